Background: an optimization exercise with open tools, aiming at small area, a short achievable clock period and few clock cycles. Do not read the settings as production practice.
In this exercise RTL edits were held to simulation tests only and were not proved equivalent to the original.
The runs stand in the order in which they began. Some may have run side by side, so a run need not build on the results above it, and the first need not be the original design.
Not every run is shown, and edits may drop behaviour that the tests do not exercise.
No activity file was given, so power comes from the tool's default toggle rates.

--- design/flow/run.sh ---
#!/bin/bash
# synth_recipe.tcl (not shown) runs the flow's synth.tcl, then flattens the netlist and writes it again
# the make line also repeats each setting of config.mk as NAME=value (left out here)
make -C /OpenROAD-flow-scripts/flow DESIGN_CONFIG=/design/flow/config.mk WORK_HOME=/design/flow/orfs CLKGATE_MAP_FILE= SYNTH_SCRIPT=/design/flow/synth_recipe.tcl finish
--- design/flow/config.mk ---
export PLATFORM = sky130hd
export DESIGN_NAME = sw
export DESIGN_NICKNAME = sw
export VERILOG_FILES = /design/flow/design.v
export SDC_FILE = /design/flow/constraint.sdc
export NUM_CORES = 4
export LEC_CHECK = 0
export CAP_MARGIN = 20
export CORE_MARGIN = 2
export CORE_UTILIZATION = 40
export PLACE_DENSITY = 0.6
export SLEW_MARGIN = 20
--- design/flow/constraint.sdc ---
create_clock -name core_clock -period 6.0 [get_ports {clk}]
set_input_delay 1.2000 -clock core_clock [delete_from_list [all_inputs] [get_ports {clk}]]
set_output_delay 1.2000 -clock core_clock [all_outputs]
set_load 0.01 [all_outputs]
--- design/flow/design.v ---
module sw(i0, i1, i2, i3, o0, o1, o2, o3, clk, rst);
  input clk, rst;
  input [9:0] i0, i1, i2, i3;
  output [9:0] o0, o1, o2, o3;
	wire [9:0] co0, co1, co2, co3;  
	wire [3:0] req0, req1, req2, req3;  
	ib ib0(i0, co0, req0, ack0, full0, clk, rst);
	ib ib1(i1, co1, req1, ack1, full1, clk, rst);
	ib ib2(i2, co2, req2, ack2, full2, clk, rst);
	ib ib3(i3, co3, req3, ack3, full3, clk, rst);
	ackor ackor0(ack00, ack10, ack20, ack30, ack0);
	ackor ackor1(ack01, ack11, ack21, ack31, ack1);
	ackor ackor2(ack02, ack12, ack22, ack32, ack2);
	ackor ackor3(ack03, ack13, ack23, ack33, ack3);
	arb arb0(req0[0], req1[0], req2[0], req3[0], ack00, ack01, ack02, ack03, clk, rst);
	arb arb1(req0[1], req1[1], req2[1], req3[1], ack10, ack11, ack12, ack13, clk, rst);
	arb arb2(req0[2], req1[2], req2[2], req3[2], ack20, ack21, ack22, ack23, clk, rst);
	arb arb3(req0[3], req1[3], req2[3], req3[3], ack30, ack31, ack32, ack33, clk, rst);
	cb cb(co0, co1, co2, co3, o0, o1, o2, o3,
		{ack03, ack02, ack01, ack00}, {ack13, ack12, ack11, ack10},
		{ack23, ack22, ack21, ack20}, {ack33, ack32, ack31, ack30});
endmodule
module ib(pkti, pkto, req, ack, full, clk, rst);
  input ack, clk, rst;
  input [9:0] pkti;
  output full;
  output [9:0] pkto;
  output [3:0] req;
	wire [3:0] reqi;
	mkwe mkwe(pkti, we);  
	fifo fifo(pkti, we, full, pkto, re, empty, clk, rst);
	isbm isbm(pkto[9:8], re, empty, reqi, req, ack, clk, rst);
	mkreq mkreq(pkto, reqi, clk, rst);
endmodule
module isbm(cmd, re, empty, reqi, req_out, ack, clk, rst);
  input clk, rst, empty, ack;
  input [1:0] cmd;
  input [3:0] reqi;
  output re;
  reg [3:0] req;
  reg [1:0] mode;
  localparam MODE_WAIT_HEAD = 2'b00;
  localparam MODE_WAIT_ACK = 2'b01;
  localparam MODE_WAIT_TAIL = 2'b10;
  localparam CMD_HEAD = 2'b10;
  localparam CMD_TAIL = 2'b11;
  output [3:0] req_out;
  assign req_out = req;
  assign re = ack;
  always @(posedge clk) begin
    if (rst) begin
      mode <= MODE_WAIT_HEAD;
      req <= 0;
    end else begin
      if (mode == MODE_WAIT_HEAD && !empty && cmd == CMD_HEAD) begin
        mode <= MODE_WAIT_ACK;
        req <= reqi;
      end else if (mode == MODE_WAIT_ACK && ack) begin
        mode <= MODE_WAIT_TAIL;
      end else if (mode == MODE_WAIT_TAIL && !empty && cmd == CMD_TAIL) begin
        mode <= MODE_WAIT_HEAD;
        req <= 0;
      end else begin
      end
    end
  end
endmodule
module fifo(in, we, full, out, re, empty, clk, rst);
  input clk, rst, we, re;
  input [9:0] in;
  output [9:0] out;
  output empty, full;
  reg [4:0] head, tail;
  reg [9:0] buffer [0:16];  
  wire [4:0] next_head;
  wire [4:0] next_tail;
  assign out = empty ? {(9+1){1'b0}} : buffer[head];
  assign next_head = (head + 1) % 17;
  assign next_tail = (tail + 1) % 17;
  assign empty = (head == tail);
  assign full = (next_tail == head);
  integer i;
  always @(posedge clk) begin
    if (rst) begin
      head <= 0;
      tail <= 0;
      for (i = 0; i <= 16; i++) begin
        buffer[i] = 0;
      end
    end else begin
      if (we & !full) begin
        buffer[tail] <= in;
        tail <= next_tail;
      end
      if (re & !empty) begin
        head <= next_head;
      end
    end
  end
endmodule
module mkreq(pkt, req, clk, rst);
  input clk, rst;
  input [9:0] pkt;
  output [3:0] req;
  assign req = pkt[9:8] == 2'b10 ? (1 << pkt[1:0]) : 0;
endmodule
module mkwe (pkt, we);
  input [9:0] pkt;
  output we;
  assign we = pkt[9:8] != 0;
endmodule
module arb (req0, req1, req2, req3, ack0, ack1, ack2, ack3, clk, rst);
  input clk, rst;
  input req0, req1, req2, req3;  
  output ack0, ack1, ack2, ack3;  
  reg [3:0] lead;  
  reg [2:0] ack;  
  wire [3:0] first, second, third, forth;
  wire [3:0] reqs;
  assign first = lead;
  assign second = (lead + 1) % 4;
  assign third = (lead + 2) % 4;
  assign forth = (lead + 3) % 4;
  assign reqs = {req3, req2, req1, req0};
  assign ack0 = (req0 && ack == 1);
  assign ack1 = (req1 && ack == 2);
  assign ack2 = (req2 && ack == 3);
  assign ack3 = (req3 && ack == 4);
  always @(posedge clk) begin
    if (rst) begin
      lead <= 0;
      ack <= 0;
    end else begin
      if (ack != 0) begin
        if ((ack == 1 && !req0) || (ack == 2 && !req1) || (ack == 3 && !req2) || (ack == 4 && !req3)) begin
          ack <= 0;
        end
      end else begin
        if (reqs[first]) begin
          ack <= first + 1;
          lead <= (lead + 1) % 4;
        end else if (reqs[second]) begin
          ack <= second + 1;
          lead <= (lead + 1) % 4;
        end else if (reqs[third]) begin
          ack <= third + 1;
          lead <= (lead + 1) % 4;
        end else if (reqs[forth]) begin
          ack <= forth + 1;
          lead <= (lead + 1) % 4;
        end else begin
        end
      end
    end
  end
endmodule
module cb(i0, i1, i2, i3, o0, o1, o2, o3, d0, d1, d2, d3);
  input [9:0] i0, i1, i2, i3;
  input [3:0] d0, d1, d2, d3;
  output [9:0] o0, o1, o2, o3;
  cbsel cbsel0(i0, i1, i2, i3, o0, d0);
  cbsel cbsel1(i0, i1, i2, i3, o1, d1);
  cbsel cbsel2(i0, i1, i2, i3, o2, d2);
  cbsel cbsel3(i0, i1, i2, i3, o3, d3);
endmodule
module cbsel (in0, in1, in2, in3, out, port);
  input [9:0] in0, in1, in2, in3;
  input [3:0] port;
  output[9:0] out;
  assign out = (port == 4'b0000) ? 0 :
               (port == 4'b0001) ? in0 :
               (port == 4'b0010) ? in1 :
               (port == 4'b0100) ? in2 :
               (port == 4'b1000) ? in3 :
               9'bx;
endmodule
module ackor (ack0, ack1, ack2, ack3, ack);
  input ack0, ack1, ack2, ack3;
  output ack;
  assign ack = ack0 || ack1 || ack2 || ack3;
endmodule
==> impl_metrics.yaml, run 1 <==
global_routing:
  grt_overflow_total: 0
  grt_pass1_vias: 37660
  antenna_found_initial: 12
  grt_pass1_wl_microns: 245000
  grtUsageTotal_pct: 20.2
  grt_max_degree: 58
clock_network:
  numClockSinks: 1384
  cts.htree.levels: 4
  clk_pin_slew_worst_paths_ns: 0.06
  cts_tree: "done"
  clock_path_buffers: 3
  ctsHoldBuffers: 0
  cts_inserted_buffers: 146
  clock_latency_ns: 0.78
  cts_root_buffer: "clkbuf_16"
worst_setup_path:
  cp_common_cell: "mux4_2"
  worst-setup-path-type: "reg -> out"
  path_cells: "buf_12 -> mux4_2 -> mux4_2 -> mux2i_1 -> nor2_1 -> a22oi_1 -> o221ai_1 -> clkdlybuf4s50_1"
  setup.worst_path.end_class: "primary output"
  slowest_stage: "dfxtp_4"
  critPathMaxStageDelay_ns: 0.70
  crit_fanout: 42
  arrival_ns: 4.60
  cp_num_buf_inv: 2
  start_kind: "register"
  cp_top_family: "multiplexers"
  crit_required_ns: 4.80
synth:
  synth_compound_area_share_pct: 4.52
  ys_seq_area_share_pct: 63.8
  yosysTopAreaCell: "edfxtp_1"
  syn_inst: 4331
  synth.area.mux_share_pct: 15.9
  netlist_top_cells_count: "edfxtp_1 (1280), nor2_1 (890), mux4_2 (402)"
  yosys_register_bits: 1384
  synth.top_cells.by_area: "edfxtp_1 (61%), mux4_2 (14%), nor2_1 (5.3%)"
  synth_xor_area_share_pct: 1.42
  synth_edf_count: 1280
  synth-simple-area-share_pct: 10.3
  synth_warnings: 30
  synth_ff_type: "edfxtp_1"
  yosys.cell_types.count: 108
  syn_area_sq_mm: 0.0635
  synth.most_common_cell: "edfxtp_1"
  async_flop_share_pct: 0
  synthAdderAreaFrac_pct: 1.50
  synth_top_area_share_pct: 60.5
  synth_nets: 4449
  synth_top_family_by_area: "multiplexers"
  syn_area_per_cell_sq_um: 14.7
place:
  io_buffers: 81
  place_congestion: 0.869
  place_ws_ns: 0.548
  dp_hpwl_microns: 109000
job:
  max_cap_viol_count: 0
sta:
  setup_slack_ns: 0.205
  layout_min_cycle_time_ns: 5.80
  fmax_mhz: 173
  relSlewSlack_pct: 28.4
  fin_skew_ns: 0.0187
  tightest_slew_ns: 1.07
  slew_violations: 0
  setup_viol: 0
  rsz0062_at_grt: "true"
  whs_ns: 0.503
  tns_ns: 0
  min_period_over_period_pct: 96.6
  final-hold-violation-count: 0
power:
  p_per_area_mw_per_mm2: 343
  ir_drop_mv: 0.303
  p_total_uw: 24700
  p_leak_uw: 0.0234
die:
  dieArea_sq_mm: 0.162
  row_count: 146
  die_w_microns: 402
  fp.dieH_microns: 402
  num_io_pins: 82
  coreArea_sq_mm: 0.158
  start_util_pct: 40.2
detailed_routing:
  dr_wl_met3_microns: 11200
  drt-total-wl_microns: 163000
  drt_iter0_drc: 4055
  wl_per_cell_microns: 24.4
  vias: 37700
  dr.pass1.iters: 7
  routed_via_density: 5.64
  wl_met1_microns: 71700
  wl_met2_microns: 76600
  drtAntennaViolNets: 0
  drc: 0
  top_layer_used: "met5"
layout:
  drive_gt1_share_pct: 20.6
  fillers: 13720
  utilization_pct: 45.5
  layout.nets: 4614
  area.growth.synth_to_final_pct: 13.3
outcome:
  status: "timing/DRC/antenna clean"
min_path:
  min_path_type: "reg -> reg"
-- layout make-up --
type	instances	area, sq um	share of cell area (%)
Timing Repair Buffer	299	2640	3.66
Clock inverter	66	510	0.710
Multi-Input combinational cell	2588	21400	29.8
Tap cell	2072	2590	3.60
Inverter	77	289	0.402
Clock buffer	190	3910	5.44
Sequential cell	1384	40500	56.4
Antenna cell	4	10.0	0.0139
-- metal layers --
layer | up-vias | global-route usage, %
li1 | 16808 | -
met1 | 19376 | 29.3
met2 | 1305 | 31.6
met3 | 207 | 3.34
met4 | 4 | 5.43
met5 | - | 0
-- power breakdown --
| part | internal (uW) | switching (uW) |
|---|---|---|
| clock network | 4780 | 3720 |
| logic | 1600 | 3100 |
| registers | 11100 | 332 |
-- state kept, by name, indices dropped and copies added, names as in the netlist, 320 cells and up, named ones only --
signal / flops
ib0.fifo.buffer: 320
ib1.fifo.buffer: 320
ib2.fifo.buffer: 320
ib3.fifo.buffer: 320
-- worst reg2reg max path, stage by stage, from the launching register on --
cell and delay (ns):
dfxtp_1 0.51, ha_1 0.44, xnor2_1 0.17, ha_1 0.26, nor2_1 0.26, o21ai_0 0.18, nand2_1 0.15, xnor2_1 0.22
ha_1 0.26, o311ai_2 0.12, nor2b_1 0.16, a31oi_1 0.26, mux2_2 0.38, o21ai_2 0.11, or3_1 0.46, nand2_1 0.34
o21ai_1 0.85
-- kinds of logic after synthesis --
family	Yosys count
XOR/XNOR	92
AO/OA/AOI/OAI	421
multiplexers	502
AND/OR/NAND/NOR	1497
flip-flops	1384
adder cells (fa/ha/maj)	76
buffers and inverters	359
-- final timing paths --
check / startpoint / to / slack, ns / depth (start not counted)
setup / recovery: register / o1[0] / 0.20 / 8
hold / removal: ib3.isbm.mode[0] / ib3.isbm.mode[0] / 0.50 / 2
setup reg to reg: ib1.fifo.tail[1] / ib1.fifo.buffer[12][5] / 0.50 / 16
hold reg to reg: ib3.isbm.mode[0] / ib3.isbm.mode[0] / 0.50 / 2
-- through the flow --
step                      instances  instance area [sq um]
after floorplan                4331                  63500
after global placement         6416                  67400
after detailed placement       6416                  67400
after CTS                      6673                  71800
after global routing           6676                  71900
final                          6680                  71900
-- what timing repair did --
item,4_1_cts,5_1_grt
endpoints found under the hold margin,0,0
setup buffers,1,2
setup endpoints to repair,3,27
pin swaps,0,0
resized for setup,1,2
-- layout by cell type (no fill, tap or decap), types with 19 or more instances in the layout --
| cell type | instances |
|---|---|
| nand2_1 | 315 |
| nand3_1 | 40 |
| nor3_1 | 30 |
| and3_1 | 25 |
| o21ai_0 | 123 |
| and2_1 | 32 |
| a211oi_1 | 24 |
| clkbuf_1 | 38 |
| clkinv_1 | 25 |
| xor2_1 | 28 |
| clkinv_2 | 20 |
| a22oi_1 | 19 |
| buf_4 | 203 |
| mux4_2 | 402 |
| nor2b_1 | 24 |
| clkbuf_16 | 149 |
| ha_1 | 76 |
| mux2_2 | 31 |
| edfxtp_1 | 1280 |
| nor2_1 | 877 |
| dfxtp_1 | 96 |
| inv_1 | 75 |
| a21oi_1 | 82 |
| xnor2_1 | 57 |
| nand2b_1 | 23 |
| clkdlybuf4s50_1 | 78 |
| mux2i_1 | 68 |
Testbench counts, summed over its fixed seeds: cycles 3,679.
==> inputs of run 2 (changes only) <==
==> design/flow/design.v (replaced) <==
module sw(i0, i1, i2, i3, o0, o1, o2, o3, clk, rst);
  input clk, rst;
  input [9:0] i0, i1, i2, i3;
  output [9:0] o0, o1, o2, o3;
  wire [9:0] in [0:3];
  assign in[0] = i0; assign in[1] = i1; assign in[2] = i2; assign in[3] = i3;
  wire [8:0] f [0:3];      
  wire [3:0] av;           
  reg  [3:0] hd;           
  wire [3:0] pop;
  reg  [3:0] busy;         
  reg  [3:0] own [0:3];    
  reg  [3:0] win [0:3];    
  reg  [3:0] pri [0:3];    
  reg  [9:0] ob [0:3];     
  wire [3:0] req [0:3];    
  wire [3:0] sel [0:3];    
  wire [3:0] nwin [0:3];
  genvar i, j;
  generate
    for (i = 0; i < 4; i = i + 1) begin : g_in
      fifo q(.clk(clk), .rst(rst), .din({in[i][9], in[i][7:0]}),
             .dval(in[i][9] | in[i][8]), .pop(pop[i]), .dout(f[i]), .avail(av[i]));
      assign pop[i] = sel[0][i] | sel[1][i] | sel[2][i] | sel[3][i];
    end
    for (j = 0; j < 4; j = j + 1) begin : g_out
      for (i = 0; i < 4; i = i + 1) begin : g_r
        assign req[j][i] = av[i] & hd[i] & (f[i][1:0] == j);
        assign sel[j][i] = av[i] & (busy[j] ? own[j][i] : win[j][i]);
      end
      arb a(.req(req[j]), .pri(pri[j]), .gnt(nwin[j]));
    end
  endgenerate
  function [9:0] pick;
    input [3:0] s;
    input [8:0] f0, f1, f2, f3;
    input [3:0] h;
    begin
      pick = ({10{s[0]}} & {f0[8], ~h[0], f0[7:0]}) |
             ({10{s[1]}} & {f1[8], ~h[1], f1[7:0]}) |
             ({10{s[2]}} & {f2[8], ~h[2], f2[7:0]}) |
             ({10{s[3]}} & {f3[8], ~h[3], f3[7:0]});
    end
  endfunction
  integer k, n;
  always @(posedge clk) begin
    for (k = 0; k < 4; k = k + 1)
      ob[k] <= pick(sel[k], f[0], f[1], f[2], f[3], hd);
    if (rst) begin
      hd <= 4'b1111;
      busy <= 4'b0000;
      for (k = 0; k < 4; k = k + 1) begin
        win[k] <= 4'b0000;
        pri[k] <= 4'b0001;
        ob[k][9:8] <= 2'b00;
      end
    end else begin
      for (n = 0; n < 4; n = n + 1)
        if (pop[n]) hd[n] <= ~hd[n] & f[n][8];
      for (k = 0; k < 4; k = k + 1) begin
        win[k] <= nwin[k];
        if (busy[k]) begin
          if (|(sel[k] & ~hd & {f[3][8], f[2][8], f[1][8], f[0][8]}))
            busy[k] <= 1'b0;
        end else if (|sel[k]) begin
          busy[k] <= 1'b1;
          own[k] <= win[k];
          pri[k] <= {win[k][2:0], win[k][3]};
        end
      end
    end
  end
  assign o0 = ob[0];
  assign o1 = ob[1];
  assign o2 = ob[2];
  assign o3 = ob[3];
endmodule
module fifo(clk, rst, din, dval, pop, dout, avail);
  input clk, rst, dval, pop;
  input [8:0] din;
  output [8:0] dout;
  output avail;
  reg [4:0] rp, wp;
  reg [8:0] mem [0:15];
  wire full = (rp[3:0] == wp[3:0]) && (rp[4] != wp[4]);
  assign avail = (rp != wp);
  assign dout = mem[rp[3:0]];
  integer k;
  always @(posedge clk) begin
    for (k = 0; k < 16; k = k + 1)
      if (!full && wp[3:0] == k) mem[k] <= din;
    if (rst) begin
      rp <= 5'd0;
      wp <= 5'd0;
    end else begin
      if (dval) wp <= wp + 5'd1;
      if (pop) rp <= rp + 5'd1;
    end
  end
endmodule
module arb(req, pri, gnt);
  input [3:0] req, pri;
  output [3:0] gnt;
  wire [7:0] d = {req, req} & ~({req, req} - {4'b0000, pri});
  assign gnt = d[3:0] | d[7:4];
endmodule
==> run 2 against run 1 <==
Against the previous run: register-to-register slack better by 1.1 ns; flip-flop and latch count is 672 lower; sequential power is 49% lower; non-clock buffer count is 152 lower; combinational power is 36% lower; worst hold slack worse by 0.039 ns; total power is 45% lower; critical path depth is 6 higher; first-iteration DRC count is 35% lower; clock-buffer cell count is 84 lower; clock skew is 0.010 ns higher; wire length is 50% lower.
==> impl_metrics.yaml, run 2 <==
outcome:
  status: "timing/DRC/antenna clean"
layout:
  top_regs: "g_in.q.mem x576, ob x40"
  largest_reg_flops: 576
  stdcell_count: 3249
  layout_commonest_cell: "edfxtp_1"
  regArea_sq_mm: 0.0202
  area.growth.synth_to_final_pct: 15.9
  drive_gt1_share_pct: 12.2
  final_cell_area_sq_mm: 0.0340
  num_antenna_cells: 0
  final_cell_mix: "edfxtp_1 (592), nor2_1 (160), nand2_1 (121)"
  multiInputGateArea_sq_mm: 0.00848
  layout.nets: 2318
  fillers: 6278
  top_register: "g_in.q.mem"
place:
  io_buffers: 81
  place_congestion: 0.930
  dp_cells: 3109
  place_area_sq_mm: 0.0313
  dp_hpwl_microns: 52200
min_path:
  hold_depth: 0
  min_path_type: "reg -> reg"
die:
  fp.dieH_microns: 275
  dieArea_sq_mm: 0.0754
  row_count: 99
  coreArea_sq_mm: 0.0727
  num_io_pins: 82
  start_util_pct: 40.3
  die_w_microns: 275
power:
  power_frac_comb_pct: 22.2
  p_int_uw: 9500
  switching_power_uw: 4130
  ir_drop_mv: 0.253
  p_per_area_mw_per_mm2: 401
  p_leak_uw: 0.0111
  swShare_pct: 30.3
  pwr-share-clk_pct: 35.2
  p_seq_share_pct: 42.6
synth:
  ys_seq_area_share_pct: 68.9
  async_flop_share_pct: 0
  synth.top_cells.by_area: "edfxtp_1 (61%), dfxtp_1 (8.2%), a22oi_1 (2.6%)"
  syn_area_per_cell_sq_um: 13.7
  yosys.cell_types.count: 72
  yosys_register_bits: 712
  syn_inst: 2136
  synth_nets: 2226
  yosysTopAreaCell: "edfxtp_1"
  synth_ff_type: "edfxtp_1"
  syn_area_sq_mm: 0.0293
  synth.most_common_cell: "edfxtp_1"
  synth_edf_count: 592
  synth_warnings: 11
  netlist_top_cells_count: "edfxtp_1 (592), nor2_1 (175), nand2_1 (121)"
  synth_top_area_share_pct: 60.7
worst_setup_path:
  cp-endpoint: "win[0][2]"
  setup.worst_path.end_class: "register"
  path_cells: "buf_4 -> mux2i_1 -> o22ai_1 -> a211oi_1 -> nand3_1 -> or3_1 -> and2_1 -> fa_1 -> nor2b_1 -> o21ai_0 -> nand2b_1 -> inv_1 -> a31oi_1 -> nor3_1"
  cp_top_family: "simple AND/OR/NAND/NOR gates"
  crit_fanout: 38
  cp_num_buf_inv: 2
  crit_required_ns: 6.46
  arrival_ns: 4.89
  startpoint: "g_in[0].q.rp[3]"
  reg2reg_slack_ns: 1.56
  critPathMaxStageDelay_ns: 0.85
  reg2reg_depth: 14
  worst-setup-path-type: "reg -> reg"
  timing.rr.start: "g_in[0].q.rp[3]"
  r2r-end: "win[0][2]"
  start_kind: "register"
  cp_num_cells: 14
  slowest_stage: "dfxtp_2"
clock_network:
  clk_pin_slew_worst_paths_ns: 0.06
  numClockSinks: 712
  clock_path_buffers: 3
  cts_root_buffer: "clkbuf_16"
  ctsHoldBuffers: 0
  clock_latency_ns: 0.62
  cts_tree: "done"
  cts.htree.levels: 3
  cts_inserted_buffers: 76
  cts_resized: 0
  post-cts-setup-buffers: 0
global_routing:
  grt_overflow_total: 0
  grtUsageTotal_pct: 21.2
  grt_pass1_wl_microns: 120000
  grt_pass1_vias: 18760
  antenna_found_initial: 4
  grt_max_degree: 65
detailed_routing:
  wl_per_cell_microns: 24.9
  drtAntennaViolNets: 0
  dr.pass1.iters: 7
  drt-total-wl_microns: 81000
  routed_via_density: 5.88
  vias: 19110
  drc: 0
  drt_iter0_drc: 2634
sta:
  slew_violations: 0
  tns_ns: 0
  whs_ns: 0.465
  setup_viol: 0
  min_period_over_period_pct: 73.9
  layout_min_cycle_time_ns: 4.44
  final-hold-violation-count: 0
  tightest_slew_ns: 1.14
  relSlewSlack_pct: 23.8
  fin_skew_ns: 0.0291
  fmax_mhz: 225
  rsz0062_at_grt: "false"
job:
  max_cap_viol_count: 0
[run 2: cell types whose count changed after synthesis, moves of 55 or more]
cell	delta
buf_2	-59
edfxtp_1	-688
nand2_1	-194
a222oi_1	+55
a22oi_1	+81
nor2_1	-715
mux4_2	-389
[run 2: per-stage QoR]
step                power (uW)  utilization, %  setup slack [ns]
detailed placement        8860            43.1              1.71
global route             14100            46.7              1.34
finish                   13600            46.7              1.56
global placement          8810            43.0              1.71
floorplan                 7690               -              2.52
CTS                      13600            46.7              1.69
[run 2: worst reg2reg max path, cell delays in order (launching register included)]
cell and delay [ns]:
dfxtp_2 0.85, buf_4 0.37, mux2i_1 0.22, o22ai_1 0.09
a211oi_1 0.24, nand3_1 0.55, or3_1 0.64, and2_1 0.22
fa_1 0.43, nor2b_1 0.12, o21ai_0 0.08, nand2b_1 0.10
inv_1 0.07, a31oi_1 0.21, nor3_1 0.07
[run 2: cells by family (layout without fill, tap and decap cells)]
| group | after synthesis | count (layout) | synth area share, % |
|---|---|---|---|
| buffers and inverters | 179 | 333 | 2.38 |
| XOR/XNOR | 48 | 48 | 1.43 |
| AND/OR/NAND/NOR | 525 | 525 | 8.49 |
| AO/OA/AOI/OAI | 547 | 547 | 13.3 |
| multiplexers | 77 | 77 | 3.33 |
| adder cells (fa/ha/maj) | 48 | 48 | 2.15 |
| flip-flops | 712 | 712 | 68.9 |
[run 2: worst min path at each step]
stage               from        end  slack, ns
6_report       win[2][1]  own[2][1]       0.46
3_3_place_gp   win[2][1]  own[2][1]       0.45
4_1_cts        win[0][1]  own[0][1]       0.46
3_5_place_dp   win[0][1]  own[0][1]       0.45
5_1_grt        win[0][1]  own[0][1]       0.47
2_1_floorplan  win[0][0]  own[0][0]       0.43
[run 2: layout make-up]
type                    count  area share [%]
well taps                 959            3.53
multi-input cells        1245            25.0
inverters                  46           0.509
clock buffers             106            6.73
clock inverters            34           0.936
repair buffers            147            3.86
flip-flops and latches    712            59.4
[run 2: power by group through the flow]
stage | registers, uW | clock network (uW) | logic (uW)
after floorplan | 5870 | 0 | 1820
after global placement | 5900 | 0 | 2900
after detailed placement | 5910 | 0 | 2960
after CTS | 5810 | 4870 | 2970
after global routing | 5830 | 5060 | 3230
final | 5810 | 4800 | 3020
[run 2: metal layers]
metal / routed length [microns] / up-vias / global-route usage [%]
met5: 16 / - / 0
met4: 2210 / 2 / 7.29
met3: 6030 / 134 / 3.88
met2: 37200 / 875 / 32.7
met1: 35600 / 9559 / 30.3
li1: - / 8540 / -
Testbench counts for the RTL of run 2, summed over its fixed seeds: cycles 2,897.
==> inputs of run 3 (changes only) <==
--- a/design/flow/design.v
+++ b/design/flow/design.v
@@ -12,3 +12,2 @@
   reg  [3:0] own [0:3];    
-  reg  [3:0] win [0:3];    
   reg  [3:0] pri [0:3];    
@@ -16,4 +15,4 @@
   wire [3:0] req [0:3];    
+  wire [3:0] gnt [0:3];
   wire [3:0] sel [0:3];    
-  wire [3:0] nwin [0:3];
   genvar i, j;
@@ -22,3 +21,3 @@
       fifo q(.clk(clk), .rst(rst), .din({in[i][9], in[i][7:0]}),
-             .dval(in[i][9] | in[i][8]), .pop(pop[i]), .dout(f[i]), .avail(av[i]));
+             .dval(in[i][9] | in[i][8]), .pop(pop[i]), .h(f[i]), .hv(av[i]));
       assign pop[i] = sel[0][i] | sel[1][i] | sel[2][i] | sel[3][i];
@@ -28,5 +27,5 @@
         assign req[j][i] = av[i] & hd[i] & (f[i][1:0] == j);
-        assign sel[j][i] = av[i] & (busy[j] ? own[j][i] : win[j][i]);
+        assign sel[j][i] = busy[j] ? (own[j][i] & av[i]) : gnt[j][i];
       end
-      arb a(.req(req[j]), .pri(pri[j]), .gnt(nwin[j]));
+      arb a(.req(req[j]), .pri(pri[j]), .gnt(gnt[j]));
     end
@@ -52,3 +51,2 @@
       for (k = 0; k < 4; k = k + 1) begin
-        win[k] <= 4'b0000;
         pri[k] <= 4'b0001;
@@ -60,10 +58,9 @@
       for (k = 0; k < 4; k = k + 1) begin
-        win[k] <= nwin[k];
         if (busy[k]) begin
-          if (|(sel[k] & ~hd & {f[3][8], f[2][8], f[1][8], f[0][8]}))
+          if (|(sel[k] & {f[3][8], f[2][8], f[1][8], f[0][8]}))
             busy[k] <= 1'b0;
-        end else if (|sel[k]) begin
+        end else if (|gnt[k]) begin
           busy[k] <= 1'b1;
-          own[k] <= win[k];
-          pri[k] <= {win[k][2:0], win[k][3]};
+          own[k] <= gnt[k];
+          pri[k] <= {gnt[k][2:0], gnt[k][3]};
         end
@@ -77,22 +74,52 @@
 endmodule
-module fifo(clk, rst, din, dval, pop, dout, avail);
+module fifo(clk, rst, din, dval, pop, h, hv);
   input clk, rst, dval, pop;
   input [8:0] din;
-  output [8:0] dout;
-  output avail;
-  reg [4:0] rp, wp;
-  reg [8:0] mem [0:15];
-  wire full = (rp[3:0] == wp[3:0]) && (rp[4] != wp[4]);
-  assign avail = (rp != wp);
-  assign dout = mem[rp[3:0]];
+  output reg [8:0] h;    
+  output reg hv;         
+  reg [8:0] mem [0:14];
+  reg [3:0] rp, wp;      
+  reg [3:0] cnt;         
+  wire empty = (cnt == 4'd0);
+  wire full = (cnt == 4'd15);
+  wire take = ~hv | pop;
+  wire fromm = take & ~empty;
+  wire byp = take & empty & dval;
+  wire wr = dval & ~byp;
+  function [3:0] nx;
+    input [3:0] p;
+    nx = {p[2:0], p[3] ^ p[2]};
+  endfunction
+  function [3:0] st;
+    input integer k;
+    integer n;
+    reg [3:0] p;
+    begin
+      p = 4'b0001;
+      for (n = 0; n < k; n = n + 1) p = nx(p);
+      st = p;
+    end
+  endfunction
+  reg [8:0] rd;
   integer k;
+  always @* begin
+    rd = mem[0];
+    for (k = 1; k < 15; k = k + 1)
+      if (rp == st(k)) rd = mem[k];
+  end
   always @(posedge clk) begin
-    for (k = 0; k < 16; k = k + 1)
-      if (!full && wp[3:0] == k) mem[k] <= din;
+    for (k = 0; k < 15; k = k + 1)
+      if (!full && wp == st(k)) mem[k] <= din;
+    if (fromm) h <= rd;
+    else if (byp) h <= din;
     if (rst) begin
-      rp <= 5'd0;
-      wp <= 5'd0;
+      rp <= 4'b0001;
+      wp <= 4'b0001;
+      cnt <= 4'd0;
+      hv <= 1'b0;
     end else begin
-      if (dval) wp <= wp + 5'd1;
-      if (pop) rp <= rp + 5'd1;
+      if (wr) wp <= nx(wp);
+      if (fromm) rp <= nx(rp);
+      cnt <= cnt + {3'b000, wr} - {3'b000, fromm};
+      hv <= (hv & ~pop) | ~empty | dval;
     end
@@ -103,4 +130,11 @@
   output [3:0] gnt;
-  wire [7:0] d = {req, req} & ~({req, req} - {4'b0000, pri});
-  assign gnt = d[3:0] | d[7:4];
+  genvar i;
+  generate
+    for (i = 0; i < 4; i = i + 1) begin : g
+      assign gnt[i] = req[i] & (pri[i] |
+                        (pri[(i+3)%4] & ~req[(i+3)%4]) |
+                        (pri[(i+2)%4] & ~req[(i+2)%4] & ~req[(i+3)%4]) |
+                        (pri[(i+1)%4] & ~req[(i+1)%4] & ~req[(i+2)%4] & ~req[(i+3)%4]));
+    end
+  endgenerate
 endmodule
--- a/design/flow/config.mk
+++ b/design/flow/config.mk
@@ -11,2 +11,3 @@
 export PLACE_DENSITY = 0.6
+export SETUP_SLACK_MARGIN = 3.6
 export SLEW_MARGIN = 20
==> run 3 against run 2 <==
Against the previous run: sequential share of layout area decreased by 8.4 points; cell count increased by 19%; worst hold slack improved by 0.078 ns; register-to-register slack improved by 1.3 ns; die area increased by 5.8%; setup slack improved by 1.3 ns; via count increased by 17%; utilization increased by 4.5 points; clock power decreased by 1%; total power increased by 45%; combinational power increased to 2.6 times the previous value; global-route usage increased by 0.29 points; largest cell class unchanged; largest power group is now combinational cells.
==> impl_metrics.yaml, run 3 <==
synth:
  synth_warnings: 9
  syn_area_per_cell_sq_um: 12.5
  yosys_register_bits: 708
  ys_seq_area_share_pct: 64.7
  synth_nets: 2588
  synth.most_common_cell: "edfxtp_1"
  synth_edf_count: 592
  syn_inst: 2486
  syn_area_sq_mm: 0.0310
  synth_top_area_share_pct: 57.3
  yosysTopAreaCell: "edfxtp_1"
  async_flop_share_pct: 0
  synth.top_cells.by_area: "edfxtp_1 (57%), dfxtp_1 (7.5%), nor2_1 (2.8%)"
  yosys.cell_types.count: 99
  netlist_top_cells_count: "edfxtp_1 (592), nor2_1 (232), nand2_1 (216)"
  synth_ff_type: "edfxtp_1"
worst_setup_path:
  cp_num_buf_inv: 4
  setup.worst_path.end_class: "register"
  timing.rr.start: "g_in[0].q.h[0]"
  cp_num_cells: 13
  start_kind: "register"
  reg2reg_slack_ns: 2.91
  startpoint: "g_in[0].q.h[0]"
  reg2reg_depth: 13
  worst-setup-path-type: "reg -> reg"
  cp-endpoint: "g_in[1].q.cnt[1]"
  path_cells: "buf_6 -> buf_6 -> nand4b_1 -> o22ai_4 -> o31ai_4 -> a2111oi_4 -> a21o_4 -> inv_4 -> ha_4 -> inv_2 -> ha_4 -> fa_2 -> nor2b_1"
  cp_top_family: "compound AO/OA/AOI/OAI gates"
  crit_fanout: 4
  r2r-end: "g_in[1].q.cnt[1]"
  arrival_ns: 3.64
  slowest_stage: "edfxtp_1"
  crit_required_ns: 6.55
  critPathMaxStageDelay_ns: 0.51
sta:
  setup_slack_ns: 2.91
  setup_viol: 0
  relSlewSlack_pct: 28.1
  tns_ns: 0
  slew_violations: 0
  tightest_slew_ns: 1.08
  layout_min_cycle_time_ns: 3.09
  fmax_mhz: 323
  rsz0062_at_grt: "true"
  final-hold-violation-count: 0
  min_period_over_period_pct: 51.6
  fin_skew_ns: 0.0317
clock_network:
  clock_latency_ns: 0.64
  cts_root_buffer: "clkbuf_16"
  numClockSinks: 708
  cts_inserted_buffers: 75
  cts.htree.levels: 3
  cts_tree: "done"
  clk_pin_slew_worst_paths_ns: 0.06
  ctsHoldBuffers: 0
  clock_path_buffers: 3
power:
  p_seq_share_pct: 35.7
  p_leak_uw: 0.0138
  swShare_pct: 35.7
  pwr-share-clk_pct: 24.0
  ir_drop_mv: 0.255
  p_per_area_mw_per_mm2: 501
  switching_power_uw: 7060
  p_total_uw: 19800
  power_frac_comb_pct: 40.3
  p_int_uw: 12700
die:
  num_io_pins: 82
  coreArea_sq_mm: 0.0771
  die_w_microns: 283
  dieArea_sq_mm: 0.0798
  fp.dieH_microns: 283
  row_count: 102
  start_util_pct: 40.3
place:
  place_congestion: 0.911
  dp_hpwl_microns: 53800
  place_ws_ns: 1.99
  place_area_sq_mm: 0.0330
  io_buffers: 81
global_routing:
  antenna_found_initial: 0
  grt_overflow_total: 0
  grt_max_degree: 86
  grtUsageTotal_pct: 21.5
  grt_pass1_wl_microns: 132000
  grt_pass1_vias: 22039
layout:
  final_cell_area_sq_mm: 0.0395
  drive_gt1_share_pct: 27.5
  utilization_pct: 51.2
  layout_commonest_cell: "edfxtp_1"
  top_register: "g_in.q.mem"
  final_cell_mix: "edfxtp_1 (592), nor2_1 (218), nand2_1 (191)"
  largest_reg_flops: 540
  fillers: 6457
  multiInputGateArea_sq_mm: 0.0121
  layout.nets: 2862
  top_regs: "g_in.q.mem x540, ob x40, g_in.q.h x36"
  area.growth.synth_to_final_pct: 27.1
  regArea_sq_mm: 0.0202
job:
  max_cap_viol_count: 0
detailed_routing:
  dr.pass1.iters: 9
  vias: 22437
  routed_via_density: 5.81
  drc: 0
  wl_per_cell_microns: 22.6
  drt-total-wl_microns: 87400
  drt_iter0_drc: 2503
  drtAntennaViolNets: 0
min_path:
  hold_depth: 2
  min_path_type: "reg -> reg"
outcome:
  status: "timing/DRC/antenna clean"
==> run 3: changes by cell type after synthesis, sizes merged, moves of 23 or more <==
cell    delta
a22oi     -79
mux2      -32
nor2      +56
nand2     +95
o21ai     +31
mux2i     +51
xnor2     -23
a211oi    +31
o22ai     +47
o31ai     +37
a21oi     +47
nor3      +27
inv       +42
==> run 3: power groups by stage <==
| stage | Sequential (uW) | Combinational (uW) | Clock (uW) |
|---|---|---|---|
| floorplan | 6790 | 4000 | 0 |
| global placement | 7100 | 5320 | 0 |
| detailed placement | 7130 | 5430 | 0 |
| CTS | 7040 | 7300 | 4800 |
| global route | 7140 | 8550 | 5010 |
| finish | 7070 | 7970 | 4740 |
==> run 3: tightest hold or removal path, stage by stage, from the launching register on <==
cell,delay [ns]
edfxtp_1,0.40
nand2_1,0.07
nand2_1,0.05
==> run 3: timing repair <==
action,in CTS,in global routing
gates cloned,9,4
setup endpoints to repair,215,212
pin swaps,111,65
buffers inserted,179,42
resized for setup,487,121
==> run 3: cell families after synthesis <==
kind of cell / share of synthesized area (%)
AO/OA/AOI/OAI: 15.7
XOR/XNOR: 0.226
flip-flops: 64.7
buffers and inverters: 3.12
AND/OR/NAND/NOR: 11.0
adder cells (fa/ha/maj): 2.52
multiplexers: 2.68
==> run 3: how the worst min path moves through the flow <==
stage / startpoint / endpoint / slack, ns
2_1_floorplan: g_in[0].q.h[2] / ob[0][2] / 0.48
3_3_place_gp: pri[1][0] / pri[1][0] / 0.53
3_5_place_dp: pri[1][0] / pri[1][0] / 0.52
4_1_cts: g_in[2].q.h[6] / ob[2][6] / 0.53
5_1_grt: g_in[3].q.rp[2] / g_in[3].q.rp[3] / 0.57
6_report: g_in[2].q.h[6] / ob[2][6] / 0.54
==> run 3: stage by stage <==
| step | cells | hold WS (ns) |
|---|---|---|
| floorplan | 2486 | 0.481 |
| global placement | 3489 | 0.528 |
| detailed placement | 3489 | 0.522 |
| CTS | 3816 | 0.532 |
| global route | 3862 | 0.573 |
| finish | 3865 | 0.543 |
==> run 3: routing by layer <==
metal / vias up / GRT usage, % / wire length [microns] / part of all wire (%)
li1: 10136 / - / - / -
met1: 11132 / 29.6 / 37200 / 43
met2: 972 / 34.9 / 41100 / 47
met3: 197 / 3.55 / 6580 / 7.5
met4: 0 / 6.66 / 2480 / 2.8
met5: - / 0 / 0 / 0
==> run 3: layout make-up <==
| cell class | instances | area share, % |
|---|---|---|
| timing repair buffer | 334 | 7.68 |
| multi-input combinational | 1552 | 30.5 |
| clock inverter | 32 | 0.812 |
| inverter | 89 | 0.942 |
| clock buffer | 107 | 5.63 |
| antenna | 3 | 0.0190 |
| tap | 1040 | 3.30 |
| sequential | 708 | 51.1 |
Testbench counts for the RTL of run 3, summed over its fixed seeds: cycles 2,639.
==> inputs of run 4 (changes only) <==
--- a/design/flow/config.mk
+++ b/design/flow/config.mk
@@ -11,3 +11,2 @@
 export PLACE_DENSITY = 0.6
-export SETUP_SLACK_MARGIN = 3.6
 export SLEW_MARGIN = 20
==> run 4 against run 3 <==
Against the previous run: still clean; register-to-register slack lost 0.88 ns; fmax shrank 22%; area after synthesis is the same; via count shrank 7.0%; clock-buffer cell count shrank 16; clock skew grew 0.0055 ns; setup slack lost 0.88 ns; wire length shrank 8.3%; die area is the same; critical path depth is the same; cell count shrank 6.2%; critical path type unchanged; highest routed layer unchanged.
==> impl_metrics.yaml, run 4 <==
detailed_routing:
  drt_iter0_drc: 2344
  drc: 0
  routed_via_density: 5.76
  vias: 20864
  wl_per_cell_microns: 22.1
  dr.pass1.iters: 10
  drt-total-wl_microns: 80100
  drtAntennaViolNets: 0
power:
  p_total_uw: 17100
  ir_drop_mv: 0.196
  p_per_area_mw_per_mm2: 484
  p_leak_uw: 0.0121
clock_network:
  cts_inserted_buffers: 75
  clock_latency_ns: 0.63
  cts_resized: 0
  ctsHoldBuffers: 0
  cts_root_buffer: "clkbuf_16"
  cts_tree: "done"
  post-cts-setup-buffers: 0
  clk_pin_slew_worst_paths_ns: 0.06
  cts.htree.levels: 3
  clock_path_buffers: 3
  numClockSinks: 708
synth:
  yosysTopAreaCell: "edfxtp_1"
  synth_warnings: 9
  synth_nets: 2588
  synth_edf_count: 592
  synth.most_common_cell: "edfxtp_1"
  yosys.cell_types.count: 99
  synth_top_area_share_pct: 57.3
  netlist_top_cells_count: "edfxtp_1 (592), nor2_1 (232), nand2_1 (216)"
  async_flop_share_pct: 0
  synth.top_cells.by_area: "edfxtp_1 (57%), dfxtp_1 (7.5%), nor2_1 (2.8%)"
  syn_area_per_cell_sq_um: 12.5
  ys_seq_area_share_pct: 64.7
  synth_ff_type: "edfxtp_1"
  yosys_register_bits: 708
  syn_inst: 2486
  syn_area_sq_mm: 0.0310
worst_setup_path:
  r2r-end: "g_in[0].q.cnt[2]"
  reg2reg_slack_ns: 2.03
  crit_fanout: 22
  setup.worst_path.end_class: "register"
  arrival_ns: 4.44
  crit_required_ns: 6.47
  timing.rr.start: "g_in[0].q.hv"
  worst-setup-path-type: "reg -> reg"
  start_kind: "register"
  reg2reg_depth: 13
die:
  row_count: 102
  dieArea_sq_mm: 0.0798
  start_util_pct: 40.3
  die_w_microns: 283
  num_io_pins: 82
  coreArea_sq_mm: 0.0771
  fp.dieH_microns: 283
sta:
  setup_viol: 0
  fmax_mhz: 252
  slew_violations: 0
  whs_ns: 0.550
  layout_min_cycle_time_ns: 3.97
  relSlewSlack_pct: 27.4
  final-hold-violation-count: 0
  min_period_over_period_pct: 66.2
  tightest_slew_ns: 1.08
  rsz0062_at_grt: "false"
  tns_ns: 0
  fin_skew_ns: 0.0372
layout:
  largest_reg_flops: 540
  top_register: "g_in.q.mem"
  area.growth.synth_to_final_pct: 13.7
  layout.nets: 2630
  final_cell_mix: "edfxtp_1 (592), nor2_1 (232), nand2_1 (216)"
  layout_commonest_cell: "edfxtp_1"
  top_regs: "g_in.q.mem x540, ob x40, g_in.q.h x36"
  final_cell_area_sq_mm: 0.0353
  utilization_pct: 45.8
  drive_gt1_share_pct: 9.01
  num_antenna_cells: 0
place:
  io_buffers: 81
  dp_hpwl_microns: 53900
  place_congestion: 0.892
  place_area_sq_mm: 0.0328
global_routing:
  grt_max_degree: 80
  grt_overflow_total: 0
  grtUsageTotal_pct: 19.8
  antenna_found_initial: 1
  grt_pass1_wl_microns: 122000
  grt_pass1_vias: 20256
min_path:
  worstHoldStart: "pri[1][0]"
  holdPathEnd: "pri[1][0]"
  min_path_type: "reg -> reg"
  hold_depth: 1
outcome:
  status: "timing/DRC/antenna clean"
job:
  max_cap_viol_count: 0
## run 4: cell types whose count changed in the layout (fill, tap and decap cells not counted), moves of 20 or more
| cell | change |
|---|---|
| nand2_1 | +25 |
| buf_2 | -21 |
| a211oi_1 | +24 |
| buf_6 | -46 |
| buf_4 | -154 |
| ha_1 | +22 |
| clkdlybuf4s50_1 | +42 |
| ha_4 | -20 |
| dfxtp_1 | +24 |
## run 4: cell type report
| type | instances | area (sq um) |
|---|---|---|
| clock buffer | 91 | 1980 |
| clock inverter | 43 | 533 |
| fill | 6935 | 41800 |
| inverter | 89 | 334 |
| multi-input combinational | 1543 | 10000 |
| sequential | 708 | 20100 |
| tap | 1040 | 1300 |
| timing repair buffer | 111 | 1030 |
## run 4: worst max-delay path by stage
stage | from | end | slack (ns)
final | g_in[0].q.hv | g_in[0].q.cnt[2] | 2.03
after global routing | g_in[2].q.hv | g_in[1].q.cnt[2] | 1.76
after CTS | g_in[0].q.hv | g_in[0].q.cnt[2] | 2.02
after detailed placement | i2[9] | g_in[2].q.cnt[2] | 1.98
after global placement | i3[9] | g_in[3].q.cnt[2] | 2.02
after floorplan | g_in[0].q.h[0] | g_in[2].q.cnt[2] | 2.81
## run 4: critical path, stage by stage (launching register included)
cell,delay [ns]
dfxtp_1,0.71
nand4bb_2,0.30
o41ai_2,0.85
buf_4,0.30
nor3_2,0.07
a21o_2,0.39
inv_2,0.11
ha_1,0.23
inv_1,0.06
ha_1,0.14
inv_1,0.06
fa_1,0.41
xor2_1,0.14
nor2_1,0.05
## run 4: cell families (layout without fill, tap and decap cells)
| logic type | count (synthesis) | count (layout) | share of synthesized area, % |
|---|---|---|---|
| buf+inv | 235 | 334 | 3.12 |
| mux | 83 | 83 | 2.68 |
| compound gates | 681 | 681 | 15.7 |
| flops | 708 | 708 | 64.7 |
| xor+xnor | 8 | 8 | 0.226 |
| simple gates | 711 | 711 | 11.0 |
| fa+ha+maj | 60 | 60 | 2.52 |
## run 4: power by group
group	total (uW)	switching, uW	internal (uW)
logic	5290	3300	1990
clock network	4740	1900	2830
registers	7060	736	6330
## run 4: metrics by stage
step	setup slack, ns	instances
6_report	2.03	3625
2_1_floorplan	2.81	2486
3_3_place_gp	2.02	3489
3_5_place_dp	1.98	3490
5_1_grt	1.76	3625
4_1_cts	2.02	3624
## run 4: metal layers
metal,share of wire [%],wire length (microns),vias to the layer above,global-route usage [%]
li1,-,-,9637,-
met1,44,35400,10323,27.5
met2,47,37300,775,31.8
met3,6.6,5280,129,2.97
met4,2.6,2120,0,6.76
met5,0,0,-,0
==> inputs of run 5 (changes only) <==
--- a/design/flow/design.v
+++ b/design/flow/design.v
@@ -8,3 +8,5 @@
   wire [3:0] av;           
+  wire [3:0] rq [0:3];     
   reg  [3:0] hd;           
+  reg  [3:0] str;          
   wire [3:0] pop;
@@ -17,2 +19,3 @@
   wire [3:0] sel [0:3];    
+  wire [3:0] gin;          
   genvar i, j;
@@ -21,4 +24,5 @@
       fifo q(.clk(clk), .rst(rst), .din({in[i][9], in[i][7:0]}),
-             .dval(in[i][9] | in[i][8]), .pop(pop[i]), .h(f[i]), .hv(av[i]));
-      assign pop[i] = sel[0][i] | sel[1][i] | sel[2][i] | sel[3][i];
+             .dval(in[i][9] | in[i][8]), .pop(pop[i]), .h(f[i]), .hv(av[i]), .req(rq[i]));
+      assign gin[i] = gnt[0][i] | gnt[1][i] | gnt[2][i] | gnt[3][i];
+      assign pop[i] = (str[i] & av[i]) | gin[i];
     end
@@ -26,6 +30,6 @@
       for (i = 0; i < 4; i = i + 1) begin : g_r
-        assign req[j][i] = av[i] & hd[i] & (f[i][1:0] == j);
+        assign req[j][i] = rq[i][j];
         assign sel[j][i] = busy[j] ? (own[j][i] & av[i]) : gnt[j][i];
       end
-      arb a(.req(req[j]), .pri(pri[j]), .gnt(gnt[j]));
+      arb a(.req(req[j]), .pri(pri[j]), .busy(busy[j]), .gnt(gnt[j]));
     end
@@ -43,2 +47,3 @@
   endfunction
+  wire [3:0] tl = av & {f[3][8], f[2][8], f[1][8], f[0][8]};
   integer k, n;
@@ -46,5 +51,5 @@
     for (k = 0; k < 4; k = k + 1)
-      ob[k] <= pick(sel[k], f[0], f[1], f[2], f[3], hd);
+      ob[k] <= pick(sel[k], f[0], f[1], f[2], f[3], str ^ 4'b1111);
     if (rst) begin
-      hd <= 4'b1111;
+      str <= 4'b0000;
       busy <= 4'b0000;
@@ -55,8 +60,6 @@
     end else begin
-      for (n = 0; n < 4; n = n + 1)
-        if (pop[n]) hd[n] <= ~hd[n] & f[n][8];
+      str <= (str & ~tl) | gin;
       for (k = 0; k < 4; k = k + 1) begin
         if (busy[k]) begin
-          if (|(sel[k] & {f[3][8], f[2][8], f[1][8], f[0][8]}))
-            busy[k] <= 1'b0;
+          if (|(own[k] & tl)) busy[k] <= 1'b0;
         end else if (|gnt[k]) begin
@@ -74,3 +77,3 @@
 endmodule
-module fifo(clk, rst, din, dval, pop, h, hv);
+module fifo(clk, rst, din, dval, pop, h, hv, req);
   input clk, rst, dval, pop;
@@ -79,7 +82,7 @@
   output reg hv;         
+  output reg [3:0] req;  
   reg [8:0] mem [0:14];
   reg [3:0] rp, wp;      
-  reg [3:0] cnt;         
-  wire empty = (cnt == 4'd0);
-  wire full = (cnt == 4'd15);
+  reg hd;                
+  reg empty, full;       
   wire take = ~hv | pop;
@@ -102,2 +105,6 @@
   endfunction
+  function [3:0] dec;
+    input [1:0] d;
+    dec = 4'b0001 << d;
+  endfunction
   reg [8:0] rd;
@@ -109,2 +116,4 @@
   end
+  wire [3:0] rq_pop = (~hd & h[8]) ? (empty ? (dval ? dec(din[1:0]) : 4'b0000) : dec(rd[1:0])) : 4'b0000;
+  wire [3:0] rq_idle = (hd & dval) ? dec(din[1:0]) : 4'b0000;
   always @(posedge clk) begin
@@ -117,4 +126,7 @@
       wp <= 4'b0001;
-      cnt <= 4'd0;
+      empty <= 1'b1;
+      full <= 1'b0;
       hv <= 1'b0;
+      hd <= 1'b1;
+      req <= 4'b0000;
     end else begin
@@ -122,4 +134,16 @@
       if (fromm) rp <= nx(rp);
-      cnt <= cnt + {3'b000, wr} - {3'b000, fromm};
+      if (wr & ~fromm) begin
+        empty <= 1'b0;
+        full <= (nx(wp) == rp);
+      end else if (fromm & ~wr) begin
+        empty <= (nx(rp) == wp);
+        full <= 1'b0;
+      end
       hv <= (hv & ~pop) | ~empty | dval;
+      if (pop) begin
+        hd <= ~hd & h[8];
+        req <= rq_pop;
+      end else if (!hv) begin
+        req <= rq_idle;
+      end
     end
@@ -127,4 +151,5 @@
 endmodule
-module arb(req, pri, gnt);
+module arb(req, pri, busy, gnt);
   input [3:0] req, pri;
+  input busy;
   output [3:0] gnt;
@@ -133,3 +158,3 @@
     for (i = 0; i < 4; i = i + 1) begin : g
-      assign gnt[i] = req[i] & (pri[i] |
+      assign gnt[i] = req[i] & ~busy & (pri[i] |
                         (pri[(i+3)%4] & ~req[(i+3)%4]) |
--- a/design/flow/config.mk
+++ b/design/flow/config.mk
@@ -11,2 +11,3 @@
 export PLACE_DENSITY = 0.6
+export SETUP_SLACK_MARGIN = 3.6
 export SLEW_MARGIN = 20
==> run 5 against run 4 <==
Against the previous run: global-route usage rose by 1.1 points; largest cell class unchanged; worst hold slack got worse by 0.032 ns; clock-buffer cell count rose by 10; non-clock buffer count rose by 186; wire length rose by 13%; die area rose by 1.7%; cell count rose by 7.7%; still clean; critical path depth fell by 2; largest power group unchanged.
==> impl_metrics.yaml, run 5 <==
die:
  coreArea_sq_mm: 0.0786
  die_w_microns: 285
  fp.dieH_microns: 285
  num_io_pins: 82
  start_util_pct: 40.2
  row_count: 103
  dieArea_sq_mm: 0.0812
synth:
  yosys.cell_types.count: 97
  synth_top_area_share_pct: 56.3
  async_flop_share_pct: 0
  synth.area.mux_share_pct: 2.41
  synth.top_cells.by_area: "edfxtp_1 (56%), dfxtp_1 (8.1%), a21oi_1 (2.8%)"
  yosysTopAreaCell: "edfxtp_1"
  yosys_register_bits: 720
  synth_edf_count: 592
  syn_inst: 2567
  synth.most_common_cell: "edfxtp_1"
  synthAdderAreaFrac_pct: 1.43
  synth_ff_type: "edfxtp_1"
  syn_area_sq_mm: 0.0316
  netlist_top_cells_count: "edfxtp_1 (592), nand2_1 (220), nor2_1 (199)"
  synth_compound_area_share_pct: 16.6
  synth_nets: 2645
  synth_xor_area_share_pct: 0.888
  synth_warnings: 9
  ys_seq_area_share_pct: 64.4
  synth_top_family_by_area: "compound AO/OA/AOI/OAI gates"
  syn_area_per_cell_sq_um: 12.3
  synth-simple-area-share_pct: 11.6
worst_setup_path:
  cp_num_cells: 11
  start_kind: "register"
  reg2reg_depth: 11
  slowest_stage: "a222oi_1"
  critPathMaxStageDelay_ns: 0.38
  crit_fanout: 5
  arrival_ns: 3.00
  reg2reg_slack_ns: 3.48
  startpoint: "g_in[1].q.rp[2]"
  crit_required_ns: 6.48
  cp_top_family: "compound AO/OA/AOI/OAI gates"
  worst-setup-path-type: "reg -> reg"
  cp_num_buf_inv: 3
  timing.rr.start: "g_in[1].q.rp[2]"
  cp-endpoint: "g_in[1].q.req[0]"
  path_cells: "ha_4 -> buf_12 -> buf_8 -> nand3b_1 -> o21ai_1 -> o211ai_1 -> o311ai_4 -> a222oi_1 -> a21oi_2 -> buf_6 -> a311o_1"
  setup.worst_path.end_class: "register"
  r2r-end: "g_in[1].q.req[0]"
power:
  p_per_area_mw_per_mm2: 435
  p_leak_uw: 0.0133
  ir_drop_mv: 0.202
place:
  dp_hpwl_microns: 56300
  dp_cells: 3579
  place_area_sq_mm: 0.0334
  place_congestion: 0.895
  io_buffers: 81
detailed_routing:
  dr.pass1.iters: 11
  drc: 0
  wl_per_cell_microns: 23.1
  vias: 23211
  routed_via_density: 5.95
  drt-total-wl_microns: 90300
  drtAntennaViolNets: 0
  drt_iter0_drc: 2979
clock_network:
  clock_latency_ns: 0.62
  cts.htree.levels: 3
  ctsHoldBuffers: 0
  clock_path_buffers: 3
  clk_pin_slew_worst_paths_ns: 0.06
  cts_tree: "done"
  cts_inserted_buffers: 75
  numClockSinks: 720
  cts_root_buffer: "clkbuf_16"
layout:
  layout.nets: 2872
  stdcell_count: 3903
  fillers: 6642
  drive_gt1_share_pct: 24.6
  top_register: "g_in.q.mem"
  layout_commonest_cell: "edfxtp_1"
  area.growth.synth_to_final_pct: 24.6
  utilization_pct: 50.0
  largest_reg_flops: 540
  num_antenna_cells: 0
  final_cell_area_sq_mm: 0.0393
  top_regs: "g_in.q.mem x540, ob x40, g_in.q.h x36"
  final_cell_mix: "edfxtp_1 (592), nand2_1 (213), nor2_1 (189)"
outcome:
  status: "timing/DRC/antenna clean"
min_path:
  min_path_type: "reg -> reg"
global_routing:
  grt_pass1_vias: 22241
  grt_max_degree: 69
  antenna_found_initial: 1
  grt_pass1_wl_microns: 134000
  grtUsageTotal_pct: 21.0
  grt_overflow_total: 0
sta:
  whs_ns: 0.517
  slew_violations: 0
  layout_min_cycle_time_ns: 2.52
  tightest_slew_ns: 1.16
  relSlewSlack_pct: 22.6
  tns_ns: 0
  min_period_over_period_pct: 42.0
  rsz0062_at_grt: "true"
  final-hold-violation-count: 0
  setup_viol: 0
  fin_skew_ns: 0.0243
  fmax_mhz: 397
job:
  max_cap_viol_count: 0
[run 5: cell families (layout without fill, tap and decap cells)]
logic type | Yosys count | count (layout)
xor gates and xnor gates | 32 | 32
adders and majority gates | 36 | 36
DFF | 720 | 720
and+or+nand+nor | 737 | 739
AOI/OAI and AO/OA | 757 | 757
buffers and inverters | 210 | 494
muxes | 75 | 75
[run 5: worst min path at each step]
stage	startpoint	to	slack (ns)	cells past startpoint
final	pri[3][2]	pri[3][2]	0.52	2
after global routing	pri[1][0]	pri[1][0]	0.54	1
after CTS	pri[3][0]	pri[3][0]	0.51	1
after detailed placement	pri[1][0]	pri[1][0]	0.49	1
after global placement	pri[1][0]	pri[1][0]	0.47	1
after floorplan	pri[1][0]	pri[1][0]	0.45	1
[run 5: power by group]
part / total, uW / leakage (uW) / internal, uW / switching, uW
sequential: 7060 / 0.00648 / 6260 / 799
clock: 4710 / 0.00123 / 2770 / 1940
combinational: 5330 / 0.00561 / 2230 / 3100
[run 5: layout make-up]
cell class              instances  area (sq um)  area share, %
repair inverters                1          5.00         0.0127
repair buffers                297          2800           7.12
clock inverters                35           360          0.916
inverters                      60           274          0.697
flip-flops and latches        720         20400           52.0
multi-input cells            1639         12000           30.5
well taps                    1050          1310           3.34
clock buffers                 101          2130           5.43
[run 5: per-stage QoR]
stage	worst slack, ns	power (uW)
floorplan	3.55	9530
global placement	2.44	11000
detailed placement	2.42	11100
CTS	3.51	16500
global route	3.40	17700
finish	3.48	17100
[run 5: worst min-delay path: stages, from the launching register on]
cell and delay [ns]:
dfxtp_2 0.35, a21oi_1 0.06, nor2_1 0.07
[run 5: repair_timing]
item                                    in CTS  in global routing
setup buffers                              118                 59
gates cloned                                 7                  4
endpoints found under the setup margin     174                127
pin swaps                                   88                 88
gates resized for setup                    401                204
[run 5: routing by layer]
metal / routed length [microns] / GRT usage, % / up-vias
met5: 13 / 0 / -
met4: 1950 / 5.39 / 2
met3: 7110 / 3.53 / 145
met1: 39000 / 29.9 / 11526
met2: 42300 / 33.3 / 1147
li1: - / - / 10391
Testbench counts for the RTL of run 5, summed over its fixed seeds: cycles 2,639.
==> inputs of run 6 (changes only) <==
--- a/design/flow/config.mk
+++ b/design/flow/config.mk
@@ -11,3 +11,3 @@
 export PLACE_DENSITY = 0.6
-export SETUP_SLACK_MARGIN = 3.6
+export SETUP_SLACK_MARGIN = 3.0
 export SLEW_MARGIN = 20
==> run 6 against run 5 <==
Against the previous run: still clean; clock power is essentially flat; setup slack got worse by 0.46 ns; register-to-register slack lost 0.46 ns; flip-flop and latch count did not move; sequential share of layout area is 4.1 points higher; global-route usage shrank 1.0 points; clock skew about the same; cell count shrank 4.1%; worst hold slack worse by 0.032 ns; non-clock buffer count is 167 lower; wire length is 8.0% lower; first-iteration DRC count up 4.4%; critical endpoint is now g_in[0].q.h[6].
==> impl_metrics.yaml, run 6 <==
sta:
  fin_skew_ns: 0.0238
  relSlewSlack_pct: 27.5
  whs_ns: 0.486
  rsz0062_at_grt: "true"
  layout_min_cycle_time_ns: 2.98
  final-hold-violation-count: 0
  slew_violations: 0
  setup_slack_ns: 3.02
  min_period_over_period_pct: 49.6
  tns_ns: 0
  tightest_slew_ns: 1.07
  fmax_mhz: 336
  setup_viol: 0
synth:
  ys_seq_area_share_pct: 64.4
  yosys_register_bits: 720
  synth.most_common_cell: "edfxtp_1"
  yosys.cell_types.count: 97
  synth_warnings: 9
  synth_ff_type: "edfxtp_1"
  syn_area_sq_mm: 0.0316
  synth_edf_count: 592
  synth_nets: 2645
  synth.top_cells.by_area: "edfxtp_1 (56%), dfxtp_1 (8.1%), a21oi_1 (2.8%)"
  async_flop_share_pct: 0
  synth_top_area_share_pct: 56.3
  syn_area_per_cell_sq_um: 12.3
  yosysTopAreaCell: "edfxtp_1"
  syn_inst: 2567
  netlist_top_cells_count: "edfxtp_1 (592), nand2_1 (220), nor2_1 (199)"
place:
  place_congestion: 0.905
  dp_hpwl_microns: 55400
  io_buffers: 81
  place_ws_ns: 2.31
clock_network:
  cts_inserted_buffers: 78
  clock_path_buffers: 3
  cts_tree: "done"
  numClockSinks: 720
  clk_pin_slew_worst_paths_ns: 0.05
  cts_root_buffer: "clkbuf_16"
  clock_latency_ns: 0.62
  cts.htree.levels: 3
global_routing:
  grtUsageTotal_pct: 19.9
  antenna_found_initial: 1
  grt_overflow_total: 0
  grt_pass1_vias: 21510
  grt_pass1_wl_microns: 127000
  grt_max_degree: 49
layout:
  layout.nets: 2705
  fillers: 6921
  largest_reg_flops: 540
  num_antenna_cells: 0
  layout_commonest_cell: "edfxtp_1"
  top_register: "g_in.q.mem"
  drive_gt1_share_pct: 10.8
  area.growth.synth_to_final_pct: 15.0
  top_regs: "g_in.q.mem x540, ob x40, g_in.q.h x36"
  final_cell_mix: "edfxtp_1 (592), nand2_1 (220), nor2_1 (198)"
die:
  num_io_pins: 82
  coreArea_sq_mm: 0.0786
  die_w_microns: 285
  dieArea_sq_mm: 0.0812
  start_util_pct: 40.2
  fp.dieH_microns: 285
  row_count: 103
detailed_routing:
  dr.pass1.iters: 12
  drt_iter0_drc: 3110
  drc: 0
  wl_per_cell_microns: 22.2
  drt-total-wl_microns: 83100
  drtAntennaViolNets: 0
  routed_via_density: 5.93
  vias: 22192
worst_setup_path:
  slowest_stage: "a221oi_1"
  crit_fanout: 22
  cp_top_family: "compound AO/OA/AOI/OAI gates"
  arrival_ns: 3.31
  startpoint: "g_in[0].q.rp[3]"
  path_cells: "inv_1 -> ha_1 -> buf_4 -> nand2b_2 -> o22ai_1 -> o21ai_0 -> a221oi_1 -> o21ai_0 -> a21oi_1 -> o2bb2ai_1"
  critPathMaxStageDelay_ns: 0.45
  cp_common_cell: "o21ai_0"
  start_kind: "register"
  crit_required_ns: 6.34
  reg2reg_slack_ns: 3.02
  setup.worst_path.end_class: "register"
  timing.rr.start: "g_in[0].q.rp[3]"
  cp_num_buf_inv: 2
  worst-setup-path-type: "reg -> reg"
min_path:
  worstHoldStart: "pri[1][0]"
  min_path_type: "reg -> reg"
job:
  max_cap_viol_count: 0
power:
  ir_drop_mv: 0.231
  p_per_area_mw_per_mm2: 439
  p_leak_uw: 0.0120
outcome:
  status: "timing/DRC/antenna clean"
==> run 6: final timing paths <==
check             cells past startpoint             end
hold / removal                        1       pri[1][0]
setup reg to reg                     10  g_in[0].q.h[6]
setup / recovery                     10  g_in[0].q.h[6]
hold reg to reg                       1       pri[1][0]
==> run 6: per-layer routing <==
layer / vias up / track usage, % / wire length [microns]
met5: - / 0 / 9
met4: 2 / 6.66 / 2250
met3: 155 / 3.76 / 6690
met2: 1022 / 31.1 / 37800
met1: 10960 / 28.1 / 36400
li1: 10053 / - / -
==> run 6: repair_timing <==
| action | 4_1_cts | 5_1_grt |
|---|---|---|
| setup buffers | 7 | 12 |
| pin swaps | 4 | 7 |
| resized for setup | 34 | 45 |
| setup endpoints to repair | 65 | 70 |
| hold buffers | 0 | 0 |
==> run 6: logic make-up (layout without fill, tap and decap cells) <==
kind of cell             Yosys count  after routing  synth area share (%)
AO/OA/AOI/OAI                    757            757                  16.6
XOR/XNOR                          32             32                 0.888
adder cells (fa/ha/maj)           36             36                  1.43
buffers and inverters            210            335                  2.67
flip-flops                       720            720                  64.4
multiplexers                      75             75                  2.41
AND/OR/NAND/NOR                  737            737                  11.6
==> run 6: where the power goes <==
group | total [uW] | internal (uW) | switching, uW
Combinational | 4160 | 1600 | 2560
Clock | 4730 | 2750 | 1970
Sequential | 7060 | 6250 | 809
==> run 6: final cells by class <==
type	count	area (sq um)	area share, %
Clock buffer	101	2100	5.78
Multi-Input combinational cell	1637	10700	29.4
Sequential cell	720	20400	56.1
Tap cell	1050	1310	3.62
Timing Repair Buffer	130	1190	3.28
Inverter	60	231	0.638
Clock inverter	44	427	1.18
==> run 6: per-stage QoR <==
stage | cell area [sq um] | utilization [%] | std cells | power (uW)
floorplan | 31600 | - | 2567 | 9500
global placement | 33300 | 42.4 | 3578 | 10900
detailed placement | 33300 | 42.4 | 3578 | 11000
CTS | 36000 | 45.8 | 3730 | 15800
global route | 36300 | 46.2 | 3742 | 16600
finish | 36300 | 46.2 | 3742 | 15900
==> inputs of run 7 (changes only) <==
--- a/design/flow/design.v
+++ b/design/flow/design.v
@@ -93,13 +93,3 @@
     input [3:0] p;
-    nx = {p[2:0], p[3] ^ p[2]};
-  endfunction
-  function [3:0] st;
-    input integer k;
-    integer n;
-    reg [3:0] p;
-    begin
-      p = 4'b0001;
-      for (n = 0; n < k; n = n + 1) p = nx(p);
-      st = p;
-    end
+    nx = (p == 4'd14) ? 4'd0 : p + 4'd1;
   endfunction
@@ -109,9 +99,4 @@
   endfunction
-  reg [8:0] rd;
+  wire [8:0] rd = mem[rp];
   integer k;
-  always @* begin
-    rd = mem[0];
-    for (k = 1; k < 15; k = k + 1)
-      if (rp == st(k)) rd = mem[k];
-  end
   wire [3:0] rq_pop = (~hd & h[8]) ? (empty ? (dval ? dec(din[1:0]) : 4'b0000) : dec(rd[1:0])) : 4'b0000;
@@ -120,3 +105,3 @@
     for (k = 0; k < 15; k = k + 1)
-      if (!full && wp == st(k)) mem[k] <= din;
+      if (!full && wp == k) mem[k] <= din;
     if (fromm) h <= rd;
@@ -124,4 +109,4 @@
     if (rst) begin
-      rp <= 4'b0001;
-      wp <= 4'b0001;
+      rp <= 4'd0;
+      wp <= 4'd0;
       empty <= 1'b1;
--- a/design/flow/config.mk
+++ b/design/flow/config.mk
@@ -11,3 +11,3 @@
 export PLACE_DENSITY = 0.6
-export SETUP_SLACK_MARGIN = 3.0
+export SETUP_SLACK_MARGIN = 3.6
 export SLEW_MARGIN = 20
==> run 7 against run 6 <==
Against the previous run: still clean on timing, DRC and antenna; area after synthesis decreased by 1.5%; worst hold slack got worse by 0.020 ns; flip-flop and latch count unchanged; clock skew rose by 0.012 ns; wire length up 13%; cell count up 2.0%; sequential power fell by 5.2%; register-to-register slack improved by 0.43 ns; design area rose by 5.3%; clock power shrank 2%; combinational power fell by 6.0%; largest cell class unchanged; largest power group unchanged.
==> impl_metrics.yaml, run 7 <==
outcome:
  status: "timing/DRC/antenna clean"
synth:
  syn_inst: 2520
  synth-simple-area-share_pct: 11.2
  synthAdderAreaFrac_pct: 0.161
  yosys.cell_types.count: 90
  synth_warnings: 9
  yosysTopAreaCell: "edfxtp_1"
  syn_area_per_cell_sq_um: 12.3
  netlist_top_cells_count: "edfxtp_1 (592), nand2_1 (225), nor2_1 (173)"
  synth.most_common_cell: "edfxtp_1"
  ys_seq_area_share_pct: 65.4
  synth_top_area_share_pct: 57.2
  synth_edf_count: 592
  synth_top_family_by_area: "compound AO/OA/AOI/OAI gates"
  synth.area.mux_share_pct: 3.12
  synth_ff_type: "edfxtp_1"
  async_flop_share_pct: 0
  yosys_register_bits: 720
  synth_xor_area_share_pct: 0.394
  syn_area_sq_mm: 0.0311
  synth.top_cells.by_area: "edfxtp_1 (57%), dfxtp_1 (8.2%), a22oi_1 (3.0%)"
  synth_compound_area_share_pct: 16.9
  synth_nets: 2566
sta:
  layout_min_cycle_time_ns: 2.55
  fmax_mhz: 393
  min_period_over_period_pct: 42.4
  tightest_slew_ns: 1.13
  whs_ns: 0.466
  slew_violations: 0
  relSlewSlack_pct: 24.0
  setup_slack_ns: 3.45
  tns_ns: 0
  final-hold-violation-count: 0
  setup_viol: 0
  rsz0062_at_grt: "true"
  fin_skew_ns: 0.0355
die:
  start_util_pct: 40.3
  dieArea_sq_mm: 0.0800
  die_w_microns: 283
  num_io_pins: 82
  coreArea_sq_mm: 0.0772
  row_count: 102
  fp.dieH_microns: 283
clock_network:
  clock_path_buffers: 3
  cts.htree.levels: 3
  cts_root_buffer: "clkbuf_16"
  numClockSinks: 720
  clock_latency_ns: 0.63
  clk_pin_slew_worst_paths_ns: 0.07
  cts_tree: "done"
  cts_inserted_buffers: 76
power:
  p_seq_share_pct: 43.9
  p_int_uw: 10400
  p_per_area_mw_per_mm2: 399
  power_frac_comb_pct: 25.7
  p_leak_uw: 0.0127
  ir_drop_mv: 0.256
  switching_power_uw: 4870
  swShare_pct: 31.9
  pwr-share-clk_pct: 30.5
detailed_routing:
  drt_iter0_drc: 2769
  drc: 0
  drtAntennaViolNets: 0
  drt-total-wl_microns: 94300
  vias: 23142
  routed_via_density: 6.06
  wl_per_cell_microns: 24.7
  dr.pass1.iters: 6
worst_setup_path:
  start_kind: "register"
  crit_required_ns: 6.51
  setup.worst_path.end_class: "register"
  timing.rr.start: "g_in[2].q.req[2]"
  worst-setup-path-type: "reg -> reg"
  reg2reg_slack_ns: 3.45
  r2r-end: "g_in[3].q.empty"
  crit_fanout: 5
  reg2reg_depth: 10
  arrival_ns: 3.05
layout:
  fillers: 6570
  top_regs: "g_in.q.mem x540, ob x40, g_in.q.h x36"
  final_cell_mix: "edfxtp_1 (592), nand2_1 (215), buf_4 (162)"
  largest_reg_flops: 540
  stdcell_count: 3818
  layout.nets: 2766
  layout_commonest_cell: "edfxtp_1"
  top_register: "g_in.q.mem"
  drive_gt1_share_pct: 23.8
  area.growth.synth_to_final_pct: 23.0
  num_antenna_cells: 0
min_path:
  min_path_type: "reg -> reg"
  hold_depth: 1
  holdPathEnd: "g_in[0].q.hd"
  worstHoldStart: "g_in[0].q.hd"
place:
  place_ws_ns: 2.09
  dp_hpwl_microns: 57100
  place_congestion: 0.908
  dp_cells: 3541
  io_buffers: 81
global_routing:
  use_met3_pct: 3.86
  grtUsageTotal_pct: 23.0
  met1_usage_pct: 32.3
  grt_overflow_total: 0
  antenna_found_initial: 1
  grt_pass1_wl_microns: 140000
  grt_use_met2_pct: 36.4
  grt_pass1_vias: 22081
  gr-max-usage-layer: "met2"
  grt_max_degree: 62
job:
  max_cap_viol_count: 0
==> run 7: worst max-delay path by stage <==
stage,startpoint,endpoint,cells past startpoint
after CTS,pri[3][2],g_in[1].q.full,10
after detailed placement,i1[9],g_in[1].q.full,9
after global placement,i1[9],g_in[1].q.full,9
after global routing,g_in[2].q.req[2],g_in[3].q.empty,10
final,g_in[2].q.req[2],g_in[3].q.empty,10
after floorplan,i1[8],g_in[1].q.full,8
==> run 7: kinds of logic (layout without fill, tap and decap cells) <==
logic type,count (synthesis),in the layout
AND/OR/NAND/NOR,708,708
flip-flops,720,720
buffers and inverters,230,485
multiplexers,82,82
AO/OA/AOI/OAI,762,765
adder cells (fa/ha/maj),4,4
XOR/XNOR,14,14
==> run 7: timing repair <==
action | 4_1_cts | 5_1_grt
cloned | 5 | 5
hold buffers | 0 | 0
endpoints found under the hold margin | 0 | 0
buffers inserted | 82 | 49
pin swaps | 57 | 53
setup endpoints to repair | 230 | 168
gates resized for setup | 327 | 162
==> run 7: area by class of cell <==
class	instances	area [sq um]	share of cell area [%]
sequential	720	20500	53.5
multi-input combinational	1573	11100	28.9
timing repair buffer	290	2740	7.17
clock buffer	113	2210	5.77
tap	1040	1300	3.40
inverter	59	250	0.654
clock inverter	23	235	0.615
==> run 7: power by group through the flow <==
stage | Sequential (uW) | Combinational (uW) | Clock [uW]
floorplan | 6420 | 2030 | 0
global route | 6750 | 4170 | 4910
CTS | 6660 | 3460 | 4710
finish | 6690 | 3910 | 4650
detailed placement | 6730 | 2970 | 0
global placement | 6700 | 2890 | 0
==> run 7: metrics by stage <==
step                cell area [sq um]  util [%]  power [uW]
global placement                33300      43.1        9600
global route                    38200      49.5       15800
finish                          38200      49.5       15300
floorplan                       31200         -        8450
detailed placement              33300      43.1        9700
CTS                             37300      48.2       14800
==> run 7: routing by layer <==
layer  share of wire [%]  vias to the layer above
met3                 8.4                      180
met5               0.015                        -
met4                 2.7                        2
li1                    -                    10178
met1                  42                    11595
met2                  47                     1187
==> run 7: worst max-delay path, cell delays in order (launching register included) <==
cell      delay (ns)
dfxtp_4         0.37
or4b_4          0.54
a21oi_4         0.22
nor4_4          0.08
buf_4           0.18
buf_6           0.11
a21oi_4         0.17
clkinv_4        0.11
ha_4            0.30
nor4_4          0.04
a221o_1         0.29
Testbench counts for the RTL of run 7, summed over its fixed seeds: cycles 2,639.
==> inputs of run 8 (changes only) <==
--- a/design/flow/config.mk
+++ b/design/flow/config.mk
@@ -11,3 +11,3 @@
 export PLACE_DENSITY = 0.6
-export SETUP_SLACK_MARGIN = 3.6
+export SETUP_SLACK_MARGIN = 4.0
 export SLEW_MARGIN = 20
==> run 8 against run 7 <==
Against the previous run: flip-flop and latch count is the same; area after synthesis is the same; sequential share of layout area shrank 3.4 points; critical path depth is the same; wire length grew 3.6%; non-clock buffer count grew 79; via count grew 2.3%; utilization grew 3.5 points; setup slack lost 0.019 ns; clock power is essentially flat; synthesized cell count is the same; critical endpoint unchanged; largest cell class unchanged; largest power group unchanged.
==> impl_metrics.yaml, run 8 <==
clock_network:
  cts_tree: "done"
  numClockSinks: 720
  ctsHoldBuffers: 0
  clock_path_buffers: 3
  cts.htree.levels: 3
  cts_root_buffer: "clkbuf_16"
  clock_latency_ns: 0.65
  cts_inserted_buffers: 77
  clk_pin_slew_worst_paths_ns: 0.06
sta:
  fin_skew_ns: 0.0352
  fmax_mhz: 390
  final-hold-violation-count: 0
  tightest_slew_ns: 0.919
  min_period_over_period_pct: 42.7
  setup_viol: 0
  layout_min_cycle_time_ns: 2.56
  tns_ns: 0
  relSlewSlack_pct: 38.2
  rsz0062_at_grt: "true"
  slew_violations: 0
detailed_routing:
  vias: 23665
  drtAntennaViolNets: 0
  drc: 0
  wl_per_cell_microns: 25.1
  dr.pass1.iters: 6
  drt_iter0_drc: 2818
  drt-total-wl_microns: 97700
  routed_via_density: 6.07
worst_setup_path:
  arrival_ns: 3.09
  critPathMaxStageDelay_ns: 0.57
  worst-setup-path-type: "reg -> reg"
  cp_top_family: "compound AO/OA/AOI/OAI gates"
  path_cells: "or4b_4 -> a21oi_4 -> nor4_4 -> buf_6 -> buf_12 -> a21oi_4 -> clkinv_4 -> ha_4 -> nor4_2 -> a221o_1"
  start_kind: "register"
  slowest_stage: "or4b_4"
  crit_required_ns: 6.52
  cp_num_buf_inv: 3
  setup.worst_path.end_class: "register"
  crit_fanout: 5
  cp_common_cell: "a21oi_4"
power:
  p_per_area_mw_per_mm2: 399
  p_leak_uw: 0.0136
  ir_drop_mv: 0.209
global_routing:
  grt_pass1_wl_microns: 143000
  grt_pass1_vias: 22524
  grt_overflow_total: 0
  grtUsageTotal_pct: 23.6
  grt_max_degree: 56
  antenna_found_initial: 1
die:
  dieArea_sq_mm: 0.0800
  fp.dieH_microns: 283
  die_w_microns: 283
  num_io_pins: 82
  start_util_pct: 40.3
  row_count: 102
  coreArea_sq_mm: 0.0772
synth:
  synth.top_cells.by_area: "edfxtp_1 (57%), dfxtp_1 (8.2%), a22oi_1 (3.0%)"
  synth.most_common_cell: "edfxtp_1"
  yosysTopAreaCell: "edfxtp_1"
  synth_edf_count: 592
  syn_area_per_cell_sq_um: 12.3
  yosys_register_bits: 720
  async_flop_share_pct: 0
  ys_seq_area_share_pct: 65.4
  syn_inst: 2520
  synth_top_area_share_pct: 57.2
  synth_warnings: 9
  synth_ff_type: "edfxtp_1"
  synth_nets: 2566
  netlist_top_cells_count: "edfxtp_1 (592), nand2_1 (225), nor2_1 (173)"
  yosys.cell_types.count: 90
  syn_area_sq_mm: 0.0311
place:
  dp_hpwl_microns: 57000
  io_buffers: 81
  place_area_sq_mm: 0.0335
  place_congestion: 0.882
job:
  max_cap_viol_count: 0
layout:
  regArea_sq_mm: 0.0205
  drive_gt1_share_pct: 33.4
  area.growth.synth_to_final_pct: 31.7
  layout_commonest_cell: "edfxtp_1"
  multiInputGateArea_sq_mm: 0.0124
  layout.nets: 2846
  final_cell_area_sq_mm: 0.0410
  largest_reg_flops: 540
  final_cell_mix: "edfxtp_1 (592), nand2_1 (191), buf_4 (149)"
  num_antenna_cells: 0
  top_register: "g_in.q.mem"
  top_regs: "g_in.q.mem x540, ob x40, g_in.q.h x36"
  fillers: 6239
outcome:
  status: "timing/DRC/antenna clean"
min_path:
  min_path_type: "reg -> reg"
-- run 8: through the flow --
step                total power, uW  utilization, %  hold WS [ns]  std cells  worst slack (ns)
floorplan                      8580               -         0.435       2520              3.14
global placement               9700            43.3         0.445       3517              2.07
detailed placement             9800            43.4         0.451       3519              2.02
CTS                           15500            50.7         0.465       3828              3.45
global route                  16900            53.1         0.502       3900              3.38
finish                        16300            53.1         0.459       3900              3.44
-- run 8: where the power goes --
group          switching [uW]  leakage (uW)  internal (uW)
Combinational            2670       0.00589           2220
Sequential                700       0.00651           6080
Clock                    2020       0.00121           2650
Total                    5390        0.0136          10900
-- run 8: worst register-to-register path, stage by stage, from the launching register on --
cell and delay (ns):
dfxtp_4 0.38, or4b_4 0.57, a21oi_4 0.21, nor4_4 0.05
buf_6 0.15, buf_12 0.12, a21oi_4 0.22, clkinv_4 0.13
ha_4 0.30, nor4_2 0.05, a221o_1 0.28
-- run 8: final cells by class --
type                            count  area share [%]
Clock buffer                      101            5.19
Clock inverter                     38           0.825
Inverter                           59           0.632
Multi-Input combinational cell   1573            30.3
Sequential cell                   720            50.1
Tap cell                         1040            3.18
Timing Repair Buffer              369            9.86
-- run 8: repair_timing --
item / CTS / global route
gates resized for setup: 614 / 254
setup endpoints to repair: 602 / 425
pin swaps: 117 / 105
cloned: 11 / 2
setup buffers: 159 / 70
-- run 8: cell families (layout without fill, tap and decap cells) --
logic type | count (synthesis) | in the layout | synth area share (%)
compound gates | 762 | 765 | 16.9
flops | 720 | 720 | 65.4
simple gates | 708 | 708 | 11.2
mux | 82 | 82 | 3.12
buf+inv | 230 | 567 | 2.84
xor+xnor | 14 | 14 | 0.394
fa+ha+maj | 4 | 4 | 0.161
-- run 8: per-layer routing --
| metal | share of wire (%) | track usage [%] | vias to the layer above |
|---|---|---|---|
| met1 | 41 | 32.8 | 11869 |
| li1 | - | - | 10372 |
| met2 | 47 | 37.4 | 1189 |
| met3 | 8.6 | 4.22 | 233 |
| met4 | 3.2 | 8.30 | 2 |
| met5 | 0.013 | 0 | - |
-- run 8: worst paths after layout --
path                    start              end  slack (ns)  depth (start not counted)
max          g_in[2].q.req[2]  g_in[3].q.empty        3.44                         10
max reg2reg  g_in[2].q.req[2]  g_in[3].q.empty        3.44                         10
min              g_in[0].q.hd     g_in[0].q.hd        0.46                          1
min reg2reg      g_in[0].q.hd     g_in[0].q.hd        0.46                          1
==> inputs of run 9 (changes only) <==
--- a/design/flow/design.v
+++ b/design/flow/design.v
@@ -14,3 +14,2 @@
   reg  [3:0] own [0:3];    
-  reg  [3:0] pri [0:3];    
   reg  [9:0] ob [0:3];     
@@ -33,3 +32,3 @@
       end
-      arb a(.req(req[j]), .pri(pri[j]), .busy(busy[j]), .gnt(gnt[j]));
+      arb a(.clk(clk), .rst(rst), .req(req[j]), .busy(busy[j]), .gnt(gnt[j]));
     end
@@ -56,3 +55,2 @@
       for (k = 0; k < 4; k = k + 1) begin
-        pri[k] <= 4'b0001;
         ob[k][9:8] <= 2'b00;
@@ -67,3 +65,2 @@
           own[k] <= gnt[k];
-          pri[k] <= {gnt[k][2:0], gnt[k][3]};
         end
@@ -83,3 +80,3 @@
   output reg [3:0] req;  
-  reg [8:0] mem [0:14];
+  reg [15*9-1:0] mem;    
   reg [3:0] rp, wp;      
@@ -87,21 +84,23 @@
   reg empty, full;       
-  wire take = ~hv | pop;
-  wire fromm = take & ~empty;
-  wire byp = take & empty & dval;
-  wire wr = dval & ~byp;
-  function [3:0] nx;
-    input [3:0] p;
-    nx = (p == 4'd14) ? 4'd0 : p + 4'd1;
-  endfunction
   function [3:0] dec;
     input [1:0] d;
-    dec = 4'b0001 << d;
+    dec = {d == 2'd3, d == 2'd2, d == 2'd1, d == 2'd0};
   endfunction
-  wire [8:0] rd = mem[rp];
+  wire [8:0] rd = mem[9*rp +: 9];
+  wire [3:0] rpn, wpn;           
+  inc15 ir(.p(rp), .n(rpn));
+  inc15 iw(.p(wp), .n(wpn));
+  wire e_rd = (rpn == wp);       
+  wire f_wr = (wpn == rp);       
+  wire take = ~hv | pop;         
+  wire fromm = take & ~empty;    
+  wire byp = take & empty & dval;  
+  wire wr = dval & ~byp;         
+  wire [3:0] rq_rd = dec(rd[1:0]);
+  wire [3:0] rq_in = dval ? dec(din[1:0]) : 4'b0000;
+  wire tl = ~hd & h[8];          
   integer k;
-  wire [3:0] rq_pop = (~hd & h[8]) ? (empty ? (dval ? dec(din[1:0]) : 4'b0000) : dec(rd[1:0])) : 4'b0000;
-  wire [3:0] rq_idle = (hd & dval) ? dec(din[1:0]) : 4'b0000;
   always @(posedge clk) begin
     for (k = 0; k < 15; k = k + 1)
-      if (!full && wp == k) mem[k] <= din;
+      if (!full && wp == k) mem[9*k +: 9] <= din;
     if (fromm) h <= rd;
@@ -117,18 +116,10 @@
     end else begin
-      if (wr) wp <= nx(wp);
-      if (fromm) rp <= nx(rp);
-      if (wr & ~fromm) begin
-        empty <= 1'b0;
-        full <= (nx(wp) == rp);
-      end else if (fromm & ~wr) begin
-        empty <= (nx(rp) == wp);
-        full <= 1'b0;
-      end
-      hv <= (hv & ~pop) | ~empty | dval;
-      if (pop) begin
-        hd <= ~hd & h[8];
-        req <= rq_pop;
-      end else if (!hv) begin
-        req <= rq_idle;
-      end
+      if (wr) wp <= wpn;
+      if (fromm) rp <= rpn;
+      empty <= fromm ? (wr ? empty : e_rd) : (wr ? 1'b0 : empty);
+      full <= wr ? (fromm ? full : f_wr) : (fromm ? 1'b0 : full);
+      hv <= ~take | ~empty | dval;
+      if (pop) hd <= tl;
+      if (pop) req <= tl ? (empty ? rq_in : rq_rd) : 4'b0000;
+      else if (!hv) req <= hd ? rq_in : 4'b0000;
     end
@@ -136,6 +127,17 @@
 endmodule
-module arb(req, pri, busy, gnt);
-  input [3:0] req, pri;
-  input busy;
+module inc15(p, n);
+  input [3:0] p;
+  output [3:0] n;
+  assign n = (p == 4'd14) ? 4'd0 : p + 4'd1;
+endmodule
+module arb(clk, rst, req, busy, gnt);
+  input clk, rst, busy;
+  input [3:0] req;
   output [3:0] gnt;
+  reg [5:0] p;           
+  wire [3:0] w [0:3];
+  assign w[0] = {p[2], p[1], p[0], 1'b0};
+  assign w[1] = {p[4], p[3], 1'b0, ~p[0]};
+  assign w[2] = {p[5], 1'b0, ~p[3], ~p[1]};
+  assign w[3] = {1'b0, ~p[5], ~p[4], ~p[2]};
   genvar i;
@@ -143,8 +145,17 @@
     for (i = 0; i < 4; i = i + 1) begin : g
-      assign gnt[i] = req[i] & ~busy & (pri[i] |
-                        (pri[(i+3)%4] & ~req[(i+3)%4]) |
-                        (pri[(i+2)%4] & ~req[(i+2)%4] & ~req[(i+3)%4]) |
-                        (pri[(i+1)%4] & ~req[(i+1)%4] & ~req[(i+2)%4] & ~req[(i+3)%4]));
+      assign gnt[i] = req[i] & ~busy &
+                      ~(req[(i+1)%4] & w[(i+1)%4][i]) &
+                      ~(req[(i+2)%4] & w[(i+2)%4][i]) &
+                      ~(req[(i+3)%4] & w[(i+3)%4][i]);
     end
   endgenerate
+  always @(posedge clk) begin
+    if (rst)
+      p <= 6'b111111;    
+    else if (|gnt)
+      p <= ({6{gnt[0]}} & 6'b111000) |    
+           ({6{gnt[1]}} & 6'b100001) |    
+           ({6{gnt[2]}} & 6'b001011) |    
+           ({6{gnt[3]}} & 6'b111111);     
+  end
 endmodule
--- a/design/flow/config.mk
+++ b/design/flow/config.mk
@@ -11,3 +11,3 @@
 export PLACE_DENSITY = 0.6
-export SETUP_SLACK_MARGIN = 4.0
+export SETUP_SLACK_MARGIN = 3.6
 export SLEW_MARGIN = 20
==> run 9 against run 8 <==
Against the previous run: area after synthesis grew 0.23%; clock-buffer cell count shrank 4; clock skew shrank 0.017 ns; critical endpoint is now g_in[1].q.req[2]; fmax grew 8.5%; global-route usage shrank 4.8 points.
==> impl_metrics.yaml, run 9 <==
synth:
  ys_seq_area_share_pct: 65.8
  synth.most_common_cell: "edfxtp_1"
  synth_ff_type: "edfxtp_1"
  yosysTopAreaCell: "edfxtp_1"
  yosys_register_bits: 728
  syn_inst: 2153
  syn_area_sq_mm: 0.0312
  async_flop_share_pct: 0
  synth_edf_count: 592
  yosys.cell_types.count: 84
  synth.top_cells.by_area: "edfxtp_1 (57%), mux4_2 (9.5%), dfxtp_1 (8.7%)"
  synth_nets: 2195
  netlist_top_cells_count: "edfxtp_1 (592), nand2_1 (243), dfxtp_1 (136)"
  syn_area_per_cell_sq_um: 14.5
  synth_top_area_share_pct: 57.0
  synth_warnings: 7
detailed_routing:
  drt_iter0_drc: 2040
  dr.pass1.iters: 6
  vias: 19333
  drt-total-wl_microns: 76800
  wl_per_cell_microns: 22.9
  routed_via_density: 5.77
  drtAntennaViolNets: 0
  drc: 0
layout:
  top_register: "g_in.q.mem"
  utilization_pct: 46.7
  final_cell_mix: "edfxtp_1 (592), nand2_1 (243), mux4_2 (132)"
  layout_commonest_cell: "edfxtp_1"
  drive_gt1_share_pct: 21.2
  area.growth.synth_to_final_pct: 15.8
  num_antenna_cells: 0
  largest_reg_flops: 540
  layout.nets: 2293
  fillers: 6639
  top_regs: "g_in.q.mem x540, ob x40, g_in.q.h x36"
worst_setup_path:
  start_kind: "input port"
  crit_fanout: 13
  critPathMaxStageDelay_ns: 0.53
  setup.worst_path.end_class: "register"
  worst-setup-path-type: "in -> reg"
  path_cells: "clkdlybuf4s50_1 -> nor2_4 -> nor3b_4 -> nand3b_1 -> a21oi_1 -> a21oi_1 -> a2111oi_2"
  crit_required_ns: 6.52
  cp_common_cell: "a21oi_1"
  slowest_stage: "clkdlybuf4s50_1"
  arrival_ns: 2.88
sta:
  final-hold-violation-count: 0
  layout_min_cycle_time_ns: 2.36
  tns_ns: 0
  fin_skew_ns: 0.0177
  min_period_over_period_pct: 39.4
  rsz0062_at_grt: "true"
  relSlewSlack_pct: 26.7
  setup_viol: 0
  slew_violations: 0
  tightest_slew_ns: 1.10
  fmax_mhz: 423
global_routing:
  grt_max_degree: 81
  grt_pass1_wl_microns: 117000
  met1_usage_pct: 26.8
  gr-max-usage-layer: "met2"
  grtUsageTotal_pct: 18.8
  use_met3_pct: 2.90
  grt_use_met2_pct: 29.7
  antenna_found_initial: 3
  grt_overflow_total: 0
  grt_pass1_vias: 19041
die:
  coreArea_sq_mm: 0.0773
  dieArea_sq_mm: 0.0802
  die_w_microns: 283
  row_count: 102
  num_io_pins: 82
  start_util_pct: 40.3
  fp.dieH_microns: 283
power:
  p_seq_share_pct: 45.2
  p_per_area_mw_per_mm2: 423
  ir_drop_mv: 0.242
  p_leak_uw: 0.0118
  pwr-share-clk_pct: 30.7
  swShare_pct: 31.6
  p_int_uw: 10500
  power_frac_comb_pct: 24.1
  switching_power_uw: 4830
clock_network:
  numClockSinks: 728
  cts.htree.levels: 3
  cts_tree: "done"
  cts_root_buffer: "clkbuf_16"
  clock_latency_ns: 0.62
  ctsHoldBuffers: 0
  clk_pin_slew_worst_paths_ns: 0.06
  cts_inserted_buffers: 76
  clock_path_buffers: 3
outcome:
  status: "timing/DRC/antenna clean"
min_path:
  min_path_type: "reg -> reg"
place:
  place_congestion: 0.862
  dp_hpwl_microns: 48800
  io_buffers: 81
job:
  max_cap_viol_count: 0
run 9: cell count changes after synthesis, moves of 14 or more:
cell / previous run / this run
nand2_1: 225 / 243
a32oi_1: 31 / 4
mux4_2: 9 / 132
buf_2: 15 / 39
a221oi_1: 22 / 8
buf_1: 31 / 6
clkbuf_1: 125 / 84
mux2_2: 29 / 9
o22ai_1: 35 / 5
o21ai_0: 153 / 83
nor2_1: 173 / 94
inv_1: 57 / 35
a22oi_1: 124 / 97
a21oi_1: 159 / 79
run 9: stage by stage:
step           hold WS [ns]  area [sq um]  worst slack, ns  instances  total power [uW]
6_report              0.477         36100             3.64       3351             15300
5_1_grt               0.515         36100             3.57       3351             15900
4_1_cts               0.475         35900             3.54       3339             15200
3_5_place_dp          0.466         33200             2.26       3191             10500
3_3_place_gp          0.450         33100             2.35       3190             10400
2_1_floorplan         0.431         31200             3.62       2153              9170
run 9: kinds of logic (layout without fill, tap and decap cells):
logic type      Yosys count  count (layout)  synth area share, %
flops                   728             728                 65.8
simple gates            604             604                 9.49
compound gates          431             431                 10.1
mux                     196             196                 11.7
buf+inv                 180             338                 2.57
xor+xnor                 14              14                0.393
run 9: power groups by stage:
| stage | sequential [uW] | combinational [uW] | clock (uW) |
|---|---|---|---|
| 2_1_floorplan | 6620 | 2550 | 0 |
| 3_3_place_gp | 6970 | 3400 | 0 |
| 3_5_place_dp | 7010 | 3480 | 0 |
| 4_1_cts | 6880 | 3570 | 4800 |
| 5_1_grt | 6980 | 3980 | 4990 |
| 6_report | 6910 | 3680 | 4690 |
run 9: worst paths after layout:
path / from / end / slack, ns / cells past startpoint
worst max-delay path: i1[8] / g_in[1].q.req[2] / 3.64 / 7
worst min-delay path: g_out[1].a.p[2] / g_out[1].a.p[2] / 0.48 / 2
worst max register to register: g_in[1].q.rp[0] / g_in[1].q.req[2] / 3.67 / 7
worst min register to register: g_out[1].a.p[2] / g_out[1].a.p[2] / 0.48 / 2
run 9: layout make-up:
| type | count | area (sq um) | area share [%] |
|---|---|---|---|
| clock inverters | 41 | 464 | 1.29 |
| well taps | 1040 | 1300 | 3.60 |
| flip-flops and latches | 728 | 20500 | 56.9 |
| repair buffers | 163 | 1490 | 4.12 |
| multi-input cells | 1245 | 10200 | 28.1 |
| clock buffers | 97 | 2030 | 5.63 |
| inverters | 37 | 139 | 0.385 |
run 9: critical path: cells and delay by family:
family,cells,cell delay (ns)
AO/OA/AOI/OAI,3,0.65
AND/OR/NAND/NOR,3,0.49
buffers and inverters,1,0.53
run 9: what timing repair did:
action,CTS,global route
pin swaps,4,7
setup buffers,10,10
cloned,0,1
hold endpoints to repair,0,0
endpoints found under the setup margin,155,182
gates resized for setup,138,62
run 9: layer usage:
layer | vias to the layer above | wire length, microns
met3 | 132 | 4690
met5 | - | 21
li1 | 8639 | -
met4 | 4 | 1770
met2 | 699 | 36100
met1 | 9859 | 34200
Testbench counts for the RTL of run 9, summed over its fixed seeds: cycles 2,639.
==> inputs of run 10 (changes only) <==
--- a/design/flow/config.mk
+++ b/design/flow/config.mk
@@ -10,2 +10,5 @@
 export CORE_UTILIZATION = 40
+export CTS_BUF_LIST = sky130_fd_sc_hd__clkbuf_8
+export CTS_CLUSTER_DIAMETER = 50
+export CTS_CLUSTER_SIZE = 16
 export PLACE_DENSITY = 0.6
==> run 10 against run 9 <==
Against the previous run: clock skew grew 0.022 ns; global-route usage is essentially flat; total power down 8.8%; wire length down 0.18%; synthesized cell count did not move; utilization decreased by 1.2 points; area after synthesis did not move; via count down 0.55%; cell count grew 0.21%; setup slack lost 0.020 ns; critical path type is now reg -> out; critical endpoint is now o3[1]; highest routed layer unchanged.
==> impl_metrics.yaml, run 10 <==
layout:
  top_register: "g_in.q.mem"
  final_cell_mix: "edfxtp_1 (592), nand2_1 (243), mux4_2 (132)"
  layout_commonest_cell: "edfxtp_1"
  area.growth.synth_to_final_pct: 12.8
  layout.nets: 2296
  top_regs: "g_in.q.mem x540, ob x40, g_in.q.h x36"
  drive_gt1_share_pct: 23.1
  largest_reg_flops: 540
global_routing:
  grt_pass1_wl_microns: 117000
  grt_overflow_total: 0
  grt_max_degree: 81
  grt_pass1_vias: 18962
  grtUsageTotal_pct: 18.8
  antenna_found_initial: 3
sta:
  final-hold-violation-count: 0
  fmax_mhz: 419
  rsz0062_at_grt: "true"
  tns_ns: 0
  slew_violations: 0
  relSlewSlack_pct: 27.1
  layout_min_cycle_time_ns: 2.38
  whs_ns: 0.484
  tightest_slew_ns: 1.09
  min_period_over_period_pct: 39.7
  fin_skew_ns: 0.0395
  setup_viol: 0
detailed_routing:
  routed_via_density: 5.73
  drc: 0
  drt_iter0_drc: 2250
  drtAntennaViolNets: 0
  dr.pass1.iters: 6
  drt-total-wl_microns: 76700
  wl_per_cell_microns: 22.8
  vias: 19227
place:
  dp_hpwl_microns: 48800
  place_congestion: 0.862
  io_buffers: 81
synth:
  synth_nets: 2195
  async_flop_share_pct: 0
  yosys.cell_types.count: 84
  netlist_top_cells_count: "edfxtp_1 (592), nand2_1 (243), dfxtp_1 (136)"
  yosysTopAreaCell: "edfxtp_1"
  yosys_register_bits: 728
  synth_edf_count: 592
  synth_top_area_share_pct: 57.0
  syn_inst: 2153
  synth_ff_type: "edfxtp_1"
  ys_seq_area_share_pct: 65.8
  syn_area_sq_mm: 0.0312
  synth.top_cells.by_area: "edfxtp_1 (57%), mux4_2 (9.5%), dfxtp_1 (8.7%)"
  syn_area_per_cell_sq_um: 14.5
  synth.most_common_cell: "edfxtp_1"
  synth_warnings: 7
power:
  ir_drop_mv: 0.175
  p_leak_uw: 0.0115
  power_frac_comb_pct: 26.3
  p_seq_share_pct: 49.5
  switching_power_uw: 4810
  pwr-share-clk_pct: 24.1
  p_int_uw: 9120
  swShare_pct: 34.5
  p_per_area_mw_per_mm2: 396
clock_network:
  cts_inserted_buffers: 75
  clock_latency_ns: 0.70
  clk_pin_slew_worst_paths_ns: 0.09
  cts.htree.levels: 3
  cts_tree: "done"
  cts_root_buffer: "clkbuf_8"
  clock_path_buffers: 3
  numClockSinks: 728
die:
  dieArea_sq_mm: 0.0802
  row_count: 102
  die_w_microns: 283
  coreArea_sq_mm: 0.0773
  fp.dieH_microns: 283
  num_io_pins: 82
  start_util_pct: 40.3
worst_setup_path:
  crit_required_ns: 4.80
  setup.worst_path.end_class: "primary output"
  cp_top_family: "flip-flops"
  slowest_stage: "dfxtp_4"
  path_cells: "buf_6"
  worst-setup-path-type: "reg -> out"
  arrival_ns: 1.18
  cp_num_buf_inv: 1
  start_kind: "register"
  crit_fanout: 1
  critPathMaxStageDelay_ns: 0.37
min_path:
  min_path_type: "reg -> reg"
outcome:
  status: "timing/DRC/antenna clean"
job:
  max_cap_viol_count: 0
run 10: cell count changes in the layout (fill, tap and decap cells not counted), sizes merged:
cell / delta
buf: +39
bufinv: -5
clkbuf: -35
clkdlybuf4s15: -21
clkdlybuf4s50: +1
clkinv: -8
diode: +2
dlygate4sd2: -1
inv: +35
run 10: kinds of logic (layout without fill, tap and decap cells):
group                     count (synthesis)  count (layout)  share of synthesized area (%)
DFF                                     728             728                           65.8
and+or+nand+nor                         604             604                           9.49
AOI/OAI and AO/OA                       431             431                           10.1
muxes                                   196             196                           11.7
buffers and inverters                   180             343                           2.57
xor gates and xnor gates                 14              14                          0.393
other                                     0               2                              0
run 10: layout make-up:
| class | count | area [sq um] |
|---|---|---|
| repair buffers | 167 | 1420 |
| diodes | 2 | 5.00 |
| fillers | 6791 | 42200 |
| well taps | 1040 | 1300 |
| inverters | 37 | 139 |
| clock buffers | 76 | 1050 |
| clock inverters | 63 | 569 |
| flip-flops and latches | 728 | 20500 |
| multi-input cells | 1245 | 10100 |
run 10: path summary, 6_finish.rpt:
path	end	slack, ns	depth (start not counted)	startpoint
max reg2reg	g_in[3].q.mem[121]	3.68	2	g_in[3].q.wp[0]
min	g_out[1].a.p[2]	0.48	2	g_out[1].a.p[2]
max	o3[1]	3.62	1	ob[3][1]
min reg2reg	g_out[1].a.p[2]	0.48	2	g_out[1].a.p[2]
run 10: through the flow:
stage          power (uW)  area (sq um)  instances  worst slack [ns]  utilization, %
6_report            13900         35200       3358              3.62            45.5
3_3_place_gp        10400         33100       3190              2.35            42.9
5_1_grt             14600         35200       3358              3.53            45.5
3_5_place_dp        10500         33200       3191              2.26            42.9
4_1_cts             13900         34900       3347              3.56            45.1
2_1_floorplan        9170         31200       2153              3.62               -
run 10: per-layer routing:
layer	up-vias	GRT usage, %	part of all wire [%]
met3	124	2.83	6.4
met5	-	0	0.017
met2	710	29.9	47
met1	9751	27.0	45
li1	8640	-	-
met4	2	5.09	2.0
run 10: timing repair:
action                                  4_1_cts  5_1_grt
endpoints found under the setup margin      153      145
resized for setup                           211       51
hold buffers                                  0        0
pin swaps                                     7        4
cloned                                        0        1
setup buffers                                17        7
run 10: power by group through the flow:
stage	Clock, uW	Sequential, uW	Combinational (uW)
4_1_cts	3460	6880	3560
6_report	3360	6900	3670
3_5_place_dp	0	7010	3480
3_3_place_gp	0	6970	3400
2_1_floorplan	0	6620	2550
5_1_grt	3650	6970	3980
==> inputs of run 11 (changes only) <==
==> design/flow/flow/run.sh (new file) <==
#!/bin/bash
# Standard ORFS layout, with plain buffers (buf_4) on the ports instead of the
# delay-cell buffers buffer_ports picks by default.
set -euo pipefail
export BUFFER_PORTS_ARGS="-buffer_cell sky130_fd_sc_hd__buf_4"
bash standard.sh finish > orfs_make.log 2>&1
==> design/flow/standard.sh (new file) <==
#!/bin/bash
# synth_recipe.tcl (not shown) runs the flow's synth.tcl, then flattens the netlist and writes it again
# the make line also repeats each setting of config.mk as NAME=value (left out here)
make -C /OpenROAD-flow-scripts/flow DESIGN_CONFIG=/design/flow/config.mk WORK_HOME=/design/flow/orfs CLKGATE_MAP_FILE= SYNTH_SCRIPT=/design/flow/synth_recipe.tcl "${@:-finish}"
removed: design/flow/run.sh
==> run 11 against run 10 <==
Against the previous run: sequential power hardly changed; worst hold slack worse by 0.0088 ns; clock-buffer cell count is 2 higher; still clean on timing, DRC and antenna; total power is 2.4% higher; register-to-register slack hardly changed; first-iteration DRC count is 14% lower; combinational power is 1% higher; largest power group unchanged.
==> impl_metrics.yaml, run 11 <==
place:
  dp_hpwl_microns: 48400
  place_congestion: 0.867
  io_buffers: 81
  place_area_sq_mm: 0.0329
detailed_routing:
  wl_met1_microns: 34000
  drtAntennaViolNets: 0
  dr_wl_met3_microns: 4400
  top_layer_used: "met4"
  wl_per_cell_microns: 22.7
  drt_iter0_drc: 1927
  drt-total-wl_microns: 76200
  drc: 0
  routed_via_density: 5.72
  wl_met2_microns: 36300
  vias: 19196
  dr.pass1.iters: 6
synth:
  synth_ff_type: "edfxtp_1"
  syn_area_per_cell_sq_um: 14.5
  netlist_top_cells_count: "edfxtp_1 (592), nand2_1 (243), dfxtp_1 (136)"
  yosys_register_bits: 728
  synth_edf_count: 592
  syn_inst: 2153
  synth.top_cells.by_area: "edfxtp_1 (57%), mux4_2 (9.5%), dfxtp_1 (8.7%)"
  ys_seq_area_share_pct: 65.8
  async_flop_share_pct: 0
  synth_warnings: 7
  yosys.cell_types.count: 84
  syn_area_sq_mm: 0.0312
  synth_top_area_share_pct: 57.0
  synth_nets: 2195
  synth.most_common_cell: "edfxtp_1"
  yosysTopAreaCell: "edfxtp_1"
worst_setup_path:
  slowest_stage: "dfxtp_4"
  setup.worst_path.end_class: "primary output"
  reg2reg_depth: 7
  critPathMaxStageDelay_ns: 0.37
  crit_required_ns: 4.80
  cp_top_family: "flip-flops"
  reg2reg_slack_ns: 3.69
  cp_num_buf_inv: 1
  startpoint: "ob[0][1]"
  path_cells: "buf_6"
  start_kind: "register"
  arrival_ns: 1.20
  r2r-end: "g_in[0].q.req[1]"
  timing.rr.start: "g_in[0].q.rp[1]"
  crit_fanout: 1
  worst-setup-path-type: "reg -> out"
sta:
  relSlewSlack_pct: 24.1
  slew_violations: 0
  tns_ns: 0
  fmax_mhz: 417
  fin_skew_ns: 0.0412
  layout_min_cycle_time_ns: 2.40
  rsz0062_at_grt: "true"
  tightest_slew_ns: 1.13
  final-hold-violation-count: 0
  min_period_over_period_pct: 40.0
  setup_viol: 0
job:
  max_cap_viol_count: 0
global_routing:
  grt_overflow_total: 0
  grt_pass1_vias: 18785
  grt_pass1_wl_microns: 116000
  grtUsageTotal_pct: 18.6
  grt_max_degree: 51
  antenna_found_initial: 1
min_path:
  hold_depth: 2
  worstHoldStart: "g_out[0].a.p[2]"
  min_path_type: "reg -> reg"
  holdPathEnd: "g_out[0].a.p[2]"
layout:
  top_register: "g_in.q.mem"
  area.growth.synth_to_final_pct: 13.3
  largest_reg_flops: 540
  final_cell_area_sq_mm: 0.0353
  final_cell_mix: "edfxtp_1 (592), nand2_1 (243), buf_4 (143)"
  layout_commonest_cell: "edfxtp_1"
  layout.nets: 2295
  drive_gt1_share_pct: 24.0
  top_regs: "g_in.q.mem x540, ob x40, g_in.q.h x36"
die:
  num_io_pins: 82
  row_count: 102
  dieArea_sq_mm: 0.0802
  start_util_pct: 40.3
  fp.dieH_microns: 283
  coreArea_sq_mm: 0.0773
  die_w_microns: 283
clock_network:
  cts_inserted_buffers: 77
  clk_pin_slew_worst_paths_ns: 0.09
  numClockSinks: 728
  clock_latency_ns: 0.72
  clock_path_buffers: 3
  ctsHoldBuffers: 0
  cts_tree: "done"
  cts.htree.levels: 3
  cts_root_buffer: "clkbuf_8"
outcome:
  status: "timing/DRC/antenna clean"
power:
  p_per_area_mw_per_mm2: 404
  p_int_uw: 9390
  p_seq_share_pct: 48.5
  power_frac_comb_pct: 26.1
  ir_drop_mv: 0.170
  swShare_pct: 34.2
  p_leak_uw: 0.0115
  pwr-share-clk_pct: 25.4
  switching_power_uw: 4870
## run 11: cell types whose count changed in the layout (fill, tap and decap cells not counted), sizes merged, moves of 3 or more
cell and delta:
buf +34, bufbuf +3, bufinv +4, clkdlybuf4s50 -32, clkinv +3, dlymetal6s2s -4
inv -9
## run 11: how the worst max path moves through the flow
stage | endpoint | slack (ns) | cells past startpoint
floorplan | g_in[0].q.h[0] | 3.62 | 3
global placement | g_in[3].q.rp[3] | 2.87 | 4
detailed placement | g_in[3].q.rp[3] | 2.82 | 4
CTS | o0[1] | 3.55 | 1
global route | o0[1] | 3.56 | 1
finish | o0[1] | 3.60 | 1
## run 11: power by group through the flow
stage | Clock, uW | Combinational, uW | Sequential, uW
3_5_place_dp | 0 | 3410 | 7020
4_1_cts | 3720 | 3570 | 6900
3_3_place_gp | 0 | 3340 | 6990
6_report | 3620 | 3720 | 6920
5_1_grt | 3930 | 4030 | 6990
2_1_floorplan | 0 | 2550 | 6620
## run 11: cell type report
type / count / area (sq um)
antenna: 2 / 5.00
clock buffer: 78 / 1070
clock inverter: 61 / 709
fill: 6778 / 42000
inverter: 37 / 140
multi-input combinational: 1245 / 10100
sequential: 728 / 20500
tap: 1040 / 1300
timing repair buffer: 164 / 1460
## run 11: routing by layer
layer | track usage (%) | vias to the layer above
li1 | - | 8610
met1 | 26.4 | 9774
met2 | 29.8 | 681
met3 | 3.00 | 131
met4 | 5.29 | 0
met5 | 0 | -
## run 11: logic make-up (layout without fill, tap and decap cells)
kind of cell	Yosys count	in the layout	share of synthesized area (%)
compound gates	431	431	10.1
xor+xnor	14	14	0.393
buf+inv	180	340	2.57
flops	728	728	65.8
mux	196	196	11.7
other cells	0	2	0
simple gates	604	604	9.49
## run 11: repair_timing
item | in CTS | in global routing
resized for setup | 52 | 30
pin swaps | 3 | 8
buffers inserted | 11 | 16
cloned | 3 | 1
endpoints found under the setup margin | 132 | 118
## run 11: through the flow
step | power, uW | hold WS [ns] | setup WS [ns] | util (%) | std cells
2_1_floorplan | 9170 | 0.431 | 3.62 | - | 2153
3_3_place_gp | 10300 | 0.456 | 2.87 | 42.5 | 3179
3_5_place_dp | 10400 | 0.462 | 2.82 | 42.5 | 3181
4_1_cts | 14200 | 0.474 | 3.55 | 45.3 | 3334
5_1_grt | 14900 | 0.506 | 3.56 | 45.7 | 3355
6_report | 14300 | 0.475 | 3.60 | 45.7 | 3355
==> inputs of run 12 (changes only) <==
==> design/flow/flow/run.sh (replaced) <==
#!/bin/bash
# Standard ORFS layout, with plain buffers (buf_4) on the ports instead of the
# delay-cell buffers buffer_ports picks by default, and sizing not held to
# the cell footprint.
set -euo pipefail
export BUFFER_PORTS_ARGS="-buffer_cell sky130_fd_sc_hd__buf_4"
bash standard.sh MATCH_CELL_FOOTPRINT=0 finish > orfs_make.log 2>&1
--- a/design/flow/config.mk
+++ b/design/flow/config.mk
@@ -14,3 +14,3 @@
 export PLACE_DENSITY = 0.6
-export SETUP_SLACK_MARGIN = 3.6
+export SETUP_SLACK_MARGIN = 3.9
 export SLEW_MARGIN = 20
==> run 12 against run 11 <==
Against the previous run: still clean on timing, DRC and antenna; sequential share of layout area shrank 3.2 points; sequential power grew 1%; worst hold slack lost 0.0097 ns; critical path depth is the same; global-route usage grew 0.64 points; area after synthesis is the same; total power grew 6.7%; clock power shrank 1%; setup slack gained 0.076 ns; critical endpoint is now o3[6]; largest cell class unchanged; largest power group unchanged.
==> impl_metrics.yaml, run 12 <==
layout:
  drive_gt1_share_pct: 34.1
  largest_reg_flops: 540
  regArea_sq_mm: 0.0207
  final_cell_area_sq_mm: 0.0376
  stdcell_count: 3448
  top_register: "g_in.q.mem"
  fillers: 6561
  final_cell_mix: "edfxtp_1 (592), nand2_1 (228), buf_4 (152)"
  layout.nets: 2392
  multiInputGateArea_sq_mm: 0.0110
  area.growth.synth_to_final_pct: 20.7
  top_regs: "g_in.q.mem x540, ob x40, g_in.q.h x36"
  layout_commonest_cell: "edfxtp_1"
synth:
  synth_warnings: 7
  synth.most_common_cell: "edfxtp_1"
  syn_inst: 2153
  yosysTopAreaCell: "edfxtp_1"
  syn_area_per_cell_sq_um: 14.5
  ys_seq_area_share_pct: 65.8
  synth_edf_count: 592
  syn_area_sq_mm: 0.0312
  synth_ff_type: "edfxtp_1"
  synth_nets: 2195
  yosys_register_bits: 728
  synth.top_cells.by_area: "edfxtp_1 (57%), mux4_2 (9.5%), dfxtp_1 (8.7%)"
  yosys.cell_types.count: 84
  async_flop_share_pct: 0
  netlist_top_cells_count: "edfxtp_1 (592), nand2_1 (243), dfxtp_1 (136)"
  synth_top_area_share_pct: 57.0
place:
  place_area_sq_mm: 0.0329
  dp_hpwl_microns: 48000
  place_ws_ns: 2.97
  io_buffers: 81
  dp_cells: 3166
  place_congestion: 0.865
job:
  max_cap_viol_count: 0
clock_network:
  ctsHoldBuffers: 0
  clk_pin_slew_worst_paths_ns: 0.09
  numClockSinks: 728
  cts_root_buffer: "clkbuf_8"
  clock_latency_ns: 0.68
  cts_inserted_buffers: 76
  clock_path_buffers: 3
  cts_tree: "done"
  cts.htree.levels: 3
worst_setup_path:
  crit_required_ns: 4.80
  setup.worst_path.end_class: "primary output"
  cp_top_family: "flip-flops"
  crit_fanout: 1
  worst-setup-path-type: "reg -> out"
  start_kind: "register"
  arrival_ns: 1.12
  path_cells: "buf_6"
  slowest_stage: "dfxtp_2"
  reg2reg_slack_ns: 3.77
  cp_num_buf_inv: 1
  critPathMaxStageDelay_ns: 0.33
detailed_routing:
  drt-total-wl_microns: 79800
  vias: 19748
  wl_per_cell_microns: 23.2
  drc: 0
  drtAntennaViolNets: 0
  drt_iter0_drc: 1983
  dr.pass1.iters: 6
  routed_via_density: 5.73
power:
  p_per_area_mw_per_mm2: 405
  p_leak_uw: 0.0123
  p_total_uw: 15200
  ir_drop_mv: 0.175
die:
  start_util_pct: 40.3
  row_count: 102
  fp.dieH_microns: 283
  num_io_pins: 82
  coreArea_sq_mm: 0.0773
  die_w_microns: 283
  dieArea_sq_mm: 0.0802
sta:
  layout_min_cycle_time_ns: 2.32
  rsz0062_at_grt: "true"
  fin_skew_ns: 0.0296
  min_period_over_period_pct: 38.7
  tightest_slew_ns: 0.934
  setup_slack_ns: 3.68
  slew_violations: 0
  fmax_mhz: 431
  tns_ns: 0
  final-hold-violation-count: 0
  relSlewSlack_pct: 37.5
  setup_viol: 0
min_path:
  min_path_type: "reg -> reg"
global_routing:
  grt_pass1_wl_microns: 120000
  grtUsageTotal_pct: 19.3
  grt_max_degree: 81
  grt_pass1_vias: 19449
  grt_overflow_total: 0
  antenna_found_initial: 5
outcome:
  status: "timing/DRC/antenna clean"
[run 12: kinds of logic after synthesis]
| logic type | Yosys count | synth area share, % |
|---|---|---|
| AOI/OAI and AO/OA | 431 | 10.1 |
| xor gates and xnor gates | 14 | 0.393 |
| buffers and inverters | 180 | 2.57 |
| DFF | 728 | 65.8 |
| muxes | 196 | 11.7 |
| and+or+nand+nor | 604 | 9.49 |
[run 12: repair_timing]
item	4_1_cts	5_1_grt
resized for setup	248	147
endpoints found under the hold margin	0	0
setup buffers	62	62
gates cloned	12	9
setup endpoints to repair	541	498
pin swaps	42	63
[run 12: worst paths after layout]
path / from / end / cells past startpoint
max: ob[3][6] / o3[6] / 1
min: g_out[0].a.p[2] / g_out[0].a.p[2] / 2
max reg2reg: g_in[0].q.rp[1] / g_in[0].q.req[1] / 8
min reg2reg: g_out[0].a.p[2] / g_out[0].a.p[2] / 2
[run 12: metal layers]
metal / vias up / GRT usage, % / share of wire [%]
met5: - / 0 / 0.049
met4: 6 / 4.52 / 1.6
met1: 9979 / 27.1 / 42
met3: 110 / 3.62 / 7.4
li1: 8827 / - / -
met2: 826 / 31.1 / 48
[run 12: report_power, final]
part           internal (uW)  total, uW  switching, uW
Sequential              6250       7010            756
Clock                   1630       3570           1930
Combinational           2120       4650           2520
Total                  10000      15200           5220
[run 12: layout make-up]
| type | count | share of cell area, % |
|---|---|---|
| flip-flops and latches | 728 | 54.9 |
| repair buffers | 261 | 7.34 |
| diodes | 1 | 0.00665 |
| inverters | 37 | 0.379 |
| clock inverters | 57 | 1.75 |
| clock buffers | 78 | 2.85 |
| well taps | 1040 | 3.46 |
| multi-input cells | 1246 | 29.3 |
[run 12: through the flow]
step | hold WS [ns] | util [%]
after global placement | 0.446 | 42.5
after floorplan | 0.431 | -
final | 0.466 | 48.6
after detailed placement | 0.449 | 42.6
after global routing | 0.499 | 48.6
after CTS | 0.465 | 47.0
==> inputs of run 13 (changes only) <==
--- a/design/flow/design.v
+++ b/design/flow/design.v
@@ -60,8 +60,4 @@
       for (k = 0; k < 4; k = k + 1) begin
-        if (busy[k]) begin
-          if (|(own[k] & tl)) busy[k] <= 1'b0;
-        end else if (|gnt[k]) begin
-          busy[k] <= 1'b1;
-          own[k] <= gnt[k];
-        end
+        busy[k] <= busy[k] ? ~|(own[k] & tl) : |req[k];
+        if (!busy[k]) own[k] <= gnt[k];
       end
@@ -105,4 +101,3 @@
       if (!full && wp == k) mem[9*k +: 9] <= din;
-    if (fromm) h <= rd;
-    else if (byp) h <= din;
+    if (take) h <= empty ? din : rd;
     if (rst) begin
@@ -154,3 +149,3 @@
       p <= 6'b111111;    
-    else if (|gnt)
+    else if (~busy & |req)    
       p <= ({6{gnt[0]}} & 6'b111000) |    
==> design/flow/flow/run.sh (replaced) <==
#!/bin/bash
# Standard ORFS layout, with plain buffers (buf_4) on the ports instead of the
# delay-cell buffers buffer_ports picks by default.
set -euo pipefail
export BUFFER_PORTS_ARGS="-buffer_cell sky130_fd_sc_hd__buf_4"
bash standard.sh finish > orfs_make.log 2>&1
--- a/design/flow/config.mk
+++ b/design/flow/config.mk
@@ -10,7 +10,6 @@
 export CORE_UTILIZATION = 40
-export CTS_BUF_LIST = sky130_fd_sc_hd__clkbuf_8
-export CTS_CLUSTER_DIAMETER = 50
-export CTS_CLUSTER_SIZE = 16
+export CTS_CLUSTER_DIAMETER = 80
+export CTS_CLUSTER_SIZE = 24
 export PLACE_DENSITY = 0.6
-export SETUP_SLACK_MARGIN = 3.9
+export SETUP_SLACK_MARGIN = 3.6
 export SLEW_MARGIN = 20
==> run 13 against run 12 <==
Against the previous run: global-route usage decreased by 0.45 points; via count is 3.7% lower; fmax fell by 0.15%; highest routed layer is now met4.
==> impl_metrics.yaml, run 13 <==
sta:
  setup_viol: 0
  min_period_over_period_pct: 38.8
  tns_ns: 0
  rsz0062_at_grt: "true"
  slew_violations: 0
  tightest_slew_ns: 1.10
  fmax_mhz: 430
  final-hold-violation-count: 0
  fin_skew_ns: 0.0328
  relSlewSlack_pct: 25.4
  layout_min_cycle_time_ns: 2.33
place:
  place_congestion: 0.880
  io_buffers: 81
  dp_hpwl_microns: 49400
  place_area_sq_mm: 0.0328
worst_setup_path:
  reg2reg_depth: 2
  arrival_ns: 2.52
  startpoint: "g_in[1].q.wp[0]"
  timing.rr.start: "g_in[1].q.wp[0]"
  reg2reg_slack_ns: 3.67
  crit_required_ns: 6.19
  crit_fanout: 17
  worst-setup-path-type: "reg -> reg"
  start_kind: "register"
  setup.worst_path.end_class: "register"
synth:
  synth_nets: 2172
  synth.most_common_cell: "edfxtp_1"
  netlist_top_cells_count: "edfxtp_1 (592), nand2_1 (172), dfxtp_1 (136)"
  synth_warnings: 7
  ys_seq_area_share_pct: 65.8
  synth-simple-area-share_pct: 8.60
  yosys.cell_types.count: 91
  synthAdderAreaFrac_pct: 0
  synth_top_area_share_pct: 57.1
  yosys_register_bits: 728
  async_flop_share_pct: 0
  yosysTopAreaCell: "edfxtp_1"
  synth_ff_type: "edfxtp_1"
  synth.top_cells.by_area: "edfxtp_1 (57%), mux4_2 (9.0%), dfxtp_1 (8.7%)"
  syn_area_per_cell_sq_um: 14.6
  syn_area_sq_mm: 0.0311
  syn_inst: 2130
  synth.area.mux_share_pct: 12.2
  synth_compound_area_share_pct: 10.3
  synth_xor_area_share_pct: 0.450
  synth_top_family_by_area: "multiplexers"
  synth_edf_count: 592
outcome:
  status: "timing/DRC/antenna clean"
detailed_routing:
  drt-total-wl_microns: 77200
  wl_met1_microns: 34500
  routed_via_density: 5.85
  dr.pass1.iters: 6
  dr_wl_met3_microns: 4940
  wl_per_cell_microns: 23.8
  drt_iter0_drc: 2053
  drc: 0
  wl_met2_microns: 36400
  drtAntennaViolNets: 0
  vias: 19020
  top_layer_used: "met4"
power:
  p_leak_uw: 0.0110
  p_per_area_mw_per_mm2: 396
  ir_drop_mv: 0.186
die:
  row_count: 102
  fp.dieH_microns: 283
  coreArea_sq_mm: 0.0772
  num_io_pins: 82
  dieArea_sq_mm: 0.0801
  die_w_microns: 283
  start_util_pct: 40.3
layout:
  layout_commonest_cell: "edfxtp_1"
  top_register: "g_in.q.mem"
  top_regs: "g_in.q.mem x540, ob x40, g_in.q.h x36"
  final_cell_mix: "edfxtp_1 (592), nand2_1 (171), buf_4 (140)"
  layout.nets: 2224
  area.growth.synth_to_final_pct: 11.4
  final_cell_area_sq_mm: 0.0347
  num_antenna_cells: 0
  largest_reg_flops: 540
  drive_gt1_share_pct: 22.7
clock_network:
  clock_latency_ns: 0.59
  cts_root_buffer: "clkbuf_16"
  numClockSinks: 728
  ctsHoldBuffers: 0
  cts_tree: "done"
  clk_pin_slew_worst_paths_ns: 0.09
  cts.htree.levels: 2
  cts_inserted_buffers: 39
  clock_path_buffers: 3
job:
  max_cap_viol_count: 0
global_routing:
  grt_max_degree: 81
  grt_pass1_vias: 18565
  grtUsageTotal_pct: 18.8
  grt_overflow_total: 0
  grt_pass1_wl_microns: 117000
  antenna_found_initial: 0
min_path:
  worstHoldStart: "g_out[0].a.p[2]"
  min_path_type: "reg -> reg"
  hold_depth: 2
## run 13: cell count changes in the layout (fill, tap and decap cells not counted), moves of 16 or more
cell,before,now
clkbuf_8,78,1
dfxtp_1,50,120
buf_6,67,6
nand2_1,228,171
dfxtp_2,64,8
mux2_2,2,35
nor2_4,30,2
clkbuf_16,14,41
a21oi_1,64,87
nor2_1,54,75
buf_12,23,3
nor2_2,11,27
## run 13: power breakdown
part           leakage (uW)  switching (uW)  internal, uW
registers           0.00656             823          6280
clock network      0.000598            1640          1350
logic               0.00385            2070          1590
total                0.0110            4530          9220
## run 13: per-stage QoR
stage	cells	hold slack, ns	setup WS (ns)	total power (uW)	utilization, %
final	3251	0.464	3.67	13800	44.9
after global routing	3251	0.492	3.45	14400	44.9
after CTS	3230	0.468	3.56	13700	44.5
after detailed placement	3144	0.454	2.82	10600	42.5
after global placement	3143	0.446	2.90	10500	42.4
after floorplan	2130	0.430	3.59	9250	-
## run 13: cell type report
type | instances | area (sq um)
fill | 6754 | 42500
sequential | 728 | 20500
multi-input combinational | 1216 | 10100
timing repair buffer | 156 | 1350
tap | 1040 | 1300
clock buffer | 55 | 1070
clock inverter | 15 | 158
inverter | 41 | 156
## run 13: repair_timing
| action | 4_1_cts | 5_1_grt |
|---|---|---|
| buffers inserted | 15 | 20 |
| resized for setup | 44 | 38 |
| gates cloned | 1 | 1 |
| pin swaps | 4 | 4 |
| setup endpoints to repair | 174 | 112 |
## run 13: logic make-up after synthesis
group                     count (synthesis)
muxes                                   221
DFF                                     728
AOI/OAI and AO/OA                       446
xor gates and xnor gates                 16
and+or+nand+nor                         533
buffers and inverters                   186
## run 13: worst max-delay path, cell delays in order (launching register included)
cell and delay [ns]:
dfxtp_1 0.77, nand2b_1 0.33, nor2_1 0.82
## run 13: path summary, 6_finish.rpt
| check | endpoint |
|---|---|
| min reg2reg | g_out[0].a.p[2] |
| min | g_out[0].a.p[2] |
| max reg2reg | g_in[1].q.mem[13] |
| max | g_in[1].q.mem[13] |
## run 13: layer usage
metal  GRT usage, %  vias up
met2           30.3      724
met4           4.24        0
met1           27.2     9741
met3           2.69       90
li1               -     8465
met5              0        -
Testbench counts for the RTL of run 13, summed over its fixed seeds: cycles 2,639.
==> inputs of run 14 (changes only) <==
--- a/design/flow/config.mk
+++ b/design/flow/config.mk
@@ -10,4 +10,4 @@
 export CORE_UTILIZATION = 40
-export CTS_CLUSTER_DIAMETER = 80
-export CTS_CLUSTER_SIZE = 24
+export CTS_CLUSTER_DIAMETER = 100
+export CTS_CLUSTER_SIZE = 30
 export PLACE_DENSITY = 0.6
==> run 14 against run 13 <==
Against the previous run: clock power shrank 16%; via count decreased by 0.58%; flip-flop and latch count is the same; combinational power is 1% lower; area after synthesis unchanged; register-to-register slack about the same; sequential share of layout area grew 0.77 points; largest cell class unchanged; critical endpoint is now g_in[3].q.wp[1]; setup slack got worse by 0.0057 ns.
==> impl_metrics.yaml, run 14 <==
worst_setup_path:
  setup.worst_path.end_class: "register"
  crit_required_ns: 6.48
  path_cells: "a22o_1 -> a2111oi_4 -> nor4_4 -> a21oi_2 -> o311ai_1 -> o41ai_1"
  crit_fanout: 7
  slowest_stage: "nor4_4"
  critPathMaxStageDelay_ns: 0.62
  arrival_ns: 2.82
  cp_num_buf_inv: 0
  start_kind: "register"
  cp_top_family: "compound AO/OA/AOI/OAI gates"
  worst-setup-path-type: "reg -> reg"
clock_network:
  ctsHoldBuffers: 0
  numClockSinks: 728
  cts_root_buffer: "clkbuf_16"
  clk_pin_slew_worst_paths_ns: 0.12
  cts.htree.levels: 1
  cts_inserted_buffers: 29
  clock_path_buffers: 3
  clock_latency_ns: 0.64
  cts_tree: "done"
place:
  dp_hpwl_microns: 49400
  io_buffers: 81
  place_congestion: 0.880
  place_ws_ns: 2.82
sta:
  setup_slack_ns: 3.67
  final-hold-violation-count: 0
  relSlewSlack_pct: 23.4
  rsz0062_at_grt: "true"
  fmax_mhz: 429
  slew_violations: 0
  setup_viol: 0
  tightest_slew_ns: 1.13
  fin_skew_ns: 0.0307
  layout_min_cycle_time_ns: 2.33
  tns_ns: 0
  min_period_over_period_pct: 38.9
die:
  fp.dieH_microns: 283
  start_util_pct: 40.3
  num_io_pins: 82
  die_w_microns: 283
  coreArea_sq_mm: 0.0772
  row_count: 102
  dieArea_sq_mm: 0.0801
power:
  ir_drop_mv: 0.194
  p_leak_uw: 0.0108
  p_per_area_mw_per_mm2: 386
layout:
  largest_reg_flops: 540
  layout.nets: 2204
  drive_gt1_share_pct: 21.6
  final_cell_mix: "edfxtp_1 (592), nand2_1 (171), buf_4 (130)"
  area.growth.synth_to_final_pct: 9.94
  layout_commonest_cell: "edfxtp_1"
  top_register: "g_in.q.mem"
  top_regs: "g_in.q.mem x540, ob x40, g_in.q.h x36"
synth:
  synth_edf_count: 592
  yosys.cell_types.count: 91
  syn_area_per_cell_sq_um: 14.6
  synth_warnings: 7
  async_flop_share_pct: 0
  synth.most_common_cell: "edfxtp_1"
  synth_nets: 2172
  syn_inst: 2130
  yosysTopAreaCell: "edfxtp_1"
  netlist_top_cells_count: "edfxtp_1 (592), nand2_1 (172), dfxtp_1 (136)"
  synth.top_cells.by_area: "edfxtp_1 (57%), mux4_2 (9.0%), dfxtp_1 (8.7%)"
  syn_area_sq_mm: 0.0311
  synth_ff_type: "edfxtp_1"
  synth_top_area_share_pct: 57.1
  ys_seq_area_share_pct: 65.8
  yosys_register_bits: 728
global_routing:
  grt_pass1_wl_microns: 117000
  grt_max_degree: 81
  grtUsageTotal_pct: 18.6
  grt_overflow_total: 0
  antenna_found_initial: 0
  grt_pass1_vias: 18515
min_path:
  min_path_type: "reg -> reg"
detailed_routing:
  routed_via_density: 5.86
  drt_iter0_drc: 2104
  drtAntennaViolNets: 0
  drc: 0
  dr_wl_met3_microns: 4900
  top_layer_used: "met4"
  drt-total-wl_microns: 77000
  wl_met1_microns: 34200
  dr.pass1.iters: 6
  vias: 18909
  wl_per_cell_microns: 23.9
  wl_met2_microns: 36600
outcome:
  status: "timing/DRC/antenna clean"
job:
  max_cap_viol_count: 0
-- run 14: cell counts after synthesis --
No cell type changed its count.
-- run 14: logic make-up after synthesis --
group | after synthesis | synth area share, %
flops | 728 | 65.8
mux | 221 | 12.2
compound gates | 446 | 10.3
xor+xnor | 16 | 0.450
buf+inv | 186 | 2.61
simple gates | 533 | 8.60
-- run 14: final cells by class --
| type | count | area, sq um |
|---|---|---|
| clock inverters | 5 | 78.8 |
| well taps | 1040 | 1300 |
| repair buffers | 146 | 1270 |
| inverters | 41 | 156 |
| clock buffers | 48 | 797 |
| multi-input cells | 1216 | 10100 |
| flip-flops and latches | 728 | 20500 |
| fillers | 6789 | 43000 |
| diodes | 1 | 2.50 |
-- run 14: stage by stage --
stage / util [%] / hold slack (ns) / cells / total power [uW] / instance area [sq um]
global placement: 42.4 / 0.446 / 3143 / 10500 / 32800
finish: 44.3 / 0.469 / 3225 / 13200 / 34200
global route: 44.3 / 0.497 / 3224 / 13800 / 34200
CTS: 44.0 / 0.473 / 3214 / 13200 / 34000
detailed placement: 42.5 / 0.454 / 3144 / 10600 / 32800
floorplan: - / 0.430 / 2130 / 9250 / 31100
-- run 14: worst register-to-register path, cell delays in order, from the launching register on --
cell and delay [ns]:
dfxtp_1 0.50, a22o_1 0.23, a2111oi_4 0.09, nor4_4 0.62
a21oi_2 0.22, o311ai_1 0.39, o41ai_1 0.15
-- run 14: what timing repair did --
item | 4_1_cts | 5_1_grt
pin swaps | 3 | 2
setup endpoints to repair | 172 | 101
resized for setup | 45 | 35
buffers inserted | 17 | 8
gates cloned | 0 | 2
-- run 14: path summary, 6_finish.rpt --
kind,from,end,slack (ns),cells after the start
hold reg to reg,g_out[0].a.p[2],g_out[0].a.p[2],0.47,2
setup / recovery,g_in[2].q.req[2],g_in[3].q.wp[1],3.67,6
setup reg to reg,g_in[2].q.req[2],g_in[3].q.wp[1],3.67,6
hold / removal,g_out[0].a.p[2],g_out[0].a.p[2],0.47,2
-- run 14: layer usage --
layer	GRT usage (%)	up-vias
met5	0	-
met4	3.82	0
met3	2.32	86
met2	30.4	709
met1	26.9	9686
li1	-	8428
-- run 14: where the power goes --
group	switching (uW)	internal [uW]
clock network	1540	967
registers	824	6280
logic	2060	1550
total	4420	8800
==> inputs of run 15 (changes only) <==
--- a/design/flow/config.mk
+++ b/design/flow/config.mk
@@ -10,6 +10,6 @@
 export CORE_UTILIZATION = 40
-export CTS_CLUSTER_DIAMETER = 100
-export CTS_CLUSTER_SIZE = 30
+export CTS_CLUSTER_DIAMETER = 80
+export CTS_CLUSTER_SIZE = 24
 export PLACE_DENSITY = 0.6
-export SETUP_SLACK_MARGIN = 3.6
+export SETUP_SLACK_MARGIN = 3.8
 export SLEW_MARGIN = 20
==> run 15 against run 14 <==
Against the previous run: critical endpoint is now g_in[1].q.mem[124]; die area unchanged; design area up 5.2%; largest power group unchanged; synthesized cell count unchanged; utilization up 2.3 points; largest cell class unchanged.
==> impl_metrics.yaml, run 15 <==
detailed_routing:
  wl_per_cell_microns: 23.8
  routed_via_density: 5.87
  drt_iter0_drc: 2218
  drtAntennaViolNets: 0
  dr.pass1.iters: 10
  vias: 19266
  drc: 0
  drt-total-wl_microns: 78100
place:
  io_buffers: 81
  place_congestion: 0.851
  dp_hpwl_microns: 48800
layout:
  top_regs: "g_in.q.mem x540, ob x40, g_in.q.h x36"
  regArea_sq_mm: 0.0206
  multiInputGateArea_sq_mm: 0.0106
  layout_commonest_cell: "edfxtp_1"
  top_register: "g_in.q.mem"
  fillers: 6594
  largest_reg_flops: 540
  area.growth.synth_to_final_pct: 15.7
  drive_gt1_share_pct: 29.1
  layout.nets: 2255
  final_cell_mix: "edfxtp_1 (592), nand2_1 (169), mux4_2 (124)"
  num_antenna_cells: 0
  utilization_pct: 46.7
clock_network:
  cts.htree.levels: 2
  cts_inserted_buffers: 39
  clock_path_buffers: 3
  cts_root_buffer: "clkbuf_16"
  clk_pin_slew_worst_paths_ns: 0.09
  clock_latency_ns: 0.60
  numClockSinks: 728
  cts_tree: "done"
  ctsHoldBuffers: 0
worst_setup_path:
  crit_fanout: 17
  path_cells: "nand2b_1 -> nor3_4"
  setup.worst_path.end_class: "register"
  crit_required_ns: 6.23
  start_kind: "register"
  slowest_stage: "dfxtp_1"
  critPathMaxStageDelay_ns: 0.80
  arrival_ns: 2.49
  worst-setup-path-type: "reg -> reg"
die:
  row_count: 102
  fp.dieH_microns: 283
  dieArea_sq_mm: 0.0801
  start_util_pct: 40.3
  num_io_pins: 82
  coreArea_sq_mm: 0.0772
  die_w_microns: 283
synth:
  synth_warnings: 7
  syn_area_per_cell_sq_um: 14.6
  ys_seq_area_share_pct: 65.8
  async_flop_share_pct: 0
  yosysTopAreaCell: "edfxtp_1"
  syn_area_sq_mm: 0.0311
  yosys.cell_types.count: 91
  synth.most_common_cell: "edfxtp_1"
  yosys_register_bits: 728
  synth_ff_type: "edfxtp_1"
  synth.top_cells.by_area: "edfxtp_1 (57%), mux4_2 (9.0%), dfxtp_1 (8.7%)"
  netlist_top_cells_count: "edfxtp_1 (592), nand2_1 (172), dfxtp_1 (136)"
  syn_inst: 2130
  synth_top_area_share_pct: 57.1
  synth_edf_count: 592
  synth_nets: 2172
global_routing:
  grt_pass1_vias: 18821
  grt_pass1_wl_microns: 118000
  grt_overflow_total: 0
  grt_max_degree: 45
  antenna_found_initial: 3
  grtUsageTotal_pct: 18.9
outcome:
  status: "timing/DRC/antenna clean"
sta:
  fmax_mhz: 443
  slew_violations: 0
  layout_min_cycle_time_ns: 2.26
  final-hold-violation-count: 0
  rsz0062_at_grt: "true"
  tightest_slew_ns: 1.03
  tns_ns: 0
  setup_viol: 0
  whs_ns: 0.470
  fin_skew_ns: 0.0319
  min_period_over_period_pct: 37.6
  relSlewSlack_pct: 31.4
power:
  p_leak_uw: 0.0114
  ir_drop_mv: 0.202
  p_per_area_mw_per_mm2: 397
job:
  max_cap_viol_count: 0
min_path:
  min_path_type: "reg -> reg"
[run 15: changes by cell type in the layout (fill, tap and decap cells not counted), sizes merged]
cell,delta
clkbuf,+15
inv,+4
bufbuf,+1
bufinv,+1
buf,+34
diode,-1
clkinv,+4
clkinvlp,+1
[run 15: cells by family (layout without fill, tap and decap cells)]
logic type / Yosys count / after routing / share of synthesized area, %
multiplexers: 221 / 221 / 12.2
AND/OR/NAND/NOR: 533 / 533 / 8.60
XOR/XNOR: 16 / 16 / 0.450
buffers and inverters: 186 / 300 / 2.61
flip-flops: 728 / 728 / 65.8
AO/OA/AOI/OAI: 446 / 446 / 10.3
[run 15: area by class of cell]
type	count	share of cell area, %
Multi-Input combinational cell	1216	29.3
Clock inverter	15	0.472
Tap cell	1040	3.61
Sequential cell	728	57.3
Clock buffer	57	3.01
Timing Repair Buffer	187	5.80
Inverter	41	0.451
[run 15: per-layer routing]
layer,part of all wire [%],track usage [%],vias to the layer above
met1,45,27.4,9856
met4,2.4,4.77,6
met3,6.1,3.00,129
li1,-,-,8551
met5,0.051,0,-
met2,47,29.8,724
[run 15: worst paths after layout]
path	start	end	slack [ns]	cells past startpoint
worst max-delay path	g_in[1].q.wp[0]	g_in[1].q.mem[124]	3.74	2
worst min-delay path	g_out[0].a.p[2]	g_out[0].a.p[2]	0.47	2
worst max register to register	g_in[1].q.wp[0]	g_in[1].q.mem[124]	3.74	2
worst min register to register	g_out[0].a.p[2]	g_out[0].a.p[2]	0.47	2
[run 15: metrics by stage]
stage	setup WS, ns	power, uW	cell area [sq um]	cells
after CTS	3.57	13900	35000	3241
after floorplan	3.80	9260	31200	2130
after global placement	2.93	10500	32700	3137
after detailed placement	2.92	10600	32800	3137
after global routing	3.65	14900	36000	3284
final	3.74	14300	36000	3284
[run 15: where the power goes]
group / internal, uW / switching, uW / leakage [uW] / total, uW
clock: 1380 / 1640 / 0.000614 / 3020
combinational: 1870 / 2230 / 0.00422 / 4090
sequential: 6310 / 864 / 0.00658 / 7170
total: 9550 / 4730 / 0.0114 / 14300
[run 15: repair_timing]
item / in CTS / in global routing
resized for setup: 177 / 144
cloned: 3 / 8
endpoints found under the setup margin: 429 / 334
buffers inserted: 29 / 35
pin swaps: 10 / 20
endpoints found under the hold margin: 0 / 0
[run 15: worst max-delay path: cells and delay by family, from the launching register on]
kind / cells / cell delay (ns)
flip-flops: 1 / 0.80
AND/OR/NAND/NOR: 2 / 1.11
==> inputs of run 16 (changes only) <==
==> design/flow/flow/run.sh (replaced) <==
#!/bin/bash
# Standard ORFS layout, with plain buffers (buf_4) on the ports instead of the
# delay-cell buffers buffer_ports picks by default, and sizing not held to
# the cell footprint.
set -euo pipefail
export BUFFER_PORTS_ARGS="-buffer_cell sky130_fd_sc_hd__buf_4"
bash standard.sh MATCH_CELL_FOOTPRINT=0 finish > orfs_make.log 2>&1
==> run 16 against run 15 <==
Against the previous run: wire length about the same; die area unchanged; utilization down 0.14 points; clock power about the same; register-to-register slack about the same; synthesized cell count unchanged; sequential share of layout area up 0.12 points; flip-flop and latch count unchanged; still clean on timing, DRC and antenna.
==> impl_metrics.yaml, run 16 <==
global_routing:
  met1_usage_pct: 28.6
  antenna_found_initial: 3
  use_met3_pct: 2.35
  grt_pass1_vias: 18577
  grt_overflow_total: 0
  grt_pass1_wl_microns: 119000
  gr-max-usage-layer: "met2"
  grtUsageTotal_pct: 19.0
  grt_max_degree: 44
  grt_use_met2_pct: 29.6
detailed_routing:
  drt-total-wl_microns: 78200
  dr.pass1.iters: 10
  wl_per_cell_microns: 23.8
  drtAntennaViolNets: 0
  drt_iter0_drc: 2174
  routed_via_density: 5.85
  vias: 19218
  drc: 0
synth:
  syn_area_sq_mm: 0.0311
  async_flop_share_pct: 0
  synth_ff_type: "edfxtp_1"
  synth.most_common_cell: "edfxtp_1"
  synth-simple-area-share_pct: 8.60
  yosys.cell_types.count: 91
  synth_xor_area_share_pct: 0.450
  synthAdderAreaFrac_pct: 0
  netlist_top_cells_count: "edfxtp_1 (592), nand2_1 (172), dfxtp_1 (136)"
  synth_compound_area_share_pct: 10.3
  ys_seq_area_share_pct: 65.8
  synth_top_family_by_area: "multiplexers"
  synth_edf_count: 592
  yosys_register_bits: 728
  synth_nets: 2172
  syn_area_per_cell_sq_um: 14.6
  yosysTopAreaCell: "edfxtp_1"
  synth_warnings: 7
  syn_inst: 2130
  synth.area.mux_share_pct: 12.2
  synth_top_area_share_pct: 57.1
  synth.top_cells.by_area: "edfxtp_1 (57%), mux4_2 (9.0%), dfxtp_1 (8.7%)"
place:
  place_congestion: 0.876
  dp_hpwl_microns: 49300
  place_area_sq_mm: 0.0328
  dp_cells: 3137
  io_buffers: 81
clock_network:
  numClockSinks: 728
  clk_pin_slew_worst_paths_ns: 0.10
  cts_root_buffer: "clkbuf_16"
  ctsHoldBuffers: 0
  clock_latency_ns: 0.62
  cts_tree: "done"
  cts_inserted_buffers: 39
  cts.htree.levels: 2
  clock_path_buffers: 3
layout:
  drive_gt1_share_pct: 29.0
  final_cell_area_sq_mm: 0.0359
  area.growth.synth_to_final_pct: 15.4
  layout.nets: 2255
  num_antenna_cells: 0
  largest_reg_flops: 540
  layout_commonest_cell: "edfxtp_1"
  stdcell_count: 3284
  top_register: "g_in.q.mem"
  final_cell_mix: "edfxtp_1 (592), nand2_1 (170), mux4_2 (124)"
  top_regs: "g_in.q.mem x540, ob x40, g_in.q.h x36"
sta:
  tightest_slew_ns: 0.989
  final-hold-violation-count: 0
  whs_ns: 0.466
  fmax_mhz: 443
  setup_viol: 0
  tns_ns: 0
  layout_min_cycle_time_ns: 2.26
  rsz0062_at_grt: "true"
  min_period_over_period_pct: 37.6
  relSlewSlack_pct: 34.0
  slew_violations: 0
  fin_skew_ns: 0.0307
worst_setup_path:
  path_cells: "buf_6"
  setup.worst_path.end_class: "primary output"
  cp_top_family: "flip-flops"
  cp_num_buf_inv: 1
  cp_num_cells: 1
  crit_fanout: 1
  crit_required_ns: 4.80
  critPathMaxStageDelay_ns: 0.33
  arrival_ns: 1.06
  slowest_stage: "dfxtp_2"
  worst-setup-path-type: "reg -> out"
  start_kind: "register"
  reg2reg_depth: 2
power:
  p_total_uw: 14200
  p_per_area_mw_per_mm2: 395
  p_leak_uw: 0.0114
  ir_drop_mv: 0.221
die:
  die_w_microns: 283
  coreArea_sq_mm: 0.0772
  fp.dieH_microns: 283
  num_io_pins: 82
  dieArea_sq_mm: 0.0801
  row_count: 102
  start_util_pct: 40.3
outcome:
  status: "timing/DRC/antenna clean"
min_path:
  hold_depth: 2
  min_path_type: "reg -> reg"
job:
  max_cap_viol_count: 0
==> run 16: cell counts after synthesis <==
No cell type changed its count.
==> run 16: path summary, 6_finish.rpt <==
kind	to	start	slack [ns]
setup reg to reg	g_in[1].q.mem[107]	g_in[1].q.wp[1]	3.75
setup / recovery	o1[3]	ob[1][3]	3.74
hold reg to reg	g_out[1].a.p[2]	g_out[1].a.p[2]	0.47
hold / removal	g_out[1].a.p[2]	g_out[1].a.p[2]	0.47
==> run 16: logic make-up (layout without fill, tap and decap cells) <==
family / count (synthesis) / after routing
DFF: 728 / 728
and+or+nand+nor: 533 / 533
AOI/OAI and AO/OA: 446 / 446
muxes: 221 / 221
buffers and inverters: 186 / 300
xor gates and xnor gates: 16 / 16
==> run 16: stage by stage <==
stage,utilization [%],setup WS (ns)
5_1_grt,46.5,3.58
6_report,46.5,3.74
4_1_cts,45.4,3.71
2_1_floorplan,-,3.80
3_5_place_dp,42.5,2.97
3_3_place_gp,42.4,3.01
==> run 16: timing repair <==
item | CTS | global route
endpoints found under the setup margin | 428 | 365
endpoints found under the hold margin | 0 | 0
resized for setup | 174 | 129
pin swaps | 13 | 27
buffers inserted | 34 | 34
gates cloned | 4 | 3
==> run 16: cell type report <==
class                           count  area, sq um
Clock inverter                     14          180
Tap cell                         1040         1300
Multi-Input combinational cell   1216        10600
Sequential cell                   728        20600
Inverter                           41          163
Clock buffer                       58         1080
Fill cell                        6623        41300
Timing Repair Buffer              187         1990
==> run 16: layer usage <==
layer  vias to the layer above  wire [microns]
li1                       8550               -
met1                      9865           35400
met2                       697           36000
met3                       102            5060
met4                         4            1660
met5                         -              27
==> run 16: where the power goes <==
part	internal (uW)	switching [uW]	leakage, uW	total (uW)
combinational	1790	2160	0.00418	3950
clock	1390	1660	0.000611	3050
sequential	6310	873	0.00658	7180
==> inputs of run 17 (changes only) <==
--- a/design/flow/design.v
+++ b/design/flow/design.v
@@ -9,4 +9,3 @@
   wire [3:0] rq [0:3];     
-  reg  [3:0] hd;           
-  reg  [3:0] str;          
+  wire [3:0] hd;           
   wire [3:0] pop;
@@ -23,5 +22,5 @@
       fifo q(.clk(clk), .rst(rst), .din({in[i][9], in[i][7:0]}),
-             .dval(in[i][9] | in[i][8]), .pop(pop[i]), .h(f[i]), .hv(av[i]), .req(rq[i]));
+             .dval(in[i][9] | in[i][8]), .pop(pop[i]), .h(f[i]), .hv(av[i]), .hd(hd[i]), .req(rq[i]));
       assign gin[i] = gnt[0][i] | gnt[1][i] | gnt[2][i] | gnt[3][i];
-      assign pop[i] = (str[i] & av[i]) | gin[i];
+      assign pop[i] = (~hd[i] & av[i]) | gin[i];
     end
@@ -50,5 +49,4 @@
     for (k = 0; k < 4; k = k + 1)
-      ob[k] <= pick(sel[k], f[0], f[1], f[2], f[3], str ^ 4'b1111);
+      ob[k] <= pick(sel[k], f[0], f[1], f[2], f[3], hd);
     if (rst) begin
-      str <= 4'b0000;
       busy <= 4'b0000;
@@ -58,3 +56,2 @@
     end else begin
-      str <= (str & ~tl) | gin;
       for (k = 0; k < 4; k = k + 1) begin
@@ -70,3 +67,3 @@
 endmodule
-module fifo(clk, rst, din, dval, pop, h, hv, req);
+module fifo(clk, rst, din, dval, pop, h, hv, hd, req);
   input clk, rst, dval, pop;
@@ -78,4 +75,4 @@
   reg [3:0] rp, wp;      
-  reg hd;                
-  reg empty, full;       
+  output reg hd;         
+  reg empty;             
   function [3:0] dec;
@@ -89,3 +86,2 @@
   wire e_rd = (rpn == wp);       
-  wire f_wr = (wpn == rp);       
   wire take = ~hv | pop;         
@@ -100,3 +96,3 @@
     for (k = 0; k < 15; k = k + 1)
-      if (!full && wp == k) mem[9*k +: 9] <= din;
+      if (dval && wp == k) mem[9*k +: 9] <= din;
     if (take) h <= empty ? din : rd;
@@ -106,3 +102,2 @@
       empty <= 1'b1;
-      full <= 1'b0;
       hv <= 1'b0;
@@ -114,3 +109,2 @@
       empty <= fromm ? (wr ? empty : e_rd) : (wr ? 1'b0 : empty);
-      full <= wr ? (fromm ? full : f_wr) : (fromm ? 1'b0 : full);
       hv <= ~take | ~empty | dval;
==> design/flow/flow/run.sh (replaced) <==
#!/bin/bash
# Standard ORFS layout, with plain buffers (buf_4) on the ports instead of the
# delay-cell buffers buffer_ports picks by default.
set -euo pipefail
export BUFFER_PORTS_ARGS="-buffer_cell sky130_fd_sc_hd__buf_4"
bash standard.sh finish > orfs_make.log 2>&1
--- a/design/flow/config.mk
+++ b/design/flow/config.mk
@@ -13,3 +13,3 @@
 export PLACE_DENSITY = 0.6
-export SETUP_SLACK_MARGIN = 3.8
+export SETUP_SLACK_MARGIN = 3.6
 export SLEW_MARGIN = 20
==> run 17 against run 16 <==
Against the previous run: critical endpoint is now g_in[3].q.mem[11]; flip-flop and latch count down 8; critical path depth is 4 higher; combinational power decreased by 21%; area after synthesis down 3.3%; non-clock buffer count shrank 74; via count decreased by 7.5%; setup slack got worse by 0.19 ns; wire length shrank 6.9%.
==> impl_metrics.yaml, run 17 <==
synth:
  syn_inst: 2000
  netlist_top_cells_count: "edfxtp_1 (592), nand2_1 (146), dfxtp_1 (128)"
  yosys_register_bits: 720
  ys_seq_area_share_pct: 67.5
  synth_edf_count: 592
  yosys.cell_types.count: 82
  synth_top_family_by_area: "multiplexers"
  synth-simple-area-share_pct: 7.94
  synth.area.mux_share_pct: 12.7
  async_flop_share_pct: 0
  synth_nets: 2042
  syn_area_per_cell_sq_um: 15.1
  synth.top_cells.by_area: "edfxtp_1 (59%), mux4_2 (9.5%), dfxtp_1 (8.5%)"
  syn_area_sq_mm: 0.0301
  synth.most_common_cell: "edfxtp_1"
  yosysTopAreaCell: "edfxtp_1"
  synth_top_area_share_pct: 59.0
  synthAdderAreaFrac_pct: 0
  synth_warnings: 7
  synth_ff_type: "edfxtp_1"
  synth_xor_area_share_pct: 0.233
  synth_compound_area_share_pct: 9.23
detailed_routing:
  drt_iter0_drc: 2041
  vias: 17781
  dr.pass1.iters: 6
  wl_per_cell_microns: 24.1
  drt-total-wl_microns: 72800
  drc: 0
  drtAntennaViolNets: 0
  routed_via_density: 5.89
power:
  p_int_uw: 8760
  ir_drop_mv: 0.238
  swShare_pct: 31.4
  p_seq_share_pct: 52.3
  pwr-share-clk_pct: 23.3
  p_leak_uw: 0.0106
  switching_power_uw: 4000
  p_per_area_mw_per_mm2: 379
  power_frac_comb_pct: 24.4
layout:
  num_antenna_cells: 0
  top_register: "g_in.q.mem"
  utilization_pct: 45.2
  largest_reg_flops: 540
  top_regs: "g_in.q.mem x540, ob x40, g_in.q.h x36"
  final_cell_mix: "edfxtp_1 (592), nand2_1 (142), mux4_2 (127)"
  layout_commonest_cell: "edfxtp_1"
  layout.nets: 2062
  drive_gt1_share_pct: 23.5
  area.growth.synth_to_final_pct: 11.7
clock_network:
  cts_inserted_buffers: 38
  ctsHoldBuffers: 0
  cts.htree.levels: 2
  clock_path_buffers: 3
  numClockSinks: 720
  cts_tree: "done"
  clk_pin_slew_worst_paths_ns: 0.09
  clock_latency_ns: 0.58
  cts_root_buffer: "clkbuf_16"
global_routing:
  grtUsageTotal_pct: 18.6
  grt_pass1_wl_microns: 111000
  antenna_found_initial: 1
  grt_pass1_vias: 17487
  grt_overflow_total: 0
  grt_max_degree: 80
worst_setup_path:
  cp-endpoint: "g_in[3].q.mem[11]"
  start_kind: "input port"
  timing.rr.start: "g_in[3].q.hv"
  arrival_ns: 2.65
  reg2reg_depth: 6
  cp_common_cell: "nor2_1"
  slowest_stage: "nor3_2"
  reg2reg_slack_ns: 3.68
  cp_num_buf_inv: 1
  worst-setup-path-type: "in -> reg"
  path_cells: "buf_4 -> nor2_1 -> nor2_1 -> nand2_1 -> nor3_2"
  r2r-end: "g_in[3].q.wp[1]"
  cp_num_cells: 5
  crit_required_ns: 6.20
  cp_top_family: "simple AND/OR/NAND/NOR gates"
  crit_fanout: 18
  setup.worst_path.end_class: "register"
  critPathMaxStageDelay_ns: 0.77
  startpoint: "i3[9]"
place:
  io_buffers: 81
  place_congestion: 0.837
  dp_hpwl_microns: 47700
sta:
  final-hold-violation-count: 0
  min_period_over_period_pct: 40.8
  slew_violations: 0
  rsz0062_at_grt: "true"
  layout_min_cycle_time_ns: 2.45
  setup_viol: 0
  tns_ns: 0
  fin_skew_ns: 0.0131
  fmax_mhz: 408
  relSlewSlack_pct: 36.3
  tightest_slew_ns: 0.950
die:
  coreArea_sq_mm: 0.0744
  fp.dieH_microns: 278
  die_w_microns: 278
  row_count: 100
  num_io_pins: 82
  dieArea_sq_mm: 0.0775
  start_util_pct: 40.5
job:
  max_cap_viol_count: 0
outcome:
  status: "timing/DRC/antenna clean"
min_path:
  min_path_type: "reg -> reg"
==> run 17: cell types whose count changed in the layout (fill, tap and decap cells not counted), sizes merged, moves of 10 or more <==
cell	before	now
buf	176	110
nand2	172	146
a21oi	89	71
o2111ai	16	1
nand3b	18	4
nand2b	39	29
nor2b	31	21
==> run 17: cell type report <==
cell class                      count  area [sq um]
Timing Repair inverter              1          7.51
Tap cell                          969          1210
Fill cell                        6461         40800
Multi-Input combinational cell   1101          9600
Inverter                           45           179
Clock buffer                       57          1110
Sequential cell                   720         20400
Timing Repair Buffer              113          1020
Clock inverter                     13           140
==> run 17: how the worst min path moves through the flow <==
stage / from / depth (start not counted) / end / slack [ns]
final: g_out[0].a.p[3] / 1 / g_out[0].a.p[3] / 0.48
after CTS: g_out[0].a.p[3] / 1 / g_out[0].a.p[3] / 0.48
after floorplan: g_out[2].a.p[1] / 1 / g_out[2].a.p[1] / 0.44
after global placement: g_out[1].a.p[1] / 1 / g_out[1].a.p[1] / 0.46
after detailed placement: g_out[0].a.p[3] / 1 / g_out[0].a.p[3] / 0.46
after global routing: g_out[0].a.p[3] / 1 / g_out[0].a.p[3] / 0.50
==> run 17: power by group through the flow <==
stage	Combinational, uW	Sequential [uW]	Clock [uW]
after floorplan	2150	6410	0
after global placement	2830	6770	0
after detailed placement	2870	6790	0
after CTS	3000	6650	3050
after global routing	3370	6740	3200
final	3110	6680	2970
==> run 17: repair_timing <==
action | in CTS | in global routing
endpoints found under the setup margin | 139 | 251
pin swaps | 3 | 6
setup buffers | 11 | 7
resized for setup | 41 | 55
gates cloned | 1 | 3
==> run 17: metrics by stage <==
stage | area (sq um) | worst slack, ns | hold WS (ns) | std cells | total power (uW)
5_1_grt | 33600 | 3.47 | 0.503 | 3019 | 13300
3_5_place_dp | 31800 | 2.80 | 0.461 | 2927 | 9670
3_3_place_gp | 31800 | 2.85 | 0.455 | 2927 | 9600
4_1_cts | 33300 | 3.57 | 0.483 | 3009 | 12700
6_report | 33600 | 3.55 | 0.476 | 3019 | 12800
2_1_floorplan | 30500 | 3.48 | 0.440 | 2000 | 8560
==> run 17: kinds of logic (layout without fill, tap and decap cells) <==
kind of cell,Yosys count,after routing
XOR/XNOR,8,8
multiplexers,219,219
AND/OR/NAND/NOR,483,483
buffers and inverters,179,229
AO/OA/AOI/OAI,391,391
flip-flops,720,720
==> run 17: routing by layer <==
layer / routed length, microns / global-route usage [%]
met5: 13 / 0
met4: 1740 / 4.95
met3: 4630 / 2.63
met2: 34200 / 29.5
met1: 32200 / 26.9
Testbench counts for the RTL of run 17, summed over its fixed seeds: cycles 2,639.
==> inputs of run 18 (changes only) <==
==> design/flow/flow/run.sh (replaced) <==
#!/bin/bash
# Standard ORFS layout, with plain buffers (buf_4) on the ports instead of the
# delay-cell buffers buffer_ports picks by default, and sizing not held to
# the cell footprint.
set -euo pipefail
export BUFFER_PORTS_ARGS="-buffer_cell sky130_fd_sc_hd__buf_4"
bash standard.sh MATCH_CELL_FOOTPRINT=0 finish > orfs_make.log 2>&1
--- a/design/flow/config.mk
+++ b/design/flow/config.mk
@@ -13,3 +13,3 @@
 export PLACE_DENSITY = 0.6
-export SETUP_SLACK_MARGIN = 3.6
+export SETUP_SLACK_MARGIN = 3.8
 export SLEW_MARGIN = 20
==> run 18 against run 17 <==
Against the previous run: synthesized cell count is the same; critical path depth grew 3; global-route usage rose by 0.17 points; still clean; critical path type is now reg -> reg; utilization is 2.2 points higher; largest cell class unchanged; wire length up 1.8%; clock power barely moved; non-clock buffer count is 75 higher; total power up 4.1%; via count up 2.0%.
==> impl_metrics.yaml, run 18 <==
outcome:
  status: "timing/DRC/antenna clean"
place:
  place_congestion: 0.892
  dp_hpwl_microns: 46800
  place_ws_ns: 2.78
  dp_cells: 2925
  io_buffers: 81
clock_network:
  clock_path_buffers: 3
  cts_inserted_buffers: 39
  cts_tree: "done"
  cts_root_buffer: "clkbuf_16"
  numClockSinks: 720
  clk_pin_slew_worst_paths_ns: 0.09
  ctsHoldBuffers: 0
  clock_latency_ns: 0.60
  cts.htree.levels: 2
die:
  fp.dieH_microns: 278
  coreArea_sq_mm: 0.0744
  num_io_pins: 82
  start_util_pct: 40.5
  dieArea_sq_mm: 0.0775
  row_count: 100
  die_w_microns: 278
power:
  ir_drop_mv: 0.178
  p_total_uw: 13300
  pwr-share-clk_pct: 22.3
  p_leak_uw: 0.0112
  p_int_uw: 9090
  switching_power_uw: 4200
  p_per_area_mw_per_mm2: 376
  swShare_pct: 31.6
  p_seq_share_pct: 50.8
  power_frac_comb_pct: 26.9
layout:
  layout.nets: 2137
  layout_commonest_cell: "edfxtp_1"
  fillers: 6248
  top_register: "g_in.q.mem"
  regArea_sq_mm: 0.0205
  final_cell_mix: "edfxtp_1 (592), nand2_1 (141), mux4_2 (127)"
  area.growth.synth_to_final_pct: 17.3
  drive_gt1_share_pct: 30.6
  stdcell_count: 3091
  multiInputGateArea_sq_mm: 0.0101
  top_regs: "g_in.q.mem x540, ob x40, g_in.q.h x36"
  largest_reg_flops: 540
  utilization_pct: 47.4
  num_antenna_cells: 0
worst_setup_path:
  crit_fanout: 9
  timing.rr.start: "g_in[3].q.rp[0]"
  start_kind: "register"
  arrival_ns: 2.79
  startpoint: "g_in[3].q.rp[0]"
  worst-setup-path-type: "reg -> reg"
  crit_required_ns: 6.48
  setup.worst_path.end_class: "register"
global_routing:
  grtUsageTotal_pct: 18.7
  grt_pass1_wl_microns: 112000
  grt_overflow_total: 0
  grt_max_degree: 78
  grt_pass1_vias: 17789
  antenna_found_initial: 2
synth:
  synth.most_common_cell: "edfxtp_1"
  yosys_register_bits: 720
  ys_seq_area_share_pct: 67.5
  async_flop_share_pct: 0
  synth.top_cells.by_area: "edfxtp_1 (59%), mux4_2 (9.5%), dfxtp_1 (8.5%)"
  yosys.cell_types.count: 82
  syn_area_per_cell_sq_um: 15.1
  synth_ff_type: "edfxtp_1"
  syn_area_sq_mm: 0.0301
  synth_nets: 2042
  synth_warnings: 7
  netlist_top_cells_count: "edfxtp_1 (592), nand2_1 (146), dfxtp_1 (128)"
  synth_edf_count: 592
  syn_inst: 2000
  synth_top_area_share_pct: 59.0
  yosysTopAreaCell: "edfxtp_1"
sta:
  setup_slack_ns: 3.70
  tns_ns: 0
  tightest_slew_ns: 1.11
  slew_violations: 0
  fin_skew_ns: 0.0218
  fmax_mhz: 434
  min_period_over_period_pct: 38.4
  setup_viol: 0
  layout_min_cycle_time_ns: 2.30
  relSlewSlack_pct: 26.0
  final-hold-violation-count: 0
  rsz0062_at_grt: "true"
min_path:
  min_path_type: "reg -> reg"
  worstHoldStart: "g_out[1].a.p[1]"
detailed_routing:
  wl_per_cell_microns: 24.0
  drtAntennaViolNets: 0
  dr.pass1.iters: 6
  drc: 0
  vias: 18141
  drt_iter0_drc: 2313
  routed_via_density: 5.87
  drt-total-wl_microns: 74100
job:
  max_cap_viol_count: 0
## run 18: cell types whose count changed in the layout (fill, tap and decap cells not counted), moves of 9 or more
cell,change
mux2_2,-14
mux2_4,+14
nor2_1,-9
buf_6,+38
nor2_4,+33
dfxtp_4,+13
dfxtp_1,-57
dfxtp_2,+44
buf_4,+9
buf_12,+19
nor2_2,-24
## run 18: power by group through the flow
| stage | Clock, uW | Sequential [uW] | Combinational [uW] |
|---|---|---|---|
| 2_1_floorplan | 0 | 6410 | 2220 |
| 3_3_place_gp | 0 | 6810 | 2860 |
| 3_5_place_dp | 0 | 6840 | 2900 |
| 4_1_cts | 3050 | 6720 | 3250 |
| 5_1_grt | 3200 | 6820 | 3830 |
| 6_report | 2960 | 6750 | 3570 |
## run 18: final timing paths
path | to | slack (ns) | cells past startpoint
setup / recovery | g_in[3].q.req[0] | 3.70 | 8
hold / removal | g_out[1].a.p[1] | 0.48 | 1
setup reg to reg | g_in[3].q.req[0] | 3.70 | 8
hold reg to reg | g_out[1].a.p[1] | 0.48 | 1
## run 18: metrics by stage
stage,hold slack [ns],cell area [sq um]
final,0.483,35300
after global routing,0.505,35300
after floorplan,0.440,30900
after CTS,0.482,34300
after global placement,0.455,32200
after detailed placement,0.462,32200
## run 18: worst max-delay path, stage by stage, from the launching register on
cell	delay, ns
dfxtp_4	0.37
buf_4	0.12
buf_12	0.12
mux4_2	0.49
mux2i_1	0.17
o211ai_1	0.21
a2111oi_2	0.47
nor2_1	0.10
nor4_2	0.16
## run 18: area by class of cell
type,count,area share [%]
multi-input cells,1101,28.6
repair buffers,188,5.96
clock buffers,57,3.14
well taps,969,3.43
clock inverters,11,0.326
inverters,45,0.517
flip-flops and latches,720,58.0
## run 18: logic make-up (layout without fill, tap and decap cells)
family | Yosys count | count (layout) | share of synthesized area [%]
DFF | 720 | 720 | 67.5
and+or+nand+nor | 483 | 483 | 7.94
AOI/OAI and AO/OA | 391 | 391 | 9.23
muxes | 219 | 219 | 12.7
buffers and inverters | 179 | 301 | 2.36
xor gates and xnor gates | 8 | 8 | 0.233
## run 18: what timing repair did
| action | CTS | global route |
|---|---|---|
| cloned | 4 | 6 |
| pin swaps | 15 | 35 |
| setup endpoints to repair | 234 | 367 |
| buffers inserted | 39 | 49 |
| gates resized for setup | 163 | 85 |
## run 18: layer usage
metal,global-route usage (%),vias to the layer above,routed length (microns)
li1,-,8103,-
met1,26.9,9305,32800
met2,30.1,625,35400
met3,2.75,104,4140
met4,4.56,4,1680
met5,0,-,23
==> inputs of run 19 (changes only) <==
--- a/design/flow/design.v
+++ b/design/flow/design.v
@@ -76,3 +76,3 @@
   output reg hd;         
-  reg empty;             
+  reg empty, full;       
   function [3:0] dec;
@@ -86,2 +86,3 @@
   wire e_rd = (rpn == wp);       
+  wire f_wr = (wpn == rp);       
   wire take = ~hv | pop;         
@@ -96,3 +97,3 @@
     for (k = 0; k < 15; k = k + 1)
-      if (dval && wp == k) mem[9*k +: 9] <= din;
+      if (!full && wp == k) mem[9*k +: 9] <= din;
     if (take) h <= empty ? din : rd;
@@ -102,2 +103,3 @@
       empty <= 1'b1;
+      full <= 1'b0;
       hv <= 1'b0;
@@ -109,2 +111,3 @@
       empty <= fromm ? (wr ? empty : e_rd) : (wr ? 1'b0 : empty);
+      full <= wr ? (fromm ? full : f_wr) : (fromm ? 1'b0 : full);
       hv <= ~take | ~empty | dval;
==> design/flow/flow/run.sh (replaced) <==
#!/bin/bash
# Standard ORFS layout, with plain buffers (buf_4) on the ports instead of the
# delay-cell buffers buffer_ports picks by default.
set -euo pipefail
export BUFFER_PORTS_ARGS="-buffer_cell sky130_fd_sc_hd__buf_4"
bash standard.sh finish > orfs_make.log 2>&1
--- a/design/flow/config.mk
+++ b/design/flow/config.mk
@@ -13,3 +13,3 @@
 export PLACE_DENSITY = 0.6
-export SETUP_SLACK_MARGIN = 3.8
+export SETUP_SLACK_MARGIN = 3.6
 export SLEW_MARGIN = 20
==> run 19 against run 18 <==
Against the previous run: total power rose by 0.56%; design area is 2.8% lower; global-route usage is 0.50 points lower; area after synthesis is 2.4% higher; non-clock buffer count fell by 52; clock-buffer cell count shrank 5; combinational power decreased by 3%; sequential power rose by 3%.
==> impl_metrics.yaml, run 19 <==
sta:
  final-hold-violation-count: 0
  tns_ns: 0
  rsz0062_at_grt: "true"
  fin_skew_ns: 0.0406
  layout_min_cycle_time_ns: 2.39
  relSlewSlack_pct: 26.8
  slew_violations: 0
  tightest_slew_ns: 1.09
  setup_viol: 0
  whs_ns: 0.473
  min_period_over_period_pct: 39.8
  setup_slack_ns: 3.61
  fmax_mhz: 418
detailed_routing:
  dr.pass1.iters: 6
  drtAntennaViolNets: 0
  vias: 18530
  drc: 0
  drt-total-wl_microns: 73100
  routed_via_density: 5.79
  wl_per_cell_microns: 22.8
  drt_iter0_drc: 2146
clock_network:
  clock_path_buffers: 3
  cts_tree: "done"
  ctsHoldBuffers: 0
  cts_inserted_buffers: 39
  clk_pin_slew_worst_paths_ns: 0.09
  clock_latency_ns: 0.61
  cts.htree.levels: 2
  numClockSinks: 724
  cts_root_buffer: "clkbuf_16"
synth:
  yosys.cell_types.count: 86
  syn_area_per_cell_sq_um: 14.6
  synth.top_cells.by_area: "edfxtp_1 (58%), dfxtp_1 (8.6%), mux4_2 (8.2%)"
  syn_inst: 2110
  synth_edf_count: 592
  yosysTopAreaCell: "edfxtp_1"
  synth.most_common_cell: "edfxtp_1"
  async_flop_share_pct: 0
  syn_area_sq_mm: 0.0308
  netlist_top_cells_count: "edfxtp_1 (592), nand2_1 (137), dfxtp_1 (132)"
  synth_top_area_share_pct: 57.6
  ys_seq_area_share_pct: 66.2
  synth_warnings: 7
  synth_nets: 2152
  synth_ff_type: "edfxtp_1"
  yosys_register_bits: 724
layout:
  drive_gt1_share_pct: 21.2
  layout.nets: 2186
  num_antenna_cells: 0
  top_regs: "g_in.q.mem x540, ob x40, g_in.q.h x36"
  area.growth.synth_to_final_pct: 11.2
  final_cell_mix: "edfxtp_1 (592), nand2_1 (136), buf_4 (120)"
  top_register: "g_in.q.mem"
  layout_commonest_cell: "edfxtp_1"
  fillers: 6583
  largest_reg_flops: 540
worst_setup_path:
  crit_fanout: 8
  start_kind: "register"
  setup.worst_path.end_class: "register"
  cp-endpoint: "g_in[0].q.req[1]"
  timing.rr.start: "g_in[0].q.req[1]"
  r2r-end: "g_in[0].q.req[1]"
  startpoint: "g_in[0].q.req[1]"
  worst-setup-path-type: "reg -> reg"
  reg2reg_slack_ns: 3.61
  crit_required_ns: 6.50
  reg2reg_depth: 7
  arrival_ns: 2.89
global_routing:
  antenna_found_initial: 1
  grt_overflow_total: 0
  grt_max_degree: 77
  grtUsageTotal_pct: 18.2
  grt_pass1_wl_microns: 111000
  grt_pass1_vias: 17810
die:
  coreArea_sq_mm: 0.0762
  fp.dieH_microns: 282
  num_io_pins: 82
  start_util_pct: 40.5
  row_count: 101
  die_w_microns: 282
  dieArea_sq_mm: 0.0794
min_path:
  hold_depth: 2
  min_path_type: "reg -> reg"
job:
  max_cap_viol_count: 0
outcome:
  status: "timing/DRC/antenna clean"
place:
  place_congestion: 0.849
  dp_hpwl_microns: 46900
  io_buffers: 81
  place_ws_ns: 2.53
power:
  ir_drop_mv: 0.221
  p_leak_uw: 0.0108
  p_per_area_mw_per_mm2: 389
==> run 19: kinds of logic (layout without fill, tap and decap cells) <==
family	Yosys count	count (layout)	share of synthesized area [%]
AO/OA/AOI/OAI	487	487	11.5
multiplexers	217	217	11.7
XOR/XNOR	10	10	0.284
AND/OR/NAND/NOR	480	480	7.84
buffers and inverters	192	252	2.53
flip-flops	724	724	66.2
==> run 19: critical path, cell delays in order (launching register included) <==
cell,delay [ns]
dfxtp_1,0.49
nor2b_1,0.17
o2111a_1,0.36
nor4_4,0.11
buf_4,0.18
nor3b_2,0.31
or4b_1,0.48
a211oi_1,0.20
==> run 19: worst min-delay path by stage <==
stage,from,to,slack [ns]
2_1_floorplan,g_out[0].a.p[2],g_out[0].a.p[2],0.43
3_3_place_gp,g_out[0].a.p[2],g_out[0].a.p[2],0.45
3_5_place_dp,g_out[1].a.p[1],g_out[1].a.p[1],0.46
4_1_cts,g_out[1].a.p[2],g_out[1].a.p[2],0.47
5_1_grt,g_out[1].a.p[2],g_out[1].a.p[2],0.51
6_report,g_out[1].a.p[2],g_out[1].a.p[2],0.47
==> run 19: layer usage <==
layer	share of wire, %	up-vias	global-route usage [%]
li1	-	8429	-
met1	45	9388	26.7
met2	46	638	28.8
met3	6.6	73	3.09
met4	1.5	2	3.46
met5	0.019	-	0
==> run 19: through the flow <==
| stage | utilization [%] | power, uW | cells | area (sq um) |
|---|---|---|---|---|
| after global placement | 42.6 | 10100 | 3107 | 32500 |
| after floorplan | - | 8990 | 2110 | 30900 |
| after detailed placement | 42.6 | 10200 | 3107 | 32500 |
| after global routing | 45.0 | 14000 | 3200 | 34300 |
| after CTS | 44.7 | 13300 | 3193 | 34100 |
| final | 45.0 | 13400 | 3200 | 34300 |
==> run 19: repair_timing <==
item                                    in CTS  in global routing
buffers inserted                            19                  7
endpoints found under the setup margin     207                171
pin swaps                                    3                  4
cloned                                       0                  0
resized for setup                           58                 47
==> run 19: where the power goes <==
part / leakage, uW / switching (uW) / internal (uW)
clock: 0.000612 / 1600 / 1380
sequential: 0.00652 / 734 / 6180
combinational: 0.00367 / 1960 / 1500
total: 0.0108 / 4300 / 9060
==> run 19: cell type report <==
| type | count | area [sq um] | share of cell area [%] |
|---|---|---|---|
| inverter | 49 | 191 | 0.558 |
| timing repair buffer | 136 | 1140 | 3.31 |
| tap | 1030 | 1290 | 3.76 |
| clock inverter | 15 | 156 | 0.456 |
| clock buffer | 52 | 1090 | 3.17 |
| sequential | 724 | 20500 | 59.7 |
| multi-input combinational | 1194 | 9980 | 29.1 |
Testbench counts for the RTL of run 19, summed over its fixed seeds: cycles 2,639.
==> inputs of run 20 (changes only) <==
==> design/flow/flow/run.sh (replaced) <==
#!/bin/bash
# Standard ORFS layout, with plain buffers (buf_4) on the ports instead of the
# delay-cell buffers buffer_ports picks by default, and sizing not held to
# the cell footprint.
set -euo pipefail
export BUFFER_PORTS_ARGS="-buffer_cell sky130_fd_sc_hd__buf_4"
bash standard.sh MATCH_CELL_FOOTPRINT=0 finish > orfs_make.log 2>&1
--- a/design/flow/config.mk
+++ b/design/flow/config.mk
@@ -13,3 +13,3 @@
 export PLACE_DENSITY = 0.6
-export SETUP_SLACK_MARGIN = 3.6
+export SETUP_SLACK_MARGIN = 3.8
 export SLEW_MARGIN = 20
==> run 20 against run 19 <==
Against the previous run: sequential share of layout area is 2.5 points lower; non-clock buffer count is 74 higher; fmax is 6.7% higher; utilization is 2.2 points higher; register-to-register slack better by 0.15 ns; die area stayed put; combinational power is 15% higher; global-route usage is 0.68 points higher; synthesized cell count stayed put; clock power is 2% lower; largest cell class unchanged.
==> impl_metrics.yaml, run 20 <==
worst_setup_path:
  crit_required_ns: 6.51
  start_kind: "register"
  worst-setup-path-type: "reg -> reg"
  timing.rr.start: "g_in[2].q.rp[1]"
  reg2reg_depth: 6
  setup.worst_path.end_class: "register"
  startpoint: "g_in[2].q.rp[1]"
  crit_fanout: 6
  arrival_ns: 2.75
layout:
  layout.nets: 2260
  largest_reg_flops: 540
  layout_commonest_cell: "edfxtp_1"
  fillers: 6547
  area.growth.synth_to_final_pct: 16.7
  top_regs: "g_in.q.mem x540, ob x40, g_in.q.h x36"
  utilization_pct: 47.2
  drive_gt1_share_pct: 29.3
  final_cell_mix: "edfxtp_1 (592), nand2_1 (136), buf_4 (119)"
  top_register: "g_in.q.mem"
sta:
  relSlewSlack_pct: 27.1
  tns_ns: 0
  layout_min_cycle_time_ns: 2.24
  fin_skew_ns: 0.0267
  slew_violations: 0
  fmax_mhz: 446
  tightest_slew_ns: 1.09
  min_period_over_period_pct: 37.3
  setup_viol: 0
  final-hold-violation-count: 0
  setup_slack_ns: 3.76
  rsz0062_at_grt: "true"
outcome:
  status: "timing/DRC/antenna clean"
die:
  fp.dieH_microns: 282
  coreArea_sq_mm: 0.0762
  row_count: 101
  num_io_pins: 82
  start_util_pct: 40.5
  dieArea_sq_mm: 0.0794
  die_w_microns: 282
detailed_routing:
  drtAntennaViolNets: 0
  drt-total-wl_microns: 76800
  wl_per_cell_microns: 23.5
  vias: 19191
  dr.pass1.iters: 7
  drc: 0
  routed_via_density: 5.87
  drt_iter0_drc: 2485
clock_network:
  cts.htree.levels: 2
  cts_tree: "done"
  ctsHoldBuffers: 0
  cts_root_buffer: "clkbuf_16"
  clock_path_buffers: 3
  numClockSinks: 724
  cts_inserted_buffers: 39
  clock_latency_ns: 0.59
  clk_pin_slew_worst_paths_ns: 0.09
power:
  ir_drop_mv: 0.190
  pwr-share-clk_pct: 21.0
  power_frac_comb_pct: 28.7
  p_per_area_mw_per_mm2: 386
  switching_power_uw: 4530
  p_seq_share_pct: 50.3
  p_leak_uw: 0.0115
  p_int_uw: 9360
  swShare_pct: 32.6
global_routing:
  grt_pass1_vias: 18404
  grtUsageTotal_pct: 18.9
  grt_overflow_total: 0
  antenna_found_initial: 2
  grt_max_degree: 77
  grt_pass1_wl_microns: 115000
place:
  dp_hpwl_microns: 46900
  place_ws_ns: 2.54
  io_buffers: 81
  place_congestion: 0.894
synth:
  syn_area_per_cell_sq_um: 14.6
  ys_seq_area_share_pct: 66.2
  synth_top_area_share_pct: 57.6
  netlist_top_cells_count: "edfxtp_1 (592), nand2_1 (137), dfxtp_1 (132)"
  syn_area_sq_mm: 0.0308
  synth_edf_count: 592
  yosys_register_bits: 724
  syn_inst: 2110
  synth_warnings: 7
  async_flop_share_pct: 0
  synth_ff_type: "edfxtp_1"
  yosysTopAreaCell: "edfxtp_1"
  synth.most_common_cell: "edfxtp_1"
  synth.top_cells.by_area: "edfxtp_1 (58%), dfxtp_1 (8.6%), mux4_2 (8.2%)"
  yosys.cell_types.count: 86
  synth_nets: 2152
min_path:
  worstHoldStart: "g_out[3].a.p[2]"
  hold_depth: 2
  min_path_type: "reg -> reg"
job:
  max_cap_viol_count: 0
-- run 20: cell types whose count changed in the layout (fill, tap and decap cells not counted), moves of 9 or more --
cell	previous run	this run
buf_12	4	22
buf_6	7	50
clkbuf_16	42	54
dfxtp_1	110	49
dfxtp_2	13	62
dfxtp_4	9	21
mux2_2	22	12
mux2_4	1	11
nor2_1	97	81
nor2_2	23	32
-- run 20: power by group through the flow --
stage / combinational, uW / clock [uW] / sequential (uW)
detailed placement: 3210 / 0 / 7030
finish: 3990 / 2920 / 6980
floorplan: 2460 / 0 / 6580
CTS: 3730 / 2990 / 6930
global placement: 3160 / 0 / 7000
global route: 4290 / 3160 / 7060
-- run 20: logic make-up after synthesis --
kind of cell	Yosys count	synth area share [%]
xor gates and xnor gates	10	0.284
and+or+nand+nor	480	7.84
DFF	724	66.2
AOI/OAI and AO/OA	487	11.5
muxes	217	11.7
buffers and inverters	192	2.53
-- run 20: worst paths after layout --
check / endpoint / slack [ns]
min: g_out[3].a.p[2] / 0.47
max: g_in[2].q.req[0] / 3.76
min reg2reg: g_out[3].a.p[2] / 0.47
max reg2reg: g_in[2].q.req[0] / 3.76
-- run 20: timing repair --
item / CTS / global route
setup endpoints to repair: 420 / 385
pin swaps: 21 / 27
gates cloned: 10 / 4
gates resized for setup: 212 / 134
setup buffers: 52 / 30
-- run 20: final cells by class --
cell class	count	area [sq um]	area share (%)
Inverter	49	213	0.591
Multi-Input combinational cell	1194	10400	29.0
Tap cell	1030	1290	3.58
Sequential cell	724	20600	57.2
Antenna cell	1	2.50	0.00695
Clock inverter	13	119	0.330
Timing Repair Buffer	210	2300	6.39
Clock buffer	51	1060	2.95
-- run 20: metal layers --
layer	part of all wire, %	GRT usage (%)	wire length, microns	vias to the layer above
met3	7.4	3.77	5660	103
met5	0.017	0	13	-
met1	44	27.2	33800	9786
met4	1.9	4.42	1450	2
li1	-	-	-	8577
met2	47	29.7	36000	723
-- run 20: per-stage QoR --
step	hold slack, ns	instances	total power, uW	cell area (sq um)
after floorplan	0.435	2110	9030	31000
after global placement	0.452	3109	10200	32500
after global routing	0.487	3271	14500	36000
after CTS	0.468	3235	13600	35100
final	0.467	3272	13900	36000
after detailed placement	0.454	3109	10200	32500
-- run 20: worst max-delay path, cell delays in order (launching register included) --
cell       delay (ns)
dfxtp_4          0.43
mux4_2           0.52
mux2_4           0.31
a2111oi_4        0.41
a21oi_2          0.05
a211o_1          0.26
a211oi_2         0.17
==> inputs of run 21 (changes only) <==
--- a/design/flow/config.mk
+++ b/design/flow/config.mk
@@ -7,2 +7,3 @@
 export LEC_CHECK = 0
+export ABC_AREA = 1
 export CAP_MARGIN = 20
==> run 21 against run 20 <==
Against the previous run: highest routed layer unchanged; synthesized cell count is 36% higher; total power rose by 11%; first-iteration DRC count rose by 9.3%; utilization down 2.2 points; sequential power is 5.4% higher; critical path depth decreased by 5; clock skew fell by 0.0066 ns; worst hold slack improved by 0.0044 ns; combinational power rose by 26%; register-to-register slack improved by 0.11 ns.
==> impl_metrics.yaml, run 21 <==
power:
  power_frac_comb_pct: 32.7
  switching_power_uw: 5880
  swShare_pct: 38.3
  ir_drop_mv: 0.197
  p_leak_uw: 0.0124
  p_per_area_mw_per_mm2: 450
  pwr-share-clk_pct: 19.4
  p_int_uw: 9470
  p_seq_share_pct: 47.9
place:
  dp_cells: 3821
  io_buffers: 81
  place_congestion: 0.901
  dp_hpwl_microns: 53700
  place_area_sq_mm: 0.0320
sta:
  fin_skew_ns: 0.0202
  whs_ns: 0.471
  min_period_over_period_pct: 38.1
  setup_viol: 0
  relSlewSlack_pct: 22.5
  tns_ns: 0
  tightest_slew_ns: 1.16
  final-hold-violation-count: 0
  rsz0062_at_grt: "true"
  layout_min_cycle_time_ns: 2.29
  fmax_mhz: 438
  slew_violations: 0
die:
  start_util_pct: 40.4
  num_io_pins: 82
  fp.dieH_microns: 281
  dieArea_sq_mm: 0.0787
  die_w_microns: 281
  coreArea_sq_mm: 0.0758
  row_count: 101
global_routing:
  grt_max_degree: 46
  grtUsageTotal_pct: 20.9
  grt_overflow_total: 0
  grt_pass1_wl_microns: 127000
  grt_pass1_vias: 20909
  antenna_found_initial: 1
synth:
  netlist_top_cells_count: "edfxtp_1 (592), nand2_1 (532), nor2_1 (354)"
  async_flop_share_pct: 0
  yosys_register_bits: 724
  synth.top_cells.by_area: "edfxtp_1 (58%), dfxtp_1 (8.6%), nand2_1 (6.5%)"
  synth_warnings: 7
  synth.most_common_cell: "edfxtp_1"
  synth_ff_type: "edfxtp_1"
  syn_area_per_cell_sq_um: 10.7
  synth_top_area_share_pct: 58.1
  synth_edf_count: 592
  syn_area_sq_mm: 0.0306
  yosys.cell_types.count: 52
  yosysTopAreaCell: "edfxtp_1"
  ys_seq_area_share_pct: 66.7
  syn_inst: 2863
  synth_nets: 2905
detailed_routing:
  drt-total-wl_microns: 83600
  wl_per_cell_microns: 21.2
  drtAntennaViolNets: 0
  vias: 22011
  routed_via_density: 5.59
  dr.pass1.iters: 6
  drc: 0
  drt_iter0_drc: 2717
layout:
  stdcell_count: 3937
  top_register: "g_in.q.mem"
  final_cell_mix: "edfxtp_1 (592), nand2_1 (527), nor2_1 (341)"
  drive_gt1_share_pct: 12.3
  area.growth.synth_to_final_pct: 11.6
  utilization_pct: 45.0
  multiInputGateArea_sq_mm: 0.00883
  top_regs: "g_in.q.mem x540, ob x40, g_in.q.h x36"
  final_cell_area_sq_mm: 0.0341
  layout_commonest_cell: "edfxtp_1"
  fillers: 6893
  num_antenna_cells: 0
  layout.nets: 2971
  largest_reg_flops: 540
  regArea_sq_mm: 0.0205
clock_network:
  clock_latency_ns: 0.60
  cts_tree: "done"
  cts_inserted_buffers: 39
  cts_root_buffer: "clkbuf_16"
  numClockSinks: 724
  clk_pin_slew_worst_paths_ns: 0.08
  cts.htree.levels: 2
  clock_path_buffers: 3
worst_setup_path:
  cp_num_buf_inv: 1
  setup.worst_path.end_class: "primary output"
  critPathMaxStageDelay_ns: 0.37
  path_cells: "buf_6"
  slowest_stage: "dfxtp_4"
  crit_fanout: 1
  arrival_ns: 1.09
  cp_top_family: "flip-flops"
  crit_required_ns: 4.80
  worst-setup-path-type: "reg -> out"
  start_kind: "register"
job:
  max_cap_viol_count: 0
min_path:
  min_path_type: "reg -> reg"
outcome:
  status: "timing/DRC/antenna clean"
run 21: cell types whose count changed in the layout (fill, tap and decap cells not counted), sizes merged, moves of 112 or more:
cell,previous run,this run
nor2,121,373
nand2,137,550
nand3,37,159
inv,44,242
o21ai,76,258
mux4,112,0
run 21: path summary, 6_finish.rpt:
path | from | to | slack (ns) | cells past startpoint
worst max-delay path | ob[3][8] | o3[8] | 3.72 | 1
worst min-delay path | g_out[3].a.p[4] | g_out[3].a.p[4] | 0.47 | 2
worst max register to register | g_in[2].q.wp[1] | g_in[2].q.mem[91] | 3.87 | 4
worst min register to register | g_out[3].a.p[4] | g_out[3].a.p[4] | 0.47 | 2
run 21: what timing repair did:
action,CTS,global route
pin swaps,0,1
gates resized for setup,131,56
setup buffers,19,14
setup endpoints to repair,129,172
hold buffers,0,0
cloned,8,2
run 21: routing by layer:
layer	vias up	wire, microns	GRT usage [%]	part of all wire, %
li1	10199	-	-	-
met1	10742	36600	30.1	44
met2	953	38700	33.2	46
met3	115	6540	3.17	7.8
met4	2	1750	5.33	2.1
met5	-	13	0	0.016
run 21: logic make-up after synthesis:
group / Yosys count / share of synthesized area [%]
flops: 724 / 66.7
simple gates: 1154 / 16.0
compound gates: 600 / 11.8
buf+inv: 364 / 4.92
xor+xnor: 21 / 0.601
run 21: per-stage QoR:
step | total power (uW) | worst slack [ns]
2_1_floorplan | 10200 | 3.85
4_1_cts | 15200 | 3.68
3_3_place_gp | 12000 | 3.07
5_1_grt | 16200 | 3.69
6_report | 15400 | 3.72
3_5_place_dp | 12000 | 2.98
run 21: layout make-up:
type / instances / area share (%)
clock buffer: 58 / 3.25
clock inverter: 13 / 0.341
inverter: 251 / 3.02
multi-input combinational: 1775 / 25.9
sequential: 724 / 60.0
tap: 978 / 3.58
timing repair buffer: 130 / 3.73
timing repair inverter: 8 / 0.169
run 21: power groups by stage:
stage | sequential, uW | combinational, uW | clock, uW
2_1_floorplan | 6960 | 3240 | 0
3_3_place_gp | 7380 | 4580 | 0
3_5_place_dp | 7390 | 4650 | 0
4_1_cts | 7340 | 4850 | 3040
5_1_grt | 7450 | 5530 | 3210
6_report | 7360 | 5020 | 2980
==> inputs of run 22 (changes only) <==
--- a/design/flow/config.mk
+++ b/design/flow/config.mk
@@ -7,3 +7,2 @@
 export LEC_CHECK = 0
-export ABC_AREA = 1
 export CAP_MARGIN = 20
@@ -14,3 +13,3 @@
 export PLACE_DENSITY = 0.6
-export SETUP_SLACK_MARGIN = 3.8
+export SETUP_SLACK_MARGIN = 3.7
 export SLEW_MARGIN = 20
==> run 22 against run 21 <==
Against the previous run: total power fell by 12%; die area rose by 0.77%; critical endpoint is now g_in[3].q.mem[84]; design area rose by 2.5%; area after synthesis rose by 0.78%; register-to-register slack got worse by 0.29 ns; still clean; sequential share of layout area fell by 1.4 points; highest routed layer unchanged; setup slack got worse by 0.14 ns; non-clock buffer count rose by 55; flip-flop and latch count did not move; clock power fell by 1%.
==> impl_metrics.yaml, run 22 <==
worst_setup_path:
  arrival_ns: 2.66
  worst-setup-path-type: "reg -> reg"
  setup.worst_path.end_class: "register"
  startpoint: "g_in[3].q.wp[3]"
  reg2reg_slack_ns: 3.58
  timing.rr.start: "g_in[3].q.wp[3]"
  crit_fanout: 16
  crit_required_ns: 6.24
  start_kind: "register"
clock_network:
  cts_inserted_buffers: 39
  cts_root_buffer: "clkbuf_16"
  clk_pin_slew_worst_paths_ns: 0.09
  numClockSinks: 724
  cts.htree.levels: 2
  cts_tree: "done"
  clock_latency_ns: 0.60
  ctsHoldBuffers: 0
  clock_path_buffers: 3
sta:
  fmax_mhz: 413
  tightest_slew_ns: 0.987
  slew_violations: 0
  rsz0062_at_grt: "true"
  layout_min_cycle_time_ns: 2.42
  fin_skew_ns: 0.0307
  setup_viol: 0
  min_period_over_period_pct: 40.4
  tns_ns: 0
  final-hold-violation-count: 0
  relSlewSlack_pct: 34.0
synth:
  syn_area_per_cell_sq_um: 14.6
  yosys.cell_types.count: 86
  syn_area_sq_mm: 0.0308
  netlist_top_cells_count: "edfxtp_1 (592), nand2_1 (137), dfxtp_1 (132)"
  synth_nets: 2152
  async_flop_share_pct: 0
  synth_ff_type: "edfxtp_1"
  syn_inst: 2110
  ys_seq_area_share_pct: 66.2
  synth_edf_count: 592
  yosysTopAreaCell: "edfxtp_1"
  synth.most_common_cell: "edfxtp_1"
  synth_top_area_share_pct: 57.6
  synth_warnings: 7
  synth.top_cells.by_area: "edfxtp_1 (58%), dfxtp_1 (8.6%), mux4_2 (8.2%)"
  yosys_register_bits: 724
global_routing:
  antenna_found_initial: 1
  grt_max_degree: 77
  grt_pass1_vias: 18404
  grtUsageTotal_pct: 18.5
  grt_overflow_total: 0
  grt_pass1_wl_microns: 113000
detailed_routing:
  routed_via_density: 5.82
  drc: 0
  wl_per_cell_microns: 22.8
  drt_iter0_drc: 2339
  drt-total-wl_microns: 74200
  drtAntennaViolNets: 0
  vias: 18906
  dr.pass1.iters: 6
power:
  pwr-share-clk_pct: 21.7
  p_int_uw: 9140
  p_leak_uw: 0.0111
  ir_drop_mv: 0.183
  swShare_pct: 32.5
  p_seq_share_pct: 51.2
  p_per_area_mw_per_mm2: 387
  power_frac_comb_pct: 27.1
  switching_power_uw: 4390
die:
  row_count: 101
  num_io_pins: 82
  fp.dieH_microns: 282
  start_util_pct: 40.5
  coreArea_sq_mm: 0.0762
  dieArea_sq_mm: 0.0794
  die_w_microns: 282
min_path:
  worstHoldStart: "g_out[3].a.p[2]"
  min_path_type: "reg -> reg"
layout:
  final_cell_mix: "edfxtp_1 (592), buf_4 (159), nand2_1 (136)"
  top_regs: "g_in.q.mem x540, ob x40, g_in.q.h x36"
  layout.nets: 2235
  drive_gt1_share_pct: 24.7
  stdcell_count: 3249
  layout_commonest_cell: "edfxtp_1"
  num_antenna_cells: 0
  area.growth.synth_to_final_pct: 13.4
  largest_reg_flops: 540
  top_register: "g_in.q.mem"
outcome:
  status: "timing/DRC/antenna clean"
place:
  io_buffers: 81
  place_congestion: 0.859
  dp_hpwl_microns: 47200
  dp_cells: 3108
job:
  max_cap_viol_count: 0
## run 22: cell type report
class | instances | area (sq um)
fillers | 6585 | 41200
flip-flops and latches | 724 | 20500
multi-input cells | 1194 | 10100
repair buffers | 185 | 1690
well taps | 1030 | 1290
clock buffers | 54 | 1080
inverters | 49 | 199
clock inverters | 13 | 126
## run 22: power groups by stage
stage               logic, uW  clock network (uW)  registers [uW]
global route             3970                3170            6990
detailed placement       3180                   0            7030
global placement         3130                   0            6990
floorplan                2420                   0            6570
CTS                      3500                3010            6880
finish                   3660                2940            6920
## run 22: cell families (layout without fill, tap and decap cells)
kind of cell           after synthesis  after routing  synth area share (%)
multiplexers                       217            217                  11.7
AO/OA/AOI/OAI                      487            487                  11.5
buffers and inverters              192            301                  2.53
AND/OR/NAND/NOR                    480            480                  7.84
XOR/XNOR                            10             10                 0.284
flip-flops                         724            724                  66.2
## run 22: through the flow
stage	cell area (sq um)	hold WS, ns	util [%]	worst slack [ns]	power (uW)
after global routing	35000	0.508	45.9	3.51	14100
final	35000	0.476	45.9	3.58	13500
after global placement	32500	0.451	42.6	2.56	10100
after floorplan	30900	0.435	-	3.71	9000
after detailed placement	32500	0.456	42.6	2.52	10200
after CTS	34500	0.472	45.2	3.51	13400
## run 22: critical path, cell delays in order (launching register included)
cell and delay, ns:
dfxtp_1 0.66, inv_1 0.25, or3_1 0.53, nor2_2 0.60
## run 22: routing by layer
metal / routed length, microns / up-vias / global-route usage (%)
met5: 16 / - / 0
li1: - / 8522 / -
met4: 1380 / 2 / 4.00
met1: 33700 / 9587 / 27.3
met2: 34300 / 697 / 29.0
met3: 4770 / 98 / 2.81
## run 22: worst paths after layout
path | to | depth (start not counted)
worst max-delay path | g_in[3].q.mem[84] | 3
worst min-delay path | g_out[3].a.p[2] | 2
worst max register to register | g_in[3].q.mem[84] | 3
worst min register to register | g_out[3].a.p[2] | 2
## run 22: what timing repair did
action,CTS,global route
endpoints found under the hold margin,0,0
gates resized for setup,87,85
pin swaps,11,21
gates cloned,3,2
setup endpoints to repair,279,256
buffers inserted,46,23
==> inputs of run 23 (changes only) <==
--- a/design/flow/config.mk
+++ b/design/flow/config.mk
@@ -7,2 +7,3 @@
 export LEC_CHECK = 0
+export ABC_AREA = 1
 export CAP_MARGIN = 20
@@ -13,3 +14,3 @@
 export PLACE_DENSITY = 0.6
-export SETUP_SLACK_MARGIN = 3.7
+export SETUP_SLACK_MARGIN = 4.0
 export SLEW_MARGIN = 20
==> run 23 against run 22 <==
Against the previous run: utilization shrank 0.20 points; clock skew shrank 0.0039 ns; flip-flop and latch count is the same; first-iteration DRC count grew 4.5%; sequential power grew 7.1%; via count grew 17%.
==> impl_metrics.yaml, run 23 <==
layout:
  final_cell_mix: "edfxtp_1 (592), nand2_1 (524), nor2_1 (307)"
  layout.nets: 2985
  fillers: 6912
  final_cell_area_sq_mm: 0.0347
  top_register: "g_in.q.mem"
  drive_gt1_share_pct: 15.3
  top_regs: "g_in.q.mem x540, ob x40, g_in.q.h x36"
  layout_commonest_cell: "edfxtp_1"
  largest_reg_flops: 540
  area.growth.synth_to_final_pct: 13.3
  num_antenna_cells: 0
detailed_routing:
  dr_wl_met3_microns: 6370
  wl_met1_microns: 37300
  dr.pass1.iters: 7
  wl_met2_microns: 38800
  drt-total-wl_microns: 84600
  wl_per_cell_microns: 21.4
  vias: 22161
  drtAntennaViolNets: 0
  routed_via_density: 5.61
  drc: 0
  drt_iter0_drc: 2445
  top_layer_used: "met5"
synth:
  synth.most_common_cell: "edfxtp_1"
  synth.top_cells.by_area: "edfxtp_1 (58%), dfxtp_1 (8.6%), nand2_1 (6.5%)"
  synth_warnings: 7
  yosys_register_bits: 724
  syn_area_per_cell_sq_um: 10.7
  async_flop_share_pct: 0
  syn_inst: 2863
  netlist_top_cells_count: "edfxtp_1 (592), nand2_1 (532), nor2_1 (354)"
  syn_area_sq_mm: 0.0306
  synth_edf_count: 592
  synth_top_area_share_pct: 58.1
  synth_ff_type: "edfxtp_1"
  yosysTopAreaCell: "edfxtp_1"
  yosys.cell_types.count: 52
  ys_seq_area_share_pct: 66.7
  synth_nets: 2905
die:
  dieArea_sq_mm: 0.0787
  die_w_microns: 281
  coreArea_sq_mm: 0.0758
  fp.dieH_microns: 281
  row_count: 101
  start_util_pct: 40.4
  num_io_pins: 82
global_routing:
  grt_overflow_total: 0
  grt_pass1_vias: 21044
  grtUsageTotal_pct: 21.0
  grt_pass1_wl_microns: 127000
  grt_max_degree: 55
  antenna_found_initial: 1
sta:
  fin_skew_ns: 0.0268
  tns_ns: 0
  setup_viol: 0
  fmax_mhz: 439
  tightest_slew_ns: 1.07
  rsz0062_at_grt: "true"
  slew_violations: 0
  min_period_over_period_pct: 37.9
  relSlewSlack_pct: 28.7
  layout_min_cycle_time_ns: 2.28
  final-hold-violation-count: 0
  setup_slack_ns: 3.72
worst_setup_path:
  crit_fanout: 1
  critPathMaxStageDelay_ns: 0.39
  crit_required_ns: 4.80
  path_cells: "buf_6"
  setup.worst_path.end_class: "primary output"
  cp_num_buf_inv: 1
  start_kind: "register"
  cp_top_family: "flip-flops"
  worst-setup-path-type: "reg -> out"
  arrival_ns: 1.08
  slowest_stage: "dfxtp_4"
clock_network:
  cts_root_buffer: "clkbuf_16"
  clock_path_buffers: 3
  clock_latency_ns: 0.59
  clk_pin_slew_worst_paths_ns: 0.09
  cts_inserted_buffers: 39
  numClockSinks: 724
  cts.htree.levels: 2
  cts_tree: "done"
place:
  place_ws_ns: 3.13
  dp_hpwl_microns: 53700
  place_congestion: 0.925
  place_area_sq_mm: 0.0320
  io_buffers: 81
outcome:
  status: "timing/DRC/antenna clean"
power:
  ir_drop_mv: 0.224
  p_leak_uw: 0.0125
  p_per_area_mw_per_mm2: 448
min_path:
  min_path_type: "reg -> reg"
job:
  max_cap_viol_count: 0
[run 23: metal layers]
metal,GRT usage [%],vias up
li1,-,10235
met1,30.2,10824
met2,33.3,962
met3,2.84,138
met4,5.91,2
met5,0,-
[run 23: tightest hold or removal path: cells and delay by family (launching register included)]
family | cells | cell delay, ns
flip-flops | 1 | 0.33
AND/OR/NAND/NOR | 2 | 0.11
[run 23: layout make-up]
type / instances / area [sq um] / share of cell area, %
sequential: 724 / 20500 / 59.2
clock buffer: 53 / 1080 / 3.12
tap: 978 / 1220 / 3.53
clock inverter: 16 / 120 / 0.346
inverter: 251 / 1110 / 3.20
multi-input combinational: 1775 / 9150 / 26.4
timing repair buffer: 139 / 1360 / 3.93
timing repair inverter: 13 / 95.1 / 0.274
[run 23: path summary, 6_finish.rpt]
kind,startpoint,end,slack [ns],depth (start not counted)
setup / recovery,ob[3][9],o3[9],3.72,1
hold / removal,g_out[3].a.p[4],g_out[3].a.p[4],0.48,2
setup reg to reg,g_in[3].q.rp[0],g_in[3].q.h[7],4.07,7
hold reg to reg,g_out[3].a.p[4],g_out[3].a.p[4],0.48,2
[run 23: what timing repair did]
item	in CTS	in global routing
setup buffers	22	20
resized for setup	197	127
setup endpoints to repair	254	382
hold buffers	0	0
gates cloned	10	6
pin swaps	1	5
[run 23: logic make-up after synthesis]
group | synth area share, %
simple gates | 16.0
flops | 66.7
compound gates | 11.8
buf+inv | 4.92
xor+xnor | 0.601
[run 23: where the power goes]
part	switching, uW	internal, uW	leakage [uW]
registers	867	6540	0.00654
clock network	1640	1310	0.000579
logic	3510	1690	0.00538
total	6010	9540	0.0125
[run 23: stage by stage]
step | hold WS [ns] | total power, uW | std cells | util, %
after floorplan | 0.442 | 10200 | 2863 | -
after global placement | 0.464 | 11900 | 3822 | 42.2
after detailed placement | 0.469 | 12000 | 3822 | 42.2
after CTS | 0.486 | 15300 | 3923 | 44.8
after global routing | 0.528 | 16400 | 3949 | 45.7
final | 0.482 | 15500 | 3949 | 45.7
==> inputs of run 24 (changes only) <==
--- a/design/flow/config.mk
+++ b/design/flow/config.mk
@@ -10,7 +10,7 @@
 export CORE_MARGIN = 2
-export CORE_UTILIZATION = 40
+export CORE_UTILIZATION = 55
 export CTS_CLUSTER_DIAMETER = 80
 export CTS_CLUSTER_SIZE = 24
-export PLACE_DENSITY = 0.6
-export SETUP_SLACK_MARGIN = 4.0
+export PLACE_DENSITY = 0.75
+export SETUP_SLACK_MARGIN = 3.8
 export SLEW_MARGIN = 20
==> run 24 against run 23 <==
Against the previous run: fmax rose by 1.6%; global-route usage rose by 6.2 points; worst hold slack got worse by 0.0090 ns; die area is 27% lower; still clean on timing, DRC and antenna; clock-buffer cell count grew 6; design area fell by 2.7%; combinational power is 4.8% lower; cell count shrank 6.3%; critical endpoint is now o1[1].
==> impl_metrics.yaml, run 24 <==
synth:
  yosysTopAreaCell: "edfxtp_1"
  yosys_register_bits: 724
  synth_nets: 2905
  netlist_top_cells_count: "edfxtp_1 (592), nand2_1 (532), nor2_1 (354)"
  synth_top_area_share_pct: 58.1
  ys_seq_area_share_pct: 66.7
  synth_edf_count: 592
  syn_inst: 2863
  yosys.cell_types.count: 52
  syn_area_sq_mm: 0.0306
  syn_area_per_cell_sq_um: 10.7
  async_flop_share_pct: 0
  synth.most_common_cell: "edfxtp_1"
  synth_ff_type: "edfxtp_1"
  synth_warnings: 7
  synth.top_cells.by_area: "edfxtp_1 (58%), dfxtp_1 (8.6%), nand2_1 (6.5%)"
detailed_routing:
  wl_met2_microns: 37100
  drt_iter0_drc: 2669
  wl_met1_microns: 33300
  dr.pass1.iters: 6
  top_layer_used: "met4"
  routed_via_density: 6.01
  drt-total-wl_microns: 80000
  dr_wl_met3_microns: 7770
  drc: 0
  drtAntennaViolNets: 0
  vias: 22236
  wl_per_cell_microns: 21.6
worst_setup_path:
  setup.worst_path.end_class: "primary output"
  arrival_ns: 1.04
  crit_fanout: 1
  worst-setup-path-type: "reg -> out"
  cp_top_family: "flip-flops"
  start_kind: "register"
  cp_num_buf_inv: 1
  crit_required_ns: 4.80
  slowest_stage: "dfxtp_2"
  path_cells: "buf_6"
  critPathMaxStageDelay_ns: 0.33
sta:
  layout_min_cycle_time_ns: 2.24
  fmax_mhz: 446
  slew_violations: 0
  relSlewSlack_pct: 25.3
  tns_ns: 0
  fin_skew_ns: 0.0289
  tightest_slew_ns: 1.12
  rsz0062_at_grt: "true"
  final-hold-violation-count: 0
  min_period_over_period_pct: 37.4
  setup_viol: 0
  whs_ns: 0.473
power:
  ir_drop_mv: 0.209
  p_leak_uw: 0.0123
  p_per_area_mw_per_mm2: 449
layout:
  final_cell_mix: "edfxtp_1 (592), nand2_1 (528), nor2_1 (345)"
  fillers: 4378
  regArea_sq_mm: 0.0205
  utilization_pct: 61.2
  largest_reg_flops: 540
  top_regs: "g_in.q.mem x540, ob x40, g_in.q.h x36"
  drive_gt1_share_pct: 12.0
  stdcell_count: 3702
  layout.nets: 2966
  area.growth.synth_to_final_pct: 10.2
  layout_commonest_cell: "edfxtp_1"
  top_register: "g_in.q.mem"
  multiInputGateArea_sq_mm: 0.00880
die:
  num_io_pins: 82
  fp.dieH_microns: 240
  dieArea_sq_mm: 0.0576
  coreArea_sq_mm: 0.0551
  die_w_microns: 240
  row_count: 86
  start_util_pct: 55.6
clock_network:
  cts_root_buffer: "clkbuf_16"
  cts_tree: "done"
  numClockSinks: 724
  ctsHoldBuffers: 0
  clock_path_buffers: 3
  cts_inserted_buffers: 38
  cts.htree.levels: 2
  clock_latency_ns: 0.61
  clk_pin_slew_worst_paths_ns: 0.09
place:
  dp_cells: 3590
  dp_hpwl_microns: 50500
  place_congestion: 0.934
  io_buffers: 81
job:
  max_cap_viol_count: 0
global_routing:
  grt_overflow_total: 0
  grt_pass1_vias: 20999
  grtUsageTotal_pct: 27.2
  grt_pass1_wl_microns: 120000
  grt_max_degree: 46
  antenna_found_initial: 1
min_path:
  min_path_type: "reg -> reg"
outcome:
  status: "timing/DRC/antenna clean"
-- run 24: changes by cell type in the layout (fill, tap and decap cells not counted), sizes merged --
cell      change
clkbuf        +6
inv           +3
clkinv        -3
diode         +1
buf          -15
clkinvlp      -9
-- run 24: repair_timing --
item	4_1_cts	5_1_grt
endpoints found under the setup margin	134	141
pin swaps	0	2
hold endpoints to repair	0	0
resized for setup	134	65
buffers inserted	11	18
cloned	8	5
-- run 24: layout make-up --
| type | instances | area share (%) |
|---|---|---|
| timing repair buffer | 124 | 3.55 |
| sequential | 724 | 60.8 |
| clock inverter | 10 | 0.263 |
| multi-input combinational | 1775 | 26.1 |
| antenna | 1 | 0.00742 |
| inverter | 251 | 3.15 |
| clock buffer | 59 | 3.18 |
| timing repair inverter | 10 | 0.215 |
| tap | 748 | 2.78 |
-- run 24: worst min-delay path, delay by kind of cell (launching register included) --
| family | cells | cell delay [ns] |
|---|---|---|
| AND/OR/NAND/NOR | 2 | 0.11 |
| flip-flops | 1 | 0.33 |
-- run 24: worst paths after layout --
kind	depth (start not counted)	startpoint	slack, ns	endpoint
setup / recovery	1	ob[1][1]	3.76	o1[1]
hold / removal	2	g_out[3].a.p[4]	0.47	g_out[3].a.p[4]
setup reg to reg	7	g_in[0].q.rp[2]	3.85	g_in[0].q.h[5]
hold reg to reg	2	g_out[3].a.p[4]	0.47	g_out[3].a.p[4]
-- run 24: logic make-up after synthesis --
kind of cell / Yosys count / synth area share (%)
AO/OA/AOI/OAI: 600 / 11.8
XOR/XNOR: 21 / 0.601
buffers and inverters: 364 / 4.92
flip-flops: 724 / 66.7
AND/OR/NAND/NOR: 1154 / 16.0
-- run 24: report_power, final --
group | total (uW) | leakage (uW) | internal [uW] | switching [uW]
sequential | 7330 | 0.00654 | 6540 | 794
clock | 2870 | 0.000555 | 1270 | 1600
combinational | 4940 | 0.00523 | 1570 | 3370
total | 15100 | 0.0123 | 9390 | 5760
-- run 24: metal layers --
layer  up-vias  track usage, %
met3       146            4.52
li1      10198               -
met4         0            7.89
met1     10743            39.2
met2      1149            42.9
met5         -               0
-- run 24: per-stage QoR --
stage / power, uW / worst slack (ns) / instance area (sq um)
3_5_place_dp: 11900 / 2.79 / 31700
5_1_grt: 15900 / 3.72 / 33700
4_1_cts: 14900 / 3.74 / 33300
6_report: 15100 / 3.76 / 33700
2_1_floorplan: 10200 / 3.85 / 30600
3_3_place_gp: 11800 / 2.81 / 31700
==> inputs of run 25 (changes only) <==
--- a/design/flow/config.mk
+++ b/design/flow/config.mk
@@ -10,6 +10,6 @@
 export CORE_MARGIN = 2
-export CORE_UTILIZATION = 55
+export CORE_UTILIZATION = 65
 export CTS_CLUSTER_DIAMETER = 80
 export CTS_CLUSTER_SIZE = 24
-export PLACE_DENSITY = 0.75
+export PLACE_DENSITY = 0.85
 export SETUP_SLACK_MARGIN = 3.8
==> run 25 against run 24 <==
Against the previous run: still clean; total power is 0.23% lower; cell count down 4.1%; sequential share of layout area increased by 0.57 points; first-iteration DRC count is 28% higher; clock-buffer cell count up 1; largest power group unchanged; highest routed layer unchanged.
==> impl_metrics.yaml, run 25 <==
sta:
  relSlewSlack_pct: 19.3
  setup_viol: 0
  setup_slack_ns: 3.77
  layout_min_cycle_time_ns: 2.23
  slew_violations: 0
  rsz0062_at_grt: "true"
  tightest_slew_ns: 1.21
  fmax_mhz: 449
  tns_ns: 0
  whs_ns: 0.486
  final-hold-violation-count: 0
  fin_skew_ns: 0.0169
  min_period_over_period_pct: 37.2
global_routing:
  grt_overflow_total: 0
  grt_max_degree: 46
  antenna_found_initial: 0
  grtUsageTotal_pct: 32.2
  met1_usage_pct: 45.7
  grt_use_met2_pct: 49.7
  grt_pass1_wl_microns: 123000
  grt_pass1_vias: 21786
  use_met3_pct: 6.00
  gr-max-usage-layer: "met2"
clock_network:
  cts_inserted_buffers: 37
  ctsHoldBuffers: 0
  cts_tree: "done"
  cts.htree.levels: 2
  numClockSinks: 724
  clock_path_buffers: 3
  clock_latency_ns: 0.59
  cts_root_buffer: "clkbuf_16"
  clk_pin_slew_worst_paths_ns: 0.09
worst_setup_path:
  arrival_ns: 1.03
  crit_required_ns: 4.80
  path_cells: "buf_6"
  cp_num_buf_inv: 1
  worst-setup-path-type: "reg -> out"
  start_kind: "register"
  startpoint: "ob[1][8]"
  setup.worst_path.end_class: "primary output"
  slowest_stage: "dfxtp_2"
  timing.rr.start: "g_in[0].q.rp[0]"
  reg2reg_slack_ns: 3.83
  critPathMaxStageDelay_ns: 0.33
  crit_fanout: 1
  cp_top_family: "flip-flops"
die:
  start_util_pct: 65.7
  dieArea_sq_mm: 0.0488
  coreArea_sq_mm: 0.0466
  die_w_microns: 221
  fp.dieH_microns: 221
  row_count: 79
  num_io_pins: 82
detailed_routing:
  wl_per_cell_microns: 22.5
  drtAntennaViolNets: 0
  routed_via_density: 6.41
  vias: 22763
  dr.pass1.iters: 9
  drt_iter0_drc: 3425
  drc: 0
  drt-total-wl_microns: 79900
place:
  place_ws_ns: 2.92
  io_buffers: 81
  dp_hpwl_microns: 51500
  place_congestion: 0.964
  place_area_sq_mm: 0.0315
layout:
  layout.nets: 2960
  top_register: "g_in.q.mem"
  area.growth.synth_to_final_pct: 9.19
  layout_commonest_cell: "edfxtp_1"
  fillers: 3181
  largest_reg_flops: 540
  final_cell_area_sq_mm: 0.0334
  num_antenna_cells: 0
  drive_gt1_share_pct: 11.9
  final_cell_mix: "edfxtp_1 (592), nand2_1 (528), nor2_1 (347)"
  top_regs: "g_in.q.mem x540, ob x40, g_in.q.h x36"
synth:
  syn_area_sq_mm: 0.0306
  synth.top_cells.by_area: "edfxtp_1 (58%), dfxtp_1 (8.6%), nand2_1 (6.5%)"
  ys_seq_area_share_pct: 66.7
  yosys.cell_types.count: 52
  syn_area_per_cell_sq_um: 10.7
  syn_inst: 2863
  synth.most_common_cell: "edfxtp_1"
  synth_edf_count: 592
  yosys_register_bits: 724
  synth_ff_type: "edfxtp_1"
  yosysTopAreaCell: "edfxtp_1"
  synth_top_area_share_pct: 58.1
  netlist_top_cells_count: "edfxtp_1 (592), nand2_1 (532), nor2_1 (354)"
  synth_warnings: 7
  synth_nets: 2905
  async_flop_share_pct: 0
power:
  p_per_area_mw_per_mm2: 452
  p_total_uw: 15100
  p_leak_uw: 0.0123
  ir_drop_mv: 0.419
min_path:
  worstHoldStart: "g_out[3].a.p[4]"
  min_path_type: "reg -> reg"
job:
  max_cap_viol_count: 0
outcome:
  status: "timing/DRC/antenna clean"
run 25: cell counts after synthesis:
Identical to the previous run, type by type.
run 25: worst paths after layout:
check                                       end  depth (start not counted)
worst max-delay path                      o1[8]                          1
worst min-delay path            g_out[3].a.p[4]                          2
worst max register to register   g_in[0].q.h[7]                          7
worst min register to register  g_out[3].a.p[4]                          2
run 25: per-stage QoR:
stage	instances	utilization, %
after floorplan	2863	-
after global placement	3448	67.7
after detailed placement	3448	67.7
after CTS	3533	71.1
after global routing	3551	71.8
final	3551	71.8
run 25: power breakdown:
| group | internal (uW) | switching, uW |
|---|---|---|
| clock network | 1250 | 1550 |
| registers | 6540 | 823 |
| logic | 1560 | 3390 |
| total | 9340 | 5770 |
run 25: layout make-up:
class	instances	area [sq um]	share of cell area (%)
Timing Repair inverter	8	57.6	0.172
Multi-Input combinational cell	1775	8800	26.3
Timing Repair Buffer	121	1150	3.44
Tap cell	607	759	2.27
Clock inverter	5	40.0	0.120
Inverter	251	1050	3.13
Clock buffer	60	1070	3.19
Sequential cell	724	20500	61.3
run 25: what timing repair did:
item / in CTS / in global routing
setup endpoints to repair: 127 / 154
resized for setup: 128 / 67
cloned: 6 / 3
pin swaps: 0 / 1
buffers inserted: 14 / 15
run 25: kinds of logic (layout without fill, tap and decap cells):
logic type      Yosys count  count (layout)  share of synthesized area (%)
compound gates          600             600                           11.8
flops                   724             724                           66.7
buf+inv                 364             445                           4.92
simple gates           1154            1154                           16.0
xor+xnor                 21              21                          0.601
run 25: per-layer routing:
layer  up-vias  wire (microns)
li1      10174               -
met1     10785           30200
met2      1567           36800
met3       237            9940
met4         0            3010
met5         -               0
==> inputs of run 26 (changes only) <==
--- a/design/flow/config.mk
+++ b/design/flow/config.mk
@@ -10,6 +10,6 @@
 export CORE_MARGIN = 2
-export CORE_UTILIZATION = 65
+export CORE_UTILIZATION = 75
 export CTS_CLUSTER_DIAMETER = 80
 export CTS_CLUSTER_SIZE = 24
-export PLACE_DENSITY = 0.85
+export PLACE_DENSITY = 0.92
 export SETUP_SLACK_MARGIN = 3.8
==> run 26 against run 25 <==
Against the previous run: still clean; via count up 4.2%; critical path type unchanged; critical endpoint is now o3[9]; cell count decreased by 1.9%; setup slack worse by 0.030 ns.
==> impl_metrics.yaml, run 26 <==
worst_setup_path:
  cp_num_buf_inv: 1
  arrival_ns: 1.06
  crit_fanout: 1
  critPathMaxStageDelay_ns: 0.37
  crit_required_ns: 4.80
  cp_top_family: "flip-flops"
  start_kind: "register"
  setup.worst_path.end_class: "primary output"
  slowest_stage: "dfxtp_2"
  path_cells: "buf_6"
  worst-setup-path-type: "reg -> out"
detailed_routing:
  vias: 23714
  drt-total-wl_microns: 83600
  wl_per_cell_microns: 24.0
  drtAntennaViolNets: 0
  dr.pass1.iters: 9
  routed_via_density: 6.81
  drc: 0
  drt_iter0_drc: 4254
sta:
  layout_min_cycle_time_ns: 2.26
  slew_violations: 0
  fin_skew_ns: 0.0328
  final-hold-violation-count: 0
  min_period_over_period_pct: 37.7
  fmax_mhz: 443
  setup_viol: 0
  rsz0062_at_grt: "true"
  tns_ns: 0
  tightest_slew_ns: 1.17
  relSlewSlack_pct: 21.8
die:
  dieArea_sq_mm: 0.0424
  die_w_microns: 206
  start_util_pct: 75.5
  num_io_pins: 82
  row_count: 74
  coreArea_sq_mm: 0.0406
  fp.dieH_microns: 206
place:
  place_congestion: 0.962
  io_buffers: 81
  dp_hpwl_microns: 51800
  dp_cells: 3379
layout:
  layout_commonest_cell: "edfxtp_1"
  drive_gt1_share_pct: 11.8
  largest_reg_flops: 540
  top_register: "g_in.q.mem"
  final_cell_mix: "edfxtp_1 (592), nand2_1 (527), nor2_1 (342)"
  layout.nets: 2963
  fillers: 2137
  stdcell_count: 3483
  area.growth.synth_to_final_pct: 9.19
  top_regs: "g_in.q.mem x540, ob x40, g_in.q.h x36"
power:
  p_per_area_mw_per_mm2: 460
  p_leak_uw: 0.0123
  ir_drop_mv: 0.401
synth:
  synth.most_common_cell: "edfxtp_1"
  synth_warnings: 7
  syn_area_per_cell_sq_um: 10.7
  netlist_top_cells_count: "edfxtp_1 (592), nand2_1 (532), nor2_1 (354)"
  synth_edf_count: 592
  syn_inst: 2863
  synth_nets: 2905
  synth.top_cells.by_area: "edfxtp_1 (58%), dfxtp_1 (8.6%), nand2_1 (6.5%)"
  yosys.cell_types.count: 52
  yosys_register_bits: 724
  synth_ff_type: "edfxtp_1"
  syn_area_sq_mm: 0.0306
  ys_seq_area_share_pct: 66.7
  async_flop_share_pct: 0
  synth_top_area_share_pct: 58.1
  yosysTopAreaCell: "edfxtp_1"
clock_network:
  clock_path_buffers: 3
  cts.htree.levels: 2
  numClockSinks: 724
  cts_root_buffer: "clkbuf_16"
  cts_inserted_buffers: 37
  clock_latency_ns: 0.60
  ctsHoldBuffers: 0
  clk_pin_slew_worst_paths_ns: 0.09
  cts_tree: "done"
global_routing:
  grt_pass1_wl_microns: 124000
  grt_max_degree: 47
  grt_pass1_vias: 22382
  grt_overflow_total: 0
  antenna_found_initial: 2
  grtUsageTotal_pct: 38.5
outcome:
  status: "timing/DRC/antenna clean"
min_path:
  min_path_type: "reg -> reg"
job:
  max_cap_viol_count: 0
-- run 26: cell counts after synthesis --
No cell type changed its count.
-- run 26: per-layer routing --
layer	wire, microns	vias to the layer above	GRT usage, %
met4	3860	2	16.5
met1	28700	10989	52.6
li1	-	10165	-
met2	38900	2187	61.0
met3	12000	371	7.85
met5	16	-	0
-- run 26: final cells by class --
type,count,area [sq um],share of cell area [%]
Sequential cell,724,20500,61.3
Multi-Input combinational cell,1775,8820,26.4
Timing Repair Buffer,124,1210,3.62
Clock buffer,62,1080,3.24
Inverter,251,1030,3.09
Tap cell,532,666,1.99
Clock inverter,6,58.8,0.176
Timing Repair inverter,8,57.6,0.172
Antenna cell,1,2.50,0.00749
-- run 26: power breakdown --
group | internal (uW) | switching [uW]
combinational | 1590 | 3550
sequential | 6540 | 830
clock | 1270 | 1580
-- run 26: timing repair --
| item | 4_1_cts | 5_1_grt |
|---|---|---|
| pin swaps | 0 | 2 |
| buffers inserted | 10 | 13 |
| resized for setup | 121 | 75 |
| setup endpoints to repair | 113 | 140 |
| gates cloned | 8 | 3 |
-- run 26: logic make-up (layout without fill, tap and decap cells) --
group,count (synthesis),in the layout,share of synthesized area [%]
AND/OR/NAND/NOR,1154,1154,16.0
flip-flops,724,724,66.7
buffers and inverters,364,451,4.92
other,0,1,0
XOR/XNOR,21,21,0.601
AO/OA/AOI/OAI,600,600,11.8
-- run 26: worst paths after layout --
check                                startpoint  cells after the start           endpoint  slack, ns
worst min register to register  g_out[3].a.p[4]                      2    g_out[3].a.p[4]       0.49
worst min-delay path            g_out[3].a.p[4]                      2    g_out[3].a.p[4]       0.49
worst max register to register  g_in[3].q.wp[1]                      4  g_in[3].q.mem[91]       3.82
worst max-delay path                   ob[3][9]                      1              o3[9]       3.74
-- run 26: per-stage QoR --
| step | utilization, % | hold slack (ns) | power [uW] | area [sq um] | worst slack [ns] |
|---|---|---|---|---|---|
| finish | 82.4 | 0.490 | 15400 | 33400 | 3.74 |
| detailed placement | 77.5 | 0.477 | 11900 | 31400 | 3.06 |
| global placement | 77.5 | 0.466 | 11700 | 31400 | 3.19 |
| global route | 82.4 | 0.505 | 15900 | 33400 | 3.72 |
| CTS | 81.5 | 0.492 | 14900 | 33000 | 3.73 |
| floorplan | - | 0.442 | 10200 | 30600 | 3.85 |
==> inputs of run 27 (changes only) <==
--- a/design/flow/design.v
+++ b/design/flow/design.v
@@ -12,3 +12,3 @@
   reg  [3:0] busy;         
-  reg  [3:0] own [0:3];    
+  wire [3:0] own [0:3];    
   reg  [9:0] ob [0:3];     
@@ -28,3 +28,4 @@
       for (i = 0; i < 4; i = i + 1) begin : g_r
-        assign req[j][i] = rq[i][j];
+        assign req[j][i] = rq[i][j] & hd[i];
+        assign own[j][i] = rq[i][j] & ~hd[i];
         assign sel[j][i] = busy[j] ? (own[j][i] & av[i]) : gnt[j][i];
@@ -58,3 +59,2 @@
         busy[k] <= busy[k] ? ~|(own[k] & tl) : |req[k];
-        if (!busy[k]) own[k] <= gnt[k];
       end
@@ -114,4 +114,5 @@
       if (pop) hd <= tl;
-      if (pop) req <= tl ? (empty ? rq_in : rq_rd) : 4'b0000;
-      else if (!hv) req <= hd ? rq_in : 4'b0000;
+      if (pop) begin
+        if (tl) req <= empty ? rq_in : rq_rd;
+      end else if (!hv && hd) req <= rq_in;
     end
--- a/design/flow/config.mk
+++ b/design/flow/config.mk
@@ -10,6 +10,6 @@
 export CORE_MARGIN = 2
-export CORE_UTILIZATION = 75
+export CORE_UTILIZATION = 65
 export CTS_CLUSTER_DIAMETER = 80
 export CTS_CLUSTER_SIZE = 24
-export PLACE_DENSITY = 0.92
+export PLACE_DENSITY = 0.85
 export SETUP_SLACK_MARGIN = 3.8
==> run 27 against run 26 <==
Against the previous run: non-clock buffer count grew 10; worst hold slack lost 0.015 ns; fmax grew 0.82%; largest power group unchanged; register-to-register slack gained 0.03 ns; area after synthesis shrank 1.3%; setup slack gained 0.018 ns; utilization shrank 9.6 points.
==> impl_metrics.yaml, run 27 <==
outcome:
  status: "timing/DRC/antenna clean"
synth:
  syn_inst: 2918
  syn_area_per_cell_sq_um: 10.3
  syn_area_sq_mm: 0.0302
  synth_warnings: 5
  synth_nets: 2960
  synth_edf_count: 576
  ys_seq_area_share_pct: 66.0
  yosys.cell_types.count: 49
  yosys_register_bits: 708
  synth.top_cells.by_area: "edfxtp_1 (57%), dfxtp_1 (8.8%), nand2_1 (7.5%)"
  synth.most_common_cell: "nand2_1"
  synth_top_area_share_pct: 57.3
  synth_ff_type: "edfxtp_1"
  netlist_top_cells_count: "nand2_1 (602), edfxtp_1 (576), nor2_1 (464)"
  async_flop_share_pct: 0
  yosysTopAreaCell: "edfxtp_1"
die:
  start_util_pct: 66.3
  num_io_pins: 82
  fp.dieH_microns: 220
  row_count: 78
  die_w_microns: 220
  coreArea_sq_mm: 0.0456
  dieArea_sq_mm: 0.0482
global_routing:
  grtUsageTotal_pct: 32.2
  grt_pass1_vias: 21535
  grt_max_degree: 42
  grt_pass1_wl_microns: 119000
  grt_overflow_total: 0
  antenna_found_initial: 1
sta:
  fin_skew_ns: 0.0231
  setup_viol: 0
  fmax_mhz: 446
  min_period_over_period_pct: 37.4
  final-hold-violation-count: 0
  rsz0062_at_grt: "true"
  layout_min_cycle_time_ns: 2.24
  relSlewSlack_pct: 21.5
  tns_ns: 0
  tightest_slew_ns: 1.17
  slew_violations: 0
worst_setup_path:
  path_cells: "buf_6"
  crit_required_ns: 4.80
  setup.worst_path.end_class: "primary output"
  crit_fanout: 1
  cp_num_buf_inv: 1
  slowest_stage: "dfxtp_2"
  cp_top_family: "flip-flops"
  critPathMaxStageDelay_ns: 0.33
  start_kind: "register"
  arrival_ns: 1.04
  worst-setup-path-type: "reg -> out"
layout:
  top_regs: "g_in.q.mem x540, ob x40, g_in.q.h x36"
  layout.nets: 3044
  final_cell_mix: "nand2_1 (598), edfxtp_1 (576), nor2_1 (453)"
  area.growth.synth_to_final_pct: 9.90
  regArea_sq_mm: 0.0200
  layout_commonest_cell: "nand2_1"
  largest_reg_flops: 540
  top_register: "g_in.q.mem"
  multiInputGateArea_sq_mm: 0.00893
  drive_gt1_share_pct: 11.8
  num_antenna_cells: 0
  utilization_pct: 72.8
  fillers: 3052
clock_network:
  cts_inserted_buffers: 37
  cts_root_buffer: "clkbuf_16"
  cts.htree.levels: 2
  clock_path_buffers: 3
  cts_tree: "done"
  clk_pin_slew_worst_paths_ns: 0.09
  clock_latency_ns: 0.59
  numClockSinks: 708
detailed_routing:
  dr.pass1.iters: 8
  wl_per_cell_microns: 21.4
  drtAntennaViolNets: 0
  routed_via_density: 6.27
  drt_iter0_drc: 3521
  drt-total-wl_microns: 77800
  vias: 22759
  drc: 0
min_path:
  min_path_type: "reg -> reg"
power:
  p_leak_uw: 0.0125
  p_per_area_mw_per_mm2: 451
  ir_drop_mv: 0.319
place:
  dp_hpwl_microns: 49700
  io_buffers: 81
  place_congestion: 0.946
job:
  max_cap_viol_count: 0
==> run 27: changes by cell type after synthesis, moves of 16 or more <==
| cell | before | now |
|---|---|---|
| o2111ai_1 | 23 | 40 |
| o21ai_0 | 249 | 169 |
| edfxtp_1 | 592 | 576 |
| nand2_1 | 532 | 602 |
| nor2_1 | 354 | 464 |
| o21ai_1 | 7 | 23 |
==> run 27: power by group <==
| part | total (uW) | leakage, uW | internal (uW) | switching (uW) |
|---|---|---|---|---|
| Combinational | 4970 | 0.00556 | 1540 | 3430 |
| Sequential | 7170 | 0.00638 | 6440 | 731 |
| Clock | 2840 | 0.000557 | 1280 | 1560 |
| Total | 15000 | 0.0125 | 9260 | 5720 |
==> run 27: per-layer routing <==
| metal | global-route usage [%] | wire length, microns |
|---|---|---|
| met1 | 45.4 | 30100 |
| met2 | 51.0 | 35800 |
| met3 | 5.78 | 9350 |
| met4 | 11.1 | 2570 |
| met5 | 0 | 16 |
==> run 27: per-stage QoR <==
| step | cell area, sq um | setup WS (ns) | cells | power, uW | hold WS, ns |
|---|---|---|---|---|---|
| after floorplan | 30200 | 3.90 | 2918 | 10100 | 0.433 |
| after global placement | 31200 | 2.78 | 3516 | 11600 | 0.451 |
| after detailed placement | 31200 | 2.77 | 3516 | 11800 | 0.464 |
| after CTS | 32800 | 3.75 | 3605 | 14700 | 0.476 |
| after global routing | 33200 | 3.74 | 3631 | 15700 | 0.498 |
| final | 33200 | 3.76 | 3631 | 15000 | 0.475 |
==> run 27: cells by family (layout without fill, tap and decap cells) <==
group / Yosys count / count (layout) / synth area share, %
XOR/XNOR: 16 / 16 / 0.464
AO/OA/AOI/OAI: 495 / 495 / 10.1
buffers and inverters: 358 / 469 / 4.69
flip-flops: 708 / 708 / 66.0
AND/OR/NAND/NOR: 1341 / 1343 / 18.7
==> run 27: repair_timing <==
action,4_1_cts,5_1_grt
endpoints found under the setup margin,128,145
pin swaps,2,1
hold buffers,0,0
cloned,10,0
resized for setup,109,48
setup buffers,11,25
==> run 27: path summary, 6_finish.rpt <==
path / start / endpoint / slack [ns] / cells after the start
setup / recovery: ob[0][8] / o0[8] / 3.76 / 1
hold / removal: g_out[2].a.p[4] / g_out[2].a.p[4] / 0.47 / 2
setup reg to reg: g_in[3].q.wp[0] / g_in[3].q.mem[87] / 3.85 / 4
hold reg to reg: g_out[2].a.p[4] / g_out[2].a.p[4] / 0.47 / 2
==> run 27: area by class of cell <==
type                       count  area share, %
multi-input combinational   1854           26.9
timing repair inverter         8          0.173
inverter                     259           3.10
timing repair buffer         134           3.76
clock inverter                 8          0.226
sequential                   708           60.3
tap                          600           2.26
clock buffer                  60           3.27
Testbench counts for the RTL of run 27, summed over its fixed seeds: cycles 2,639.
==> inputs of run 28 (changes only) <==
--- a/design/flow/design.v
+++ b/design/flow/design.v
@@ -12,3 +12,3 @@
   reg  [3:0] busy;         
-  wire [3:0] own [0:3];    
+  reg  [3:0] own [0:3];    
   reg  [9:0] ob [0:3];     
@@ -28,4 +28,3 @@
       for (i = 0; i < 4; i = i + 1) begin : g_r
-        assign req[j][i] = rq[i][j] & hd[i];
-        assign own[j][i] = rq[i][j] & ~hd[i];
+        assign req[j][i] = rq[i][j];
         assign sel[j][i] = busy[j] ? (own[j][i] & av[i]) : gnt[j][i];
@@ -59,2 +58,3 @@
         busy[k] <= busy[k] ? ~|(own[k] & tl) : |req[k];
+        if (!busy[k]) own[k] <= gnt[k];
       end
@@ -114,5 +114,4 @@
       if (pop) hd <= tl;
-      if (pop) begin
-        if (tl) req <= empty ? rq_in : rq_rd;
-      end else if (!hv && hd) req <= rq_in;
+      if (pop) req <= tl ? (empty ? rq_in : rq_rd) : 4'b0000;
+      else if (!hv) req <= hd ? rq_in : 4'b0000;
     end
--- a/design/flow/config.mk
+++ b/design/flow/config.mk
@@ -12,3 +12,3 @@
 export CTS_CLUSTER_DIAMETER = 80
-export CTS_CLUSTER_SIZE = 24
+export CTS_CLUSTER_SIZE = 30
 export PLACE_DENSITY = 0.85
==> run 28 against run 27 <==
Against the previous run: utilization fell by 0.88 points; total power grew 1.6%; first-iteration DRC count increased by 0.82%; global-route usage shrank 0.16 points; die area rose by 1.3%; clock power grew 2%; critical path depth stayed put; sequential share of layout area increased by 0.93 points; non-clock buffer count is 14 lower; sequential power grew 3%; critical path type unchanged; largest power group unchanged; highest routed layer is now met4.
==> impl_metrics.yaml, run 28 <==
detailed_routing:
  drc: 0
  vias: 22739
  wl_per_cell_microns: 22.7
  drt_iter0_drc: 3550
  drt-total-wl_microns: 80300
  dr.pass1.iters: 6
  routed_via_density: 6.41
  drtAntennaViolNets: 0
layout:
  largest_reg_flops: 540
  final_cell_mix: "edfxtp_1 (592), nand2_1 (528), nor2_1 (346)"
  layout.nets: 2958
  final_cell_area_sq_mm: 0.0335
  top_register: "g_in.q.mem"
  top_regs: "g_in.q.mem x540, ob x40, g_in.q.h x36"
  drive_gt1_share_pct: 12.2
  area.growth.synth_to_final_pct: 9.42
  num_antenna_cells: 0
  fillers: 3182
  layout_commonest_cell: "edfxtp_1"
sta:
  final-hold-violation-count: 0
  setup_viol: 0
  fmax_mhz: 447
  rsz0062_at_grt: "true"
  relSlewSlack_pct: 19.3
  layout_min_cycle_time_ns: 2.24
  tightest_slew_ns: 1.21
  min_period_over_period_pct: 37.3
  whs_ns: 0.507
  tns_ns: 0
  fin_skew_ns: 0.0326
  slew_violations: 0
worst_setup_path:
  critPathMaxStageDelay_ns: 0.34
  cp_top_family: "flip-flops"
  setup.worst_path.end_class: "primary output"
  worst-setup-path-type: "reg -> out"
  cp_num_buf_inv: 1
  slowest_stage: "dfxtp_2"
  crit_required_ns: 4.80
  arrival_ns: 1.04
  crit_fanout: 1
  path_cells: "buf_6"
  start_kind: "register"
die:
  coreArea_sq_mm: 0.0466
  row_count: 79
  die_w_microns: 221
  dieArea_sq_mm: 0.0488
  fp.dieH_microns: 221
  num_io_pins: 82
  start_util_pct: 65.7
global_routing:
  grt_pass1_wl_microns: 123000
  antenna_found_initial: 0
  grt_max_degree: 46
  met1_usage_pct: 44.8
  grt_pass1_vias: 21911
  use_met3_pct: 6.20
  grtUsageTotal_pct: 32.0
  grt_use_met2_pct: 49.8
  gr-max-usage-layer: "met2"
  grt_overflow_total: 0
job:
  max_cap_viol_count: 0
synth:
  yosysTopAreaCell: "edfxtp_1"
  yosys.cell_types.count: 52
  synth_nets: 2905
  ys_seq_area_share_pct: 66.7
  synth_edf_count: 592
  syn_area_per_cell_sq_um: 10.7
  syn_inst: 2863
  synth.most_common_cell: "edfxtp_1"
  async_flop_share_pct: 0
  synth_ff_type: "edfxtp_1"
  synth.top_cells.by_area: "edfxtp_1 (58%), dfxtp_1 (8.6%), nand2_1 (6.5%)"
  synth_warnings: 7
  yosys_register_bits: 724
  syn_area_sq_mm: 0.0306
  netlist_top_cells_count: "edfxtp_1 (592), nand2_1 (532), nor2_1 (354)"
  synth_top_area_share_pct: 58.1
clock_network:
  ctsHoldBuffers: 0
  clk_pin_slew_worst_paths_ns: 0.10
  clock_path_buffers: 3
  cts_root_buffer: "clkbuf_16"
  cts_tree: "done"
  cts_inserted_buffers: 35
  numClockSinks: 724
  clock_latency_ns: 0.60
  cts.htree.levels: 2
outcome:
  status: "timing/DRC/antenna clean"
min_path:
  min_path_type: "reg -> reg"
place:
  place_area_sq_mm: 0.0315
  io_buffers: 81
  dp_hpwl_microns: 51500
  place_congestion: 0.964
power:
  p_leak_uw: 0.0123
  p_per_area_mw_per_mm2: 455
  ir_drop_mv: 0.414
run 28: layout make-up:
type	count	area, sq um	area share, %
repair buffers	120	1130	3.38
multi-input cells	1775	8810	26.3
flip-flops and latches	724	20500	61.2
well taps	607	759	2.27
inverters	251	1050	3.13
clock inverters	20	267	0.796
clock buffers	40	905	2.70
repair inverters	9	65.1	0.194
run 28: path summary, 6_finish.rpt:
check	startpoint	endpoint	slack, ns	depth (start not counted)
max	ob[1][8]	o1[8]	3.76	1
min	g_out[2].a.p[1]	g_out[2].a.p[1]	0.51	2
max reg2reg	g_in[0].q.rp[0]	g_in[0].q.h[7]	3.82	7
min reg2reg	g_out[2].a.p[1]	g_out[2].a.p[1]	0.51	2
run 28: kinds of logic (layout without fill, tap and decap cells):
logic type	count (synthesis)	after routing	synth area share, %
flops	724	724	66.7
simple gates	1154	1154	16.0
buf+inv	364	440	4.92
xor+xnor	21	21	0.601
compound gates	600	600	11.8
run 28: power by group:
part           internal (uW)  switching (uW)  total, uW
Clock                   1250            1650       2900
Sequential              6540             827       7370
Combinational           1550            3400       4960
run 28: through the flow:
stage / util [%] / setup WS, ns / total power (uW) / cells
floorplan: - / 3.85 / 10200 / 2863
global placement: 67.7 / 3.05 / 11700 / 3448
detailed placement: 67.7 / 2.92 / 11900 / 3448
CTS: 71.2 / 3.74 / 15000 / 3526
global route: 71.9 / 3.73 / 15900 / 3546
finish: 71.9 / 3.76 / 15200 / 3546
run 28: repair_timing:
action / CTS / global route
setup endpoints to repair: 127 / 146
pin swaps: 0 / 2
gates cloned: 5 / 5
setup buffers: 13 / 15
resized for setup: 130 / 70
run 28: per-layer routing:
metal,up-vias,routed length (microns)
li1,10165,-
met1,10711,30500
met2,1635,36900
met3,228,9960
met4,0,2980
met5,-,0
Testbench counts for the RTL of run 28, summed over its fixed seeds: cycles 2,639.
==> inputs of run 29 (changes only) <==
--- a/design/flow/design.v
+++ b/design/flow/design.v
@@ -12,3 +12,3 @@
   reg  [3:0] busy;         
-  reg  [3:0] own [0:3];    
+  wire [3:0] own [0:3];    
   reg  [9:0] ob [0:3];     
@@ -28,3 +28,4 @@
       for (i = 0; i < 4; i = i + 1) begin : g_r
-        assign req[j][i] = rq[i][j];
+        assign req[j][i] = rq[i][j] & hd[i];
+        assign own[j][i] = rq[i][j] & ~hd[i];
         assign sel[j][i] = busy[j] ? (own[j][i] & av[i]) : gnt[j][i];
@@ -58,3 +59,2 @@
         busy[k] <= busy[k] ? ~|(own[k] & tl) : |req[k];
-        if (!busy[k]) own[k] <= gnt[k];
       end
@@ -114,4 +114,5 @@
       if (pop) hd <= tl;
-      if (pop) req <= tl ? (empty ? rq_in : rq_rd) : 4'b0000;
-      else if (!hv) req <= hd ? rq_in : 4'b0000;
+      if (pop) begin
+        if (tl) req <= empty ? rq_in : rq_rd;
+      end else if (!hv && hd) req <= rq_in;
     end
--- a/design/flow/config.mk
+++ b/design/flow/config.mk
@@ -12,3 +12,3 @@
 export CTS_CLUSTER_DIAMETER = 80
-export CTS_CLUSTER_SIZE = 30
+export CTS_CLUSTER_SIZE = 24
 export PLACE_DENSITY = 0.85
@@ -16 +16,2 @@
 export SLEW_MARGIN = 20
+export TNS_END_PERCENT = 10
==> run 29 against run 28 <==
Against the previous run: largest power group unchanged; design area fell by 1.7%; critical path depth up 6; clock skew shrank 0.0091 ns; setup slack got worse by 0.011 ns; synthesized cell count increased by 1.9%; wire length shrank 3.8%; cell count rose by 2.2%; total power down 2.3%; clock power fell by 2%; combinational power decreased by 1%.
==> impl_metrics.yaml, run 29 <==
outcome:
  status: "timing/DRC/antenna clean"
synth:
  yosys_register_bits: 708
  netlist_top_cells_count: "nand2_1 (602), edfxtp_1 (576), nor2_1 (464)"
  yosysTopAreaCell: "edfxtp_1"
  syn_inst: 2918
  synth_top_area_share_pct: 57.3
  synth_ff_type: "edfxtp_1"
  synth.top_cells.by_area: "edfxtp_1 (57%), dfxtp_1 (8.8%), nand2_1 (7.5%)"
  syn_area_sq_mm: 0.0302
  synth_edf_count: 576
  synth_nets: 2960
  syn_area_per_cell_sq_um: 10.3
  async_flop_share_pct: 0
  synth.most_common_cell: "nand2_1"
  synth_warnings: 5
  ys_seq_area_share_pct: 66.0
  yosys.cell_types.count: 49
die:
  start_util_pct: 66.3
  die_w_microns: 220
  dieArea_sq_mm: 0.0482
  fp.dieH_microns: 220
  coreArea_sq_mm: 0.0456
  row_count: 78
  num_io_pins: 82
layout:
  top_register: "g_in.q.mem"
  num_antenna_cells: 0
  drive_gt1_share_pct: 10.1
  area.growth.synth_to_final_pct: 9.00
  fillers: 3086
  stdcell_count: 3625
  largest_reg_flops: 540
  layout_commonest_cell: "nand2_1"
  utilization_pct: 72.2
  final_cell_mix: "nand2_1 (597), edfxtp_1 (576), nor2_1 (458)"
  top_regs: "g_in.q.mem x540, ob x40, g_in.q.h x36"
  layout.nets: 3038
worst_setup_path:
  start_kind: "register"
  critPathMaxStageDelay_ns: 0.47
  worst-setup-path-type: "reg -> reg"
  setup.worst_path.end_class: "register"
  crit_required_ns: 6.34
  slowest_stage: "clkinvlp_2"
  arrival_ns: 2.59
  crit_fanout: 41
  path_cells: "clkbuf_8 -> nand2_2 -> clkinvlp_2 -> a221oi_1 -> o21ai_0 -> nand3_1 -> a21oi_1"
place:
  dp_hpwl_microns: 49700
  place_ws_ns: 2.77
  place_congestion: 0.946
  dp_cells: 3516
  io_buffers: 81
detailed_routing:
  routed_via_density: 6.24
  drt-total-wl_microns: 77300
  vias: 22620
  dr.pass1.iters: 9
  wl_per_cell_microns: 21.3
  drtAntennaViolNets: 0
  drc: 0
  drt_iter0_drc: 3620
clock_network:
  numClockSinks: 708
  cts_root_buffer: "clkbuf_16"
  clock_path_buffers: 3
  clk_pin_slew_worst_paths_ns: 0.09
  ctsHoldBuffers: 0
  cts_inserted_buffers: 37
  cts_tree: "done"
  clock_latency_ns: 0.60
  cts.htree.levels: 2
min_path:
  min_path_type: "reg -> reg"
sta:
  final-hold-violation-count: 0
  relSlewSlack_pct: 24.9
  layout_min_cycle_time_ns: 2.25
  min_period_over_period_pct: 37.5
  tightest_slew_ns: 1.12
  setup_slack_ns: 3.75
  slew_violations: 0
  setup_viol: 0
  fin_skew_ns: 0.0234
  fmax_mhz: 445
  rsz0062_at_grt: "true"
  tns_ns: 0
global_routing:
  antenna_found_initial: 2
  grtUsageTotal_pct: 31.8
  grt_pass1_vias: 21365
  grt_pass1_wl_microns: 118000
  grt_overflow_total: 0
  grt_max_degree: 42
power:
  p_per_area_mw_per_mm2: 452
  ir_drop_mv: 0.359
  p_leak_uw: 0.0124
job:
  max_cap_viol_count: 0
run 29: power breakdown:
group          internal (uW)  total (uW)  switching, uW
clock network           1280        2840           1560
logic                   1480        4890           3410
registers               6420        7140            713
total                   9190       14900           5690
run 29: logic make-up (layout without fill, tap and decap cells):
logic type	Yosys count	after routing	synth area share [%]
buf+inv	358	462	4.69
compound gates	495	495	10.1
flops	708	708	66.0
xor+xnor	16	16	0.464
simple gates	1341	1344	18.7
run 29: worst max-delay path: cells and delay by family (launching register included):
family,cells,cell delay (ns)
and+or+nand+nor,2,0.35
AOI/OAI and AO/OA,3,0.63
buffers and inverters,2,0.71
DFF,1,0.31
run 29: final timing paths:
path                    from  cells after the start  slack, ns               to
max reg2reg  g_in[2].q.rp[0]                      7       3.75   g_in[2].q.h[6]
max          g_in[2].q.rp[0]                      7       3.75   g_in[2].q.h[6]
min          g_out[2].a.p[4]                      2       0.47  g_out[2].a.p[4]
min reg2reg  g_out[2].a.p[4]                      2       0.47  g_out[2].a.p[4]
run 29: per-layer routing:
metal  track usage [%]  share of wire, %  up-vias
li1                  -                 -    10241
met1              45.1                39    10626
met2              49.8                46     1525
met3              5.91                12      224
met4              11.1               3.3        4
met5                 0             0.036        -
run 29: layout make-up:
class                           instances  area (sq um)  share of cell area [%]
Timing Repair Buffer                  127          1060                    3.23
Multi-Input combinational cell       1855          8910                    27.1
Tap cell                              600           751                    2.28
Timing Repair inverter                  8          50.0                   0.152
Clock buffer                           60          1090                    3.30
Sequential cell                       708         20000                    60.6
Clock inverter                          8          75.1                   0.228
Inverter                              259          1020                    3.09
run 29: timing repair:
action	4_1_cts	5_1_grt
buffers inserted	7	21
gates resized for setup	30	30
gates cloned	8	3
endpoints found under the setup margin	128	182
pin swaps	2	2
run 29: through the flow:
stage                     hold WS (ns)  instance area [sq um]  total power [uW]
after global placement           0.451                  31200             11600
after detailed placement         0.464                  31200             11800
after CTS                        0.476                  32600             14600
final                            0.473                  32900             14900
after global routing             0.498                  32900             15600
after floorplan                  0.433                  30200             10100
Testbench counts for the RTL of run 29, summed over its fixed seeds: cycles 2,639.
==> inputs of run 30 (changes only) <==
--- a/design/flow/config.mk
+++ b/design/flow/config.mk
@@ -11,7 +11,6 @@
 export CORE_UTILIZATION = 65
-export CTS_CLUSTER_DIAMETER = 80
-export CTS_CLUSTER_SIZE = 24
+export CTS_CLUSTER_DIAMETER = 70
+export CTS_CLUSTER_SIZE = 20
 export PLACE_DENSITY = 0.85
-export SETUP_SLACK_MARGIN = 3.8
+export SETUP_SLACK_MARGIN = 3.75
 export SLEW_MARGIN = 20
-export TNS_END_PERCENT = 10
==> run 30 against run 29 <==
Against the previous run: sequential power hardly changed; clock-buffer cell count is 12 higher; setup slack better by 0.0099 ns; synthesized cell count unchanged; area after synthesis did not move; global-route usage is 0.71 points higher; clock power grew 8.1%; flip-flop and latch count unchanged; sequential share of layout area decreased by 0.51 points; wire length up 1.3%; clock skew grew 0.0036 ns; critical path type is now reg -> out; largest cell class unchanged.
==> impl_metrics.yaml, run 30 <==
outcome:
  status: "timing/DRC/antenna clean"
layout:
  top_register: "g_in.q.mem"
  final_cell_mix: "nand2_1 (599), edfxtp_1 (576), nor2_1 (457)"
  stdcell_count: 3637
  layout_commonest_cell: "nand2_1"
  layout.nets: 3044
  area.growth.synth_to_final_pct: 10.1
  drive_gt1_share_pct: 11.3
  largest_reg_flops: 540
  top_regs: "g_in.q.mem x540, ob x40, g_in.q.h x36"
sta:
  final-hold-violation-count: 0
  slew_violations: 0
  tns_ns: 0
  fmax_mhz: 447
  min_period_over_period_pct: 37.3
  setup_viol: 0
  rsz0062_at_grt: "true"
  layout_min_cycle_time_ns: 2.24
  fin_skew_ns: 0.0270
  tightest_slew_ns: 1.13
  relSlewSlack_pct: 24.5
synth:
  synth.top_cells.by_area: "edfxtp_1 (57%), dfxtp_1 (8.8%), nand2_1 (7.5%)"
  syn_area_per_cell_sq_um: 10.3
  syn_area_sq_mm: 0.0302
  synth_ff_type: "edfxtp_1"
  synth_edf_count: 576
  ys_seq_area_share_pct: 66.0
  yosys.cell_types.count: 49
  synth_warnings: 5
  synth_nets: 2960
  yosys_register_bits: 708
  synth.most_common_cell: "nand2_1"
  yosysTopAreaCell: "edfxtp_1"
  netlist_top_cells_count: "nand2_1 (602), edfxtp_1 (576), nor2_1 (464)"
  syn_inst: 2918
  synth_top_area_share_pct: 57.3
  async_flop_share_pct: 0
worst_setup_path:
  start_kind: "register"
  slowest_stage: "dfxtp_2"
  cp_top_family: "flip-flops"
  worst-setup-path-type: "reg -> out"
  arrival_ns: 1.04
  setup.worst_path.end_class: "primary output"
  crit_fanout: 1
  path_cells: "buf_6"
  critPathMaxStageDelay_ns: 0.33
  crit_required_ns: 4.80
  cp_num_buf_inv: 1
clock_network:
  cts_root_buffer: "clkbuf_16"
  cts_inserted_buffers: 43
  clock_path_buffers: 3
  cts.htree.levels: 2
  cts_tree: "done"
  clock_latency_ns: 0.61
  clk_pin_slew_worst_paths_ns: 0.08
  numClockSinks: 708
detailed_routing:
  drtAntennaViolNets: 0
  dr.pass1.iters: 6
  drt_iter0_drc: 3637
  drt-total-wl_microns: 78300
  wl_per_cell_microns: 21.5
  routed_via_density: 6.29
  vias: 22893
  drc: 0
global_routing:
  use_met3_pct: 6.42
  met1_usage_pct: 45.2
  grt_pass1_vias: 21833
  antenna_found_initial: 1
  grt_pass1_wl_microns: 120000
  grt_overflow_total: 0
  gr-max-usage-layer: "met2"
  grt_max_degree: 42
  grtUsageTotal_pct: 32.5
  grt_use_met2_pct: 51.0
place:
  place_congestion: 0.946
  dp_cells: 3516
  io_buffers: 81
  dp_hpwl_microns: 49700
die:
  start_util_pct: 66.3
  coreArea_sq_mm: 0.0456
  num_io_pins: 82
  die_w_microns: 220
  dieArea_sq_mm: 0.0482
  row_count: 78
  fp.dieH_microns: 220
power:
  p_leak_uw: 0.0125
  ir_drop_mv: 0.291
  p_per_area_mw_per_mm2: 456
min_path:
  min_path_type: "reg -> reg"
job:
  max_cap_viol_count: 0
## run 30: cell counts after synthesis
Identical to the previous run, type by type.
## run 30: repair_timing
action / in CTS / in global routing
gates resized for setup: 76 / 49
hold buffers: 0 / 0
cloned: 7 / 0
endpoints found under the hold margin: 0 / 0
setup endpoints to repair: 106 / 115
buffers inserted: 11 / 22
pin swaps: 2 / 1
## run 30: path summary, 6_finish.rpt
kind | from | to | cells past startpoint | slack, ns
max | ob[2][6] | o2[6] | 1 | 3.76
min | g_out[2].a.p[4] | g_out[2].a.p[4] | 2 | 0.47
max reg2reg | g_in[1].q.rp[0] | g_in[1].q.h[2] | 7 | 3.80
min reg2reg | g_out[2].a.p[4] | g_out[2].a.p[4] | 2 | 0.47
## run 30: cells by family (layout without fill, tap and decap cells)
group	Yosys count	in the layout	synth area share, %
and+or+nand+nor	1341	1343	18.7
DFF	708	708	66.0
AOI/OAI and AO/OA	495	495	10.1
buffers and inverters	358	474	4.69
xor gates and xnor gates	16	16	0.464
other	0	1	0
## run 30: per-layer routing
metal  share of wire [%]  vias to the layer above  routed length [microns]
li1                    -                    10277                        -
met1                  39                    10745                    30200
met2                  46                     1606                    36200
met3                  11                      265                     8880
met4                 3.8                        0                     3000
met5                   0                        -                        0
## run 30: area by class of cell
| class | count | area (sq um) |
|---|---|---|
| Clock buffer | 72 | 1270 |
| Tap cell | 600 | 751 |
| Multi-Input combinational cell | 1854 | 8910 |
| Timing Repair inverter | 5 | 32.5 |
| Clock inverter | 7 | 72.6 |
| Inverter | 259 | 1020 |
| Sequential cell | 708 | 20000 |
| Antenna cell | 1 | 2.50 |
| Fill cell | 3010 | 12300 |
| Timing Repair Buffer | 131 | 1190 |
## run 30: metrics by stage
step | util (%) | cell area (sq um) | total power (uW) | hold slack [ns] | setup slack, ns
finish | 73.0 | 33300 | 15100 | 0.471 | 3.76
global route | 73.0 | 33300 | 15800 | 0.493 | 3.72
CTS | 72.2 | 32900 | 14900 | 0.475 | 3.75
detailed placement | 68.5 | 31200 | 11800 | 0.464 | 2.77
global placement | 68.5 | 31200 | 11600 | 0.451 | 2.78
floorplan | - | 30200 | 10100 | 0.433 | 3.90
## run 30: where the power goes
group	switching (uW)	leakage, uW	internal [uW]
clock	1580	0.000646	1490
combinational	3430	0.00553	1480
sequential	727	0.00637	6440
==> inputs of run 31 (changes only) <==
--- a/design/flow/design.v
+++ b/design/flow/design.v
@@ -129,8 +129,4 @@
   output [3:0] gnt;
-  reg [5:0] p;           
-  wire [3:0] w [0:3];
-  assign w[0] = {p[2], p[1], p[0], 1'b0};
-  assign w[1] = {p[4], p[3], 1'b0, ~p[0]};
-  assign w[2] = {p[5], 1'b0, ~p[3], ~p[1]};
-  assign w[3] = {1'b0, ~p[5], ~p[4], ~p[2]};
+  reg [1:0] ptr;
+  wire [3:0] pri = 4'b0001 << ptr;
   genvar i;
@@ -138,6 +134,6 @@
     for (i = 0; i < 4; i = i + 1) begin : g
-      assign gnt[i] = req[i] & ~busy &
-                      ~(req[(i+1)%4] & w[(i+1)%4][i]) &
-                      ~(req[(i+2)%4] & w[(i+2)%4][i]) &
-                      ~(req[(i+3)%4] & w[(i+3)%4][i]);
+      assign gnt[i] = req[i] & ~busy & (pri[i] |
+                        (pri[(i+3)%4] & ~req[(i+3)%4]) |
+                        (pri[(i+2)%4] & ~req[(i+2)%4] & ~req[(i+3)%4]) |
+                        (pri[(i+1)%4] & ~req[(i+1)%4] & ~req[(i+2)%4] & ~req[(i+3)%4]));
     end
@@ -146,8 +142,5 @@
     if (rst)
-      p <= 6'b111111;    
+      ptr <= 2'd0;
     else if (~busy & |req)    
-      p <= ({6{gnt[0]}} & 6'b111000) |    
-           ({6{gnt[1]}} & 6'b100001) |    
-           ({6{gnt[2]}} & 6'b001011) |    
-           ({6{gnt[3]}} & 6'b111111);     
+      ptr <= {gnt[1] | gnt[2], gnt[0] | gnt[2]};    
   end
--- a/design/flow/config.mk
+++ b/design/flow/config.mk
@@ -11,6 +11,6 @@
 export CORE_UTILIZATION = 65
-export CTS_CLUSTER_DIAMETER = 70
-export CTS_CLUSTER_SIZE = 20
+export CTS_CLUSTER_DIAMETER = 80
+export CTS_CLUSTER_SIZE = 24
 export PLACE_DENSITY = 0.85
-export SETUP_SLACK_MARGIN = 3.75
+export SETUP_SLACK_MARGIN = 3.8
 export SLEW_MARGIN = 20
==> run 31 against run 30 <==
Against the previous run: still clean; combinational power up 2%; cell count fell by 4.6%; global-route usage decreased by 0.23 points; non-clock buffer count is 33 higher; worst hold slack better by 0.020 ns; synthesized cell count decreased by 5.9%; register-to-register slack gained 0.02 ns; via count shrank 3.0%; clock power fell by 12%; setup slack worse by 0.020 ns; first-iteration DRC count fell by 5.4%; sequential share of layout area grew 0.57 points; critical path type unchanged; critical endpoint is now o1[8].
==> impl_metrics.yaml, run 31 <==
synth:
  async_flop_share_pct: 0
  synthAdderAreaFrac_pct: 0
  synth_top_area_share_pct: 59.3
  ys_seq_area_share_pct: 67.3
  synth_warnings: 5
  synth.most_common_cell: "nand2_1"
  yosys.cell_types.count: 43
  synth-simple-area-share_pct: 17.6
  synth_edf_count: 576
  synth.area.mux_share_pct: 0
  synth_nets: 2787
  synth_xor_area_share_pct: 0.631
  yosysTopAreaCell: "edfxtp_1"
  synth.top_cells.by_area: "edfxtp_1 (59%), dfxtp_1 (8.0%), nand2_1 (7.6%)"
  syn_area_sq_mm: 0.0292
  yosys_register_bits: 692
  netlist_top_cells_count: "nand2_1 (592), edfxtp_1 (576), nor2_1 (390)"
  synth_compound_area_share_pct: 10.8
  syn_area_per_cell_sq_um: 10.6
  syn_inst: 2745
  synth_ff_type: "edfxtp_1"
  synth_top_family_by_area: "simple AND/OR/NAND/NOR gates"
power:
  p_total_uw: 14800
  p_per_area_mw_per_mm2: 455
  ir_drop_mv: 0.349
  p_leak_uw: 0.0116
layout:
  regArea_sq_mm: 0.0197
  num_antenna_cells: 0
  top_register: "g_in.q.mem"
  largest_reg_flops: 540
  area.growth.synth_to_final_pct: 11.4
  final_cell_mix: "nand2_1 (577), edfxtp_1 (576), nor2_1 (381)"
  layout_commonest_cell: "nand2_1"
  layout.nets: 2893
  multiInputGateArea_sq_mm: 0.00866
  drive_gt1_share_pct: 12.8
  top_regs: "g_in.q.mem x540, ob x40, g_in.q.h x36"
  fillers: 2836
  utilization_pct: 73.4
clock_network:
  numClockSinks: 692
  cts_inserted_buffers: 37
  clock_path_buffers: 3
  clock_latency_ns: 0.59
  ctsHoldBuffers: 0
  cts_root_buffer: "clkbuf_16"
  cts.htree.levels: 2
  clk_pin_slew_worst_paths_ns: 0.09
  cts_tree: "done"
sta:
  min_period_over_period_pct: 37.6
  slew_violations: 0
  whs_ns: 0.491
  fmax_mhz: 443
  rsz0062_at_grt: "true"
  relSlewSlack_pct: 26.1
  layout_min_cycle_time_ns: 2.26
  tns_ns: 0
  setup_slack_ns: 3.74
  tightest_slew_ns: 1.10
  setup_viol: 0
  fin_skew_ns: 0.0239
  final-hold-violation-count: 0
worst_setup_path:
  crit_fanout: 1
  worst-setup-path-type: "reg -> out"
  setup.worst_path.end_class: "primary output"
  path_cells: "buf_6"
  start_kind: "register"
  arrival_ns: 1.06
  reg2reg_slack_ns: 3.82
  cp_top_family: "flip-flops"
  critPathMaxStageDelay_ns: 0.36
  slowest_stage: "dfxtp_4"
  crit_required_ns: 4.80
  cp_num_buf_inv: 1
detailed_routing:
  vias: 22215
  dr.pass1.iters: 6
  routed_via_density: 6.40
  wl_per_cell_microns: 21.9
  drc: 0
  drtAntennaViolNets: 0
  drt_iter0_drc: 3442
  drt-total-wl_microns: 76100
die:
  die_w_microns: 216
  fp.dieH_microns: 216
  num_io_pins: 82
  start_util_pct: 65.9
  coreArea_sq_mm: 0.0442
  dieArea_sq_mm: 0.0466
  row_count: 77
global_routing:
  antenna_found_initial: 1
  grtUsageTotal_pct: 32.2
  grt_overflow_total: 0
  grt_max_degree: 42
  grt_pass1_vias: 20819
  grt_pass1_wl_microns: 116000
place:
  dp_hpwl_microns: 48000
  place_ws_ns: 2.92
  io_buffers: 81
  place_congestion: 0.953
job:
  max_cap_viol_count: 0
min_path:
  min_path_type: "reg -> reg"
outcome:
  status: "timing/DRC/antenna clean"
-- run 31: where the power goes --
group / switching [uW] / leakage, uW / internal [uW]
clock network: 1510 / 0.000534 / 1200
logic: 3410 / 0.00479 / 1610
registers: 782 / 0.00625 / 6250
total: 5700 / 0.0116 / 9060
-- run 31: cell type report --
| type | instances | area share [%] |
|---|---|---|
| sequential | 692 | 60.7 |
| tap | 592 | 2.28 |
| timing repair buffer | 164 | 4.68 |
| inverter | 164 | 2.07 |
| timing repair inverter | 9 | 0.185 |
| clock buffer | 56 | 3.10 |
| multi-input combinational | 1783 | 26.7 |
| clock inverter | 9 | 0.320 |
-- run 31: through the flow --
step,cell area (sq um),std cells
after floorplan,29200,2745
after global placement,30200,3334
after detailed placement,30200,3334
after CTS,32000,3438
after global routing,32500,3469
final,32500,3469
-- run 31: worst paths after layout --
check / cells after the start / start / to
setup / recovery: 1 / ob[1][8] / o1[8]
hold / removal: 2 / g_in[0].q.full / g_in[0].q.full
setup reg to reg: 6 / g_in[3].q.rp[2] / g_in[3].q.h[4]
hold reg to reg: 2 / g_in[0].q.full / g_in[0].q.full
-- run 31: repair_timing --
| action | in CTS | in global routing |
|---|---|---|
| endpoints found under the hold margin | 0 | 0 |
| gates resized for setup | 112 | 81 |
| pin swaps | 4 | 4 |
| gates cloned | 9 | 1 |
| setup buffers | 30 | 30 |
| setup endpoints to repair | 129 | 116 |
-- run 31: cells by family after synthesis --
family | count (synthesis)
AOI/OAI and AO/OA | 527
xor gates and xnor gates | 21
buffers and inverters | 271
DFF | 692
and+or+nand+nor | 1234
-- run 31: layer usage --
metal,track usage [%],up-vias,part of all wire [%]
li1,-,9918,-
met5,0,-,0
met4,11.7,0,3.6
met3,5.14,209,12
met1,46.0,10568,38
met2,50.9,1520,46
-- run 31: worst reg2reg max path, stage by stage (launching register included) --
cell        delay, ns
dfxtp_4          0.54
clkinvlp_4       0.30
nand2_1          0.30
o21ai_0          0.16
o211ai_1         0.17
a31oi_1          0.16
a21oi_1          0.34
Testbench counts for the RTL of run 31, summed over its fixed seeds: cycles 2,639.
==> inputs of run 32 (changes only) <==
--- a/design/flow/config.mk
+++ b/design/flow/config.mk
@@ -11,6 +11,6 @@
 export CORE_UTILIZATION = 65
-export CTS_CLUSTER_DIAMETER = 80
-export CTS_CLUSTER_SIZE = 24
+export CTS_CLUSTER_DIAMETER = 70
+export CTS_CLUSTER_SIZE = 20
 export PLACE_DENSITY = 0.85
-export SETUP_SLACK_MARGIN = 3.8
+export SETUP_SLACK_MARGIN = 3.75
 export SLEW_MARGIN = 20
==> run 32 against run 31 <==
Against the previous run: still clean; synthesized cell count stayed put; critical path depth stayed put; global-route usage is 0.52 points higher; worst hold slack better by 0.013 ns; sequential power hardly changed; critical endpoint unchanged; largest power group unchanged; highest routed layer unchanged.
==> impl_metrics.yaml, run 32 <==
synth:
  syn_area_sq_mm: 0.0292
  synth_top_area_share_pct: 59.3
  ys_seq_area_share_pct: 67.3
  synth_nets: 2787
  netlist_top_cells_count: "nand2_1 (592), edfxtp_1 (576), nor2_1 (390)"
  synth.most_common_cell: "nand2_1"
  synth_warnings: 5
  synth.top_cells.by_area: "edfxtp_1 (59%), dfxtp_1 (8.0%), nand2_1 (7.6%)"
  yosysTopAreaCell: "edfxtp_1"
  synth_edf_count: 576
  syn_area_per_cell_sq_um: 10.6
  async_flop_share_pct: 0
  synth_ff_type: "edfxtp_1"
  syn_inst: 2745
  yosys_register_bits: 692
  yosys.cell_types.count: 43
worst_setup_path:
  r2r-end: "g_in[2].q.h[7]"
  cp_top_family: "flip-flops"
  cp_num_cells: 1
  critPathMaxStageDelay_ns: 0.37
  cp_num_buf_inv: 1
  crit_fanout: 1
  reg2reg_slack_ns: 3.76
  slowest_stage: "dfxtp_2"
  worst-setup-path-type: "reg -> out"
  cp-endpoint: "o1[8]"
  crit_required_ns: 4.80
  startpoint: "ob[1][8]"
  start_kind: "register"
  arrival_ns: 1.07
  timing.rr.start: "g_in[2].q.rp[2]"
  path_cells: "buf_6"
  reg2reg_depth: 7
  setup.worst_path.end_class: "primary output"
sta:
  layout_min_cycle_time_ns: 2.27
  min_period_over_period_pct: 37.8
  tns_ns: 0
  setup_viol: 0
  tightest_slew_ns: 1.16
  whs_ns: 0.504
  slew_violations: 0
  fmax_mhz: 441
  final-hold-violation-count: 0
  relSlewSlack_pct: 22.2
  rsz0062_at_grt: "true"
  fin_skew_ns: 0.0154
detailed_routing:
  drtAntennaViolNets: 0
  routed_via_density: 6.44
  drc: 0
  vias: 22261
  dr.pass1.iters: 8
  drt_iter0_drc: 3211
  wl_per_cell_microns: 22.5
  drt-total-wl_microns: 77800
layout:
  fillers: 2845
  drive_gt1_share_pct: 11.1
  area.growth.synth_to_final_pct: 11.1
  largest_reg_flops: 540
  utilization_pct: 73.2
  num_antenna_cells: 0
  stdcell_count: 3459
  final_cell_area_sq_mm: 0.0324
  top_regs: "g_in.q.mem x540, ob x40, g_in.q.h x36"
  final_cell_mix: "nand2_1 (586), edfxtp_1 (576), nor2_1 (386)"
  top_register: "g_in.q.mem"
  layout_commonest_cell: "nand2_1"
  layout.nets: 2875
min_path:
  min_path_type: "reg -> reg"
job:
  max_cap_viol_count: 0
die:
  num_io_pins: 82
  die_w_microns: 216
  start_util_pct: 65.9
  dieArea_sq_mm: 0.0466
  fp.dieH_microns: 216
  coreArea_sq_mm: 0.0442
  row_count: 77
power:
  ir_drop_mv: 0.257
  switching_power_uw: 5690
  p_leak_uw: 0.0115
  swShare_pct: 38.1
  p_seq_share_pct: 47.0
  pwr-share-clk_pct: 20.2
  p_int_uw: 9270
  power_frac_comb_pct: 32.8
  p_per_area_mw_per_mm2: 462
global_routing:
  grt_pass1_vias: 20845
  grt_max_degree: 43
  antenna_found_initial: 0
  grt_use_met2_pct: 50.7
  use_met3_pct: 6.64
  grtUsageTotal_pct: 32.8
  grt_pass1_wl_microns: 118000
  grt_overflow_total: 0
  met1_usage_pct: 46.5
  gr-max-usage-layer: "met2"
clock_network:
  cts_tree: "done"
  ctsHoldBuffers: 0
  clk_pin_slew_worst_paths_ns: 0.08
  cts_root_buffer: "clkbuf_16"
  numClockSinks: 692
  clock_latency_ns: 0.60
  cts_inserted_buffers: 42
  cts.htree.levels: 2
  clock_path_buffers: 3
place:
  dp_cells: 3335
  dp_hpwl_microns: 48300
  place_area_sq_mm: 0.0303
  io_buffers: 81
  place_congestion: 0.943
outcome:
  status: "timing/DRC/antenna clean"
## run 32: cell counts after synthesis
No cell type changed its count.
## run 32: cell type report
cell class | instances | area [sq um] | share of cell area [%]
Timing Repair Buffer | 142 | 1330 | 4.10
Inverter | 164 | 672 | 2.07
Timing Repair inverter | 8 | 52.6 | 0.162
Multi-Input combinational cell | 1783 | 8600 | 26.5
Sequential cell | 692 | 19700 | 60.8
Tap cell | 592 | 741 | 2.29
Clock buffer | 72 | 1230 | 3.79
Clock inverter | 6 | 82.6 | 0.255
## run 32: worst min path at each step
stage / depth (start not counted) / slack [ns] / to / from
after global routing: 2 / 0.53 / g_in[1].q.full / g_in[1].q.full
final: 2 / 0.50 / g_in[3].q.full / g_in[3].q.full
after global placement: 2 / 0.48 / g_in[3].q.full / g_in[3].q.full
after floorplan: 2 / 0.46 / g_in[1].q.full / g_in[1].q.full
after detailed placement: 2 / 0.48 / g_in[1].q.full / g_in[1].q.full
after CTS: 2 / 0.50 / g_in[0].q.full / g_in[0].q.full
## run 32: power groups by stage
stage          Clock [uW]  Combinational [uW]  Sequential [uW]
2_1_floorplan           0                3140             6670
3_3_place_gp            0                4300             7020
3_5_place_dp            0                4450             7040
4_1_cts              3020                4610             6970
5_1_grt              3200                5350             7090
6_report             3020                4910             7030
## run 32: through the flow
stage | power (uW) | setup slack [ns]
floorplan | 9810 | 3.78
global placement | 11300 | 3.09
detailed placement | 11500 | 3.02
CTS | 14600 | 3.72
global route | 15600 | 3.67
finish | 15000 | 3.73
## run 32: cell families after synthesis
logic type                count (synthesis)  share of synthesized area [%]
DFF                                     692                           67.3
AOI/OAI and AO/OA                       527                           10.8
xor gates and xnor gates                 21                          0.631
buffers and inverters                   271                           3.62
and+or+nand+nor                        1234                           17.6
## run 32: per-layer routing
layer	wire length, microns	vias to the layer above
met5	0	-
met4	2770	0
met3	9730	236
met2	35800	1621
met1	29500	10514
li1	-	9890
## run 32: what timing repair did
| action | in CTS | in global routing |
|---|---|---|
| pin swaps | 2 | 4 |
| cloned | 8 | 3 |
| hold endpoints to repair | 0 | 0 |
| buffers inserted | 20 | 14 |
| gates resized for setup | 78 | 69 |
| endpoints found under the setup margin | 91 | 113 |
==> inputs of run 33 (changes only) <==
--- a/design/flow/design.v
+++ b/design/flow/design.v
@@ -89,6 +89,4 @@
   wire fromm = take & ~empty;    
-  wire byp = take & empty & dval;  
-  wire wr = dval & ~byp;         
+  wire wr = dval;                
   wire [3:0] rq_rd = dec(rd[1:0]);
-  wire [3:0] rq_in = dval ? dec(din[1:0]) : 4'b0000;
   wire tl = ~hd & h[8];          
@@ -98,3 +96,3 @@
       if (!full && wp == k) mem[9*k +: 9] <= din;
-    if (take) h <= empty ? din : rd;
+    if (take) h <= rd;
     if (rst) begin
@@ -112,7 +110,7 @@
       full <= wr ? (fromm ? full : f_wr) : (fromm ? 1'b0 : full);
-      hv <= ~take | ~empty | dval;
+      hv <= ~take | ~empty;
       if (pop) hd <= tl;
       if (pop) begin
-        if (tl) req <= empty ? rq_in : rq_rd;
-      end else if (!hv && hd) req <= rq_in;
+        if (tl) req <= empty ? 4'b0000 : rq_rd;
+      end else if (!hv && hd) req <= empty ? 4'b0000 : rq_rd;
     end
--- a/design/flow/config.mk
+++ b/design/flow/config.mk
@@ -11,6 +11,6 @@
 export CORE_UTILIZATION = 65
-export CTS_CLUSTER_DIAMETER = 70
-export CTS_CLUSTER_SIZE = 20
+export CTS_CLUSTER_DIAMETER = 80
+export CTS_CLUSTER_SIZE = 24
 export PLACE_DENSITY = 0.85
-export SETUP_SLACK_MARGIN = 3.75
+export SETUP_SLACK_MARGIN = 3.8
 export SLEW_MARGIN = 20
==> run 33 against run 32 <==
Against the previous run: die area is 2.4% lower; via count down 7.7%; design area fell by 3.2%; non-clock buffer count shrank 9; combinational power fell by 37%; total power shrank 19%; area after synthesis down 2.5%; flip-flop and latch count stayed put; clock power is 8.9% lower; utilization decreased by 0.47 points; critical endpoint is now o3[9]; largest cell class unchanged; largest power group unchanged.
==> impl_metrics.yaml, run 33 <==
layout:
  final_cell_mix: "edfxtp_1 (576), nand2_1 (474), nor2_1 (297)"
  utilization_pct: 72.8
  largest_reg_flops: 540
  top_regs: "g_in.q.mem x540, ob x40, g_in.q.h x36"
  top_register: "g_in.q.mem"
  drive_gt1_share_pct: 12.7
  layout.nets: 2627
  stdcell_count: 3197
  layout_commonest_cell: "edfxtp_1"
  area.growth.synth_to_final_pct: 10.3
  final_cell_area_sq_mm: 0.0313
clock_network:
  ctsHoldBuffers: 0
  clk_pin_slew_worst_paths_ns: 0.09
  numClockSinks: 692
  cts_tree: "done"
  clock_latency_ns: 0.59
  cts.htree.levels: 2
  cts_root_buffer: "clkbuf_16"
  cts_inserted_buffers: 37
  clock_path_buffers: 3
min_path:
  min_path_type: "reg -> reg"
  hold_depth: 1
power:
  p_leak_uw: 0.0109
  p_per_area_mw_per_mm2: 386
  ir_drop_mv: 0.308
place:
  dp_cells: 3089
  io_buffers: 81
  dp_hpwl_microns: 44900
  place_congestion: 0.936
  place_area_sq_mm: 0.0294
synth:
  yosysTopAreaCell: "edfxtp_1"
  synth_warnings: 5
  synth.most_common_cell: "edfxtp_1"
  syn_area_per_cell_sq_um: 11.3
  syn_area_sq_mm: 0.0284
  netlist_top_cells_count: "edfxtp_1 (576), nand2_1 (482), nor2_1 (312)"
  synth_top_area_share_pct: 60.8
  synth_top_family_by_area: "simple AND/OR/NAND/NOR gates"
  async_flop_share_pct: 0
  synthAdderAreaFrac_pct: 0
  syn_inst: 2513
  synth_nets: 2555
  yosys.cell_types.count: 47
  yosys_register_bits: 692
  ys_seq_area_share_pct: 69.0
  synth-simple-area-share_pct: 15.6
  synth.top_cells.by_area: "edfxtp_1 (61%), dfxtp_1 (8.2%), nand2_1 (6.4%)"
  synth_ff_type: "edfxtp_1"
  synth_xor_area_share_pct: 0.739
  synth_edf_count: 576
  synth.area.mux_share_pct: 0
  synth_compound_area_share_pct: 11.2
worst_setup_path:
  setup.worst_path.end_class: "primary output"
  r2r-end: "g_in[0].q.h[2]"
  reg2reg_depth: 8
  critPathMaxStageDelay_ns: 0.37
  cp_num_buf_inv: 1
  start_kind: "register"
  worst-setup-path-type: "reg -> out"
  path_cells: "buf_6"
  timing.rr.start: "g_in[0].q.rp[1]"
  cp_num_cells: 1
  cp_top_family: "flip-flops"
  reg2reg_slack_ns: 3.88
  arrival_ns: 1.06
  cp-endpoint: "o3[9]"
  startpoint: "ob[3][9]"
  crit_fanout: 1
  slowest_stage: "dfxtp_2"
  crit_required_ns: 4.80
global_routing:
  grt_max_degree: 47
  antenna_found_initial: 1
  grt_pass1_wl_microns: 111000
  grtUsageTotal_pct: 32.2
  grt_pass1_vias: 19608
  grt_overflow_total: 0
sta:
  whs_ns: 0.465
  fmax_mhz: 442
  layout_min_cycle_time_ns: 2.26
  relSlewSlack_pct: 20.0
  fin_skew_ns: 0.0246
  tightest_slew_ns: 1.20
  min_period_over_period_pct: 37.7
  setup_viol: 0
  slew_violations: 0
  tns_ns: 0
  final-hold-violation-count: 0
  rsz0062_at_grt: "true"
die:
  fp.dieH_microns: 213
  start_util_pct: 66.0
  dieArea_sq_mm: 0.0454
  coreArea_sq_mm: 0.0431
  die_w_microns: 213
  row_count: 76
  num_io_pins: 82
detailed_routing:
  drt_iter0_drc: 2974
  routed_via_density: 6.42
  drc: 0
  wl_per_cell_microns: 22.8
  dr.pass1.iters: 6
  vias: 20539
  drt-total-wl_microns: 72700
  drtAntennaViolNets: 0
outcome:
  status: "timing/DRC/antenna clean"
job:
  max_cap_viol_count: 0
## run 33: per-layer routing
metal / track usage [%] / wire [microns] / up-vias
li1: - / - / 9149
met1: 45.8 / 28000 / 9804
met2: 50.7 / 34000 / 1412
met3: 6.28 / 8650 / 174
met4: 10.2 / 2110 / 0
met5: 0 / 0 / -
## run 33: area by class of cell
type,instances,area (sq um)
antenna,1,2.50
clock buffer,58,1030
clock inverter,7,88.8
fill,2846,11700
inverter,134,547
multi-input combinational,1583,7960
sequential,692,19700
tap,585,732
timing repair buffer,133,1270
timing repair inverter,4,30.0
## run 33: how the worst min path moves through the flow
| stage | from | end |
|---|---|---|
| floorplan | g_in[0].q.empty | g_in[0].q.hv |
| global placement | g_in[2].q.empty | g_in[2].q.hv |
| detailed placement | g_in[2].q.empty | g_in[2].q.hv |
| CTS | g_in[2].q.empty | g_in[2].q.hv |
| global route | g_in[2].q.empty | g_in[2].q.hv |
| finish | g_in[2].q.empty | g_in[2].q.hv |
## run 33: cells by family after synthesis
kind of cell	Yosys count
flops	692
buf+inv	240
compound gates	526
xor+xnor	24
simple gates	1031
## run 33: power breakdown
group	internal (uW)	switching (uW)	leakage [uW]
sequential	5760	527	0.00625
combinational	1020	2050	0.00412
clock	1220	1530	0.000534
total	8000	4110	0.0109
## run 33: stage by stage
step                power [uW]  worst slack [ns]
floorplan                 8050              4.13
detailed placement        9120              3.18
CTS                      11900              3.72
global route             12600              3.72
finish                   12100              3.74
global placement          9000              3.24
## run 33: what timing repair did
action | CTS | global route
setup endpoints to repair | 109 | 106
pin swaps | 3 | 2
buffers inserted | 19 | 15
gates cloned | 6 | 0
gates resized for setup | 104 | 52
Testbench counts for the RTL of run 33, summed over its fixed seeds: cycles 2,647.
==> inputs of run 34 (changes only) <==
--- a/design/flow/config.mk
+++ b/design/flow/config.mk
@@ -14,3 +14,3 @@
 export PLACE_DENSITY = 0.85
-export SETUP_SLACK_MARGIN = 3.8
+export SETUP_SLACK_MARGIN = 3.85
 export SLEW_MARGIN = 20
==> run 34 against run 33 <==
Against the previous run: largest cell class unchanged; sequential power barely moved; setup slack improved by 0.00097 ns; highest routed layer is now met5; register-to-register slack barely moved; clock skew rose by 0.0032 ns; cell count rose by 0.19%; critical endpoint unchanged.
==> impl_metrics.yaml, run 34 <==
power:
  p_total_uw: 12200
  switching_power_uw: 4140
  p_seq_share_pct: 51.7
  p_int_uw: 8040
  power_frac_comb_pct: 25.7
  p_per_area_mw_per_mm2: 387
  pwr-share-clk_pct: 22.6
  ir_drop_mv: 0.307
  swShare_pct: 34.0
  p_leak_uw: 0.0109
detailed_routing:
  dr.pass1.iters: 6
  drtAntennaViolNets: 0
  routed_via_density: 6.49
  vias: 20779
  wl_per_cell_microns: 23.0
  drt_iter0_drc: 3045
  drc: 0
  drt-total-wl_microns: 73600
sta:
  fin_skew_ns: 0.0277
  rsz0062_at_grt: "true"
  min_period_over_period_pct: 37.7
  final-hold-violation-count: 0
  layout_min_cycle_time_ns: 2.26
  tns_ns: 0
  fmax_mhz: 442
  tightest_slew_ns: 1.23
  relSlewSlack_pct: 17.5
  setup_slack_ns: 3.74
  setup_viol: 0
  slew_violations: 0
worst_setup_path:
  arrival_ns: 1.06
  cp_num_buf_inv: 1
  critPathMaxStageDelay_ns: 0.37
  path_cells: "buf_6"
  setup.worst_path.end_class: "primary output"
  cp_top_family: "flip-flops"
  crit_fanout: 1
  worst-setup-path-type: "reg -> out"
  start_kind: "register"
  slowest_stage: "dfxtp_2"
  crit_required_ns: 4.80
layout:
  final_cell_mix: "edfxtp_1 (576), nand2_1 (473), nor2_1 (295)"
  top_regs: "g_in.q.mem x540, ob x40, g_in.q.h x36"
  largest_reg_flops: 540
  fillers: 2830
  area.growth.synth_to_final_pct: 10.7
  drive_gt1_share_pct: 13.1
  layout.nets: 2633
  layout_commonest_cell: "edfxtp_1"
  utilization_pct: 73.0
  top_register: "g_in.q.mem"
  final_cell_area_sq_mm: 0.0315
global_routing:
  grt_pass1_wl_microns: 111000
  grt_overflow_total: 0
  grt_pass1_vias: 19598
  antenna_found_initial: 1
  grt_max_degree: 47
  grtUsageTotal_pct: 32.2
die:
  die_w_microns: 213
  coreArea_sq_mm: 0.0431
  row_count: 76
  num_io_pins: 82
  start_util_pct: 66.0
  fp.dieH_microns: 213
  dieArea_sq_mm: 0.0454
clock_network:
  clk_pin_slew_worst_paths_ns: 0.09
  cts_inserted_buffers: 37
  cts_root_buffer: "clkbuf_16"
  cts.htree.levels: 2
  clock_path_buffers: 3
  cts_tree: "done"
  clock_latency_ns: 0.59
  ctsHoldBuffers: 0
  numClockSinks: 692
synth:
  async_flop_share_pct: 0
  yosysTopAreaCell: "edfxtp_1"
  synth_edf_count: 576
  syn_area_per_cell_sq_um: 11.3
  syn_area_sq_mm: 0.0284
  synth.top_cells.by_area: "edfxtp_1 (61%), dfxtp_1 (8.2%), nand2_1 (6.4%)"
  syn_inst: 2513
  synth.most_common_cell: "edfxtp_1"
  ys_seq_area_share_pct: 69.0
  synth_warnings: 5
  synth_top_area_share_pct: 60.8
  yosys.cell_types.count: 47
  synth_nets: 2555
  yosys_register_bits: 692
  synth_ff_type: "edfxtp_1"
  netlist_top_cells_count: "edfxtp_1 (576), nand2_1 (482), nor2_1 (312)"
place:
  dp_hpwl_microns: 44900
  place_area_sq_mm: 0.0294
  place_congestion: 0.936
  io_buffers: 81
  place_ws_ns: 3.18
outcome:
  status: "timing/DRC/antenna clean"
job:
  max_cap_viol_count: 0
min_path:
  min_path_type: "reg -> reg"
==> run 34: timing repair <==
item	4_1_cts	5_1_grt
cloned	6	2
setup buffers	19	20
endpoints found under the setup margin	111	98
gates resized for setup	118	55
pin swaps	4	4
==> run 34: cells by family (layout without fill, tap and decap cells) <==
| group | after synthesis | after routing | synth area share [%] |
|---|---|---|---|
| flip-flops | 692 | 692 | 69.0 |
| AND/OR/NAND/NOR | 1031 | 1033 | 15.6 |
| buffers and inverters | 240 | 342 | 3.42 |
| AO/OA/AOI/OAI | 526 | 526 | 11.2 |
| other | 0 | 1 | 0 |
| XOR/XNOR | 24 | 24 | 0.739 |
==> run 34: final timing paths <==
path	from	end	slack, ns	cells past startpoint
hold / removal	g_in[2].q.empty	g_in[2].q.hv	0.47	1
setup reg to reg	g_in[1].q.rp[3]	g_in[1].q.empty	3.87	7
setup / recovery	ob[3][9]	o3[9]	3.74	1
hold reg to reg	g_in[2].q.empty	g_in[2].q.hv	0.47	1
==> run 34: per-stage QoR <==
stage	std cells	hold slack [ns]
after floorplan	2513	0.435
after global placement	3089	0.454
after detailed placement	3089	0.452
after CTS	3179	0.465
after global routing	3202	0.498
final	3203	0.467
==> run 34: worst register-to-register path: cells and delay by family (launching register included) <==
| kind | cells | cell delay, ns |
|---|---|---|
| DFF | 1 | 0.61 |
| and+or+nand+nor | 3 | 0.59 |
| buffers and inverters | 1 | 0.42 |
| AOI/OAI and AO/OA | 2 | 0.28 |
| xor gates and xnor gates | 1 | 0.18 |
==> run 34: layout make-up <==
class                   instances  area [sq um]  share of cell area (%)
diodes                          1          2.50                 0.00795
clock buffers                  58          1030                    3.26
repair inverters                5          35.0                   0.111
well taps                     585           732                    2.33
multi-input cells            1583          7990                    25.4
clock inverters                 7          88.8                   0.282
inverters                     134           556                    1.77
flip-flops and latches        692         19700                    62.6
repair buffers                138          1340                    4.25
==> run 34: layer usage <==
metal,wire length (microns),up-vias,track usage (%)
met5,13,-,0
met3,8870,178,6.13
li1,-,9161,-
met4,2110,2,10.5
met1,28200,9933,46.0
met2,34400,1505,50.5
==> run 34: power groups by stage <==
stage	logic (uW)	registers (uW)	clock network (uW)
2_1_floorplan	1960	6090	0
3_3_place_gp	2690	6310	0
3_5_place_dp	2790	6330	0
4_1_cts	2930	6250	2760
5_1_grt	3410	6320	2920
6_report	3130	6290	2750
==> inputs of run 35 (changes only) <==
==> design/flow/flow/run.sh (replaced) <==
#!/bin/bash
# Standard ORFS layout, with plain buffers (buf_2) on the ports instead of the
# delay-cell buffers buffer_ports picks by default, and sizing not held to
# the cell footprint.
set -euo pipefail
export BUFFER_PORTS_ARGS="-buffer_cell sky130_fd_sc_hd__buf_2"
bash standard.sh MATCH_CELL_FOOTPRINT=0 finish > orfs_make.log 2>&1
--- a/design/flow/config.mk
+++ b/design/flow/config.mk
@@ -14,3 +14,3 @@
 export PLACE_DENSITY = 0.85
-export SETUP_SLACK_MARGIN = 3.85
+export SETUP_SLACK_MARGIN = 3.8
 export SLEW_MARGIN = 20
==> run 35 against run 34 <==
Against the previous run: flip-flop and latch count unchanged; worst hold slack got worse by 0.0036 ns; critical endpoint unchanged; combinational power is essentially flat; critical path type unchanged; clock-buffer cell count shrank 6; still clean; utilization decreased by 0.68 points; sequential power hardly changed; register-to-register slack worse by 0.11 ns; die area unchanged; first-iteration DRC count is 9.2% higher; largest power group unchanged; wire length shrank 0.46%.
==> impl_metrics.yaml, run 35 <==
worst_setup_path:
  start_kind: "register"
  cp_num_buf_inv: 1
  timing.rr.start: "g_in[0].q.rp[1]"
  reg2reg_depth: 10
  r2r-end: "g_in[0].q.empty"
  reg2reg_slack_ns: 3.76
  setup.worst_path.end_class: "primary output"
  crit_fanout: 1
  critPathMaxStageDelay_ns: 0.37
  worst-setup-path-type: "reg -> out"
  slowest_stage: "dfxtp_4"
  crit_required_ns: 4.80
  path_cells: "buf_6"
  cp_top_family: "flip-flops"
  arrival_ns: 1.08
power:
  p_per_area_mw_per_mm2: 388
  p_leak_uw: 0.0109
  swShare_pct: 34.3
  power_frac_comb_pct: 25.7
  p_total_uw: 12100
  pwr-share-clk_pct: 22.5
  p_seq_share_pct: 51.8
  ir_drop_mv: 0.327
  p_int_uw: 7950
  switching_power_uw: 4150
clock_network:
  clock_path_buffers: 3
  cts_inserted_buffers: 37
  cts_tree: "done"
  clk_pin_slew_worst_paths_ns: 0.09
  cts.htree.levels: 2
  clock_latency_ns: 0.60
  numClockSinks: 692
  ctsHoldBuffers: 0
  cts_root_buffer: "clkbuf_16"
sta:
  tightest_slew_ns: 1.16
  rsz0062_at_grt: "true"
  setup_viol: 0
  fmax_mhz: 439
  fin_skew_ns: 0.0224
  min_period_over_period_pct: 38.0
  final-hold-violation-count: 0
  layout_min_cycle_time_ns: 2.28
  whs_ns: 0.464
  relSlewSlack_pct: 22.4
  tns_ns: 0
  slew_violations: 0
layout:
  area.growth.synth_to_final_pct: 9.66
  drive_gt1_share_pct: 12.6
  final_cell_mix: "edfxtp_1 (576), nand2_1 (474), nor2_1 (298)"
  stdcell_count: 3208
  top_regs: "g_in.q.mem x540, ob x40, g_in.q.h x36"
  largest_reg_flops: 540
  num_antenna_cells: 0
  layout.nets: 2642
  top_register: "g_in.q.mem"
  layout_commonest_cell: "edfxtp_1"
synth:
  synth_nets: 2555
  yosysTopAreaCell: "edfxtp_1"
  synth_edf_count: 576
  netlist_top_cells_count: "edfxtp_1 (576), nand2_1 (482), nor2_1 (312)"
  syn_area_per_cell_sq_um: 11.3
  yosys_register_bits: 692
  syn_inst: 2513
  synth_warnings: 5
  synth.most_common_cell: "edfxtp_1"
  async_flop_share_pct: 0
  ys_seq_area_share_pct: 69.0
  yosys.cell_types.count: 47
  synth_top_area_share_pct: 60.8
  synth.top_cells.by_area: "edfxtp_1 (61%), dfxtp_1 (8.2%), nand2_1 (6.4%)"
  syn_area_sq_mm: 0.0284
  synth_ff_type: "edfxtp_1"
detailed_routing:
  routed_via_density: 6.52
  drtAntennaViolNets: 0
  vias: 20909
  wl_per_cell_microns: 22.8
  drt_iter0_drc: 3324
  dr.pass1.iters: 8
  drt-total-wl_microns: 73200
  drc: 0
global_routing:
  grt_pass1_wl_microns: 109000
  antenna_found_initial: 1
  grt_overflow_total: 0
  grt_pass1_vias: 19584
  grt_max_degree: 47
  grtUsageTotal_pct: 31.6
place:
  dp_hpwl_microns: 44900
  place_congestion: 0.938
  dp_cells: 3090
  io_buffers: 81
die:
  row_count: 76
  die_w_microns: 213
  start_util_pct: 66.0
  fp.dieH_microns: 213
  coreArea_sq_mm: 0.0431
  dieArea_sq_mm: 0.0454
  num_io_pins: 82
min_path:
  holdPathEnd: "g_in[2].q.hv"
  min_path_type: "reg -> reg"
  hold_depth: 1
  worstHoldStart: "g_in[2].q.empty"
outcome:
  status: "timing/DRC/antenna clean"
job:
  max_cap_viol_count: 0
-- run 35: cell counts after synthesis --
No cell type changed its count.
-- run 35: metal layers --
metal / share of wire [%] / vias to the layer above / routed length, microns / track usage [%]
li1: - / 9174 / - / -
met1: 37 / 9973 / 27400 / 44.2
met2: 48 / 1522 / 34800 / 50.1
met3: 12 / 238 / 8680 / 5.54
met4: 3.2 / 2 / 2360 / 11.7
met5: 0.014 / - / 10 / 0
-- run 35: cell families (layout without fill, tap and decap cells) --
| logic type | after synthesis | after routing | synth area share [%] |
|---|---|---|---|
| buffers and inverters | 240 | 347 | 3.42 |
| AO/OA/AOI/OAI | 526 | 526 | 11.2 |
| flip-flops | 692 | 692 | 69.0 |
| AND/OR/NAND/NOR | 1031 | 1034 | 15.6 |
| XOR/XNOR | 24 | 24 | 0.739 |
-- run 35: power groups by stage --
stage               Clock (uW)  Sequential (uW)  Combinational (uW)
CTS                       2740             6230                2870
floorplan                    0             6090                1960
global route              2890             6300                3390
detailed placement           0             6320                2770
global placement             0             6300                2650
finish                    2720             6270                3110
-- run 35: what timing repair did --
item                       CTS  global route
setup buffers               17            28
pin swaps                    2             5
gates cloned                 6             3
gates resized for setup     64            66
setup endpoints to repair  126           107
-- run 35: worst max-delay path by stage --
stage,startpoint,end,slack (ns),cells after the start
after floorplan,i3[8],g_in[3].q.wp[3],4.13,4
after global placement,rst,g_in[0].q.rp[2],3.15,5
after detailed placement,rst,g_in[1].q.rp[0],3.08,5
after CTS,ob[3][8],o3[8],3.71,1
after global routing,g_in[0].q.rp[1],g_in[0].q.empty,3.69,10
final,ob[3][9],o3[9],3.72,1
-- run 35: metrics by stage --
stage	util (%)	setup WS, ns	cell area [sq um]
detailed placement	67.8	3.08	29200
global placement	67.8	3.15	29200
global route	72.4	3.69	31200
CTS	71.2	3.71	30700
floorplan	-	4.13	28400
finish	72.4	3.72	31200
-- run 35: layout make-up --
type                       count  area [sq um]
sequential                   692         19700
fill                        2845         11900
multi-input combinational   1584          7970
timing repair buffer         147          1120
clock buffer                  52           982
tap                          585           732
inverter                     134           557
clock inverter                10           111
timing repair inverter         4          27.5
==> inputs of run 36 (changes only) <==
==> design/flow/flow/run.sh (replaced) <==
#!/bin/bash
# Standard ORFS layout, with plain buffers (buf_4) on the ports instead of the
# delay-cell buffers buffer_ports picks by default, and sizing not held to
# the cell footprint.
set -euo pipefail
export BUFFER_PORTS_ARGS="-buffer_cell sky130_fd_sc_hd__buf_4"
bash standard.sh MATCH_CELL_FOOTPRINT=0 finish > orfs_make.log 2>&1
--- a/design/flow/config.mk
+++ b/design/flow/config.mk
@@ -10,6 +10,6 @@
 export CORE_MARGIN = 2
-export CORE_UTILIZATION = 65
+export CORE_UTILIZATION = 70
 export CTS_CLUSTER_DIAMETER = 80
 export CTS_CLUSTER_SIZE = 24
-export PLACE_DENSITY = 0.85
+export PLACE_DENSITY = 0.88
 export SETUP_SLACK_MARGIN = 3.8
==> run 36 against run 35 <==
Against the previous run: total power increased by 0.26%; die area decreased by 7.0%; flip-flop and latch count unchanged; cell count decreased by 2.0%; first-iteration DRC count increased by 6.5%; critical path type unchanged; global-route usage increased by 4.0 points; clock skew decreased by 0.0040 ns; non-clock buffer count decreased by 4; via count increased by 1.5%.
==> impl_metrics.yaml, run 36 <==
clock_network:
  cts_root_buffer: "clkbuf_16"
  cts_inserted_buffers: 35
  cts.htree.levels: 2
  clock_path_buffers: 3
  cts_tree: "done"
  clock_latency_ns: 0.58
  clk_pin_slew_worst_paths_ns: 0.09
  numClockSinks: 692
place:
  dp_hpwl_microns: 45500
  place_congestion: 0.968
  dp_cells: 3030
  io_buffers: 81
worst_setup_path:
  startpoint: "ob[1][1]"
  crit_fanout: 1
  worst-setup-path-type: "reg -> out"
  start_kind: "register"
  critPathMaxStageDelay_ns: 0.37
  arrival_ns: 1.06
  crit_required_ns: 4.80
  setup.worst_path.end_class: "primary output"
  path_cells: "buf_6"
  cp_num_buf_inv: 1
  slowest_stage: "dfxtp_4"
  timing.rr.start: "g_in[3].q.rp[3]"
  cp_top_family: "flip-flops"
detailed_routing:
  dr.pass1.iters: 8
  drt_iter0_drc: 3541
  wl_per_cell_microns: 24.0
  drtAntennaViolNets: 0
  wl_met1_microns: 26900
  drc: 0
  dr_wl_met3_microns: 10300
  top_layer_used: "met4"
  vias: 21213
  routed_via_density: 6.75
  wl_met2_microns: 34900
  drt-total-wl_microns: 75300
synth:
  synth_warnings: 5
  synth_ff_type: "edfxtp_1"
  synth_edf_count: 576
  synth_top_area_share_pct: 60.8
  yosys_register_bits: 692
  syn_inst: 2513
  netlist_top_cells_count: "edfxtp_1 (576), nand2_1 (482), nor2_1 (312)"
  ys_seq_area_share_pct: 69.0
  synth_nets: 2555
  syn_area_per_cell_sq_um: 11.3
  async_flop_share_pct: 0
  yosysTopAreaCell: "edfxtp_1"
  synth.most_common_cell: "edfxtp_1"
  syn_area_sq_mm: 0.0284
  yosys.cell_types.count: 47
  synth.top_cells.by_area: "edfxtp_1 (61%), dfxtp_1 (8.2%), nand2_1 (6.4%)"
power:
  p_per_area_mw_per_mm2: 388
  power_frac_comb_pct: 25.8
  ir_drop_mv: 0.339
  p_int_uw: 8010
  p_leak_uw: 0.0109
  pwr-share-clk_pct: 22.0
  p_seq_share_pct: 52.2
  swShare_pct: 34.0
  switching_power_uw: 4130
sta:
  fin_skew_ns: 0.0184
  relSlewSlack_pct: 20.3
  tightest_slew_ns: 1.19
  setup_viol: 0
  fmax_mhz: 442
  rsz0062_at_grt: "true"
  slew_violations: 0
  min_period_over_period_pct: 37.7
  layout_min_cycle_time_ns: 2.26
  tns_ns: 0
  final-hold-violation-count: 0
die:
  num_io_pins: 82
  die_w_microns: 206
  coreArea_sq_mm: 0.0399
  start_util_pct: 71.2
  row_count: 73
  fp.dieH_microns: 206
  dieArea_sq_mm: 0.0422
job:
  max_cap_viol_count: 0
layout:
  largest_reg_flops: 540
  multiInputGateArea_sq_mm: 0.00798
  fillers: 2279
  layout_commonest_cell: "edfxtp_1"
  num_antenna_cells: 0
  regArea_sq_mm: 0.0197
  top_register: "g_in.q.mem"
  final_cell_mix: "edfxtp_1 (576), nand2_1 (473), nor2_1 (294)"
  stdcell_count: 3144
  drive_gt1_share_pct: 13.2
  top_regs: "g_in.q.mem x540, ob x40, g_in.q.h x36"
  area.growth.synth_to_final_pct: 10.1
  layout.nets: 2636
min_path:
  worstHoldStart: "g_in[2].q.empty"
  min_path_type: "reg -> reg"
global_routing:
  grt_pass1_wl_microns: 113000
  antenna_found_initial: 0
  grt_overflow_total: 0
  grt_pass1_vias: 20301
  grtUsageTotal_pct: 35.6
  grt_max_degree: 47
outcome:
  status: "timing/DRC/antenna clean"
==> run 36: final timing paths <==
kind,to,slack (ns),depth (start not counted)
hold / removal,g_in[2].q.hv,0.47,1
setup / recovery,o1[1],3.74,1
setup reg to reg,g_in[3].q.req[3],3.78,8
hold reg to reg,g_in[2].q.hv,0.47,1
==> run 36: power groups by stage <==
| stage | Sequential [uW] | Clock [uW] | Combinational [uW] |
|---|---|---|---|
| 3_5_place_dp | 6370 | 0 | 2750 |
| 4_1_cts | 6290 | 2670 | 2920 |
| 5_1_grt | 6360 | 2830 | 3380 |
| 6_report | 6340 | 2680 | 3130 |
| 2_1_floorplan | 6090 | 0 | 1960 |
| 3_3_place_gp | 6360 | 0 | 2650 |
==> run 36: timing repair <==
action | 4_1_cts | 5_1_grt
endpoints found under the setup margin | 110 | 100
gates resized for setup | 115 | 46
gates cloned | 6 | 1
setup buffers | 26 | 18
pin swaps | 3 | 2
hold buffers | 0 | 0
==> run 36: logic make-up (layout without fill, tap and decap cells) <==
logic type / count (synthesis) / in the layout / share of synthesized area (%)
buffers and inverters: 240 / 343 / 3.42
AOI/OAI and AO/OA: 526 / 526 / 11.2
xor gates and xnor gates: 24 / 24 / 0.739
DFF: 692 / 692 / 69.0
and+or+nand+nor: 1031 / 1034 / 15.6
==> run 36: layout make-up <==
class,count,share of cell area (%)
Sequential cell,692,62.9
Multi-Input combinational cell,1584,25.5
Timing Repair Buffer,143,4.17
Clock buffer,58,3.24
Tap cell,525,2.10
Inverter,134,1.77
Clock inverter,4,0.184
Timing Repair inverter,4,0.0879
==> run 36: stage by stage <==
stage | utilization (%) | hold WS [ns] | power, uW | cell area [sq um] | setup slack [ns]
after floorplan | - | 0.435 | 8050 | 28400 | 4.13
after global placement | 73.5 | 0.452 | 9000 | 29300 | 2.89
after detailed placement | 73.5 | 0.461 | 9130 | 29400 | 3.12
after CTS | 77.6 | 0.477 | 11900 | 31000 | 3.73
after global routing | 78.4 | 0.499 | 12600 | 31300 | 3.73
final | 78.4 | 0.475 | 12100 | 31300 | 3.74
==> run 36: layer usage <==
metal	vias to the layer above	GRT usage, %
met3	295	6.75
li1	9175	-
met4	0	15.7
met5	-	0
met1	9942	49.3
met2	1801	55.8
==> inputs of run 37 (changes only) <==
--- a/design/flow/config.mk
+++ b/design/flow/config.mk
@@ -10,6 +10,6 @@
 export CORE_MARGIN = 2
-export CORE_UTILIZATION = 70
+export CORE_UTILIZATION = 60
 export CTS_CLUSTER_DIAMETER = 80
 export CTS_CLUSTER_SIZE = 24
-export PLACE_DENSITY = 0.88
+export PLACE_DENSITY = 0.8
 export SETUP_SLACK_MARGIN = 3.8
==> run 37 against run 36 <==
Against the previous run: via count decreased by 3.6%; clock-buffer cell count fell by 1; die area up 16%; flip-flop and latch count stayed put; highest routed layer unchanged; critical path depth did not move; critical path type unchanged; largest power group unchanged; synthesized cell count did not move; fmax fell by 0.65%; worst hold slack worse by 0.0051 ns; still clean on timing, DRC and antenna; largest cell class unchanged.
==> impl_metrics.yaml, run 37 <==
outcome:
  status: "timing/DRC/antenna clean"
sta:
  fmax_mhz: 439
  tns_ns: 0
  layout_min_cycle_time_ns: 2.28
  setup_viol: 0
  final-hold-violation-count: 0
  fin_skew_ns: 0.0280
  relSlewSlack_pct: 21.7
  rsz0062_at_grt: "true"
  min_period_over_period_pct: 38.0
  slew_violations: 0
  tightest_slew_ns: 1.17
layout:
  layout.nets: 2621
  fillers: 3252
  area.growth.synth_to_final_pct: 10.6
  largest_reg_flops: 540
  multiInputGateArea_sq_mm: 0.00795
  utilization_pct: 67.4
  top_regs: "g_in.q.mem x540, ob x40, g_in.q.h x36"
  layout_commonest_cell: "edfxtp_1"
  final_cell_area_sq_mm: 0.0314
  num_antenna_cells: 0
  regArea_sq_mm: 0.0197
  top_register: "g_in.q.mem"
  final_cell_mix: "edfxtp_1 (576), nand2_1 (478), nor2_1 (300)"
  drive_gt1_share_pct: 12.7
place:
  place_area_sq_mm: 0.0295
  dp_hpwl_microns: 44600
  io_buffers: 81
  place_congestion: 0.918
synth:
  yosys_register_bits: 692
  synth-simple-area-share_pct: 15.6
  yosysTopAreaCell: "edfxtp_1"
  synth.most_common_cell: "edfxtp_1"
  syn_area_per_cell_sq_um: 11.3
  synth_ff_type: "edfxtp_1"
  synth_warnings: 5
  synth_top_area_share_pct: 60.8
  synthAdderAreaFrac_pct: 0
  synth_compound_area_share_pct: 11.2
  yosys.cell_types.count: 47
  synth_top_family_by_area: "simple AND/OR/NAND/NOR gates"
  syn_area_sq_mm: 0.0284
  ys_seq_area_share_pct: 69.0
  async_flop_share_pct: 0
  netlist_top_cells_count: "edfxtp_1 (576), nand2_1 (482), nor2_1 (312)"
  synth_nets: 2555
  synth.top_cells.by_area: "edfxtp_1 (61%), dfxtp_1 (8.2%), nand2_1 (6.4%)"
  synth_xor_area_share_pct: 0.739
  syn_inst: 2513
  synth.area.mux_share_pct: 0
  synth_edf_count: 576
die:
  fp.dieH_microns: 222
  coreArea_sq_mm: 0.0467
  num_io_pins: 82
  row_count: 79
  die_w_microns: 222
  dieArea_sq_mm: 0.0491
  start_util_pct: 60.9
worst_setup_path:
  path_cells: "buf_6"
  slowest_stage: "dfxtp_2"
  setup.worst_path.end_class: "primary output"
  crit_required_ns: 4.80
  cp_num_buf_inv: 1
  arrival_ns: 1.08
  start_kind: "register"
  reg2reg_slack_ns: 3.85
  critPathMaxStageDelay_ns: 0.38
  crit_fanout: 1
  worst-setup-path-type: "reg -> out"
  cp_top_family: "flip-flops"
power:
  p_per_area_mw_per_mm2: 390
  p_leak_uw: 0.0109
  ir_drop_mv: 0.328
detailed_routing:
  wl_per_cell_microns: 22.3
  drtAntennaViolNets: 0
  routed_via_density: 6.36
  drc: 0
  drt-total-wl_microns: 71700
  drt_iter0_drc: 3140
  vias: 20455
  dr.pass1.iters: 19
global_routing:
  grt_pass1_wl_microns: 109000
  grt_overflow_total: 0
  met1_usage_pct: 40.8
  grtUsageTotal_pct: 28.6
  use_met3_pct: 4.70
  grt_max_degree: 43
  grt_use_met2_pct: 45.4
  antenna_found_initial: 1
  grt_pass1_vias: 19465
  gr-max-usage-layer: "met2"
min_path:
  min_path_type: "reg -> reg"
clock_network:
  numClockSinks: 692
  ctsHoldBuffers: 0
  clock_path_buffers: 3
  cts_inserted_buffers: 37
  clock_latency_ns: 0.59
  cts_tree: "done"
  clk_pin_slew_worst_paths_ns: 0.10
  cts_root_buffer: "clkbuf_16"
  cts.htree.levels: 2
job:
  max_cap_viol_count: 0
==> run 37: kinds of logic after synthesis <==
family                    count (synthesis)
and+or+nand+nor                        1031
DFF                                     692
AOI/OAI and AO/OA                       526
buffers and inverters                   240
xor gates and xnor gates                 24
==> run 37: final timing paths <==
| check | startpoint | depth (start not counted) | to |
|---|---|---|---|
| max reg2reg | g_in[0].q.hv | 8 | ob[0][9] |
| min | g_in[2].q.empty | 1 | g_in[2].q.hv |
| max | ob[3][8] | 1 | o3[8] |
| min reg2reg | g_in[2].q.empty | 1 | g_in[2].q.hv |
==> run 37: metal layers <==
metal	vias to the layer above	routed length [microns]	part of all wire, %
met5	-	0	0
met4	0	2120	3.0
met3	184	7740	11
met2	1348	33600	47
met1	9791	28200	39
li1	9132	-	-
==> run 37: area by class of cell <==
cell class,count,share of cell area (%)
Clock buffer,57,3.39
Sequential cell,692,62.7
Clock inverter,11,0.485
Multi-Input combinational cell,1583,25.3
Tap cell,607,2.42
Timing Repair inverter,5,0.119
Inverter,134,1.77
Timing Repair Buffer,126,3.89
==> run 37: repair_timing <==
action | 4_1_cts | 5_1_grt
setup endpoints to repair | 109 | 127
endpoints found under the hold margin | 0 | 0
gates cloned | 7 | 1
setup buffers | 13 | 15
resized for setup | 121 | 45
pin swaps | 1 | 0
==> run 37: power breakdown <==
group | internal, uW | switching (uW)
registers | 5760 | 551
clock network | 1360 | 1530
logic | 1020 | 2040
==> run 37: per-stage QoR <==
step           hold slack (ns)  total power (uW)  setup slack [ns]  std cells
5_1_grt                  0.495             12700              3.70       3215
3_3_place_gp             0.452              9030              3.06       3110
6_report                 0.470             12300              3.72       3215
2_1_floorplan            0.435              8050              4.13       2513
4_1_cts                  0.471             12100              3.71       3199
3_5_place_dp             0.457              9120              2.98       3111
==> inputs of run 38 (changes only) <==
--- a/design/flow/design.v
+++ b/design/flow/design.v
@@ -76,3 +76,3 @@
   output reg hd;         
-  reg empty, full;       
+  reg empty;             
   function [3:0] dec;
@@ -86,3 +86,2 @@
   wire e_rd = (rpn == wp);       
-  wire f_wr = (wpn == rp);       
   wire take = ~hv | pop;         
@@ -95,3 +94,3 @@
     for (k = 0; k < 15; k = k + 1)
-      if (!full && wp == k) mem[9*k +: 9] <= din;
+      if (dval && wp == k) mem[9*k +: 9] <= din;
     if (take) h <= rd;
@@ -101,3 +100,2 @@
       empty <= 1'b1;
-      full <= 1'b0;
       hv <= 1'b0;
@@ -109,3 +107,2 @@
       empty <= fromm ? (wr ? empty : e_rd) : (wr ? 1'b0 : empty);
-      full <= wr ? (fromm ? full : f_wr) : (fromm ? 1'b0 : full);
       hv <= ~take | ~empty;
--- a/design/flow/config.mk
+++ b/design/flow/config.mk
@@ -10,6 +10,6 @@
 export CORE_MARGIN = 2
-export CORE_UTILIZATION = 60
+export CORE_UTILIZATION = 65
 export CTS_CLUSTER_DIAMETER = 80
 export CTS_CLUSTER_SIZE = 24
-export PLACE_DENSITY = 0.8
+export PLACE_DENSITY = 0.85
 export SETUP_SLACK_MARGIN = 3.8
==> run 38 against run 37 <==
Against the previous run: largest power group unchanged; die area decreased by 7.8%; total power fell by 4.6%; flip-flop and latch count is 4 lower; highest routed layer unchanged; critical path depth rose by 4; utilization grew 5.6 points; setup slack lost 0.092 ns; global-route usage grew 2.5 points; wire length shrank 0.56%.
==> impl_metrics.yaml, run 38 <==
synth:
  synth_ff_type: "edfxtp_1"
  syn_inst: 2569
  synth_top_area_share_pct: 61.0
  yosys.cell_types.count: 45
  synth.most_common_cell: "nand2_1"
  synth_nets: 2611
  yosys_register_bits: 688
  netlist_top_cells_count: "nand2_1 (596), edfxtp_1 (576), nor2_1 (333)"
  synth_edf_count: 576
  ys_seq_area_share_pct: 68.9
  yosysTopAreaCell: "edfxtp_1"
  syn_area_sq_mm: 0.0284
  async_flop_share_pct: 0
  synth.top_cells.by_area: "edfxtp_1 (61%), dfxtp_1 (7.9%), nand2_1 (7.9%)"
  synth_warnings: 5
  syn_area_per_cell_sq_um: 11.0
detailed_routing:
  drt-total-wl_microns: 71300
  drtAntennaViolNets: 0
  drt_iter0_drc: 3210
  routed_via_density: 6.31
  vias: 20507
  wl_per_cell_microns: 21.9
  drc: 0
  dr.pass1.iters: 6
worst_setup_path:
  crit_required_ns: 6.19
  startpoint: "i2[9]"
  path_cells: "buf_4 -> nor2_1 -> inv_1 -> nand3_1 -> nor2_1"
  r2r-end: "g_in[3].q.h[3]"
  critPathMaxStageDelay_ns: 0.77
  cp_top_family: "simple AND/OR/NAND/NOR gates"
  start_kind: "input port"
  crit_fanout: 16
  slowest_stage: "nor2_1"
  cp_num_buf_inv: 2
  timing.rr.start: "g_in[3].q.rp[1]"
  arrival_ns: 2.56
  setup.worst_path.end_class: "register"
  cp_num_cells: 5
  reg2reg_depth: 7
  cp_common_cell: "nor2_1"
  reg2reg_slack_ns: 3.89
  worst-setup-path-type: "in -> reg"
sta:
  layout_min_cycle_time_ns: 2.37
  setup_slack_ns: 3.63
  final-hold-violation-count: 0
  setup_viol: 0
  min_period_over_period_pct: 39.5
  tns_ns: 0
  slew_violations: 0
  rsz0062_at_grt: "true"
  whs_ns: 0.444
  tightest_slew_ns: 0.951
  relSlewSlack_pct: 36.4
  fin_skew_ns: 0.0243
  fmax_mhz: 422
clock_network:
  cts_inserted_buffers: 36
  clock_path_buffers: 3
  ctsHoldBuffers: 0
  cts.htree.levels: 2
  cts_tree: "done"
  numClockSinks: 688
  clock_latency_ns: 0.58
  cts_root_buffer: "clkbuf_16"
  clk_pin_slew_worst_paths_ns: 0.09
place:
  place_ws_ns: 3.03
  io_buffers: 81
  dp_hpwl_microns: 45400
  place_congestion: 0.969
outcome:
  status: "timing/DRC/antenna clean"
layout:
  num_antenna_cells: 0
  utilization_pct: 73.0
  top_regs: "g_in.q.mem x540, ob x40, g_in.q.h x36"
  layout_commonest_cell: "nand2_1"
  area.growth.synth_to_final_pct: 10.9
  top_register: "g_in.q.mem"
  largest_reg_flops: 540
  drive_gt1_share_pct: 14.2
  final_cell_mix: "nand2_1 (593), edfxtp_1 (576), nor2_1 (273)"
  layout.nets: 2680
die:
  fp.dieH_microns: 213
  dieArea_sq_mm: 0.0453
  coreArea_sq_mm: 0.0431
  row_count: 76
  num_io_pins: 82
  start_util_pct: 65.8
  die_w_microns: 213
min_path:
  hold_depth: 1
  min_path_type: "reg -> reg"
  holdPathEnd: "g_in[3].q.hv"
  worstHoldStart: "g_in[3].q.empty"
global_routing:
  grtUsageTotal_pct: 31.1
  antenna_found_initial: 0
  grt_pass1_wl_microns: 107000
  grt_overflow_total: 0
  grt_max_degree: 53
  grt_pass1_vias: 19223
power:
  p_per_area_mw_per_mm2: 372
  ir_drop_mv: 0.254
  p_leak_uw: 0.0111
job:
  max_cap_viol_count: 0
==> run 38: worst reg2reg max path, cell delays in order (launching register included) <==
cell        delay, ns
dfxtp_2          0.54
clkinvlp_4       0.21
nor2_4           0.32
buf_6            0.30
a221oi_1         0.13
o21ai_0          0.13
nand3_1          0.16
o211ai_1         0.15
==> run 38: timing repair <==
action | CTS | global route
endpoints found under the hold margin | 0 | 0
buffers inserted | 11 | 20
setup endpoints to repair | 291 | 342
gates resized for setup | 115 | 78
pin swaps | 2 | 9
cloned | 5 | 2
==> run 38: how the worst max path moves through the flow <==
stage	end	slack (ns)
after floorplan	g_in[1].q.mem[10]	3.72
after global placement	g_in[3].q.mem[83]	3.17
after detailed placement	g_in[3].q.mem[83]	3.03
after CTS	g_in[2].q.mem[41]	3.69
after global routing	g_in[2].q.mem[0]	3.56
final	g_in[2].q.mem[41]	3.63
==> run 38: per-stage QoR <==
stage               area, sq um  power [uW]  instances
detailed placement        29500        8810       3147
global route              31500       12100       3248
CTS                       31000       11500       3226
floorplan                 28500        7830       2569
finish                    31500       11700       3248
global placement          29500        8710       3147
==> run 38: kinds of logic after synthesis <==
kind of cell,after synthesis,share of synthesized area [%]
and+or+nand+nor,1207,18.3
DFF,688,68.9
AOI/OAI and AO/OA,406,8.84
buffers and inverters,261,3.78
xor gates and xnor gates,7,0.216
==> run 38: layout make-up <==
type | instances | area (sq um)
Sequential cell | 688 | 19600
Fill cell | 2787 | 11600
Multi-Input combinational cell | 1622 | 8120
Timing Repair Buffer | 122 | 1230
Clock buffer | 56 | 1020
Tap cell | 585 | 732
Inverter | 163 | 661
Clock inverter | 7 | 62.6
Timing Repair inverter | 5 | 31.3
==> run 38: power breakdown <==
| group | total (uW) | switching (uW) | internal, uW |
|---|---|---|---|
| sequential | 6150 | 516 | 5640 |
| clock | 2680 | 1470 | 1200 |
| combinational | 2860 | 1920 | 940 |
| total | 11700 | 3910 | 7780 |
==> run 38: routing by layer <==
layer / GRT usage (%) / routed length, microns / vias to the layer above
li1: - / - / 9179
met3: 4.85 / 8300 / 213
met1: 44.9 / 27300 / 9649
met4: 10.7 / 2420 / 0
met5: 0 / 0 / -
met2: 48.8 / 33200 / 1466
Testbench counts for the RTL of run 38, summed over its fixed seeds: cycles 2,647.

static timing again, ports no longer ideal:
The flow's constraints put no driver on any port. The routed layouts listed below were extracted and timed again, unchanged, in two steps. Step 1 assumes that a clkbuf_16 drives the clock port and a buf_2 every other input. Step 2 adds t to the input delays and takes it off the output delays; t is the mean of the earliest and latest rising clock arrival at the registers after step 1. Input paths then give back, and output paths get back, about the clock's delay inside the block. Slacks: ideal / step 1 / step 2; pairs: ideal / step 1.
| run | t (ns) | setup WS [ns] | worst setup path after step 2 |
|---|---|---|---|
| run 1 | 0.849 | 0.205 / 0.126 / 0.495 | register to register |
| run 2 | 0.671 | 1.564 / 1.564 / 1.564 | register to register |
| run 3 | 0.685 | 2.907 / 2.907 / 2.413 | input to register |
| run 4 | 0.679 | 2.029 / 2.029 / 1.966 | input to register |
| run 5 | 0.667 | 3.481 / 3.481 / 2.848 | input to register |
| run 6 | 0.667 | 3.024 / 3.024 / 2.601 | input to register |
| run 7 | 0.679 | 3.454 / 3.454 / 2.834 | input to register |
| run 8 | 0.700 | 3.435 / 3.435 / 2.827 | input to register |
| run 9 | 0.682 | 3.636 / 3.570 / 2.973 | input to register |
| run 10 | 0.744 | 3.615 / 3.550 / 2.914 | input to register |
| run 11 | 0.758 | 3.602 / 3.535 / 3.065 | input to register |
| run 12 | 0.734 | 3.677 / 3.617 / 3.193 | input to register |
| run 13 | 0.637 | 3.674 / 3.673 / 3.036 | input to register |
| run 14 | 0.676 | 3.668 / 3.634 / 3.064 | input to register |
| run 15 | 0.655 | 3.744 / 3.688 / 3.213 | input to register |
| run 16 | 0.663 | 3.744 / 3.678 / 3.157 | input to register |
| run 17 | 0.643 | 3.549 / 3.587 / 2.945 | input to register |
| run 18 | 0.642 | 3.696 / 3.665 / 3.248 | input to register |
| run 19 | 0.657 | 3.609 / 3.609 / 3.129 | input to register |
| run 20 | 0.644 | 3.759 / 3.704 / 3.299 | input to register |
| run 21 | 0.645 | 3.715 / 3.657 / 3.281 | input to register |
| run 22 | 0.657 | 3.577 / 3.577 / 3.279 | input to register |
| run 23 | 0.633 | 3.723 / 3.667 / 3.456 | input to register |
| run 24 | 0.647 | 3.758 / 3.702 / 3.319 | input to register |
| run 25 | 0.641 | 3.770 / 3.711 / 3.317 | input to register |
| run 26 | 0.640 | 3.741 / 3.682 / 3.194 | input to register |
| run 27 | 0.641 | 3.759 / 3.700 / 3.353 | input to register |
| run 28 | 0.647 | 3.763 / 3.704 / 3.293 | input to register |
| run 29 | 0.645 | 3.753 / 3.693 / 3.166 | input to register |
| run 30 | 0.651 | 3.763 / 3.703 / 3.361 | input to register |
| run 31 | 0.632 | 3.743 / 3.683 / 3.237 | input to register |
| run 32 | 0.655 | 3.732 / 3.672 / 3.191 | input to register |
| run 33 | 0.637 | 3.736 / 3.678 / 3.295 | input to register |
| run 34 | 0.633 | 3.737 / 3.679 / 3.362 | input to register |
| run 35 | 0.641 | 3.720 / 3.664 / 3.293 | input to register |
| run 36 | 0.629 | 3.736 / 3.676 / 3.207 | input to register |
| run 37 | 0.637 | 3.722 / 3.660 / 3.260 | input to register |
| run 38 | 0.623 | 3.630 / 3.648 / 3.025 | input to register |
After both steps every run listed still meets setup and hold. For run 10, which loses most, drivers alone change the setup slack by -0.065 ns; drivers and shift together by -0.701 ns.
